Context: an optimization exercise on an open-source flow, tuned for small area, a short achievable clock period and few clock cycles. The choices shown serve that exercise and are no tape-out recipe.
RTL that was checked went through simulation tests only; none was proved equivalent to the original.
The runs stand in the order in which they began. Some may have run side by side, so a run need not build on the results above it, and the first need not be the original design.
Not every run is shown, and edits may drop behaviour that the tests do not exercise.
Only the layout flow was run in runs 2 to 7, 10 to 12, 26, 31 and 34; the RTL was not checked for function there.
Power and IR drop assume default switching activity.

$ cat config.mk
export PLATFORM = sky130hd
export DESIGN_NAME = infix_calc
export DESIGN_NICKNAME = infix_calc
export VERILOG_FILES = /design/flow/design.v
export SDC_FILE = /design/flow/constraint.sdc
export NUM_CORES = 4
export LEC_CHECK = 0
export CAP_MARGIN = 20
export CORE_MARGIN = 2
export CORE_UTILIZATION = 40
export SLEW_MARGIN = 20
$ cat constraint.sdc
create_clock -name core_clock -period 13.0 [get_ports {CLK}]
set_input_delay 2.6000 -clock core_clock [delete_from_list [all_inputs] [get_ports {CLK}]]
set_output_delay 2.6000 -clock core_clock [all_outputs]
set_load 0.01 [all_outputs]
$ cat design.v
module stack
(
input  wire        CLK,
input  wire        RST,
input  wire        PUSH_STB,
input  wire [31:0] PUSH_DAT,
input  wire        POP_STB,
output wire [31:0] POP_DAT,
output wire        POP_ACK,
output wire        PUSH_ACK
);
reg    [3:0] push_ptr;
reg    [3:0] pop_ptr;
always@(posedge CLK)
if(RST)
	begin
		pop_ptr  <= 4'hF;
		push_ptr <= 4'h0;
end
else if(PUSH_STB)
	begin
		push_ptr <= push_ptr + 4'd1;
		pop_ptr  <= pop_ptr  + 4'd1;
end
	else if(POP_STB)
		begin
			push_ptr <= push_ptr - 4'd1;
			pop_ptr  <= pop_ptr  - 4'd1;
end
reg [31:0] RAM [0:15];
reg [31:0] O_BUF;
always@( posedge CLK)
if(PUSH_STB) RAM [ push_ptr ] <= PUSH_DAT;
always@( posedge CLK) O_BUF <= RAM[pop_ptr];
assign POP_DAT  = POP_STB  ? O_BUF : 0;
assign POP_ACK  = PUSH_STB ?     0 : 1;
assign PUSH_ACK = POP_STB  ?     0 : 1;
endmodule
module conv
(
    input  wire       RST,
    input  wire       CLK,
    output wire       BUSY,
    input  wire [7:0] INPUT_SIGN,
    input  wire       SIGN_STB,
    output wire [2:0] SIGN_OUT,
    output wire       SIGN_OUT_STB,
    input  wire [7:0] INPUT_NUMBER,
    input  wire       NUMBER_STB,
    output reg  [7:0] NUMBER_OUT,
    output wire       NUMBER_OUT_STB,
    output wire       END_STB
);
wire         push_stb;
wire [31:0]  push_dat;
wire [31:0]  pop_dat;
wire         pop_stb;
wire         pop_ack;
wire         push_ack;
stack stck
      (
          .CLK(CLK),
          .RST(RST),
          .PUSH_STB(push_stb),
          .PUSH_DAT(push_dat),
          .POP_STB(pop_stb),
          .POP_DAT(pop_dat),
          .POP_ACK(pop_ack),
          .PUSH_ACK(push_ack)
      );
localparam GET_DATA   = 4'd1,   
           CHECK_PREC = 4'd2,   
           PUSH_BACK  = 4'd3,   
           PUSH_DATA  = 4'd4,   
           POP_TOP    = 4'd5,   
           PRINT_NUM  = 4'd6,   
           END_CHECK  = 4'd7,   
           END_POP    = 4'd8,   
           END_PRINT  = 4'd9,   
           DECIDE     = 4'd10,  
           FINISHED   = 4'd11;  
reg  [3:0] state;
reg  [4:0] stack_counter;
reg  [2:0] sign;
reg  [2:0] top;
wire top_high  = (top  == 3'd3) || (top  == 3'd4);
wire sign_high = (sign == 3'd3) || (sign == 3'd4);
wire emit_top  = top_high || !sign_high;
always @(posedge CLK) begin
    if(RST) begin
        state <= GET_DATA;
        stack_counter <= 0;
        sign <= 0;
        top <= 0;
        NUMBER_OUT <= 0;
    end else begin
        case (state)
            GET_DATA: begin
                if (NUMBER_STB && SIGN_STB) begin
                    state <= END_CHECK;
                end else if (NUMBER_STB) begin
                    NUMBER_OUT <= INPUT_NUMBER;
                    state <= PRINT_NUM;
                end else if (SIGN_STB) begin
                    case (INPUT_SIGN)
                        "+": sign <= 3'd1;
                        "-": sign <= 3'd2;
                        "*": sign <= 3'd3;
                        "/": sign <= 3'd4;
                        default: sign <= 3'd1;
                    endcase
                    state <= CHECK_PREC;
                end
            end
            PRINT_NUM: state <= GET_DATA;
            CHECK_PREC: begin
                if (stack_counter == 0) state <= PUSH_DATA;
                else                    state <= POP_TOP;
            end
            POP_TOP: begin
                top <= pop_dat[2:0];
                stack_counter <= stack_counter - 5'd1;
                state <= DECIDE;
            end
            DECIDE: begin
                if (emit_top) state <= CHECK_PREC;
                else          state <= PUSH_BACK;
            end
            PUSH_BACK: begin
                stack_counter <= stack_counter + 5'd1;
                state <= PUSH_DATA;
            end
            PUSH_DATA: begin
                stack_counter <= stack_counter + 5'd1;
                state <= GET_DATA;
            end
            END_CHECK: begin
                if (stack_counter == 0) state <= FINISHED;
                else                    state <= END_POP;
            end
            END_POP: begin
                top <= pop_dat[2:0];
                stack_counter <= stack_counter - 5'd1;
                state <= END_PRINT;
            end
            END_PRINT: state <= END_CHECK;
            FINISHED: state <= GET_DATA;
            default: state <= GET_DATA;
        endcase
    end
end
assign push_stb = (state == PUSH_BACK) || (state == PUSH_DATA);
assign push_dat = {29'd0, (state == PUSH_BACK) ? top : sign};
assign pop_stb  = (state == POP_TOP) || (state == END_POP);
assign SIGN_OUT       = top;
assign SIGN_OUT_STB   = ((state == DECIDE) && emit_top) || (state == END_PRINT);
assign NUMBER_OUT_STB = (state == PRINT_NUM);
assign END_STB        = (state == FINISHED);
assign BUSY           = (state != GET_DATA);
endmodule
module man
(
    input  wire        RST,
    input  wire        CLK,
    output reg  [7:0]  OUT,
    output reg         OUT_STB,
    input  wire [2:0]  INPUT_SIGN,
    input  wire        SIGN_STB,
    input  wire [7:0]  INPUT_NUMBER,
    input  wire        NUMBER_STB,
    input  wire        END_STB
);
reg [7:0] num_stack [15:0];
reg [3:0] num_stack_ptr;
wire [7:0] ftmp = num_stack[num_stack_ptr - 4'd1];  
wire [7:0] stmp = num_stack[num_stack_ptr - 4'd2];  
reg  [7:0] tmp;
always @(*) begin
    case (INPUT_SIGN)
        3'd1:    tmp = stmp + ftmp;
        3'd2:    tmp = stmp - ftmp;
        3'd3:    tmp = stmp * ftmp;
        default: tmp = (ftmp == 8'd0) ? 8'hFF : (stmp / ftmp);
    endcase
end
always @(posedge CLK) begin
    if (NUMBER_STB)
        num_stack[num_stack_ptr] <= INPUT_NUMBER;
    else if (SIGN_STB)
        num_stack[num_stack_ptr - 4'd2] <= tmp;
end
always @(posedge CLK) begin
    if(RST) begin
        num_stack_ptr <= 0;
        OUT <= 0;
        OUT_STB <= 0;
    end else begin
        OUT_STB <= 0;
        if (END_STB) begin
            OUT <= ftmp;
            OUT_STB <= 1;
            num_stack_ptr <= 0;
        end else if (NUMBER_STB) begin
            num_stack_ptr <= num_stack_ptr + 4'd1;
        end else if (SIGN_STB) begin
            num_stack_ptr <= num_stack_ptr - 4'd1;
        end
    end
end
endmodule
module infix_calc
(
    input  wire       CLK,
    input  wire       RST,
    output wire       BUSY,
    input  wire [7:0] INPUT_SIGN,
    input  wire       SIGN_STB,
    input  wire [7:0] INPUT_NUMBER,
    input  wire       NUMBER_STB,
    output wire [7:0] OUT,
    output wire       OUT_STB
);
wire [2:0] pf_sign;
wire       pf_sign_stb;
wire [7:0] pf_number;
wire       pf_number_stb;
wire       pf_end;
conv converter
     (
         .RST(RST),
         .CLK(CLK),
         .BUSY(BUSY),
         .INPUT_SIGN(INPUT_SIGN),
         .SIGN_STB(SIGN_STB),
         .SIGN_OUT(pf_sign),
         .SIGN_OUT_STB(pf_sign_stb),
         .INPUT_NUMBER(INPUT_NUMBER),
         .NUMBER_STB(NUMBER_STB),
         .NUMBER_OUT(pf_number),
         .NUMBER_OUT_STB(pf_number_stb),
         .END_STB(pf_end)
     );
man evaluator
    (
        .RST(RST),
        .CLK(CLK),
        .OUT(OUT),
        .OUT_STB(OUT_STB),
        .INPUT_SIGN(pf_sign),
        .SIGN_STB(pf_sign_stb),
        .INPUT_NUMBER(pf_number),
        .NUMBER_STB(pf_number_stb),
        .END_STB(pf_end)
    );
endmodule
$ cat run.sh
#!/bin/bash
# synth_recipe.tcl (not shown) runs the flow's synth.tcl, then flattens the netlist and writes it again
# the make line also repeats each setting of config.mk as NAME=value (left out here)
make -C /OpenROAD-flow-scripts/flow DESIGN_CONFIG=/design/flow/config.mk WORK_HOME=/design/flow/orfs CLKGATE_MAP_FILE= SYNTH_SCRIPT=/design/flow/synth_recipe.tcl finish
==> results of run 1 <==
cell type report:
| type | count | area, µm² |
|---|---|---|
| inverter | 52 | 196 |
| timing repair buffer | 68 | 651 |
| clock buffer | 28 | 679 |
| tap | 448 | 561 |
| sequential | 223 | 6230 |
| clock inverter | 20 | 258 |
| multi-input combinational | 789 | 7070 |
| fill | 2980 | 18000 |
critical path: cells and delay by family, from the launching register on:
| kind | cells | cell delay (ns) |
|---|---|---|
| AOI/OAI and AO/OA | 33 | 5.28 |
| xor gates and xnor gates | 1 | 0.16 |
| adders and majority gates | 8 | 2.23 |
| buffers and inverters | 5 | 0.77 |
| DFF | 1 | 0.36 |
| muxes | 4 | 1.40 |
| and+or+nand+nor | 10 | 1.76 |
cell families (layout without fill, tap and decap cells):
logic type | Yosys count | in the layout
AND/OR/NAND/NOR | 302 | 302
flip-flops | 223 | 223
AO/OA/AOI/OAI | 175 | 175
multiplexers | 169 | 169
buffers and inverters | 104 | 168
adder cells (fa/ha/maj) | 84 | 84
XOR/XNOR | 59 | 59
worst paths after layout:
path	start	to
setup / recovery	evaluator.num_stack_ptr[0]	evaluator.num_stack[10][0]
hold / removal	evaluator.OUT[6]	evaluator.OUT[6]
setup reg to reg	evaluator.num_stack_ptr[0]	evaluator.num_stack[10][0]
hold reg to reg	evaluator.OUT[6]	evaluator.OUT[6]
layer usage:
metal,global-route usage [%],wire [µm],vias up
met1,25.9,14900,4593
met4,5.50,894,0
met3,2.72,2120,59
li1,-,-,4289
met2,32.2,16600,327
met5,0,0,-
metrics by stage:
step | hold slack, ns | util [%] | worst slack (ns) | std cells | TNS (ns)
2_1_floorplan | 0.441 | - | 0.0953 | 1116 | 0
3_3_place_gp | 0.444 | 43.0 | 0.329 | 1567 | 0
3_5_place_dp | 0.446 | 43.1 | 0.0604 | 1568 | 0
4_1_cts | 0.455 | 45.9 | 0.0952 | 1616 | 0
5_1_grt | 0.482 | 46.5 | -0.0198 | 1628 | -0.280
6_report | 0.454 | 46.5 | 0.723 | 1628 | 0
state kept, by name, indices dropped and copies added, names as in the netlist:
signal and cells:
converter.stck.pop_ptr 4, evaluator.OUT 8, converter.sign 3, converter.stck.push_ptr 4, converter.NUMBER_OUT 8, converter.stck.RAM 48
converter.stck.O_BUF 3, converter.state 4, evaluator.num_stack 128, converter.top 3, converter.stack_counter 5, evaluator.num_stack_ptr 4
evaluator.OUT_STB 1
repair_timing:
action / CTS / global route
endpoints found under the hold margin: 0 / 0
gates cloned: 0 / 2
gates resized for setup: 1 / 20
setup endpoints to repair: 15 / 16
pin swaps: 0 / 5
buffers inserted: 0 / 10
synth_stat cells (8+ instances only):
| cell | n | share of area [%] |
|---|---|---|
| o21ai_0 | 28 | 1.0 |
| nand2b_1 | 12 | 0.55 |
| fa_1 | 16 | 2.3 |
| nand3_1 | 21 | 0.77 |
| xor2_1 | 17 | 1.1 |
| mux2_2 | 27 | 2.2 |
| clkbuf_1 | 25 | 0.69 |
| a21o_1 | 9 | 0.49 |
| ha_1 | 68 | 6.2 |
| buf_2 | 10 | 0.37 |
| edfxtp_1 | 176 | 39 |
| xnor2_1 | 39 | 2.5 |
| nor2_1 | 139 | 3.8 |
| a21oi_1 | 58 | 2.1 |
| mux4_2 | 81 | 13 |
| nand2_1 | 65 | 1.8 |
| nor3_1 | 18 | 0.66 |
| mux2i_1 | 60 | 4.4 |
| o21a_1 | 16 | 0.88 |
| inv_1 | 48 | 1.3 |
| dfxtp_1 | 47 | 6.9 |
| a31oi_1 | 8 | 0.37 |
| nor2b_1 | 14 | 0.64 |
==> impl_summary.txt, run 1 <==
----------------------------------------------------
[Status]
  Status ... no timing/DRC/antenna violations

[Final layout]
  Nets ... around 1300
  Most common cell after layout, fill and taps aside ... edfxtp_1
  Area growth, synth to finish ... 14.4%
  Design area ... 15600 µm²
  Antenna diodes ... 0
  Commonest cells after routing, fill and taps aside ... edfxtp_1, nor2_1, mux4_2
  Share of layout cells above drive strength 1 ... roughly a fifth

[Floorplanning]
  Die width ... roughly 190 µm
  Floorplan row count ... 67
  Die span in y ... around 190 µm
  Area of the core region ... 33600 µm²
  # IOs ... 30
  Starting Density ... 40.7%
  Die Area ... approximately 36000 µm²

[Yosys]
  Synthesized netlist net count ... 1220
  Number of synthesized flops with an enable pin ... 176
  Post-Syn Area ... about 14000 µm²
  Area share of and/or/nand/nor cells after synthesis ... 9.91%
  Seq cells post-synth ... 223
  Async set-or-reset flop fraction in the synthesized netlist ... 0%
  Area fraction in compound gates after synthesis ... 8.40%
  Number of distinct library cells after synthesis ... 79
  Count of synthesis-stage warnings from yosys ... 3
  Combinational family with the most area after synthesis ... multiplexers
  Avg Inst Size Synth ... 12.3 µm²
  Adder-cell share of the synthesized area ... 8.56%
  Gate Count Post-Synth ... 1116
  Sequential area share after synthesis ... 45.5%
  Share of cell area taken by muxes after synthesis ... 20.1%
  Top_reg_cell synth ... edfxtp_1
  Synthesized-area fraction occupied by xor and xnor cells ... 3.99%

[Global routing]
  Overflow left after global routing ... 0
  Antenna violations before repair ... 0
  Pin count of the biggest net entering global routing ... 84
  Vias in the first global route ... 9025
  First-pass GRT wire length ... 52700 µm
  GRT Resource Usage Total ... 19.1%

[CTS]
  Master cell of the clock root buffer ... clkbuf_16
  CTS tree ... yes
  Number of hold buffers added after CTS ... 0
  Number of buffers on the longest clock path ... 3
  H-tree Lvls ... 1
  Clock buffers created by TritonCTS ... 26
  Clock tree sinks ... 223
  Reg clk slew, reported paths ... 0.06 ns
  Clock insertion delay at the later pin of the skew report ... 0.53 ns

[Place]
  Weighted congestion reported at the end of routability-driven placement ... approximately 0.88
  Placed Instance Area ... ~14000 µm²
  DP Wirelength ... 24000 µm
  Buffers added on ports ... 29

[Route]
  Residual DRC count ... 0
  Average detailed-routed wire length per instance ... 21.2 µm
  First-pass iteration count of the detailed router ... 5
  Post-Route WL ... about 35000 µm
  Vias ... 9268
  Detailed-route vias per instance ... 5.69
  Drt first-iter violations ... 798
  Number of nets with antenna violations after routing ... 0

[Min path]
  Worst hold path class ... reg2reg
  Hold path cells ... 2

[Timing]
  Worst max-slew margin expressed relative to the limit ... 25.5%
  Number of max-slew violations in the final report ... 0
  Slew @ Worst Pin ... between 1 and 1.5 ns
  Final Setup Violations ... 0
  Final setup skew ... 0.0180 ns
  Final count of hold timing violations ... 0
  Min Clock Period, post-route ... 12.28 ns
  Final period util ... 94.4%
  Max Clock Freq ... 81.5 MHz

[Critical path]
  Critical-path top delay cell ... mux4_2
  FF-to-FF setup slack ... 0.72 ns
  Critical path endpoint category ... register
  Required time at the endpoint of the critical path ... 13.25 ns
  CP most frequent cell ... o21a_1
  Largest fanout on the critical path ... 16
  Critical path data arrival time ... between 10 and 15 ns
  Worst R2R Path Depth ... 61
  Crit path launch type ... register
  Worst path max stage delay ... 0.51 ns
  Crit Path Category ... reg2reg

[Job]
  Max-capacitance violation count ... 0

----------------------------------------------------
Testbench counts, summed over its fixed seeds: cycles 56,301.
Power of run 1 is not shown: the default activity estimate is doubtful for this run.
==> run 2: changes to the inputs <==
==> design.v (replaced) <==
module infix_calc
(
    input  wire       CLK,
    input  wire       RST,
    output reg        BUSY,
    input  wire [7:0] INPUT_SIGN,
    input  wire       SIGN_STB,
    input  wire [7:0] INPUT_NUMBER,
    input  wire       NUMBER_STB,
    output wire [7:0] OUT,
    output reg        OUT_STB
);
wire in_mul = (INPUT_SIGN == "*");
wire in_div = (INPUT_SIGN == "/");
wire in_sub = (INPUT_SIGN == "-");
wire take_num = NUMBER_STB & ~SIGN_STB & ~BUSY;
wire take_op  = SIGN_STB & ~NUMBER_STB & ~BUSY;
wire take_end = SIGN_STB & NUMBER_STB & ~BUSY;
reg       r_num;     
reg       r_lo;      
reg       r_end;     
reg       r_sub;     
reg [7:0] r_val;     
reg       m_mul;     
reg       m_div;     
always @(posedge CLK) begin
    if (RST) begin
        r_num <= 1'b0;
        r_lo  <= 1'b0;
        r_end <= 1'b0;
        m_mul <= 1'b0;
        m_div <= 1'b0;
        BUSY  <= 1'b0;
    end else begin
        r_num <= take_num;
        r_lo  <= take_op & ~in_mul & ~in_div;
        r_end <= take_end;
        if (take_op | take_end) begin
            m_mul <= in_mul & take_op;
            m_div <= in_div & take_op;
        end
        BUSY  <= r_num & m_div & take_op & (in_mul | in_div);
    end
    r_sub <= in_sub;
    if (take_num)
        r_val <= INPUT_NUMBER;
end
reg  [7:0]    term;
reg           a_num;      
reg           a_mul;
reg           a_div;
reg  [7:0]    a_val;      
reg  [K1-1:0] a_rem;      
reg  [K1-1:0] a_q;        
reg           b_div;      
reg  [K2-1:0] b_rem;      
reg  [K2-1:0] b_q;        
localparam K1 = 3;
localparam K2 = 6;
wire [0:0] dv0 = term[7];
wire [1:0] ds0 = {1'b0, dv0} - {1'b0, r_val[0:0]};
wire dq0 = ~ds0[1] & (r_val[7:1] == 7'd0);
wire [0:0] dr0 = dq0 ? ds0[0:0] : dv0;
wire [1:0] dv1 = {dr0, term[6]};
wire [2:0] ds1 = {1'b0, dv1} - {1'b0, r_val[1:0]};
wire dq1 = ~ds1[2] & (r_val[7:2] == 6'd0);
wire [1:0] dr1 = dq1 ? ds1[1:0] : dv1;
wire [2:0] dv2 = {dr1, term[5]};
wire [3:0] ds2 = {1'b0, dv2} - {1'b0, r_val[2:0]};
wire dq2 = ~ds2[3] & (r_val[7:3] == 5'd0);
wire [2:0] dr2 = dq2 ? ds2[2:0] : dv2;
wire [3:0] dv3 = {a_rem, term[4]};
wire [4:0] ds3 = {1'b0, dv3} - {1'b0, a_val[3:0]};
wire dq3 = ~ds3[4] & (a_val[7:4] == 4'd0);
wire [3:0] dr3 = dq3 ? ds3[3:0] : dv3;
wire [4:0] dv4 = {dr3, term[3]};
wire [5:0] ds4 = {1'b0, dv4} - {1'b0, a_val[4:0]};
wire dq4 = ~ds4[5] & (a_val[7:5] == 3'd0);
wire [4:0] dr4 = dq4 ? ds4[4:0] : dv4;
wire [5:0] dv5 = {dr4, term[2]};
wire [6:0] ds5 = {1'b0, dv5} - {1'b0, a_val[5:0]};
wire dq5 = ~ds5[6] & (a_val[7:6] == 2'd0);
wire [5:0] dr5 = dq5 ? ds5[5:0] : dv5;
wire [6:0] dv6 = {b_rem, term[1]};
wire [7:0] ds6 = {1'b0, dv6} - {1'b0, a_val[6:0]};
wire dq6 = ~ds6[7] & (a_val[7:7] == 1'd0);
wire [6:0] dr6 = dq6 ? ds6[6:0] : dv6;
wire [7:0] dv7 = {dr6, term[0]};
wire [8:0] ds7 = {1'b0, dv7} - {1'b0, a_val[7:0]};
wire dq7 = ~ds7[8];
wire [7:0] dr7 = dq7 ? ds7[7:0] : dv7;
wire [K1-1:0] q1 = {dq0, dq1, dq2};
wire [K2-1:0] q2 = {a_q, dq3, dq4, dq5};
wire [7:0]    q3 = {b_q, dq6, dq7};
wire [7:0] prod = term * a_val;
always @(posedge CLK) begin
    if (RST) begin
        a_num <= 1'b0;
        b_div <= 1'b0;
    end else begin
        a_num <= r_num;
        b_div <= a_num & a_div;
    end
    if (r_num) begin
        a_mul <= m_mul;
        a_div <= m_div;
    end
    a_val <= r_val;
    a_rem <= dr2;
    a_q   <= q1;
    b_rem <= dr5;
    b_q   <= q2;
    if (b_div)
        term <= q3;
    else if (a_num & ~a_div)
        term <= a_mul ? prod : a_val;
end
reg [7:0] sum;
reg       first;     
reg       sop_sub;   
reg       lo1, lo2, end1, end2, sub1, sub2;
wire [7:0] base  = first ? 8'd0 : sum;
wire [7:0] total = sop_sub ? (base - term) : (base + term);
always @(posedge CLK) begin
    if (RST) begin
        lo1     <= 1'b0;
        lo2     <= 1'b0;
        end1    <= 1'b0;
        end2    <= 1'b0;
        first   <= 1'b1;
        sop_sub <= 1'b0;
        OUT_STB <= 1'b0;
    end else begin
        lo1     <= r_lo;
        lo2     <= lo1;
        end1    <= r_end;
        end2    <= end1;
        OUT_STB <= end2;
        if (lo2) begin
            first   <= 1'b0;
            sop_sub <= sub2;
        end else if (end2) begin
            first   <= 1'b1;
            sop_sub <= 1'b0;
        end
    end
    sub1 <= r_sub;
    sub2 <= sub1;
    if (lo2 | end2)
        sum <= total;
end
assign OUT = sum;
endmodule
==> flow/run.sh (new file) <==
#!/bin/bash
# Standard ORFS layout at the design's clock and constraints, with a larger setup
# target for the timing repair and a faster ABC mapping target.
set -euo pipefail
source flow/params.sh
bash standard.sh SETUP_SLACK_MARGIN=$SETUP_MARGIN ABC_CLOCK_PERIOD_IN_PS=$ABC_PS finish > make.log 2>&1
==> flow/params.sh (new file) <==
SETUP_MARGIN=9.3
ABC_PS=4000
==> standard.sh (new file) <==
#!/bin/bash
# synth_recipe.tcl (not shown) runs the flow's synth.tcl, then flattens the netlist and writes it again
# the make line also repeats each setting of config.mk as NAME=value (left out here)
make -C /OpenROAD-flow-scripts/flow DESIGN_CONFIG=/design/flow/config.mk WORK_HOME=/design/flow/orfs CLKGATE_MAP_FILE= SYNTH_SCRIPT=/design/flow/synth_recipe.tcl "${@:-finish}"
removed: run.sh
==> run 2 against run 1 <==
Compared with the run above: still clean on timing, DRC and antenna; setup slack better by 7.8 ns; via count is 61% lower; register-to-register slack better by 7.8 ns; count of clock-buffer cells in the layout is 17 lower; routed wire length is 69% lower; maximum frequency grew to 2.7 times the previous value; highest routed layer unchanged.
==> impl_summary.txt, run 2 <==
----------------------------------------------------
[Place]
  Worst Setup Slack post-DPL ... 8.15 ns (+8.09 ns)
  Weighted congestion reported at the end of routability-driven placement ... 0.906 (+2.8%)
  Buffers added on ports ... 29 (unchanged)
  DP Wirelength ... 7640 µm (-68%)
  Placed Instance Area ... 5440 µm² (-62%)

[Final layout]
  Area growth, synth to finish ... 28.9%
  Antenna diodes ... 0 (unchanged)
  Design area ... 6320 µm² (-60%)
  Commonest cells after routing, fill and taps aside ... ha_1, inv_1, dfxtp_1, nor2_1, buf_4
  Final Util ... 52.6% (+6.1 points)
  Nets ... 671 (-47%)
  Most common cell after layout, fill and taps aside ... ha_1
  Share of layout cells above drive strength 1 ... 25.2% (+6.0 points)

[Power and ir drop]
  Leakage power summed over all cells ... ~0.0028 µW
  Total power ... 674 µW
  Worst vdd ir ... 0.0000742 V
  PwrDens ... 107 nW/µm²

[Floorplanning]
  Die Area ... 13200 µm² (-63%)
  Starting Density ... 40.8% (+0.15 points)
  # IOs ... 30 (unchanged)
  Area of the core region ... 12000 µm² (-64%)
  Die span in y ... 115 µm (-39%)
  Die width ... 115 µm (-39%)
  Floorplan row count ... 40 (-40%)

[Critical path]
  Critical path endpoint category ... register
  Required time at the endpoint of the critical path ... 13.22 ns (-0.03 ns)
  Crit path launch type ... register
  CP delay by family, top ... compound AO/OA/AOI/OAI gates
  Critical-path top delay cell ... edfxtp_1
  Cells along the critical path ... inv_2 > ha_4 > inv_2 > fa_2 > a21o_1 > a21o_1 > and2_4 > mux2_4 > ha_4 > o21a_1 > o21ai_2 > a211oi_4 > buf_6 > mux2_4 > ha_4 > a21o_1 > a21oi_2 > o21bai_1 > a32oi_2 > buf_4 > mux2_4
  Largest fanout on the critical path ... 5 (-11)
  Critical path data arrival time ... 4.69 ns (-7.84 ns)
  CP Buf/Inv Count ... 4 (-1)
  Crit Path Category ... reg2reg
  Worst path max stage delay ... 0.40 ns (-0.11 ns)

[Global routing]
  First-pass GRT wire length ... 17500 µm (-67%)
  Vias in the first global route ... 3619 (-60%)
  Pin count of the biggest net entering global routing ... 18 (-79%)
  GRT Resource Usage Total ... 17.1% (-2.0 points)
  Antenna violations before repair ... 0 (unchanged)
  Overflow left after global routing ... 0 (unchanged)

[CTS]
  Clock buffers created by TritonCTS ... 9 (-65%)
  Clock insertion delay at the later pin of the skew report ... 0.33 ns (-0.20 ns)
  Clock tree sinks ... 70 (-69%)
  Number of buffers on the longest clock path ... 2 (-1)
  CTS tree ... yes
  H-tree Lvls ... 3 (+2)
  Master cell of the clock root buffer ... clkbuf_16
  Reg clk slew, reported paths ... 0.06 ns (about the same)

[Route]
  Post-Route WL ... 10700 µm (-69%)
  Vias ... 3625 (-61%)
  Detailed-route vias per instance ... 5.02 (-12%)
  Average detailed-routed wire length per instance ... 14.9 µm (-30%)
  Number of nets with antenna violations after routing ... 0 (unchanged)
  First-pass iteration count of the detailed router ... 4 (-1)
  Drt first-iter violations ... 140 (-82%)
  Residual DRC count ... 0 (unchanged)

[Yosys]
  Post-Syn Area ... 4910 µm² (-64%)
  Async set-or-reset flop fraction in the synthesized netlist ... 0% (unchanged)
  Sequential area share after synthesis ... 33.9% (-12 points)
  Avg Inst Size Synth ... 9.99 µm² (-18%)
  Most instantiated cells after synthesis ... ha_1, inv_1, nor2_1, dfxtp_1, nand2_1
  Most common cell in the netlist ... ha_1
  Dominant cells by area after synthesis ... dfxtp_1, edfxtp_1, ha_1
  Top_reg_cell synth ... dfxtp_1
  Seq cells post-synth ... 70 (-69%)
  Synthesized netlist net count ... 592 (-51%)
  Number of distinct library cells after synthesis ... 49 (-38%)
  Gate Count Post-Synth ... 491 (-56%)
  Count of synthesis-stage warnings from yosys ... 1 (-2)
  Biggest area consumer among synthesized cells ... dfxtp_1
  Number of synthesized flops with an enable pin ... 26 (-85%)
  Yosys top cell area share ... 18.0% (-21 points)

[Timing]
  Final period util ... 34.4% (-60 points)
  Slew @ Worst Pin ... 0.519 ns (-0.596 ns)
  RSZ-0062 raised after global routing ... true
  Max Clock Freq ... 224 MHz (+170%)
  Final worst slack ... 8.53 ns (+7.81 ns)
  Number of max-slew violations in the final report ... 0 (unchanged)
  Final setup skew ... 0.00849 ns (-0.00954 ns)
  Final count of hold timing violations ... 0 (unchanged)
  Total negative setup slack ... 0 ns (unchanged)
  Worst max-slew margin expressed relative to the limit ... 65.4% (+40 points)
  Final Setup Violations ... 0 (unchanged)
  Min Clock Period, post-route ... 4.47 ns (-7.81 ns)

[Status]
  Status ... no timing/DRC/antenna violations

[Min path]
  Worst hold path class ... reg2reg

[Job]
  Max-capacitance violation count ... 0 (unchanged)

----------------------------------------------------
## run 2: cell type report
type | instances | area [µm²]
timing repair buffer | 75 | 658
multi-input combinational | 357 | 3270
sequential | 70 | 1680
fill | 1082 | 5690
clock buffer | 11 | 233
tap | 147 | 184
clock inverter | 5 | 60.1
inverter | 57 | 235
## run 2: worst paths after layout
| path | from | end | slack, ns | depth (start not counted) |
|---|---|---|---|---|
| setup / recovery | term[4] | b_rem[1] | 8.53 | 21 |
| hold / removal | a_q[0] | b_q[3] | 0.32 | 0 |
| setup reg to reg | term[4] | b_rem[1] | 8.53 | 21 |
| hold reg to reg | a_q[0] | b_q[3] | 0.32 | 0 |
## run 2: per-stage QoR
step	hold slack (ns)	instances
global route	0.323	722
global placement	0.311	661
finish	0.316	722
floorplan	0.310	491
detailed placement	0.312	661
CTS	0.321	705
## run 2: what timing repair did
item,CTS,global route
gates cloned,0,0
pin swaps,11,17
hold buffers,0,0
endpoints found under the hold margin,0,0
resized for setup,37,39
setup buffers,28,17
setup endpoints to repair,31,16
## run 2: cells by family (layout without fill, tap and decap cells)
| family | count (synthesis) | after routing | synth area share [%] |
|---|---|---|---|
| XOR/XNOR | 35 | 35 | 7.09 |
| AO/OA/AOI/OAI | 78 | 78 | 10.5 |
| AND/OR/NAND/NOR | 134 | 134 | 13.3 |
| buffers and inverters | 64 | 148 | 5.20 |
| adder cells (fa/ha/maj) | 81 | 81 | 23.6 |
| flip-flops | 70 | 70 | 33.9 |
| multiplexers | 29 | 29 | 6.48 |
## run 2: per-layer routing
metal  part of all wire, %  vias to the layer above  GRT usage [%]
met4                   2.5                        0           8.27
met1                    47                     1715           22.7
met2                    48                       59           27.8
met5                     0                        -              0
met3                   2.9                       19           2.42
li1                      -                     1832              -
## run 2: report_power, final
part	switching (µW)	internal [µW]	total, µW
logic	87.9	99.5	187
registers	8.59	237	246
clock network	92.1	149	241
==> run 3: changes to the inputs <==
--- a/design.v
+++ b/design.v
@@ -58,3 +58,3 @@
 localparam K1 = 3;
-localparam K2 = 6;
+localparam K2 = 5;
 wire [0:0] dv0 = term[7];
@@ -79,3 +79,3 @@
 wire [4:0] dr4 = dq4 ? ds4[4:0] : dv4;
-wire [5:0] dv5 = {dr4, term[2]};
+wire [5:0] dv5 = {b_rem, term[2]};
 wire [6:0] ds5 = {1'b0, dv5} - {1'b0, a_val[5:0]};
@@ -83,3 +83,3 @@
 wire [5:0] dr5 = dq5 ? ds5[5:0] : dv5;
-wire [6:0] dv6 = {b_rem, term[1]};
+wire [6:0] dv6 = {dr5, term[1]};
 wire [7:0] ds6 = {1'b0, dv6} - {1'b0, a_val[6:0]};
@@ -92,4 +92,4 @@
 wire [K1-1:0] q1 = {dq0, dq1, dq2};
-wire [K2-1:0] q2 = {a_q, dq3, dq4, dq5};
-wire [7:0]    q3 = {b_q, dq6, dq7};
+wire [K2-1:0] q2 = {a_q, dq3, dq4};
+wire [7:0]    q3 = {b_q, dq5, dq6, dq7};
 wire [7:0] prod = term * a_val;
@@ -110,3 +110,3 @@
     a_q   <= q1;
-    b_rem <= dr5;
+    b_rem <= dr4;
     b_q   <= q2;
==> run 3 against run 2 <==
Compared with the run above: still clean on timing, DRC and antenna; synthesized area decreased by 2.1%; maximum frequency increased by 5.8%; critical path depth decreased by 1; largest cell class unchanged; highest routed layer unchanged.
==> impl_summary.txt, run 3 <==
----------------------------------------------------
[Status]
  Status ... no timing/DRC/antenna violations

[Route]
  Residual DRC count ... 0 (unchanged)
  Number of nets with antenna violations after routing ... 0 (unchanged)
  First-pass iteration count of the detailed router ... 4 (unchanged)
  Routed wire length on met3 ... 402 µm (+30%)
  Average detailed-routed wire length per instance ... 15.2 µm (+2.3%)
  Post-Route WL ... 10900 µm (+1.3%)
  Top routing layer in use ... met4
  Vias ... 3634 (+0.25%)
  Drt first-iter violations ... 144 (+2.9%)
  Routed length on met2 ... 5240 µm (+1.6%)
  Detailed-route vias per instance ... 5.08 (+1.2%)
  Routed metal-1 wire length ... 5070 µm (+1.4%)

[Timing]
  Number of max-slew violations in the final report ... 0 (unchanged)
  Final period util ... 32.5% (-1.9 points)
  Slew @ Worst Pin ... 0.590 ns (+0.0706 ns)
  Worst max-slew margin expressed relative to the limit ... 60.6% (-4.8 points)
  Final Setup Violations ... 0 (unchanged)
  RSZ-0062 raised after global routing ... true
  Min Clock Period, post-route ... 4.22 ns (-0.246 ns)
  Total negative setup slack ... 0 ns (unchanged)
  Max Clock Freq ... 237 MHz (+5.8%)
  Final count of hold timing violations ... 0 (unchanged)
  Final setup skew ... 0.00650 ns (-0.00199 ns)

[Critical path]
  CP Buf/Inv Count ... 2 (-2)
  CP delay by family, top ... compound AO/OA/AOI/OAI gates
  Required time at the endpoint of the critical path ... 13.08 ns (-0.14 ns)
  Crit Path Category ... reg2reg
  Critical-path top delay cell ... or4_4
  Worst path max stage delay ... 0.55 ns (+0.15 ns)
  Critical path data arrival time ... 4.30 ns (-0.39 ns)
  Crit path launch type ... register
  CP most frequent cell ... a21o_1
  Largest fanout on the critical path ... 8 (+3)
  Cells along the critical path ... inv_4 > ha_4 > inv_2 > fa_2 > a21o_1 > a21oi_2 > nand2b_4 > a21oi_4 > mux2_2 > ha_1 > or4_4 > o21ai_4 > nand2_1 > o21ai_1 > ha_1 > a21o_1 > a21o_1 > a21o_1 > a21oi_2 > o21ai_1
  Critical path endpoint category ... register

[Global routing]
  Vias in the first global route ... 3778 (+4.4%)
  Pin count of the biggest net entering global routing ... 19 (+1)
  First-pass GRT wire length ... 18000 µm (+3.0%)
  Antenna violations before repair ... 0 (unchanged)
  Overflow left after global routing ... 0 (unchanged)
  GRT Resource Usage Total ... 17.7% (+0.51 points)

[Final layout]
  Final Util ... 52.3% (-0.30 points)
  Filler Cell Count ... 1021 (-5.6%)
  Commonest cells after routing, fill and taps aside ... ha_1, inv_1, dfxtp_1, nor2_1, nand2_1
  Nets ... 664 (-1.0%)
  Most common cell after layout, fill and taps aside ... ha_1
  Design area ... 6210 µm² (-1.8%)
  Reg area ... 1640 µm² (-2.7%)
  Area of the multi-input gates ... 3230 µm² (-1.4%)
  Area growth, synth to finish ... 29.2%
  Antenna diodes ... 0 (unchanged)
  Number of non-filler instances in the completed layout ... 715 (-0.97%)
  Share of layout cells above drive strength 1 ... 24.3% (-0.92 points)

[Place]
  Weighted congestion reported at the end of routability-driven placement ... 0.827 (-8.8%)
  Placed cells ... 661 (unchanged)
  DP Wirelength ... 7800 µm (+2.0%)
  Placed Instance Area ... 5310 µm² (-2.3%)
  Buffers added on ports ... 29 (unchanged)

[Yosys]
  Count of synthesis-stage warnings from yosys ... 1 (unchanged)
  Sequential area share after synthesis ... 33.8% (-0.12 points)
  Number of synthesized flops with an enable pin ... 26 (unchanged)
  Yosys top cell area share ... 17.5% (-0.45 points)
  Most instantiated cells after synthesis ... ha_1, inv_1, nor2_1, dfxtp_1, nand2_1
  Most common cell in the netlist ... ha_1
  Synthesized netlist net count ... 593 (+0.17%)
  Biggest area consumer among synthesized cells ... dfxtp_1
  Dominant cells by area after synthesis ... dfxtp_1, edfxtp_1, ha_1
  Seq cells post-synth ... 68 (-2.9%)
  Number of distinct library cells after synthesis ... 47 (-4.1%)
  Post-Syn Area ... 4800 µm² (-2.1%)
  Top_reg_cell synth ... dfxtp_1
  Avg Inst Size Synth ... 9.77 µm² (-2.3%)
  Gate Count Post-Synth ... 492 (+0.20%)
  Async set-or-reset flop fraction in the synthesized netlist ... 0% (unchanged)

[Floorplanning]
  Die width ... 114 µm (-1.0%)
  # IOs ... 30 (unchanged)
  Area of the core region ... 11900 µm² (-1.2%)
  Floorplan row count ... 40 (unchanged)
  Die span in y ... 114 µm (-1.0%)
  Die Area ... 12900 µm² (-2.0%)
  Starting Density ... 40.5% (-0.34 points)

[CTS]
  Number of buffers on the longest clock path ... 2 (unchanged)
  Number of hold buffers added after CTS ... 0 (unchanged)
  Clock buffers created by TritonCTS ... 9 (unchanged)
  Reg clk slew, reported paths ... 0.06 ns (about the same)
  Clock insertion delay at the later pin of the skew report ... 0.33 ns (about the same)
  Clock tree sinks ... 68 (-2.9%)
  Master cell of the clock root buffer ... clkbuf_16
  CTS tree ... yes
  H-tree Lvls ... 3 (unchanged)

[Min path]
  Worst hold path class ... reg2reg

[Power and ir drop]
  Leakage power summed over all cells ... 0.00269 µW (-2.3%)
  Worst vdd ir ... 0.0000570 V (-23%)
  Total power ... 688 µW (+2.1%)
  PwrDens ... 111 nW/µm² (+4.0%)

[Job]
  Max-capacitance violation count ... 0 (unchanged)

----------------------------------------------------
## run 3: cell types whose count changed after synthesis, moves of 3 or more
cell      change
o21ai_1      +12
a21oi_1       +7
o21ai_0       -7
inv_2         +6
a21o_1        -4
nand2_1       +4
a21boi_0      -3
inv_1         -3
nor2_1        -3
o21a_1        +3
## run 3: worst reg2reg max path: stages (launching register included)
cell and delay, ns:
edfxtp_1 0.43, inv_4 0.09, ha_4 0.13, inv_2 0.03, fa_2 0.33, a21o_1 0.17, a21oi_2 0.14, nand2b_4 0.15
a21oi_4 0.08, mux2_2 0.32, ha_1 0.21, or4_4 0.55, o21ai_4 0.29, nand2_1 0.09, o21ai_1 0.08, ha_1 0.24
a21o_1 0.15, a21o_1 0.14, a21o_1 0.16, a21oi_2 0.12, o21ai_1 0.07
## run 3: cells by family (layout without fill, tap and decap cells)
group | Yosys count | in the layout | share of synthesized area [%]
buffers and inverters | 66 | 142 | 5.21
XOR/XNOR | 34 | 34 | 7.21
flip-flops | 68 | 68 | 33.8
AO/OA/AOI/OAI | 86 | 86 | 11.0
adder cells (fa/ha/maj) | 81 | 81 | 24.1
multiplexers | 26 | 26 | 5.78
AND/OR/NAND/NOR | 131 | 131 | 13.0
## run 3: per-layer routing
| metal | vias up | GRT usage, % |
|---|---|---|
| met5 | - | 0 |
| met4 | 0 | 6.02 |
| met3 | 17 | 3.35 |
| met2 | 61 | 29.7 |
| met1 | 1739 | 23.0 |
| li1 | 1817 | - |
## run 3: layout make-up
type / count / share of cell area, %
Inverter: 59 / 3.83
Multi-Input combinational cell: 358 / 52.0
Timing Repair Buffer: 67 / 9.66
Sequential cell: 68 / 26.3
Clock buffer: 9 / 3.63
Clock inverter: 7 / 1.59
Tap cell: 147 / 2.96
## run 3: power breakdown
part | internal (µW) | leakage, µW | switching, µW
clock | 169 | 0.000156 | 94.8
combinational | 96.4 | 0.00195 | 91.0
sequential | 230 | 0.000588 | 7.96
total | 495 | 0.00269 | 194
## run 3: worst paths after layout
kind / slack (ns) / startpoint / to / depth (start not counted)
worst max register to register: 8.78 / term[2] / term[0] / 20
worst min-delay path: 0.33 / r_sub / sub1 / 0
worst max-delay path: 8.78 / term[2] / term[0] / 20
worst min register to register: 0.33 / r_sub / sub1 / 0
## run 3: stage by stage
step	setup slack [ns]	hold WS, ns
6_report	8.78	0.326
5_1_grt	8.54	0.329
4_1_cts	8.72	0.326
3_5_place_dp	8.28	0.312
3_3_place_gp	8.37	0.313
2_1_floorplan	8.72	0.310
## run 3: timing repair
action                     CTS  global route
hold endpoints to repair     0             0
gates resized for setup     47            32
buffers inserted            28            10
pin swaps                   22            21
setup endpoints to repair   29            22
==> run 4: changes to the inputs <==
--- a/design.v
+++ b/design.v
@@ -57,4 +57,4 @@
 reg  [K2-1:0] b_q;        
-localparam K1 = 3;
-localparam K2 = 5;
+localparam K1 = 4;
+localparam K2 = 6;
 wire [0:0] dv0 = term[7];
@@ -71,7 +71,7 @@
 wire [2:0] dr2 = dq2 ? ds2[2:0] : dv2;
-wire [3:0] dv3 = {a_rem, term[4]};
-wire [4:0] ds3 = {1'b0, dv3} - {1'b0, a_val[3:0]};
-wire dq3 = ~ds3[4] & (a_val[7:4] == 4'd0);
+wire [3:0] dv3 = {dr2, term[4]};
+wire [4:0] ds3 = {1'b0, dv3} - {1'b0, r_val[3:0]};
+wire dq3 = ~ds3[4] & (r_val[7:4] == 4'd0);
 wire [3:0] dr3 = dq3 ? ds3[3:0] : dv3;
-wire [4:0] dv4 = {dr3, term[3]};
+wire [4:0] dv4 = {a_rem, term[3]};
 wire [5:0] ds4 = {1'b0, dv4} - {1'b0, a_val[4:0]};
@@ -79,3 +79,3 @@
 wire [4:0] dr4 = dq4 ? ds4[4:0] : dv4;
-wire [5:0] dv5 = {b_rem, term[2]};
+wire [5:0] dv5 = {dr4, term[2]};
 wire [6:0] ds5 = {1'b0, dv5} - {1'b0, a_val[5:0]};
@@ -83,3 +83,3 @@
 wire [5:0] dr5 = dq5 ? ds5[5:0] : dv5;
-wire [6:0] dv6 = {dr5, term[1]};
+wire [6:0] dv6 = {b_rem, term[1]};
 wire [7:0] ds6 = {1'b0, dv6} - {1'b0, a_val[6:0]};
@@ -91,5 +91,5 @@
 wire [7:0] dr7 = dq7 ? ds7[7:0] : dv7;
-wire [K1-1:0] q1 = {dq0, dq1, dq2};
-wire [K2-1:0] q2 = {a_q, dq3, dq4};
-wire [7:0]    q3 = {b_q, dq5, dq6, dq7};
+wire [K1-1:0] q1 = {dq0, dq1, dq2, dq3};
+wire [K2-1:0] q2 = {a_q, dq4, dq5};
+wire [7:0]    q3 = {b_q, dq6, dq7};
 wire [7:0] prod = term * a_val;
@@ -108,5 +108,5 @@
     a_val <= r_val;
-    a_rem <= dr2;
+    a_rem <= dr3;
     a_q   <= q1;
-    b_rem <= dr4;
+    b_rem <= dr5;
     b_q   <= q2;
==> flow/run.sh (replaced) <==
#!/bin/bash
# Standard ORFS layout at the design's clock and constraints, with a larger setup
# target for the timing repair (see params.sh).
set -euo pipefail
source flow/params.sh
bash standard.sh SETUP_SLACK_MARGIN=$SETUP_MARGIN $EXTRA finish > make.log 2>&1
==> flow/params.sh (replaced) <==
SETUP_MARGIN=9.3
EXTRA=""
==> run 4 against run 3 <==
Compared with the run above: synthesized area is 1.4% higher; die area up 1.3%; routed wire length increased by 1.5%; clock skew grew 0.0035 ns; non-clock buffer count increased by 10; count of clock-buffer cells in the layout stayed put; synthesized cell count down 0.61%; maximum frequency fell by 6.3%; critical path depth shrank 1; final area increased by 3.1%; worst hold slack got worse by 0.0014 ns; combinational power about the same.
==> impl_summary.txt, run 4 <==
----------------------------------------------------
[Status]
  Status ... no timing/DRC/antenna violations

[Route]
  Post-Route WL ... 11000 µm (+1.5%)
  Number of nets with antenna violations after routing ... 0 (unchanged)
  Detailed-route vias per instance ... 5.15 (+1.3%)
  Vias ... 3724 (+2.5%)
  Average detailed-routed wire length per instance ... 15.3 µm (+0.35%)
  Drt first-iter violations ... 162 (+13%)
  Residual DRC count ... 0 (unchanged)
  First-pass iteration count of the detailed router ... 4 (unchanged)

[Critical path]
  Required time at the endpoint of the critical path ... 13.22 ns (+0.14 ns)
  Crit path launch type ... register
  Crit Path Category ... reg2reg
  Critical path data arrival time ... 4.72 ns (+0.42 ns)
  Critical path endpoint category ... register
  Largest fanout on the critical path ... 5 (-3)

[CTS]
  Clock buffers created by TritonCTS ... 9 (unchanged)
  Master cell of the clock root buffer ... clkbuf_16
  Clock tree sinks ... 72 (+5.9%)
  H-tree Lvls ... 3 (unchanged)
  Reg clk slew, reported paths ... 0.06 ns (about the same)
  Number of hold buffers added after CTS ... 0 (unchanged)
  Number of buffers on the longest clock path ... 2 (unchanged)
  Clock insertion delay at the later pin of the skew report ... 0.34 ns (about the same)
  CTS tree ... yes

[Yosys]
  Avg Inst Size Synth ... 9.96 µm² (+2.0%)
  Dominant cells by area after synthesis ... dfxtp_1, edfxtp_1, ha_1
  Post-Syn Area ... 4870 µm² (+1.4%)
  Gate Count Post-Synth ... 489 (-0.61%)
  Biggest area consumer among synthesized cells ... dfxtp_1
  Synthesized-area fraction occupied by xor and xnor cells ... 7.14% (-0.071 points)
  Combinational family with the most area after synthesis ... adder cells
  Adder-cell share of the synthesized area ... 23.5% (-0.58 points)
  Share of cell area taken by muxes after synthesis ... 5.78% (about the same)
  Top_reg_cell synth ... dfxtp_1
  Area fraction in compound gates after synthesis ... 10.3% (-0.69 points)
  Async set-or-reset flop fraction in the synthesized netlist ... 0% (unchanged)
  Number of synthesized flops with an enable pin ... 26 (unchanged)
  Seq cells post-synth ... 72 (+5.9%)
  Most common cell in the netlist ... ha_1
  Area share of and/or/nand/nor cells after synthesis ... 13.5% (+0.49 points)
  Count of synthesis-stage warnings from yosys ... 1 (unchanged)
  Number of distinct library cells after synthesis ... 46 (-2.1%)
  Synthesized netlist net count ... 589 (-0.67%)
  Most instantiated cells after synthesis ... ha_1, inv_1, nor2_1, dfxtp_1, nand2_1
  Yosys top cell area share ... 18.9% (+1.4 points)
  Sequential area share after synthesis ... 34.9% (+1.2 points)

[Timing]
  Worst max-slew margin expressed relative to the limit ... 66.4% (+5.7 points)
  Worst hold slack ... 0.324 ns (-0.00137 ns)
  Max Clock Freq ... 222 MHz (-6.3%)
  Min Clock Period, post-route ... 4.51 ns (+0.284 ns)
  Total negative setup slack ... 0 ns (unchanged)
  Final Setup Violations ... 0 (unchanged)
  Number of max-slew violations in the final report ... 0 (unchanged)
  RSZ-0062 raised after global routing ... true
  Final worst slack ... 8.49 ns (-0.284 ns)
  Final period util ... 34.7% (+2.2 points)
  Final count of hold timing violations ... 0 (unchanged)
  Final setup skew ... 0.0100 ns (+0.00352 ns)
  Slew @ Worst Pin ... 0.504 ns (-0.0859 ns)

[Floorplanning]
  Area of the core region ... 12000 µm² (+0.84%)
  Die Area ... 13100 µm² (+1.3%)
  Die width ... 114 µm (+0.65%)
  Die span in y ... 114 µm (+0.65%)
  # IOs ... 30 (unchanged)
  Starting Density ... 40.7% (+0.20 points)
  Floorplan row count ... 40 (unchanged)

[Final layout]
  Filler Cell Count ... 1040 (+1.9%)
  Area of the multi-input gates ... 3290 µm² (+1.8%)
  Reg area ... 1710 µm² (+4.7%)
  Area growth, synth to finish ... 31.4%
  Share of layout cells above drive strength 1 ... 27.8% (+3.5 points)
  Most common cell after layout, fill and taps aside ... ha_1
  Commonest cells after routing, fill and taps aside ... ha_1, inv_1, buf_4
  Design area ... 6400 µm² (+3.1%)
  Nets ... 671 (+1.1%)
  Antenna diodes ... 0 (unchanged)

[Global routing]
  Overflow left after global routing ... 0 (unchanged)
  Pin count of the biggest net entering global routing ... 18 (-1)
  Vias in the first global route ... 3708 (-1.9%)
  First-pass GRT wire length ... 17900 µm (-0.49%)
  Antenna violations before repair ... 0 (unchanged)
  GRT Resource Usage Total ... 17.6% (-0.030 points)

[Place]
  Worst Setup Slack post-DPL ... 8.20 ns (-0.0752 ns)
  Weighted congestion reported at the end of routability-driven placement ... 0.816 (-1.2%)
  DP Wirelength ... 7740 µm (-0.69%)
  Placed Instance Area ... 5400 µm² (+1.7%)
  Buffers added on ports ... 29 (unchanged)

[Job]
  Max-capacitance violation count ... 0 (unchanged)

[Min path]
  Worst hold path class ... reg2reg

[Power and ir drop]
  Worst vdd ir ... 0.0000840 V (+47%)
  PwrDens ... 110 nW/µm² (-0.64%)
  Leakage power summed over all cells ... 0.00276 µW (+2.6%)

----------------------------------------------------
==> run 4: per-stage QoR <==
step | instances | utilization [%] | total power (µW)
finish | 723 | 53.5 | 705
global route | 723 | 53.5 | 744
CTS | 709 | 50.9 | 689
detailed placement | 660 | 45.1 | 402
global placement | 660 | 45.1 | 398
floorplan | 489 | - | 366
==> run 4: layout make-up <==
type / instances / share of cell area (%)
clock inverters: 7 / 1.60
repair buffers: 77 / 10.3
inverters: 57 / 3.66
clock buffers: 9 / 3.52
flip-flops and latches: 72 / 26.7
well taps: 147 / 2.87
multi-input cells: 354 / 51.3
==> run 4: final timing paths <==
kind         slack, ns  depth (start not counted)        to     start
min reg2reg       0.32                          0    b_q[5]    a_q[3]
max reg2reg       8.49                         19  a_rem[3]  r_val[4]
max               8.49                         19  a_rem[3]  r_val[4]
min               0.32                          0    b_q[5]    a_q[3]
==> run 4: cell families after synthesis <==
| family | Yosys count |
|---|---|
| mux | 26 |
| xor+xnor | 35 |
| simple gates | 135 |
| buf+inv | 63 |
| flops | 72 |
| compound gates | 78 |
| fa+ha+maj | 80 |
==> run 4: timing repair <==
item | in CTS | in global routing
hold endpoints to repair | 0 | 0
endpoints found under the setup margin | 34 | 16
resized for setup | 45 | 50
buffers inserted | 33 | 14
pin swaps | 15 | 33
==> run 4: worst max-delay path, stage by stage (launching register included) <==
cell	delay (ns)
edfxtp_1	0.38
or4_4	0.54
or3_4	0.36
nor3_4	0.15
o21ai_2	0.08
fa_2	0.39
nor4_4	0.22
nor2_1	0.09
a21oi_2	0.14
ha_1	0.24
nor2b_1	0.12
o21ai_1	0.14
a211oi_2	0.08
buf_4	0.16
mux2_4	0.32
ha_4	0.28
a21o_1	0.12
a21oi_2	0.07
nor2_4	0.14
mux2_2	0.35
==> run 4: power by group <==
group          internal, µW  switching, µW  leakage [µW]
Clock                   170           97.8      0.000162
Combinational          97.3           87.1       0.00198
Sequential              243           9.48      0.000621
Total                   511            194       0.00276
==> run 4: per-layer routing <==
metal	part of all wire (%)	track usage, %
met2	50	30.2
met5	0	0
met4	1.5	6.34
met3	3.2	3.76
met1	45	21.9
==> run 5: changes to the inputs <==
--- a/design.v
+++ b/design.v
@@ -57,4 +57,4 @@
 reg  [K2-1:0] b_q;        
-localparam K1 = 4;
-localparam K2 = 6;
+localparam K1 = 3;
+localparam K2 = 5;
 wire [0:0] dv0 = term[7];
@@ -71,7 +71,7 @@
 wire [2:0] dr2 = dq2 ? ds2[2:0] : dv2;
-wire [3:0] dv3 = {dr2, term[4]};
-wire [4:0] ds3 = {1'b0, dv3} - {1'b0, r_val[3:0]};
-wire dq3 = ~ds3[4] & (r_val[7:4] == 4'd0);
+wire [3:0] dv3 = {a_rem, term[4]};
+wire [4:0] ds3 = {1'b0, dv3} - {1'b0, a_val[3:0]};
+wire dq3 = ~ds3[4] & (a_val[7:4] == 4'd0);
 wire [3:0] dr3 = dq3 ? ds3[3:0] : dv3;
-wire [4:0] dv4 = {a_rem, term[3]};
+wire [4:0] dv4 = {dr3, term[3]};
 wire [5:0] ds4 = {1'b0, dv4} - {1'b0, a_val[4:0]};
@@ -79,3 +79,3 @@
 wire [4:0] dr4 = dq4 ? ds4[4:0] : dv4;
-wire [5:0] dv5 = {dr4, term[2]};
+wire [5:0] dv5 = {b_rem, term[2]};
 wire [6:0] ds5 = {1'b0, dv5} - {1'b0, a_val[5:0]};
@@ -83,3 +83,3 @@
 wire [5:0] dr5 = dq5 ? ds5[5:0] : dv5;
-wire [6:0] dv6 = {b_rem, term[1]};
+wire [6:0] dv6 = {dr5, term[1]};
 wire [7:0] ds6 = {1'b0, dv6} - {1'b0, a_val[6:0]};
@@ -91,5 +91,5 @@
 wire [7:0] dr7 = dq7 ? ds7[7:0] : dv7;
-wire [K1-1:0] q1 = {dq0, dq1, dq2, dq3};
-wire [K2-1:0] q2 = {a_q, dq4, dq5};
-wire [7:0]    q3 = {b_q, dq6, dq7};
+wire [K1-1:0] q1 = {dq0, dq1, dq2};
+wire [K2-1:0] q2 = {a_q, dq3, dq4};
+wire [7:0]    q3 = {b_q, dq5, dq6, dq7};
 wire [7:0] prod = term * a_val;
@@ -108,5 +108,5 @@
     a_val <= r_val;
-    a_rem <= dr3;
+    a_rem <= dr2;
     a_q   <= q1;
-    b_rem <= dr5;
+    b_rem <= dr4;
     b_q   <= q2;
==> flow/params.sh (replaced) <==
SETUP_MARGIN=9.3
EXTRA="ABC_AREA=1"
==> run 5 against run 4 <==
Compared with the run above: still clean on timing, DRC and antenna; total power is 5.4% lower; register-to-register slack better by 0.60 ns; final cell count up 23%; first-iteration DRC count grew 6.8%; clock power down 17%; setup slack better by 0.60 ns; sequential share of layout area shrank 1.2 points; sequential cell count is 4 lower; die area rose by 5.0%; maximum frequency grew 15%; non-clock buffer count down 21; via count grew 15%; critical path type unchanged; critical endpoint is now term[0]; largest power group is now registers; highest routed layer unchanged.
==> impl_summary.txt, run 5 <==
----------------------------------------------------
[Timing]
  Total negative setup slack ... 0 ns (unchanged)
  Final setup skew ... 0.00561 ns (-0.00441 ns)
  Number of max-slew violations in the final report ... 0 (unchanged)
  Worst hold slack ... 0.327 ns (+0.00272 ns)
  Worst max-slew margin expressed relative to the limit ... 63.1% (-3.3 points)
  Final count of hold timing violations ... 0 (unchanged)
  Max Clock Freq ... 256 MHz (+15%)
  RSZ-0062 raised after global routing ... true
  Slew @ Worst Pin ... 0.550 ns (+0.0465 ns)
  Final Setup Violations ... 0 (unchanged)
  Final period util ... 30.0% (-4.6 points)
  Min Clock Period, post-route ... 3.91 ns (-0.600 ns)

[Place]
  Buffers added on ports ... 29 (unchanged)
  Placed cells ... 843 (+28%)
  DP Wirelength ... 8660 µm (+12%)
  Weighted congestion reported at the end of routability-driven placement ... 0.834 (+2.1%)
  Placed Instance Area ... 5650 µm² (+4.7%)

[Route]
  Drt first-iter violations ... 173 (+6.8%)
  Post-Route WL ... 11600 µm (+5.5%)
  Vias ... 4290 (+15%)
  Average detailed-routed wire length per instance ... 13.1 µm (-14%)
  Number of nets with antenna violations after routing ... 0 (unchanged)
  Residual DRC count ... 0 (unchanged)
  Detailed-route vias per instance ... 4.84 (-6.1%)
  First-pass iteration count of the detailed router ... 4 (unchanged)

[CTS]
  Clock buffers created by TritonCTS ... 9 (unchanged)
  Master cell of the clock root buffer ... clkbuf_16
  CTS tree ... yes
  Reg clk slew, reported paths ... 0.05 ns (about the same)
  Number of buffers on the longest clock path ... 2 (unchanged)
  Clock insertion delay at the later pin of the skew report ... 0.33 ns (about the same)
  H-tree Lvls ... 3 (unchanged)
  Clock tree sinks ... 68 (-5.6%)
  Number of hold buffers added after CTS ... 0 (unchanged)

[Floorplanning]
  # IOs ... 30 (unchanged)
  Die width ... 117 µm (+2.5%)
  Area of the core region ... 12600 µm² (+5.1%)
  Die span in y ... 117 µm (+2.5%)
  Die Area ... 13700 µm² (+5.0%)
  Starting Density ... 40.7% (about the same)
  Floorplan row count ... 41 (+2.5%)

[Power and ir drop]
  PwrDens ... 104 nW/µm² (-5.2%)
  Worst vdd ir ... 0.0000601 V (-28%)
  Leakage power summed over all cells ... 0.00317 µW (+15%)
  Total power ... 667 µW (-5.4%)

[Yosys]
  Seq cells post-synth ... 68 (-5.6%)
  Number of synthesized flops with an enable pin ... 26 (unchanged)
  Synthesized-area fraction occupied by xor and xnor cells ... 4.79% (-2.4 points)
  Sequential area share after synthesis ... 31.7% (-3.3 points)
  Biggest area consumer among synthesized cells ... dfxtp_1
  Area share of and/or/nand/nor cells after synthesis ... 19.6% (+6.1 points)
  Most instantiated cells after synthesis ... nand2_1, inv_1, ha_1, dfxtp_1, a21oi_1
  Gate Count Post-Synth ... 653 (+34%)
  Top_reg_cell synth ... dfxtp_1
  Most common cell in the netlist ... nand2_1
  Count of synthesis-stage warnings from yosys ... 1 (unchanged)
  Number of distinct library cells after synthesis ... 35 (-24%)
  Combinational family with the most area after synthesis ... adder cells
  Adder-cell share of the synthesized area ... 22.6% (-0.91 points)
  Synthesized netlist net count ... 754 (+28%)
  Yosys top cell area share ... 16.4% (-2.5 points)
  Avg Inst Size Synth ... 7.84 µm² (-21%)
  Share of cell area taken by muxes after synthesis ... 0% (-5.8 points)
  Async set-or-reset flop fraction in the synthesized netlist ... 0% (unchanged)
  Area fraction in compound gates after synthesis ... 10.3% (+0.057 points)
  Dominant cells by area after synthesis ... dfxtp_1, edfxtp_1, ha_1
  Post-Syn Area ... 5120 µm² (+5.2%)

[Critical path]
  Crit Path Category ... reg2reg
  Crit path launch type ... register
  Worst setup path startpoint ... a_val[3]
  Largest fanout on the critical path ... 8 (+3)
  FF-to-FF setup slack ... 9.09 ns (+0.60 ns)
  Critical path endpoint category ... register
  Required time at the endpoint of the critical path ... 13.06 ns (-0.16 ns)
  Critical path data arrival time ... 3.97 ns (-0.75 ns)
  Worst R2R Start ... a_val[3]

[Final layout]
  Antenna diodes ... 0 (unchanged)
  Area growth, synth to finish ... 24.7%
  Nets ... 811 (+21%)
  Share of layout cells above drive strength 1 ... 18.9% (-8.9 points)
  Design area ... 6390 µm² (-0.22%)
  Filler Cell Count ... 1197 (+15%)
  Commonest cells after routing, fill and taps aside ... nand2_1, inv_1, ha_1
  Number of non-filler instances in the completed layout ... 887 (+23%)
  Most common cell after layout, fill and taps aside ... nand2_1

[Global routing]
  Antenna violations before repair ... 0 (unchanged)
  Pin count of the biggest net entering global routing ... 15 (-3)
  GRT Resource Usage Total ... 17.3% (-0.30 points)
  First-pass GRT wire length ... 18700 µm (+4.3%)
  Overflow left after global routing ... 0 (unchanged)
  Vias in the first global route ... 4072 (+9.8%)

[Min path]
  Worst hold path class ... reg2reg
  Hold path startpoint ... a_q[0]

[Status]
  Status ... no timing/DRC/antenna violations

[Job]
  Max-capacitance violation count ... 0 (unchanged)

----------------------------------------------------
## run 5: cell count changes in the layout (fill, tap and decap cells not counted), sizes merged, moves of 21 or more
cell,change
buf,-21
inv,+74
nand2,+131
nand3,+28
nor2b,-21
o21ai,+22
## run 5: final cells by class
| type | count | area (µm²) | area share, % |
|---|---|---|---|
| Clock buffer | 10 | 239 | 3.74 |
| Clock inverter | 6 | 38.8 | 0.607 |
| Timing Repair Buffer | 56 | 492 | 7.70 |
| Multi-Input combinational cell | 443 | 3250 | 51.0 |
| Tap cell | 172 | 215 | 3.37 |
| Inverter | 132 | 513 | 8.03 |
| Sequential cell | 68 | 1630 | 25.6 |
## run 5: through the flow
step	util (%)	worst slack, ns
3_5_place_dp	45.0	8.70
6_report	50.8	9.09
3_3_place_gp	45.0	8.76
4_1_cts	48.6	9.09
2_1_floorplan	-	9.29
5_1_grt	50.8	8.84
## run 5: per-layer routing
metal	GRT usage, %	up-vias	routed length (µm)
met3	2.52	20	391
met5	0	-	0
li1	-	2188	-
met2	30.4	75	5700
met4	4.31	0	214
met1	22.4	2007	5340
## run 5: repair_timing
item / in CTS / in global routing
resized for setup: 33 / 44
pin swaps: 15 / 32
endpoints found under the setup margin: 21 / 6
cloned: 1 / 1
buffers inserted: 13 / 13
## run 5: worst paths after layout
check	endpoint	cells past startpoint
worst max-delay path	term[0]	21
worst min-delay path	b_q[2]	0
worst max register to register	term[0]	21
worst min register to register	b_q[2]	0
## run 5: where the power goes
| part | switching (µW) | internal, µW | leakage [µW] | total [µW] |
|---|---|---|---|---|
| registers | 10.2 | 229 | 0.000588 | 240 |
| logic | 112 | 93.0 | 0.00244 | 205 |
| clock network | 88.7 | 134 | 0.000143 | 222 |
| total | 211 | 456 | 0.00317 | 667 |
## run 5: kinds of logic (layout without fill, tap and decap cells)
| group | Yosys count | after routing |
|---|---|---|
| flops | 68 | 68 |
| compound gates | 90 | 90 |
| buf+inv | 144 | 204 |
| xor+xnor | 28 | 28 |
| simple gates | 242 | 244 |
| fa+ha+maj | 81 | 81 |
## run 5: critical path, stage by stage, from the launching register on
cell and delay [ns]:
dfxtp_2 0.45, clkinvlp_4 0.21, ha_4 0.34, a21oi_2 0.06, or2_1 0.22, nand3_2 0.11
nand2_4 0.10, nand2_1 0.10, o21ai_2 0.08, ha_1 0.34, inv_1 0.12, o311ai_4 0.38
buf_4 0.19, nand2_4 0.08, nand2_2 0.08, o21ai_2 0.05, ha_1 0.27, nand2_1 0.07
o21ai_1 0.06, nor3b_2 0.15, o21ai_1 0.11, o21ai_1 0.07
==> run 6: changes to the inputs <==
==> design.v (replaced) <==
module infix_calc
(
    input  wire       CLK,
    input  wire       RST,
    output reg        BUSY,
    input  wire [7:0] INPUT_SIGN,
    input  wire       SIGN_STB,
    input  wire [7:0] INPUT_NUMBER,
    input  wire       NUMBER_STB,
    output wire [7:0] OUT,
    output reg        OUT_STB
);
wire in_mul = ~INPUT_SIGN[0];
wire in_div = INPUT_SIGN[2] & INPUT_SIGN[1];
wire in_sub = ~INPUT_SIGN[1];
wire take_num = NUMBER_STB & ~SIGN_STB & ~BUSY;
wire take_op  = SIGN_STB & ~NUMBER_STB & ~BUSY;
wire take_end = SIGN_STB & NUMBER_STB & ~BUSY;
reg       r_num;     
reg       r_lo;      
reg       r_end;     
reg [7:0] r_val;     
reg       m_mul;     
reg       m_div;     
reg       n_sub;     
always @(posedge CLK) begin
    if (RST) begin
        r_num <= 1'b0;
        r_lo  <= 1'b0;
        r_end <= 1'b0;
        m_mul <= 1'b0;
        m_div <= 1'b0;
        BUSY  <= 1'b0;
    end else begin
        r_num <= take_num;
        r_lo  <= take_op & ~in_mul & ~in_div;
        r_end <= take_end;
        if (take_op | take_end) begin
            m_mul <= in_mul & take_op;
            m_div <= in_div & take_op;
        end
        BUSY  <= r_num & m_mul & take_op & (in_mul | in_div);
    end
    r_val <= INPUT_NUMBER;
    if (take_op & ~in_mul & ~in_div)
        n_sub <= in_sub;
end
reg  [7:0]    term;
reg           a_num;      
reg           a_mul;
reg           a_div;
reg  [7:0]    a_val;      
reg  [K1-1:0] a_rem;      
reg           b_div;      
reg           b_mul;      
reg  [K2-1:0] b_rem;      
localparam K1 = 3;
localparam K2 = 5;
wire [7:0] x1 = r_val ^ {8{m_div}};    
wire [0:0] dv0 = m_div & term[7];
wire [1:0] ds0 = {1'b0, dv0} + {1'b0, x1[0:0]} + {1'd0, m_div};
wire dq0 = m_div ? (ds0[1] & (x1[7:1] == {7{m_div}})) : term[7];
wire [0:0] dr0 = dq0 ? ds0[0:0] : dv0;
wire [1:0] dv1 = {dr0, m_div & term[6]};
wire [2:0] ds1 = {1'b0, dv1} + {1'b0, x1[1:0]} + {2'd0, m_div};
wire dq1 = m_div ? (ds1[2] & (x1[7:2] == {6{m_div}})) : term[6];
wire [1:0] dr1 = dq1 ? ds1[1:0] : dv1;
wire [2:0] dv2 = {dr1, m_div & term[5]};
wire [3:0] ds2 = {1'b0, dv2} + {1'b0, x1[2:0]} + {3'd0, m_div};
wire dq2 = m_div ? (ds2[3] & (x1[7:3] == {5{m_div}})) : term[5];
wire [2:0] dr2 = dq2 ? ds2[2:0] : dv2;
wire [3:0] dv3 = {a_rem, a_div & term[4]};
wire [4:0] ds3 = {1'b0, dv3} + {1'b0, a_val[3:0]} + {4'd0, a_div};
wire dq3 = a_div ? (ds3[4] & (a_val[7:4] == {4{a_div}})) : term[4];
wire [3:0] dr3 = dq3 ? ds3[3:0] : dv3;
wire [4:0] dv4 = {dr3, a_div & term[3]};
wire [5:0] ds4 = {1'b0, dv4} + {1'b0, a_val[4:0]} + {5'd0, a_div};
wire dq4 = a_div ? (ds4[5] & (a_val[7:5] == {3{a_div}})) : term[3];
wire [4:0] dr4 = dq4 ? ds4[4:0] : dv4;
wire [5:0] dv5 = {b_rem, a_div & term[2]};
wire [6:0] ds5 = {1'b0, dv5} + {1'b0, a_val[5:0]} + {6'd0, a_div};
wire dq5 = a_div ? (ds5[6] & (a_val[7:6] == {2{a_div}})) : term[2];
wire [5:0] dr5 = dq5 ? ds5[5:0] : dv5;
wire [6:0] dv6 = {dr5, a_div & term[1]};
wire [7:0] ds6 = {1'b0, dv6} + {1'b0, a_val[6:0]} + {7'd0, a_div};
wire dq6 = a_div ? (ds6[7] & (a_val[7:7] == {1{a_div}})) : term[1];
wire [6:0] dr6 = dq6 ? ds6[6:0] : dv6;
wire [7:0] dv7 = {dr6, a_div & term[0]};
wire [8:0] ds7 = {1'b0, dv7} + {1'b0, a_val[7:0]} + {8'd0, a_div};
wire dq7 = a_div ? (ds7[8]) : term[0];
wire [7:0] dr7 = dq7 ? ds7[7:0] : dv7;
wire [K1-1:0]    q1 = {dq0, dq1, dq2};
wire [K2-K1-1:0] q2 = {dq3, dq4};
wire [7-K2:0]    q3 = {dq5, dq6, dq7};
wire [7:0]       r3 = dr7;    
always @(posedge CLK) begin
    if (RST) begin
        a_num <= 1'b0;
        b_div <= 1'b0;
        b_mul <= 1'b0;
    end else begin
        a_num <= r_num;
        b_div <= a_num & a_div;
        b_mul <= a_num & a_mul;
    end
    if (r_num) begin
        a_mul <= m_mul;
        a_div <= m_div;
        a_val <= x1;
    end
    a_rem <= dr2;
    b_rem <= dr4;
    if (a_num & ~a_div & ~a_mul)
        term <= a_val;
    else if (b_mul)
        term <= r3;
    else begin
        if (r_num & m_div)
            term[7:8-K1] <= q1;
        if (a_num & a_div)
            term[7-K1:8-K2] <= q2;
        if (b_div)
            term[7-K2:0] <= q3;
    end
end
reg [7:0] sum;
reg       first;     
reg       sop_sub;   
reg       p_sub;     
reg       lo1, lo2, end1, end2;
wire [7:0] base  = first ? 8'd0 : sum;
wire [7:0] total = base + (term ^ {8{sop_sub}}) + {7'd0, sop_sub};
always @(posedge CLK) begin
    if (RST) begin
        lo1     <= 1'b0;
        lo2     <= 1'b0;
        end1    <= 1'b0;
        end2    <= 1'b0;
        first   <= 1'b1;
        sop_sub <= 1'b0;
        OUT_STB <= 1'b0;
    end else begin
        lo1     <= r_lo;
        lo2     <= lo1;
        end1    <= r_end;
        end2    <= end1;
        OUT_STB <= end2;
        if (lo2) begin
            first   <= 1'b0;
            sop_sub <= p_sub;
        end else if (end2) begin
            first   <= 1'b1;
            sop_sub <= 1'b0;
        end
    end
    if (lo1)
        p_sub <= n_sub;
    if (lo2 | end2)
        sum <= total;
end
assign OUT = sum;
endmodule
==> run 6 against run 5 <==
Compared with the run above: count of clock-buffer cells in the layout stayed put; maximum frequency is 12% lower; setup slack worse by 0.55 ns; total power is 19% lower; sequential power is 12% lower; global-route usage is 1.7 points higher; via count is 8.9% lower.
==> impl_summary.txt, run 6 <==
----------------------------------------------------
[Yosys]
  Number of distinct library cells after synthesis ... 35 (unchanged)
  Gate Count Post-Synth ... 575 (-12%)
  Yosys top cell area share ... 19.2% (+2.8 points)
  Top_reg_cell synth ... dfxtp_1
  Avg Inst Size Synth ... 7.63 µm² (-2.7%)
  Sequential area share after synthesis ... 33.8% (+2.1 points)
  Post-Syn Area ... 4390 µm² (-14%)
  Seq cells post-synth ... 60 (-12%)
  Number of synthesized flops with an enable pin ... 28 (+7.7%)
  Most common cell in the netlist ... nand2_1
  Dominant cells by area after synthesis ... edfxtp_1, dfxtp_1, nand2_1
  Count of synthesis-stage warnings from yosys ... 1 (unchanged)
  Biggest area consumer among synthesized cells ... edfxtp_1
  Async set-or-reset flop fraction in the synthesized netlist ... 0% (unchanged)
  Most instantiated cells after synthesis ... nand2_1, inv_1, nand3_1, nor2_1, ha_1
  Synthesized netlist net count ... 641 (-15%)

[Timing]
  Worst hold slack ... 0.400 ns (+0.0731 ns)
  RSZ-0062 raised after global routing ... true
  Final count of hold timing violations ... 0 (unchanged)
  Final setup skew ... 0.0141 ns (+0.00846 ns)
  Slew @ Worst Pin ... 0.547 ns (-0.00305 ns)
  Final period util ... 34.3% (+4.2 points)
  Max Clock Freq ... 225 MHz (-12%)
  Worst max-slew margin expressed relative to the limit ... 63.4% (+0.29 points)
  Number of max-slew violations in the final report ... 0 (unchanged)
  Min Clock Period, post-route ... 4.45 ns (+0.548 ns)
  Final Setup Violations ... 0 (unchanged)
  Total negative setup slack ... 0 ns (unchanged)

[CTS]
  Number of buffers on the longest clock path ... 2 (unchanged)
  Clock insertion delay at the later pin of the skew report ... 0.34 ns (about the same)
  Reg clk slew, reported paths ... 0.08 ns (+0.03 ns)
  Clock buffers created by TritonCTS ... 9 (unchanged)
  Number of hold buffers added after CTS ... 0 (unchanged)
  CTS tree ... yes
  Master cell of the clock root buffer ... clkbuf_8
  Clock tree sinks ... 60 (-12%)
  H-tree Lvls ... 3 (unchanged)

[Route]
  Residual DRC count ... 0 (unchanged)
  Drt first-iter violations ... 169 (-2.3%)
  Average detailed-routed wire length per instance ... 13.8 µm (+4.8%)
  Routed length on met2 ... 5440 µm (-4.5%)
  First-pass iteration count of the detailed router ... 6 (+2)
  Vias ... 3909 (-8.9%)
  Top routing layer in use ... met4
  Number of nets with antenna violations after routing ... 0 (unchanged)
  Detailed-route vias per instance ... 4.94 (+2.2%)
  Post-Route WL ... 10900 µm (-6.5%)
  Routed wire length on met3 ... 312 µm (-20%)
  Routed metal-1 wire length ... 4960 µm (-7.1%)

[Final layout]
  Most common cell after layout, fill and taps aside ... nand2_1
  Share of layout cells above drive strength 1 ... 25.3% (+6.5 points)
  Antenna diodes ... 0 (unchanged)
  Nets ... 712 (-12%)
  Registers with the highest flip-flop counts ... a_val x8, r_val x8, sum x8
  Commonest cells after routing, fill and taps aside ... nand2_1, inv_1, buf_4
  Area growth, synth to finish ... 33.5%

[Global routing]
  Pin count of the biggest net entering global routing ... 21 (+6)
  Antenna violations before repair ... 0 (unchanged)
  Vias in the first global route ... 3700 (-9.1%)
  Overflow left after global routing ... 0 (unchanged)
  First-pass GRT wire length ... 17500 µm (-6.4%)
  GRT Resource Usage Total ... 19.0% (+1.7 points)

[Floorplanning]
  Die Area ... 11800 µm² (-14%)
  Die width ... 109 µm (-7.2%)
  # IOs ... 30 (unchanged)
  Starting Density ... 40.8% (+0.066 points)
  Die span in y ... 109 µm (-7.2%)
  Floorplan row count ... 38 (-7.3%)
  Area of the core region ... 10700 µm² (-15%)

[Critical path]
  Worst R2R Start ... a_div
  CP delay by family, top ... simple AND/OR/NAND/NOR gates
  Crit path launch type ... register
  Worst R2R Path Depth ... 32 (+52%)
  Critical path endpoint category ... register
  CP Buf/Inv Count ... 7 (+4)
  Worst path max stage delay ... 0.41 ns (-0.04 ns)
  Crit Path Category ... reg2reg
  Largest fanout on the critical path ... 7 (-1)
  Reg-to-reg endpoint ... term[4]
  Critical-path top delay cell ... fa_2
  Critical path data arrival time ... 4.54 ns (+0.57 ns)
  CP most frequent cell ... nand2_2
  Required time at the endpoint of the critical path ... 13.09 ns (+0.03 ns)
  FF-to-FF setup slack ... 8.55 ns (-0.55 ns)

[Job]
  Max-capacitance violation count ... 0 (unchanged)

[Min path]
  Worst hold path class ... reg2reg
  Hold path cells ... 2 (+2)
  Hold path startpoint ... r_lo
  Worst Hold Endpoint ... lo1

[Power and ir drop]
  Leakage power summed over all cells ... 0.00284 µW (-11%)
  Worst vdd ir ... 0.0000769 V (+28%)
  PwrDens ... 92.0 nW/µm² (-12%)

[Place]
  Buffers added on ports ... 24 (-17%)
  Weighted congestion reported at the end of routability-driven placement ... 0.861 (+3.3%)
  DP Wirelength ... 7760 µm (-10%)

[Status]
  Status ... no timing/DRC/antenna violations

----------------------------------------------------
-- run 6: timing repair --
| action | 4_1_cts | 5_1_grt |
|---|---|---|
| buffers inserted | 27 | 15 |
| endpoints found under the setup margin | 23 | 17 |
| cloned | 1 | 0 |
| gates resized for setup | 62 | 54 |
| pin swaps | 27 | 35 |
-- run 6: worst max-delay path by stage --
stage	depth (start not counted)	endpoint	startpoint
floorplan	32	register	a_div
global placement	36	term[7]	a_div
detailed placement	33	term[7]	a_div
CTS	35	term[4]	a_div
global route	36	term[4]	a_div
finish	32	term[4]	a_div
-- run 6: tightest hold or removal path: cells and delay by family (launching register included) --
kind	cells	cell delay, ns
DFF	1	0.30
buffers and inverters	1	0.04
and+or+nand+nor	1	0.03
-- run 6: per-stage QoR --
stage / total power [µW] / worst slack, ns / instances / instance area, µm² / utilization, %
final: 538 / 8.55 / 791 / 5850 / 54.5
after CTS: 524 / 8.62 / 776 / 5550 / 51.6
after global placement: 319 / 7.69 / 732 / 4910 / 45.7
after detailed placement: 322 / 7.68 / 732 / 4910 / 45.7
after floorplan: 296 / 8.70 / 575 / 4540 / -
after global routing: 568 / 8.28 / 791 / 5850 / 54.5
-- run 6: power by group --
part	switching, µW	internal, µW	leakage [µW]	total [µW]
clock	81.4	103	0.000115	185
sequential	7.20	204	0.000523	211
combinational	78.0	64.3	0.00220	142
-- run 6: cells by family after synthesis --
logic type	after synthesis	share of synthesized area, %
AND/OR/NAND/NOR	257	25.0
AO/OA/AOI/OAI	67	8.84
XOR/XNOR	38	7.59
flip-flops	60	33.8
adder cells (fa/ha/maj)	46	15.3
buffers and inverters	107	9.47
-- run 6: area by class of cell --
| type | count | area (µm²) |
|---|---|---|
| Fill cell | 1028 | 4890 |
| Clock buffer | 10 | 149 |
| Clock inverter | 6 | 73.8 |
| Timing Repair Buffer | 66 | 567 |
| Sequential cell | 60 | 1480 |
| Inverter | 100 | 390 |
| Multi-Input combinational cell | 409 | 3020 |
| Tap cell | 140 | 175 |
-- run 6: per-layer routing --
metal | vias to the layer above | global-route usage [%]
met1 | 1835 | 25.3
li1 | 2000 | -
met2 | 61 | 32.4
met5 | - | 0
met3 | 13 | 2.45
met4 | 0 | 5.49
==> run 7: changes to the inputs <==
--- a/design.v
+++ b/design.v
@@ -57,3 +57,3 @@
 localparam K1 = 3;
-localparam K2 = 5;
+localparam K2 = 6;
 wire [7:0] x1 = r_val ^ {8{m_div}};    
@@ -61,3 +61,4 @@
 wire [1:0] ds0 = {1'b0, dv0} + {1'b0, x1[0:0]} + {1'd0, m_div};
-wire dq0 = m_div ? (ds0[1] & (x1[7:1] == {7{m_div}})) : term[7];
+wire qd0 = ds0[1] & (x1[7:1] == {7{m_div}});    
+wire dq0 = m_div ? qd0 : term[7];
 wire [0:0] dr0 = dq0 ? ds0[0:0] : dv0;
@@ -65,3 +66,4 @@
 wire [2:0] ds1 = {1'b0, dv1} + {1'b0, x1[1:0]} + {2'd0, m_div};
-wire dq1 = m_div ? (ds1[2] & (x1[7:2] == {6{m_div}})) : term[6];
+wire qd1 = ds1[2] & (x1[7:2] == {6{m_div}});    
+wire dq1 = m_div ? qd1 : term[6];
 wire [1:0] dr1 = dq1 ? ds1[1:0] : dv1;
@@ -69,3 +71,4 @@
 wire [3:0] ds2 = {1'b0, dv2} + {1'b0, x1[2:0]} + {3'd0, m_div};
-wire dq2 = m_div ? (ds2[3] & (x1[7:3] == {5{m_div}})) : term[5];
+wire qd2 = ds2[3] & (x1[7:3] == {5{m_div}});    
+wire dq2 = m_div ? qd2 : term[5];
 wire [2:0] dr2 = dq2 ? ds2[2:0] : dv2;
@@ -73,3 +76,4 @@
 wire [4:0] ds3 = {1'b0, dv3} + {1'b0, a_val[3:0]} + {4'd0, a_div};
-wire dq3 = a_div ? (ds3[4] & (a_val[7:4] == {4{a_div}})) : term[4];
+wire qd3 = ds3[4] & (a_val[7:4] == {4{a_div}});    
+wire dq3 = a_div ? qd3 : term[4];
 wire [3:0] dr3 = dq3 ? ds3[3:0] : dv3;
@@ -77,11 +81,14 @@
 wire [5:0] ds4 = {1'b0, dv4} + {1'b0, a_val[4:0]} + {5'd0, a_div};
-wire dq4 = a_div ? (ds4[5] & (a_val[7:5] == {3{a_div}})) : term[3];
+wire qd4 = ds4[5] & (a_val[7:5] == {3{a_div}});    
+wire dq4 = a_div ? qd4 : term[3];
 wire [4:0] dr4 = dq4 ? ds4[4:0] : dv4;
-wire [5:0] dv5 = {b_rem, a_div & term[2]};
+wire [5:0] dv5 = {dr4, a_div & term[2]};
 wire [6:0] ds5 = {1'b0, dv5} + {1'b0, a_val[5:0]} + {6'd0, a_div};
-wire dq5 = a_div ? (ds5[6] & (a_val[7:6] == {2{a_div}})) : term[2];
+wire qd5 = ds5[6] & (a_val[7:6] == {2{a_div}});    
+wire dq5 = a_div ? qd5 : term[2];
 wire [5:0] dr5 = dq5 ? ds5[5:0] : dv5;
-wire [6:0] dv6 = {dr5, a_div & term[1]};
+wire [6:0] dv6 = {b_rem, a_div & term[1]};
 wire [7:0] ds6 = {1'b0, dv6} + {1'b0, a_val[6:0]} + {7'd0, a_div};
-wire dq6 = a_div ? (ds6[7] & (a_val[7:7] == {1{a_div}})) : term[1];
+wire qd6 = ds6[7] & (a_val[7:7] == {1{a_div}});    
+wire dq6 = a_div ? qd6 : term[1];
 wire [6:0] dr6 = dq6 ? ds6[6:0] : dv6;
@@ -89,7 +96,8 @@
 wire [8:0] ds7 = {1'b0, dv7} + {1'b0, a_val[7:0]} + {8'd0, a_div};
-wire dq7 = a_div ? (ds7[8]) : term[0];
+wire qd7 = ds7[8];    
+wire dq7 = a_div ? qd7 : term[0];
 wire [7:0] dr7 = dq7 ? ds7[7:0] : dv7;
-wire [K1-1:0]    q1 = {dq0, dq1, dq2};
-wire [K2-K1-1:0] q2 = {dq3, dq4};
-wire [7-K2:0]    q3 = {dq5, dq6, dq7};
+wire [K1-1:0]    q1 = {qd0, qd1, qd2};
+wire [K2-K1-1:0] q2 = {qd3, qd4, qd5};
+wire [7-K2:0]    q3 = {qd6, qd7};
 wire [7:0]       r3 = dr7;    
@@ -111,3 +119,3 @@
     a_rem <= dr2;
-    b_rem <= dr4;
+    b_rem <= dr5;
     if (a_num & ~a_div & ~a_mul)
==> run 7 against run 6 <==
Compared with the run above: final cell count rose by 1.4%; still clean; sequential cell count rose by 1; combinational power barely moved; global-route usage fell by 1.1 points; sequential power rose by 3%; count of clock-buffer cells in the layout fell by 1; first-iteration DRC count rose by 22%; maximum frequency rose by 3.9%; highest routed layer unchanged; critical path type unchanged; core utilization fell by 0.48 points; register-to-register slack improved by 0.17 ns; final area rose by 1.3%.
==> impl_summary.txt, run 7 <==
----------------------------------------------------
[Status]
  Status ... no timing/DRC/antenna violations

[Power and ir drop]
  Sequential fraction of design power ... 36.8% (-2.5 points)
  Combinational group share of total power ... 24.3% (-2.1 points)
  Cell-internal power ... 407 µW (+9.6%)
  Leakage power summed over all cells ... 0.00284 µW (about the same)
  Worst vdd ir ... 0.0000609 V (-21%)
  Switching power summed over all nets ... 181 µW (+8.6%)
  PwrDens ... 99.2 nW/µm² (+7.9%)
  Switching fraction of total power ... 30.8% (-0.20 points)
  Clock power frac ... 38.8% (+4.5 points)

[Yosys]
  Post-Syn Area ... 4540 µm² (+3.6%)
  Sequential area share after synthesis ... 33.0% (-0.74 points)
  Gate Count Post-Synth ... 595 (+3.5%)
  Yosys top cell area share ... 18.5% (-0.67 points)
  Synthesized netlist net count ... 661 (+3.1%)
  Avg Inst Size Synth ... 7.64 µm² (+0.14%)
  Most common cell in the netlist ... nand2_1
  Top_reg_cell synth ... dfxtp_1
  Most instantiated cells after synthesis ... nand2_1, inv_1, nor2_1, nand3_1
  Number of distinct library cells after synthesis ... 38 (+8.6%)
  Seq cells post-synth ... 61 (+1.7%)
  Biggest area consumer among synthesized cells ... edfxtp_1
  Number of synthesized flops with an enable pin ... 28 (unchanged)
  Dominant cells by area after synthesis ... edfxtp_1, dfxtp_1, nand2_1
  Async set-or-reset flop fraction in the synthesized netlist ... 0% (unchanged)
  Count of synthesis-stage warnings from yosys ... 1 (unchanged)

[Route]
  Vias ... 4000 (+2.3%)
  Post-Route WL ... 10800 µm (-0.93%)
  Average detailed-routed wire length per instance ... 13.4 µm (-2.3%)
  First-pass iteration count of the detailed router ... 4 (-2)
  Residual DRC count ... 0 (unchanged)
  Drt first-iter violations ... 206 (+22%)
  Number of nets with antenna violations after routing ... 0 (unchanged)
  Detailed-route vias per instance ... 4.99 (+0.92%)

[Min path]
  Hold path startpoint ... r_end
  Worst hold path class ... reg2reg
  Hold path cells ... 2 (unchanged)
  Worst Hold Endpoint ... end1

[CTS]
  Number of buffers on the longest clock path ... 2 (unchanged)
  Reg clk slew, reported paths ... 0.06 ns (-0.02 ns)
  CTS tree ... yes
  Clock insertion delay at the later pin of the skew report ... 0.33 ns (about the same)
  Clock tree sinks ... 61 (+1.7%)
  H-tree Lvls ... 3 (unchanged)
  Master cell of the clock root buffer ... clkbuf_16
  Number of hold buffers added after CTS ... 0 (unchanged)
  Clock buffers created by TritonCTS ... 9 (unchanged)

[Global routing]
  First-pass GRT wire length ... 17900 µm (+2.4%)
  GRT Resource Usage Total ... 18.0% (-1.1 points)
  Pin count of the biggest net entering global routing ... 18 (-14%)
  Busiest metal layer after global routing ... met2
  Global-route met1 utilization ... 23.4% (-1.9 points)
  Met2 track utilization from global routing ... 31.1% (-1.3 points)
  Overflow left after global routing ... 0 (unchanged)
  Global routing usage on met3 ... 2.74% (+0.29 points)
  Antenna violations before repair ... 0 (unchanged)
  Vias in the first global route ... 3796 (+2.6%)

[Critical path]
  Required time at the endpoint of the critical path ... 13.26 ns (+0.17 ns)
  Worst R2R Path Depth ... 27 (-16%)
  Largest fanout on the critical path ... 7 (unchanged)
  Critical path data arrival time ... 4.55 ns (about the same)
  Reg-to-reg endpoint ... b_rem[1]
  FF-to-FF setup slack ... 8.71 ns (+0.17 ns)
  Worst R2R Start ... a_div
  Crit Path Category ... reg2reg
  Crit path launch type ... register
  Critical path endpoint category ... register

[Floorplanning]
  Die Area ... 12200 µm² (+3.5%)
  Die span in y ... 111 µm (+1.7%)
  # IOs ... 30 (unchanged)
  Die width ... 111 µm (+1.7%)
  Starting Density ... 41.4% (+0.56 points)
  Area of the core region ... 11000 µm² (+2.2%)
  Floorplan row count ... 38 (unchanged)

[Place]
  Worst Setup Slack post-DPL ... 8.15 ns (+0.478 ns)
  Weighted congestion reported at the end of routability-driven placement ... 0.852 (-1.0%)
  Placed cells ... 752 (+2.7%)
  Buffers added on ports ... 24 (unchanged)
  DP Wirelength ... 7720 µm (-0.56%)

[Final layout]
  Area growth, synth to finish ... 30.5%
  Antenna diodes ... 0 (unchanged)
  Number of non-filler instances in the completed layout ... 802 (+1.4%)
  Share of layout cells above drive strength 1 ... 21.8% (-3.6 points)
  Most common cell after layout, fill and taps aside ... nand2_1
  Nets ... 723 (+1.5%)
  Final Util ... 54.0% (-0.48 points)
  Commonest cells after routing, fill and taps aside ... nand2_1, inv_1, nor2_1

[Timing]
  Final Setup Violations ... 0 (unchanged)
  Final setup skew ... 0.00965 ns (-0.00442 ns)
  Total negative setup slack ... 0 ns (unchanged)
  Max Clock Freq ... 233 MHz (+3.9%)
  Final worst slack ... 8.71 ns (+0.169 ns)
  RSZ-0062 raised after global routing ... true
  Slew @ Worst Pin ... 0.514 ns (-0.0332 ns)
  Worst max-slew margin expressed relative to the limit ... 65.4% (+2.0 points)
  Final period util ... 33.0% (-1.3 points)
  Number of max-slew violations in the final report ... 0 (unchanged)
  Worst hold slack ... 0.402 ns (+0.00228 ns)
  Final count of hold timing violations ... 0 (unchanged)
  Min Clock Period, post-route ... 4.29 ns (-0.169 ns)

[Job]
  Max-capacitance violation count ... 0 (unchanged)

----------------------------------------------------
-- run 7: cells by family (layout without fill, tap and decap cells) --
group	count (synthesis)	count (layout)	synth area share, %
AND/OR/NAND/NOR	269	270	26.5
buffers and inverters	108	174	9.36
AO/OA/AOI/OAI	73	73	8.95
flip-flops	61	61	33.0
adder cells (fa/ha/maj)	46	46	14.8
XOR/XNOR	38	38	7.32
-- run 7: per-layer routing --
layer	up-vias	part of all wire, %
met4	0	1.4
met5	-	0
li1	2042	-
met2	79	50
met3	13	4.5
met1	1866	44
-- run 7: timing repair --
item	in CTS	in global routing
setup endpoints to repair	24	17
setup buffers	19	13
cloned	1	1
gates resized for setup	34	46
pin swaps	25	11
-- run 7: area by class of cell --
type	instances	area [µm²]
clock buffers	9	225
clock inverters	7	61.3
inverters	100	384
fillers	1014	5050
repair buffers	58	524
multi-input cells	427	3060
well taps	140	175
flip-flops and latches	61	1500
-- run 7: how the worst max path moves through the flow --
| stage | start | end | cells past startpoint |
|---|---|---|---|
| after floorplan | a_div | b_rem[1] | 28 |
| after global placement | a_div | b_rem[1] | 26 |
| after detailed placement | a_div | b_rem[1] | 26 |
| after CTS | a_div | b_rem[1] | 27 |
| after global routing | a_div | b_rem[5] | 28 |
| final | a_div | b_rem[1] | 27 |
-- run 7: power groups by stage --
stage | Combinational (µW) | Clock [µW] | Sequential (µW)
after floorplan | 89.1 | 0 | 218
after global routing | 162 | 242 | 218
final | 143 | 228 | 217
after detailed placement | 111 | 0 | 221
after CTS | 123 | 232 | 217
after global placement | 109 | 0 | 221
-- run 7: critical path, cell delays in order, from the launching register on --
cell        delay (ns)
edfxtp_1          0.40
buf_12            0.14
clkinvlp_4        0.10
fa_2              0.36
fa_2              0.38
o21ai_4           0.20
nand4_4           0.21
nand2_4           0.14
nand2_2           0.09
nand2_2           0.08
ha_4              0.22
nand2_1           0.06
nand2_1           0.06
nand2_1           0.07
nand3_2           0.10
nand2_4           0.09
nand2_4           0.07
nand2_8           0.11
nand3_2           0.11
and2_4            0.16
ha_4              0.26
nand2_2           0.06
nor3_2            0.19
o21ai_2           0.10
nand2_2           0.09
o21ai_4           0.09
or2_0             0.21
o21ai_1           0.07
-- run 7: metrics by stage --
stage	area, µm²	power, µW
2_1_floorplan	4720	307
3_3_place_gp	5090	330
3_5_place_dp	5090	332
4_1_cts	5640	572
5_1_grt	5930	622
6_report	5930	588
==> run 8: changes to the inputs <==
--- a/design.v
+++ b/design.v
@@ -56,3 +56,3 @@
 reg  [K2-1:0] b_rem;      
-localparam K1 = 3;
+localparam K1 = 4;
 localparam K2 = 6;
@@ -74,8 +74,8 @@
 wire [2:0] dr2 = dq2 ? ds2[2:0] : dv2;
-wire [3:0] dv3 = {a_rem, a_div & term[4]};
-wire [4:0] ds3 = {1'b0, dv3} + {1'b0, a_val[3:0]} + {4'd0, a_div};
-wire qd3 = ds3[4] & (a_val[7:4] == {4{a_div}});    
-wire dq3 = a_div ? qd3 : term[4];
+wire [3:0] dv3 = {dr2, m_div & term[4]};
+wire [4:0] ds3 = {1'b0, dv3} + {1'b0, x1[3:0]} + {4'd0, m_div};
+wire qd3 = ds3[4] & (x1[7:4] == {4{m_div}});    
+wire dq3 = m_div ? qd3 : term[4];
 wire [3:0] dr3 = dq3 ? ds3[3:0] : dv3;
-wire [4:0] dv4 = {dr3, a_div & term[3]};
+wire [4:0] dv4 = {a_rem, a_div & term[3]};
 wire [5:0] ds4 = {1'b0, dv4} + {1'b0, a_val[4:0]} + {5'd0, a_div};
@@ -99,4 +99,4 @@
 wire [7:0] dr7 = dq7 ? ds7[7:0] : dv7;
-wire [K1-1:0]    q1 = {qd0, qd1, qd2};
-wire [K2-K1-1:0] q2 = {qd3, qd4, qd5};
+wire [K1-1:0]    q1 = {qd0, qd1, qd2, qd3};
+wire [K2-K1-1:0] q2 = {qd4, qd5};
 wire [7-K2:0]    q3 = {qd6, qd7};
@@ -118,3 +118,3 @@
     end
-    a_rem <= dr2;
+    a_rem <= dr3;
     b_rem <= dr5;
==> run 8 against run 7 <==
Compared with the run above: still clean on timing, DRC and antenna; clock power is 29% lower; count of clock-buffer cells in the layout unchanged; clock skew increased by 0.0032 ns; critical endpoint is now OUT[5].
==> impl_summary.txt, run 8 <==
----------------------------------------------------
[CTS]
  Reg clk slew, reported paths ... 0.08 ns (+0.02 ns)
  Clock tree sinks ... 62 (+1.6%)
  Master cell of the clock root buffer ... clkbuf_8
  H-tree Lvls ... 3 (unchanged)
  Number of buffers on the longest clock path ... 2 (unchanged)
  Clock insertion delay at the later pin of the skew report ... 0.35 ns (+0.02 ns)
  CTS tree ... yes
  Clock buffers created by TritonCTS ... 9 (unchanged)
  Number of hold buffers added after CTS ... 0 (unchanged)

[Power and ir drop]
  Worst vdd ir ... 0.0000618 V (+1.6%)
  PwrDens ... 92.2 nW/µm² (-7.1%)
  Leakage power summed over all cells ... 0.00267 µW (-6.1%)
  Total power ... 522 µW (-11%)

[Route]
  Vias ... 3855 (-3.6%)
  Residual DRC count ... 0 (unchanged)
  Drt first-iter violations ... 202 (-1.9%)
  Post-Route WL ... 10700 µm (-0.93%)
  Detailed-route vias per instance ... 4.89 (-2.0%)
  First-pass iteration count of the detailed router ... 4 (unchanged)
  Average detailed-routed wire length per instance ... 13.5 µm (+0.70%)
  Number of nets with antenna violations after routing ... 0 (unchanged)

[Yosys]
  Avg Inst Size Synth ... 7.79 µm² (+2.0%)
  Area fraction in compound gates after synthesis ... 11.1% (+2.1 points)
  Seq cells post-synth ... 62 (+1.6%)
  Async set-or-reset flop fraction in the synthesized netlist ... 0% (unchanged)
  Share of cell area taken by muxes after synthesis ... 0.225% (+0.23 points)
  Most instantiated cells after synthesis ... nand2_1, inv_1, nor2_1, nand3_1, dfxtp_1
  Post-Syn Area ... 4450 µm² (-2.1%)
  Most common cell in the netlist ... nand2_1
  Gate Count Post-Synth ... 571 (-4.0%)
  Area share of and/or/nand/nor cells after synthesis ... 23.3% (-3.2 points)
  Yosys top cell area share ... 18.9% (+0.40 points)
  Number of synthesized flops with an enable pin ... 28 (unchanged)
  Number of distinct library cells after synthesis ... 39 (+2.6%)
  Biggest area consumer among synthesized cells ... edfxtp_1
  Adder-cell share of the synthesized area ... 14.7% (-0.13 points)
  Top_reg_cell synth ... dfxtp_1
  Count of synthesis-stage warnings from yosys ... 1 (unchanged)
  Dominant cells by area after synthesis ... edfxtp_1, dfxtp_1, nand2_1
  Synthesized-area fraction occupied by xor and xnor cells ... 7.48% (+0.16 points)
  Combinational family with the most area after synthesis ... simple AND/OR/NAND/NOR gates
  Sequential area share after synthesis ... 34.2% (+1.2 points)
  Synthesized netlist net count ... 636 (-3.8%)

[Critical path]
  Worst path max stage delay ... 0.40 ns (about the same)
  CP Buf/Inv Count ... 1 (-1)
  Critical path data arrival time ... 1.04 ns (-3.51 ns)
  Crit Path Category ... reg2out
  Critical-path top delay cell ... edfxtp_1
  Cells along the critical path ... dlygate4sd2_1
  Largest fanout on the critical path ... 2 (-5)
  Required time at the endpoint of the critical path ... 10.40 ns (-2.86 ns)
  Critical path endpoint category ... primary output
  Crit path launch type ... register
  Path length in cells of the critical path ... 1 (-96%)
  CP delay by family, top ... flip-flops
  Worst R2R Path Depth ... 28 (+3.7%)

[Timing]
  Final period util ... 28.0% (-5.0 points)
  RSZ-0062 raised after global routing ... true
  Max Clock Freq ... 275 MHz (+18%)
  Worst max-slew margin expressed relative to the limit ... 63.0% (-2.4 points)
  Final Setup Violations ... 0 (unchanged)
  Number of max-slew violations in the final report ... 0 (unchanged)
  Min Clock Period, post-route ... 3.64 ns (-0.644 ns)
  Total negative setup slack ... 0 ns (unchanged)
  Final setup skew ... 0.0129 ns (+0.00322 ns)
  Final count of hold timing violations ... 0 (unchanged)
  Slew @ Worst Pin ... 0.550 ns (+0.0358 ns)

[Final layout]
  Nets ... 709 (-1.9%)
  Area growth, synth to finish ... 27.3%
  Most common cell after layout, fill and taps aside ... nand2_1
  Share of layout cells above drive strength 1 ... 25.0% (+3.2 points)
  Antenna diodes ... 0 (unchanged)
  Number of non-filler instances in the completed layout ... 789 (-1.6%)
  Commonest cells after routing, fill and taps aside ... nand2_1, inv_1, buf_4
  Final Util ... 52.3% (-1.7 points)

[Global routing]
  Overflow left after global routing ... 0 (unchanged)
  GRT Resource Usage Total ... 18.0% (about the same)
  Vias in the first global route ... 3700 (-2.5%)
  Antenna violations before repair ... 0 (unchanged)
  First-pass GRT wire length ... 16700 µm (-6.9%)
  Pin count of the biggest net entering global routing ... 16 (-2)

[Job]
  Max-capacitance violation count ... 0 (unchanged)

[Floorplanning]
  Die width ... 109 µm (-1.0%)
  Die Area ... 12000 µm² (-2.0%)
  Floorplan row count ... 38 (unchanged)
  # IOs ... 30 (unchanged)
  Starting Density ... 41.0% (-0.34 points)
  Die span in y ... 109 µm (-1.0%)
  Area of the core region ... 10800 µm² (-1.3%)

[Place]
  Placed cells ... 727 (-3.3%)
  DP Wirelength ... 7630 µm (-1.2%)
  Buffers added on ports ... 24 (unchanged)
  Weighted congestion reported at the end of routability-driven placement ... 0.865 (+1.5%)

[Min path]
  Hold path cells ... 2 (unchanged)
  Worst hold path class ... reg2reg

[Status]
  Status ... no timing/DRC/antenna violations

----------------------------------------------------
-- run 8: changes by cell type in the layout (fill, tap and decap cells not counted), sizes merged, moves of 3 or more --
| cell | change |
|---|---|
| a21oi | -3 |
| buf | +13 |
| inv | -8 |
| nand2 | -3 |
| nand3 | -7 |
| nor2 | -11 |
| o21ai | +5 |
-- run 8: routing by layer --
metal / global-route usage (%) / routed length, µm / vias to the layer above
met5: 0 / 0 / -
met4: 6.78 / 151 / 0
met3: 2.49 / 321 / 10
met2: 31.3 / 5470 / 61
met1: 22.5 / 4740 / 1785
li1: - / - / 1999
-- run 8: metrics by stage --
stage | worst slack (ns) | instance area [µm²] | hold slack [ns]
CTS | 9.30 | 5150 | 0.411
detailed placement | 8.31 | 4820 | 0.398
global route | 9.17 | 5660 | 0.424
global placement | 8.43 | 4820 | 0.389
floorplan | 9.30 | 4460 | 0.388
finish | 9.36 | 5660 | 0.407
-- run 8: layout make-up --
class	instances	area (µm²)
Tap cell	140	175
Timing Repair Buffer	70	589
Inverter	92	354
Fill cell	1036	5180
Clock buffer	9	124
Clock inverter	7	62.6
Multi-Input combinational cell	409	2820
Sequential cell	62	1540
-- run 8: final timing paths --
path                    to  slack (ns)     start
setup reg to reg  a_rem[0]        9.42  r_val[4]
hold / removal        end1        0.41     r_end
setup / recovery    OUT[5]        9.36    sum[5]
hold reg to reg       end1        0.41     r_end
-- run 8: kinds of logic (layout without fill, tap and decap cells) --
kind of cell	Yosys count	in the layout
compound gates	82	82
simple gates	243	243
flops	62	62
buf+inv	100	178
mux	1	1
xor+xnor	38	38
fa+ha+maj	45	45
-- run 8: repair_timing --
item                       CTS  global route
pin swaps                    6            38
resized for setup           28            77
setup endpoints to repair   28            20
setup buffers               14            32
-- run 8: worst reg2reg max path: cells and delay by family, from the launching register on --
kind | cells | cell delay, ns
AND/OR/NAND/NOR | 18 | 1.44
adder cells (fa/ha/maj) | 3 | 0.96
AO/OA/AOI/OAI | 2 | 0.38
flip-flops | 1 | 0.35
buffers and inverters | 4 | 0.24
XOR/XNOR | 1 | 0.13
-- run 8: where the power goes --
part | internal (µW) | leakage [µW] | switching [µW] | total [µW]
Clock | 73.5 | 0.0000946 | 88.4 | 162
Sequential | 212 | 0.000542 | 8.10 | 220
Combinational | 63.6 | 0.00203 | 76.2 | 140
Testbench counts for the RTL of run 8, summed over its fixed seeds: cycles 14,680.
==> run 9: changes to the inputs <==
==> flow/run.sh (replaced) <==
#!/bin/bash
# Standard ORFS layout at the design's clock and constraints, with a larger setup
# target for the timing repair and plain buffers on the ports (see params.sh).
set -euo pipefail
source flow/params.sh
bash standard.sh SETUP_SLACK_MARGIN=$SETUP_MARGIN "BUFFER_PORTS_ARGS=-buffer_cell $PORT_BUF" $EXTRA finish > make.log 2>&1
==> flow/params.sh (replaced) <==
SETUP_MARGIN=9.3
EXTRA="ABC_AREA=1"
PORT_BUF=sky130_fd_sc_hd__buf_2
==> run 9 against run 8 <==
Compared with the run above: synthesized area did not move; still clean; clock skew down 0.0018 ns; clock power is 7% lower; register-to-register slack lost 0.10 ns; maximum frequency shrank 1.1%; sequential power is essentially flat; sequential cell count unchanged; highest routed layer unchanged; first-iteration DRC count is 23% lower; final area is 2.6% lower; via count increased by 0.36%; final cell count unchanged; largest power group unchanged; count of clock-buffer cells in the layout up 2.
==> impl_summary.txt, run 9 <==
----------------------------------------------------
[Status]
  Status ... no timing/DRC/antenna violations

[Yosys]
  Synthesized netlist net count ... 636 (unchanged)
  Number of synthesized flops with an enable pin ... 28 (unchanged)
  Avg Inst Size Synth ... 7.79 µm² (unchanged)
  Biggest area consumer among synthesized cells ... edfxtp_1
  Most instantiated cells after synthesis ... nand2_1, inv_1, nor2_1, nand3_1, dfxtp_1
  Top_reg_cell synth ... dfxtp_1
  Sequential area share after synthesis ... 34.2% (unchanged)
  Most common cell in the netlist ... nand2_1
  Seq cells post-synth ... 62 (unchanged)
  Gate Count Post-Synth ... 571 (unchanged)
  Count of synthesis-stage warnings from yosys ... 1 (unchanged)
  Dominant cells by area after synthesis ... edfxtp_1, dfxtp_1, nand2_1
  Post-Syn Area ... 4450 µm² (unchanged)
  Async set-or-reset flop fraction in the synthesized netlist ... 0% (unchanged)
  Number of distinct library cells after synthesis ... 39 (unchanged)
  Yosys top cell area share ... 18.9% (unchanged)

[CTS]
  Number of hold buffers added after CTS ... 0 (unchanged)
  Clock buffers created by TritonCTS ... 9 (unchanged)
  Number of buffers on the longest clock path ... 2 (unchanged)
  CTS tree ... yes
  Clock tree sinks ... 62 (unchanged)
  H-tree Lvls ... 3 (unchanged)
  Master cell of the clock root buffer ... clkbuf_8
  Reg clk slew, reported paths ... 0.07 ns (about the same)
  Clock insertion delay at the later pin of the skew report ... 0.35 ns (about the same)

[Timing]
  Max Clock Freq ... 272 MHz (-1.1%)
  Worst hold slack ... 0.406 ns (-0.00151 ns)
  Number of max-slew violations in the final report ... 0 (unchanged)
  Slew @ Worst Pin ... 0.587 ns (+0.0372 ns)
  Min Clock Period, post-route ... 3.68 ns (+0.0397 ns)
  Worst max-slew margin expressed relative to the limit ... 60.4% (-2.5 points)
  Final Setup Violations ... 0 (unchanged)
  RSZ-0062 raised after global routing ... true
  Total negative setup slack ... 0 ns (unchanged)
  Final period util ... 28.3% (+0.31 points)
  Final worst slack ... 9.32 ns (-0.0397 ns)
  Final count of hold timing violations ... 0 (unchanged)
  Final setup skew ... 0.0111 ns (-0.00181 ns)

[Final layout]
  Most common cell after layout, fill and taps aside ... nand2_1
  Antenna diodes ... 0 (unchanged)
  Nets ... 709 (unchanged)
  Share of layout cells above drive strength 1 ... 26.8% (+1.8 points)
  Area growth, synth to finish ... 24.0%
  Commonest cells after routing, fill and taps aside ... nand2_1, inv_1, buf_4
  Filler Cell Count ... 1032 (-0.39%)

[Floorplanning]
  Starting Density ... 41.0% (unchanged)
  Die span in y ... 109 µm (unchanged)
  Floorplan row count ... 38 (unchanged)
  Die Area ... 12000 µm² (unchanged)
  Die width ... 109 µm (unchanged)
  # IOs ... 30 (unchanged)
  Area of the core region ... 10800 µm² (unchanged)

[Critical path]
  Capture point of the critical path ... a_rem[0]
  Critical-path top delay cell ... dfxtp_1
  FF-to-FF setup slack ... 9.32 ns (-0.10 ns)
  Worst R2R Start ... r_val[1]
  Crit Path Category ... reg2reg
  CP most frequent cell ... nand2_2
  Path length in cells of the critical path ... 26 (+25)
  Largest fanout on the critical path ... 5 (+3)
  CP Buf/Inv Count ... 4 (+3)
  Critical path data arrival time ... 3.91 ns (+2.87 ns)
  Reg-to-reg endpoint ... a_rem[0]
  Worst path max stage delay ... 0.40 ns (about the same)
  Worst R2R Path Depth ... 26 (-7.1%)
  Critical path endpoint category ... register
  Crit path launch type ... register
  Worst setup path startpoint ... r_val[1]
  CP delay by family, top ... simple AND/OR/NAND/NOR gates
  Required time at the endpoint of the critical path ... 13.23 ns (+2.83 ns)

[Route]
  Detailed-route vias per instance ... 4.90 (+0.36%)
  Average detailed-routed wire length per instance ... 13.1 µm (-3.5%)
  Drt first-iter violations ... 155 (-23%)
  First-pass iteration count of the detailed router ... 4 (unchanged)
  Vias ... 3869 (+0.36%)
  Number of nets with antenna violations after routing ... 0 (unchanged)
  Residual DRC count ... 0 (unchanged)
  Post-Route WL ... 10300 µm (-3.5%)

[Job]
  Max-capacitance violation count ... 0 (unchanged)

[Power and ir drop]
  Worst vdd ir ... 0.0000586 V (-5.2%)
  PwrDens ... 92.0 nW/µm² (-0.21%)
  Leakage power summed over all cells ... 0.00265 µW (-0.69%)

[Min path]
  Worst hold path class ... reg2reg

[Global routing]
  First-pass GRT wire length ... 16400 µm (-1.8%)
  GRT Resource Usage Total ... 17.6% (-0.34 points)
  Overflow left after global routing ... 0 (unchanged)
  Vias in the first global route ... 3567 (-3.6%)
  Antenna violations before repair ... 0 (unchanged)
  Pin count of the biggest net entering global routing ... 16 (unchanged)

[Place]
  Weighted congestion reported at the end of routability-driven placement ... 0.855 (-1.2%)
  Buffers added on ports ... 24 (unchanged)
  DP Wirelength ... 7470 µm (-2.1%)
  Worst Setup Slack post-DPL ... 8.42 ns (+0.109 ns)

----------------------------------------------------
-- run 9: cell counts after synthesis --
No cell type changed its count.
-- run 9: how the worst min path moves through the flow --
stage / cells past startpoint / start / slack [ns] / end
floorplan: 2 / r_end / 0.39 / end1
global placement: 2 / r_end / 0.39 / end1
detailed placement: 2 / end1 / 0.40 / end2
CTS: 2 / end1 / 0.41 / end2
global route: 2 / end1 / 0.41 / end2
finish: 2 / r_end / 0.41 / end1
-- run 9: per-stage QoR --
stage / area [µm²] / power, µW / utilization, % / instances
after global routing: 5520 / 538 / 50.9 / 789
final: 5520 / 507 / 50.9 / 789
after floorplan: 4460 / 308 / - / 571
after CTS: 5030 / 484 / 46.4 / 756
after global placement: 4700 / 328 / 43.4 / 727
after detailed placement: 4700 / 332 / 43.4 / 727
-- run 9: final cells by class --
class,instances,area [µm²],area share [%]
multi-input cells,409,2790,50.5
flip-flops and latches,62,1540,27.9
repair buffers,70,485,8.80
inverters,92,354,6.42
well taps,140,175,3.18
clock buffers,11,141,2.56
clock inverters,5,35.0,0.635
-- run 9: power breakdown --
| part | leakage, µW | internal [µW] | switching [µW] |
|---|---|---|---|
| Clock | 0.0000792 | 73.9 | 76.6 |
| Combinational | 0.00203 | 61.2 | 75.4 |
| Sequential | 0.000542 | 212 | 7.74 |
| Total | 0.00265 | 348 | 160 |
-- run 9: logic make-up after synthesis --
| kind of cell | count (synthesis) | synth area share [%] |
|---|---|---|
| AND/OR/NAND/NOR | 243 | 23.3 |
| buffers and inverters | 100 | 9.03 |
| AO/OA/AOI/OAI | 82 | 11.1 |
| flip-flops | 62 | 34.2 |
| adder cells (fa/ha/maj) | 45 | 14.7 |
| XOR/XNOR | 38 | 7.48 |
| multiplexers | 1 | 0.225 |
-- run 9: routing by layer --
| metal | routed length [µm] | global-route usage, % |
|---|---|---|
| met3 | 452 | 3.26 |
| met5 | 0 | 0 |
| met1 | 4570 | 22.6 |
| met4 | 210 | 6.24 |
| met2 | 5080 | 29.7 |
-- run 9: worst register-to-register path, delay by kind of cell (launching register included) --
kind / cells / cell delay, ns
adders and majority gates: 3 / 1.01
DFF: 1 / 0.40
AOI/OAI and AO/OA: 2 / 0.39
xor gates and xnor gates: 1 / 0.14
buffers and inverters: 4 / 0.31
and+or+nand+nor: 16 / 1.29
-- run 9: repair_timing --
item                       CTS  global route
pin swaps                    6            35
buffers inserted            13            33
setup endpoints to repair   18            18
resized for setup           19            62
==> run 10: changes to the inputs <==
--- a/design.v
+++ b/design.v
@@ -43,3 +43,3 @@
     end
-    r_val <= INPUT_NUMBER;
+    r_val <= INPUT_NUMBER ^ {8{m_div}};
     if (take_op & ~in_mul & ~in_div)
@@ -53,4 +53,3 @@
 reg  [K1-1:0] a_rem;      
-reg           b_div;      
-reg           b_mul;      
+reg           b_num;      
 reg  [K2-1:0] b_rem;      
@@ -58,3 +57,3 @@
 localparam K2 = 6;
-wire [7:0] x1 = r_val ^ {8{m_div}};    
+wire [7:0] x1 = r_val;    
 wire [0:0] dv0 = m_div & term[7];
@@ -106,8 +105,6 @@
         a_num <= 1'b0;
-        b_div <= 1'b0;
-        b_mul <= 1'b0;
+        b_num <= 1'b0;
     end else begin
         a_num <= r_num;
-        b_div <= a_num & a_div;
-        b_mul <= a_num & a_mul;
+        b_num <= a_num;
     end
@@ -116,3 +113,3 @@
         a_div <= m_div;
-        a_val <= x1;
+        a_val <= r_val;
     end
@@ -122,3 +119,3 @@
         term <= a_val;
-    else if (b_mul)
+    else if (b_num & a_mul)
         term <= r3;
@@ -129,3 +126,3 @@
             term[7-K1:8-K2] <= q2;
-        if (b_div)
+        if (b_num & a_div)
             term[7-K2:0] <= q3;
==> run 10 against run 9 <==
Compared with the run above: sequential cell count is 1 lower; largest power group is now the clock network; die area is 1.8% higher; synthesized area rose by 1.9%; clock skew decreased by 0.0028 ns; sequential share of layout area shrank 1.8 points; count of clock-buffer cells in the layout grew 1; final cell count rose by 1.0%; largest cell class unchanged; maximum frequency shrank 9.9%; worst hold slack got worse by 0.0041 ns; via count up 2.5%.
==> impl_summary.txt, run 10 <==
----------------------------------------------------
[Route]
  Detailed-route vias per instance ... 4.98 (+1.5%)
  Post-Route WL ... 11000 µm (+6.7%)
  First-pass iteration count of the detailed router ... 4 (unchanged)
  Vias ... 3966 (+2.5%)
  Number of nets with antenna violations after routing ... 0 (unchanged)
  Average detailed-routed wire length per instance ... 13.8 µm (+5.6%)
  Residual DRC count ... 0 (unchanged)
  Drt first-iter violations ... 165 (+6.5%)

[Timing]
  Min Clock Period, post-route ... 4.09 ns (+0.406 ns)
  Slew @ Worst Pin ... 0.627 ns (+0.0402 ns)
  Final count of hold timing violations ... 0 (unchanged)
  Total negative setup slack ... 0 ns (unchanged)
  Final period util ... 31.4% (+3.1 points)
  Max Clock Freq ... 245 MHz (-9.9%)
  Number of max-slew violations in the final report ... 0 (unchanged)
  RSZ-0062 raised after global routing ... true
  Final Setup Violations ... 0 (unchanged)
  Final setup skew ... 0.00826 ns (-0.00280 ns)
  Worst max-slew margin expressed relative to the limit ... 57.7% (-2.7 points)

[Final layout]
  Final Util ... 53.1% (+2.2 points)
  Area growth, synth to finish ... 28.1%
  Nets ... 721 (+1.7%)
  Most common cell after layout, fill and taps aside ... nand2_1
  Share of layout cells above drive strength 1 ... 25.9% (-0.94 points)
  Antenna diodes ... 0 (unchanged)
  Commonest cells after routing, fill and taps aside ... nand2_1, inv_1, buf_4

[Yosys]
  Avg Inst Size Synth ... 7.82 µm² (+0.33%)
  Async set-or-reset flop fraction in the synthesized netlist ... 0% (unchanged)
  Count of synthesis-stage warnings from yosys ... 1 (unchanged)
  Gate Count Post-Synth ... 580 (+1.6%)
  Top_reg_cell synth ... dfxtp_1
  Number of distinct library cells after synthesis ... 42 (+7.7%)
  Biggest area consumer among synthesized cells ... edfxtp_1
  Most instantiated cells after synthesis ... nand2_1, inv_1, nand3_1, nor2_1, ha_1
  Post-Syn Area ... 4530 µm² (+1.9%)
  Dominant cells by area after synthesis ... edfxtp_1, dfxtp_1, nand2_1
  Number of synthesized flops with an enable pin ... 28 (unchanged)
  Yosys top cell area share ... 18.5% (-0.35 points)
  Synthesized netlist net count ... 649 (+2.0%)
  Seq cells post-synth ... 61 (-1.6%)
  Most common cell in the netlist ... nand2_1
  Sequential area share after synthesis ... 33.1% (-1.1 points)

[Power and ir drop]
  Leakage power summed over all cells ... 0.00278 µW (+5.0%)
  Worst vdd ir ... 0.0000687 V (+17%)
  Total power ... 648 µW (+28%)
  PwrDens ... 112 nW/µm² (+21%)

[Status]
  Status ... no timing/DRC/antenna violations

[Critical path]
  Critical path data arrival time ... 4.31 ns (+0.40 ns)
  CP most frequent cell ... nand2_2
  Critical-path top delay cell ... edfxtp_1
  Critical path endpoint category ... register
  Crit Path Category ... reg2reg
  Required time at the endpoint of the critical path ... 13.22 ns (about the same)
  Largest fanout on the critical path ... 5 (unchanged)
  Worst path max stage delay ... 0.43 ns (+0.03 ns)
  Crit path launch type ... register

[Global routing]
  Vias in the first global route ... 3794 (+6.4%)
  First-pass GRT wire length ... 17800 µm (+8.3%)
  GRT Resource Usage Total ... 17.9% (+0.25 points)
  Antenna violations before repair ... 0 (unchanged)
  Overflow left after global routing ... 0 (unchanged)
  Pin count of the biggest net entering global routing ... 14 (-2)

[CTS]
  CTS tree ... yes
  Clock tree sinks ... 61 (-1.6%)
  Master cell of the clock root buffer ... clkbuf_16
  H-tree Lvls ... 3 (unchanged)
  Reg clk slew, reported paths ... 0.06 ns (about the same)
  Clock insertion delay at the later pin of the skew report ... 0.33 ns (-0.02 ns)
  Number of buffers on the longest clock path ... 2 (unchanged)
  Clock buffers created by TritonCTS ... 9 (unchanged)

[Job]
  Max-capacitance violation count ... 0 (unchanged)

[Floorplanning]
  Floorplan row count ... 38 (unchanged)
  # IOs ... 30 (unchanged)
  Die width ... 110 µm (+0.92%)
  Area of the core region ... 10900 µm² (+0.88%)
  Die Area ... 12200 µm² (+1.8%)
  Starting Density ... 41.5% (+0.42 points)
  Die span in y ... 110 µm (+0.92%)

[Place]
  DP Wirelength ... 7570 µm (+1.4%)
  Weighted congestion reported at the end of routability-driven placement ... 0.854 (-0.12%)
  Buffers added on ports ... 24 (unchanged)

[Min path]
  Worst hold path class ... reg2reg

----------------------------------------------------
-- run 10: critical path: cells and delay by family, from the launching register on --
kind / cells / cell delay [ns]
and+or+nand+nor: 21 / 1.72
adders and majority gates: 3 / 0.84
AOI/OAI and AO/OA: 4 / 0.56
DFF: 1 / 0.43
buffers and inverters: 4 / 0.41
-- run 10: routing by layer --
metal,routed length [µm],global-route usage (%)
met5,0,0
met4,259,6.58
met3,309,3.35
met2,5530,29.9
met1,4900,23.1
-- run 10: kinds of logic after synthesis --
kind of cell / Yosys count / share of synthesized area (%)
xor gates and xnor gates: 39 / 7.54
AOI/OAI and AO/OA: 81 / 10.2
adders and majority gates: 49 / 16.0
and+or+nand+nor: 252 / 24.3
buffers and inverters: 98 / 8.78
DFF: 61 / 33.1
-- run 10: worst paths after layout --
| path | start | endpoint | slack, ns | cells after the start |
|---|---|---|---|---|
| setup / recovery | term[7] | a_rem[3] | 8.91 | 32 |
| hold / removal | r_lo | lo1 | 0.40 | 2 |
| setup reg to reg | term[7] | a_rem[3] | 8.91 | 32 |
| hold reg to reg | r_lo | lo1 | 0.40 | 2 |
-- run 10: final cells by class --
class	count	area, µm²
flip-flops and latches	61	1510
repair buffers	69	465
well taps	140	175
fillers	1040	5130
multi-input cells	422	2990
inverters	89	348
clock inverters	4	35.0
clock buffers	12	279
-- run 10: metrics by stage --
stage                     cells  hold slack, ns  setup WS, ns  instance area [µm²]
after floorplan             580           0.388          9.19                 4620
after global placement      735           0.390          8.49                 4840
after detailed placement    735           0.395          8.44                 4840
after CTS                   779           0.404          8.98                 5510
after global routing        797           0.420          8.69                 5810
final                       797           0.402          8.91                 5810
-- run 10: what timing repair did --
item	CTS	global route
hold buffers	0	0
pin swaps	31	25
endpoints found under the setup margin	18	18
setup buffers	28	17
gates resized for setup	34	37
cloned	0	1
-- run 10: report_power, final --
part	total (µW)	switching, µW	internal [µW]
Combinational	182	101	81.4
Clock	244	90.3	154
Sequential	222	10.5	211
==> run 11: changes to the inputs <==
==> flow/params.sh (replaced) <==
SETUP_MARGIN=10.0
EXTRA="ABC_AREA=1"
PORT_BUF=sky130_fd_sc_hd__buf_2
==> run 11 against run 10 <==
Compared with the run above: still clean; core utilization grew 7.5 points; final cell count rose by 4.3%; sequential share of layout area is 3.2 points lower; total power grew 8.6%; register-to-register slack lost 0.05 ns; maximum frequency fell by 1.1%; clock power is 6% lower; final area up 14%; synthesized area unchanged; setup slack got worse by 0.047 ns; synthesized cell count did not move; non-clock buffer count rose by 33.
==> impl_summary.txt, run 11 <==
----------------------------------------------------
[Timing]
  Worst hold slack ... 0.405 ns (+0.00362 ns)
  Final Setup Violations ... 0 (unchanged)
  Slew @ Worst Pin ... 0.591 ns (-0.0359 ns)
  Total negative setup slack ... 0 ns (unchanged)
  Final count of hold timing violations ... 0 (unchanged)
  Min Clock Period, post-route ... 4.13 ns (+0.0474 ns)
  Worst max-slew margin expressed relative to the limit ... 60.2% (+2.4 points)
  Max Clock Freq ... 242 MHz (-1.1%)
  RSZ-0062 raised after global routing ... true
  Final period util ... 31.8% (+0.36 points)
  Number of max-slew violations in the final report ... 0 (unchanged)
  Final setup skew ... 0.00840 ns (+0.000146 ns)

[Floorplanning]
  Floorplan row count ... 38 (unchanged)
  # IOs ... 30 (unchanged)
  Die Area ... 12200 µm² (unchanged)
  Starting Density ... 41.5% (unchanged)
  Area of the core region ... 10900 µm² (unchanged)
  Die span in y ... 110 µm (unchanged)
  Die width ... 110 µm (unchanged)

[Critical path]
  Critical-path top delay cell ... edfxtp_1
  Critical path data arrival time ... 4.36 ns (+0.05 ns)
  Largest fanout on the critical path ... 5 (unchanged)
  Capture point of the critical path ... a_rem[1]
  Critical path endpoint category ... register
  Required time at the endpoint of the critical path ... 13.23 ns (about the same)
  Crit Path Category ... reg2reg
  CP most frequent cell ... nand2_2
  Worst R2R Path Depth ... 33 (+3.1%)
  Crit path launch type ... register
  FF-to-FF setup slack ... 8.87 ns (-0.05 ns)
  Worst R2R Start ... term[7]
  Reg-to-reg endpoint ... a_rem[1]
  Worst setup path startpoint ... term[7]
  Worst path max stage delay ... 0.47 ns (+0.04 ns)

[Global routing]
  Antenna violations before repair ... 0 (unchanged)
  First-pass GRT wire length ... 19400 µm (+9.4%)
  GRT Resource Usage Total ... 19.6% (+1.7 points)
  Pin count of the biggest net entering global routing ... 14 (unchanged)
  Vias in the first global route ... 4113 (+8.4%)
  Overflow left after global routing ... 0 (unchanged)

[Yosys]
  Sequential area share after synthesis ... 33.1% (unchanged)
  Synthesized netlist net count ... 649 (unchanged)
  Avg Inst Size Synth ... 7.82 µm² (unchanged)
  Dominant cells by area after synthesis ... edfxtp_1, dfxtp_1, nand2_1
  Biggest area consumer among synthesized cells ... edfxtp_1
  Number of synthesized flops with an enable pin ... 28 (unchanged)
  Yosys top cell area share ... 18.5% (unchanged)
  Seq cells post-synth ... 61 (unchanged)
  Number of distinct library cells after synthesis ... 42 (unchanged)
  Most instantiated cells after synthesis ... nand2_1, inv_1, nand3_1, nor2_1, ha_1
  Most common cell in the netlist ... nand2_1
  Top_reg_cell synth ... dfxtp_1
  Async set-or-reset flop fraction in the synthesized netlist ... 0% (unchanged)
  Count of synthesis-stage warnings from yosys ... 1 (unchanged)
  Gate Count Post-Synth ... 580 (unchanged)
  Post-Syn Area ... 4530 µm² (unchanged)

[Final layout]
  Most common cell after layout, fill and taps aside ... nand2_1
  Filler Cell Count ... 945 (-9.1%)
  Antenna diodes ... 0 (unchanged)
  Design area ... 6630 µm² (+14%)
  Area growth, synth to finish ... 46.3%
  Nets ... 755 (+4.7%)
  Commonest cells after routing, fill and taps aside ... nand2_1, inv_1, buf_4
  Share of layout cells above drive strength 1 ... 40.8% (+15 points)

[CTS]
  Number of buffers on the longest clock path ... 2 (unchanged)
  Master cell of the clock root buffer ... clkbuf_16
  Reg clk slew, reported paths ... 0.06 ns (about the same)
  Clock buffers created by TritonCTS ... 9 (unchanged)
  CTS tree ... yes
  Number of hold buffers added after CTS ... 0 (unchanged)
  Clock tree sinks ... 61 (unchanged)
  Clock insertion delay at the later pin of the skew report ... 0.33 ns (about the same)
  H-tree Lvls ... 3 (unchanged)

[Route]
  Post-Route WL ... 12100 µm (+10%)
  Residual DRC count ... 0 (unchanged)
  Average detailed-routed wire length per instance ... 14.6 µm (+5.6%)
  Detailed-route vias per instance ... 5.02 (+0.79%)
  Number of nets with antenna violations after routing ... 0 (unchanged)
  Drt first-iter violations ... 148 (-10%)
  First-pass iteration count of the detailed router ... 4 (unchanged)
  Vias ... 4168 (+5.1%)

[Power and ir drop]
  Total power ... 704 µW (+8.6%)
  Leakage power summed over all cells ... 0.00303 µW (+9.0%)
  Worst vdd ir ... 0.0000748 V (+8.9%)
  PwrDens ... 106 nW/µm² (-4.9%)

[Job]
  Max-capacitance violation count ... 0 (unchanged)

[Place]
  Weighted congestion reported at the end of routability-driven placement ... 0.842 (-1.3%)
  DP Wirelength ... 7770 µm (+2.6%)
  Placed Instance Area ... 4960 µm² (+2.5%)
  Buffers added on ports ... 24 (unchanged)

[Status]
  Status ... no timing/DRC/antenna violations

[Min path]
  Hold path startpoint ... end1
  Worst hold path class ... reg2reg

----------------------------------------------------
-- run 11: cell counts after synthesis --
No cell type changed its count.
-- run 11: how the worst min path moves through the flow --
stage | endpoint | slack, ns | cells after the start
4_1_cts | end1 | 0.41 | 2
2_1_floorplan | end1 | 0.39 | 2
6_report | end2 | 0.41 | 2
3_5_place_dp | end2 | 0.40 | 2
3_3_place_gp | end1 | 0.39 | 2
5_1_grt | lo1 | 0.41 | 2
-- run 11: final cells by class --
cell class / count / area [µm²] / area share (%)
multi-input cells: 423 / 3520 / 53.1
flip-flops and latches: 61 / 1520 / 22.9
repair buffers: 102 / 762 / 11.5
inverters: 89 / 362 / 5.45
clock buffers: 11 / 254 / 3.83
well taps: 140 / 175 / 2.64
clock inverters: 5 / 41.3 / 0.623
-- run 11: repair_timing --
item / 4_1_cts / 5_1_grt
pin swaps: 69 / 71
cloned: 2 / 0
resized for setup: 101 / 76
setup endpoints to repair: 29 / 29
setup buffers: 57 / 21
-- run 11: worst max-delay path: cells and delay by family (launching register included) --
kind,cells,cell delay [ns]
buf+inv,6,0.61
compound gates,6,0.86
fa+ha+maj,3,0.61
flops,1,0.47
simple gates,18,1.46
-- run 11: logic make-up (layout without fill, tap and decap cells) --
group	count (synthesis)	after routing	synth area share (%)
AOI/OAI and AO/OA	81	81	10.2
xor gates and xnor gates	39	39	7.54
adders and majority gates	49	49	16.0
DFF	61	61	33.1
buffers and inverters	98	207	8.78
and+or+nand+nor	252	254	24.3
-- run 11: stage by stage --
step	utilization, %	worst slack, ns	cells
4_1_cts	55.9	8.94	810
5_1_grt	60.6	8.63	831
3_5_place_dp	45.4	8.39	735
3_3_place_gp	45.4	8.49	735
2_1_floorplan	-	9.19	580
6_report	60.6	8.87	831
-- run 11: power breakdown --
group | internal [µW] | switching [µW]
Sequential | 211 | 12.3
Combinational | 117 | 133
Clock | 142 | 88.6
-- run 11: metal layers --
layer / wire length [µm] / vias up / track usage (%) / part of all wire (%)
met2: 6140 / 85 / 33.1 / 51
met5: 0 / - / 0 / 0
met4: 267 / 0 / 6.92 / 2.2
met3: 739 / 24 / 4.72 / 6.1
met1: 4960 / 1971 / 24.3 / 41
li1: - / 2088 / - / -
==> run 12: changes to the inputs <==
==> flow/params.sh (replaced) <==
SETUP_MARGIN=9.6
EXTRA="ABC_AREA=1"
PORT_BUF=sky130_fd_sc_hd__buf_2
==> run 12 against run 11 <==
Compared with the run above: still clean on timing, DRC and antenna; routed wire length is 4.5% lower; first-iteration DRC count is 30% higher; final cell count is 0.48% higher; critical endpoint is now term[4].
==> impl_summary.txt, run 12 <==
----------------------------------------------------
[Place]
  Buffers added on ports ... 24 (unchanged)
  DP Wirelength ... 7490 µm (-3.6%)
  Placed Instance Area ... 4860 µm² (-2.1%)
  Weighted congestion reported at the end of routability-driven placement ... 0.837 (-0.66%)
  Worst Setup Slack post-DPL ... 8.42 ns (+0.0326 ns)

[Power and ir drop]
  Worst vdd ir ... 0.0000918 V (+23%)
  PwrDens ... 105 nW/µm² (-1.2%)
  Leakage power summed over all cells ... 0.00301 µW (-0.80%)

[Timing]
  Worst max-slew margin expressed relative to the limit ... 59.6% (-0.53 points)
  Final setup skew ... 0.00595 ns (-0.00245 ns)
  Number of max-slew violations in the final report ... 0 (unchanged)
  Final worst slack ... 8.87 ns (+0.00513 ns)
  Max Clock Freq ... 242 MHz (+0.12%)
  RSZ-0062 raised after global routing ... true
  Final count of hold timing violations ... 0 (unchanged)
  Min Clock Period, post-route ... 4.13 ns (-0.00513 ns)
  Slew @ Worst Pin ... 0.602 ns (+0.0109 ns)
  Total negative setup slack ... 0 ns (unchanged)
  Final period util ... 31.8% (-0.039 points)
  Final Setup Violations ... 0 (unchanged)

[Final layout]
  Final Util ... 58.1% (-2.5 points)
  Most common cell after layout, fill and taps aside ... nand2_1
  Commonest cells after routing, fill and taps aside ... nand2_1, inv_1, buf_4
  Antenna diodes ... 0 (unchanged)
  Area growth, synth to finish ... 40.2%
  Design area ... 6350 µm² (-4.2%)
  Filler Cell Count ... 969 (+2.5%)
  Share of layout cells above drive strength 1 ... 38.1% (-2.7 points)
  Nets ... 759 (+0.53%)

[Global routing]
  Overflow left after global routing ... 0 (unchanged)
  Global-route met1 utilization ... 22.8% (-1.6 points)
  First-pass GRT wire length ... 18200 µm (-6.2%)
  Busiest metal layer after global routing ... met2
  Met2 track utilization from global routing ... 30.7% (-2.4 points)
  Antenna violations before repair ... 0 (unchanged)
  Pin count of the biggest net entering global routing ... 14 (unchanged)
  Global routing usage on met3 ... 4.50% (-0.22 points)
  Vias in the first global route ... 3994 (-2.9%)
  GRT Resource Usage Total ... 18.3% (-1.3 points)

[Status]
  Status ... no timing/DRC/antenna violations

[Yosys]
  Count of synthesis-stage warnings from yosys ... 1 (unchanged)
  Sequential area share after synthesis ... 33.1% (unchanged)
  Post-Syn Area ... 4530 µm² (unchanged)
  Synthesized netlist net count ... 649 (unchanged)
  Seq cells post-synth ... 61 (unchanged)
  Share of cell area taken by muxes after synthesis ... 0% (unchanged)
  Async set-or-reset flop fraction in the synthesized netlist ... 0% (unchanged)
  Top_reg_cell synth ... dfxtp_1
  Avg Inst Size Synth ... 7.82 µm² (unchanged)
  Yosys top cell area share ... 18.5% (unchanged)
  Most common cell in the netlist ... nand2_1
  Number of synthesized flops with an enable pin ... 28 (unchanged)
  Synthesized-area fraction occupied by xor and xnor cells ... 7.54% (unchanged)
  Area share of and/or/nand/nor cells after synthesis ... 24.3% (unchanged)
  Biggest area consumer among synthesized cells ... edfxtp_1
  Gate Count Post-Synth ... 580 (unchanged)
  Dominant cells by area after synthesis ... edfxtp_1, dfxtp_1, nand2_1
  Combinational family with the most area after synthesis ... simple AND/OR/NAND/NOR gates
  Most instantiated cells after synthesis ... nand2_1, inv_1, nand3_1, nor2_1, ha_1
  Adder-cell share of the synthesized area ... 16.0% (unchanged)
  Area fraction in compound gates after synthesis ... 10.2% (unchanged)
  Number of distinct library cells after synthesis ... 42 (unchanged)

[CTS]
  H-tree Lvls ... 3 (unchanged)
  Number of hold buffers added after CTS ... 0 (unchanged)
  Clock buffers created by TritonCTS ... 9 (unchanged)
  Master cell of the clock root buffer ... clkbuf_16
  Number of buffers on the longest clock path ... 2 (unchanged)
  Clock insertion delay at the later pin of the skew report ... 0.32 ns (about the same)
  CTS tree ... yes
  Reg clk slew, reported paths ... 0.06 ns (about the same)
  Clock tree sinks ... 61 (unchanged)

[Job]
  Max-capacitance violation count ... 0 (unchanged)

[Critical path]
  Crit Path Category ... reg2reg
  Worst path max stage delay ... 0.37 ns (-0.10 ns)
  Crit path launch type ... register
  Critical path endpoint category ... register
  Required time at the endpoint of the critical path ... 13.07 ns (-0.16 ns)
  Largest fanout on the critical path ... 6 (+1)
  Critical path data arrival time ... 4.20 ns (-0.16 ns)
  Critical-path top delay cell ... dfxtp_4
  CP most frequent cell ... buf_4

[Route]
  Drt first-iter violations ... 192 (+30%)
  Vias ... 4192 (+0.58%)
  Average detailed-routed wire length per instance ... 13.9 µm (-4.9%)
  Post-Route WL ... 11600 µm (-4.5%)
  Number of nets with antenna violations after routing ... 0 (unchanged)
  First-pass iteration count of the detailed router ... 5 (+1)
  Detailed-route vias per instance ... 5.02 (about the same)
  Residual DRC count ... 0 (unchanged)

[Floorplanning]
  Starting Density ... 41.5% (unchanged)
  Area of the core region ... 10900 µm² (unchanged)
  Die Area ... 12200 µm² (unchanged)
  Die width ... 110 µm (unchanged)
  Floorplan row count ... 38 (unchanged)
  Die span in y ... 110 µm (unchanged)
  # IOs ... 30 (unchanged)

[Min path]
  Worst hold path class ... reg2reg

----------------------------------------------------
==> run 12: what timing repair did <==
action | in CTS | in global routing
setup buffers | 53 | 30
resized for setup | 55 | 92
pin swaps | 47 | 59
setup endpoints to repair | 27 | 27
cloned | 1 | 0
==> run 12: logic make-up after synthesis <==
group           after synthesis
flops                        61
simple gates                252
fa+ha+maj                    49
buf+inv                      98
compound gates               81
xor+xnor                     39
==> run 12: cell type report <==
class | count | area [µm²] | area share [%]
inverter | 89 | 347 | 5.45
clock inverter | 7 | 55.1 | 0.866
clock buffer | 9 | 225 | 3.54
sequential | 61 | 1510 | 23.8
tap | 140 | 175 | 2.76
timing repair buffer | 107 | 800 | 12.6
multi-input combinational | 422 | 3240 | 51.0
==> run 12: power by group <==
group	total, µW	internal, µW	switching, µW	leakage (µW)
logic	217	101	116	0.00233
clock network	227	132	94.9	0.000143
registers	222	211	11.3	0.000531
total	666	444	222	0.00301
==> run 12: path summary, 6_finish.rpt <==
check | from | slack (ns) | end | cells past startpoint
worst max-delay path | m_div | 8.87 | term[4] | 33
worst min-delay path | r_lo | 0.40 | lo1 | 2
worst max register to register | m_div | 8.87 | term[4] | 33
worst min register to register | r_lo | 0.40 | lo1 | 2
==> run 12: critical path, delay by kind of cell, from the launching register on <==
family	cells	cell delay, ns
adders and majority gates	2	0.49
and+or+nand+nor	15	1.26
buffers and inverters	12	1.38
DFF	1	0.37
AOI/OAI and AO/OA	4	0.40
==> run 12: layer usage <==
layer	wire length (µm)	share of wire, %
met4	276	2.4
met2	5690	49
met1	4930	43
met3	667	5.8
met5	0	0
==> run 12: stage by stage <==
step / instances / power [µW] / hold WS, ns
6_report: 835 / 666 / 0.401
3_5_place_dp: 735 / 370 / 0.395
3_3_place_gp: 735 / 366 / 0.389
2_1_floorplan: 580 / 342 / 0.388
5_1_grt: 835 / 706 / 0.420
4_1_cts: 805 / 626 / 0.404
==> run 13: changes to the inputs <==
--- a/design.v
+++ b/design.v
@@ -43,3 +43,3 @@
     end
-    r_val <= INPUT_NUMBER ^ {8{m_div}};
+    r_val <= INPUT_NUMBER;
     if (take_op & ~in_mul & ~in_div)
@@ -53,3 +53,4 @@
 reg  [K1-1:0] a_rem;      
-reg           b_num;      
+reg           b_div;      
+reg           b_mul;      
 reg  [K2-1:0] b_rem;      
@@ -57,3 +58,3 @@
 localparam K2 = 6;
-wire [7:0] x1 = r_val;    
+wire [7:0] x1 = r_val ^ {8{m_div}};    
 wire [0:0] dv0 = m_div & term[7];
@@ -105,6 +106,8 @@
         a_num <= 1'b0;
-        b_num <= 1'b0;
+        b_div <= 1'b0;
+        b_mul <= 1'b0;
     end else begin
         a_num <= r_num;
-        b_num <= a_num;
+        b_div <= a_num & a_div;
+        b_mul <= a_num & a_mul;
     end
@@ -113,3 +116,3 @@
         a_div <= m_div;
-        a_val <= r_val;
+        a_val <= x1;
     end
@@ -119,3 +122,3 @@
         term <= a_val;
-    else if (b_num & a_mul)
+    else if (b_mul)
         term <= r3;
@@ -126,3 +129,3 @@
             term[7-K1:8-K2] <= q2;
-        if (b_num & a_div)
+        if (b_div)
             term[7-K2:0] <= q3;
==> flow/params.sh (replaced) <==
SETUP_MARGIN=9.3
EXTRA="ABC_AREA=1 PLACE_DENSITY=0.70"
PORT_BUF=sky130_fd_sc_hd__buf_2
==> run 13 against run 12 <==
Compared with the run above: clock skew increased by 0.0089 ns; routed wire length decreased by 6.4%; final cell count decreased by 6.5%; die area decreased by 1.8%; total power decreased by 22%; worst hold slack improved by 0.0052 ns; sequential cell count increased by 1; clock power decreased by 26%; sequential power about the same; first-iteration DRC count increased by 18%; largest cell class unchanged; largest power group is now registers; highest routed layer unchanged.
==> impl_summary.txt, run 13 <==
----------------------------------------------------
[Status]
  Status ... no timing/DRC/antenna violations

[CTS]
  Reg clk slew, reported paths ... 0.08 ns (+0.02 ns)
  Clock tree sinks ... 62 (+1.6%)
  Number of buffers on the longest clock path ... 2 (unchanged)
  CTS tree ... yes
  Clock buffers created by TritonCTS ... 9 (unchanged)
  Master cell of the clock root buffer ... clkbuf_8
  Clock insertion delay at the later pin of the skew report ... 0.34 ns (+0.02 ns)
  H-tree Lvls ... 3 (unchanged)
  Number of hold buffers added after CTS ... 0 (unchanged)

[Power and ir drop]
  Worst vdd ir ... 0.0000671 V (-27%)
  PwrDens ... 94.6 nW/µm² (-9.8%)
  Leakage power summed over all cells ... 0.00264 µW (-12%)

[Yosys]
  Post-Syn Area ... 4450 µm² (-1.9%)
  Synthesized-area fraction occupied by xor and xnor cells ... 7.48% (-0.053 points)
  Yosys top cell area share ... 18.9% (+0.35 points)
  Combinational family with the most area after synthesis ... simple AND/OR/NAND/NOR gates
  Seq cells post-synth ... 62 (+1.6%)
  Number of synthesized flops with an enable pin ... 28 (unchanged)
  Synthesized netlist net count ... 636 (-2.0%)
  Adder-cell share of the synthesized area ... 14.7% (-1.3 points)
  Count of synthesis-stage warnings from yosys ... 1 (unchanged)
  Gate Count Post-Synth ... 571 (-1.6%)
  Area share of and/or/nand/nor cells after synthesis ... 23.3% (-1.0 points)
  Share of cell area taken by muxes after synthesis ... 0.225% (+0.23 points)
  Avg Inst Size Synth ... 7.79 µm² (-0.33%)
  Biggest area consumer among synthesized cells ... edfxtp_1
  Number of distinct library cells after synthesis ... 39 (-7.1%)
  Area fraction in compound gates after synthesis ... 11.1% (+0.84 points)
  Sequential area share after synthesis ... 34.2% (+1.1 points)
  Most common cell in the netlist ... nand2_1
  Top_reg_cell synth ... dfxtp_1
  Dominant cells by area after synthesis ... edfxtp_1, dfxtp_1, nand2_1
  Async set-or-reset flop fraction in the synthesized netlist ... 0% (unchanged)
  Most instantiated cells after synthesis ... nand2_1, inv_1, nor2_1, nand3_1, dfxtp_1

[Critical path]
  Critical path endpoint category ... register
  Worst R2R Start ... r_val[0]
  Crit Path Category ... reg2reg
  Crit path launch type ... register
  Required time at the endpoint of the critical path ... 13.22 ns (+0.15 ns)
  FF-to-FF setup slack ... 9.21 ns (+0.34 ns)
  Worst R2R Path Depth ... 26 (-21%)
  Largest fanout on the critical path ... 5 (-1)
  Critical path data arrival time ... 4.01 ns (-0.19 ns)
  Reg-to-reg endpoint ... a_rem[0]

[Final layout]
  Most common cell after layout, fill and taps aside ... nand2_1
  Number of non-filler instances in the completed layout ... 781 (-6.5%)
  Area growth, synth to finish ... 23.7%
  Share of layout cells above drive strength 1 ... 27.0% (-11 points)
  Commonest cells after routing, fill and taps aside ... nand2_1, inv_1, buf_4
  Antenna diodes ... 0 (unchanged)
  Final Util ... 50.8% (-7.3 points)
  Nets ... 701 (-7.6%)

[Place]
  Weighted congestion reported at the end of routability-driven placement ... 0.881 (+5.3%)
  DP Wirelength ... 7400 µm (-1.1%)
  Buffers added on ports ... 24 (unchanged)
  Placed cells ... 727 (-1.1%)

[Min path]
  Hold path startpoint ... r_end
  Hold path cells ... 2 (unchanged)
  Worst Hold Endpoint ... end1
  Worst hold path class ... reg2reg

[Timing]
  Max Clock Freq ... 264 MHz (+9.1%)
  Worst hold slack ... 0.407 ns (+0.00520 ns)
  Total negative setup slack ... 0 ns (unchanged)
  Slew @ Worst Pin ... 0.587 ns (-0.0157 ns)
  Number of max-slew violations in the final report ... 0 (unchanged)
  RSZ-0062 raised after global routing ... true
  Final setup skew ... 0.0148 ns (+0.00886 ns)
  Final count of hold timing violations ... 0 (unchanged)
  Min Clock Period, post-route ... 3.79 ns (-0.343 ns)
  Final period util ... 29.1% (-2.6 points)
  Final Setup Violations ... 0 (unchanged)
  Worst max-slew margin expressed relative to the limit ... 60.5% (+0.86 points)

[Global routing]
  First-pass GRT wire length ... 16400 µm (-9.8%)
  GRT Resource Usage Total ... 17.6% (-0.71 points)
  Overflow left after global routing ... 0 (unchanged)
  Antenna violations before repair ... 0 (unchanged)
  Vias in the first global route ... 3630 (-9.1%)
  Pin count of the biggest net entering global routing ... 16 (+2)

[Route]
  Vias ... 3921 (-6.5%)
  Detailed-route vias per instance ... 5.02 (about the same)
  Residual DRC count ... 0 (unchanged)
  Drt first-iter violations ... 227 (+18%)
  Number of nets with antenna violations after routing ... 0 (unchanged)
  First-pass iteration count of the detailed router ... 4 (-1)
  Average detailed-routed wire length per instance ... 13.9 µm (about the same)
  Post-Route WL ... 10800 µm (-6.4%)

[Job]
  Max-capacitance violation count ... 0 (unchanged)

[Floorplanning]
  Starting Density ... 41.0% (-0.42 points)
  Floorplan row count ... 38 (unchanged)
  Area of the core region ... 10800 µm² (-0.87%)
  Die width ... 109 µm (-0.91%)
  Die span in y ... 109 µm (-0.91%)
  # IOs ... 30 (unchanged)
  Die Area ... 12000 µm² (-1.8%)

----------------------------------------------------
## run 13: cell types whose count changed in the layout (fill, tap and decap cells not counted), moves of 6 or more
cell	before	now
buf_4	72	31
nand2_1	115	126
o21ai_2	14	4
clkbuf_8	0	9
nand2_2	31	22
clkbuf_16	9	1
nand3_1	23	30
nand3_2	12	5
nand3_4	8	1
buf_6	11	5
## run 13: worst max path at each step
stage,from,endpoint,cells past startpoint
after floorplan,m_div,a_rem[0],27
after global placement,m_div,a_rem[0],26
after detailed placement,m_div,a_rem[0],26
after CTS,r_val[5],a_rem[3],29
after global routing,r_val[6],a_rem[0],28
final,r_val[0],a_rem[0],26
## run 13: worst max-delay path, cell delays in order (launching register included)
cell and delay, ns:
dfxtp_4 0.39, inv_1 0.09, nand2_2 0.12, nand3_2 0.14
fa_2 0.42, nor2_4 0.12, nand2_1 0.06, nand2_2 0.12
nand2_2 0.08, o21ai_4 0.08, inv_2 0.07, ha_4 0.26
nand3_2 0.07, nand2_2 0.09, nand2_4 0.06, o21ai_4 0.21
inv_2 0.07, nand2_2 0.06, nand2_2 0.07, fa_2 0.34
inv_2 0.08, nand3_2 0.07, a21oi_2 0.18, nand2_1 0.09
nand2_2 0.12, nand2_2 0.07, xor2_1 0.13
## run 13: layout make-up
cell class / instances / area (µm²)
multi-input cells: 411 / 2830
repair buffers: 60 / 409
clock buffers: 10 / 149
inverters: 92 / 354
flip-flops and latches: 62 / 1540
well taps: 140 / 175
fillers: 989 / 5340
clock inverters: 6 / 46.3
## run 13: what timing repair did
action                     CTS  global route
pin swaps                    8            38
buffers inserted            14            22
gates cloned                 0             2
setup endpoints to repair   18            18
resized for setup           21            68
## run 13: metrics by stage
stage / setup WS (ns) / power, µW / area (µm²)
6_report: 9.21 / 521 / 5500
5_1_grt: 8.97 / 552 / 5500
4_1_cts: 9.29 / 500 / 5060
3_5_place_dp: 8.35 / 331 / 4700
3_3_place_gp: 8.48 / 327 / 4700
2_1_floorplan: 9.30 / 308 / 4460
## run 13: power breakdown
part           switching (µW)  leakage, µW  internal [µW]
logic                    76.1      0.00200           57.5
clock network            83.4     0.000104           83.2
registers                8.42     0.000542            212
total                     168      0.00264            353
## run 13: metal layers
layer / GRT usage [%] / vias up / wire length (µm)
li1: - / 1982 / -
met3: 3.32 / 19 / 585
met2: 29.9 / 82 / 5590
met5: 0 / - / 0
met4: 6.33 / 0 / 206
met1: 22.1 / 1838 / 4440
## run 13: logic make-up (layout without fill, tap and decap cells)
| logic type | after synthesis | count (layout) |
|---|---|---|
| AOI/OAI and AO/OA | 82 | 82 |
| xor gates and xnor gates | 38 | 38 |
| adders and majority gates | 45 | 45 |
| buffers and inverters | 100 | 168 |
| DFF | 62 | 62 |
| muxes | 1 | 1 |
| and+or+nand+nor | 243 | 245 |
Testbench counts for the RTL of run 13, summed over its fixed seeds: cycles 14,680.
==> run 14: changes to the inputs <==
==> flow/params.sh (replaced) <==
SETUP_MARGIN=9.3
EXTRA="ABC_AREA=1 CORE_UTILIZATION=50"
PORT_BUF=sky130_fd_sc_hd__buf_2
==> run 14 against run 13 <==
Compared with the run above: non-clock buffer count unchanged; highest routed layer unchanged; critical path depth is 3 higher; sequential power about the same; final cell count shrank 4.1%; largest cell class unchanged; synthesized area stayed put; via count down 1.9%; still clean; clock power up 6%; setup slack improved by 0.023 ns; maximum frequency is 0.60% higher; core utilization up 12 points.
==> impl_summary.txt, run 14 <==
----------------------------------------------------
[Power and ir drop]
  Leakage power summed over all cells ... 0.00263 µW (-0.42%)
  PwrDens ... 97.2 nW/µm² (+2.7%)
  Worst vdd ir ... 0.0000698 V (+4.1%)
  Total power ... 526 µW (+1.0%)

[Global routing]
  First-pass GRT wire length ... 16500 µm (+0.21%)
  Global routing usage on met3 ... 3.65% (+0.33 points)
  Met2 track utilization from global routing ... 36.2% (+6.3 points)
  Pin count of the biggest net entering global routing ... 16 (unchanged)
  Global-route met1 utilization ... 28.1% (+6.0 points)
  Busiest metal layer after global routing ... met2
  Antenna violations before repair ... 0 (unchanged)
  Vias in the first global route ... 3550 (-2.2%)
  GRT Resource Usage Total ... 21.5% (+3.9 points)
  Overflow left after global routing ... 0 (unchanged)

[Critical path]
  Worst R2R Path Depth ... 29 (+12%)
  Required time at the endpoint of the critical path ... 13.23 ns (about the same)
  Worst R2R Start ... r_val[5]
  Crit Path Category ... reg2reg
  Crit path launch type ... register
  Reg-to-reg endpoint ... a_rem[3]
  Critical-path top delay cell ... fa_2
  FF-to-FF setup slack ... 9.24 ns (+0.02 ns)
  Critical path endpoint category ... register
  Critical path data arrival time ... 3.99 ns (-0.02 ns)
  Worst path max stage delay ... 0.42 ns (about the same)
  CP most frequent cell ... nand2_2
  Largest fanout on the critical path ... 4 (-1)

[Timing]
  Final setup skew ... 0.0149 ns (+0.000115 ns)
  Total negative setup slack ... 0 ns (unchanged)
  RSZ-0062 raised after global routing ... true
  Min Clock Period, post-route ... 3.76 ns (-0.0228 ns)
  Final worst slack ... 9.24 ns (+0.0228 ns)
  Max Clock Freq ... 266 MHz (+0.60%)
  Slew @ Worst Pin ... 0.562 ns (-0.0250 ns)
  Worst max-slew margin expressed relative to the limit ... 62.2% (+1.7 points)
  Final count of hold timing violations ... 0 (unchanged)
  Final period util ... 29.0% (-0.18 points)
  Final Setup Violations ... 0 (unchanged)
  Number of max-slew violations in the final report ... 0 (unchanged)

[Yosys]
  Yosys top cell area share ... 18.9% (unchanged)
  Most instantiated cells after synthesis ... nand2_1, inv_1, nor2_1, nand3_1, dfxtp_1
  Seq cells post-synth ... 62 (unchanged)
  Number of distinct library cells after synthesis ... 39 (unchanged)
  Count of synthesis-stage warnings from yosys ... 1 (unchanged)
  Dominant cells by area after synthesis ... edfxtp_1, dfxtp_1, nand2_1
  Top_reg_cell synth ... dfxtp_1
  Biggest area consumer among synthesized cells ... edfxtp_1
  Sequential area share after synthesis ... 34.2% (unchanged)
  Synthesized netlist net count ... 636 (unchanged)
  Async set-or-reset flop fraction in the synthesized netlist ... 0% (unchanged)
  Most common cell in the netlist ... nand2_1
  Post-Syn Area ... 4450 µm² (unchanged)
  Gate Count Post-Synth ... 571 (unchanged)
  Avg Inst Size Synth ... 7.79 µm² (unchanged)
  Number of synthesized flops with an enable pin ... 28 (unchanged)

[Place]
  Buffers added on ports ... 24 (unchanged)
  Weighted congestion reported at the end of routability-driven placement ... 0.844 (-4.2%)
  Worst Setup Slack post-DPL ... 8.31 ns (-0.0412 ns)
  DP Wirelength ... 7560 µm (+2.1%)
  Placed Instance Area ... 4660 µm² (-0.85%)
  Placed cells ... 695 (-4.4%)

[Route]
  Average detailed-routed wire length per instance ... 14.0 µm (+0.75%)
  Residual DRC count ... 0 (unchanged)
  First-pass iteration count of the detailed router ... 4 (unchanged)
  Number of nets with antenna violations after routing ... 0 (unchanged)
  Vias ... 3848 (-1.9%)
  Drt first-iter violations ... 136 (-40%)
  Detailed-route vias per instance ... 5.14 (+2.3%)
  Post-Route WL ... 10500 µm (-3.4%)

[Final layout]
  Filler Cell Count ... 780 (-21%)
  Reg area ... 1540 µm² (unchanged)
  Area of the multi-input gates ... 2790 µm² (-1.5%)
  Nets ... 701 (unchanged)
  Number of non-filler instances in the completed layout ... 749 (-4.1%)
  Design area ... 5420 µm² (-1.6%)
  Antenna diodes ... 0 (unchanged)
  Most common cell after layout, fill and taps aside ... nand2_1
  Commonest cells after routing, fill and taps aside ... nand2_1, inv_1, buf_4
  Share of layout cells above drive strength 1 ... 25.7% (-1.2 points)
  Area growth, synth to finish ... 21.7%

[Floorplanning]
  Floorplan row count ... 34 (-11%)
  Starting Density ... 51.3% (+10 points)
  Area of the core region ... 8680 µm² (-20%)
  # IOs ... 30 (unchanged)
  Die width ... 98.3 µm (-10%)
  Die span in y ... 98.3 µm (-10%)
  Die Area ... 9670 µm² (-19%)

[CTS]
  Master cell of the clock root buffer ... clkbuf_8
  CTS tree ... yes
  Reg clk slew, reported paths ... 0.08 ns (about the same)
  Number of hold buffers added after CTS ... 0 (unchanged)
  Clock buffers created by TritonCTS ... 9 (unchanged)
  Clock tree sinks ... 62 (unchanged)
  Number of buffers on the longest clock path ... 2 (unchanged)
  Clock insertion delay at the later pin of the skew report ... 0.34 ns (about the same)
  H-tree Lvls ... 3 (unchanged)

[Min path]
  Worst Hold Endpoint ... lo1
  Hold path cells ... 2 (unchanged)
  Hold path startpoint ... r_lo
  Worst hold path class ... reg2reg

[Job]
  Max-capacitance violation count ... 0 (unchanged)

[Status]
  Status ... no timing/DRC/antenna violations

----------------------------------------------------
==> run 14: cell counts after synthesis <==
No cell type changed its count.
==> run 14: where the power goes <==
group	internal (µW)	switching, µW
registers	212	8.15
clock network	91.3	85.5
logic	55.4	73.9
total	359	167
==> run 14: critical path, delay by kind of cell (launching register included) <==
kind | cells | cell delay [ns]
AND/OR/NAND/NOR | 18 | 1.47
buffers and inverters | 5 | 0.31
flip-flops | 1 | 0.37
adder cells (fa/ha/maj) | 3 | 1.04
AO/OA/AOI/OAI | 3 | 0.45
==> run 14: timing repair <==
item                                    4_1_cts  5_1_grt
endpoints found under the setup margin       18       18
gates cloned                                  0        2
buffers inserted                             12       24
endpoints found under the hold margin         0        0
resized for setup                            23       53
pin swaps                                     8       34
==> run 14: cells by family (layout without fill, tap and decap cells) <==
family,count (synthesis),count (layout),share of synthesized area [%]
buffers and inverters,100,168,9.03
AO/OA/AOI/OAI,82,82,11.1
adder cells (fa/ha/maj),45,45,14.7
XOR/XNOR,38,38,7.48
multiplexers,1,1,0.225
flip-flops,62,62,34.2
AND/OR/NAND/NOR,243,245,23.3
==> run 14: stage by stage <==
stage	hold slack, ns	util (%)
CTS	0.407	57.8
finish	0.404	62.4
detailed placement	0.394	53.7
floorplan	0.388	-
global route	0.418	62.4
global placement	0.389	53.7
==> run 14: worst max-delay path by stage <==
stage / to / cells past startpoint / start
after floorplan: a_rem[0] / 27 / m_div
after global placement: a_rem[3] / 26 / m_div
after detailed placement: a_rem[3] / 27 / m_div
after CTS: term[6] / 18 / a_div
after global routing: a_rem[1] / 27 / r_val[4]
final: a_rem[3] / 29 / r_val[5]
==> run 14: area by class of cell <==
class | instances | area share, %
multi-input combinational | 411 | 51.6
sequential | 62 | 28.4
timing repair buffer | 60 | 7.35
inverter | 92 | 6.47
tap | 108 | 2.50
clock buffer | 9 | 2.29
clock inverter | 7 | 1.46
==> run 14: metal layers <==
layer  routed length [µm]  up-vias
met3                  268       20
met2                 5260       60
li1                     -     1980
met1                 4720     1788
met5                    0        -
met4                  202        0
==> run 15: changes to the inputs <==
==> flow/params.sh (replaced) <==
SETUP_MARGIN=9.3
EXTRA="ABC_AREA=1 CTS_CLUSTER_SIZE=30 CTS_CLUSTER_DIAMETER=100 CTS_BUF_LIST=sky130_fd_sc_hd__clkbuf_8"
PORT_BUF=sky130_fd_sc_hd__buf_2
==> run 15 against run 14 <==
Compared with the run above: still clean on timing, DRC and antenna; sequential power barely moved; clock skew fell by 0.0039 ns; worst hold slack improved by 0.0017 ns; largest cell class unchanged.
==> impl_summary.txt, run 15 <==
----------------------------------------------------
[Timing]
  Final Setup Violations ... 0 (unchanged)
  Final period util ... 28.3% (-0.64 points)
  Max Clock Freq ... 272 MHz (+2.2%)
  Worst max-slew margin expressed relative to the limit ... 60.4% (-1.7 points)
  Number of max-slew violations in the final report ... 0 (unchanged)
  Min Clock Period, post-route ... 3.68 ns (-0.0826 ns)
  RSZ-0062 raised after global routing ... true
  Slew @ Worst Pin ... 0.587 ns (+0.0256 ns)
  Final count of hold timing violations ... 0 (unchanged)
  Total negative setup slack ... 0 ns (unchanged)
  Final setup skew ... 0.0111 ns (-0.00386 ns)

[Critical path]
  Crit Path Category ... reg2reg
  Required time at the endpoint of the critical path ... 13.23 ns (about the same)
  Critical-path top delay cell ... dfxtp_1
  CP most frequent cell ... nand2_2
  Worst R2R Start ... r_val[1]
  Largest fanout on the critical path ... 5 (+1)
  Critical path data arrival time ... 3.91 ns (-0.08 ns)
  Crit path launch type ... register
  Critical path endpoint category ... register
  Reg-to-reg endpoint ... a_rem[0]
  Worst path max stage delay ... 0.40 ns (-0.02 ns)
  Worst R2R Path Depth ... 26 (-10%)
  FF-to-FF setup slack ... 9.32 ns (+0.08 ns)

[Power and ir drop]
  PwrDens ... 91.8 nW/µm² (-5.5%)
  Cell-internal power ... 347 µW (-3.4%)
  Switching power summed over all nets ... 160 µW (-4.6%)
  Total power ... 506 µW (-3.8%)
  Switching fraction of total power ... 31.5% (-0.28 points)
  Leakage power summed over all cells ... 0.00265 µW (+0.92%)
  Combinational group share of total power ... 27.0% (+2.4 points)
  Clock power frac ... 29.6% (-4.0 points)
  Sequential fraction of design power ... 43.4% (+1.5 points)
  Worst vdd ir ... 0.0000586 V (-16%)

[Status]
  Status ... no timing/DRC/antenna violations

[CTS]
  H-tree Lvls ... 3 (unchanged)
  Reg clk slew, reported paths ... 0.07 ns (about the same)
  Master cell of the clock root buffer ... clkbuf_8
  Clock buffers created by TritonCTS ... 9 (unchanged)
  Number of buffers on the longest clock path ... 2 (unchanged)
  Number of hold buffers added after CTS ... 0 (unchanged)
  CTS tree ... yes
  Clock tree sinks ... 62 (unchanged)
  Clock insertion delay at the later pin of the skew report ... 0.35 ns (about the same)

[Floorplanning]
  Die width ... 109 µm (+11%)
  Area of the core region ... 10800 µm² (+25%)
  Die span in y ... 109 µm (+11%)
  # IOs ... 30 (unchanged)
  Starting Density ... 41.0% (-10 points)
  Die Area ... 12000 µm² (+24%)
  Floorplan row count ... 38 (+12%)

[Yosys]
  Yosys top cell area share ... 18.9% (unchanged)
  Top_reg_cell synth ... dfxtp_1
  Biggest area consumer among synthesized cells ... edfxtp_1
  Seq cells post-synth ... 62 (unchanged)
  Gate Count Post-Synth ... 571 (unchanged)
  Avg Inst Size Synth ... 7.79 µm² (unchanged)
  Async set-or-reset flop fraction in the synthesized netlist ... 0% (unchanged)
  Most common cell in the netlist ... nand2_1
  Number of distinct library cells after synthesis ... 39 (unchanged)
  Post-Syn Area ... 4450 µm² (unchanged)
  Dominant cells by area after synthesis ... edfxtp_1, dfxtp_1, nand2_1
  Count of synthesis-stage warnings from yosys ... 1 (unchanged)
  Sequential area share after synthesis ... 34.2% (unchanged)
  Synthesized netlist net count ... 636 (unchanged)
  Number of synthesized flops with an enable pin ... 28 (unchanged)
  Most instantiated cells after synthesis ... nand2_1, inv_1, nor2_1, nand3_1, dfxtp_1

[Job]
  Max-capacitance violation count ... 0 (unchanged)

[Global routing]
  Overflow left after global routing ... 0 (unchanged)
  GRT Resource Usage Total ... 17.6% (-3.9 points)
  First-pass GRT wire length ... 16400 µm (-0.46%)
  Antenna violations before repair ... 0 (unchanged)
  Pin count of the biggest net entering global routing ... 16 (unchanged)
  Vias in the first global route ... 3567 (+0.48%)

[Final layout]
  Antenna diodes ... 0 (unchanged)
  Most common cell after layout, fill and taps aside ... nand2_1
  Share of layout cells above drive strength 1 ... 26.8% (+1.1 points)
  Commonest cells after routing, fill and taps aside ... nand2_1, inv_1, buf_4
  Filler Cell Count ... 1032 (+32%)
  Area of the multi-input gates ... 2790 µm² (-0.18%)
  Design area ... 5520 µm² (+1.8%)
  Area growth, synth to finish ... 24.0%
  Nets ... 709 (+1.1%)
  Reg area ... 1540 µm² (unchanged)

[Route]
  Number of nets with antenna violations after routing ... 0 (unchanged)
  Residual DRC count ... 0 (unchanged)
  Average detailed-routed wire length per instance ... 13.1 µm (-6.5%)
  First-pass iteration count of the detailed router ... 4 (unchanged)
  Post-Route WL ... 10300 µm (-1.5%)
  Detailed-route vias per instance ... 4.90 (-4.6%)
  Drt first-iter violations ... 155 (+14%)
  Vias ... 3869 (+0.55%)

[Min path]
  Worst Hold Endpoint ... end1
  Worst hold path class ... reg2reg
  Hold path cells ... 2 (unchanged)
  Hold path startpoint ... r_end

[Place]
  DP Wirelength ... 7470 µm (-1.2%)
  Buffers added on ports ... 24 (unchanged)
  Weighted congestion reported at the end of routability-driven placement ... 0.855 (+1.3%)
  Placed Instance Area ... 4700 µm² (+0.86%)

----------------------------------------------------
[run 15: cell counts after synthesis]
No cell type changed its count.
[run 15: layout make-up]
type	count	area share, %
tap	140	3.18
multi-input combinational	409	50.5
timing repair buffer	70	8.80
clock buffer	10	2.50
sequential	62	27.9
clock inverter	6	0.703
inverter	92	6.42
[run 15: worst max path at each step]
stage	start	endpoint	slack, ns	cells after the start
floorplan	m_div	a_rem[0]	9.30	27
global placement	m_div	a_rem[0]	8.44	26
detailed placement	m_div	a_rem[0]	8.42	26
CTS	r_val[4]	a_rem[0]	9.29	28
global route	r_val[1]	a_rem[0]	9.00	26
finish	r_val[1]	a_rem[0]	9.32	26
[run 15: critical path: cells and delay by family (launching register included)]
kind	cells	cell delay, ns
AO/OA/AOI/OAI	2	0.39
XOR/XNOR	1	0.14
adder cells (fa/ha/maj)	3	1.01
buffers and inverters	4	0.31
flip-flops	1	0.40
AND/OR/NAND/NOR	16	1.29
[run 15: logic make-up (layout without fill, tap and decap cells)]
| kind of cell | Yosys count | after routing | share of synthesized area [%] |
|---|---|---|---|
| AO/OA/AOI/OAI | 82 | 82 | 11.1 |
| adder cells (fa/ha/maj) | 45 | 45 | 14.7 |
| buffers and inverters | 100 | 178 | 9.03 |
| AND/OR/NAND/NOR | 243 | 243 | 23.3 |
| multiplexers | 1 | 1 | 0.225 |
| XOR/XNOR | 38 | 38 | 7.48 |
| flip-flops | 62 | 62 | 34.2 |
[run 15: what timing repair did]
item	in CTS	in global routing
endpoints found under the setup margin	18	18
setup buffers	13	33
pin swaps	6	35
resized for setup	19	62
[run 15: power groups by stage]
stage / combinational (µW) / clock (µW) / sequential [µW]
2_1_floorplan: 86.4 / 0 / 221
3_3_place_gp: 103 / 0 / 225
3_5_place_dp: 107 / 0 / 225
4_1_cts: 110 / 153 / 220
5_1_grt: 155 / 161 / 221
6_report: 137 / 150 / 220
[run 15: per-layer routing]
| layer | routed length, µm | track usage, % | share of wire [%] |
|---|---|---|---|
| met5 | 0 | 0 | 0 |
| met1 | 4570 | 22.6 | 44 |
| met4 | 210 | 6.24 | 2.0 |
| met3 | 452 | 3.26 | 4.4 |
| met2 | 5080 | 29.7 | 49 |
[run 15: through the flow]
step	utilization, %	worst slack [ns]	hold WS [ns]	std cells
2_1_floorplan	-	9.30	0.388	571
3_3_place_gp	43.4	8.44	0.389	727
3_5_place_dp	43.4	8.42	0.396	727
4_1_cts	46.4	9.29	0.405	756
5_1_grt	50.9	9.00	0.413	789
6_report	50.9	9.32	0.406	789
==> run 16: changes to the inputs <==
==> flow/params.sh (replaced) <==
SETUP_MARGIN=9.3
EXTRA=""
PORT_BUF=sky130_fd_sc_hd__buf_2
==> run 16 against run 15 <==
Compared with the run above: still clean; via count shrank 8.8%; final cell count shrank 15%; final area grew 2.6%; count of clock-buffer cells in the layout shrank 1; critical path depth shrank 8; clock skew is essentially flat; synthesized area shrank 3.9%; critical endpoint is now a_rem[3].
==> impl_summary.txt, run 16 <==
----------------------------------------------------
[CTS]
  Number of buffers on the longest clock path ... 2 (unchanged)
  Master cell of the clock root buffer ... clkbuf_8
  CTS tree ... yes
  Clock tree sinks ... 62 (unchanged)
  Clock insertion delay at the later pin of the skew report ... 0.34 ns (about the same)
  Number of hold buffers added after CTS ... 0 (unchanged)
  Clock buffers created by TritonCTS ... 9 (unchanged)
  H-tree Lvls ... 3 (unchanged)
  Reg clk slew, reported paths ... 0.08 ns (about the same)

[Yosys]
  Most instantiated cells after synthesis ... dfxtp_1, ha_1, o21ai_0, a21oi_1, nor2_1
  Synthesized netlist net count ... 506 (-20%)
  Seq cells post-synth ... 62 (unchanged)
  Yosys top cell area share ... 19.7% (+0.77 points)
  Most common cell in the netlist ... dfxtp_1
  Number of synthesized flops with an enable pin ... 28 (unchanged)
  Avg Inst Size Synth ... 9.69 µm² (+24%)
  Top_reg_cell synth ... dfxtp_1
  Async set-or-reset flop fraction in the synthesized netlist ... 0% (unchanged)
  Count of synthesis-stage warnings from yosys ... 1 (unchanged)
  Sequential area share after synthesis ... 35.6% (+1.4 points)
  Biggest area consumer among synthesized cells ... edfxtp_1
  Post-Syn Area ... 4270 µm² (-3.9%)
  Gate Count Post-Synth ... 441 (-23%)
  Number of distinct library cells after synthesis ... 58 (+49%)
  Dominant cells by area after synthesis ... edfxtp_1, dfxtp_1, ha_1

[Power and ir drop]
  PwrDens ... 105 nW/µm² (+14%)
  Cell-internal power ... 396 µW (+14%)
  Switching fraction of total power ... 33.3% (+1.7 points)
  Worst vdd ir ... 0.0000727 V (+24%)
  Sequential fraction of design power ... 37.6% (-5.8 points)
  Combinational group share of total power ... 36.0% (+9.0 points)
  Total power ... 593 µW (+17%)
  Leakage power summed over all cells ... 0.00233 µW (-12%)
  Clock power frac ... 26.4% (-3.2 points)
  Switching power summed over all nets ... 197 µW (+23%)

[Critical path]
  CP delay by family, top ... simple AND/OR/NAND/NOR gates
  Worst path max stage delay ... 0.54 ns (+0.14 ns)
  Critical path endpoint category ... register
  CP Buf/Inv Count ... 0 (-4)
  Crit path launch type ... register
  Critical-path top delay cell ... or4_4
  Largest fanout on the critical path ... 3 (-2)
  Required time at the endpoint of the critical path ... 13.23 ns (about the same)
  Worst R2R Path Depth ... 18 (-31%)
  Critical path data arrival time ... 4.67 ns (+0.76 ns)
  Crit Path Category ... reg2reg
  Cells along the critical path ... or4_4 > or3_4 > o221ai_4 > fa_2 > nor4_4 > a21oi_2 > mux2i_2 > ha_4 > a21oi_4 > nor4_2 > mux2_2 > fa_2 > nor2b_1 > o21ai_1 > a21oi_2 > nand2_1 > nand2_2 > mux2_4
  FF-to-FF setup slack ... 8.56 ns (-0.76 ns)
  Path length in cells of the critical path ... 18 (-31%)

[Global routing]
  Pin count of the biggest net entering global routing ... 27 (+11)
  Overflow left after global routing ... 0 (unchanged)
  Vias in the first global route ... 3436 (-3.7%)
  Antenna violations before repair ... 0 (unchanged)
  GRT Resource Usage Total ... 18.4% (+0.77 points)
  First-pass GRT wire length ... 16600 µm (+1.0%)

[Timing]
  Min Clock Period, post-route ... 4.44 ns (+0.757 ns)
  Slew @ Worst Pin ... 0.525 ns (-0.0618 ns)
  Total negative setup slack ... 0 ns (unchanged)
  Max Clock Freq ... 225 MHz (-17%)
  Number of max-slew violations in the final report ... 0 (unchanged)
  Worst max-slew margin expressed relative to the limit ... 64.9% (+4.5 points)
  Final period util ... 34.1% (+5.8 points)
  Final setup skew ... 0.0110 ns (-0.0000842 ns)
  RSZ-0062 raised after global routing ... true
  Final count of hold timing violations ... 0 (unchanged)
  Worst hold slack ... 0.424 ns (+0.0183 ns)
  Final Setup Violations ... 0 (unchanged)

[Floorplanning]
  Die span in y ... 107 µm (-1.9%)
  Floorplan row count ... 37 (-2.6%)
  Area of the core region ... 10400 µm² (-4.3%)
  # IOs ... 30 (unchanged)
  Die Area ... 11500 µm² (-3.8%)
  Starting Density ... 41.2% (+0.18 points)
  Die width ... 107 µm (-1.9%)

[Final layout]
  Share of layout cells above drive strength 1 ... 35.6% (+8.8 points)
  Filler Cell Count ... 921 (-11%)
  Area growth, synth to finish ... 32.4%
  Antenna diodes ... 0 (unchanged)
  Design area ... 5660 µm² (+2.6%)
  Nets ... 593 (-16%)
  Most common cell after layout, fill and taps aside ... buf_4
  Commonest cells after routing, fill and taps aside ... buf_4, dfxtp_1, nor2_1
  Final Util ... 54.6% (+3.7 points)

[Route]
  Detailed-route vias per instance ... 5.27 (+7.5%)
  Average detailed-routed wire length per instance ... 15.4 µm (+18%)
  First-pass iteration count of the detailed router ... 4 (unchanged)
  Number of nets with antenna violations after routing ... 0 (unchanged)
  Post-Route WL ... 10300 µm (-0.19%)
  Drt first-iter violations ... 140 (-9.7%)
  Residual DRC count ... 0 (unchanged)
  Vias ... 3527 (-8.8%)

[Min path]
  Worst hold path class ... reg2reg
  Hold path cells ... 0 (-2)

[Place]
  Weighted congestion reported at the end of routability-driven placement ... 0.840 (-1.7%)
  Buffers added on ports ... 24 (unchanged)
  Placed Instance Area ... 4710 µm² (+0.21%)
  DP Wirelength ... 6910 µm (-7.5%)

[Job]
  Max-capacitance violation count ... 0 (unchanged)

[Status]
  Status ... no timing/DRC/antenna violations

----------------------------------------------------
==> run 16: what timing repair did <==
action / CTS / global route
buffers inserted: 49 / 13
cloned: 0 / 0
resized for setup: 47 / 23
pin swaps: 28 / 12
setup endpoints to repair: 18 / 18
==> run 16: power by group through the flow <==
stage	clock (µW)	combinational [µW]	sequential [µW]
after floorplan	0	122	224
after global placement	0	145	227
after detailed placement	0	149	228
after CTS	162	193	223
after global routing	171	231	224
final	157	214	223
==> run 16: routing by layer <==
metal / vias up / share of wire [%] / GRT usage, %
li1: 1763 / - / -
met4: 0 / 1.4 / 5.22
met3: 14 / 3.7 / 3.69
met5: - / 0 / 0
met2: 55 / 50 / 31.0
met1: 1695 / 45 / 24.0
==> run 16: stage by stage <==
step | worst slack, ns | cells
6_report | 8.56 | 669
5_1_grt | 8.35 | 669
3_5_place_dp | 8.10 | 591
2_1_floorplan | 8.64 | 441
4_1_cts | 8.56 | 656
3_3_place_gp | 8.14 | 591
==> run 16: final cells by class <==
| type | instances | area, µm² | share of cell area, % |
|---|---|---|---|
| flip-flops and latches | 62 | 1520 | 26.9 |
| repair buffers | 87 | 662 | 11.7 |
| inverters | 20 | 77.6 | 1.37 |
| multi-input cells | 348 | 3050 | 53.8 |
| well taps | 136 | 170 | 3.01 |
| clock inverters | 7 | 56.3 | 0.995 |
| clock buffers | 9 | 124 | 2.19 |
==> run 16: worst reg2reg max path: cells and delay by family, from the launching register on <==
kind | cells | cell delay [ns]
AOI/OAI and AO/OA | 5 | 0.68
adders and majority gates | 3 | 0.84
DFF | 1 | 0.32
muxes | 3 | 1.02
and+or+nand+nor | 7 | 1.46
==> run 16: cell families (layout without fill, tap and decap cells) <==
group           count (synthesis)  after routing  share of synthesized area (%)
simple gates                  128            128                           15.6
mux                            25             25                           6.41
compound gates                114            114                           17.0
fa+ha+maj                      45             45                           15.3
flops                          62             62                           35.6
xor+xnor                       36             36                           7.38
buf+inv                        31            123                           2.78
==> run 16: final timing paths <==
path,endpoint,startpoint
max,a_rem[3],r_val[7]
min,p_sub,n_sub
max reg2reg,a_rem[3],r_val[7]
min reg2reg,p_sub,n_sub
==> run 17: changes to the inputs <==
==> flow/run.sh (replaced) <==
#!/bin/bash
# Standard ORFS layout at the design's clock and constraints, with a larger setup
# target for the timing repair (see params.sh).
set -euo pipefail
source flow/params.sh
bash standard.sh SETUP_SLACK_MARGIN=$SETUP_MARGIN $EXTRA finish > make.log 2>&1
==> flow/params.sh (replaced) <==
SETUP_MARGIN=9.5
EXTRA="ABC_AREA=1"
==> run 17 against run 16 <==
Compared with the run above: final area increased by 8.0%; via count rose by 15%; largest cell class unchanged; register-to-register slack better by 0.73 ns; sequential cell count unchanged; routed wire length is 9.8% higher; setup slack improved by 0.73 ns; first-iteration DRC count grew 64%; sequential power about the same.
==> impl_summary.txt, run 17 <==
----------------------------------------------------
[Route]
  Number of nets with antenna violations after routing ... 0 (unchanged)
  Average detailed-routed wire length per instance ... 13.8 µm (-10%)
  Routed wire length on met3 ... 425 µm (+12%)
  Routed metal-1 wire length ... 4730 µm (+3.2%)
  Detailed-route vias per instance ... 4.97 (-5.8%)
  Routed length on met2 ... 5780 µm (+12%)
  Post-Route WL ... 11300 µm (+9.8%)
  Top routing layer in use ... met4
  Residual DRC count ... 0 (unchanged)
  Drt first-iter violations ... 229 (+64%)
  Vias ... 4072 (+15%)
  First-pass iteration count of the detailed router ... 4 (unchanged)

[Min path]
  Hold path cells ... 2 (+2)
  Worst Hold Endpoint ... end1
  Worst hold path class ... reg2reg
  Hold path startpoint ... r_end

[Critical path]
  Required time at the endpoint of the critical path ... 13.23 ns (about the same)
  Worst R2R Start ... r_val[7]
  Reg-to-reg endpoint ... a_rem[2]
  Crit path launch type ... register
  Critical path data arrival time ... 3.94 ns (-0.73 ns)
  Crit Path Category ... reg2reg
  Worst R2R Path Depth ... 29 (+11)
  FF-to-FF setup slack ... 9.29 ns (+0.73 ns)
  Critical path endpoint category ... register
  Largest fanout on the critical path ... 4 (+1)
  Worst setup path startpoint ... r_val[7]
  CP most frequent cell ... nand2_2
  Critical-path top delay cell ... fa_2
  Worst path max stage delay ... 0.43 ns (-0.11 ns)

[Status]
  Status ... no timing/DRC/antenna violations

[Place]
  Weighted congestion reported at the end of routability-driven placement ... 0.889 (+5.7%)
  Worst Setup Slack post-DPL ... 8.42 ns (+0.320 ns)
  Buffers added on ports ... 24 (unchanged)
  DP Wirelength ... 7540 µm (+9.1%)

[Yosys]
  Number of synthesized flops with an enable pin ... 28 (unchanged)
  Seq cells post-synth ... 62 (unchanged)
  Most instantiated cells after synthesis ... nand2_1, inv_1, nor2_1, nand3_1, dfxtp_1
  Yosys top cell area share ... 18.9% (-0.77 points)
  Async set-or-reset flop fraction in the synthesized netlist ... 0% (unchanged)
  Top_reg_cell synth ... dfxtp_1
  Most common cell in the netlist ... nand2_1
  Dominant cells by area after synthesis ... edfxtp_1, dfxtp_1, nand2_1
  Synthesized netlist net count ... 636 (+26%)
  Number of distinct library cells after synthesis ... 39 (-33%)
  Post-Syn Area ... 4450 µm² (+4.1%)
  Biggest area consumer among synthesized cells ... edfxtp_1
  Gate Count Post-Synth ... 571 (+29%)
  Count of synthesis-stage warnings from yosys ... 1 (unchanged)
  Sequential area share after synthesis ... 34.2% (-1.4 points)
  Avg Inst Size Synth ... 7.79 µm² (-20%)

[Timing]
  Min Clock Period, post-route ... 3.71 ns (-0.730 ns)
  Worst max-slew margin expressed relative to the limit ... 61.9% (-3.0 points)
  Final setup skew ... 0.00941 ns (-0.00157 ns)
  Number of max-slew violations in the final report ... 0 (unchanged)
  Slew @ Worst Pin ... 0.566 ns (+0.0403 ns)
  Final worst slack ... 9.29 ns (+0.730 ns)
  Final count of hold timing violations ... 0 (unchanged)
  RSZ-0062 raised after global routing ... true
  Final Setup Violations ... 0 (unchanged)
  Max Clock Freq ... 270 MHz (+20%)
  Final period util ... 28.5% (-5.6 points)
  Total negative setup slack ... 0 ns (unchanged)

[CTS]
  Number of buffers on the longest clock path ... 2 (unchanged)
  Master cell of the clock root buffer ... clkbuf_8
  Clock buffers created by TritonCTS ... 9 (unchanged)
  Clock tree sinks ... 62 (unchanged)
  H-tree Lvls ... 3 (unchanged)
  Reg clk slew, reported paths ... 0.07 ns (about the same)
  CTS tree ... yes
  Clock insertion delay at the later pin of the skew report ... 0.35 ns (about the same)
  Number of hold buffers added after CTS ... 0 (unchanged)

[Final layout]
  Share of layout cells above drive strength 1 ... 34.4% (-1.2 points)
  Commonest cells after routing, fill and taps aside ... nand2_1, inv_1, buf_4
  Most common cell after layout, fill and taps aside ... nand2_1
  Antenna diodes ... 0 (unchanged)
  Final Util ... 56.4% (+1.8 points)
  Area growth, synth to finish ... 37.4%
  Nets ... 740 (+25%)

[Power and ir drop]
  Total power ... 576 µW (-2.9%)
  PwrDens ... 94.2 nW/µm² (-10%)
  Leakage power summed over all cells ... 0.00290 µW (+25%)
  Worst vdd ir ... 0.0000710 V (-2.3%)

[Global routing]
  Pin count of the biggest net entering global routing ... 16 (-41%)
  Overflow left after global routing ... 0 (unchanged)
  GRT Resource Usage Total ... 18.8% (+0.38 points)
  Vias in the first global route ... 3796 (+10%)
  First-pass GRT wire length ... 17300 µm (+4.5%)
  Antenna violations before repair ... 0 (unchanged)

[Floorplanning]
  Starting Density ... 41.0% (-0.18 points)
  Floorplan row count ... 38 (+2.7%)
  Area of the core region ... 10800 µm² (+4.5%)
  Die width ... 109 µm (+1.9%)
  Die span in y ... 109 µm (+1.9%)
  # IOs ... 30 (unchanged)
  Die Area ... 12000 µm² (+3.9%)

[Job]
  Max-capacitance violation count ... 0 (unchanged)

----------------------------------------------------
[run 17: layout make-up]
class | instances | area (µm²)
fillers | 976 | 4730
multi-input cells | 411 | 3020
flip-flops and latches | 62 | 1540
repair buffers | 99 | 793
inverters | 92 | 359
well taps | 140 | 175
clock buffers | 9 | 124
clock inverters | 7 | 104
[run 17: metrics by stage]
step                hold WS [ns]  cell area (µm²)  std cells
floorplan                  0.388             4500        571
global placement           0.388             4860        727
detailed placement         0.396             4860        727
CTS                        0.410             5480        784
global route               0.423             6110        820
finish                     0.407             6110        820
[run 17: how the worst max path moves through the flow]
| stage | endpoint | slack (ns) | depth (start not counted) |
|---|---|---|---|
| 5_1_grt | a_rem[2] | 9.07 | 29 |
| 2_1_floorplan | a_rem[0] | 9.51 | 27 |
| 6_report | a_rem[2] | 9.29 | 29 |
| 4_1_cts | a_rem[0] | 9.45 | 26 |
| 3_3_place_gp | a_rem[3] | 8.52 | 27 |
| 3_5_place_dp | a_rem[0] | 8.42 | 26 |
[run 17: routing by layer]
| metal | global-route usage, % | vias up |
|---|---|---|
| met5 | 0 | - |
| met3 | 3.26 | 27 |
| met4 | 7.96 | 0 |
| met2 | 32.5 | 71 |
| li1 | - | 2063 |
| met1 | 22.9 | 1911 |
[run 17: report_power, final]
| group | switching [µW] | internal [µW] | total, µW |
|---|---|---|---|
| Combinational | 85.8 | 74.4 | 160 |
| Sequential | 7.79 | 212 | 220 |
| Clock | 85.2 | 111 | 196 |
[run 17: cells by family (layout without fill, tap and decap cells)]
logic type | after synthesis | after routing | synth area share [%]
flops | 62 | 62 | 34.2
buf+inv | 100 | 207 | 9.03
simple gates | 243 | 245 | 23.3
mux | 1 | 1 | 0.225
compound gates | 82 | 82 | 11.1
xor+xnor | 38 | 38 | 7.48
fa+ha+maj | 45 | 45 | 14.7
[run 17: what timing repair did]
action / 4_1_cts / 5_1_grt
setup endpoints to repair: 29 / 30
pin swaps: 25 / 58
resized for setup: 84 / 101
gates cloned: 1 / 1
buffers inserted: 40 / 35
[run 17: critical path: cells and delay by family, from the launching register on]
kind / cells / cell delay (ns)
AND/OR/NAND/NOR: 19 / 1.49
adder cells (fa/ha/maj): 3 / 1.09
AO/OA/AOI/OAI: 2 / 0.36
flip-flops: 1 / 0.35
buffers and inverters: 5 / 0.30
==> run 18: changes to the inputs <==
==> flow/params.sh (replaced) <==
SETUP_MARGIN=9.0
EXTRA="ABC_AREA=1"
==> run 18 against run 17 <==
Compared with the run above: register-to-register slack got worse by 0.03 ns; final cell count fell by 7.0%; first-iteration DRC count rose by 8.7%; final area fell by 13%; die area did not move; still clean on timing, DRC and antenna; combinational power fell by 27%; total power fell by 8.0%; non-clock buffer count fell by 55.
==> impl_summary.txt, run 18 <==
----------------------------------------------------
[Final layout]
  Area growth, synth to finish ... 19.4%
  Design area ... 5310 µm² (-13%)
  Area of the multi-input gates ... 2620 µm² (-13%)
  Antenna diodes ... 0 (unchanged)
  Most common cell after layout, fill and taps aside ... nand2_1
  Filler Cell Count ... 1067 (+9.3%)
  Share of layout cells above drive strength 1 ... 14.9% (-19 points)
  Commonest cells after routing, fill and taps aside ... nand2_1, inv_1, nor2_1
  Nets ... 683 (-7.7%)
  Reg area ... 1530 µm² (-0.41%)

[Place]
  Buffers added on ports ... 24 (unchanged)
  DP Wirelength ... 7370 µm (-2.1%)
  Placed Instance Area ... 4810 µm² (-0.95%)
  Weighted congestion reported at the end of routability-driven placement ... 0.865 (-2.6%)

[Yosys]
  Most common cell in the netlist ... nand2_1
  Avg Inst Size Synth ... 7.79 µm² (unchanged)
  Async set-or-reset flop fraction in the synthesized netlist ... 0% (unchanged)
  Dominant cells by area after synthesis ... edfxtp_1, dfxtp_1, nand2_1
  Number of distinct library cells after synthesis ... 39 (unchanged)
  Most instantiated cells after synthesis ... nand2_1, inv_1, nor2_1, nand3_1, dfxtp_1
  Synthesized netlist net count ... 636 (unchanged)
  Top_reg_cell synth ... dfxtp_1
  Post-Syn Area ... 4450 µm² (unchanged)
  Number of synthesized flops with an enable pin ... 28 (unchanged)
  Seq cells post-synth ... 62 (unchanged)
  Yosys top cell area share ... 18.9% (unchanged)
  Gate Count Post-Synth ... 571 (unchanged)
  Biggest area consumer among synthesized cells ... edfxtp_1
  Sequential area share after synthesis ... 34.2% (unchanged)
  Count of synthesis-stage warnings from yosys ... 1 (unchanged)

[Timing]
  Total negative setup slack ... 0 ns (unchanged)
  Min Clock Period, post-route ... 3.92 ns (+0.208 ns)
  RSZ-0062 raised after global routing ... false
  Worst max-slew margin expressed relative to the limit ... 62.7% (+0.77 points)
  Final count of hold timing violations ... 0 (unchanged)
  Final Setup Violations ... 0 (unchanged)
  Max Clock Freq ... 255 MHz (-5.3%)
  Number of max-slew violations in the final report ... 0 (unchanged)
  Final setup skew ... 0.0107 ns (+0.00126 ns)
  Slew @ Worst Pin ... 0.554 ns (-0.0114 ns)
  Final period util ... 30.1% (+1.6 points)

[Route]
  Vias ... 3720 (-8.6%)
  Residual DRC count ... 0 (unchanged)
  First-pass iteration count of the detailed router ... 4 (unchanged)
  Detailed-route vias per instance ... 4.88 (-1.8%)
  Average detailed-routed wire length per instance ... 12.8 µm (-7.3%)
  Post-Route WL ... 9740 µm (-14%)
  Drt first-iter violations ... 249 (+8.7%)
  Number of nets with antenna violations after routing ... 0 (unchanged)

[CTS]
  Clock insertion delay at the later pin of the skew report ... 0.34 ns (about the same)
  Number of buffers on the longest clock path ... 2 (unchanged)
  Reg clk slew, reported paths ... 0.07 ns (about the same)
  CTS tree ... yes
  H-tree Lvls ... 3 (unchanged)
  Number of hold buffers added after CTS ... 0 (unchanged)
  Clock tree sinks ... 62 (unchanged)
  Clock buffers created by TritonCTS ... 9 (unchanged)
  Master cell of the clock root buffer ... clkbuf_8

[Global routing]
  Overflow left after global routing ... 0 (unchanged)
  Pin count of the biggest net entering global routing ... 18 (+2)
  First-pass GRT wire length ... 16000 µm (-7.6%)
  GRT Resource Usage Total ... 17.2% (-1.5 points)
  Vias in the first global route ... 3514 (-7.4%)
  Antenna violations before repair ... 0 (unchanged)

[Critical path]
  Critical path data arrival time ... 1.32 ns (-2.62 ns)
  Largest fanout on the critical path ... 4 (unchanged)
  CP Buf/Inv Count ... 1 (-4)
  Crit path launch type ... register
  Required time at the endpoint of the critical path ... 10.40 ns (-2.83 ns)
  Cells along the critical path ... clkdlybuf4s50_1
  CP delay by family, top ... buffers and inverters
  Critical-path top delay cell ... clkdlybuf4s50_1
  Worst path max stage delay ... 0.56 ns (+0.13 ns)
  Crit Path Category ... reg2out
  Critical path endpoint category ... primary output

[Power and ir drop]
  Cell-internal power ... 377 µW (-5.0%)
  Leakage power summed over all cells ... 0.00253 µW (-13%)
  Combinational group share of total power ... 22.1% (-5.7 points)
  Switching fraction of total power ... 28.8% (-2.3 points)
  Sequential fraction of design power ... 41.6% (+3.4 points)
  Clock power frac ... 36.3% (+2.3 points)
  Worst vdd ir ... 0.0000632 V (-11%)
  Switching power summed over all nets ... 152 µW (-15%)
  PwrDens ... 99.8 nW/µm² (+5.9%)

[Floorplanning]
  # IOs ... 30 (unchanged)
  Die width ... 109 µm (unchanged)
  Floorplan row count ... 38 (unchanged)
  Die Area ... 12000 µm² (unchanged)
  Die span in y ... 109 µm (unchanged)
  Starting Density ... 41.0% (unchanged)
  Area of the core region ... 10800 µm² (unchanged)

[Job]
  Max-capacitance violation count ... 0 (unchanged)

[Min path]
  Worst hold path class ... reg2reg

[Status]
  Status ... no timing/DRC/antenna violations

----------------------------------------------------
[run 18: cell counts after synthesis]
Identical to the previous run, type by type.
[run 18: power by group through the flow]
stage               Clock, µW  Combinational, µW  Sequential (µW)
floorplan                   0               86.1              221
global placement            0                105              225
detailed placement          0                108              225
CTS                       196                111              220
global route              205                135              221
finish                    192                117              220
[run 18: kinds of logic (layout without fill, tap and decap cells)]
family | Yosys count | after routing | synth area share [%]
multiplexers | 1 | 1 | 0.225
adder cells (fa/ha/maj) | 45 | 45 | 14.7
buffers and inverters | 100 | 152 | 9.03
AO/OA/AOI/OAI | 82 | 82 | 11.1
XOR/XNOR | 38 | 38 | 7.48
flip-flops | 62 | 62 | 34.2
AND/OR/NAND/NOR | 243 | 243 | 23.3
[run 18: path summary, 6_finish.rpt]
check / start / end / slack (ns) / cells after the start
worst min-delay path: r_end / end1 / 0.40 / 2
worst min register to register: r_end / end1 / 0.40 / 2
worst max register to register: m_div / a_rem[1] / 9.26 / 28
worst max-delay path: sum[0] / OUT[0] / 9.08 / 1
[run 18: cell type report]
| cell class | count | share of cell area, % |
|---|---|---|
| multi-input combinational | 409 | 49.4 |
| sequential | 62 | 28.9 |
| timing repair buffer | 44 | 7.35 |
| inverter | 92 | 6.60 |
| clock buffer | 14 | 4.26 |
| tap | 140 | 3.30 |
| clock inverter | 2 | 0.259 |
[run 18: repair_timing]
| item | in CTS | in global routing |
|---|---|---|
| pin swaps | 2 | 13 |
| setup endpoints to repair | 5 | 18 |
| endpoints found under the hold margin | 0 | 0 |
| resized for setup | 8 | 25 |
| gates cloned | 0 | 0 |
| buffers inserted | 5 | 15 |
[run 18: routing by layer]
layer | share of wire, % | vias to the layer above | track usage (%)
met5 | 0 | - | 0
met4 | 2.0 | 0 | 5.79
met3 | 4.2 | 16 | 2.79
met2 | 50 | 74 | 30.6
met1 | 44 | 1688 | 21.2
li1 | - | 1942 | -
[run 18: metrics by stage]
stage               hold slack (ns)  util (%)  total power [µW]  worst slack (ns)  std cells
floorplan                     0.388         -               307              9.24        571
global placement              0.389      44.4               330              8.33        727
detailed placement            0.396      44.4               334              8.24        727
CTS                           0.406      47.2               527              9.02        748
global route                  0.422      49.0               561              8.94        763
finish                        0.404      49.0               530              9.08        763
==> run 19: changes to the inputs <==
==> flow/run.sh (replaced) <==
#!/bin/bash
# Standard ORFS layout at the design's clock and constraints, with a larger setup
# target for the timing repair and clock tree options (see params.sh).
set -euo pipefail
source flow/params.sh
bash standard.sh SETUP_SLACK_MARGIN=$SETUP_MARGIN "CTS_ARGS=$CTS" $EXTRA finish > make.log 2>&1
==> flow/params.sh (replaced) <==
SETUP_MARGIN=9.3
EXTRA="ABC_AREA=1"
CTS="-sink_clustering_enable -repair_clock_nets -dont_use_dummy_load -sink_clustering_size 64 -sink_clustering_max_diameter 300 -sink_clustering_levels 1"
==> run 19 against run 18 <==
Compared with the run above: global-route usage is 0.63 points higher; final cell count is 2.5% higher; critical path depth stayed put; clock power is 34% lower; routed wire length is 8.8% higher; maximum frequency is 6.9% higher; synthesized cell count stayed put; first-iteration DRC count is 29% lower; sequential share of layout area is 1.4 points lower; final area is 5.5% higher; synthesized area stayed put.
==> impl_summary.txt, run 19 <==
----------------------------------------------------
[Status]
  Status ... no timing/DRC/antenna violations

[Yosys]
  Synthesized netlist net count ... 636 (unchanged)
  Most common cell in the netlist ... nand2_1
  Dominant cells by area after synthesis ... edfxtp_1, dfxtp_1, nand2_1
  Post-Syn Area ... 4450 µm² (unchanged)
  Sequential area share after synthesis ... 34.2% (unchanged)
  Number of synthesized flops with an enable pin ... 28 (unchanged)
  Seq cells post-synth ... 62 (unchanged)
  Yosys top cell area share ... 18.9% (unchanged)
  Async set-or-reset flop fraction in the synthesized netlist ... 0% (unchanged)
  Gate Count Post-Synth ... 571 (unchanged)
  Biggest area consumer among synthesized cells ... edfxtp_1
  Avg Inst Size Synth ... 7.79 µm² (unchanged)
  Count of synthesis-stage warnings from yosys ... 1 (unchanged)
  Number of distinct library cells after synthesis ... 39 (unchanged)
  Top_reg_cell synth ... dfxtp_1
  Most instantiated cells after synthesis ... nand2_1, inv_1, nor2_1, nand3_1, dfxtp_1

[Global routing]
  Pin count of the biggest net entering global routing ... 16 (-2)
  GRT Resource Usage Total ... 17.9% (+0.63 points)
  Vias in the first global route ... 3692 (+5.1%)
  Antenna violations before repair ... 0 (unchanged)
  Overflow left after global routing ... 0 (unchanged)
  First-pass GRT wire length ... 16600 µm (+3.6%)

[Route]
  Average detailed-routed wire length per instance ... 13.6 µm (+6.2%)
  First-pass iteration count of the detailed router ... 4 (unchanged)
  Residual DRC count ... 0 (unchanged)
  Post-Route WL ... 10600 µm (+8.8%)
  Detailed-route vias per instance ... 4.93 (+1.2%)
  Drt first-iter violations ... 178 (-29%)
  Vias ... 3857 (+3.7%)
  Number of nets with antenna violations after routing ... 0 (unchanged)

[Critical path]
  Cells along the critical path ... dlygate4sd2_1
  Required time at the endpoint of the critical path ... 10.40 ns (about the same)
  Crit Path Category ... reg2out
  Crit path launch type ... register
  Worst R2R Path Depth ... 28 (unchanged)
  Critical path endpoint category ... primary output
  Path length in cells of the critical path ... 1 (unchanged)
  Critical-path top delay cell ... edfxtp_1
  FF-to-FF setup slack ... 9.41 ns (+0.15 ns)
  Worst path max stage delay ... 0.42 ns (-0.14 ns)
  Critical path data arrival time ... 1.06 ns (-0.26 ns)
  CP Buf/Inv Count ... 1 (unchanged)
  Largest fanout on the critical path ... 2 (-2)
  CP delay by family, top ... flip-flops

[Timing]
  Number of max-slew violations in the final report ... 0 (unchanged)
  Final count of hold timing violations ... 0 (unchanged)
  Final Setup Violations ... 0 (unchanged)
  Final period util ... 28.2% (-1.9 points)
  Worst max-slew margin expressed relative to the limit ... 61.3% (-1.4 points)
  RSZ-0062 raised after global routing ... true
  Min Clock Period, post-route ... 3.66 ns (-0.252 ns)
  Final setup skew ... 0.0337 ns (+0.0230 ns)
  Worst hold slack ... 0.406 ns (+0.00245 ns)
  Max Clock Freq ... 273 MHz (+6.9%)
  Total negative setup slack ... 0 ns (unchanged)
  Slew @ Worst Pin ... 0.579 ns (+0.0244 ns)

[Power and ir drop]
  Worst vdd ir ... 0.0000612 V (-3.2%)
  Leakage power summed over all cells ... 0.00264 µW (+4.2%)
  PwrDens ... 87.1 nW/µm² (-13%)

[Final layout]
  Nets ... 709 (+3.8%)
  Area growth, synth to finish ... 25.9%
  Most common cell after layout, fill and taps aside ... nand2_1
  Antenna diodes ... 0 (unchanged)
  Filler Cell Count ... 1053 (-1.3%)
  Share of layout cells above drive strength 1 ... 24.1% (+9.2 points)
  Commonest cells after routing, fill and taps aside ... nand2_1, inv_1, buf_4

[CTS]
  Number of buffers on the longest clock path ... 2 (unchanged)
  Clock buffers created by TritonCTS ... 9 (unchanged)
  Clock insertion delay at the later pin of the skew report ... 0.35 ns (about the same)
  Clock tree sinks ... 62 (unchanged)
  Reg clk slew, reported paths ... 0.08 ns (about the same)
  Master cell of the clock root buffer ... clkbuf_8
  H-tree Lvls ... 3 (unchanged)
  CTS tree ... yes

[Floorplanning]
  Die width ... 109 µm (unchanged)
  Die span in y ... 109 µm (unchanged)
  # IOs ... 30 (unchanged)
  Area of the core region ... 10800 µm² (unchanged)
  Starting Density ... 41.0% (unchanged)
  Floorplan row count ... 38 (unchanged)
  Die Area ... 12000 µm² (unchanged)

[Place]
  Buffers added on ports ... 24 (unchanged)
  Weighted congestion reported at the end of routability-driven placement ... 0.865 (about the same)
  DP Wirelength ... 7630 µm (+3.4%)

[Min path]
  Hold path cells ... 2 (unchanged)
  Worst hold path class ... reg2reg

[Job]
  Max-capacitance violation count ... 0 (unchanged)

----------------------------------------------------
==> run 19: cell counts after synthesis <==
No cell type changed its count.
==> run 19: what timing repair did <==
action / CTS / global route
hold buffers: 0 / 0
buffers inserted: 13 / 33
gates resized for setup: 31 / 74
pin swaps: 6 / 41
endpoints found under the setup margin: 28 / 19
==> run 19: worst paths after layout <==
check                           startpoint  endpoint
worst min register to register       r_end      end1
worst min-delay path                 r_end      end1
worst max-delay path                sum[0]    OUT[0]
worst max register to register    r_val[4]  a_rem[0]
==> run 19: power by group <==
| group | internal [µW] | leakage [µW] | switching (µW) |
|---|---|---|---|
| Combinational | 64.5 | 0.00203 | 76.3 |
| Clock | 61.4 | 0.0000647 | 64.7 |
| Sequential | 213 | 0.000542 | 8.18 |
==> run 19: per-stage QoR <==
stage / utilization (%) / power [µW] / worst slack (ns) / instance area, µm² / std cells
2_1_floorplan: - / 308 / 9.30 / 4460 / 571
3_3_place_gp: 44.5 / 331 / 8.43 / 4820 / 727
3_5_place_dp: 44.5 / 334 / 8.31 / 4820 / 727
4_1_cts: 47.0 / 464 / 9.28 / 5090 / 749
5_1_grt: 51.7 / 518 / 9.16 / 5600 / 782
6_report: 51.7 / 488 / 9.34 / 5600 / 782
==> run 19: logic make-up (layout without fill, tap and decap cells) <==
group | Yosys count | after routing | synth area share, %
simple gates | 243 | 243 | 23.3
buf+inv | 100 | 171 | 9.03
compound gates | 82 | 82 | 11.1
flops | 62 | 62 | 34.2
fa+ha+maj | 45 | 45 | 14.7
xor+xnor | 38 | 38 | 7.48
mux | 1 | 1 | 0.225
==> run 19: worst min-delay path: stages, from the launching register on <==
cell     delay (ns)
dfxtp_1        0.30
inv_1          0.04
nor2_1         0.03
==> run 19: layout make-up <==
| cell class | instances | area, µm² | area share, % |
|---|---|---|---|
| clock buffers | 9 | 124 | 2.21 |
| inverters | 92 | 354 | 6.32 |
| multi-input cells | 409 | 2820 | 50.3 |
| flip-flops and latches | 62 | 1540 | 27.5 |
| well taps | 140 | 175 | 3.13 |
| repair buffers | 70 | 592 | 10.6 |
==> run 19: per-layer routing <==
| layer | global-route usage, % | vias to the layer above | wire [µm] |
|---|---|---|---|
| li1 | - | 1986 | - |
| met1 | 22.3 | 1788 | 4720 |
| met2 | 31.1 | 62 | 5340 |
| met3 | 2.73 | 21 | 291 |
| met4 | 6.60 | 0 | 246 |
| met5 | 0 | - | 0 |
==> run 20: changes to the inputs <==
==> flow/params.sh (replaced) <==
SETUP_MARGIN=9.3
EXTRA="ABC_AREA=1"
CTS="-sink_clustering_enable -repair_clock_nets -dont_use_dummy_load"
==> run 20 against run 19 <==
Compared with the run above: still clean; non-clock buffer count stayed put; combinational power hardly changed; sequential cell count stayed put; setup slack stayed put; count of clock-buffer cells in the layout stayed put; first-iteration DRC count stayed put; maximum frequency stayed put; critical endpoint unchanged; highest routed layer unchanged.
==> impl_summary.txt, run 20 <==
----------------------------------------------------
[Status]
  Status ... no timing/DRC/antenna violations

[Critical path]
  Critical path endpoint category ... primary output
  Largest fanout on the critical path ... 2 (unchanged)
  Worst R2R Start ... r_val[4]
  Worst path max stage delay ... 0.42 ns (about the same)
  FF-to-FF setup slack ... 9.41 ns (about the same)
  Critical path data arrival time ... 1.06 ns (about the same)
  Capture point of the critical path ... OUT[0]
  Crit path launch type ... register
  Crit Path Category ... reg2out
  Path length in cells of the critical path ... 1 (unchanged)
  Cells along the critical path ... dlygate4sd2_1
  Required time at the endpoint of the critical path ... 10.40 ns (about the same)
  CP Buf/Inv Count ... 1 (unchanged)
  Worst setup path startpoint ... sum[0]
  Critical-path top delay cell ... edfxtp_1
  Worst R2R Path Depth ... 28 (unchanged)
  Reg-to-reg endpoint ... a_rem[0]
  CP delay by family, top ... flip-flops

[Power and ir drop]
  Total power ... 488 µW (unchanged)
  PwrDens ... 87.1 nW/µm² (unchanged)
  Leakage power summed over all cells ... 0.00264 µW (unchanged)
  Worst vdd ir ... 0.0000612 V (unchanged)

[Global routing]
  Pin count of the biggest net entering global routing ... 16 (unchanged)
  Antenna violations before repair ... 0 (unchanged)
  Overflow left after global routing ... 0 (unchanged)
  First-pass GRT wire length ... 16600 µm (unchanged)
  Vias in the first global route ... 3692 (unchanged)
  GRT Resource Usage Total ... 17.9% (unchanged)

[Yosys]
  Area share of and/or/nand/nor cells after synthesis ... 23.3% (unchanged)
  Gate Count Post-Synth ... 571 (unchanged)
  Count of synthesis-stage warnings from yosys ... 1 (unchanged)
  Number of synthesized flops with an enable pin ... 28 (unchanged)
  Seq cells post-synth ... 62 (unchanged)
  Number of distinct library cells after synthesis ... 39 (unchanged)
  Adder-cell share of the synthesized area ... 14.7% (unchanged)
  Combinational family with the most area after synthesis ... simple AND/OR/NAND/NOR gates
  Dominant cells by area after synthesis ... edfxtp_1, dfxtp_1, nand2_1
  Area fraction in compound gates after synthesis ... 11.1% (unchanged)
  Share of cell area taken by muxes after synthesis ... 0.225% (unchanged)
  Async set-or-reset flop fraction in the synthesized netlist ... 0% (unchanged)
  Top_reg_cell synth ... dfxtp_1
  Avg Inst Size Synth ... 7.79 µm² (unchanged)
  Most common cell in the netlist ... nand2_1
  Synthesized-area fraction occupied by xor and xnor cells ... 7.48% (unchanged)
  Yosys top cell area share ... 18.9% (unchanged)
  Biggest area consumer among synthesized cells ... edfxtp_1
  Synthesized netlist net count ... 636 (unchanged)
  Sequential area share after synthesis ... 34.2% (unchanged)
  Most instantiated cells after synthesis ... nand2_1, inv_1, nor2_1, nand3_1, dfxtp_1
  Post-Syn Area ... 4450 µm² (unchanged)

[Place]
  DP Wirelength ... 7630 µm (unchanged)
  Buffers added on ports ... 24 (unchanged)
  Weighted congestion reported at the end of routability-driven placement ... 0.865 (unchanged)
  Worst Setup Slack post-DPL ... 8.31 ns (unchanged)
  Placed Instance Area ... 4820 µm² (unchanged)

[CTS]
  Reg clk slew, reported paths ... 0.08 ns (about the same)
  Clock tree sinks ... 62 (unchanged)
  Clock buffers created by TritonCTS ... 9 (unchanged)
  H-tree Lvls ... 3 (unchanged)
  Number of buffers on the longest clock path ... 2 (unchanged)
  Master cell of the clock root buffer ... clkbuf_8
  Clock insertion delay at the later pin of the skew report ... 0.35 ns (about the same)
  CTS tree ... yes
  Number of hold buffers added after CTS ... 0 (unchanged)

[Floorplanning]
  Die width ... 109 µm (unchanged)
  # IOs ... 30 (unchanged)
  Die span in y ... 109 µm (unchanged)
  Floorplan row count ... 38 (unchanged)
  Area of the core region ... 10800 µm² (unchanged)
  Die Area ... 12000 µm² (unchanged)
  Starting Density ... 41.0% (unchanged)

[Min path]
  Worst hold path class ... reg2reg

[Timing]
  Total negative setup slack ... 0 ns (unchanged)
  Final worst slack ... 9.34 ns (unchanged)
  Min Clock Period, post-route ... 3.66 ns (unchanged)
  Worst max-slew margin expressed relative to the limit ... 61.3% (unchanged)
  Final period util ... 28.2% (unchanged)
  RSZ-0062 raised after global routing ... true
  Worst hold slack ... 0.406 ns (unchanged)
  Final Setup Violations ... 0 (unchanged)
  Final count of hold timing violations ... 0 (unchanged)
  Slew @ Worst Pin ... 0.579 ns (unchanged)
  Final setup skew ... 0.0337 ns (unchanged)
  Max Clock Freq ... 273 MHz (unchanged)
  Number of max-slew violations in the final report ... 0 (unchanged)

[Route]
  Detailed-route vias per instance ... 4.93 (unchanged)
  Residual DRC count ... 0 (unchanged)
  Post-Route WL ... 10600 µm (unchanged)
  Drt first-iter violations ... 178 (unchanged)
  Average detailed-routed wire length per instance ... 13.6 µm (unchanged)
  First-pass iteration count of the detailed router ... 4 (unchanged)
  Vias ... 3857 (unchanged)
  Number of nets with antenna violations after routing ... 0 (unchanged)

[Final layout]
  Share of layout cells above drive strength 1 ... 24.1% (unchanged)
  Nets ... 709 (unchanged)
  Commonest cells after routing, fill and taps aside ... nand2_1, inv_1, buf_4
  Design area ... 5600 µm² (unchanged)
  Antenna diodes ... 0 (unchanged)
  Most common cell after layout, fill and taps aside ... nand2_1
  Area growth, synth to finish ... 25.9% (unchanged)

[Job]
  Max-capacitance violation count ... 0 (unchanged)

----------------------------------------------------
-- run 20: layout make-up --
type	instances	area [µm²]
tap	140	175
inverter	92	354
sequential	62	1540
clock buffer	9	124
timing repair buffer	70	592
multi-input combinational	409	2820
fill	1053	5240
-- run 20: worst min path at each step --
stage | startpoint | endpoint | slack (ns) | depth (start not counted)
floorplan | r_end | end1 | 0.39 | 2
global placement | r_lo | lo1 | 0.39 | 2
detailed placement | r_end | end1 | 0.40 | 2
CTS | r_end | end1 | 0.41 | 2
global route | r_end | end1 | 0.42 | 2
finish | r_end | end1 | 0.41 | 2
-- run 20: repair_timing --
action                                  CTS  global route
setup buffers                            13            33
endpoints found under the hold margin     0             0
gates resized for setup                  31            74
endpoints found under the setup margin   28            19
pin swaps                                 6            41
-- run 20: cell families after synthesis --
logic type / after synthesis
and+or+nand+nor: 243
buffers and inverters: 100
AOI/OAI and AO/OA: 82
DFF: 62
adders and majority gates: 45
xor gates and xnor gates: 38
muxes: 1
-- run 20: stage by stage --
| stage | instances | utilization (%) |
|---|---|---|
| floorplan | 571 | - |
| global placement | 727 | 44.5 |
| detailed placement | 727 | 44.5 |
| CTS | 749 | 47.0 |
| global route | 782 | 51.7 |
| finish | 782 | 51.7 |
-- run 20: metal layers --
layer | vias to the layer above | track usage, % | share of wire (%)
met5 | - | 0 | 0
met4 | 0 | 6.60 | 2.3
met3 | 21 | 2.73 | 2.7
met2 | 62 | 31.1 | 50
met1 | 1788 | 22.3 | 45
li1 | 1986 | - | -
-- run 20: where the power goes --
group	switching (µW)	internal (µW)	total, µW	leakage (µW)
clock	64.7	61.4	126	0.0000647
sequential	8.18	213	221	0.000542
combinational	76.3	64.5	141	0.00203
total	149	338	488	0.00264
==> run 21: changes to the inputs <==
==> flow/params.sh (replaced) <==
SETUP_MARGIN=9.3
EXTRA="ABC_AREA=1 CAP_MARGIN=5 SLEW_MARGIN=5"
CTS="-sink_clustering_enable -repair_clock_nets -dont_use_dummy_load"
==> run 21 against run 20 <==
Compared with the run above: still clean on timing, DRC and antenna; synthesized cell count unchanged; maximum frequency unchanged; clock power about the same; combinational power barely moved; via count stayed put; die area stayed put; worst hold slack unchanged; sequential share of layout area did not move; critical endpoint unchanged.
==> impl_summary.txt, run 21 <==
----------------------------------------------------
[Power and ir drop]
  Worst vdd ir ... 0.0000612 V (unchanged)
  Clock power frac ... 25.9% (about the same)
  Switching fraction of total power ... 30.6% (unchanged)
  Switching power summed over all nets ... 149 µW (unchanged)
  PwrDens ... 87.1 nW/µm² (unchanged)
  Leakage power summed over all cells ... 0.00264 µW (unchanged)
  Combinational group share of total power ... 28.9% (about the same)
  Sequential fraction of design power ... 45.3% (about the same)
  Cell-internal power ... 338 µW (unchanged)

[Timing]
  Slew @ Worst Pin ... 0.579 ns (unchanged)
  RSZ-0062 raised after global routing ... true
  Total negative setup slack ... 0 ns (unchanged)
  Final worst slack ... 9.34 ns (unchanged)
  Number of max-slew violations in the final report ... 0 (unchanged)
  Worst max-slew margin expressed relative to the limit ... 61.3% (unchanged)
  Final Setup Violations ... 0 (unchanged)
  Final period util ... 28.2% (unchanged)
  Min Clock Period, post-route ... 3.66 ns (unchanged)
  Final count of hold timing violations ... 0 (unchanged)
  Max Clock Freq ... 273 MHz (unchanged)
  Final setup skew ... 0.0337 ns (unchanged)

[Yosys]
  Number of synthesized flops with an enable pin ... 28 (unchanged)
  Number of distinct library cells after synthesis ... 39 (unchanged)
  Biggest area consumer among synthesized cells ... edfxtp_1
  Yosys top cell area share ... 18.9% (unchanged)
  Most instantiated cells after synthesis ... nand2_1, inv_1, nor2_1, nand3_1, dfxtp_1
  Most common cell in the netlist ... nand2_1
  Gate Count Post-Synth ... 571 (unchanged)
  Top_reg_cell synth ... dfxtp_1
  Count of synthesis-stage warnings from yosys ... 1 (unchanged)
  Seq cells post-synth ... 62 (unchanged)
  Post-Syn Area ... 4450 µm² (unchanged)
  Sequential area share after synthesis ... 34.2% (unchanged)
  Avg Inst Size Synth ... 7.79 µm² (unchanged)
  Synthesized netlist net count ... 636 (unchanged)
  Async set-or-reset flop fraction in the synthesized netlist ... 0% (unchanged)
  Dominant cells by area after synthesis ... edfxtp_1, dfxtp_1, nand2_1

[Floorplanning]
  Floorplan row count ... 38 (unchanged)
  Starting Density ... 41.0% (unchanged)
  # IOs ... 30 (unchanged)
  Area of the core region ... 10800 µm² (unchanged)
  Die span in y ... 109 µm (unchanged)
  Die width ... 109 µm (unchanged)
  Die Area ... 12000 µm² (unchanged)

[CTS]
  Clock insertion delay at the later pin of the skew report ... 0.35 ns (about the same)
  Reg clk slew, reported paths ... 0.08 ns (about the same)
  Number of buffers on the longest clock path ... 2 (unchanged)
  Number of hold buffers added after CTS ... 0 (unchanged)
  H-tree Lvls ... 3 (unchanged)
  Master cell of the clock root buffer ... clkbuf_8
  CTS tree ... yes
  Clock tree sinks ... 62 (unchanged)
  Clock buffers created by TritonCTS ... 9 (unchanged)

[Job]
  Max-capacitance violation count ... 0 (unchanged)

[Critical path]
  Cells along the critical path ... dlygate4sd2_1
  Crit Path Category ... reg2out
  Crit path launch type ... register
  Critical path endpoint category ... primary output
  Worst path max stage delay ... 0.42 ns (about the same)
  Critical-path top delay cell ... edfxtp_1
  Required time at the endpoint of the critical path ... 10.40 ns (about the same)
  Critical path data arrival time ... 1.06 ns (about the same)
  CP delay by family, top ... flip-flops
  Largest fanout on the critical path ... 2 (unchanged)
  CP Buf/Inv Count ... 1 (unchanged)

[Global routing]
  GRT Resource Usage Total ... 17.9% (unchanged)
  Antenna violations before repair ... 0 (unchanged)
  First-pass GRT wire length ... 16600 µm (unchanged)
  Pin count of the biggest net entering global routing ... 16 (unchanged)
  Overflow left after global routing ... 0 (unchanged)
  Vias in the first global route ... 3692 (unchanged)

[Place]
  Placed cells ... 727 (unchanged)
  Buffers added on ports ... 24 (unchanged)
  Worst Setup Slack post-DPL ... 8.31 ns (unchanged)
  Weighted congestion reported at the end of routability-driven placement ... 0.865 (unchanged)
  DP Wirelength ... 7630 µm (unchanged)

[Final layout]
  Number of non-filler instances in the completed layout ... 782 (unchanged)
  Commonest cells after routing, fill and taps aside ... nand2_1, inv_1, buf_4
  Area growth, synth to finish ... 25.9% (unchanged)
  Final Util ... 51.7% (unchanged)
  Antenna diodes ... 0 (unchanged)
  Most common cell after layout, fill and taps aside ... nand2_1
  Nets ... 709 (unchanged)
  Filler Cell Count ... 1053 (unchanged)
  Share of layout cells above drive strength 1 ... 24.1% (unchanged)

[Status]
  Status ... no timing/DRC/antenna violations

[Route]
  Vias ... 3857 (unchanged)
  Drt first-iter violations ... 178 (unchanged)
  Post-Route WL ... 10600 µm (unchanged)
  Average detailed-routed wire length per instance ... 13.6 µm (unchanged)
  Detailed-route vias per instance ... 4.93 (unchanged)
  Number of nets with antenna violations after routing ... 0 (unchanged)
  First-pass iteration count of the detailed router ... 4 (unchanged)
  Residual DRC count ... 0 (unchanged)

[Min path]
  Worst hold path class ... reg2reg

----------------------------------------------------
run 21: cell counts after synthesis:
No cell type changed its count.
run 21: final timing paths:
path,start,endpoint,slack [ns],depth (start not counted)
worst max-delay path,sum[0],OUT[0],9.34,1
worst min-delay path,r_end,end1,0.41,2
worst max register to register,r_val[4],a_rem[0],9.41,28
worst min register to register,r_end,end1,0.41,2
run 21: routing by layer:
metal	GRT usage (%)	vias to the layer above	share of wire (%)
met5	0	-	0
met4	6.60	0	2.3
met3	2.73	21	2.7
met2	31.1	62	50
met1	22.3	1788	45
li1	-	1986	-
run 21: cell type report:
type                            instances  area [µm²]  area share [%]
Clock buffer                            9         124            2.21
Timing Repair Buffer                   70         592            10.6
Inverter                               92         354            6.32
Sequential cell                        62        1540            27.5
Tap cell                              140         175            3.13
Multi-Input combinational cell        409        2820            50.3
run 21: metrics by stage:
step | power [µW] | area [µm²] | hold slack, ns
5_1_grt | 518 | 5600 | 0.424
2_1_floorplan | 308 | 4460 | 0.388
6_report | 488 | 5600 | 0.406
3_3_place_gp | 331 | 4820 | 0.389
3_5_place_dp | 334 | 4820 | 0.398
4_1_cts | 464 | 5090 | 0.411
run 21: power groups by stage:
stage,Clock (µW),Sequential (µW),Combinational (µW)
floorplan,0,221,86.4
global placement,0,225,106
finish,126,221,141
CTS,130,221,114
global route,137,222,159
detailed placement,0,225,109
run 21: tightest hold or removal path, stage by stage, from the launching register on:
cell	delay, ns
dfxtp_1	0.30
inv_1	0.04
nor2_1	0.03
run 21: repair_timing:
action                                  4_1_cts  5_1_grt
setup buffers                                13       33
endpoints found under the setup margin       28       19
gates resized for setup                      31       74
pin swaps                                     6       41
run 21: cell families after synthesis:
group	Yosys count	synth area share, %
XOR/XNOR	38	7.48
flip-flops	62	34.2
multiplexers	1	0.225
AO/OA/AOI/OAI	82	11.1
AND/OR/NAND/NOR	243	23.3
buffers and inverters	100	9.03
adder cells (fa/ha/maj)	45	14.7
==> run 22: changes to the inputs <==
==> flow/run.sh (replaced) <==
#!/bin/bash
# Standard ORFS layout at the design's clock and constraints, with a larger setup
# target for the timing repair, plain buffers on the ports and clock tree options
# (see params.sh).
set -euo pipefail
source flow/params.sh
bash standard.sh SETUP_SLACK_MARGIN=$SETUP_MARGIN "BUFFER_PORTS_ARGS=-buffer_cell $PORT_BUF" "CTS_ARGS=$CTS" $EXTRA finish > make.log 2>&1
==> flow/params.sh (replaced) <==
SETUP_MARGIN=9.3
EXTRA="ABC_AREA=1"
CTS="-sink_clustering_enable -repair_clock_nets -dont_use_dummy_load"
PORT_BUF=sky130_fd_sc_hd__buf_2
==> run 22 against run 21 <==
Compared with the run above: final area down 4.2%; still clean; sequential share of layout area up 1.2 points; largest power group unchanged; global-route usage down 0.092 points; synthesized cell count unchanged; die area unchanged.
==> impl_summary.txt, run 22 <==
----------------------------------------------------
[Yosys]
  Gate Count Post-Synth ... 571 (unchanged)
  Async set-or-reset flop fraction in the synthesized netlist ... 0% (unchanged)
  Most common cell in the netlist ... nand2_1
  Sequential area share after synthesis ... 34.2% (unchanged)
  Post-Syn Area ... 4450 µm² (unchanged)
  Dominant cells by area after synthesis ... edfxtp_1, dfxtp_1, nand2_1
  Seq cells post-synth ... 62 (unchanged)
  Number of synthesized flops with an enable pin ... 28 (unchanged)
  Number of distinct library cells after synthesis ... 39 (unchanged)
  Top_reg_cell synth ... dfxtp_1
  Yosys top cell area share ... 18.9% (unchanged)
  Biggest area consumer among synthesized cells ... edfxtp_1
  Synthesized netlist net count ... 636 (unchanged)
  Avg Inst Size Synth ... 7.79 µm² (unchanged)
  Most instantiated cells after synthesis ... nand2_1, inv_1, nor2_1, nand3_1, dfxtp_1
  Count of synthesis-stage warnings from yosys ... 1 (unchanged)

[CTS]
  Clock insertion delay at the later pin of the skew report ... 0.34 ns (about the same)
  Number of hold buffers added after CTS ... 0 (unchanged)
  H-tree Lvls ... 3 (unchanged)
  Clock buffers created by TritonCTS ... 9 (unchanged)
  Clock tree sinks ... 62 (unchanged)
  Master cell of the clock root buffer ... clkbuf_8
  Reg clk slew, reported paths ... 0.06 ns (-0.02 ns)
  CTS tree ... yes
  Number of buffers on the longest clock path ... 2 (unchanged)

[Floorplanning]
  # IOs ... 30 (unchanged)
  Die span in y ... 109 µm (unchanged)
  Die Area ... 12000 µm² (unchanged)
  Area of the core region ... 10800 µm² (unchanged)
  Die width ... 109 µm (unchanged)
  Floorplan row count ... 38 (unchanged)
  Starting Density ... 41.0% (unchanged)

[Timing]
  Final setup skew ... 0.0258 ns (-0.00785 ns)
  Slew @ Worst Pin ... 0.583 ns (+0.00466 ns)
  Final count of hold timing violations ... 0 (unchanged)
  Final period util ... 28.5% (+0.31 points)
  Min Clock Period, post-route ... 3.70 ns (+0.0403 ns)
  Worst max-slew margin expressed relative to the limit ... 60.7% (-0.59 points)
  Final Setup Violations ... 0 (unchanged)
  Total negative setup slack ... 0 ns (unchanged)
  Max Clock Freq ... 270 MHz (-1.1%)
  Number of max-slew violations in the final report ... 0 (unchanged)
  RSZ-0062 raised after global routing ... true

[Final layout]
  Most common cell after layout, fill and taps aside ... nand2_1
  Share of layout cells above drive strength 1 ... 24.5% (+0.34 points)
  Area growth, synth to finish ... 20.7%
  Nets ... 700 (-1.3%)
  Design area ... 5370 µm² (-4.2%)
  Commonest cells after routing, fill and taps aside ... nand2_1, inv_1, buf_4
  Antenna diodes ... 0 (unchanged)

[Place]
  Placed Instance Area ... 4700 µm² (-2.5%)
  Weighted congestion reported at the end of routability-driven placement ... 0.855 (-1.2%)
  Buffers added on ports ... 24 (unchanged)
  DP Wirelength ... 7470 µm (-2.1%)

[Power and ir drop]
  Worst vdd ir ... 0.0000589 V (-3.7%)
  PwrDens ... 88.7 nW/µm² (+1.8%)
  Leakage power summed over all cells ... 0.00259 µW (-2.0%)

[Route]
  Vias ... 3834 (-0.60%)
  First-pass iteration count of the detailed router ... 5 (+1)
  Drt first-iter violations ... 199 (+12%)
  Post-Route WL ... 10300 µm (-3.0%)
  Average detailed-routed wire length per instance ... 13.3 µm (-1.8%)
  Detailed-route vias per instance ... 4.96 (+0.56%)
  Number of nets with antenna violations after routing ... 0 (unchanged)
  Residual DRC count ... 0 (unchanged)

[Global routing]
  Antenna violations before repair ... 0 (unchanged)
  Pin count of the biggest net entering global routing ... 16 (unchanged)
  First-pass GRT wire length ... 16500 µm (-0.59%)
  GRT Resource Usage Total ... 17.8% (-0.092 points)
  Vias in the first global route ... 3563 (-3.5%)
  Overflow left after global routing ... 0 (unchanged)

[Critical path]
  Worst R2R Path Depth ... 28 (unchanged)
  Reg-to-reg endpoint ... a_rem[0]
  Critical path data arrival time ... 3.91 ns (+2.85 ns)
  FF-to-FF setup slack ... 9.30 ns (-0.11 ns)
  Worst setup path startpoint ... r_val[6]
  Crit path launch type ... register
  Worst path max stage delay ... 0.40 ns (-0.02 ns)
  Largest fanout on the critical path ... 5 (+3)
  Required time at the endpoint of the critical path ... 13.20 ns (+2.80 ns)
  Worst R2R Start ... r_val[6]
  Critical-path top delay cell ... fa_2
  Critical path endpoint category ... register
  Crit Path Category ... reg2reg
  CP most frequent cell ... nand2_2

[Job]
  Max-capacitance violation count ... 0 (unchanged)

[Min path]
  Worst Hold Endpoint ... end1
  Hold path cells ... 2 (unchanged)
  Worst hold path class ... reg2reg
  Hold path startpoint ... r_end

[Status]
  Status ... no timing/DRC/antenna violations

----------------------------------------------------
-- run 22: timing repair --
action	in CTS	in global routing
resized for setup	20	51
endpoints found under the setup margin	18	18
pin swaps	6	30
setup buffers	14	22
cloned	0	1
-- run 22: cell families (layout without fill, tap and decap cells) --
family                   Yosys count  in the layout  share of synthesized area (%)
AO/OA/AOI/OAI                     82             82                           11.1
XOR/XNOR                          38             38                           7.48
adder cells (fa/ha/maj)           45             45                           14.7
buffers and inverters            100            161                           9.03
flip-flops                        62             62                           34.2
multiplexers                       1              1                          0.225
AND/OR/NAND/NOR                  243            244                           23.3
-- run 22: area by class of cell --
type                    count  area, µm²
repair buffers             60        390
clock buffers               9        124
inverters                  92        354
well taps                 140        175
fillers                  1047       5470
multi-input cells         410       2790
flip-flops and latches     62       1540
-- run 22: critical path, delay by kind of cell, from the launching register on --
| family | cells | cell delay [ns] |
|---|---|---|
| flip-flops | 1 | 0.34 |
| AO/OA/AOI/OAI | 2 | 0.41 |
| buffers and inverters | 4 | 0.25 |
| AND/OR/NAND/NOR | 18 | 1.39 |
| adder cells (fa/ha/maj) | 3 | 1.02 |
| XOR/XNOR | 1 | 0.14 |
-- run 22: worst max path at each step --
stage | end | slack, ns | depth (start not counted)
after global placement | a_rem[0] | 8.44 | 26
after global routing | a_rem[0] | 9.00 | 26
after floorplan | a_rem[0] | 9.30 | 27
after detailed placement | a_rem[0] | 8.42 | 26
final | a_rem[0] | 9.30 | 28
after CTS | a_rem[0] | 9.28 | 28
-- run 22: per-stage QoR --
stage / std cells / utilization [%] / total power [µW] / setup WS [ns] / hold WS (ns)
after floorplan: 571 / - / 308 / 9.30 / 0.388
after global placement: 727 / 43.4 / 328 / 8.44 / 0.389
after detailed placement: 727 / 43.4 / 332 / 8.42 / 0.396
after CTS: 750 / 46.0 / 459 / 9.28 / 0.405
after global routing: 773 / 49.5 / 507 / 9.00 / 0.413
final: 773 / 49.5 / 476 / 9.30 / 0.405
-- run 22: power by group --
| group | switching, µW | internal (µW) | total (µW) |
|---|---|---|---|
| clock | 63.8 | 61.4 | 125 |
| sequential | 7.93 | 213 | 221 |
| combinational | 73.3 | 56.9 | 130 |
| total | 145 | 331 | 476 |
-- run 22: metal layers --
metal  up-vias  part of all wire (%)  routed length (µm)  track usage [%]
met4         0                   1.4                 148             5.97
met3        11                   4.2                 435             3.79
met1      1772                    45                4650             22.8
met2        74                    49                5050             29.8
met5         -                     0                   0                0
li1       1977                     -                   -                -
==> run 23: changes to the inputs <==
==> flow/run.sh (replaced) <==
#!/bin/bash
# Standard ORFS layout at the design's clock and constraints, with: the standard
# synthesis script except for ABC's mapping script (flow/abc.script, area-oriented),
# a larger setup target for the timing repair, plain buffers on the ports and clock
# tree options (see params.sh).
set -euo pipefail
source flow/params.sh
export MY_ABC_SCRIPT=$PWD/flow/abc.script
bash standard.sh SYNTH_SCRIPT=$PWD/flow/synth.tcl SETUP_SLACK_MARGIN=$SETUP_MARGIN "BUFFER_PORTS_ARGS=-buffer_cell $PORT_BUF" "CTS_ARGS=$CTS" $EXTRA finish > make.log 2>&1
==> flow/abc.script (new file) <==
strash
dch
map -a
topo
stime -c
buffer -c
upsize -c
dnsize -c
==> flow/synth.tcl (new file) <==
# Yosys synthesis: the standard synthesis script (synth_recipe.tcl), with ABC run
# on the script named by MY_ABC_SCRIPT instead of ORFS's own.
proc synth {args} { yosys synth -nofsm -noshare {*}$args }
proc abc {args} {
  if {[info exists ::env(MY_ABC_SCRIPT)] && $::env(MY_ABC_SCRIPT) ne ""} {
    set i [lsearch -exact $args -script]
    if {$i >= 0} { lset args [expr {$i + 1}] $::env(MY_ABC_SCRIPT) }
  }
  yosys abc {*}$args
}
source $::env(SCRIPTS_DIR)/synth.tcl
# left out here: clear keep_hierarchy, flatten, clean up, hide names made inside functions, write 1_2_yosys.v
==> run 23 against run 22 <==
Compared with the run above: combinational power rose by 65%; total power rose by 18%; worst hold slack got worse by 0.00099 ns; critical path depth is 6 lower; global-route usage up 1.4 points; sequential power about the same; clock power about the same; largest power group unchanged.
==> impl_summary.txt, run 23 <==
----------------------------------------------------
[Power and ir drop]
  Switching fraction of total power ... 31.8% (+1.3 points)
  Worst vdd ir ... 0.0000553 V (-6.2%)
  Leakage power summed over all cells ... 0.00254 µW (-1.7%)
  Clock power frac ... 22.2% (-4.1 points)
  Combinational group share of total power ... 38.3% (+11 points)
  Switching power summed over all nets ... 178 µW (+23%)
  PwrDens ... 96.4 nW/µm² (+8.7%)
  Sequential fraction of design power ... 39.5% (-6.8 points)
  Cell-internal power ... 382 µW (+15%)

[Final layout]
  Share of layout cells above drive strength 1 ... 40.5% (+16 points)
  Number of non-filler instances in the completed layout ... 733 (-5.2%)
  Design area ... 5810 µm² (+8.2%)
  Nets ... 664 (-5.1%)
  Commonest cells after routing, fill and taps aside ... buf_4, nand2_1, inv_1
  Antenna diodes ... 0 (unchanged)
  Area growth, synth to finish ... 40.9%
  Filler Cell Count ... 846 (-19%)
  Final Util ... 57.0% (+7.5 points)
  Most common cell after layout, fill and taps aside ... buf_4

[Critical path]
  Worst setup path startpoint ... a_div
  Required time at the endpoint of the critical path ... 13.04 ns (-0.16 ns)
  Worst R2R Path Depth ... 22 (-21%)
  Largest fanout on the critical path ... 7 (+2)
  Worst R2R Start ... a_div
  FF-to-FF setup slack ... 8.86 ns (-0.44 ns)
  Critical path data arrival time ... 4.18 ns (+0.27 ns)
  Critical path endpoint category ... register
  Reg-to-reg endpoint ... term[5]
  Crit path launch type ... register
  Crit Path Category ... reg2reg

[Yosys]
  Post-Syn Area ... 4120 µm² (-7.3%)
  Avg Inst Size Synth ... 8.64 µm² (+11%)
  Number of synthesized flops with an enable pin ... 28 (unchanged)
  Async set-or-reset flop fraction in the synthesized netlist ... 0% (unchanged)
  Yosys top cell area share ... 20.4% (+1.5 points)
  Most instantiated cells after synthesis ... nand2_1, inv_1, nor2_1, xor2_1, dfxtp_1
  Most common cell in the netlist ... nand2_1
  Biggest area consumer among synthesized cells ... edfxtp_1
  Top_reg_cell synth ... dfxtp_1
  Dominant cells by area after synthesis ... edfxtp_1, dfxtp_1, ha_1
  Count of synthesis-stage warnings from yosys ... 1 (unchanged)
  Seq cells post-synth ... 62 (unchanged)
  Gate Count Post-Synth ... 477 (-16%)
  Number of distinct library cells after synthesis ... 45 (+15%)
  Synthesized netlist net count ... 542 (-15%)
  Sequential area share after synthesis ... 36.9% (+2.7 points)

[Floorplanning]
  Die span in y ... 106 µm (-3.6%)
  Die Area ... 11100 µm² (-7.1%)
  # IOs ... 30 (unchanged)
  Area of the core region ... 10200 µm² (-6.0%)
  Starting Density ... 40.5% (-0.57 points)
  Floorplan row count ... 37 (-2.6%)
  Die width ... 106 µm (-3.6%)

[Place]
  Weighted congestion reported at the end of routability-driven placement ... 0.903 (+5.6%)
  Buffers added on ports ... 24 (unchanged)
  Placed cells ... 628 (-14%)
  Placed Instance Area ... 4430 µm² (-5.8%)
  Worst Setup Slack post-DPL ... 8.09 ns (-0.325 ns)
  DP Wirelength ... 6780 µm (-9.3%)

[Min path]
  Worst Hold Endpoint ... end1
  Worst hold path class ... reg2reg
  Hold path startpoint ... r_end
  Hold path cells ... 2 (unchanged)

[Global routing]
  GRT Resource Usage Total ... 19.2% (+1.4 points)
  Global-route met1 utilization ... 24.5% (+1.8 points)
  Global routing usage on met3 ... 3.22% (-0.58 points)
  Antenna violations before repair ... 0 (unchanged)
  Vias in the first global route ... 3585 (+0.62%)
  First-pass GRT wire length ... 17000 µm (+3.0%)
  Overflow left after global routing ... 0 (unchanged)
  Pin count of the biggest net entering global routing ... 16 (unchanged)
  Busiest metal layer after global routing ... met2
  Met2 track utilization from global routing ... 32.7% (+2.9 points)

[Timing]
  Min Clock Period, post-route ... 4.14 ns (+0.437 ns)
  Worst max-slew margin expressed relative to the limit ... 62.5% (+1.8 points)
  Final count of hold timing violations ... 0 (unchanged)
  Final period util ... 31.9% (+3.4 points)
  Final worst slack ... 8.86 ns (-0.437 ns)
  Slew @ Worst Pin ... 0.556 ns (-0.0274 ns)
  Max Clock Freq ... 241 MHz (-11%)
  RSZ-0062 raised after global routing ... true
  Number of max-slew violations in the final report ... 0 (unchanged)
  Total negative setup slack ... 0 ns (unchanged)
  Final setup skew ... 0.0246 ns (-0.00117 ns)
  Final Setup Violations ... 0 (unchanged)

[Route]
  Vias ... 3670 (-4.3%)
  Number of nets with antenna violations after routing ... 0 (unchanged)
  Residual DRC count ... 0 (unchanged)
  Detailed-route vias per instance ... 5.01 (+0.95%)
  First-pass iteration count of the detailed router ... 5 (unchanged)
  Drt first-iter violations ... 190 (-4.5%)
  Average detailed-routed wire length per instance ... 14.5 µm (+8.7%)
  Post-Route WL ... 10600 µm (+3.1%)

[CTS]
  Number of buffers on the longest clock path ... 2 (unchanged)
  Clock insertion delay at the later pin of the skew report ... 0.33 ns (about the same)
  Number of hold buffers added after CTS ... 0 (unchanged)
  Reg clk slew, reported paths ... 0.07 ns (about the same)
  Clock buffers created by TritonCTS ... 9 (unchanged)
  H-tree Lvls ... 3 (unchanged)
  Clock tree sinks ... 62 (unchanged)
  Master cell of the clock root buffer ... clkbuf_8
  CTS tree ... yes

[Job]
  Max-capacitance violation count ... 0 (unchanged)

[Status]
  Status ... no timing/DRC/antenna violations

----------------------------------------------------
## run 23: changes by cell type after synthesis, sizes merged, moves of 6 or more
cell   delta
xor2     +10
nand2    -83
xnor2     -6
nand3    -29
nor2     +18
o21ai    +11
inv      -30
## run 23: repair_timing
action / in CTS / in global routing
buffers inserted: 67 / 27
gates cloned: 2 / 0
pin swaps: 43 / 52
gates resized for setup: 71 / 57
endpoints found under the setup margin: 18 / 18
## run 23: logic make-up after synthesis
| kind of cell | share of synthesized area [%] |
|---|---|
| XOR/XNOR | 8.93 |
| AO/OA/AOI/OAI | 16.6 |
| buffers and inverters | 6.86 |
| multiplexers | 0.607 |
| adder cells (fa/ha/maj) | 15.8 |
| flip-flops | 36.9 |
| AND/OR/NAND/NOR | 14.3 |
## run 23: area by class of cell
class	count	area, µm²	area share (%)
Clock buffer	9	124	2.13
Inverter	62	253	4.35
Multi-Input combinational cell	343	2800	48.3
Sequential cell	62	1530	26.4
Tap cell	136	170	2.93
Timing Repair Buffer	119	910	15.7
Timing Repair inverter	2	15.0	0.259
## run 23: worst max-delay path by stage
stage	end	slack, ns
finish	term[5]	8.86
CTS	term[5]	9.03
global placement	term[3]	8.15
detailed placement	term[5]	8.09
global route	a_rem[3]	8.54
floorplan	term[5]	9.15
## run 23: metrics by stage
step / power, µW / hold slack [ns]
2_1_floorplan: 320 / 0.388
3_3_place_gp: 338 / 0.389
3_5_place_dp: 342 / 0.399
4_1_cts: 517 / 0.410
5_1_grt: 592 / 0.430
6_report: 560 / 0.404
## run 23: critical path: stages (launching register included)
cell and delay [ns]:
edfxtp_1 0.41, buf_6 0.14, clkinv_4 0.05, nor2_4 0.03
fa_2 0.33, inv_2 0.09, nor2_2 0.04, a211oi_2 0.24
nor3_2 0.07, o21ai_2 0.24, nor2_4 0.06, a21oi_4 0.25
buf_6 0.18, nand2_1 0.07, o21ai_1 0.18, ha_1 0.30
a21o_1 0.22, a31oi_4 0.16, nand2_2 0.08, nand2_4 0.11
clkinvlp_4 0.14, o211ai_1 0.27, o221ai_1 0.17
## run 23: power groups by stage
stage          Sequential [µW]  Combinational, µW  Clock, µW
3_5_place_dp               225                116          0
5_1_grt                    222                233        136
4_1_cts                    221                168        128
6_report                   221                214        124
3_3_place_gp               225                113          0
2_1_floorplan              222               98.1          0
## run 23: layer usage
layer,wire length (µm),share of wire (%)
met5,0,0
met4,242,2.3
met3,460,4.3
met2,5280,50
met1,4610,44
==> run 24: changes to the inputs <==
==> flow/run.sh (replaced) <==
#!/bin/bash
# Standard ORFS layout at the design's clock and constraints, with a larger setup
# target for the timing repair, plain buffers on the ports and clock tree options
# (see params.sh).
set -euo pipefail
source flow/params.sh
bash standard.sh SETUP_SLACK_MARGIN=$SETUP_MARGIN "BUFFER_PORTS_ARGS=-buffer_cell $PORT_BUF" "CTS_ARGS=$CTS" $EXTRA finish > make.log 2>&1
--- a/flow/params.sh
+++ b/flow/params.sh
@@ -1,2 +1,2 @@
-SETUP_MARGIN=9.3
+SETUP_MARGIN=9.5
 EXTRA="ABC_AREA=1"
removed: flow/abc.script
removed: flow/synth.tcl
==> run 24 against run 23 <==
Compared with the run above: first-iteration DRC count fell by 5.8%; core utilization fell by 1.7 points; synthesized area rose by 7.9%; global-route usage fell by 0.27 points; total power fell by 8.8%; critical endpoint is now a_rem[3]; highest routed layer unchanged.
==> impl_summary.txt, run 24 <==
----------------------------------------------------
[Critical path]
  Critical path endpoint category ... register
  Worst R2R Start ... m_div
  FF-to-FF setup slack ... 9.27 ns (+0.42 ns)
  CP most frequent cell ... nand2_2
  Crit Path Category ... reg2reg
  Largest fanout on the critical path ... 5 (-2)
  Required time at the endpoint of the critical path ... 13.22 ns (+0.18 ns)
  Crit path launch type ... register
  Path length in cells of the critical path ... 26 (+18%)
  Worst path max stage delay ... 0.39 ns (-0.02 ns)
  CP delay by family, top ... simple AND/OR/NAND/NOR gates
  Worst R2R Path Depth ... 26 (+18%)
  Worst setup path startpoint ... m_div
  Critical path data arrival time ... 3.94 ns (-0.24 ns)
  Capture point of the critical path ... a_rem[3]
  CP Buf/Inv Count ... 5 (unchanged)
  Critical-path top delay cell ... fa_2
  Reg-to-reg endpoint ... a_rem[3]

[Yosys]
  Post-Syn Area ... 4450 µm² (+7.9%)
  Sequential area share after synthesis ... 34.2% (-2.7 points)
  Async set-or-reset flop fraction in the synthesized netlist ... 0% (unchanged)
  Top_reg_cell synth ... dfxtp_1
  Number of synthesized flops with an enable pin ... 28 (unchanged)
  Dominant cells by area after synthesis ... edfxtp_1, dfxtp_1, nand2_1
  Number of distinct library cells after synthesis ... 39 (-13%)
  Avg Inst Size Synth ... 7.79 µm² (-9.8%)
  Biggest area consumer among synthesized cells ... edfxtp_1
  Most instantiated cells after synthesis ... nand2_1, inv_1, nor2_1, nand3_1, dfxtp_1
  Synthesized netlist net count ... 636 (+17%)
  Most common cell in the netlist ... nand2_1
  Seq cells post-synth ... 62 (unchanged)
  Yosys top cell area share ... 18.9% (-1.5 points)
  Gate Count Post-Synth ... 571 (+20%)
  Count of synthesis-stage warnings from yosys ... 1 (unchanged)

[Final layout]
  Share of layout cells above drive strength 1 ... 35.4% (-5.2 points)
  Design area ... 6000 µm² (+3.3%)
  Antenna diodes ... 0 (unchanged)
  Area growth, synth to finish ... 34.9%
  Reg area ... 1530 µm² (about the same)
  Nets ... 740 (+11%)
  Filler Cell Count ... 956 (+13%)
  Area of the multi-input gates ... 3070 µm² (+9.5%)
  Most common cell after layout, fill and taps aside ... nand2_1
  Commonest cells after routing, fill and taps aside ... nand2_1, inv_1, buf_4

[Timing]
  Max Clock Freq ... 268 MHz (+11%)
  Slew @ Worst Pin ... 0.605 ns (+0.0495 ns)
  Final period util ... 28.7% (-3.2 points)
  Total negative setup slack ... 0 ns (unchanged)
  Worst max-slew margin expressed relative to the limit ... 59.2% (-3.3 points)
  Min Clock Period, post-route ... 3.73 ns (-0.415 ns)
  Final Setup Violations ... 0 (unchanged)
  Number of max-slew violations in the final report ... 0 (unchanged)
  Final worst slack ... 9.27 ns (+0.415 ns)
  Final setup skew ... 0.0199 ns (-0.00475 ns)
  RSZ-0062 raised after global routing ... true
  Final count of hold timing violations ... 0 (unchanged)

[Global routing]
  Pin count of the biggest net entering global routing ... 16 (unchanged)
  GRT Resource Usage Total ... 18.9% (-0.27 points)
  Overflow left after global routing ... 0 (unchanged)
  First-pass GRT wire length ... 17200 µm (+1.6%)
  Vias in the first global route ... 3676 (+2.5%)
  Antenna violations before repair ... 0 (unchanged)

[Floorplanning]
  # IOs ... 30 (unchanged)
  Die Area ... 12000 µm² (+7.6%)
  Die span in y ... 109 µm (+3.7%)
  Area of the core region ... 10800 µm² (+6.4%)
  Floorplan row count ... 38 (+2.7%)
  Starting Density ... 41.0% (+0.57 points)
  Die width ... 109 µm (+3.7%)

[CTS]
  Number of buffers on the longest clock path ... 2 (unchanged)
  Reg clk slew, reported paths ... 0.07 ns (about the same)
  Clock buffers created by TritonCTS ... 9 (unchanged)
  Clock tree sinks ... 62 (unchanged)
  CTS tree ... yes
  Clock insertion delay at the later pin of the skew report ... 0.34 ns (about the same)
  H-tree Lvls ... 3 (unchanged)
  Master cell of the clock root buffer ... clkbuf_8
  Number of hold buffers added after CTS ... 0 (unchanged)

[Power and ir drop]
  Leakage power summed over all cells ... 0.00286 µW (+13%)
  PwrDens ... 85.1 nW/µm² (-12%)
  Worst vdd ir ... 0.0000639 V (+15%)

[Job]
  Max-capacitance violation count ... 0 (unchanged)

[Route]
  Detailed-route vias per instance ... 5.01 (about the same)
  Residual DRC count ... 0 (unchanged)
  First-pass iteration count of the detailed router ... 4 (-1)
  Number of nets with antenna violations after routing ... 0 (unchanged)
  Post-Route WL ... 11600 µm (+9.7%)
  Drt first-iter violations ... 179 (-5.8%)
  Average detailed-routed wire length per instance ... 14.3 µm (-1.1%)
  Vias ... 4072 (+11%)

[Place]
  Weighted congestion reported at the end of routability-driven placement ... 0.848 (-6.1%)
  Worst Setup Slack post-DPL ... 8.87 ns (+0.774 ns)
  DP Wirelength ... 7590 µm (+12%)
  Buffers added on ports ... 24 (unchanged)
  Placed Instance Area ... 4750 µm² (+7.1%)

[Status]
  Status ... no timing/DRC/antenna violations

[Min path]
  Worst hold path class ... reg2reg

----------------------------------------------------
-- run 24: layer usage --
metal / track usage, % / wire length [µm] / vias up
met5: 0 / 0 / -
met3: 3.20 / 291 / 24
met4: 6.96 / 296 / 0
li1: - / - / 2058
met1: 22.6 / 4920 / 1923
met2: 33.9 / 6120 / 67
-- run 24: cells by family after synthesis --
logic type | Yosys count | share of synthesized area (%)
AO/OA/AOI/OAI | 82 | 11.1
AND/OR/NAND/NOR | 243 | 23.3
flip-flops | 62 | 34.2
multiplexers | 1 | 0.225
adder cells (fa/ha/maj) | 45 | 14.7
buffers and inverters | 100 | 9.03
XOR/XNOR | 38 | 7.48
-- run 24: per-stage QoR --
step	hold slack [ns]	instances	power, µW	util (%)
finish	0.399	813	510	55.3
CTS	0.404	771	472	48.7
global route	0.418	813	539	55.3
global placement	0.389	728	330	43.8
detailed placement	0.395	728	334	43.8
floorplan	0.388	571	309	-
-- run 24: worst register-to-register path, stage by stage, from the launching register on --
cell and delay [ns]:
dfxtp_2 0.34, buf_12 0.14, buf_6 0.11, nor2_4 0.09, nor2_4 0.06, fa_2 0.39
nor2_2 0.11, nand2_1 0.07, nand2_2 0.12, nand2_2 0.06, nand2_2 0.08, inv_2 0.05
ha_4 0.28, nand3_2 0.08, nand2_2 0.10, nand2_4 0.06, o21ai_4 0.20, nand2_1 0.10
nand2_2 0.09, buf_4 0.11, inv_1 0.03, ha_1 0.27, nand2_1 0.07, nor2_1 0.04
a211oi_1 0.28, xor2_1 0.21, o21ai_2 0.07
-- run 24: layout make-up --
cell class	count	share of cell area [%]
multi-input combinational	411	51.2
sequential	62	25.6
timing repair buffer	99	12.3
inverter	92	5.99
tap	140	2.92
clock buffer	9	2.06
-- run 24: worst min path at each step --
stage	start	endpoint	slack (ns)	cells after the start
floorplan	r_end	end1	0.39	2
global placement	end1	end2	0.39	2
detailed placement	end1	end2	0.40	2
CTS	end1	end2	0.40	2
global route	r_end	end1	0.42	2
finish	r_lo	lo1	0.40	2
-- run 24: what timing repair did --
action / 4_1_cts / 5_1_grt
hold endpoints to repair: 0 / 0
buffers inserted: 33 / 41
gates resized for setup: 43 / 99
setup endpoints to repair: 24 / 26
pin swaps: 21 / 58
gates cloned: 1 / 1
-- run 24: where the power goes --
| group | internal (µW) | switching, µW |
|---|---|---|
| sequential | 213 | 8.04 |
| clock | 61.5 | 66.2 |
| combinational | 73.4 | 88.6 |
| total | 348 | 163 |
==> run 25: changes to the inputs <==
--- a/flow/params.sh
+++ b/flow/params.sh
@@ -1,2 +1,2 @@
-SETUP_MARGIN=9.5
+SETUP_MARGIN=9.1
 EXTRA="ABC_AREA=1"
==> run 25 against run 24 <==
Compared with the run above: still clean; maximum frequency shrank 1.0%; sequential cell count did not move; register-to-register slack got worse by 0.04 ns; largest cell class unchanged; largest power group unchanged.
==> impl_summary.txt, run 25 <==
----------------------------------------------------
[Yosys]
  Biggest area consumer among synthesized cells ... edfxtp_1
  Most common cell in the netlist ... nand2_1
  Number of synthesized flops with an enable pin ... 28 (unchanged)
  Dominant cells by area after synthesis ... edfxtp_1, dfxtp_1, nand2_1
  Avg Inst Size Synth ... 7.79 µm² (unchanged)
  Most instantiated cells after synthesis ... nand2_1, inv_1, nor2_1, nand3_1, dfxtp_1
  Gate Count Post-Synth ... 571 (unchanged)
  Yosys top cell area share ... 18.9% (unchanged)
  Number of distinct library cells after synthesis ... 39 (unchanged)
  Post-Syn Area ... 4450 µm² (unchanged)
  Count of synthesis-stage warnings from yosys ... 1 (unchanged)
  Sequential area share after synthesis ... 34.2% (unchanged)
  Seq cells post-synth ... 62 (unchanged)
  Async set-or-reset flop fraction in the synthesized netlist ... 0% (unchanged)
  Top_reg_cell synth ... dfxtp_1
  Synthesized netlist net count ... 636 (unchanged)

[Global routing]
  GRT Resource Usage Total ... 17.1% (-1.9 points)
  Antenna violations before repair ... 0 (unchanged)
  Busiest metal layer after global routing ... met2
  First-pass GRT wire length ... 16000 µm (-7.3%)
  Met2 track utilization from global routing ... 29.4% (-4.5 points)
  Overflow left after global routing ... 0 (unchanged)
  Global-route met1 utilization ... 21.6% (-0.96 points)
  Vias in the first global route ... 3542 (-3.6%)
  Pin count of the biggest net entering global routing ... 16 (unchanged)
  Global routing usage on met3 ... 3.32% (+0.12 points)

[Place]
  Weighted congestion reported at the end of routability-driven placement ... 0.845 (-0.31%)
  Placed Instance Area ... 4690 µm² (-1.1%)
  DP Wirelength ... 7440 µm (-2.0%)
  Worst Setup Slack post-DPL ... 8.27 ns (-0.594 ns)
  Buffers added on ports ... 24 (unchanged)

[Min path]
  Worst hold path class ... reg2reg

[Critical path]
  Critical-path top delay cell ... dfxtp_2
  Crit path launch type ... register
  CP delay by family, top ... simple AND/OR/NAND/NOR gates
  CP Buf/Inv Count ... 5 (unchanged)
  Crit Path Category ... reg2reg
  Largest fanout on the critical path ... 5 (unchanged)
  Required time at the endpoint of the critical path ... 13.25 ns (+0.03 ns)
  Worst path max stage delay ... 0.41 ns (+0.02 ns)
  Critical path data arrival time ... 4.01 ns (+0.07 ns)
  Critical path endpoint category ... register

[Final layout]
  Nets ... 681 (-8.0%)
  Most common cell after layout, fill and taps aside ... nand2_1
  Commonest cells after routing, fill and taps aside ... nand2_1, inv_1, nor2_1
  Design area ... 5090 µm² (-15%)
  Area growth, synth to finish ... 14.5%
  Filler Cell Count ... 1081 (+13%)
  Antenna diodes ... 0 (unchanged)
  Share of layout cells above drive strength 1 ... 17.9% (-17 points)

[Floorplanning]
  Floorplan row count ... 38 (unchanged)
  Area of the core region ... 10800 µm² (unchanged)
  Die width ... 109 µm (unchanged)
  Starting Density ... 41.0% (unchanged)
  # IOs ... 30 (unchanged)
  Die span in y ... 109 µm (unchanged)
  Die Area ... 12000 µm² (unchanged)

[CTS]
  Number of hold buffers added after CTS ... 0 (unchanged)
  Clock tree sinks ... 62 (unchanged)
  Clock buffers created by TritonCTS ... 9 (unchanged)
  Clock insertion delay at the later pin of the skew report ... 0.33 ns (about the same)
  CTS tree ... yes
  Number of buffers on the longest clock path ... 2 (unchanged)
  Reg clk slew, reported paths ... 0.07 ns (about the same)
  Master cell of the clock root buffer ... clkbuf_8
  H-tree Lvls ... 3 (unchanged)

[Timing]
  Worst max-slew margin expressed relative to the limit ... 62.9% (+3.7 points)
  Slew @ Worst Pin ... 0.550 ns (-0.0553 ns)
  Final setup skew ... 0.0218 ns (+0.00195 ns)
  Max Clock Freq ... 266 MHz (-1.0%)
  Final count of hold timing violations ... 0 (unchanged)
  Number of max-slew violations in the final report ... 0 (unchanged)
  Final worst slack ... 9.24 ns (-0.0375 ns)
  Total negative setup slack ... 0 ns (unchanged)
  Final period util ... 29.0% (+0.29 points)
  Final Setup Violations ... 0 (unchanged)
  RSZ-0062 raised after global routing ... true
  Min Clock Period, post-route ... 3.76 ns (+0.0375 ns)

[Route]
  Vias ... 3740 (-8.2%)
  Detailed-route vias per instance ... 4.96 (-0.97%)
  Drt first-iter violations ... 144 (-20%)
  Residual DRC count ... 0 (unchanged)
  Average detailed-routed wire length per instance ... 13.0 µm (-9.2%)
  First-pass iteration count of the detailed router ... 4 (unchanged)
  Number of nets with antenna violations after routing ... 0 (unchanged)
  Post-Route WL ... 9790 µm (-16%)

[Power and ir drop]
  Worst vdd ir ... 0.0000731 V (+14%)
  PwrDens ... 90.7 nW/µm² (+6.6%)
  Leakage power summed over all cells ... 0.00249 µW (-13%)
  Total power ... 462 µW (-9.5%)

[Job]
  Max-capacitance violation count ... 0 (unchanged)

[Status]
  Status ... no timing/DRC/antenna violations

----------------------------------------------------
-- run 25: changes by cell type in the layout (fill, tap and decap cells not counted), moves of 9 or more --
cell     delta
a21oi_1     +9
nand2_2    -14
inv_1       +9
buf_4      -49
nand2_1    +23
nand2_4    -10
-- run 25: layout make-up --
cell class	count	area (µm²)	share of cell area, %
timing repair buffer	42	259	5.08
clock buffer	9	124	2.43
inverter	92	350	6.88
multi-input combinational	409	2650	52.1
tap	140	175	3.44
sequential	62	1530	30.1
-- run 25: kinds of logic (layout without fill, tap and decap cells) --
group,Yosys count,in the layout,share of synthesized area [%]
buffers and inverters,100,143,9.03
xor gates and xnor gates,38,38,7.48
DFF,62,62,34.2
and+or+nand+nor,243,243,23.3
adders and majority gates,45,45,14.7
muxes,1,1,0.225
AOI/OAI and AO/OA,82,82,11.1
-- run 25: tightest hold or removal path, delay by kind of cell, from the launching register on --
family	cells	cell delay [ns]
buf+inv	1	0.04
flops	1	0.30
simple gates	1	0.03
-- run 25: worst paths after layout --
path / start / to / slack [ns] / cells past startpoint
setup / recovery: r_val[0] / a_rem[3] / 9.24 / 26
hold / removal: r_lo / lo1 / 0.40 / 2
setup reg to reg: r_val[0] / a_rem[3] / 9.24 / 26
hold reg to reg: r_lo / lo1 / 0.40 / 2
-- run 25: where the power goes --
part | switching (µW) | internal, µW | total [µW]
Clock | 63.7 | 61.5 | 125
Combinational | 67.9 | 48.3 | 116
Sequential | 7.98 | 213 | 221
-- run 25: metal layers --
layer / vias to the layer above / routed length, µm / part of all wire, %
li1: 1923 / - / -
met1: 1745 / 4360 / 45
met2: 60 / 4900 / 50
met3: 12 / 408 / 4.2
met4: 0 / 128 / 1.3
met5: - / 0 / 0
-- run 25: per-stage QoR --
step | utilization, % | instances | hold WS [ns]
floorplan | - | 571 | 0.388
global placement | 43.3 | 727 | 0.389
detailed placement | 43.3 | 727 | 0.394
CTS | 45.4 | 745 | 0.404
global route | 47.0 | 754 | 0.424
finish | 47.0 | 754 | 0.403
-- run 25: repair_timing --
item / in CTS / in global routing
endpoints found under the setup margin: 16 / 13
buffers inserted: 9 / 9
resized for setup: 9 / 32
pin swaps: 3 / 16
==> run 26: changes to the inputs <==
--- a/design.v
+++ b/design.v
@@ -53,4 +53,3 @@
 reg  [K1-1:0] a_rem;      
-reg           b_div;      
-reg           b_mul;      
+reg           b_num;      
 reg  [K2-1:0] b_rem;      
@@ -106,8 +105,6 @@
         a_num <= 1'b0;
-        b_div <= 1'b0;
-        b_mul <= 1'b0;
+        b_num <= 1'b0;
     end else begin
         a_num <= r_num;
-        b_div <= a_num & a_div;
-        b_mul <= a_num & a_mul;
+        b_num <= a_num;
     end
@@ -122,3 +119,3 @@
         term <= a_val;
-    else if (b_mul)
+    else if (b_num & a_mul)
         term <= r3;
@@ -129,3 +126,3 @@
             term[7-K1:8-K2] <= q2;
-        if (b_div)
+        if (b_num & a_div)
             term[7-K2:0] <= q3;
@@ -134,3 +131,2 @@
 reg [7:0] sum;
-reg       first;     
 reg       sop_sub;   
@@ -138,4 +134,3 @@
 reg       lo1, lo2, end1, end2;
-wire [7:0] base  = first ? 8'd0 : sum;
-wire [7:0] total = base + (term ^ {8{sop_sub}}) + {7'd0, sop_sub};
+wire [7:0] total = sum + (term ^ {8{sop_sub}}) + {7'd0, sop_sub};
 always @(posedge CLK) begin
@@ -146,3 +141,2 @@
         end2    <= 1'b0;
-        first   <= 1'b1;
         sop_sub <= 1'b0;
@@ -155,9 +149,6 @@
         OUT_STB <= end2;
-        if (lo2) begin
-            first   <= 1'b0;
+        if (lo2)
             sop_sub <= p_sub;
-        end else if (end2) begin
-            first   <= 1'b1;
+        else if (end2)
             sop_sub <= 1'b0;
-        end
     end
@@ -165,3 +156,5 @@
         p_sub <= n_sub;
-    if (lo2 | end2)
+    if (RST | OUT_STB)
+        sum <= 8'd0;
+    else if (lo2 | end2)
         sum <= total;
--- a/flow/params.sh
+++ b/flow/params.sh
@@ -1,2 +1,2 @@
-SETUP_MARGIN=9.1
+SETUP_MARGIN=9.3
 EXTRA="ABC_AREA=1"
==> run 26 against run 25 <==
Compared with the run above: count of clock-buffer cells in the layout did not move; final cell count rose by 12%; core utilization rose by 4.9 points; via count rose by 13%; synthesized cell count rose by 6.7%; routed wire length rose by 19%; critical path depth did not move; worst hold slack barely moved; critical endpoint is now a_rem[0].
==> impl_summary.txt, run 26 <==
----------------------------------------------------
[Critical path]
  Critical path data arrival time ... 4.13 ns (+0.12 ns)
  Largest fanout on the critical path ... 7 (+2)
  Critical path endpoint category ... register
  CP delay by family, top ... simple AND/OR/NAND/NOR gates
  Crit path launch type ... register
  CP Buf/Inv Count ... 4 (-1)
  CP most frequent cell ... nand2_2
  Critical-path top delay cell ... fa_2
  Required time at the endpoint of the critical path ... 13.24 ns (about the same)
  Crit Path Category ... reg2reg
  Worst path max stage delay ... 0.41 ns (about the same)

[Yosys]
  Post-Syn Area ... 4580 µm² (+3.0%)
  Count of synthesis-stage warnings from yosys ... 1 (unchanged)
  Biggest area consumer among synthesized cells ... dfxtp_1
  Top_reg_cell synth ... dfxtp_1
  Synthesized netlist net count ... 674 (+6.0%)
  Dominant cells by area after synthesis ... dfxtp_1, edfxtp_1, nand2_1
  Number of synthesized flops with an enable pin ... 20 (-29%)
  Synthesized-area fraction occupied by xor and xnor cells ... 7.08% (-0.41 points)
  Combinational family with the most area after synthesis ... simple AND/OR/NAND/NOR gates
  Most instantiated cells after synthesis ... nand2_1, inv_1, nor2_1, dfxtp_1, nand3_1
  Sequential area share after synthesis ... 30.6% (-3.6 points)
  Share of cell area taken by muxes after synthesis ... 0% (-0.23 points)
  Area fraction in compound gates after synthesis ... 12.2% (+1.1 points)
  Yosys top cell area share ... 17.5% (-1.4 points)
  Adder-cell share of the synthesized area ... 14.3% (-0.42 points)
  Gate Count Post-Synth ... 609 (+6.7%)
  Avg Inst Size Synth ... 7.52 µm² (-3.5%)
  Async set-or-reset flop fraction in the synthesized netlist ... 0% (unchanged)
  Seq cells post-synth ... 60 (-3.2%)
  Number of distinct library cells after synthesis ... 40 (+2.6%)
  Area share of and/or/nand/nor cells after synthesis ... 26.2% (+2.9 points)
  Most common cell in the netlist ... nand2_1

[CTS]
  H-tree Lvls ... 3 (unchanged)
  Master cell of the clock root buffer ... clkbuf_16
  Number of buffers on the longest clock path ... 2 (unchanged)
  Number of hold buffers added after CTS ... 0 (unchanged)
  Clock buffers created by TritonCTS ... 9 (unchanged)
  Clock insertion delay at the later pin of the skew report ... 0.33 ns (about the same)
  CTS tree ... yes
  Reg clk slew, reported paths ... 0.05 ns (-0.02 ns)
  Clock tree sinks ... 60 (-3.2%)

[Route]
  Detailed-route vias per instance ... 5.00 (+0.87%)
  Post-Route WL ... 11600 µm (+19%)
  Drt first-iter violations ... 197 (+37%)
  Number of nets with antenna violations after routing ... 0 (unchanged)
  Average detailed-routed wire length per instance ... 13.8 µm (+6.4%)
  Vias ... 4208 (+13%)
  Residual DRC count ... 0 (unchanged)
  First-pass iteration count of the detailed router ... 4 (unchanged)

[Min path]
  Worst hold path class ... reg2reg

[Place]
  Buffers added on ports ... 24 (unchanged)
  DP Wirelength ... 7960 µm (+7.0%)
  Weighted congestion reported at the end of routability-driven placement ... 0.880 (+4.1%)

[Final layout]
  Share of layout cells above drive strength 1 ... 27.9% (+10 points)
  Antenna diodes ... 0 (unchanged)
  Area of the multi-input gates ... 3020 µm² (+14%)
  Nets ... 765 (+12%)
  Reg area ... 1410 µm² (-8.3%)
  Commonest cells after routing, fill and taps aside ... nand2_1, inv_1, buf_4
  Area growth, synth to finish ... 27.7%
  Most common cell after layout, fill and taps aside ... nand2_1
  Filler Cell Count ... 1028 (-4.9%)

[Global routing]
  First-pass GRT wire length ... 18200 µm (+14%)
  Pin count of the biggest net entering global routing ... 18 (+2)
  Vias in the first global route ... 3915 (+11%)
  Antenna violations before repair ... 0 (unchanged)
  GRT Resource Usage Total ... 18.2% (+1.1 points)
  Overflow left after global routing ... 0 (unchanged)

[Timing]
  Max Clock Freq ... 257 MHz (-3.2%)
  Final Setup Violations ... 0 (unchanged)
  Worst max-slew margin expressed relative to the limit ... 57.9% (-5.0 points)
  Total negative setup slack ... 0 ns (unchanged)
  Final setup skew ... 0.0196 ns (-0.00223 ns)
  RSZ-0062 raised after global routing ... true
  Min Clock Period, post-route ... 3.89 ns (+0.124 ns)
  Final count of hold timing violations ... 0 (unchanged)
  Number of max-slew violations in the final report ... 0 (unchanged)
  Final period util ... 29.9% (+0.95 points)
  Slew @ Worst Pin ... 0.625 ns (+0.0745 ns)

[Floorplanning]
  Die width ... 111 µm (+1.4%)
  Die span in y ... 111 µm (+1.4%)
  # IOs ... 30 (unchanged)
  Area of the core region ... 11300 µm² (+4.0%)
  Die Area ... 12300 µm² (+2.8%)
  Floorplan row count ... 39 (+2.6%)
  Starting Density ... 40.6% (-0.41 points)

[Power and ir drop]
  Total power ... 608 µW (+32%)
  Leakage power summed over all cells ... 0.00289 µW (+16%)
  Worst vdd ir ... 0.0000975 V (+33%)
  PwrDens ... 104 nW/µm² (+15%)

[Status]
  Status ... no timing/DRC/antenna violations

[Job]
  Max-capacitance violation count ... 0 (unchanged)

----------------------------------------------------
run 26: worst paths after layout:
check,from,endpoint,slack [ns],depth (start not counted)
max,m_div,a_rem[0],9.11,26
min,r_end,end1,0.40,2
max reg2reg,m_div,a_rem[0],9.11,26
min reg2reg,r_end,end1,0.40,2
run 26: kinds of logic (layout without fill, tap and decap cells):
logic type | Yosys count | after routing
AOI/OAI and AO/OA | 87 | 87
adders and majority gates | 45 | 45
DFF | 60 | 60
buffers and inverters | 106 | 194
and+or+nand+nor | 274 | 275
xor gates and xnor gates | 37 | 37
run 26: power breakdown:
group | leakage, µW | internal [µW] | total [µW] | switching (µW)
Combinational | 0.00226 | 89.0 | 203 | 114
Sequential | 0.000514 | 204 | 214 | 9.51
Clock | 0.000111 | 120 | 192 | 71.4
Total | 0.00289 | 414 | 608 | 194
run 26: area by class of cell:
cell class	instances	share of cell area [%]
Clock buffer	9	3.85
Inverter	97	6.27
Timing Repair Buffer	88	11.1
Tap cell	143	3.06
Sequential cell	60	24.0
Multi-Input combinational cell	444	51.6
run 26: tightest hold or removal path, cell delays in order, from the launching register on:
cell	delay, ns
dfxtp_1	0.29
inv_1	0.04
nor2_1	0.03
run 26: timing repair:
item / CTS / global route
endpoints found under the setup margin: 18 / 17
endpoints found under the hold margin: 0 / 0
pin swaps: 8 / 31
cloned: 0 / 1
gates resized for setup: 22 / 53
buffers inserted: 39 / 24
run 26: routing by layer:
| layer | vias to the layer above | share of wire, % | wire length (µm) | GRT usage (%) |
|---|---|---|---|---|
| met4 | 0 | 3.8 | 444 | 7.08 |
| met5 | - | 0 | 0 | 0 |
| met3 | 34 | 3.6 | 414 | 2.62 |
| met2 | 70 | 51 | 5880 | 31.5 |
| li1 | 2133 | - | - | - |
| met1 | 1971 | 42 | 4880 | 22.9 |
run 26: stage by stage:
| stage | setup WS (ns) | hold slack [ns] | cells | instance area (µm²) | utilization (%) |
|---|---|---|---|---|---|
| after floorplan | 9.32 | 0.388 | 609 | 4590 | - |
| after global placement | 8.77 | 0.390 | 768 | 4820 | 42.8 |
| after detailed placement | 8.65 | 0.395 | 768 | 4820 | 42.8 |
| after CTS | 9.29 | 0.403 | 816 | 5460 | 48.4 |
| after global routing | 8.92 | 0.424 | 841 | 5850 | 51.9 |
| final | 9.11 | 0.403 | 841 | 5850 | 51.9 |
==> run 27: changes to the inputs <==
--- a/design.v
+++ b/design.v
@@ -53,3 +53,4 @@
 reg  [K1-1:0] a_rem;      
-reg           b_num;      
+reg           b_div;      
+reg           b_mul;      
 reg  [K2-1:0] b_rem;      
@@ -105,6 +106,8 @@
         a_num <= 1'b0;
-        b_num <= 1'b0;
+        b_div <= 1'b0;
+        b_mul <= 1'b0;
     end else begin
         a_num <= r_num;
-        b_num <= a_num;
+        b_div <= a_num & a_div;
+        b_mul <= a_num & a_mul;
     end
@@ -119,3 +122,3 @@
         term <= a_val;
-    else if (b_num & a_mul)
+    else if (b_mul)
         term <= r3;
@@ -126,3 +129,3 @@
             term[7-K1:8-K2] <= q2;
-        if (b_num & a_div)
+        if (b_div)
             term[7-K2:0] <= q3;
@@ -131,2 +134,3 @@
 reg [7:0] sum;
+reg       first;     
 reg       sop_sub;   
@@ -134,3 +138,4 @@
 reg       lo1, lo2, end1, end2;
-wire [7:0] total = sum + (term ^ {8{sop_sub}}) + {7'd0, sop_sub};
+wire [7:0] base  = first ? 8'd0 : sum;
+wire [7:0] total = base + (term ^ {8{sop_sub}}) + {7'd0, sop_sub};
 always @(posedge CLK) begin
@@ -141,2 +146,3 @@
         end2    <= 1'b0;
+        first   <= 1'b1;
         sop_sub <= 1'b0;
@@ -149,6 +155,9 @@
         OUT_STB <= end2;
-        if (lo2)
+        if (lo2) begin
+            first   <= 1'b0;
             sop_sub <= p_sub;
-        else if (end2)
+        end else if (end2) begin
+            first   <= 1'b1;
             sop_sub <= 1'b0;
+        end
     end
@@ -156,5 +165,3 @@
         p_sub <= n_sub;
-    if (RST | OUT_STB)
-        sum <= 8'd0;
-    else if (lo2 | end2)
+    if (lo2 | end2)
         sum <= total;
--- a/flow/params.sh
+++ b/flow/params.sh
@@ -1,2 +1,2 @@
-SETUP_MARGIN=9.3
+SETUP_MARGIN=8.9
 EXTRA="ABC_AREA=1"
==> run 27 against run 26 <==
Compared with the run above: still clean; sequential power rose by 3%; first-iteration DRC count fell by 41%; setup slack improved by 0.073 ns; critical path depth fell by 6; critical path type unchanged.
==> impl_summary.txt, run 27 <==
----------------------------------------------------
[Power and ir drop]
  Leakage power summed over all cells ... 0.00246 µW (-15%)
  PwrDens ... 91.5 nW/µm² (-12%)
  Worst vdd ir ... 0.0000730 V (-25%)

[Timing]
  Max Clock Freq ... 262 MHz (+1.9%)
  RSZ-0062 raised after global routing ... false
  Final Setup Violations ... 0 (unchanged)
  Final period util ... 29.3% (-0.56 points)
  Worst max-slew margin expressed relative to the limit ... 62.9% (+5.0 points)
  Min Clock Period, post-route ... 3.82 ns (-0.0728 ns)
  Total negative setup slack ... 0 ns (unchanged)
  Final count of hold timing violations ... 0 (unchanged)
  Number of max-slew violations in the final report ... 0 (unchanged)
  Slew @ Worst Pin ... 0.550 ns (-0.0746 ns)
  Final setup skew ... 0.0236 ns (+0.00402 ns)

[Global routing]
  Antenna violations before repair ... 0 (unchanged)
  Overflow left after global routing ... 0 (unchanged)
  Vias in the first global route ... 3520 (-10%)
  Pin count of the biggest net entering global routing ... 18 (unchanged)
  GRT Resource Usage Total ... 17.0% (-1.2 points)
  First-pass GRT wire length ... 15900 µm (-13%)

[Route]
  First-pass iteration count of the detailed router ... 4 (unchanged)
  Post-Route WL ... 9470 µm (-19%)
  Vias ... 3691 (-12%)
  Number of nets with antenna violations after routing ... 0 (unchanged)
  Residual DRC count ... 0 (unchanged)
  Drt first-iter violations ... 117 (-41%)
  Average detailed-routed wire length per instance ... 12.6 µm (-8.7%)
  Detailed-route vias per instance ... 4.92 (-1.6%)

[Yosys]
  Sequential area share after synthesis ... 34.2% (+3.6 points)
  Dominant cells by area after synthesis ... edfxtp_1, dfxtp_1, nand2_1
  Avg Inst Size Synth ... 7.79 µm² (+3.6%)
  Yosys top cell area share ... 18.9% (+1.4 points)
  Synthesized netlist net count ... 636 (-5.6%)
  Most common cell in the netlist ... nand2_1
  Post-Syn Area ... 4450 µm² (-2.9%)
  Async set-or-reset flop fraction in the synthesized netlist ... 0% (unchanged)
  Most instantiated cells after synthesis ... nand2_1, inv_1, nor2_1, nand3_1, dfxtp_1
  Number of distinct library cells after synthesis ... 39 (-2.5%)
  Gate Count Post-Synth ... 571 (-6.2%)
  Count of synthesis-stage warnings from yosys ... 1 (unchanged)
  Number of synthesized flops with an enable pin ... 28 (+40%)
  Biggest area consumer among synthesized cells ... edfxtp_1
  Seq cells post-synth ... 62 (+3.3%)
  Top_reg_cell synth ... dfxtp_1

[Final layout]
  Nets ... 677 (-12%)
  Area growth, synth to finish ... 12.1%
  Share of layout cells above drive strength 1 ... 14.4% (-14 points)
  Filler Cell Count ... 1093 (+6.3%)
  Antenna diodes ... 0 (unchanged)
  Final Util ... 46.0% (-5.9 points)
  Commonest cells after routing, fill and taps aside ... nand2_1, inv_1, nor2_1
  Most common cell after layout, fill and taps aside ... nand2_1

[Floorplanning]
  Starting Density ... 41.0% (+0.41 points)
  Area of the core region ... 10800 µm² (-3.8%)
  Floorplan row count ... 38 (-2.6%)
  Die span in y ... 109 µm (-1.4%)
  # IOs ... 30 (unchanged)
  Die Area ... 12000 µm² (-2.8%)
  Die width ... 109 µm (-1.4%)

[CTS]
  Clock tree sinks ... 62 (+3.3%)
  Number of buffers on the longest clock path ... 2 (unchanged)
  Reg clk slew, reported paths ... 0.07 ns (+0.02 ns)
  Master cell of the clock root buffer ... clkbuf_8
  Clock insertion delay at the later pin of the skew report ... 0.32 ns (about the same)
  H-tree Lvls ... 3 (unchanged)
  CTS tree ... yes
  Clock buffers created by TritonCTS ... 9 (unchanged)
  Number of hold buffers added after CTS ... 0 (unchanged)

[Place]
  Weighted congestion reported at the end of routability-driven placement ... 0.845 (-4.0%)
  DP Wirelength ... 7440 µm (-6.5%)
  Buffers added on ports ... 24 (unchanged)

[Job]
  Max-capacitance violation count ... 0 (unchanged)

[Critical path]
  CP Buf/Inv Count ... 4 (unchanged)
  Critical path data arrival time ... 3.88 ns (-0.25 ns)
  Largest fanout on the critical path ... 12 (+5)
  CP delay by family, top ... simple AND/OR/NAND/NOR gates
  Cells along the critical path ... buf_6 > nand2_1 > inv_1 > fa_1 > inv_1 > fa_2 > o21bai_1 > or2_2 > nand3_1 > o21ai_0 > ha_1 > nand2_1 > a21oi_1 > nor2_1 > nand3_1 > nand2_4 > buf_4 > o211ai_1 > nand3_1 > nand2_1
  Critical-path top delay cell ... edfxtp_1
  Worst path max stage delay ... 0.52 ns (+0.11 ns)
  Crit Path Category ... reg2reg
  Critical path endpoint category ... register
  Required time at the endpoint of the critical path ... 13.06 ns (-0.18 ns)
  Crit path launch type ... register

[Min path]
  Worst hold path class ... reg2reg

[Status]
  Status ... no timing/DRC/antenna violations

----------------------------------------------------
==> run 27: cell count changes after synthesis, sizes merged, moves of 3 or more <==
cell,previous run,this run
nand2,171,153
o21bai,1,4
nor2,47,39
dfxtp,40,34
edfxtp,20,28
a21oi,33,29
xor2,22,25
inv,97,92
o21ai,39,32
nand3,41,36
nand4,2,5
==> run 27: per-stage QoR <==
step           area [µm²]  total power [µW]  cells  hold slack [ns]  setup slack [ns]
3_5_place_dp         4690               332    727            0.394              8.27
2_1_floorplan        4450               307    571            0.388              9.24
5_1_grt              4990               486    750            0.424              8.87
3_3_place_gp         4690               328    727            0.389              8.34
4_1_cts              4870               458    741            0.404              8.92
6_report             4990               456    750            0.403              9.18
==> run 27: worst register-to-register path, cell delays in order (launching register included) <==
cell and delay [ns]:
edfxtp_1 0.52, buf_6 0.21, nand2_1 0.09, inv_1 0.05, fa_1 0.40, inv_1 0.10, fa_2 0.24, o21bai_1 0.09
or2_2 0.27, nand3_1 0.09, o21ai_0 0.09, ha_1 0.36, nand2_1 0.12, a21oi_1 0.07, nor2_1 0.14, nand3_1 0.16
nand2_4 0.16, buf_4 0.12, o211ai_1 0.08, nand3_1 0.11, nand2_1 0.07
==> run 27: final timing paths <==
kind | end | start | depth (start not counted) | slack, ns
setup / recovery | term[3] | a_div | 20 | 9.18
hold / removal | lo1 | r_lo | 2 | 0.40
setup reg to reg | term[3] | a_div | 20 | 9.18
hold reg to reg | lo1 | r_lo | 2 | 0.40
==> run 27: kinds of logic after synthesis <==
kind of cell / Yosys count / share of synthesized area [%]
AOI/OAI and AO/OA: 82 / 11.1
adders and majority gates: 45 / 14.7
buffers and inverters: 100 / 9.03
DFF: 62 / 34.2
and+or+nand+nor: 243 / 23.3
xor gates and xnor gates: 38 / 7.48
muxes: 1 / 0.225
==> run 27: layer usage <==
| metal | up-vias | share of wire, % | routed length [µm] | global-route usage, % |
|---|---|---|---|---|
| met5 | - | 0 | 0 | 0 |
| met1 | 1697 | 45 | 4230 | 21.4 |
| met3 | 10 | 4.4 | 415 | 3.32 |
| met2 | 67 | 50 | 4710 | 29.3 |
| met4 | 0 | 1.3 | 120 | 5.06 |
| li1 | 1917 | - | - | - |
==> run 27: final cells by class <==
class,count,area (µm²),area share [%]
inverters,92,350,7.02
clock buffers,9,124,2.48
flip-flops and latches,62,1530,30.6
well taps,140,175,3.51
multi-input cells,409,2580,51.8
repair buffers,38,229,4.59
==> run 27: report_power, final <==
group          internal [µW]  switching, µW  leakage (µW)
Combinational           46.2           65.9       0.00186
Sequential               212           7.91      0.000541
Clock                   61.5           62.3     0.0000647
Total                    320            136       0.00246
==> run 27: what timing repair did <==
item | in CTS | in global routing
setup buffers | 5 | 9
setup endpoints to repair | 5 | 18
resized for setup | 5 | 14
pin swaps | 0 | 8
Testbench counts for the RTL of run 27, summed over its fixed seeds: cycles 14,680.
==> run 28: changes to the inputs <==
--- a/flow/params.sh
+++ b/flow/params.sh
@@ -1,2 +1,2 @@
-SETUP_MARGIN=8.9
+SETUP_MARGIN=8.5
 EXTRA="ABC_AREA=1"
==> run 28 against run 27 <==
Compared with the run above: count of clock-buffer cells in the layout did not move; worst hold slack worse by 0.00059 ns; first-iteration DRC count increased by 20%; core utilization down 1.1 points; synthesized area stayed put; still clean on timing, DRC and antenna; sequential share of layout area increased by 0.76 points; register-to-register slack worse by 0.25 ns; critical path depth increased by 8; total power shrank 0.90%; final cell count fell by 1.3%; highest routed layer unchanged; clock skew down 0.00059 ns; combinational power down 4%.
==> impl_summary.txt, run 28 <==
----------------------------------------------------
[Timing]
  Total negative setup slack ... 0 ns (unchanged)
  Worst max-slew margin expressed relative to the limit ... 62.2% (-0.74 points)
  Final count of hold timing violations ... 0 (unchanged)
  Number of max-slew violations in the final report ... 0 (unchanged)
  Final Setup Violations ... 0 (unchanged)
  Final period util ... 31.2% (+1.9 points)
  Slew @ Worst Pin ... 0.561 ns (+0.0110 ns)
  Min Clock Period, post-route ... 4.06 ns (+0.246 ns)
  Final setup skew ... 0.0230 ns (-0.000588 ns)
  RSZ-0062 raised after global routing ... false
  Max Clock Freq ... 246 MHz (-6.1%)

[Yosys]
  Seq cells post-synth ... 62 (unchanged)
  Number of synthesized flops with an enable pin ... 28 (unchanged)
  Async set-or-reset flop fraction in the synthesized netlist ... 0% (unchanged)
  Synthesized netlist net count ... 636 (unchanged)
  Avg Inst Size Synth ... 7.79 µm² (unchanged)
  Yosys top cell area share ... 18.9% (unchanged)
  Gate Count Post-Synth ... 571 (unchanged)
  Dominant cells by area after synthesis ... edfxtp_1, dfxtp_1, nand2_1
  Sequential area share after synthesis ... 34.2% (unchanged)
  Count of synthesis-stage warnings from yosys ... 1 (unchanged)
  Post-Syn Area ... 4450 µm² (unchanged)
  Most instantiated cells after synthesis ... nand2_1, inv_1, nor2_1, nand3_1, dfxtp_1
  Biggest area consumer among synthesized cells ... edfxtp_1
  Most common cell in the netlist ... nand2_1
  Number of distinct library cells after synthesis ... 39 (unchanged)
  Top_reg_cell synth ... dfxtp_1

[CTS]
  Reg clk slew, reported paths ... 0.07 ns (about the same)
  Number of buffers on the longest clock path ... 2 (unchanged)
  Clock tree sinks ... 62 (unchanged)
  Clock buffers created by TritonCTS ... 9 (unchanged)
  H-tree Lvls ... 3 (unchanged)
  Clock insertion delay at the later pin of the skew report ... 0.32 ns (about the same)
  Master cell of the clock root buffer ... clkbuf_8
  CTS tree ... yes

[Critical path]
  Largest fanout on the critical path ... 7 (-5)
  Worst R2R Start ... m_div
  FF-to-FF setup slack ... 8.94 ns (-0.25 ns)
  Reg-to-reg endpoint ... a_rem[0]
  Critical path endpoint category ... register
  Critical-path top delay cell ... fa_1
  Crit path launch type ... register
  Worst R2R Path Depth ... 28 (+40%)
  Worst path max stage delay ... 0.43 ns (-0.09 ns)
  CP most frequent cell ... nand2_1
  Critical path data arrival time ... 4.25 ns (+0.37 ns)
  Crit Path Category ... reg2reg
  Required time at the endpoint of the critical path ... 13.19 ns (+0.13 ns)

[Place]
  Buffers added on ports ... 24 (unchanged)
  DP Wirelength ... 7440 µm (unchanged)
  Weighted congestion reported at the end of routability-driven placement ... 0.845 (unchanged)
  Placed cells ... 727 (unchanged)

[Global routing]
  GRT Resource Usage Total ... 16.8% (-0.13 points)
  Pin count of the biggest net entering global routing ... 19 (+1)
  Met2 track utilization from global routing ... 28.8% (-0.44 points)
  Vias in the first global route ... 3487 (-0.94%)
  Busiest metal layer after global routing ... met2
  Antenna violations before repair ... 0 (unchanged)
  Global-route met1 utilization ... 21.4% (unchanged)
  Overflow left after global routing ... 0 (unchanged)
  First-pass GRT wire length ... 15700 µm (-0.79%)
  Global routing usage on met3 ... 3.32% (unchanged)

[Floorplanning]
  Die Area ... 12000 µm² (unchanged)
  Floorplan row count ... 38 (unchanged)
  # IOs ... 30 (unchanged)
  Starting Density ... 41.0% (unchanged)
  Die span in y ... 109 µm (unchanged)
  Area of the core region ... 10800 µm² (unchanged)
  Die width ... 109 µm (unchanged)

[Power and ir drop]
  Leakage power summed over all cells ... 0.00240 µW (-2.5%)
  Worst vdd ir ... 0.0000716 V (-1.9%)
  PwrDens ... 92.9 nW/µm² (+1.6%)

[Route]
  First-pass iteration count of the detailed router ... 5 (+1)
  Vias ... 3656 (-0.95%)
  Number of nets with antenna violations after routing ... 0 (unchanged)
  Detailed-route vias per instance ... 4.94 (+0.39%)
  Average detailed-routed wire length per instance ... 12.6 µm (-0.14%)
  Drt first-iter violations ... 140 (+20%)
  Residual DRC count ... 0 (unchanged)
  Post-Route WL ... 9330 µm (-1.5%)

[Final layout]
  Area growth, synth to finish ... 9.40%
  Area of the multi-input gates ... 2540 µm² (-1.6%)
  Most common cell after layout, fill and taps aside ... nand2_1
  Nets ... 667 (-1.5%)
  Filler Cell Count ... 1101 (+0.73%)
  Share of layout cells above drive strength 1 ... 11.5% (-2.9 points)
  Number of non-filler instances in the completed layout ... 740 (-1.3%)
  Reg area ... 1530 µm² (unchanged)
  Antenna diodes ... 0 (unchanged)
  Commonest cells after routing, fill and taps aside ... nand2_1, inv_1, nor2_1

[Min path]
  Worst Hold Endpoint ... lo1
  Worst hold path class ... reg2reg
  Hold path startpoint ... r_lo
  Hold path cells ... 2 (unchanged)

[Job]
  Max-capacitance violation count ... 0 (unchanged)

[Status]
  Status ... no timing/DRC/antenna violations

----------------------------------------------------
-- run 28: cell counts after synthesis --
No cell type changed its count.
-- run 28: cell families after synthesis --
group / count (synthesis) / share of synthesized area, %
muxes: 1 / 0.225
and+or+nand+nor: 243 / 23.3
AOI/OAI and AO/OA: 82 / 11.1
adders and majority gates: 45 / 14.7
buffers and inverters: 100 / 9.03
xor gates and xnor gates: 38 / 7.48
DFF: 62 / 34.2
-- run 28: layout make-up --
type,instances,share of cell area (%)
Timing Repair Buffer,28,3.09
Tap cell,140,3.60
Inverter,92,7.20
Multi-Input combinational cell,409,52.2
Sequential cell,62,31.3
Clock buffer,9,2.55
-- run 28: metal layers --
layer / up-vias / routed length (µm)
met1: 1681 / 4260
li1: 1899 / -
met3: 10 / 394
met4: 0 / 98
met2: 66 / 4580
met5: - / 0
-- run 28: per-stage QoR --
stage / instance area [µm²] / setup slack (ns) / utilization [%] / hold slack, ns / power (µW)
detailed placement: 4690 / 8.27 / 43.3 / 0.394 / 332
global route: 4870 / 8.55 / 44.9 / 0.424 / 481
finish: 4870 / 8.94 / 44.9 / 0.402 / 452
CTS: 4820 / 8.58 / 44.4 / 0.404 / 457
global placement: 4690 / 8.34 / 43.3 / 0.389 / 328
floorplan: 4450 / 9.24 / - / 0.388 / 307
-- run 28: repair_timing --
item,4_1_cts,5_1_grt
pin swaps,0,1
setup endpoints to repair,4,7
resized for setup,1,6
cloned,0,0
buffers inserted,0,4
hold buffers,0,0
-- run 28: power breakdown --
part	internal (µW)	total (µW)	switching [µW]	leakage, µW
sequential	212	220	7.75	0.000541
combinational	43.5	108	64.4	0.00179
clock	61.5	124	62.7	0.0000647
total	317	452	135	0.00240
-- run 28: critical path, delay by kind of cell (launching register included) --
family / cells / cell delay (ns)
and+or+nand+nor: 17 / 1.50
adders and majority gates: 3 / 1.14
AOI/OAI and AO/OA: 2 / 0.40
buffers and inverters: 5 / 0.39
DFF: 1 / 0.36
xor gates and xnor gates: 1 / 0.14
-- run 28: worst max-delay path by stage --
stage                     endpoint  start  slack (ns)  depth (start not counted)
after global routing      a_rem[0]  m_div        8.55                         28
after floorplan           a_rem[0]  m_div        9.24                         27
after global placement    a_rem[3]  m_div        8.34                         27
final                     a_rem[0]  m_div        8.94                         28
after detailed placement  a_rem[0]  m_div        8.27                         26
after CTS                 a_rem[0]  m_div        8.58                         26
==> run 29: changes to the inputs <==
--- a/flow/params.sh
+++ b/flow/params.sh
@@ -1,2 +1,2 @@
-SETUP_MARGIN=8.5
+SETUP_MARGIN=8.0
 EXTRA="ABC_AREA=1"
==> run 29 against run 28 <==
Compared with the run above: still clean on timing, DRC and antenna; synthesized cell count stayed put; clock skew about the same; critical path depth fell by 2; final cell count decreased by 0.54%; die area unchanged; final area shrank 1.0%; non-clock buffer count down 4; critical path type unchanged; largest cell class unchanged; largest power group unchanged.
==> impl_summary.txt, run 29 <==
----------------------------------------------------
[Timing]
  Number of max-slew violations in the final report ... 0 (unchanged)
  Final count of hold timing violations ... 0 (unchanged)
  RSZ-0062 raised after global routing ... false
  Final Setup Violations ... 0 (unchanged)
  Slew @ Worst Pin ... 0.653 ns (+0.0921 ns)
  Final setup skew ... 0.0235 ns (+0.000486 ns)
  Worst max-slew margin expressed relative to the limit ... 56.5% (-5.7 points)
  Min Clock Period, post-route ... 4.39 ns (+0.328 ns)
  Total negative setup slack ... 0 ns (unchanged)
  Final period util ... 33.8% (+2.5 points)
  Max Clock Freq ... 228 MHz (-7.5%)

[Route]
  Post-Route WL ... 9290 µm (-0.38%)
  Vias ... 3632 (-0.66%)
  Detailed-route vias per instance ... 4.93 (-0.12%)
  First-pass iteration count of the detailed router ... 5 (unchanged)
  Average detailed-routed wire length per instance ... 12.6 µm (+0.17%)
  Drt first-iter violations ... 132 (-5.7%)
  Residual DRC count ... 0 (unchanged)
  Number of nets with antenna violations after routing ... 0 (unchanged)

[Final layout]
  Nets ... 663 (-0.60%)
  Share of layout cells above drive strength 1 ... 10.1% (-1.4 points)
  Most common cell after layout, fill and taps aside ... nand2_1
  Area growth, synth to finish ... 8.30%
  Commonest cells after routing, fill and taps aside ... nand2_1, inv_1, nor2_1
  Antenna diodes ... 0 (unchanged)
  Number of non-filler instances in the completed layout ... 736 (-0.54%)

[Yosys]
  Number of synthesized flops with an enable pin ... 28 (unchanged)
  Post-Syn Area ... 4450 µm² (unchanged)
  Most common cell in the netlist ... nand2_1
  Synthesized netlist net count ... 636 (unchanged)
  Top_reg_cell synth ... dfxtp_1
  Count of synthesis-stage warnings from yosys ... 1 (unchanged)
  Number of distinct library cells after synthesis ... 39 (unchanged)
  Sequential area share after synthesis ... 34.2% (unchanged)
  Avg Inst Size Synth ... 7.79 µm² (unchanged)
  Most instantiated cells after synthesis ... nand2_1, inv_1, nor2_1, nand3_1, dfxtp_1
  Seq cells post-synth ... 62 (unchanged)
  Yosys top cell area share ... 18.9% (unchanged)
  Async set-or-reset flop fraction in the synthesized netlist ... 0% (unchanged)
  Gate Count Post-Synth ... 571 (unchanged)
  Biggest area consumer among synthesized cells ... edfxtp_1
  Dominant cells by area after synthesis ... edfxtp_1, dfxtp_1, nand2_1

[Critical path]
  Critical path endpoint category ... register
  CP Buf/Inv Count ... 4 (-1)
  CP most frequent cell ... nand2_1
  Worst path max stage delay ... 0.60 ns (+0.17 ns)
  CP delay by family, top ... simple AND/OR/NAND/NOR gates
  Crit Path Category ... reg2reg
  Required time at the endpoint of the critical path ... 13.19 ns (about the same)
  Largest fanout on the critical path ... 18 (+11)
  Crit path launch type ... register
  Critical path data arrival time ... 4.58 ns (+0.33 ns)
  Critical-path top delay cell ... dfxtp_2

[CTS]
  Number of buffers on the longest clock path ... 2 (unchanged)
  Master cell of the clock root buffer ... clkbuf_8
  Clock tree sinks ... 62 (unchanged)
  Post-CTS Repair Setup Buffers ... 0 (unchanged)
  Clock insertion delay at the later pin of the skew report ... 0.33 ns (about the same)
  Clock buffers created by TritonCTS ... 9 (unchanged)
  H-tree Lvls ... 3 (unchanged)
  CTS tree ... yes
  Number of hold buffers added after CTS ... 0 (unchanged)
  Reg clk slew, reported paths ... 0.07 ns (about the same)
  Number of cells upsized or downsized after cts ... 0 (-1)

[Global routing]
  Busiest metal layer after global routing ... met2
  Met2 track utilization from global routing ... 28.8% (unchanged)
  Overflow left after global routing ... 0 (unchanged)
  Antenna violations before repair ... 0 (unchanged)
  GRT Resource Usage Total ... 16.8% (unchanged)
  Pin count of the biggest net entering global routing ... 19 (unchanged)
  Global-route met1 utilization ... 21.4% (unchanged)
  Global routing usage on met3 ... 3.32% (unchanged)
  Vias in the first global route ... 3487 (unchanged)
  First-pass GRT wire length ... 15700 µm (unchanged)

[Floorplanning]
  Die width ... 109 µm (unchanged)
  Floorplan row count ... 38 (unchanged)
  Die span in y ... 109 µm (unchanged)
  Starting Density ... 41.0% (unchanged)
  # IOs ... 30 (unchanged)
  Die Area ... 12000 µm² (unchanged)
  Area of the core region ... 10800 µm² (unchanged)

[Power and ir drop]
  Leakage power summed over all cells ... 0.00238 µW (-0.86%)
  PwrDens ... 93.9 nW/µm² (+1.0%)
  Total power ... 452 µW (about the same)
  Worst vdd ir ... 0.0000739 V (+3.2%)

[Place]
  Weighted congestion reported at the end of routability-driven placement ... 0.845 (unchanged)
  Buffers added on ports ... 24 (unchanged)
  Placed cells ... 727 (unchanged)
  DP Wirelength ... 7440 µm (unchanged)

[Min path]
  Worst hold path class ... reg2reg

[Job]
  Max-capacitance violation count ... 0 (unchanged)

[Status]
  Status ... no timing/DRC/antenna violations

----------------------------------------------------
run 29: report_power, final:
group          switching [µW]  internal [µW]  total [µW]  leakage [µW]
Sequential               8.43            213         221      0.000541
Clock                    63.2           61.5         125     0.0000647
Combinational            63.6           43.0         107       0.00177
run 29: per-stage QoR:
step,setup WS [ns],util [%],hold slack [ns],instance area (µm²)
final,8.61,44.4,0.403,4820
after floorplan,9.24,-,0.388,4450
after CTS,8.25,44.4,0.404,4820
after global routing,8.04,44.4,0.424,4820
after detailed placement,8.27,43.3,0.394,4690
after global placement,8.34,43.3,0.389,4690
run 29: routing by layer:
layer	part of all wire, %	up-vias
met5	0	-
met4	1.0	0
met3	3.3	8
met2	49	49
met1	47	1685
li1	-	1890
run 29: logic make-up after synthesis:
kind of cell / Yosys count / synth area share [%]
XOR/XNOR: 38 / 7.48
AO/OA/AOI/OAI: 82 / 11.1
AND/OR/NAND/NOR: 243 / 23.3
buffers and inverters: 100 / 9.03
multiplexers: 1 / 0.225
flip-flops: 62 / 34.2
adder cells (fa/ha/maj): 45 / 14.7
run 29: worst paths after layout:
check	from	endpoint	slack, ns	cells past startpoint
worst max-delay path	m_div	a_rem[0]	8.61	26
worst min register to register	r_lo	lo1	0.40	2
worst max register to register	m_div	a_rem[0]	8.61	26
worst min-delay path	r_lo	lo1	0.40	2
run 29: area by class of cell:
type / instances / area (µm²)
Timing Repair Buffer: 24 / 120
Tap cell: 140 / 175
Fill cell: 1106 / 6020
Clock buffer: 9 / 124
Multi-Input combinational cell: 409 / 2520
Inverter: 92 / 350
Sequential cell: 62 / 1520
run 29: tightest hold or removal path: cells and delay by family, from the launching register on:
kind | cells | cell delay (ns)
buf+inv | 1 | 0.04
simple gates | 1 | 0.03
flops | 1 | 0.30
==> run 30: changes to the inputs <==
--- a/flow/params.sh
+++ b/flow/params.sh
@@ -1,2 +1,2 @@
-SETUP_MARGIN=8.0
+SETUP_MARGIN=9.0
 EXTRA="ABC_AREA=1"
==> run 30 against run 29 <==
Compared with the run above: routed wire length up 2.4%; first-iteration DRC count up 6.8%; synthesized cell count stayed put; combinational power is essentially flat; setup slack improved by 0.66 ns; clock skew fell by 0.00055 ns; critical path type unchanged; maximum frequency is 18% higher; still clean.
==> impl_summary.txt, run 30 <==
----------------------------------------------------
[Final layout]
  Antenna diodes ... 0 (unchanged)
  Commonest cells after routing, fill and taps aside ... nand2_1, inv_1, nor2_1
  Nets ... 676 (+2.0%)
  Reg area ... 1530 µm² (+0.49%)
  Filler Cell Count ... 1095 (-0.99%)
  Share of layout cells above drive strength 1 ... 15.1% (+5.0 points)
  Area of the multi-input gates ... 2570 µm² (+1.9%)
  Most common cell after layout, fill and taps aside ... nand2_1
  Area growth, synth to finish ... 11.8%

[Power and ir drop]
  Switching power summed over all nets ... 136 µW (+0.52%)
  Worst vdd ir ... 0.0000728 V (-1.5%)
  Clock power frac ... 27.3% (-0.3 points)
  Cell-internal power ... 319 µW (+0.56%)
  PwrDens ... 91.5 nW/µm² (-2.6%)
  Leakage power summed over all cells ... 0.00245 µW (+2.8%)
  Switching fraction of total power ... 29.9% (about the same)
  Sequential fraction of design power ... 48.5% (-0.4 points)
  Combinational group share of total power ... 24.2% (+0.6 points)

[Yosys]
  Combinational family with the most area after synthesis ... simple AND/OR/NAND/NOR gates
  Sequential area share after synthesis ... 34.2% (unchanged)
  Adder-cell share of the synthesized area ... 14.7% (unchanged)
  Top_reg_cell synth ... dfxtp_1
  Async set-or-reset flop fraction in the synthesized netlist ... 0% (unchanged)
  Area fraction in compound gates after synthesis ... 11.1% (unchanged)
  Synthesized netlist net count ... 636 (unchanged)
  Dominant cells by area after synthesis ... edfxtp_1, dfxtp_1, nand2_1
  Seq cells post-synth ... 62 (unchanged)
  Number of synthesized flops with an enable pin ... 28 (unchanged)
  Most common cell in the netlist ... nand2_1
  Yosys top cell area share ... 18.9% (unchanged)
  Avg Inst Size Synth ... 7.79 µm² (unchanged)
  Area share of and/or/nand/nor cells after synthesis ... 23.3% (unchanged)
  Gate Count Post-Synth ... 571 (unchanged)
  Synthesized-area fraction occupied by xor and xnor cells ... 7.48% (unchanged)
  Count of synthesis-stage warnings from yosys ... 1 (unchanged)
  Share of cell area taken by muxes after synthesis ... 0.225% (unchanged)
  Number of distinct library cells after synthesis ... 39 (unchanged)
  Post-Syn Area ... 4450 µm² (unchanged)
  Biggest area consumer among synthesized cells ... edfxtp_1
  Most instantiated cells after synthesis ... nand2_1, inv_1, nor2_1, nand3_1, dfxtp_1

[Critical path]
  CP most frequent cell ... nand2_2
  Path length in cells of the critical path ... 28 (+7.7%)
  Required time at the endpoint of the critical path ... 13.19 ns (about the same)
  Critical-path top delay cell ... dfxtp_4
  Worst R2R Path Depth ... 28 (+7.7%)
  CP delay by family, top ... simple AND/OR/NAND/NOR gates
  CP Buf/Inv Count ... 5 (+1)
  FF-to-FF setup slack ... 9.27 ns (+0.66 ns)
  Crit path launch type ... register
  Worst R2R Start ... m_div
  Worst path max stage delay ... 0.36 ns (-0.24 ns)
  Critical path endpoint category ... register
  Largest fanout on the critical path ... 4 (-14)
  Worst setup path startpoint ... m_div
  Crit Path Category ... reg2reg
  Critical path data arrival time ... 3.93 ns (-0.65 ns)

[Min path]
  Hold path cells ... 2 (unchanged)
  Hold path startpoint ... r_lo
  Worst hold path class ... reg2reg

[Route]
  Residual DRC count ... 0 (unchanged)
  Vias ... 3700 (+1.9%)
  First-pass iteration count of the detailed router ... 4 (-1)
  Average detailed-routed wire length per instance ... 12.7 µm (+0.63%)
  Post-Route WL ... 9520 µm (+2.4%)
  Detailed-route vias per instance ... 4.94 (+0.10%)
  Drt first-iter violations ... 141 (+6.8%)
  Number of nets with antenna violations after routing ... 0 (unchanged)

[Floorplanning]
  Die width ... 109 µm (unchanged)
  Floorplan row count ... 38 (unchanged)
  Starting Density ... 41.0% (unchanged)
  Die span in y ... 109 µm (unchanged)
  Area of the core region ... 10800 µm² (unchanged)
  Die Area ... 12000 µm² (unchanged)
  # IOs ... 30 (unchanged)

[Place]
  Weighted congestion reported at the end of routability-driven placement ... 0.845 (unchanged)
  DP Wirelength ... 7440 µm (unchanged)
  Buffers added on ports ... 24 (unchanged)

[Timing]
  Final Setup Violations ... 0 (unchanged)
  Final count of hold timing violations ... 0 (unchanged)
  Min Clock Period, post-route ... 3.73 ns (-0.656 ns)
  Total negative setup slack ... 0 ns (unchanged)
  Max Clock Freq ... 268 MHz (+18%)
  Worst hold slack ... 0.403 ns (unchanged)
  Slew @ Worst Pin ... 0.550 ns (-0.103 ns)
  Final period util ... 28.7% (-5.0 points)
  Final setup skew ... 0.0230 ns (-0.000547 ns)
  Worst max-slew margin expressed relative to the limit ... 63.0% (+6.5 points)
  RSZ-0062 raised after global routing ... true
  Number of max-slew violations in the final report ... 0 (unchanged)

[Global routing]
  Vias in the first global route ... 3545 (+1.7%)
  First-pass GRT wire length ... 16000 µm (+1.4%)
  Antenna violations before repair ... 0 (unchanged)
  Pin count of the biggest net entering global routing ... 16 (-3)
  Overflow left after global routing ... 0 (unchanged)
  GRT Resource Usage Total ... 17.0% (+0.21 points)

[CTS]
  H-tree Lvls ... 3 (unchanged)
  Clock tree sinks ... 62 (unchanged)
  Master cell of the clock root buffer ... clkbuf_8
  Clock buffers created by TritonCTS ... 9 (unchanged)
  Clock insertion delay at the later pin of the skew report ... 0.33 ns (about the same)
  Number of buffers on the longest clock path ... 2 (unchanged)
  CTS tree ... yes
  Reg clk slew, reported paths ... 0.07 ns (about the same)

[Status]
  Status ... no timing/DRC/antenna violations

[Job]
  Max-capacitance violation count ... 0 (unchanged)

----------------------------------------------------
-- run 30: area by class of cell --
cell class / instances / area share (%)
Clock buffer: 9 / 2.49
Multi-Input combinational cell: 409 / 51.8
Inverter: 92 / 7.05
Timing Repair Buffer: 37 / 4.38
Sequential cell: 62 / 30.8
Tap cell: 140 / 3.52
-- run 30: logic make-up after synthesis --
| kind of cell | after synthesis |
|---|---|
| AO/OA/AOI/OAI | 82 |
| XOR/XNOR | 38 |
| adder cells (fa/ha/maj) | 45 |
| buffers and inverters | 100 |
| flip-flops | 62 |
| multiplexers | 1 |
| AND/OR/NAND/NOR | 243 |
-- run 30: power by group through the flow --
stage	sequential (µW)	combinational [µW]	clock, µW
CTS	220	109	129
global placement	225	103	0
global route	221	127	135
finish	221	110	124
floorplan	221	86.1	0
detailed placement	225	107	0
-- run 30: worst reg2reg max path: cells and delay by family, from the launching register on --
family,cells,cell delay [ns]
AO/OA/AOI/OAI,2,0.36
AND/OR/NAND/NOR,17,1.40
XOR/XNOR,1,0.14
flip-flops,1,0.36
buffers and inverters,5,0.37
adder cells (fa/ha/maj),3,0.99
-- run 30: final timing paths --
check,endpoint
max,a_rem[0]
min,lo1
max reg2reg,a_rem[0]
min reg2reg,lo1
-- run 30: metrics by stage --
| stage | utilization [%] | total power [µW] | instance area, µm² | std cells | setup WS [ns] |
|---|---|---|---|---|---|
| 2_1_floorplan | - | 307 | 4450 | 571 | 9.24 |
| 3_3_place_gp | 43.3 | 328 | 4690 | 727 | 8.34 |
| 3_5_place_dp | 43.3 | 332 | 4690 | 727 | 8.27 |
| 4_1_cts | 45.2 | 458 | 4900 | 745 | 9.01 |
| 5_1_grt | 45.9 | 484 | 4970 | 749 | 8.94 |
| 6_report | 45.9 | 455 | 4970 | 749 | 9.27 |
-- run 30: what timing repair did --
action,in CTS,in global routing
hold buffers,0,0
setup buffers,9,4
endpoints found under the setup margin,7,6
pin swaps,2,6
gates resized for setup,7,15
endpoints found under the hold margin,0,0
-- run 30: routing by layer --
layer	track usage (%)	vias up	share of wire [%]
met5	0	-	0
met4	5.06	0	0.99
met3	3.32	8	3.8
met2	29.5	54	50
met1	21.5	1721	45
li1	-	1917	-
==> run 31: changes to the inputs <==
--- a/design.v
+++ b/design.v
@@ -53,4 +53,3 @@
 reg  [K1-1:0] a_rem;      
-reg           b_div;      
-reg           b_mul;      
+reg           b_num;      
 reg  [K2-1:0] b_rem;      
@@ -106,8 +105,6 @@
         a_num <= 1'b0;
-        b_div <= 1'b0;
-        b_mul <= 1'b0;
+        b_num <= 1'b0;
     end else begin
         a_num <= r_num;
-        b_div <= a_num & a_div;
-        b_mul <= a_num & a_mul;
+        b_num <= a_num;
     end
@@ -122,3 +119,3 @@
         term <= a_val;
-    else if (b_mul)
+    else if (b_num & a_mul)
         term <= r3;
@@ -129,3 +126,3 @@
             term[7-K1:8-K2] <= q2;
-        if (b_div)
+        if (b_num & a_div)
             term[7-K2:0] <= q3;
@@ -134,3 +131,2 @@
 reg [7:0] sum;
-reg       first;     
 reg       sop_sub;   
@@ -138,4 +134,3 @@
 reg       lo1, lo2, end1, end2;
-wire [7:0] base  = first ? 8'd0 : sum;
-wire [7:0] total = base + (term ^ {8{sop_sub}}) + {7'd0, sop_sub};
+wire [7:0] total = sum + (term ^ {8{sop_sub}}) + {7'd0, sop_sub};
 always @(posedge CLK) begin
@@ -146,3 +141,2 @@
         end2    <= 1'b0;
-        first   <= 1'b1;
         sop_sub <= 1'b0;
@@ -155,9 +149,6 @@
         OUT_STB <= end2;
-        if (lo2) begin
-            first   <= 1'b0;
+        if (lo2)
             sop_sub <= p_sub;
-        end else if (end2) begin
-            first   <= 1'b1;
+        else if (end2)
             sop_sub <= 1'b0;
-        end
     end
@@ -165,3 +156,5 @@
         p_sub <= n_sub;
-    if (lo2 | end2)
+    if (RST | OUT_STB)
+        sum <= 8'd0;
+    else if (lo2 | end2)
         sum <= total;
==> run 31 against run 30 <==
Compared with the run above: routed wire length increased by 5.3%; sequential share of layout area decreased by 3.8 points; largest cell class unchanged; setup slack got worse by 0.013 ns; die area increased by 2.8%; critical endpoint is now a_rem[2]; final cell count increased by 4.9%; synthesized area increased by 3.0%; worst hold slack got worse by 0.0045 ns.
==> impl_summary.txt, run 31 <==
----------------------------------------------------
[Route]
  Detailed-route vias per instance ... 4.89 (-1.0%)
  Residual DRC count ... 0 (unchanged)
  Number of nets with antenna violations after routing ... 0 (unchanged)
  Drt first-iter violations ... 179 (+27%)
  Post-Route WL ... 10000 µm (+5.3%)
  Vias ... 3843 (+3.9%)
  Average detailed-routed wire length per instance ... 12.8 µm (+0.36%)
  First-pass iteration count of the detailed router ... 6 (+2)

[Critical path]
  Critical-path top delay cell ... dfxtp_4
  Worst path max stage delay ... 0.37 ns (about the same)
  FF-to-FF setup slack ... 9.25 ns (about the same)
  Critical path endpoint category ... register
  CP most frequent cell ... nand2_1
  Critical path data arrival time ... 3.94 ns (about the same)
  Crit Path Category ... reg2reg
  Worst R2R Path Depth ... 26 (-7.1%)
  Largest fanout on the critical path ... 7 (+3)
  Required time at the endpoint of the critical path ... 13.19 ns (about the same)
  Crit path launch type ... register

[Power and ir drop]
  PwrDens ... 110 nW/µm² (+20%)
  Leakage power summed over all cells ... 0.00259 µW (+6.1%)
  Worst vdd ir ... 0.0000766 V (+5.2%)

[Global routing]
  GRT Resource Usage Total ... 16.8% (-0.24 points)
  Pin count of the biggest net entering global routing ... 18 (+2)
  Overflow left after global routing ... 0 (unchanged)
  First-pass GRT wire length ... 16700 µm (+4.7%)
  Antenna violations before repair ... 0 (unchanged)
  Vias in the first global route ... 3686 (+4.0%)

[CTS]
  Number of buffers on the longest clock path ... 2 (unchanged)
  Number of hold buffers added after CTS ... 0 (unchanged)
  H-tree Lvls ... 3 (unchanged)
  Master cell of the clock root buffer ... clkbuf_16
  CTS tree ... yes
  Clock tree sinks ... 60 (-3.2%)
  Clock buffers created by TritonCTS ... 9 (unchanged)
  Clock insertion delay at the later pin of the skew report ... 0.33 ns (about the same)
  Reg clk slew, reported paths ... 0.05 ns (-0.02 ns)

[Final layout]
  Area growth, synth to finish ... 13.9%
  Share of layout cells above drive strength 1 ... 17.0% (+1.8 points)
  Nets ... 710 (+5.0%)
  Filler Cell Count ... 1106 (+1.0%)
  Antenna diodes ... 0 (unchanged)
  Most common cell after layout, fill and taps aside ... nand2_1
  Final Util ... 46.3% (+0.41 points)
  Commonest cells after routing, fill and taps aside ... nand2_1, inv_1, nor2_1

[Yosys]
  Async set-or-reset flop fraction in the synthesized netlist ... 0% (unchanged)
  Yosys top cell area share ... 17.5% (-1.4 points)
  Biggest area consumer among synthesized cells ... dfxtp_1
  Sequential area share after synthesis ... 30.6% (-3.6 points)
  Number of synthesized flops with an enable pin ... 20 (-29%)
  Gate Count Post-Synth ... 609 (+6.7%)
  Seq cells post-synth ... 60 (-3.2%)
  Most instantiated cells after synthesis ... nand2_1, inv_1, nor2_1, dfxtp_1, nand3_1
  Avg Inst Size Synth ... 7.52 µm² (-3.5%)
  Post-Syn Area ... 4580 µm² (+3.0%)
  Top_reg_cell synth ... dfxtp_1
  Number of distinct library cells after synthesis ... 40 (+2.6%)
  Count of synthesis-stage warnings from yosys ... 1 (unchanged)
  Dominant cells by area after synthesis ... dfxtp_1, edfxtp_1, nand2_1
  Synthesized netlist net count ... 674 (+6.0%)
  Most common cell in the netlist ... nand2_1

[Place]
  Weighted congestion reported at the end of routability-driven placement ... 0.878 (+3.9%)
  DP Wirelength ... 7860 µm (+5.7%)
  Buffers added on ports ... 24 (unchanged)

[Min path]
  Hold path cells ... 2 (unchanged)
  Worst hold path class ... reg2reg

[Floorplanning]
  Die width ... 111 µm (+1.4%)
  Die span in y ... 111 µm (+1.4%)
  Floorplan row count ... 39 (+2.6%)
  Starting Density ... 40.6% (-0.41 points)
  Area of the core region ... 11300 µm² (+4.0%)
  Die Area ... 12300 µm² (+2.8%)
  # IOs ... 30 (unchanged)

[Timing]
  Total negative setup slack ... 0 ns (unchanged)
  Number of max-slew violations in the final report ... 0 (unchanged)
  Final period util ... 28.8% (+0.10 points)
  Worst max-slew margin expressed relative to the limit ... 61.6% (-1.4 points)
  Slew @ Worst Pin ... 0.574 ns (+0.0245 ns)
  Final Setup Violations ... 0 (unchanged)
  Min Clock Period, post-route ... 3.75 ns (+0.0130 ns)
  Final setup skew ... 0.0185 ns (-0.00454 ns)
  RSZ-0062 raised after global routing ... false
  Final count of hold timing violations ... 0 (unchanged)
  Max Clock Freq ... 267 MHz (-0.35%)

[Job]
  Max-capacitance violation count ... 0 (unchanged)

[Status]
  Status ... no timing/DRC/antenna violations

----------------------------------------------------
-- run 31: cell types whose count changed after synthesis, sizes merged, moves of 4 or more --
cell | before | now
inv | 92 | 97
nor2 | 39 | 47
nand2 | 153 | 171
a21oi | 29 | 33
o21ai | 32 | 39
dfxtp | 34 | 40
nand3 | 36 | 41
edfxtp | 28 | 20
-- run 31: through the flow --
stage	power, µW	setup slack (ns)	hold WS (ns)	instance area (µm²)	std cells
3_5_place_dp	378	8.63	0.392	4810	768
5_1_grt	607	9.00	0.419	5220	786
3_3_place_gp	373	8.71	0.391	4810	768
2_1_floorplan	348	9.19	0.388	4580	609
4_1_cts	573	9.01	0.400	5140	784
6_report	572	9.25	0.399	5220	786
-- run 31: logic make-up after synthesis --
family,share of synthesized area [%]
buffers and inverters,9.62
AO/OA/AOI/OAI,12.2
AND/OR/NAND/NOR,26.2
flip-flops,30.6
XOR/XNOR,7.08
adder cells (fa/ha/maj),14.3
-- run 31: critical path, delay by kind of cell, from the launching register on --
family          cells  cell delay, ns
buf+inv             2            0.18
flops               1            0.37
compound gates      6            0.71
simple gates       15            1.41
fa+ha+maj           3            0.93
-- run 31: final cells by class --
class / count / area, µm² / share of cell area [%]
inverters: 97 / 367 / 7.03
well taps: 143 / 179 / 3.43
repair buffers: 34 / 208 / 3.98
flip-flops and latches: 60 / 1410 / 27.0
multi-input cells: 443 / 2830 / 54.3
clock buffers: 9 / 225 / 4.32
-- run 31: metal layers --
layer / global-route usage (%) / up-vias / part of all wire, %
li1: - / 2007 / -
met1: 20.5 / 1764 / 46
met2: 30.1 / 57 / 49
met3: 2.68 / 15 / 2.7
met4: 5.67 / 0 / 1.7
met5: 0 / - / 0
-- run 31: timing repair --
item                       in CTS  in global routing
cloned                          0                  0
setup endpoints to repair       8                  7
setup buffers                   7                  2
pin swaps                       2                  2
resized for setup              10                 14
-- run 31: worst paths after layout --
check / from / end
max: m_div / a_rem[2]
min: r_end / end1
max reg2reg: m_div / a_rem[2]
min reg2reg: r_end / end1
-- run 31: power by group --
part | switching [µW] | internal (µW) | leakage [µW]
combinational | 99.6 | 67.1 | 0.00197
clock | 71.0 | 120 | 0.000111
sequential | 9.26 | 204 | 0.000514
==> run 32: changes to the inputs <==
--- a/design.v
+++ b/design.v
@@ -53,3 +53,4 @@
 reg  [K1-1:0] a_rem;      
-reg           b_num;      
+reg           b_div;      
+reg           b_mul;      
 reg  [K2-1:0] b_rem;      
@@ -105,6 +106,8 @@
         a_num <= 1'b0;
-        b_num <= 1'b0;
+        b_div <= 1'b0;
+        b_mul <= 1'b0;
     end else begin
         a_num <= r_num;
-        b_num <= a_num;
+        b_div <= a_num & a_div;
+        b_mul <= a_num & a_mul;
     end
@@ -119,3 +122,3 @@
         term <= a_val;
-    else if (b_num & a_mul)
+    else if (b_mul)
         term <= r3;
@@ -126,3 +129,3 @@
             term[7-K1:8-K2] <= q2;
-        if (b_num & a_div)
+        if (b_div)
             term[7-K2:0] <= q3;
@@ -131,2 +134,3 @@
 reg [7:0] sum;
+reg       first;     
 reg       sop_sub;   
@@ -134,3 +138,4 @@
 reg       lo1, lo2, end1, end2;
-wire [7:0] total = sum + (term ^ {8{sop_sub}}) + {7'd0, sop_sub};
+wire [7:0] base  = first ? 8'd0 : sum;
+wire [7:0] total = base + (term ^ {8{sop_sub}}) + {7'd0, sop_sub};
 always @(posedge CLK) begin
@@ -141,2 +146,3 @@
         end2    <= 1'b0;
+        first   <= 1'b1;
         sop_sub <= 1'b0;
@@ -149,6 +155,9 @@
         OUT_STB <= end2;
-        if (lo2)
+        if (lo2) begin
+            first   <= 1'b0;
             sop_sub <= p_sub;
-        else if (end2)
+        end else if (end2) begin
+            first   <= 1'b1;
             sop_sub <= 1'b0;
+        end
     end
@@ -156,5 +165,3 @@
         p_sub <= n_sub;
-    if (RST | OUT_STB)
-        sum <= 8'd0;
-    else if (lo2 | end2)
+    if (lo2 | end2)
         sum <= total;
==> flow/params.sh (replaced) <==
SETUP_MARGIN=9.0
EXTRA="ABC_AREA=1 CORE_UTILIZATION=30"
CTS="-sink_clustering_enable -repair_clock_nets -dont_use_dummy_load"
PORT_BUF=sky130_fd_sc_hd__buf_2
==> run 32 against run 31 <==
Compared with the run above: count of clock-buffer cells in the layout unchanged; final cell count up 1.4%; non-clock buffer count up 7; global-route usage down 4.2 points; total power down 7.3%; sequential cell count up 2; synthesized area down 2.9%; largest cell class unchanged; setup slack worse by 0.010 ns; critical path type unchanged; routed wire length down 3.6%; die area up 28%; first-iteration DRC count down 1.7%; sequential power up 3%.
==> impl_summary.txt, run 32 <==
----------------------------------------------------
[Status]
  Status ... no timing/DRC/antenna violations

[Critical path]
  Crit path launch type ... register
  Critical path endpoint category ... register
  Largest fanout on the critical path ... 4 (-3)
  Critical path data arrival time ... 3.82 ns (-0.12 ns)
  Crit Path Category ... reg2reg
  Required time at the endpoint of the critical path ... 13.06 ns (-0.13 ns)

[Timing]
  Number of max-slew violations in the final report ... 0 (unchanged)
  Final count of hold timing violations ... 0 (unchanged)
  Max Clock Freq ... 266 MHz (-0.27%)
  Slew @ Worst Pin ... 0.608 ns (+0.0334 ns)
  Worst max-slew margin expressed relative to the limit ... 59.1% (-2.5 points)
  RSZ-0062 raised after global routing ... false
  Final period util ... 28.9% (+0.079 points)
  Min Clock Period, post-route ... 3.76 ns (+0.0102 ns)
  Final worst slack ... 9.24 ns (-0.0102 ns)
  Total negative setup slack ... 0 ns (unchanged)
  Final setup skew ... 0.0163 ns (-0.00215 ns)
  Final Setup Violations ... 0 (unchanged)

[Final layout]
  Share of layout cells above drive strength 1 ... 17.1% (+0.18 points)
  Number of non-filler instances in the completed layout ... 797 (+1.4%)
  Nets ... 680 (-4.2%)
  Commonest cells after routing, fill and taps aside ... nand2_1, inv_1, nor2_1
  Filler Cell Count ... 1516 (+37%)
  Area growth, synth to finish ... 17.3%
  Antenna diodes ... 0 (unchanged)
  Most common cell after layout, fill and taps aside ... nand2_1

[CTS]
  Clock tree sinks ... 62 (+3.3%)
  CTS tree ... yes
  Number of hold buffers added after CTS ... 0 (unchanged)
  Master cell of the clock root buffer ... clkbuf_16
  Clock buffers created by TritonCTS ... 9 (unchanged)
  Reg clk slew, reported paths ... 0.06 ns (about the same)
  H-tree Lvls ... 3 (unchanged)
  Number of buffers on the longest clock path ... 2 (unchanged)
  Clock insertion delay at the later pin of the skew report ... 0.33 ns (about the same)

[Floorplanning]
  Die span in y ... 126 µm (+13%)
  Area of the core region ... 14500 µm² (+29%)
  Die Area ... 15800 µm² (+28%)
  Starting Density ... 30.6% (-10 points)
  # IOs ... 30 (unchanged)
  Floorplan row count ... 44 (+13%)
  Die width ... 126 µm (+13%)

[Global routing]
  GRT Resource Usage Total ... 12.7% (-4.2 points)
  Vias in the first global route ... 3513 (-4.7%)
  Overflow left after global routing ... 0 (unchanged)
  Antenna violations before repair ... 0 (unchanged)
  First-pass GRT wire length ... 16200 µm (-2.8%)
  Pin count of the biggest net entering global routing ... 16 (-2)

[Yosys]
  Count of synthesis-stage warnings from yosys ... 1 (unchanged)
  Gate Count Post-Synth ... 571 (-6.2%)
  Yosys top cell area share ... 18.9% (+1.4 points)
  Number of distinct library cells after synthesis ... 39 (-2.5%)
  Sequential area share after synthesis ... 34.2% (+3.6 points)
  Number of synthesized flops with an enable pin ... 28 (+40%)
  Seq cells post-synth ... 62 (+3.3%)
  Top_reg_cell synth ... dfxtp_1
  Most instantiated cells after synthesis ... nand2_1, inv_1, nor2_1, nand3_1, dfxtp_1
  Dominant cells by area after synthesis ... edfxtp_1, dfxtp_1, nand2_1
  Biggest area consumer among synthesized cells ... edfxtp_1
  Post-Syn Area ... 4450 µm² (-2.9%)
  Async set-or-reset flop fraction in the synthesized netlist ... 0% (unchanged)
  Avg Inst Size Synth ... 7.79 µm² (+3.6%)
  Synthesized netlist net count ... 636 (-5.6%)
  Most common cell in the netlist ... nand2_1

[Power and ir drop]
  Worst vdd ir ... 0.0000554 V (-28%)
  Switching fraction of total power ... 28.0% (-3.5 points)
  Switching power summed over all nets ... 148 µW (-18%)
  Sequential fraction of design power ... 41.6% (+4.2 points)
  Combinational group share of total power ... 21.5% (-7.7 points)
  Cell-internal power ... 382 µW (-2.6%)
  Clock power frac ... 36.8% (+3.3 points)
  Leakage power summed over all cells ... 0.00252 µW (-3.0%)
  PwrDens ... 102 nW/µm² (-7.4%)

[Route]
  Residual DRC count ... 0 (unchanged)
  Post-Route WL ... 9660 µm (-3.6%)
  Drt first-iter violations ... 176 (-1.7%)
  Detailed-route vias per instance ... 4.50 (-7.9%)
  First-pass iteration count of the detailed router ... 4 (-2)
  Number of nets with antenna violations after routing ... 0 (unchanged)
  Vias ... 3590 (-6.6%)
  Average detailed-routed wire length per instance ... 12.1 µm (-5.0%)

[Min path]
  Worst hold path class ... reg2reg

[Place]
  Buffers added on ports ... 24 (unchanged)
  Weighted congestion reported at the end of routability-driven placement ... 0.832 (-5.3%)
  Worst Setup Slack post-DPL ... 8.25 ns (-0.379 ns)
  Placed cells ... 771 (+0.39%)
  DP Wirelength ... 7430 µm (-5.4%)

[Job]
  Max-capacitance violation count ... 0 (unchanged)

----------------------------------------------------
## run 32: power by group through the flow
stage	registers (µW)	logic, µW	clock network [µW]
global placement	225	104	0
global route	222	132	210
floorplan	221	86.1	0
finish	221	114	195
detailed placement	225	105	0
CTS	221	107	201
## run 32: cells by family after synthesis
logic type | count (synthesis) | share of synthesized area, %
muxes | 1 | 0.225
buffers and inverters | 100 | 9.03
DFF | 62 | 34.2
AOI/OAI and AO/OA | 82 | 11.1
and+or+nand+nor | 243 | 23.3
xor gates and xnor gates | 38 | 7.48
adders and majority gates | 45 | 14.7
## run 32: timing repair
action | 4_1_cts | 5_1_grt
gates resized for setup | 7 | 29
buffers inserted | 9 | 8
setup endpoints to repair | 9 | 10
pin swaps | 1 | 13
## run 32: cell type report
class | instances | area (µm²) | area share, %
flip-flops and latches | 62 | 1530 | 29.4
well taps | 184 | 230 | 4.41
multi-input cells | 409 | 2630 | 50.4
clock buffers | 9 | 225 | 4.32
repair buffers | 41 | 248 | 4.75
inverters | 92 | 350 | 6.71
## run 32: worst paths after layout
path,startpoint,endpoint,slack [ns],cells past startpoint
setup reg to reg,m_div,term[4],9.24,26
hold reg to reg,r_end,end1,0.40,2
setup / recovery,m_div,term[4],9.24,26
hold / removal,r_end,end1,0.40,2
## run 32: layer usage
metal	global-route usage, %	vias up	wire length [µm]	part of all wire (%)
met5	0	-	0	0
met4	4.52	0	101	1.0
met3	1.91	7	378	3.9
met2	21.1	44	4640	48
met1	16.7	1606	4540	47
li1	-	1933	-	-
## run 32: metrics by stage
stage | util (%) | power, µW | hold WS [ns] | area [µm²]
final | 35.9 | 530 | 0.400 | 5220
after global placement | 32.7 | 330 | 0.392 | 4750
after detailed placement | 32.7 | 330 | 0.395 | 4750
after global routing | 35.9 | 563 | 0.424 | 5220
after floorplan | - | 307 | 0.388 | 4450
after CTS | 34.8 | 529 | 0.403 | 5060
## run 32: worst max-delay path: stages, from the launching register on
cell and delay, ns:
dfxtp_4 0.36, buf_4 0.14, nand2_2 0.06, inv_1 0.04
nand3_1 0.09, nand3_2 0.09, fa_2 0.37, nor2_4 0.11
nand2_2 0.07, nand2_4 0.11, inv_1 0.05, nand2_1 0.07
nand2_2 0.07, inv_2 0.06, ha_4 0.20, a21oi_2 0.12
nand2_1 0.06, nand2_2 0.11, o21ai_4 0.08, buf_4 0.13
buf_4 0.13, o21ai_2 0.20, ha_4 0.24, a21oi_1 0.19
a21oi_2 0.09, a22oi_1 0.16, nand2_1 0.09
Testbench counts for the RTL of run 32, summed over its fixed seeds: cycles 14,680.
==> run 33: changes to the inputs <==
==> flow/params.sh (replaced) <==
SETUP_MARGIN=9.0
EXTRA="ABC_AREA=1 CORE_UTILIZATION=50"
CTS="-sink_clustering_enable -repair_clock_nets -dont_use_dummy_load"
PORT_BUF=sky130_fd_sc_hd__buf_2
==> run 33 against run 32 <==
Compared with the run above: sequential power about the same; final cell count down 9.4%; global-route usage is 8.1 points higher; critical path depth up 1; register-to-register slack worse by 0.03 ns; routed wire length increased by 0.38%; combinational power is essentially flat; sequential cell count did not move; largest cell class unchanged; largest power group unchanged; via count up 2.6%; critical path type unchanged; setup slack got worse by 0.033 ns.
==> impl_summary.txt, run 33 <==
----------------------------------------------------
[Place]
  DP Wirelength ... 7420 µm (-0.16%)
  Weighted congestion reported at the end of routability-driven placement ... 0.853 (+2.5%)
  Buffers added on ports ... 24 (unchanged)
  Worst Setup Slack post-DPL ... 8.18 ns (-0.0688 ns)
  Placed cells ... 695 (-9.9%)

[Timing]
  Final setup skew ... 0.0247 ns (+0.00843 ns)
  Final count of hold timing violations ... 0 (unchanged)
  Min Clock Period, post-route ... 3.79 ns (+0.0332 ns)
  Worst max-slew margin expressed relative to the limit ... 62.6% (+3.5 points)
  Total negative setup slack ... 0 ns (unchanged)
  Final worst slack ... 9.21 ns (-0.0332 ns)
  Final Setup Violations ... 0 (unchanged)
  Number of max-slew violations in the final report ... 0 (unchanged)
  Slew @ Worst Pin ... 0.556 ns (-0.0522 ns)
  Worst hold slack ... 0.403 ns (+0.00360 ns)
  Final period util ... 29.2% (+0.26 points)
  Max Clock Freq ... 264 MHz (-0.87%)
  RSZ-0062 raised after global routing ... true

[Final layout]
  Most common cell after layout, fill and taps aside ... nand2_1
  Commonest cells after routing, fill and taps aside ... nand2_1, inv_1, nor2_1
  Area growth, synth to finish ... 12.5%
  Nets ... 681 (+0.15%)
  Share of layout cells above drive strength 1 ... 16.9% (-0.19 points)
  Filler Cell Count ... 843 (-44%)
  Antenna diodes ... 0 (unchanged)
  Number of non-filler instances in the completed layout ... 722 (-9.4%)

[Yosys]
  Most common cell in the netlist ... nand2_1
  Top_reg_cell synth ... dfxtp_1
  Synthesized netlist net count ... 636 (unchanged)
  Post-Syn Area ... 4450 µm² (unchanged)
  Count of synthesis-stage warnings from yosys ... 1 (unchanged)
  Yosys top cell area share ... 18.9% (unchanged)
  Sequential area share after synthesis ... 34.2% (unchanged)
  Most instantiated cells after synthesis ... nand2_1, inv_1, nor2_1, nand3_1, dfxtp_1
  Seq cells post-synth ... 62 (unchanged)
  Number of distinct library cells after synthesis ... 39 (unchanged)
  Async set-or-reset flop fraction in the synthesized netlist ... 0% (unchanged)
  Dominant cells by area after synthesis ... edfxtp_1, dfxtp_1, nand2_1
  Avg Inst Size Synth ... 7.79 µm² (unchanged)
  Gate Count Post-Synth ... 571 (unchanged)
  Biggest area consumer among synthesized cells ... edfxtp_1
  Number of synthesized flops with an enable pin ... 28 (unchanged)

[Critical path]
  Critical path data arrival time ... 3.99 ns (+0.17 ns)
  Required time at the endpoint of the critical path ... 13.20 ns (+0.14 ns)
  Worst path max stage delay ... 0.37 ns (about the same)
  Critical-path top delay cell ... dfxtp_4
  Worst setup path startpoint ... m_div
  Critical path endpoint category ... register
  CP most frequent cell ... nand2_1
  Worst R2R Start ... m_div
  Largest fanout on the critical path ... 5 (+1)
  Crit Path Category ... reg2reg
  Crit path launch type ... register

[CTS]
  Clock insertion delay at the later pin of the skew report ... 0.33 ns (about the same)
  Clock tree sinks ... 62 (unchanged)
  Number of buffers on the longest clock path ... 2 (unchanged)
  Reg clk slew, reported paths ... 0.07 ns (about the same)
  Master cell of the clock root buffer ... clkbuf_8
  H-tree Lvls ... 3 (unchanged)
  Clock buffers created by TritonCTS ... 9 (unchanged)
  CTS tree ... yes

[Global routing]
  Pin count of the biggest net entering global routing ... 16 (unchanged)
  Met2 track utilization from global routing ... 34.7% (+14 points)
  Vias in the first global route ... 3487 (-0.74%)
  Overflow left after global routing ... 0 (unchanged)
  Global routing usage on met3 ... 3.79% (+1.9 points)
  Antenna violations before repair ... 0 (unchanged)
  Busiest metal layer after global routing ... met2
  Global-route met1 utilization ... 28.2% (+11 points)
  GRT Resource Usage Total ... 20.8% (+8.1 points)
  First-pass GRT wire length ... 16200 µm (-0.51%)

[Floorplanning]
  # IOs ... 30 (unchanged)
  Floorplan row count ... 34 (-23%)
  Area of the core region ... 8680 µm² (-40%)
  Die Area ... 9670 µm² (-39%)
  Die span in y ... 98.3 µm (-22%)
  Die width ... 98.3 µm (-22%)
  Starting Density ... 51.3% (+21 points)

[Route]
  Post-Route WL ... 9700 µm (+0.38%)
  Drt first-iter violations ... 148 (-16%)
  Number of nets with antenna violations after routing ... 0 (unchanged)
  Average detailed-routed wire length per instance ... 13.4 µm (+11%)
  First-pass iteration count of the detailed router ... 5 (+1)
  Residual DRC count ... 0 (unchanged)
  Detailed-route vias per instance ... 5.10 (+13%)
  Vias ... 3682 (+2.6%)

[Power and ir drop]
  PwrDens ... 91.9 nW/µm² (-9.5%)
  Leakage power summed over all cells ... 0.00247 µW (-1.8%)
  Worst vdd ir ... 0.0000512 V (-7.5%)

[Status]
  Status ... no timing/DRC/antenna violations

[Min path]
  Hold path startpoint ... end1
  Worst hold path class ... reg2reg

[Job]
  Max-capacitance violation count ... 0 (unchanged)

----------------------------------------------------
## run 33: path summary, 6_finish.rpt
path | slack (ns) | end | depth (start not counted)
worst max-delay path | 9.21 | a_rem[3] | 27
worst min-delay path | 0.40 | end2 | 2
worst max register to register | 9.21 | a_rem[3] | 27
worst min register to register | 0.40 | end2 | 2
## run 33: final cells by class
cell class,instances,area [µm²],share of cell area (%)
Tap cell,108,135,2.70
Timing Repair Buffer,42,255,5.10
Inverter,92,350,7.00
Multi-Input combinational cell,409,2610,52.1
Clock buffer,9,124,2.48
Sequential cell,62,1530,30.6
## run 33: where the power goes
part | internal [µW] | total, µW | switching (µW) | leakage, µW
registers | 213 | 220 | 7.85 | 0.000541
logic | 46.4 | 112 | 65.9 | 0.00186
clock network | 61.6 | 127 | 65.4 | 0.0000647
## run 33: cells by family (layout without fill, tap and decap cells)
group	after synthesis	in the layout	share of synthesized area, %
and+or+nand+nor	243	243	23.3
buffers and inverters	100	143	9.03
AOI/OAI and AO/OA	82	82	11.1
DFF	62	62	34.2
adders and majority gates	45	45	14.7
xor gates and xnor gates	38	38	7.48
muxes	1	1	0.225
## run 33: metrics by stage
| stage | power, µW | util, % | instance area [µm²] |
|---|---|---|---|
| 6_report | 460 | 57.6 | 5000 |
| 2_1_floorplan | 307 | - | 4450 |
| 4_1_cts | 461 | 56.3 | 4890 |
| 3_3_place_gp | 328 | 53.6 | 4650 |
| 5_1_grt | 491 | 57.6 | 5000 |
| 3_5_place_dp | 331 | 53.6 | 4650 |
## run 33: worst max-delay path, delay by kind of cell (launching register included)
family                     cells  cell delay [ns]
AOI/OAI and AO/OA              3             0.44
DFF                            1             0.37
buffers and inverters          4             0.32
and+or+nand+nor               17             1.52
adders and majority gates      3             1.00
## run 33: what timing repair did
action	4_1_cts	5_1_grt
hold buffers	0	0
setup buffers	10	8
gates resized for setup	10	20
setup endpoints to repair	10	11
pin swaps	2	7
## run 33: per-layer routing
| metal | routed length (µm) | up-vias |
|---|---|---|
| met2 | 4590 | 72 |
| met3 | 361 | 17 |
| met4 | 162 | 0 |
| met5 | 0 | - |
| met1 | 4580 | 1669 |
| li1 | - | 1924 |
==> run 34: changes to the inputs <==
--- a/design.v
+++ b/design.v
@@ -43,3 +43,3 @@
     end
-    r_val <= INPUT_NUMBER;
+    r_val <= INPUT_NUMBER ^ {8{m_div}};
     if (take_op & ~in_mul & ~in_div)
@@ -58,3 +58,3 @@
 localparam K2 = 6;
-wire [7:0] x1 = r_val ^ {8{m_div}};    
+wire [7:0] x1 = r_val;    
 wire [0:0] dv0 = m_div & term[7];
@@ -116,3 +116,3 @@
         a_div <= m_div;
-        a_val <= x1;
+        a_val <= r_val;
     end
==> flow/params.sh (replaced) <==
SETUP_MARGIN=9.0
EXTRA="ABC_AREA=1"
CTS="-sink_clustering_enable -repair_clock_nets -dont_use_dummy_load"
PORT_BUF=sky130_fd_sc_hd__buf_2
==> run 34 against run 33 <==
Compared with the run above: largest cell class unchanged; non-clock buffer count is 16 higher; critical path type unchanged; final cell count grew 7.9%; total power is 20% higher; final area up 10%; routed wire length increased by 10%; highest routed layer unchanged; first-iteration DRC count increased by 22%; maximum frequency down 9.8%; synthesized area is 2.7% higher; setup slack got worse by 0.41 ns.
==> impl_summary.txt, run 34 <==
----------------------------------------------------
[Final layout]
  Design area ... 5530 µm² (+10%)
  Antenna diodes ... 0 (unchanged)
  Nets ... 707 (+3.8%)
  Filler Cell Count ... 1056 (+25%)
  Most common cell after layout, fill and taps aside ... nand2_1
  Area growth, synth to finish ... 20.9%
  Number of non-filler instances in the completed layout ... 779 (+7.9%)
  Share of layout cells above drive strength 1 ... 21.5% (+4.6 points)
  Commonest cells after routing, fill and taps aside ... nand2_1, inv_1, nand3_1

[Yosys]
  Biggest area consumer among synthesized cells ... edfxtp_1
  Sequential area share after synthesis ... 33.3% (-0.91 points)
  Most common cell in the netlist ... nand2_1
  Synthesized netlist net count ... 646 (+1.6%)
  Async set-or-reset flop fraction in the synthesized netlist ... 0% (unchanged)
  Number of distinct library cells after synthesis ... 40 (+2.6%)
  Seq cells post-synth ... 62 (unchanged)
  Count of synthesis-stage warnings from yosys ... 1 (unchanged)
  Most instantiated cells after synthesis ... nand2_1, inv_1, nand3_1, dfxtp_1, ha_1
  Gate Count Post-Synth ... 577 (+1.1%)
  Avg Inst Size Synth ... 7.92 µm² (+1.7%)
  Post-Syn Area ... 4570 µm² (+2.7%)
  Number of synthesized flops with an enable pin ... 28 (unchanged)
  Dominant cells by area after synthesis ... edfxtp_1, dfxtp_1, nand2_1
  Top_reg_cell synth ... dfxtp_1
  Yosys top cell area share ... 18.4% (-0.50 points)

[Place]
  Placed cells ... 736 (+5.9%)
  Weighted congestion reported at the end of routability-driven placement ... 0.889 (+4.2%)
  Worst Setup Slack post-DPL ... 7.94 ns (-0.242 ns)
  DP Wirelength ... 7640 µm (+3.0%)
  Placed Instance Area ... 4820 µm² (+3.6%)
  Buffers added on ports ... 24 (unchanged)

[Route]
  Drt first-iter violations ... 180 (+22%)
  Residual DRC count ... 0 (unchanged)
  Number of nets with antenna violations after routing ... 0 (unchanged)
  First-pass iteration count of the detailed router ... 4 (-1)
  Detailed-route vias per instance ... 4.96 (-2.8%)
  Post-Route WL ... 10700 µm (+10%)
  Average detailed-routed wire length per instance ... 13.7 µm (+2.3%)
  Vias ... 3863 (+4.9%)

[Status]
  Status ... no timing/DRC/antenna violations

[Timing]
  Number of max-slew violations in the final report ... 0 (unchanged)
  Final worst slack ... 8.80 ns (-0.412 ns)
  Worst max-slew margin expressed relative to the limit ... 62.6% (about the same)
  Final Setup Violations ... 0 (unchanged)
  Final period util ... 32.3% (+3.2 points)
  Max Clock Freq ... 238 MHz (-9.8%)
  Slew @ Worst Pin ... 0.555 ns (-0.000425 ns)
  Min Clock Period, post-route ... 4.20 ns (+0.412 ns)
  Worst hold slack ... 0.404 ns (+0.000295 ns)
  Final count of hold timing violations ... 0 (unchanged)
  Total negative setup slack ... 0 ns (unchanged)
  Final setup skew ... 0.0183 ns (-0.00643 ns)
  RSZ-0062 raised after global routing ... true

[Floorplanning]
  # IOs ... 30 (unchanged)
  Die width ... 111 µm (+13%)
  Die span in y ... 111 µm (+13%)
  Die Area ... 12300 µm² (+27%)
  Floorplan row count ... 39 (+15%)
  Area of the core region ... 11300 µm² (+30%)
  Starting Density ... 40.5% (-11 points)

[Critical path]
  Crit path launch type ... register
  Worst path max stage delay ... 0.44 ns (+0.07 ns)
  Worst R2R Path Depth ... 30 (+11%)
  Reg-to-reg endpoint ... a_rem[2]
  Worst R2R Start ... term[7]
  Required time at the endpoint of the critical path ... 13.21 ns (about the same)
  Largest fanout on the critical path ... 5 (unchanged)
  FF-to-FF setup slack ... 8.80 ns (-0.41 ns)
  Crit Path Category ... reg2reg
  Critical path data arrival time ... 4.41 ns (+0.42 ns)
  Critical-path top delay cell ... edfxtp_1
  Worst setup path startpoint ... term[7]
  Critical path endpoint category ... register
  CP most frequent cell ... nand2_2

[Min path]
  Hold path startpoint ... end1
  Worst hold path class ... reg2reg
  Hold path cells ... 2 (unchanged)
  Worst Hold Endpoint ... end2

[CTS]
  Master cell of the clock root buffer ... clkbuf_16
  Clock tree sinks ... 62 (unchanged)
  Number of buffers on the longest clock path ... 2 (unchanged)
  Clock buffers created by TritonCTS ... 9 (unchanged)
  Clock insertion delay at the later pin of the skew report ... 0.32 ns (about the same)
  CTS tree ... yes
  H-tree Lvls ... 3 (unchanged)
  Reg clk slew, reported paths ... 0.05 ns (-0.02 ns)
  Number of hold buffers added after CTS ... 0 (unchanged)

[Power and ir drop]
  Worst vdd ir ... 0.0000664 V (+30%)
  Leakage power summed over all cells ... 0.00264 µW (+7.1%)
  Combinational group share of total power ... 24.2% (-0.2 points)
  Sequential fraction of design power ... 40.6% (-7.3 points)
  Switching power summed over all nets ... 158 µW (+13%)
  Switching fraction of total power ... 28.7% (-1.6 points)
  Cell-internal power ... 393 µW (+23%)
  Clock power frac ... 35.2% (+7.6 points)
  PwrDens ... 99.7 nW/µm² (+8.5%)

[Job]
  Max-capacitance violation count ... 0 (unchanged)

[Global routing]
  First-pass GRT wire length ... 17200 µm (+6.4%)
  Antenna violations before repair ... 0 (unchanged)
  GRT Resource Usage Total ... 17.2% (-3.6 points)
  Pin count of the biggest net entering global routing ... 16 (unchanged)
  Overflow left after global routing ... 0 (unchanged)
  Vias in the first global route ... 3722 (+6.7%)

----------------------------------------------------
run 34: cell types whose count changed in the layout (fill, tap and decap cells not counted), moves of 5 or more:
cell / change
buf_4: +14
nand3_1: +13
nand2_1: -10
clkbuf_16: +9
clkbuf_8: -9
inv_1: -8
nand2_4: +5
nor2_1: -5
run 34: metal layers:
layer  track usage (%)  wire (µm)  vias up
li1                  -          -     1991
met1              22.4       4880     1800
met2              29.3       5300       56
met3              2.41        321       16
met4              6.00        199        0
met5                 0          0        -
run 34: power groups by stage:
stage,Combinational [µW],Sequential [µW],Clock [µW]
after CTS,121,224,198
after detailed placement,110,228,0
after floorplan,90.4,224,0
final,133,224,194
after global placement,108,228,0
after global routing,150,225,206
run 34: cells by family (layout without fill, tap and decap cells):
kind of cell	count (synthesis)	after routing	share of synthesized area, %
AOI/OAI and AO/OA	73	73	9.17
xor gates and xnor gates	39	39	7.48
adders and majority gates	49	49	15.9
buffers and inverters	92	151	8.08
DFF	62	62	33.3
and+or+nand+nor	262	262	26.1
run 34: area by class of cell:
cell class | instances | area (µm²) | share of cell area, %
Multi-Input combinational cell | 423 | 2880 | 52.2
Sequential cell | 62 | 1530 | 27.8
Timing Repair Buffer | 58 | 383 | 6.93
Inverter | 84 | 320 | 5.80
Clock buffer | 9 | 225 | 4.08
Tap cell | 143 | 179 | 3.24
run 34: what timing repair did:
| action | in CTS | in global routing |
|---|---|---|
| buffers inserted | 23 | 11 |
| setup endpoints to repair | 18 | 18 |
| resized for setup | 33 | 27 |
| pin swaps | 26 | 29 |
run 34: metrics by stage:
stage / util, % / total power [µW]
6_report: 49.0 / 551
5_1_grt: 49.0 / 581
4_1_cts: 47.4 / 543
3_5_place_dp: 42.7 / 339
3_3_place_gp: 42.7 / 336
2_1_floorplan: - / 314
run 34: worst max-delay path by stage:
stage | cells past startpoint | end | slack [ns]
floorplan | 34 | a_rem[1] | 9.01
global placement | 34 | a_rem[3] | 8.07
detailed placement | 34 | a_rem[3] | 7.94
CTS | 34 | a_rem[3] | 8.97
global route | 30 | a_rem[2] | 8.59
finish | 30 | a_rem[2] | 8.80
run 34: worst max-delay path, delay by kind of cell, from the launching register on:
family / cells / cell delay [ns]
buf+inv: 4 / 0.33
compound gates: 6 / 0.81
simple gates: 16 / 1.36
fa+ha+maj: 4 / 1.17
flops: 1 / 0.44
==> run 35: changes to the inputs <==
--- a/design.v
+++ b/design.v
@@ -43,3 +43,3 @@
     end
-    r_val <= INPUT_NUMBER ^ {8{m_div}};
+    r_val <= INPUT_NUMBER;
     if (take_op & ~in_mul & ~in_div)
@@ -58,3 +58,3 @@
 localparam K2 = 6;
-wire [7:0] x1 = r_val;    
+wire [7:0] x1 = r_val ^ {8{m_div}};    
 wire [0:0] dv0 = m_div & term[7];
@@ -116,3 +116,3 @@
         a_div <= m_div;
-        a_val <= r_val;
+        a_val <= x1;
     end
--- a/flow/params.sh
+++ b/flow/params.sh
@@ -1,2 +1,2 @@
-SETUP_MARGIN=9.0
+SETUP_MARGIN=9.05
 EXTRA="ABC_AREA=1"
==> run 35 against run 34 <==
Compared with the run above: worst hold slack got worse by 0.0012 ns; sequential power fell by 2%; via count fell by 4.1%; global-route usage fell by 0.13 points; routed wire length fell by 11%; sequential share of layout area rose by 2.8 points; maximum frequency rose by 13%; critical path depth fell by 4; count of clock-buffer cells in the layout did not move; critical path type unchanged; critical endpoint is now a_rem[0]; largest cell class unchanged; highest routed layer unchanged.
==> impl_summary.txt, run 35 <==
----------------------------------------------------
[CTS]
  CTS tree ... yes
  Clock buffers created by TritonCTS ... 9 (unchanged)
  Clock tree sinks ... 62 (unchanged)
  Reg clk slew, reported paths ... 0.07 ns (+0.02 ns)
  Clock insertion delay at the later pin of the skew report ... 0.33 ns (about the same)
  Number of buffers on the longest clock path ... 2 (unchanged)
  Number of hold buffers added after CTS ... 0 (unchanged)
  Master cell of the clock root buffer ... clkbuf_8
  H-tree Lvls ... 3 (unchanged)

[Timing]
  Total negative setup slack ... 0 ns (unchanged)
  Number of max-slew violations in the final report ... 0 (unchanged)
  Final period util ... 28.7% (-3.6 points)
  Slew @ Worst Pin ... 0.557 ns (+0.00131 ns)
  Final Setup Violations ... 0 (unchanged)
  Min Clock Period, post-route ... 3.73 ns (-0.472 ns)
  Final count of hold timing violations ... 0 (unchanged)
  Worst max-slew margin expressed relative to the limit ... 62.5% (-0.088 points)
  Max Clock Freq ... 268 MHz (+13%)
  RSZ-0062 raised after global routing ... true
  Final setup skew ... 0.0225 ns (+0.00420 ns)

[Route]
  Post-Route WL ... 9540 µm (-11%)
  Drt first-iter violations ... 144 (-20%)
  Residual DRC count ... 0 (unchanged)
  Detailed-route vias per instance ... 4.93 (-0.49%)
  Number of nets with antenna violations after routing ... 0 (unchanged)
  Average detailed-routed wire length per instance ... 12.7 µm (-7.5%)
  Vias ... 3706 (-4.1%)
  First-pass iteration count of the detailed router ... 5 (+1)

[Global routing]
  Vias in the first global route ... 3540 (-4.9%)
  Pin count of the biggest net entering global routing ... 16 (unchanged)
  Antenna violations before repair ... 0 (unchanged)
  GRT Resource Usage Total ... 17.0% (-0.13 points)
  First-pass GRT wire length ... 16000 µm (-7.2%)
  Overflow left after global routing ... 0 (unchanged)

[Power and ir drop]
  Worst vdd ir ... 0.0000729 V (+9.8%)
  Combinational group share of total power ... 24.6% (+0.4 points)
  Sequential fraction of design power ... 48.1% (+7.5 points)
  Switching power summed over all nets ... 137 µW (-13%)
  Switching fraction of total power ... 30.0% (+1.3 points)
  PwrDens ... 91.5 nW/µm² (-8.3%)
  Leakage power summed over all cells ... 0.00246 µW (-7.1%)
  Cell-internal power ... 321 µW (-18%)
  Total power ... 458 µW (-17%)
  Clock power frac ... 27.2% (-8.0 points)

[Yosys]
  Number of distinct library cells after synthesis ... 39 (-2.5%)
  Biggest area consumer among synthesized cells ... edfxtp_1
  Most instantiated cells after synthesis ... nand2_1, inv_1, nor2_1, nand3_1, dfxtp_1
  Sequential area share after synthesis ... 34.2% (+0.91 points)
  Dominant cells by area after synthesis ... edfxtp_1, dfxtp_1, nand2_1
  Number of synthesized flops with an enable pin ... 28 (unchanged)
  Synthesized netlist net count ... 636 (-1.5%)
  Gate Count Post-Synth ... 571 (-1.0%)
  Seq cells post-synth ... 62 (unchanged)
  Post-Syn Area ... 4450 µm² (-2.7%)
  Most common cell in the netlist ... nand2_1
  Avg Inst Size Synth ... 7.79 µm² (-1.6%)
  Yosys top cell area share ... 18.9% (+0.50 points)
  Async set-or-reset flop fraction in the synthesized netlist ... 0% (unchanged)
  Top_reg_cell synth ... dfxtp_1
  Count of synthesis-stage warnings from yosys ... 1 (unchanged)

[Critical path]
  CP most frequent cell ... nand2_2
  Crit path launch type ... register
  Crit Path Category ... reg2reg
  CP Buf/Inv Count ... 3 (-1)
  Worst path max stage delay ... 0.36 ns (-0.08 ns)
  Critical path endpoint category ... register
  Required time at the endpoint of the critical path ... 13.19 ns (-0.02 ns)
  Critical-path top delay cell ... dfxtp_4
  Critical path data arrival time ... 3.92 ns (-0.49 ns)
  Largest fanout on the critical path ... 5 (unchanged)
  CP delay by family, top ... simple AND/OR/NAND/NOR gates

[Place]
  Weighted congestion reported at the end of routability-driven placement ... 0.845 (-4.9%)
  Buffers added on ports ... 24 (unchanged)
  DP Wirelength ... 7440 µm (-2.7%)

[Final layout]
  Share of layout cells above drive strength 1 ... 15.9% (-5.7 points)
  Area growth, synth to finish ... 12.6%
  Nets ... 678 (-4.1%)
  Most common cell after layout, fill and taps aside ... nand2_1
  Antenna diodes ... 0 (unchanged)
  Commonest cells after routing, fill and taps aside ... nand2_1, inv_1, nor2_1

[Job]
  Max-capacitance violation count ... 0 (unchanged)

[Floorplanning]
  Die width ... 109 µm (-1.3%)
  Die Area ... 12000 µm² (-2.6%)
  Starting Density ... 41.0% (+0.49 points)
  Area of the core region ... 10800 µm² (-3.8%)
  Floorplan row count ... 38 (-2.6%)
  # IOs ... 30 (unchanged)
  Die span in y ... 109 µm (-1.3%)

[Status]
  Status ... no timing/DRC/antenna violations

[Min path]
  Worst hold path class ... reg2reg

----------------------------------------------------
[run 35: cell types whose count changed in the layout (fill, tap and decap cells not counted), moves of 5 or more]
cell / previous run / this run
buf_4: 32 / 15
nand3_1: 46 / 33
nand2_1: 127 / 138
clkbuf_16: 9 / 0
clkbuf_8: 0 / 9
inv_1: 78 / 87
nor2_1: 30 / 37
nand2_4: 6 / 1
[run 35: routing by layer]
metal | share of wire, % | vias up | routed length, µm | GRT usage [%]
li1 | - | 1920 | - | -
met2 | 50 | 59 | 4790 | 29.4
met4 | 0.71 | 0 | 68 | 5.06
met5 | 0 | - | 0 | 0
met1 | 46 | 1721 | 4360 | 21.6
met3 | 3.4 | 6 | 320 | 3.32
[run 35: power by group through the flow]
stage / clock network, µW / logic, µW / registers, µW
2_1_floorplan: 0 / 86.1 / 221
3_3_place_gp: 0 / 103 / 225
3_5_place_dp: 0 / 107 / 225
4_1_cts: 129 / 109 / 220
5_1_grt: 135 / 130 / 221
6_report: 125 / 113 / 220
[run 35: worst min-delay path, cell delays in order (launching register included)]
cell	delay (ns)
dfxtp_1	0.30
inv_1	0.04
nor2_1	0.03
[run 35: path summary, 6_finish.rpt]
kind | cells after the start | startpoint | endpoint | slack (ns)
worst max-delay path | 26 | m_div | a_rem[0] | 9.27
worst min-delay path | 2 | r_lo | lo1 | 0.40
worst max register to register | 26 | m_div | a_rem[0] | 9.27
worst min register to register | 2 | r_lo | lo1 | 0.40
[run 35: through the flow]
stage | cell area, µm² | hold WS [ns] | instances | util [%] | setup WS, ns
after floorplan | 4450 | 0.388 | 571 | - | 9.24
after global placement | 4690 | 0.389 | 727 | 43.3 | 8.34
after detailed placement | 4690 | 0.394 | 727 | 43.3 | 8.27
after CTS | 4920 | 0.404 | 745 | 45.3 | 9.04
after global routing | 5010 | 0.424 | 751 | 46.2 | 8.97
final | 5010 | 0.402 | 751 | 46.2 | 9.27
[run 35: final cells by class]
type | instances | area (µm²)
Clock buffer | 9 | 124
Fill cell | 1091 | 5830
Inverter | 92 | 350
Multi-Input combinational cell | 409 | 2590
Sequential cell | 62 | 1530
Tap cell | 140 | 175
Timing Repair Buffer | 39 | 233
[run 35: logic make-up (layout without fill, tap and decap cells)]
kind of cell | after synthesis | in the layout | share of synthesized area [%]
adders and majority gates | 45 | 45 | 14.7
and+or+nand+nor | 243 | 243 | 23.3
AOI/OAI and AO/OA | 82 | 82 | 11.1
muxes | 1 | 1 | 0.225
xor gates and xnor gates | 38 | 38 | 7.48
DFF | 62 | 62 | 34.2
buffers and inverters | 100 | 140 | 9.03
[run 35: repair_timing]
item	4_1_cts	5_1_grt
setup buffers	9	6
pin swaps	2	9
endpoints found under the setup margin	13	11
resized for setup	8	17
Testbench counts for the RTL of run 35, summed over its fixed seeds: cycles 14,680.
==> run 36: changes to the inputs <==
--- a/flow/params.sh
+++ b/flow/params.sh
@@ -1,2 +1,2 @@
-SETUP_MARGIN=9.05
+SETUP_MARGIN=8.95
 EXTRA="ABC_AREA=1"
==> run 36 against run 35 <==
Compared with the run above: global-route usage fell by 0.075 points; non-clock buffer count did not move; highest routed layer unchanged; synthesized area did not move; critical path type unchanged.
==> impl_summary.txt, run 36 <==
----------------------------------------------------
[Final layout]
  Number of non-filler instances in the completed layout ... 752 (+0.13%)
  Share of layout cells above drive strength 1 ... 15.5% (-0.35 points)
  Commonest cells after routing, fill and taps aside ... nand2_1, inv_1, nor2_1
  Area growth, synth to finish ... 12.6% (about the same)
  Most common cell after layout, fill and taps aside ... nand2_1
  Filler Cell Count ... 1091 (unchanged)
  Antenna diodes ... 0 (unchanged)
  Nets ... 679 (+0.15%)
  Area of the multi-input gates ... 2590 µm² (unchanged)
  Reg area ... 1530 µm² (about the same)

[Critical path]
  Worst R2R Path Depth ... 26 (unchanged)
  Worst R2R Start ... r_val[0]
  CP Buf/Inv Count ... 4 (+1)
  Required time at the endpoint of the critical path ... 13.19 ns (about the same)
  Reg-to-reg endpoint ... a_rem[0]
  Worst path max stage delay ... 0.45 ns (+0.09 ns)
  Crit Path Category ... reg2reg
  Critical path data arrival time ... 3.98 ns (+0.06 ns)
  Crit path launch type ... register
  Critical-path top delay cell ... dfxtp_1
  FF-to-FF setup slack ... 9.21 ns (-0.06 ns)
  Largest fanout on the critical path ... 5 (unchanged)
  Critical path endpoint category ... register
  CP delay by family, top ... simple AND/OR/NAND/NOR gates

[Timing]
  Number of max-slew violations in the final report ... 0 (unchanged)
  Slew @ Worst Pin ... 0.550 ns (-0.00699 ns)
  Final setup skew ... 0.0239 ns (+0.00137 ns)
  Worst hold slack ... 0.403 ns (+0.000596 ns)
  Min Clock Period, post-route ... 3.79 ns (+0.0635 ns)
  Final period util ... 29.2% (+0.49 points)
  Total negative setup slack ... 0 ns (unchanged)
  Final Setup Violations ... 0 (unchanged)
  Worst max-slew margin expressed relative to the limit ... 63.0% (+0.47 points)
  RSZ-0062 raised after global routing ... false
  Max Clock Freq ... 264 MHz (-1.7%)
  Final count of hold timing violations ... 0 (unchanged)

[Min path]
  Worst Hold Endpoint ... lo1
  Hold path cells ... 2 (unchanged)
  Worst hold path class ... reg2reg
  Hold path startpoint ... r_lo

[CTS]
  Master cell of the clock root buffer ... clkbuf_8
  Clock tree sinks ... 62 (unchanged)
  H-tree Lvls ... 3 (unchanged)
  Number of buffers on the longest clock path ... 2 (unchanged)
  Clock buffers created by TritonCTS ... 9 (unchanged)
  CTS tree ... yes
  Reg clk slew, reported paths ... 0.07 ns (about the same)
  Clock insertion delay at the later pin of the skew report ... 0.33 ns (about the same)

[Place]
  DP Wirelength ... 7440 µm (unchanged)
  Placed cells ... 727 (unchanged)
  Buffers added on ports ... 24 (unchanged)
  Weighted congestion reported at the end of routability-driven placement ... 0.845 (unchanged)

[Route]
  Average detailed-routed wire length per instance ... 12.7 µm (about the same)
  Number of nets with antenna violations after routing ... 0 (unchanged)
  Post-Route WL ... 9560 µm (+0.18%)
  First-pass iteration count of the detailed router ... 4 (-1)
  Detailed-route vias per instance ... 4.95 (+0.27%)
  Residual DRC count ... 0 (unchanged)
  Drt first-iter violations ... 110 (-24%)
  Vias ... 3721 (+0.40%)

[Yosys]
  Biggest area consumer among synthesized cells ... edfxtp_1
  Number of synthesized flops with an enable pin ... 28 (unchanged)
  Top_reg_cell synth ... dfxtp_1
  Seq cells post-synth ... 62 (unchanged)
  Yosys top cell area share ... 18.9% (unchanged)
  Count of synthesis-stage warnings from yosys ... 1 (unchanged)
  Dominant cells by area after synthesis ... edfxtp_1, dfxtp_1, nand2_1
  Gate Count Post-Synth ... 571 (unchanged)
  Async set-or-reset flop fraction in the synthesized netlist ... 0% (unchanged)
  Most common cell in the netlist ... nand2_1
  Number of distinct library cells after synthesis ... 39 (unchanged)
  Post-Syn Area ... 4450 µm² (unchanged)
  Most instantiated cells after synthesis ... nand2_1, inv_1, nor2_1, nand3_1, dfxtp_1
  Sequential area share after synthesis ... 34.2% (unchanged)
  Synthesized netlist net count ... 636 (unchanged)
  Avg Inst Size Synth ... 7.79 µm² (unchanged)

[Floorplanning]
  Floorplan row count ... 38 (unchanged)
  Die Area ... 12000 µm² (unchanged)
  # IOs ... 30 (unchanged)
  Starting Density ... 41.0% (unchanged)
  Die span in y ... 109 µm (unchanged)
  Area of the core region ... 10800 µm² (unchanged)
  Die width ... 109 µm (unchanged)

[Power and ir drop]
  PwrDens ... 91.3 nW/µm² (-0.17%)
  Sequential fraction of design power ... 48.2% (about the same)
  Combinational group share of total power ... 24.6% (about the same)
  Switching fraction of total power ... 30.0% (+0.030 points)
  Switching power summed over all nets ... 137 µW (about the same)
  Clock power frac ... 27.2% (about the same)
  Worst vdd ir ... 0.0000730 V (+0.17%)
  Cell-internal power ... 320 µW (-0.16%)
  Leakage power summed over all cells ... 0.00247 µW (+0.66%)

[Global routing]
  GRT Resource Usage Total ... 17.0% (-0.075 points)
  Vias in the first global route ... 3522 (-0.51%)
  Pin count of the biggest net entering global routing ... 18 (+2)
  Antenna violations before repair ... 0 (unchanged)
  Overflow left after global routing ... 0 (unchanged)
  First-pass GRT wire length ... 15900 µm (-0.48%)

[Job]
  Max-capacitance violation count ... 0 (unchanged)

[Status]
  Status ... no timing/DRC/antenna violations

----------------------------------------------------
[run 36: kinds of logic (layout without fill, tap and decap cells)]
| kind of cell | count (synthesis) | count (layout) | synth area share [%] |
|---|---|---|---|
| fa+ha+maj | 45 | 45 | 14.7 |
| compound gates | 82 | 82 | 11.1 |
| xor+xnor | 38 | 38 | 7.48 |
| mux | 1 | 1 | 0.225 |
| simple gates | 243 | 244 | 23.3 |
| flops | 62 | 62 | 34.2 |
| buf+inv | 100 | 140 | 9.03 |
[run 36: metrics by stage]
stage	power, µW	setup slack, ns	instance area (µm²)	utilization (%)
2_1_floorplan	307	9.24	4450	-
3_3_place_gp	328	8.34	4690	43.3
3_5_place_dp	332	8.27	4690	43.3
4_1_cts	458	8.95	4870	44.9
5_1_grt	486	8.90	5010	46.2
6_report	457	9.21	5010	46.2
[run 36: what timing repair did]
action                     4_1_cts  5_1_grt
resized for setup                6       18
hold buffers                     0        0
setup buffers                    5       10
setup endpoints to repair        5       18
gates cloned                     0        1
pin swaps                        0       10
[run 36: per-layer routing]
layer	part of all wire (%)	track usage [%]	up-vias	wire length, µm
li1	-	-	1925	-
met1	46	21.5	1724	4370
met2	50	29.3	62	4770
met3	3.2	3.32	10	307
met4	1.3	5.06	0	120
met5	0	0	-	0
[run 36: cell type report]
class | instances | area share, %
Multi-Input combinational cell | 410 | 51.8
Timing Repair Buffer | 39 | 4.72
Clock buffer | 9 | 2.47
Sequential cell | 62 | 30.5
Tap cell | 140 | 3.50
Inverter | 92 | 6.99
[run 36: worst max path at each step]
stage                to  slack [ns]  cells past startpoint     start
3_5_place_dp   a_rem[0]        8.27                     26     m_div
2_1_floorplan  a_rem[0]        9.24                     27     m_div
4_1_cts        a_rem[0]        8.95                     28     m_div
3_3_place_gp   a_rem[3]        8.34                     27     m_div
6_report       a_rem[0]        9.21                     26  r_val[0]
5_1_grt        a_rem[0]        8.90                     28     m_div
[run 36: power groups by stage]
| stage | sequential [µW] | clock [µW] | combinational [µW] |
|---|---|---|---|
| detailed placement | 225 | 0 | 107 |
| finish | 220 | 124 | 113 |
| floorplan | 221 | 0 | 86.1 |
| global placement | 225 | 0 | 103 |
| CTS | 220 | 129 | 108 |
| global route | 221 | 135 | 130 |
[run 36: worst register-to-register path: stages (launching register included)]
cell     delay, ns
dfxtp_1       0.45
inv_1         0.12
nand2_2       0.13
nand3_2       0.11
fa_2          0.35
nor2_2        0.13
nand2_1       0.08
nand2_2       0.10
nand2_1       0.07
nand2_2       0.09
inv_1         0.07
ha_4          0.28
nand3_1       0.08
nand2_1       0.08
nand2_2       0.08
o21ai_4       0.20
inv_2         0.05
nand2_1       0.07
nand2_2       0.07
fa_2          0.36
inv_2         0.06
nand3_1       0.07
a21oi_2       0.17
nand2_1       0.08
nand2_2       0.11
nand2_1       0.07
xor2_1        0.14

afterwards: timing with drivers on the ports:
Ports are ideal in the flow. The routed layouts listed here were re-timed in OpenROAD. Step 1 assumes that a clkbuf_16 drives the clock port and a buf_2 every other input. Step 2 moves the port delays by t, midway between the first and last clock arrival at a register: inputs arrive t later, outputs are due t later. That takes back most of the time a late clock gives input paths. Slacks: no drivers / after step 1 / after step 2; pairs: no drivers / after step 1.
run | t, ns | slack for setup (ns) | hold slack, ns | worst register clock-pin slew, ns
run 1 | 0.575 | 0.723 / 0.723 / 0.723 | 0.454 / 0.454 / 0.454 | 0.06 / 0.06
run 2 | 0.366 | 8.532 / 8.532 / 8.532 | 0.316 / 0.316 / 0.316 | 0.06 / 0.06
run 3 | 0.365 | 8.778 / 8.778 / 8.778 | 0.326 / 0.326 / 0.326 | 0.06 / 0.06
run 4 | 0.368 | 8.494 / 8.494 / 8.494 | 0.324 / 0.324 / 0.324 | 0.07 / 0.07
run 5 | 0.356 | 9.094 / 9.094 / 9.028 | 0.327 / 0.327 / 0.327 | 0.06 / 0.06
run 6 | 0.359 | 8.546 / 8.546 / 8.546 | 0.400 / 0.400 / 0.400 | 0.08 / 0.08
run 7 | 0.359 | 8.715 / 8.715 / 8.715 | 0.402 / 0.402 / 0.402 | 0.06 / 0.06
run 8 | 0.368 | 9.358 / 9.329 / 9.084 | 0.407 / 0.407 / 0.407 | 0.09 / 0.09
run 9 | 0.370 | 9.319 / 9.319 / 9.319 | 0.406 / 0.406 / 0.406 | 0.07 / 0.07
run 10 | 0.363 | 8.913 / 8.913 / 8.913 | 0.402 / 0.402 / 0.402 | 0.06 / 0.06
run 11 | 0.363 | 8.865 / 8.865 / 8.865 | 0.405 / 0.405 / 0.405 | 0.06 / 0.06
run 12 | 0.361 | 8.870 / 8.870 / 8.870 | 0.401 / 0.401 / 0.401 | 0.06 / 0.06
run 13 | 0.364 | 9.213 / 9.213 / 9.213 | 0.407 / 0.407 / 0.407 | 0.08 / 0.08
run 14 | 0.367 | 9.236 / 9.236 / 9.236 | 0.404 / 0.404 / 0.404 | 0.09 / 0.09
run 15 | 0.370 | 9.319 / 9.319 / 9.319 | 0.406 / 0.406 / 0.406 | 0.07 / 0.07
run 16 | 0.370 | 8.562 / 8.562 / 8.562 | 0.424 / 0.424 / 0.424 | 0.08 / 0.08
run 17 | 0.376 | 9.292 / 9.292 / 9.154 | 0.407 / 0.407 / 0.407 | 0.08 / 0.08
run 18 | 0.358 | 9.084 / 9.056 / 9.009 | 0.404 / 0.404 / 0.404 | 0.07 / 0.07
run 19 | 0.359 | 9.336 / 9.306 / 9.096 | 0.406 / 0.406 / 0.406 | 0.08 / 0.08
run 20 | 0.359 | 9.336 / 9.306 / 9.096 | 0.406 / 0.406 / 0.406 | 0.08 / 0.08
run 21 | 0.359 | 9.336 / 9.306 / 9.096 | 0.406 / 0.406 / 0.406 | 0.08 / 0.08
run 22 | 0.358 | 9.295 / 9.295 / 9.295 | 0.405 / 0.405 / 0.405 | 0.07 / 0.07
run 23 | 0.351 | 8.858 / 8.858 / 8.858 | 0.404 / 0.404 / 0.404 | 0.07 / 0.07
run 24 | 0.363 | 9.273 / 9.273 / 9.273 | 0.399 / 0.399 / 0.399 | 0.07 / 0.07
run 25 | 0.349 | 9.236 / 9.236 / 9.236 | 0.403 / 0.403 / 0.403 | 0.07 / 0.07
run 26 | 0.359 | 9.112 / 9.112 / 9.112 | 0.403 / 0.403 / 0.403 | 0.05 / 0.05
run 27 | 0.343 | 9.185 / 9.185 / 9.185 | 0.403 / 0.403 / 0.403 | 0.07 / 0.07
run 28 | 0.343 | 8.939 / 8.939 / 8.939 | 0.402 / 0.402 / 0.402 | 0.07 / 0.07
run 29 | 0.344 | 8.611 / 8.611 / 8.611 | 0.403 / 0.403 / 0.403 | 0.07 / 0.07
run 30 | 0.344 | 9.266 / 9.266 / 9.266 | 0.403 / 0.403 / 0.403 | 0.07 / 0.07
run 31 | 0.354 | 9.253 / 9.253 / 9.253 | 0.399 / 0.399 / 0.399 | 0.05 / 0.05
run 32 | 0.358 | 9.243 / 9.243 / 9.243 | 0.400 / 0.400 / 0.400 | 0.06 / 0.06
run 33 | 0.350 | 9.210 / 9.210 / 9.210 | 0.403 / 0.403 / 0.403 | 0.07 / 0.07
run 34 | 0.350 | 8.798 / 8.798 / 8.798 | 0.404 / 0.404 / 0.404 | 0.06 / 0.06
run 35 | 0.346 | 9.270 / 9.270 / 9.270 | 0.402 / 0.402 / 0.402 | 0.07 / 0.07
run 36 | 0.344 | 9.207 / 9.207 / 9.207 | 0.403 / 0.403 / 0.403 | 0.07 / 0.07
After both steps setup and hold are still met in every run listed. The setup slack of run 8, which loses most, moves by -0.029 ns with the drivers and by -0.274 ns with both steps.
